What follows belongs to an exercise in optimizing a design on an open flow for small area and a short achievable clock period; a production flow would make more cautious choices.
RTL that was checked went through simulation tests only; none was proved equivalent to the original.
The runs stand in the order in which they began. Some may have run side by side, so a run need not build on the results above it, and the first need not be the original design.
Some runs may be left out. An edit can pass the tests and still lose a function that they never use.
No functional check of the RTL was part of runs 2 to 5, 14, 15, 19, 25, 26, 28 and 29.
Power and IR drop assume default switching activity.

`flow/design.v`:
```
module adder16_7 (
    input [5:0] alufn,
    input [15:0] a,
    input [15:0] b,
    output reg [15:0] out,
    output reg z,
    output reg n,
    output reg v
  );
  reg [15:0] sum;
  reg [15:0] xb;
  always @* begin
    xb = b ^ {5'h10{alufn[0+0-:1]}};
    case (alufn[0+1-:2])
      2'h0: begin
        sum = a + b;
      end
      2'h1: begin
        sum = a - b;
      end
      2'h2: begin
        sum = a * b;
      end
      2'h3: begin
        sum = xb + 1'h1;
      end
      default: begin
        sum = a - b;
      end
    endcase
    v = (a[15+0-:1] & xb[15+0-:1] & ~sum[15+0-:1]) | (~a[15+0-:1] & ~xb[15+0-:1] & sum[15+0-:1]);
    n = sum[15+0-:1];
    z = (~|sum);
    out = sum;
  end
endmodule
module boolean16_9 (
    input [5:0] alufn,
    input [15:0] a,
    input [15:0] b,
    output reg [15:0] out
  );
  always @* begin
    case (alufn[0+3-:4])
      4'h8: begin
        out = a & b;
      end
      4'he: begin
        out = a | b;
      end
      4'h6: begin
        out = a ^ b;
      end
      4'ha: begin
        out = a;
      end
      default: begin
        out = 16'h0000;
      end
    endcase
  end
endmodule
module compare16_10 (
    input [5:0] alufn,
    input z,
    input v,
    input n,
    output reg [15:0] out
  );
  always @* begin
    case (alufn[1+1-:2])
      2'h1: begin
        out = z;
      end
      2'h2: begin
        out = n ^ v;
      end
      2'h3: begin
        out = z | (n ^ v);
      end
      default: begin
        out = 1'h0;
      end
    endcase
  end
endmodule
module shifter16_8 (
    input [15:0] a,
    input [15:0] b,
    input [5:0] alufn,
    output reg [15:0] out
  );
  always @* begin
    case (alufn[0+1-:2])
      2'h0: begin
        out = a <<< b[0+4-:5];
      end
      2'h1: begin
        out = a >>> b[0+4-:5];
      end
      2'h3: begin
        out = $signed(a) >>> b[0+4-:5];
      end
      default: begin
        out = 1'h0;
      end
    endcase
  end
endmodule
module alu_3 (
    input [5:0] alufn,
    input [15:0] a,
    input [15:0] b,
    output reg [15:0] alu_output
  );
  wire [16-1:0] M_add_out;
  wire [1-1:0] M_add_z;
  wire [1-1:0] M_add_n;
  wire [1-1:0] M_add_v;
  reg [6-1:0] M_add_alufn;
  reg [16-1:0] M_add_a;
  reg [16-1:0] M_add_b;
  adder16_7 add (
    .alufn(M_add_alufn),
    .a(M_add_a),
    .b(M_add_b),
    .out(M_add_out),
    .z(M_add_z),
    .n(M_add_n),
    .v(M_add_v)
  );
  wire [16-1:0] M_shift_out;
  reg [16-1:0] M_shift_a;
  reg [16-1:0] M_shift_b;
  reg [6-1:0] M_shift_alufn;
  shifter16_8 shift (
    .a(M_shift_a),
    .b(M_shift_b),
    .alufn(M_shift_alufn),
    .out(M_shift_out)
  );
  wire [16-1:0] M_bool_out;
  reg [6-1:0] M_bool_alufn;
  reg [16-1:0] M_bool_a;
  reg [16-1:0] M_bool_b;
  boolean16_9 bool (
    .alufn(M_bool_alufn),
    .a(M_bool_a),
    .b(M_bool_b),
    .out(M_bool_out)
  );
  wire [16-1:0] M_comp_out;
  reg [6-1:0] M_comp_alufn;
  reg [1-1:0] M_comp_z;
  reg [1-1:0] M_comp_v;
  reg [1-1:0] M_comp_n;
  compare16_10 comp (
    .alufn(M_comp_alufn),
    .z(M_comp_z),
    .v(M_comp_v),
    .n(M_comp_n),
    .out(M_comp_out)
  );
  always @* begin
    M_add_a = a;
    M_add_b = b;
    M_add_alufn = alufn;
    if (alufn[5:4] == 2'h3) begin
      M_add_alufn[1:0] = 2'h1;
    end
    M_comp_v = M_add_v;
    M_comp_n = M_add_n;
    M_comp_z = M_add_z;
    M_comp_alufn = alufn;
    M_bool_a = a;
    M_bool_b = b;
    M_bool_alufn = alufn;
    M_shift_a = a;
    M_shift_b = b;
    M_shift_alufn = alufn;
    case (alufn[4+1-:2])
      2'h0: begin
        alu_output = M_add_out;
      end
      2'h1: begin
        alu_output = M_bool_out;
      end
      2'h2: begin
        alu_output = M_shift_out;
      end
      2'h3: begin
        alu_output = M_comp_out;
      end
      default: begin
        alu_output = 16'h0000;
      end
    endcase
  end
endmodule
module alu16_top (
    input clk,
    input [5:0] alufn,
    input [15:0] a,
    input [15:0] b,
    output reg [15:0] y
  );
  reg [5:0] alufn_q;
  reg [15:0] a_q;
  reg [15:0] b_q;
  wire [15:0] alu_out;
  alu_3 alu (
    .alufn(alufn_q),
    .a(a_q),
    .b(b_q),
    .alu_output(alu_out)
  );
  always @(posedge clk) begin
    alufn_q <= alufn;
    a_q <= a;
    b_q <= b;
    y <= alu_out;
  end
endmodule
```
`flow/run.sh`:
```
#!/bin/bash
# synth_recipe.tcl (not shown) runs the flow's synth.tcl, then flattens the netlist and writes it again
# the make line also repeats each setting of config.mk as NAME=value (left out here)
make -C /OpenROAD-flow-scripts/flow DESIGN_CONFIG=/design/flow/config.mk WORK_HOME=/design/flow/orfs CLKGATE_MAP_FILE= SYNTH_SCRIPT=/design/flow/synth_recipe.tcl finish
```
`flow/config.mk`:
```
export PLATFORM = sky130hd
export DESIGN_NAME = alu16_top
export DESIGN_NICKNAME = alu16_top
export VERILOG_FILES = /design/flow/design.v
export SDC_FILE = /design/flow/constraint.sdc
export NUM_CORES = 4
export LEC_CHECK = 0
export CAP_MARGIN = 20
export CORE_MARGIN = 2
export CORE_UTILIZATION = 40
export SLEW_MARGIN = 20
```
`flow/constraint.sdc`:
```
create_clock -name core_clock -period 6.5 [get_ports {clk}]
set_input_delay 1.3000 -clock core_clock [delete_from_list [all_inputs] [get_ports {clk}]]
set_output_delay 1.3000 -clock core_clock [all_outputs]
set_load 0.01 [all_outputs]
```
==> results of run 1 <==
## state kept, by name, summed over array words and instances, names as in the netlist
signal	flops
a_q	16
b_q	16
y	16
alufn_q	6
## routing by layer
metal / share of wire / vias up / global-route usage
met1: 0.42 / 4209 / 0.409
met3: 0.10 / 102 / 0.0597
met2: 0.42 / 534 / 0.445
met4: 0.056 / 0 / 0.146
li1: - / 3972 / -
met5: 0 / - / 0
## through the flow
step           area [µm²]  hold slack [ns]  setup WS, ns   util
2_1_floorplan        9080            0.682        0.0195      -
3_3_place_gp        10100            0.736         0.420  0.452
3_5_place_dp        10100            0.779         0.348  0.452
4_1_cts             10300            0.797         0.344  0.459
5_1_grt             10300            0.879        0.0180  0.459
6_report            10300            0.796         0.219  0.459
## how the worst max path moves through the flow
| stage | start | end | depth (start not counted) |
|---|---|---|---|
| after detailed placement | b_q[5]$_DFF_P_ | y[0]$_DFF_P_ | 22 |
| after global placement | a_q[4]$_DFF_P_ | y[0]$_DFF_P_ | 22 |
| after floorplan | b_q[2]$_DFF_P_ | y[0]$_DFF_P_ | 23 |
| final | a_q[4]$_DFF_P_ | y[0]$_DFF_P_ | 20 |
| after global routing | b_q[5]$_DFF_P_ | y[0]$_DFF_P_ | 22 |
| after CTS | b_q[5]$_DFF_P_ | y[0]$_DFF_P_ | 22 |
## cell usage in the layout, fill, tap and decap left out, drive strengths merged, types with 9 or more instances in the layout
cell type / n
xor2: 16
fa: 81
o221ai: 10
o211ai: 9
o21ai: 69
buf: 57
nor3: 18
mux4: 11
nand3: 17
clkdlybuf4s50: 54
xnor2: 59
ha: 98
nor2: 121
a22oi: 12
clkinv: 11
mux2i: 13
inv: 149
dfxtp: 54
a21oi: 59
a211oi: 12
o22ai: 11
nand2: 126
nand2b: 12
## final cells by class
class	count	area [µm²]
Fill cell	2308	12100
Multi-Input combinational cell	871	7120
Sequential cell	54	1080
Timing Repair Buffer	111	993
Inverter	158	593
Tap cell	285	357
Clock buffer	5	125
Clock inverter	3	21.3
## worst min-delay path, delay by kind of cell, from the launching register on
family	cells	cell delay [ns]
AOI/OAI and AO/OA	3	0.37
DFF	1	0.40
## logic make-up after synthesis
group,after synthesis,share of synthesized area
and+or+nand+nor,326,0.158
AOI/OAI and AO/OA,261,0.190
buffers and inverters,224,0.0978
adders and majority gates,179,0.313
xor gates and xnor gates,76,0.0748
DFF,54,0.119
muxes,29,0.0478
## where the power goes
group | switching [W] | total, W | leakage, nW | internal (W)
Combinational | 0.00152 | 0.00264 | 4.10 | 0.00112
Sequential | 0.0000308 | 0.000393 | 0.453 | 0.000362
Clock | 0.000139 | 0.000282 | 0.0698 | 0.000143
==> results.toml, run 1 <==
[clock_tree]
clk_latency_ns = 0.31
postCtsSetupBuffers = 0
cts_resized = 0
hold_buffers = 0
cts_tree = "built"
clock_path_buffers = 2
numClockSinks = 54
cts_inserted_buffers = 5
root_buffer = "clkbuf_16"
clk_pin_slew_ns = 0.08
h-tree-depth = 2

[sta]
fin_skew_ns = 0.00807
final.period_utilization = 0.966
timing.setup.tns_ns = 0
setup_violations = 0
clock.fmax_mhz = 159
period_needed_ns = 6.28
rsz0062_at_grt = "false"
maxSlewViolCount = 0
tightestPinTransition_ns = 0.977
max_slew_margin = 0.348
hold_viol = 0

[routing]
wl_per_cell_um = 23.6
first_pass_iters = 6
post_drt_via_cell_ratio = 5.93
detail-route-antenna-nets = 0
drtIter0Drc = 810
wirelength_um = 35200
vias = 8817
drcViolationCount = 0

[floorplan]
dieArea_um2 = 23900
io_pins = 55
fp.dieH_um = 155
core_area_um2 = 22400
start_util = 0.405
rows = 55
die_width_um = 155

[logic_synthesis]
ys_async_sr_fraction = 0
synth-seq-area-share = 0.119
yosysWarnings = 6
synth_edf_count = 0
yosysTopAreaCell = "fa_1"
synth.distinct_cells = 75
syn_area_um2 = 9080
synthTopCellsByCount = "148 x inv_1, 126 x nand2_1, 120 x nor2_1"
ys.flop_type = "dfxtp_1"
synth_seq_cells = 54
syn-mean-instance-area_um2 = 7.91
synth_cells = 1149
synth_area_leaders = "fa_1 18%, ha_1 13%, dfxtp_1 12%, inv_1 6.1%, xnor2_1 5.7%"
synth_top_area_frac = 0.178
synthMostInstantiatedCell = "inv_1"

[setup_path]
worstSetupStartpointType = "register"
end_kind = "register"
crit_slowest_cell = "dfxtp_1"
critPathBufInv = 4
critPathMaxStageDelay_ns = 0.58
cp_top_family = "adder cells"
reg2reg_depth = 20
cp_common_cell = "fa_1"
cp_max_fo = 9
criticalPathCategory = "register to register"
r2r_slack_ns = 0.22
worstPathCellList = "inv_1 > nor2_1 > fa_1 > fa_1 > ha_1 > fa_1 > inv_1 > fa_1 > fa_1 > inv_1 > ha_1 > or3_1 > o21ai_0 > o21ai_0 > a31oi_1 > xnor2_1 > a222oi_1 > buf_4 > o22ai_1 > a41o_1"
reg2reg_to = "y[0]$_DFF_P_"
reg2reg_from = "a_q[4]$_DFF_P_"
crit_required_ns = 6.71
critPathArrivalTime_ns = 6.49

[placed_design]
hpwl_um = 27600
dpl.cell_count = 1479
port_buffers = 54
gp_congestion = 0.978

[job]
drv.max_cap_violation_count = 0

[global_route]
antenna_found_initial = 0
grt_max_degree = 44
grt_use_total = 0.297
gr-total-overflow = 0
grt_first_pass_wirelength_um = 53300
grt_pass1_vias = 8741

[power]
power_density_nw_per_um2 = 322
total_power_w = 0.00331
leakage_nw = 4.62
vdd_drop_max_uv = 224

[cells_and_area]
drive_gt1_frac = 0.0824
fin_cells = 1487
area_growth_pct = 13.3
layout.nets = 1419
diodes = 0

[run_status]
status = "complete, no violations"

[min_path]
min-delay-start = "alufn_q[2]$_DFF_P_"
hold_path_class = "register to register"
min_to = "y[0]$_DFF_P_"
holdPathStages = 3
==> inputs of run 2 (changes only) <==
==> flow/design.v (replaced) <==
module adder16_7 (
    input [15:0] x,
    input [15:0] y,
    output [15:0] sum
  );
  assign sum = x + y;
endmodule
module boolean16_9 (
    input [5:0] alufn,
    input [15:0] a,
    input [15:0] b,
    output [15:0] out
  );
  wire f_and = alufn[3:0] == 4'h8;
  wire f_or  = alufn[3:0] == 4'he;
  wire f_xor = alufn[3:0] == 4'h6;
  wire f_a   = alufn[3:0] == 4'ha;
  assign out = ({16{f_and}} & (a & b)) | ({16{f_or}} & (a | b)) |
               ({16{f_xor}} & (a ^ b)) | ({16{f_a}} & a);
endmodule
module compare16_10 (
    input eqsel,
    input ltf,
    input ltd,
    input [15:0] d,
    output out
  );
  assign out = (eqsel & ~|d) | ltf | (ltd & d[15]);
endmodule
module shifter16_8 (
    input [4:0] s,
    output [15:0] fill
  );
  genvar i;
  generate for (i = 0; i < 16; i = i + 1) begin : g_fill
    assign fill[i] = s > i;
  end endgenerate
endmodule
module alu_3 (
    input  [5:0]  alufn,
    input  [15:0] a,
    input  [15:0] b,
    output [15:0] r0,
    output [15:0] r1
  );
  wire [1:0] grp = alufn[5:4];
  wire arith = grp == 2'b00;
  wire mul   = arith & (alufn[1:0] == 2'b10);
  wire addl  = (arith & ~alufn[1]) | (grp == 2'b11);  
  wire subl  = (arith & alufn[0]) | (grp == 2'b11);  
  wire shen  = (grp == 2'b10) & ~(alufn[1] & ~alufn[0]);
  wire rsh   = (grp == 2'b10) & alufn[0];       
  wire sra   = rsh & alufn[1];
  wire cmpl  = grp == 2'b11;
  wire [15:0] arev;
  genvar gi;
  generate for (gi = 0; gi < 16; gi = gi + 1) begin : g_rev
    assign arev[gi] = a[15 - gi];
  end endgenerate
  wire [15:0] m = rsh ? arev : a;
  wire [15:0] boolr;
  boolean16_9 bu (.alufn(alufn), .a(a), .b(b), .out(boolr));
  wire [15:0] fillm;
  shifter16_8 sh (.s(b[4:0]), .fill(fillm));
  wire [15:0] yv = subl ? ~b :
                   ((arith & ~alufn[1]) ? b :
                   ((grp == 2'b01) ? boolr :
                   ((sra & a[15]) ? fillm : 16'h0000)));
  wire [16:0] bx = {b, 1'b0};
  wire [7:0] bone, btwo, bneg, one, two, neg;
  generate for (gi = 0; gi < 8; gi = gi + 1) begin : g_booth
    assign bone[gi] = bx[2*gi+1] ^ bx[2*gi];
    assign btwo[gi] = (bx[2*gi+2] & ~bx[2*gi+1] & ~bx[2*gi]) |
                      (~bx[2*gi+2] & bx[2*gi+1] & bx[2*gi]);
    assign bneg[gi] = bx[2*gi+2];
    wire hit = shen & ~b[4] & (b[3:1] == gi);
    assign one[gi] = (mul & bone[gi]) | (hit & ~b[0]) | ((gi == 0) & addl);
    assign two[gi] = (mul & btwo[gi]) | (hit & b[0]);
    assign neg[gi] = mul & bneg[gi];
  end endgenerate
  wire [16:0] mx = {m, 1'b0};
  wire [15:0] pp0;
  generate for (gi = 0; gi < 16; gi = gi + 1) begin : g_pp0
    assign pp0[gi] = ((one[0] & mx[gi + 1]) | (two[0] & mx[gi])) ^ neg[0];
  end endgenerate
  wire [13:0] pp1;
  generate for (gi = 0; gi < 14; gi = gi + 1) begin : g_pp1
    assign pp1[gi] = ((one[1] & mx[gi + 1]) | (two[1] & mx[gi]) | yv[gi + 2]) ^ neg[1];
  end endgenerate
  wire [11:0] pp2;
  generate for (gi = 0; gi < 12; gi = gi + 1) begin : g_pp2
    assign pp2[gi] = ((one[2] & mx[gi + 1]) | (two[2] & mx[gi])) ^ neg[2];
  end endgenerate
  wire [9:0] pp3;
  generate for (gi = 0; gi < 10; gi = gi + 1) begin : g_pp3
    assign pp3[gi] = ((one[3] & mx[gi + 1]) | (two[3] & mx[gi])) ^ neg[3];
  end endgenerate
  wire [7:0] pp4;
  generate for (gi = 0; gi < 8; gi = gi + 1) begin : g_pp4
    assign pp4[gi] = ((one[4] & mx[gi + 1]) | (two[4] & mx[gi])) ^ neg[4];
  end endgenerate
  wire [5:0] pp5;
  generate for (gi = 0; gi < 6; gi = gi + 1) begin : g_pp5
    assign pp5[gi] = ((one[5] & mx[gi + 1]) | (two[5] & mx[gi])) ^ neg[5];
  end endgenerate
  wire [3:0] pp6;
  generate for (gi = 0; gi < 4; gi = gi + 1) begin : g_pp6
    assign pp6[gi] = ((one[6] & mx[gi + 1]) | (two[6] & mx[gi])) ^ neg[6];
  end endgenerate
  wire [1:0] pp7;
  generate for (gi = 0; gi < 2; gi = gi + 1) begin : g_pp7
    assign pp7[gi] = ((one[7] & mx[gi + 1]) | (two[7] & mx[gi])) ^ neg[7];
  end endgenerate
  wire e0 = neg[0] | yv[0];
  wire cin = subl;
  wire fs0 = pp0[0] ^ e0 ^ cin;
  wire fc0 = (pp0[0] & e0) | (pp0[0] & cin) | (e0 & cin);
  wire hs1 = pp0[10] ^ pp1[8];
  wire hc1 = pp0[10] & pp1[8];
  wire hs2 = pp0[11] ^ pp1[9];
  wire hc2 = pp0[11] & pp1[9];
  wire fs3 = pp0[12] ^ pp1[10] ^ pp2[8];
  wire fc3 = (pp0[12] & pp1[10]) | (pp0[12] & pp2[8]) | (pp1[10] & pp2[8]);
  wire hs4 = pp3[6] ^ pp4[4];
  wire hc4 = pp3[6] & pp4[4];
  wire fs5 = pp0[13] ^ pp1[11] ^ pp2[9];
  wire fc5 = (pp0[13] & pp1[11]) | (pp0[13] & pp2[9]) | (pp1[11] & pp2[9]);
  wire hs6 = pp3[7] ^ pp4[5];
  wire hc6 = pp3[7] & pp4[5];
  wire fs7 = pp0[14] ^ pp1[12] ^ pp2[10];
  wire fc7 = (pp0[14] & pp1[12]) | (pp0[14] & pp2[10]) | (pp1[12] & pp2[10]);
  wire fs8 = pp3[8] ^ pp4[6] ^ pp5[4];
  wire fc8 = (pp3[8] & pp4[6]) | (pp3[8] & pp5[4]) | (pp4[6] & pp5[4]);
  wire hs9 = pp6[2] ^ pp7[0];
  wire hc9 = pp6[2] & pp7[0];
  wire fs10 = pp0[15] ^ pp1[13] ^ pp2[11];
  wire fs11 = pp3[9] ^ pp4[7] ^ pp5[5];
  wire hs12 = pp6[3] ^ pp7[1];
  wire hs13 = pp0[6] ^ pp1[4];
  wire hc13 = pp0[6] & pp1[4];
  wire hs14 = pp0[7] ^ pp1[5];
  wire hc14 = pp0[7] & pp1[5];
  wire fs15 = pp0[8] ^ pp1[6] ^ pp2[4];
  wire fc15 = (pp0[8] & pp1[6]) | (pp0[8] & pp2[4]) | (pp1[6] & pp2[4]);
  wire hs16 = pp3[2] ^ pp4[0];
  wire hc16 = pp3[2] & pp4[0];
  wire fs17 = pp0[9] ^ pp1[7] ^ pp2[5];
  wire fc17 = (pp0[9] & pp1[7]) | (pp0[9] & pp2[5]) | (pp1[7] & pp2[5]);
  wire hs18 = pp3[3] ^ pp4[1];
  wire hc18 = pp3[3] & pp4[1];
  wire fs19 = pp2[6] ^ pp3[4] ^ pp4[2];
  wire fc19 = (pp2[6] & pp3[4]) | (pp2[6] & pp4[2]) | (pp3[4] & pp4[2]);
  wire fs20 = pp5[0] ^ neg[5] ^ hs1;
  wire fc20 = (pp5[0] & neg[5]) | (pp5[0] & hs1) | (neg[5] & hs1);
  wire fs21 = pp2[7] ^ pp3[5] ^ pp4[3];
  wire fc21 = (pp2[7] & pp3[5]) | (pp2[7] & pp4[3]) | (pp3[5] & pp4[3]);
  wire fs22 = pp5[1] ^ hc1 ^ hs2;
  wire fc22 = (pp5[1] & hc1) | (pp5[1] & hs2) | (hc1 & hs2);
  wire fs23 = pp5[2] ^ pp6[0] ^ neg[6];
  wire fc23 = (pp5[2] & pp6[0]) | (pp5[2] & neg[6]) | (pp6[0] & neg[6]);
  wire fs24 = hc2 ^ fs3 ^ hs4;
  wire fc24 = (hc2 & fs3) | (hc2 & hs4) | (fs3 & hs4);
  wire fs25 = pp5[3] ^ pp6[1] ^ fc3;
  wire fc25 = (pp5[3] & pp6[1]) | (pp5[3] & fc3) | (pp6[1] & fc3);
  wire fs26 = hc4 ^ fs5 ^ hs6;
  wire fc26 = (hc4 & fs5) | (hc4 & hs6) | (fs5 & hs6);
  wire fs27 = neg[7] ^ fc5 ^ hc6;
  wire fc27 = (neg[7] & fc5) | (neg[7] & hc6) | (fc5 & hc6);
  wire fs28 = fs7 ^ fs8 ^ hs9;
  wire fc28 = (fs7 & fs8) | (fs7 & hs9) | (fs8 & hs9);
  wire fs29 = fc7 ^ fc8 ^ hc9;
  wire fs30 = fs10 ^ fs11 ^ hs12;
  wire hs31 = pp0[4] ^ pp1[2];
  wire hc31 = pp0[4] & pp1[2];
  wire hs32 = pp0[5] ^ pp1[3];
  wire hc32 = pp0[5] & pp1[3];
  wire fs33 = pp2[2] ^ pp3[0] ^ neg[3];
  wire fc33 = (pp2[2] & pp3[0]) | (pp2[2] & neg[3]) | (pp3[0] & neg[3]);
  wire fs34 = pp2[3] ^ pp3[1] ^ hc13;
  wire fc34 = (pp2[3] & pp3[1]) | (pp2[3] & hc13) | (pp3[1] & hc13);
  wire fs35 = neg[4] ^ hc14 ^ fs15;
  wire fc35 = (neg[4] & hc14) | (neg[4] & fs15) | (hc14 & fs15);
  wire fs36 = fc15 ^ hc16 ^ fs17;
  wire fc36 = (fc15 & hc16) | (fc15 & fs17) | (hc16 & fs17);
  wire fs37 = fc17 ^ hc18 ^ fs19;
  wire fc37 = (fc17 & hc18) | (fc17 & fs19) | (hc18 & fs19);
  wire fs38 = fc19 ^ fc20 ^ fs21;
  wire fc38 = (fc19 & fc20) | (fc19 & fs21) | (fc20 & fs21);
  wire fs39 = fc21 ^ fc22 ^ fs23;
  wire fc39 = (fc21 & fc22) | (fc21 & fs23) | (fc22 & fs23);
  wire fs40 = fc23 ^ fc24 ^ fs25;
  wire fc40 = (fc23 & fc24) | (fc23 & fs25) | (fc24 & fs25);
  wire fs41 = fc25 ^ fc26 ^ fs27;
  wire fc41 = (fc25 & fc26) | (fc25 & fs27) | (fc26 & fs27);
  wire fs42 = fc27 ^ fc28 ^ fs29;
  wire hs43 = pp0[1] ^ yv[1];
  wire hc43 = pp0[1] & yv[1];
  wire fs44 = pp0[2] ^ pp1[0] ^ neg[1];
  wire fc44 = (pp0[2] & pp1[0]) | (pp0[2] & neg[1]) | (pp1[0] & neg[1]);
  wire hs45 = pp0[3] ^ pp1[1];
  wire hc45 = pp0[3] & pp1[1];
  wire fs46 = pp2[0] ^ neg[2] ^ hs31;
  wire fc46 = (pp2[0] & neg[2]) | (pp2[0] & hs31) | (neg[2] & hs31);
  wire fs47 = pp2[1] ^ hc31 ^ hs32;
  wire fc47 = (pp2[1] & hc31) | (pp2[1] & hs32) | (hc31 & hs32);
  wire fs48 = hs13 ^ hc32 ^ fs33;
  wire fc48 = (hs13 & hc32) | (hs13 & fs33) | (hc32 & fs33);
  wire fs49 = hs14 ^ fc33 ^ fs34;
  wire fc49 = (hs14 & fc33) | (hs14 & fs34) | (fc33 & fs34);
  wire fs50 = hs16 ^ fc34 ^ fs35;
  wire fc50 = (hs16 & fc34) | (hs16 & fs35) | (fc34 & fs35);
  wire fs51 = hs18 ^ fc35 ^ fs36;
  wire fc51 = (hs18 & fc35) | (hs18 & fs36) | (fc35 & fs36);
  wire fs52 = fs20 ^ fc36 ^ fs37;
  wire fc52 = (fs20 & fc36) | (fs20 & fs37) | (fc36 & fs37);
  wire fs53 = fs22 ^ fc37 ^ fs38;
  wire fc53 = (fs22 & fc37) | (fs22 & fs38) | (fc37 & fs38);
  wire fs54 = fs24 ^ fc38 ^ fs39;
  wire fc54 = (fs24 & fc38) | (fs24 & fs39) | (fc38 & fs39);
  wire fs55 = fs26 ^ fc39 ^ fs40;
  wire fc55 = (fs26 & fc39) | (fs26 & fs40) | (fc39 & fs40);
  wire fs56 = fs28 ^ fc40 ^ fs41;
  wire fc56 = (fs28 & fc40) | (fs28 & fs41) | (fc40 & fs41);
  wire fs57 = fs30 ^ fc41 ^ fs42;
  assign r0 = {fc56, fc55, fc54, fc53, fc52, fc51, fc50, fc49, fc48, fc47, fc46, hc45, fc44, hc43, fc0, fs0};
  assign r1 = {fs57, fs56, fs55, fs54, fs53, fs52, fs51, fs50, fs49, fs48, fs47, fs46, hs45, fs44, hs43, 1'b0};
endmodule
module alu16_top (
    input clk,
    input [5:0] alufn,
    input [15:0] a,
    input [15:0] b,
    output reg [15:0] y
  );
  wire [15:0] r0, r1;
  alu_3 alu (.alufn(alufn), .a(a), .b(b), .r0(r0), .r1(r1));
  wire [1:0] grp = alufn[5:4];
  reg [15:0] r0_q;
  reg [15:1] r1_q;   
  reg sel_sum_q, sel_rev_q, eqsel_q, ltf_q, ltd_q;
  always @(posedge clk) begin
    r0_q <= r0;
    r1_q <= r1[15:1];
    sel_sum_q <= ~grp[1] | (~grp[0] & ~alufn[0]);
    sel_rev_q <= (grp == 2'b10) & alufn[0];
    eqsel_q <= (grp == 2'b11) & alufn[1];
    ltf_q <= (grp == 2'b11) & alufn[2] & a[15] & ~b[15];
    ltd_q <= (grp == 2'b11) & alufn[2] & ~(a[15] ^ b[15]);
  end
  wire [15:0] sum;
  adder16_7 add (.x(r0_q), .y({r1_q, 1'b0}), .sum(sum));
  wire cmp;
  compare16_10 comp (.eqsel(eqsel_q), .ltf(ltf_q), .ltd(ltd_q), .d(sum), .out(cmp));
  wire [15:0] rv = r0_q | {r1_q, 1'b0};
  wire [15:0] rrev;
  genvar i;
  generate for (i = 0; i < 16; i = i + 1) begin : g_rev
    assign rrev[i] = rv[15 - i];
  end endgenerate
  wire [15:0] res = ({16{sel_sum_q}} & sum) | ({16{sel_rev_q}} & rrev) |
                    {15'd0, cmp};
  always @(posedge clk) begin
    y <= res;
  end
endmodule
--- a/flow/config.mk
+++ b/flow/config.mk
@@ -5,7 +5,8 @@
 export SDC_FILE = /design/flow/constraint.sdc
 export NUM_CORES = 4
 export LEC_CHECK = 0
+export ABC_CLOCK_PERIOD_IN_PS = 3500
 export CAP_MARGIN = 20
 export CORE_MARGIN = 2
-export CORE_UTILIZATION = 40
+export CORE_UTILIZATION = 70
 export SLEW_MARGIN = 20
==> run 2 against run 1 <==
Still clean. Sequential share of layout area up 2.8 points. Final cell count down 30%. Hold slack worse by 0.31 ns. Die area shrank 55%. Routed wire length down 36%. Sequential power up 17%. Clock-buffer cell count stayed put. Area after synthesis is 24% lower. Clock power shrank 35%. Critical path depth stayed put. Core utilization is 35 points higher. Critical path type is now input pin to register. Largest cell class unchanged. Largest power group unchanged. Highest routed layer unchanged.
==> results.toml, run 2 <==
[run_status]
status = "complete, no violations"

[power]
power_density_nw_per_um2 = 191
leakage_nw = 3.34
vdd_drop_max_uv = 165

[sta]
hold_viol = 0
setup_violations = 0
clock.fmax_mhz = 159
tightestPinTransition_ns = 0.898
max_slew_margin = 0.395
final.period_utilization = 0.968
maxSlewViolCount = 0
rsz0062_at_grt = "false"
timing.setup.tns_ns = 0
period_needed_ns = 6.29
fin_skew_ns = 0.00828

[routing]
drtIter0Drc = 1022
vias = 7051
post_drt_via_cell_ratio = 6.75
wirelength_um = 22300
drcViolationCount = 0
first_pass_iters = 9
detail-route-antenna-nets = 0
wl_per_cell_um = 21.4

[placed_design]
dpl-instance-area_um2 = 7750
port_buffers = 54
gp_congestion = 1.01
hpwl_um = 17500

[logic_synthesis]
synth_seq_cells = 52
synth_cells = 863
syn-mean-instance-area_um2 = 8.05
synth-seq-area-share = 0.150
synthTopCellsByCount = "104 x inv_1, 82 x ha_1, 63 x xnor2_1"
yosysWarnings = 1
synth_top_area_frac = 0.150
synthMostInstantiatedCell = "inv_1"
ys.flop_type = "dfxtp_1"
synth_edf_count = 0
syn_area_um2 = 6940
yosysTopAreaCell = "dfxtp_1"
synth_area_leaders = "dfxtp_1 15%, ha_1 15%, fa_1 9.8%, xnor2_1 7.9%, a22oi_1 5.9%"
synth.distinct_cells = 69
ys_async_sr_fraction = 0

[cells_and_area]
area_growth_pct = 12.8
final_area_um2 = 7840
drive_gt1_frac = 0.0735
nFillCells = 619
mostFrequentLayoutCells = "104 x inv_1, 82 x ha_1, 63 x xnor2_1"
final_common_cell = "inv_1"
layout.nets = 1066
diodes = 0
top_regs = "r0_q (16), y (16), r1_q (15)"

[clock_tree]
cts_tree = "built"
hold_buffers = 0
clk_latency_ns = 0.31
postCtsSetupBuffers = 0
h-tree-depth = 2
cts_resized = 0
numClockSinks = 52
clk_pin_slew_ns = 0.10
root_buffer = "clkbuf_8"
clock_path_buffers = 2
cts_inserted_buffers = 5

[global_route]
gr-total-overflow = 0
grt_pass1_vias = 6788
antenna_found_initial = 0
grt_use_total = 0.413
grt_first_pass_wirelength_um = 35700
grt_max_degree = 23

[min_path]
min-delay-start = "sel_rev_q$_DFF_P_"
min_to = "y[15]$_DFF_P_"
hold_path_class = "register to register"
holdPathStages = 1

[floorplan]
io_pins = 55
dieArea_um2 = 10700
core_area_um2 = 9680
die_width_um = 104
start_util = 0.717
fp.dieH_um = 104
rows = 36

[setup_path]
worstSetupStartpointType = "input pin"
criticalPathCategory = "input pin to register"
end_kind = "register"
critPathArrivalTime_ns = 6.49
reg2reg_to = "y[0]$_DFF_P_"
crit_required_ns = 6.70
r2r_slack_ns = 3.49
reg2reg_depth = 10
cp_max_fo = 13
reg2reg_from = "r1_q[1]$_DFF_P_"

[job]
drv.max_cap_violation_count = 0
==> run 2: cell count changes after synthesis, sizes merged, moves of 15 or more <==
cell and change:
a22oi +43, xor2 +19, o21ai -17, inv -44, ha -16, nand2 -63
nor2 -85, buf -15, fa -47
==> run 2: critical path: stages <==
cell	delay (ns)
clkdlybuf4s50_1	0.64
nor4bb_2	0.53
buf_4	0.31
a22oi_1	0.11
o21ai_0	0.09
a21oi_1	0.07
o211ai_1	0.20
o21ai_0	0.18
o221ai_1	0.14
xor2_1	0.27
fa_1	0.50
fa_1	0.49
xnor2_1	0.29
xnor2_1	0.20
xnor2_1	0.18
xnor2_1	0.16
xnor2_1	0.16
xnor3_1	0.37
xnor2_1	0.15
xnor2_1	0.13
==> run 2: final cells by class <==
type                       instances  area (µm²)  share of cell area
timing repair buffer              94         841               0.107
clock inverter                     3        18.8             0.00240
tap                              133         166              0.0212
clock buffer                       5        68.8             0.00878
sequential                        52        1040               0.133
multi-input combinational        652        5300               0.677
inverter                         106         398              0.0508
==> run 2: how the worst max path moves through the flow <==
stage | end | depth (start not counted) | start | slack [ns]
after detailed placement | r1_q[15]$_DFF_P_ | 20 | alufn[0] | 0.26
after global placement | r1_q[15]$_DFF_P_ | 20 | alufn[1] | 0.35
after floorplan | r1_q[15]$_DFF_P_ | 18 | b[1] | 0.86
after global routing | r1_q[15]$_DFF_P_ | 20 | alufn[0] | 0.03
final | r1_q[15]$_DFF_P_ | 20 | alufn[0] | 0.21
after CTS | r1_q[15]$_DFF_P_ | 20 | alufn[0] | 0.36
==> run 2: logic make-up after synthesis <==
family | Yosys count | share of synthesized area
AO/OA/AOI/OAI | 270 | 0.263
flip-flops | 52 | 0.150
adder cells (fa/ha/maj) | 116 | 0.246
XOR/XNOR | 99 | 0.127
multiplexers | 5 | 0.00739
AND/OR/NAND/NOR | 162 | 0.118
buffers and inverters | 159 | 0.0892
==> run 2: power breakdown <==
part | switching (W) | internal [W] | total, W
clock | 0.000107 | 0.0000752 | 0.000182
sequential | 0.0000487 | 0.000412 | 0.000461
combinational | 0.000485 | 0.000368 | 0.000852
total | 0.000640 | 0.000855 | 0.00149
==> run 2: stage by stage <==
| step | hold slack, ns | std cells | utilization | total power [W] | worst slack, ns |
|---|---|---|---|---|---|
| floorplan | 0.413 | 863 | - | 0.000967 | 0.856 |
| global placement | 0.440 | 1037 | 0.800 | 0.00122 | 0.347 |
| detailed placement | 0.445 | 1037 | 0.800 | 0.00128 | 0.258 |
| CTS | 0.478 | 1045 | 0.809 | 0.00146 | 0.359 |
| global route | 0.498 | 1045 | 0.809 | 0.00157 | 0.0322 |
| finish | 0.485 | 1045 | 0.809 | 0.00149 | 0.210 |
==> run 2: routing by layer <==
layer | track usage | wire length (µm)
met2 | 0.659 | 9880
met1 | 0.555 | 8620
met3 | 0.0894 | 2780
met5 | 0 | 0
met4 | 0.153 | 1050
==> inputs of run 3 (changes only) <==
--- a/flow/config.mk
+++ b/flow/config.mk
@@ -5,8 +5,7 @@
 export SDC_FILE = /design/flow/constraint.sdc
 export NUM_CORES = 4
 export LEC_CHECK = 0
-export ABC_CLOCK_PERIOD_IN_PS = 3500
 export CAP_MARGIN = 20
 export CORE_MARGIN = 2
-export CORE_UTILIZATION = 70
+export CORE_UTILIZATION = 40
 export SLEW_MARGIN = 20
==> run 3 against run 2 <==
Combinational power decreased by 5.5%. Hold slack got worse by 0.031 ns. Sequential share of layout area decreased by 0.40 points. Cell area increased by 3.1%. Setup slack improved by 0.31 ns. Via count decreased by 8.3%. Non-clock buffer count increased by 8. Critical endpoint unchanged. Highest routed layer unchanged.
==> results.toml, run 3 <==
[routing]
drtIter0Drc = 569
first_pass_iters = 5
detail-route-antenna-nets = 0
wl_per_cell_um = 18.1
post_drt_via_cell_ratio = 5.65
drcViolationCount = 0
wirelength_um = 20700
vias = 6469

[cells_and_area]
diodes = 0
final_common_cell = "inv_1"
mostFrequentLayoutCells = "104 x inv_1, 82 x ha_1, 63 x xnor2_1"
top_regs = "r0_q (16), y (16), r1_q (15)"
nFillCells = 1730
layout.nets = 1074
area_growth_pct = 16.3
postLayoutCoreUtil = 0.472
drive_gt1_frac = 0.0815
fin_cells = 1145

[sta]
period_needed_ns = 5.98
clock.fmax_mhz = 167
final.period_utilization = 0.920
max_slew_margin = 0.302
fin_skew_ns = 0.00649
tightestPinTransition_ns = 1.04
hold_viol = 0
maxSlewViolCount = 0
rsz0062_at_grt = "false"
timing.setup.tns_ns = 0
setup_violations = 0

[global_route]
gr-total-overflow = 0
grt_pass1_vias = 6274
grt_use_total = 0.231
antenna_found_initial = 0
grt_max_degree = 27
grt_first_pass_wirelength_um = 33300

[setup_path]
critPathArrivalTime_ns = 6.15
criticalPathCategory = "input pin to register"
end_kind = "register"
worstSetupStartpointType = "input pin"
crit_required_ns = 6.68
cp_max_fo = 16

[logic_synthesis]
synthMostInstantiatedCell = "inv_1"
synth_seq_cells = 52
yosysTopAreaCell = "dfxtp_1"
syn_area_um2 = 6940
syn-mean-instance-area_um2 = 8.05
synth.distinct_cells = 69
ys.flop_type = "dfxtp_1"
synth_edf_count = 0
synthTopCellsByCount = "104 x inv_1, 82 x ha_1, 63 x xnor2_1"
synth_area_leaders = "dfxtp_1 15%, ha_1 15%, fa_1 9.8%, xnor2_1 7.9%, a22oi_1 5.9%"
synth-seq-area-share = 0.150
synth_cells = 863
yosysWarnings = 1
ys_async_sr_fraction = 0
synth_top_area_frac = 0.150

[clock_tree]
hold_buffers = 0
numClockSinks = 52
clk_pin_slew_ns = 0.07
h-tree-depth = 2
postCtsSetupBuffers = 0
cts_tree = "built"
clock_path_buffers = 2
clk_latency_ns = 0.29
cts_inserted_buffers = 5
root_buffer = "clkbuf_16"
cts_resized = 0

[floorplan]
dieArea_um2 = 18400
rows = 48
start_util = 0.406
die_width_um = 136
core_area_um2 = 17100
io_pins = 55
fp.dieH_um = 136

[job]
drv.max_cap_violation_count = 0

[power]
power_density_nw_per_um2 = 188
vdd_drop_max_uv = 216
leakage_nw = 3.40

[min_path]
hold_path_class = "register to register"

[placed_design]
hpwl_um = 17100
gp_congestion = 0.938
dpl.cell_count = 1137
port_buffers = 54

[run_status]
status = "complete, no violations"
-- run 3: worst max-delay path, stage by stage --
cell,delay [ns]
clkdlybuf4s50_1,0.68
nor2b_2,0.35
nor3b_2,0.11
a221oi_4,0.68
o22ai_1,0.19
xnor2_1,0.20
fa_1,0.43
inv_1,0.09
fa_1,0.43
fa_1,0.39
xnor2_1,0.19
xnor2_1,0.15
xnor2_1,0.15
xnor2_1,0.17
xnor3_1,0.36
xnor2_1,0.15
xnor2_1,0.12
-- run 3: power by group --
part	switching, W	internal (W)
logic	0.000443	0.000362
registers	0.0000370	0.000412
clock network	0.000118	0.000146
-- run 3: per-layer routing --
metal | share of wire | GRT usage | wire length [µm] | vias up
met5 | 0 | 0 | 0 | -
met1 | 0.44 | 0.313 | 9160 | 3038
li1 | - | - | - | 3115
met3 | 0.060 | 0.0172 | 1250 | 60
met2 | 0.45 | 0.374 | 9410 | 256
met4 | 0.043 | 0.105 | 884 | 0
-- run 3: path summary, 6_finish.rpt --
kind	start	end	slack [ns]	cells past startpoint
worst min-delay path	ltd_q$_DFF_P_	y[0]$_DFF_P_	0.45	2
worst max register to register	r1_q[1]$_DFF_P_	y[0]$_DFF_P_	3.44	10
worst min register to register	ltd_q$_DFF_P_	y[0]$_DFF_P_	0.45	2
worst max-delay path	alufn[1]	r1_q[15]$_DFF_P_	0.52	17
-- run 3: layout make-up --
class	count	area (µm²)	area share
sequential	52	1040	0.129
inverter	106	398	0.0493
tap	225	282	0.0349
clock buffer	5	125	0.0155
multi-input combinational	652	5300	0.656
clock inverter	3	27.5	0.00341
timing repair buffer	102	901	0.112
-- run 3: stage by stage --
stage               worst slack, ns  hold slack [ns]  instance area (µm²)  power, W
global route                  0.233            0.474                 8080   0.00164
global placement              0.354            0.447                 7920   0.00125
detailed placement            0.249            0.438                 7920   0.00126
finish                        0.523            0.454                 8080   0.00152
CTS                           0.543            0.459                 8080   0.00153
floorplan                     0.856            0.413                 6940  0.000967
-- run 3: kinds of logic (layout without fill, tap and decap cells) --
logic type,Yosys count,after routing,share of synthesized area
AO/OA/AOI/OAI,270,270,0.263
XOR/XNOR,99,99,0.127
adder cells (fa/ha/maj),116,116,0.246
buffers and inverters,159,216,0.0892
flip-flops,52,52,0.150
multiplexers,5,5,0.00739
AND/OR/NAND/NOR,162,162,0.118
==> inputs of run 4 (changes only) <==
==> flow/design.v (replaced) <==
module fa1 (input a, input b, input ci, output s, output co);
  assign s = a ^ b ^ ci;
  assign co = (a & b) | (a & ci) | (b & ci);
endmodule
module ha1 (input a, input b, output s, output co);
  assign s = a ^ b;
  assign co = a & b;
endmodule
module adder16_7 (
    input [15:0] x,
    input [15:0] y,
    output [15:0] sum
  );
  wire [15:0] p = x ^ y;
  wire [15:0] g[0:4];
  wire [15:0] q[0:4];
  assign g[0] = x & y;
  assign q[0] = p;
  genvar l, i;
  generate for (l = 0; l < 4; l = l + 1) begin : g_lvl
    for (i = 0; i < 16; i = i + 1) begin : g_bit
      if ((i >> l) & 1) begin : g_op
        localparam integer J = ((i >> l) << l) - 1;
        assign g[l + 1][i] = g[l][i] | (q[l][i] & g[l][J]);
        assign q[l + 1][i] = q[l][i] & q[l][J];
      end else begin : g_pass
        assign g[l + 1][i] = g[l][i];
        assign q[l + 1][i] = q[l][i];
      end
    end
  end endgenerate
  assign sum = p ^ {g[4][14:0], 1'b0};
endmodule
module boolean16_9 (
    input [5:0] alufn,
    input [15:0] a,
    input [15:0] b,
    output [15:0] out
  );
  wire f_and = alufn[3:0] == 4'h8;
  wire f_or  = alufn[3:0] == 4'he;
  wire f_xor = alufn[3:0] == 4'h6;
  wire f_a   = alufn[3:0] == 4'ha;
  assign out = ({16{f_and}} & (a & b)) | ({16{f_or}} & (a | b)) |
               ({16{f_xor}} & (a ^ b)) | ({16{f_a}} & a);
endmodule
module compare16_10 (
    input eqsel,
    input ltf,
    input ltd,
    input [15:0] d,
    output out
  );
  assign out = (eqsel & ~|d) | ltf | (ltd & d[15]);
endmodule
module shifter16_8 (
    input [4:0] s,
    output [15:0] fill
  );
  assign fill = s[4] ? 16'hffff : ~(16'hffff << s[3:0]);
endmodule
module bpp (input one, input two, input neg, input m1, input m0, output p);
  assign p = ((one & m1) | (two & m0)) ^ neg;
endmodule
module bppi (input one, input two, input neg, input m1, input m0, input inj, output p);
  assign p = ((one & m1) | (two & m0) | inj) ^ neg;
endmodule
module benc (input b2, input b1, input b0, input mul, input f1, input f2,
             output one, output two, output neg);
  assign one = (mul & (b1 ^ b0)) | f1;
  assign two = (mul & ((b2 & ~b1 & ~b0) | (~b2 & b1 & b0))) | f2;
  assign neg = mul & b2;
endmodule
module alu_3 (
    input  [5:0]  alufn,
    input  [15:0] a,
    input  [15:0] b,
    output [30:0] cs
  );
  wire [1:0] grp = alufn[5:4];
  wire arith = grp == 2'b00;
  wire mul   = arith & (alufn[1:0] == 2'b10);
  wire addl  = (arith & ~alufn[1]) | (grp == 2'b11);  
  wire subl  = (arith & alufn[0]) | (grp == 2'b11);   
  wire shen  = (grp == 2'b10) & ~(alufn[1] & ~alufn[0]);
  wire rsh   = (grp == 2'b10) & alufn[0];             
  wire sra   = rsh & alufn[1];
  wire [15:0] m;
  genvar gi;
  generate for (gi = 0; gi < 16; gi = gi + 1) begin : g_m
    assign m[gi] = rsh ? a[15 - gi] : a[gi];
  end endgenerate
  wire [15:0] boolr;
  boolean16_9 bu (.alufn(alufn), .a(a), .b(b), .out(boolr));
  wire [15:0] fillm;
  shifter16_8 sh (.s(b[4:0]), .fill(fillm));
  wire [15:0] yv = subl ? ~b :
                   ((arith & ~alufn[1]) ? b :
                   ((grp == 2'b01) ? boolr :
                   ((sra & a[15]) ? fillm : 16'h0000)));
  wire [16:0] bx = {b, 1'b0};
  wire [7:0] one, two, neg;
  generate for (gi = 0; gi < 8; gi = gi + 1) begin : g_booth
    wire hit = shen & ~b[4] & (b[3:1] == gi);
    benc u_enc (.b2(bx[2*gi+2]), .b1(bx[2*gi+1]), .b0(bx[2*gi]), .mul(mul),
                .f1((hit & ~b[0]) | ((gi == 0) & addl)), .f2(hit & b[0]),
                .one(one[gi]), .two(two[gi]), .neg(neg[gi]));
  end endgenerate
  wire [16:0] mx = {m, 1'b0};
  wire [15:0] pp0;
  generate for (gi = 0; gi < 16; gi = gi + 1) begin : g_pp0
    bpp u_pp (.one(one[0]), .two(two[0]), .neg(neg[0]), .m1(mx[gi + 1]), .m0(mx[gi]), .p(pp0[gi]));
  end endgenerate
  wire [13:0] pp1;
  generate for (gi = 0; gi < 14; gi = gi + 1) begin : g_pp1
    bppi u_pp (.one(one[1]), .two(two[1]), .neg(neg[1]), .m1(mx[gi + 1]), .m0(mx[gi]), .inj(yv[gi + 2]), .p(pp1[gi]));
  end endgenerate
  wire [11:0] pp2;
  generate for (gi = 0; gi < 12; gi = gi + 1) begin : g_pp2
    bpp u_pp (.one(one[2]), .two(two[2]), .neg(neg[2]), .m1(mx[gi + 1]), .m0(mx[gi]), .p(pp2[gi]));
  end endgenerate
  wire [9:0] pp3;
  generate for (gi = 0; gi < 10; gi = gi + 1) begin : g_pp3
    bpp u_pp (.one(one[3]), .two(two[3]), .neg(neg[3]), .m1(mx[gi + 1]), .m0(mx[gi]), .p(pp3[gi]));
  end endgenerate
  wire [7:0] pp4;
  generate for (gi = 0; gi < 8; gi = gi + 1) begin : g_pp4
    bpp u_pp (.one(one[4]), .two(two[4]), .neg(neg[4]), .m1(mx[gi + 1]), .m0(mx[gi]), .p(pp4[gi]));
  end endgenerate
  wire [5:0] pp5;
  generate for (gi = 0; gi < 6; gi = gi + 1) begin : g_pp5
    bpp u_pp (.one(one[5]), .two(two[5]), .neg(neg[5]), .m1(mx[gi + 1]), .m0(mx[gi]), .p(pp5[gi]));
  end endgenerate
  wire [3:0] pp6;
  generate for (gi = 0; gi < 4; gi = gi + 1) begin : g_pp6
    bpp u_pp (.one(one[6]), .two(two[6]), .neg(neg[6]), .m1(mx[gi + 1]), .m0(mx[gi]), .p(pp6[gi]));
  end endgenerate
  wire [1:0] pp7;
  generate for (gi = 0; gi < 2; gi = gi + 1) begin : g_pp7
    bpp u_pp (.one(one[7]), .two(two[7]), .neg(neg[7]), .m1(mx[gi + 1]), .m0(mx[gi]), .p(pp7[gi]));
  end endgenerate
  wire e0 = neg[0] | yv[0];
  wire cin = subl;
  wire s1, c2;
  fa1 u_s1 (.a(pp0[0]), .b(e0), .ci(cin), .s(s1), .co(c2));
  wire s3, c4;
  ha1 u_s3 (.a(pp0[10]), .b(pp1[8]), .s(s3), .co(c4));
  wire s5, c6;
  ha1 u_s5 (.a(pp0[11]), .b(pp1[9]), .s(s5), .co(c6));
  wire s7, c8;
  fa1 u_s7 (.a(pp0[12]), .b(pp1[10]), .ci(pp2[8]), .s(s7), .co(c8));
  wire s9, c10;
  ha1 u_s9 (.a(pp3[6]), .b(pp4[4]), .s(s9), .co(c10));
  wire s11, c12;
  fa1 u_s11 (.a(pp0[13]), .b(pp1[11]), .ci(pp2[9]), .s(s11), .co(c12));
  wire s13, c14;
  ha1 u_s13 (.a(pp3[7]), .b(pp4[5]), .s(s13), .co(c14));
  wire s15, c16;
  fa1 u_s15 (.a(pp0[14]), .b(pp1[12]), .ci(pp2[10]), .s(s15), .co(c16));
  wire s17, c18;
  fa1 u_s17 (.a(pp3[8]), .b(pp4[6]), .ci(pp5[4]), .s(s17), .co(c18));
  wire s19, c20;
  ha1 u_s19 (.a(pp6[2]), .b(pp7[0]), .s(s19), .co(c20));
  wire s21;
  fa1 u_s21 (.a(pp0[15]), .b(pp1[13]), .ci(pp2[11]), .s(s21), .co());
  wire s22;
  fa1 u_s22 (.a(pp3[9]), .b(pp4[7]), .ci(pp5[5]), .s(s22), .co());
  wire s23 = pp6[3] ^ pp7[1];
  wire s24, c25;
  ha1 u_s24 (.a(pp0[6]), .b(pp1[4]), .s(s24), .co(c25));
  wire s26, c27;
  ha1 u_s26 (.a(pp0[7]), .b(pp1[5]), .s(s26), .co(c27));
  wire s28, c29;
  fa1 u_s28 (.a(pp0[8]), .b(pp1[6]), .ci(pp2[4]), .s(s28), .co(c29));
  wire s30, c31;
  ha1 u_s30 (.a(pp3[2]), .b(pp4[0]), .s(s30), .co(c31));
  wire s32, c33;
  fa1 u_s32 (.a(pp0[9]), .b(pp1[7]), .ci(pp2[5]), .s(s32), .co(c33));
  wire s34, c35;
  ha1 u_s34 (.a(pp3[3]), .b(pp4[1]), .s(s34), .co(c35));
  wire s36, c37;
  fa1 u_s36 (.a(pp2[6]), .b(pp3[4]), .ci(pp4[2]), .s(s36), .co(c37));
  wire s38, c39;
  fa1 u_s38 (.a(pp5[0]), .b(neg[5]), .ci(s3), .s(s38), .co(c39));
  wire s40, c41;
  fa1 u_s40 (.a(pp2[7]), .b(pp3[5]), .ci(pp4[3]), .s(s40), .co(c41));
  wire s42, c43;
  fa1 u_s42 (.a(pp5[1]), .b(c4), .ci(s5), .s(s42), .co(c43));
  wire s44, c45;
  fa1 u_s44 (.a(pp5[2]), .b(pp6[0]), .ci(neg[6]), .s(s44), .co(c45));
  wire s46, c47;
  fa1 u_s46 (.a(c6), .b(s7), .ci(s9), .s(s46), .co(c47));
  wire s48, c49;
  fa1 u_s48 (.a(pp5[3]), .b(pp6[1]), .ci(c8), .s(s48), .co(c49));
  wire s50, c51;
  fa1 u_s50 (.a(c10), .b(s11), .ci(s13), .s(s50), .co(c51));
  wire s52, c53;
  fa1 u_s52 (.a(neg[7]), .b(c12), .ci(c14), .s(s52), .co(c53));
  wire s54, c55;
  fa1 u_s54 (.a(s15), .b(s17), .ci(s19), .s(s54), .co(c55));
  wire s56;
  fa1 u_s56 (.a(c16), .b(c18), .ci(c20), .s(s56), .co());
  wire s57;
  fa1 u_s57 (.a(s21), .b(s22), .ci(s23), .s(s57), .co());
  wire s58, c59;
  ha1 u_s58 (.a(pp0[4]), .b(pp1[2]), .s(s58), .co(c59));
  wire s60, c61;
  ha1 u_s60 (.a(pp0[5]), .b(pp1[3]), .s(s60), .co(c61));
  wire s62, c63;
  fa1 u_s62 (.a(pp2[2]), .b(pp3[0]), .ci(neg[3]), .s(s62), .co(c63));
  wire s64, c65;
  fa1 u_s64 (.a(pp2[3]), .b(pp3[1]), .ci(c25), .s(s64), .co(c65));
  wire s66, c67;
  fa1 u_s66 (.a(neg[4]), .b(c27), .ci(s28), .s(s66), .co(c67));
  wire s68, c69;
  fa1 u_s68 (.a(c29), .b(c31), .ci(s32), .s(s68), .co(c69));
  wire s70, c71;
  fa1 u_s70 (.a(c33), .b(c35), .ci(s36), .s(s70), .co(c71));
  wire s72, c73;
  fa1 u_s72 (.a(c37), .b(c39), .ci(s40), .s(s72), .co(c73));
  wire s74, c75;
  fa1 u_s74 (.a(c41), .b(c43), .ci(s44), .s(s74), .co(c75));
  wire s76, c77;
  fa1 u_s76 (.a(c45), .b(c47), .ci(s48), .s(s76), .co(c77));
  wire s78, c79;
  fa1 u_s78 (.a(c49), .b(c51), .ci(s52), .s(s78), .co(c79));
  wire s80;
  fa1 u_s80 (.a(c53), .b(c55), .ci(s56), .s(s80), .co());
  wire s81, c82;
  ha1 u_s81 (.a(pp0[1]), .b(yv[1]), .s(s81), .co(c82));
  wire s83, c84;
  fa1 u_s83 (.a(pp0[2]), .b(pp1[0]), .ci(neg[1]), .s(s83), .co(c84));
  wire s85, c86;
  ha1 u_s85 (.a(pp0[3]), .b(pp1[1]), .s(s85), .co(c86));
  wire s87, c88;
  fa1 u_s87 (.a(pp2[0]), .b(neg[2]), .ci(s58), .s(s87), .co(c88));
  wire s89, c90;
  fa1 u_s89 (.a(pp2[1]), .b(c59), .ci(s60), .s(s89), .co(c90));
  wire s91, c92;
  fa1 u_s91 (.a(s24), .b(c61), .ci(s62), .s(s91), .co(c92));
  wire s93, c94;
  fa1 u_s93 (.a(s26), .b(c63), .ci(s64), .s(s93), .co(c94));
  wire s95, c96;
  fa1 u_s95 (.a(s30), .b(c65), .ci(s66), .s(s95), .co(c96));
  wire s97, c98;
  fa1 u_s97 (.a(s34), .b(c67), .ci(s68), .s(s97), .co(c98));
  wire s99, c100;
  fa1 u_s99 (.a(s38), .b(c69), .ci(s70), .s(s99), .co(c100));
  wire s101, c102;
  fa1 u_s101 (.a(s42), .b(c71), .ci(s72), .s(s101), .co(c102));
  wire s103, c104;
  fa1 u_s103 (.a(s46), .b(c73), .ci(s74), .s(s103), .co(c104));
  wire s105, c106;
  fa1 u_s105 (.a(s50), .b(c75), .ci(s76), .s(s105), .co(c106));
  wire s107, c108;
  fa1 u_s107 (.a(s54), .b(c77), .ci(s78), .s(s107), .co(c108));
  wire s109;
  fa1 u_s109 (.a(s57), .b(c79), .ci(s80), .s(s109), .co());
  assign cs = {s109, c108, s107, c106, s105, c104, s103, c102, s101, c100, s99, c98, s97, c96, s95, c94, s93, c92, s91, c90, s89, c88, s87, c86, s85, c84, s83, c82, s81, c2, s1};
endmodule
module alu16_top (
    input clk,
    input [5:0] alufn,
    input [15:0] a,
    input [15:0] b,
    output reg [15:0] y
  );
  wire [30:0] cs;
  alu_3 alu (.alufn(alufn), .a(a), .b(b), .cs(cs));
  wire [1:0] grp = alufn[5:4];
  reg [30:0] cs_q;
  reg sel_sum_q, sel_rev_q, eqsel_q, ltf_q, ltd_q;
  always @(posedge clk) begin
    cs_q <= cs;
    sel_sum_q <= ~grp[1] | (~grp[0] & ~alufn[0]);    
    sel_rev_q <= (grp == 2'b10) & alufn[0];           
    eqsel_q <= (grp == 2'b11) & alufn[1];
    ltf_q <= (grp == 2'b11) & alufn[2] & a[15] & ~b[15];
    ltd_q <= (grp == 2'b11) & alufn[2] & ~(a[15] ^ b[15]);
  end
  wire [15:0] sx = {cs_q[29], cs_q[27], cs_q[25], cs_q[23], cs_q[21], cs_q[19], cs_q[17], cs_q[15], cs_q[13], cs_q[11], cs_q[9], cs_q[7], cs_q[5], cs_q[3], cs_q[1], cs_q[0]};
  wire [15:0] sy = {cs_q[30], cs_q[28], cs_q[26], cs_q[24], cs_q[22], cs_q[20], cs_q[18], cs_q[16], cs_q[14], cs_q[12], cs_q[10], cs_q[8], cs_q[6], cs_q[4], cs_q[2], 1'b0};
  wire [15:0] sum;
  adder16_7 add (.x(sx), .y(sy), .sum(sum));
  wire cmp;
  compare16_10 comp (.eqsel(eqsel_q), .ltf(ltf_q), .ltd(ltd_q), .d(sum), .out(cmp));
  wire [15:0] rv;
  assign rv[15] = cs_q[0];
  assign rv[14] = cs_q[1] | cs_q[2];
  assign rv[13] = cs_q[3] | cs_q[4];
  assign rv[12] = cs_q[5] | cs_q[6];
  assign rv[11] = cs_q[7] | cs_q[8];
  assign rv[10] = cs_q[9] | cs_q[10];
  assign rv[9] = cs_q[11] | cs_q[12];
  assign rv[8] = cs_q[13] | cs_q[14];
  assign rv[7] = cs_q[15] | cs_q[16];
  assign rv[6] = cs_q[17] | cs_q[18];
  assign rv[5] = cs_q[19] | cs_q[20];
  assign rv[4] = cs_q[21] | cs_q[22];
  assign rv[3] = cs_q[23] | cs_q[24];
  assign rv[2] = cs_q[25] | cs_q[26];
  assign rv[1] = cs_q[27] | cs_q[28];
  assign rv[0] = cs_q[29] | cs_q[30];
  wire [15:0] res = ({16{sel_sum_q}} & sum) | ({16{sel_rev_q}} & rv) |
                    {15'd0, cmp};
  always @(posedge clk) begin
    y <= res;
  end
endmodule
--- a/flow/config.mk
+++ b/flow/config.mk
@@ -7,5 +7,6 @@
 export LEC_CHECK = 0
 export CAP_MARGIN = 20
 export CORE_MARGIN = 2
-export CORE_UTILIZATION = 40
+export CORE_UTILIZATION = 55
+export SETUP_SLACK_MARGIN = 3.2
 export SLEW_MARGIN = 20
==> run 4 against run 3 <==
Setup slack gained 1.1 ns. Largest cell class unchanged. Power increased by 6.3%. Area after synthesis fell by 6.2%. Cell area increased by 9.6%. Critical path depth fell by 1. Still clean. Synthesized cell count shrank 7.8%. First-iteration DRC count is 68% higher. Clock power increased by 3%. Critical path type unchanged. Global-route usage up 12 points. Sequential power rose by 3%.
==> results.toml, run 4 <==
[run_status]
status = "complete, no violations"

[logic_synthesis]
synthTopCellsByCount = "98 x inv_1, 79 x ha_1, 67 x o22ai_1"
ys.flop_type = "dfxtp_1"
syn_area_um2 = 6510
yosysTopAreaCell = "dfxtp_1"
synth_cells = 796
synth_edf_count = 0
synthMostInstantiatedCell = "inv_1"
synth.distinct_cells = 60
synth_top_area_frac = 0.160
synth_area_leaders = "dfxtp_1 16%, ha_1 15%, fa_1 11%, xnor2_1 8.1%, o22ai_1 6.4%"
synth_seq_cells = 52
ys_async_sr_fraction = 0
yosysWarnings = 2
syn-mean-instance-area_um2 = 8.18
synth-seq-area-share = 0.160

[cells_and_area]
regMostFlops = "cs_q"
nFillCells = 820
mostFrequentLayoutCells = "86 x inv_1, 72 x buf_4, 71 x ha_1"
layout.nets = 1064
largest_reg_flops = 31
final-seq-area_um2 = 1050
multiInputGateArea_um2 = 5610
final_common_cell = "inv_1"
drive_gt1_frac = 0.278
diodes = 0
fin_cells = 1054
top_regs = "cs_q (31), y (16)"
area_growth_pct = 35.8

[sta]
clock.fmax_mhz = 204
fin_skew_ns = 0.00738
setup_violations = 0
final.period_utilization = 0.754
maxSlewViolCount = 0
fin_hold_ws_ns = 0.507
max_slew_margin = 0.393
hold_viol = 0
timing.setup.tns_ns = 0
tightestPinTransition_ns = 0.904
rsz0062_at_grt = "true"
period_needed_ns = 4.90

[global_route]
grt_first_pass_wirelength_um = 34900
grt_use_total = 0.347
gr-total-overflow = 0
grt_max_degree = 35
antenna_found_initial = 0
grt_pass1_vias = 6440

[routing]
post_drt_via_cell_ratio = 6.34
drtIter0Drc = 957
first_pass_iters = 9
wirelength_um = 22800
detail-route-antenna-nets = 0
drcViolationCount = 0
wl_met3_um = 2400
wl_met1_um = 9250
wl_per_cell_um = 21.6
wl_met2_um = 10300
vias = 6681
top_layer = "met4"

[setup_path]
crit_slowest_cell = "nor3_1"
reg2reg_to = "y[0]$_DFF_P_"
crit_required_ns = 6.68
worstSetupStartpointType = "input pin"
reg2reg_from = "cs_q[8]$_DFF_P_"
worstPathCellList = "buf_12 > nor3_1 > a221o_1 > o21ai_2 > o221ai_2 > xnor2_2 > fa_2 > inv_2 > fa_2 > fa_2 > xnor2_2 > xnor2_2 > xnor2_1 > xnor2_1 > xnor2_1 > xnor3_1"
critPathMaxStageDelay_ns = 0.74
reg2reg_depth = 15
r2r_slack_ns = 3.05
end_kind = "register"
cp_max_fo = 5
cp_top_family = "adder cells"
criticalPathCategory = "input pin to register"
critPathBufInv = 2
critPathArrivalTime_ns = 5.08

[clock_tree]
cts_tree = "built"
root_buffer = "clkbuf_16"
hold_buffers = 0
clk_latency_ns = 0.29
h-tree-depth = 2
clock_path_buffers = 2
clk_pin_slew_ns = 0.07
numClockSinks = 52
cts_inserted_buffers = 5

[floorplan]
start_util = 0.568
io_pins = 55
die_width_um = 113
core_area_um2 = 11500
dieArea_um2 = 12700
fp.dieH_um = 113
rows = 39

[power]
swShare = 0.404
switchingPower_w = 0.000651
p_int_w = 0.000963
leakage_nw = 3.81
seq_power_share = 0.288
power_frac_clock = 0.168
power_density_nw_per_um2 = 182
vdd_drop_max_uv = 222
combPwrFrac = 0.544
total_power_w = 0.00161

[placed_design]
hpwl_um = 16200
port_buffers = 54
gp_congestion = 0.982
dpl.cell_count = 984

[min_path]
min-delay-start = "cs_q[0]$_DFF_P_"
min_to = "y[15]$_DFF_P_"
hold_path_class = "register to register"
holdPathStages = 2

[job]
drv.max_cap_violation_count = 0
[run 4: timing repair]
item | in CTS | in global routing
gates resized for setup | 198 | 59
setup endpoints to repair | 32 | 32
gates cloned | 2 | 1
pin swaps | 69 | 42
buffers inserted | 45 | 14
hold endpoints to repair | 0 | 0
[run 4: kinds of logic after synthesis]
kind of cell / synth area share
AOI/OAI and AO/OA: 0.233
and+or+nand+nor: 0.119
buffers and inverters: 0.0843
adders and majority gates: 0.262
xor gates and xnor gates: 0.134
DFF: 0.160
muxes: 0.00768
[run 4: power by group through the flow]
stage | sequential [W] | combinational, W | clock (W)
finish | 0.000464 | 0.000878 | 0.000272
global placement | 0.000466 | 0.000737 | 0
detailed placement | 0.000469 | 0.000756 | 0
global route | 0.000472 | 0.000954 | 0.000285
floorplan | 0.000473 | 0.000465 | 0
CTS | 0.000462 | 0.000817 | 0.000274
[run 4: worst min-delay path, delay by kind of cell (launching register included)]
family / cells / cell delay, ns
DFF: 1 / 0.33
AOI/OAI and AO/OA: 1 / 0.06
and+or+nand+nor: 1 / 0.07
[run 4: cell type report]
type                            instances  area share
Tap cell                              143      0.0202
Timing Repair Buffer                  154       0.168
Multi-Input combinational cell        599       0.634
Clock buffer                            5      0.0141
Sequential cell                        52       0.118
Clock inverter                          3     0.00311
Inverter                               98      0.0419
[run 4: stage by stage]
| stage | instance area (µm²) | utilization | setup slack (ns) |
|---|---|---|---|
| 6_report | 8850 | 0.772 | 1.60 |
| 5_1_grt | 8850 | 0.772 | 1.47 |
| 4_1_cts | 8450 | 0.737 | 1.61 |
| 3_5_place_dp | 7510 | 0.655 | 0.394 |
| 3_3_place_gp | 7510 | 0.655 | 0.602 |
| 2_1_floorplan | 6800 | - | 1.49 |
[run 4: worst max path at each step]
stage	startpoint	to	slack (ns)	cells after the start
floorplan	alufn[0]	cs_q[30]$_DFF_P_	1.49	18
global placement	alufn[5]	cs_q[30]$_DFF_P_	0.60	17
detailed placement	alufn[5]	cs_q[30]$_DFF_P_	0.39	17
CTS	a[13]	cs_q[30]$_DFF_P_	1.61	19
global route	a[13]	cs_q[30]$_DFF_P_	1.47	19
finish	alufn[1]	cs_q[30]$_DFF_P_	1.60	16
[run 4: metal layers]
metal,track usage,vias to the layer above
met3,0.0884,75
met5,0,-
met2,0.547,380
li1,-,3024
met1,0.472,3202
met4,0.104,0
==> inputs of run 5 (changes only) <==
--- a/flow/config.mk
+++ b/flow/config.mk
@@ -8,5 +8,5 @@
 export CAP_MARGIN = 20
 export CORE_MARGIN = 2
 export CORE_UTILIZATION = 55
-export SETUP_SLACK_MARGIN = 3.2
+export SETUP_SLACK_MARGIN = 2.5
 export SLEW_MARGIN = 20
==> run 5 against run 4 <==
Fmax rose by 1.6%. Critical endpoint unchanged. Still clean on timing, DRC and antenna. Die area did not move. Largest power group unchanged. Setup slack improved by 0.076 ns.
==> results.toml, run 5 <==
[run_status]
status = "complete, no violations"

[logic_synthesis]
synthMostInstantiatedCell = "inv_1"
synthTopCellsByCount = "98 x inv_1, 79 x ha_1, 67 x o22ai_1"
synth_edf_count = 0
synth_area_leaders = "dfxtp_1 16%, ha_1 15%, fa_1 11%, xnor2_1 8.1%, o22ai_1 6.4%"
synth_seq_cells = 52
ys_async_sr_fraction = 0
syn_area_um2 = 6510
synth_cells = 796
ys.flop_type = "dfxtp_1"
yosysTopAreaCell = "dfxtp_1"
syn-mean-instance-area_um2 = 8.18
synth-seq-area-share = 0.160
yosysWarnings = 2
synth_top_area_frac = 0.160
synth.distinct_cells = 60

[clock_tree]
clk_latency_ns = 0.30
root_buffer = "clkbuf_16"
clk_pin_slew_ns = 0.07
cts_inserted_buffers = 5
cts_tree = "built"
numClockSinks = 52
hold_buffers = 0
h-tree-depth = 2
clock_path_buffers = 2

[sta]
setup_violations = 0
worst_slack_ns = 1.67
tightestPinTransition_ns = 0.575
max_slew_margin = 0.615
period_needed_ns = 4.83
hold_viol = 0
rsz0062_at_grt = "true"
maxSlewViolCount = 0
clock.fmax_mhz = 207
final.period_utilization = 0.743
timing.setup.tns_ns = 0
fin_hold_ws_ns = 0.485
fin_skew_ns = 0.00470

[placed_design]
hpwl_um = 16600
pre_cts_ws_ns = 0.317
gp_congestion = 0.966
port_buffers = 54

[setup_path]
reg2reg_depth = 15
reg2reg_to = "y[0]$_DFF_P_"
cp_max_fo = 9
crit_start = "b[5]"
crit_required_ns = 6.68
reg2reg_from = "cs_q[8]$_DFF_P_"
criticalPathCategory = "input pin to register"
worstSetupStartpointType = "input pin"
r2r_slack_ns = 2.73
critPathArrivalTime_ns = 5.00
end_kind = "register"
setup.worst_path.end = "cs_q[30]$_DFF_P_"

[routing]
drcViolationCount = 0
wirelength_um = 21900
first_pass_iters = 8
drtIter0Drc = 846
post_drt_via_cell_ratio = 6.23
detail-route-antenna-nets = 0
vias = 6490
wl_per_cell_um = 21.0

[floorplan]
core_area_um2 = 11500
fp.dieH_um = 113
io_pins = 55
dieArea_um2 = 12700
start_util = 0.568
rows = 39
die_width_um = 113

[cells_and_area]
mostFrequentLayoutCells = "85 x inv_1, 74 x ha_1, 73 x buf_4"
area_growth_pct = 32.2
regMostFlops = "cs_q"
drive_gt1_frac = 0.253
top_regs = "cs_q (31), y (16)"
layout.nets = 1052
diodes = 0
largest_reg_flops = 31
final_common_cell = "inv_1"

[power]
vdd_drop_max_uv = 227
power_density_nw_per_um2 = 183
leakage_nw = 3.68

[global_route]
grt_pass1_vias = 6397
grt_max_degree = 35
grt_use_total = 0.343
gr-total-overflow = 0
antenna_found_initial = 0
grt_first_pass_wirelength_um = 34300

[min_path]
hold_path_class = "register to register"

[job]
drv.max_cap_violation_count = 0
[run 5: cell count changes in the layout (fill, tap and decap cells not counted), sizes merged]
cell	change
buf	-15
bufbuf	+1
clkbuf	-1
clkdlybuf4s15	+5
clkdlybuf4s50	+1
clkinv	-1
dlygate4sd2	-2
dlymetal6s2s	-1
inv	+1
[run 5: cells by family after synthesis]
group,share of synthesized area
compound gates,0.233
xor+xnor,0.134
fa+ha+maj,0.262
buf+inv,0.0843
flops,0.160
mux,0.00768
simple gates,0.119
[run 5: final cells by class]
class                           count  area (µm²)
Timing Repair Buffer              142        1350
Sequential cell                    52        1040
Clock buffer                        5         125
Tap cell                          143         179
Fill cell                         866        2860
Multi-Input combinational cell    599        5530
Clock inverter                      3        25.0
Inverter                           98         370
[run 5: worst min-delay path by stage]
stage	startpoint	end	slack [ns]	cells past startpoint
floorplan	sel_rev_q$_DFF_P_	y[15]$_DFF_P_	0.44	2
CTS	cs_q[0]$_DFF_P_	y[15]$_DFF_P_	0.49	2
detailed placement	cs_q[0]$_DFF_P_	y[15]$_DFF_P_	0.47	2
global placement	cs_q[0]$_DFF_P_	y[15]$_DFF_P_	0.47	2
global route	cs_q[0]$_DFF_P_	y[15]$_DFF_P_	0.52	2
finish	cs_q[0]$_DFF_P_	y[15]$_DFF_P_	0.48	2
[run 5: where the power goes]
group	internal, W	total [W]	switching (W)	leakage (nW)
Combinational	0.000385	0.000839	0.000454	3.17
Clock	0.000146	0.000274	0.000129	0.0708
Sequential	0.000411	0.000462	0.0000509	0.433
Total	0.000942	0.00158	0.000634	3.68
[run 5: worst max-delay path, stage by stage]
cell and delay [ns]:
dlygate4sd2_1 0.36, buf_4 0.24, nand2b_1 0.13, o21ai_0 0.13, a32oi_1 0.26, buf_4 0.23
o22ai_1 0.11, xnor2_1 0.16, ha_1 0.22, inv_1 0.07, fa_1 0.44, fa_2 0.37
xnor2_2 0.14, xnor2_1 0.16, xnor2_1 0.15, xnor2_1 0.15, xnor2_1 0.14, xnor3_1 0.22
[run 5: routing by layer]
| layer | track usage | share of wire | vias to the layer above |
|---|---|---|---|
| met2 | 0.543 | 0.45 | 316 |
| li1 | - | - | 2998 |
| met5 | 0 | 0 | - |
| met1 | 0.476 | 0.42 | 3107 |
| met3 | 0.0648 | 0.093 | 69 |
| met4 | 0.109 | 0.033 | 0 |
[run 5: per-stage QoR]
step | cells | utilization | power [W] | cell area, µm²
global route | 1042 | 0.751 | 0.00167 | 8610
global placement | 988 | 0.658 | 0.00120 | 7540
finish | 1042 | 0.751 | 0.00158 | 8610
detailed placement | 988 | 0.658 | 0.00123 | 7540
CTS | 1035 | 0.735 | 0.00155 | 8430
floorplan | 796 | - | 0.000937 | 6800
[run 5: what timing repair did]
item	CTS	global route
endpoints found under the setup margin	26	18
setup buffers	37	7
cloned	2	0
pin swaps	52	14
gates resized for setup	194	31
==> inputs of run 6 (changes only) <==
==> flow/design.v (replaced) <==
module fa1 (input a, input b, input ci, output s, output co);
  assign s = a ^ b ^ ci;
  assign co = (a & b) | (a & ci) | (b & ci);
endmodule
module ha1 (input a, input b, output s, output co);
  assign s = a ^ b;
  assign co = a & b;
endmodule
module adder16_7 (
    input [15:0] x,
    input [15:0] y,
    output [15:0] sum
  );
  wire [15:0] p = x ^ y;
  wire [15:0] g[0:4];
  wire [15:0] q[0:4];
  assign g[0] = x & y;
  assign q[0] = p;
  genvar l, i;
  generate for (l = 0; l < 4; l = l + 1) begin : g_lvl
    for (i = 0; i < 16; i = i + 1) begin : g_bit
      if ((i >> l) & 1) begin : g_op
        localparam integer J = ((i >> l) << l) - 1;
        assign g[l + 1][i] = g[l][i] | (q[l][i] & g[l][J]);
        assign q[l + 1][i] = q[l][i] & q[l][J];
      end else begin : g_pass
        assign g[l + 1][i] = g[l][i];
        assign q[l + 1][i] = q[l][i];
      end
    end
  end endgenerate
  assign sum = p ^ {g[4][14:0], 1'b0};
endmodule
module boolean16_9 (
    input [5:0] alufn,
    input [15:0] a,
    input [15:0] b,
    output [15:0] out
  );
  wire f_and = alufn[3:0] == 4'h8;
  wire f_or  = alufn[3:0] == 4'he;
  wire f_xor = alufn[3:0] == 4'h6;
  wire f_a   = alufn[3:0] == 4'ha;
  assign out = ({16{f_and}} & (a & b)) | ({16{f_or}} & (a | b)) |
               ({16{f_xor}} & (a ^ b)) | ({16{f_a}} & a);
endmodule
module compare16_10 (
    input eq,
    input ltf,
    input ltd,
    input d15,
    output out
  );
  assign out = eq | ltf | (ltd & d15);
endmodule
module shifter16_8 (
    input [4:0] s,
    output [15:0] fill
  );
  assign fill = s[4] ? 16'hffff : ~(16'hffff << s[3:0]);
endmodule
module bpp (input one, input two, input neg, input m1, input m0, output p);
  assign p = ((one & m1) | (two & m0)) ^ neg;
endmodule
module bppi (input one, input two, input neg, input m1, input m0, input inj, output p);
  assign p = ((one & m1) | (two & m0) | inj) ^ neg;
endmodule
module benc (input b2, input b1, input b0, input mul, input f1, input f2,
             output one, output two, output neg);
  assign one = (mul & (b1 ^ b0)) | f1;
  assign two = (mul & ((b2 & ~b1 & ~b0) | (~b2 & b1 & b0))) | f2;
  assign neg = mul & b2;
endmodule
module alu_3 (
    input  [5:0]  alufn,
    input  [15:0] a,
    input  [15:0] b,
    output [57:0] cs
  );
  wire [1:0] grp = alufn[5:4];
  wire arith = grp == 2'b00;
  wire mul   = arith & (alufn[1:0] == 2'b10);
  wire addl  = (arith & ~alufn[1]) | (grp == 2'b11);  
  wire subl  = (arith & alufn[0]) | (grp == 2'b11);   
  wire shen  = (grp == 2'b10) & ~(alufn[1] & ~alufn[0]);
  wire rsh   = (grp == 2'b10) & alufn[0];             
  wire sra   = rsh & alufn[1];
  wire [15:0] m;
  genvar gi;
  generate for (gi = 0; gi < 16; gi = gi + 1) begin : g_m
    assign m[gi] = rsh ? a[15 - gi] : a[gi];
  end endgenerate
  wire [15:0] boolr;
  boolean16_9 bu (.alufn(alufn), .a(a), .b(b), .out(boolr));
  wire [15:0] fillm;
  shifter16_8 sh (.s(b[4:0]), .fill(fillm));
  wire [15:0] yv = subl ? ~b :
                   ((arith & ~alufn[1]) ? b :
                   ((grp == 2'b01) ? boolr :
                   ((sra & a[15]) ? fillm : 16'h0000)));
  wire [16:0] bx = {b, 1'b0};
  wire [7:0] one, two, neg;
  generate for (gi = 0; gi < 8; gi = gi + 1) begin : g_booth
    wire hit = shen & ~b[4] & (b[3:1] == gi);
    benc u_enc (.b2(bx[2*gi+2]), .b1(bx[2*gi+1]), .b0(bx[2*gi]), .mul(mul),
                .f1((hit & ~b[0]) | ((gi == 0) & addl)), .f2(hit & b[0]),
                .one(one[gi]), .two(two[gi]), .neg(neg[gi]));
  end endgenerate
  wire [16:0] mx = {m, 1'b0};
  wire [15:0] pp0;
  generate for (gi = 0; gi < 16; gi = gi + 1) begin : g_pp0
    bpp u_pp (.one(one[0]), .two(two[0]), .neg(neg[0]), .m1(mx[gi + 1]), .m0(mx[gi]), .p(pp0[gi]));
  end endgenerate
  wire [13:0] pp1;
  generate for (gi = 0; gi < 14; gi = gi + 1) begin : g_pp1
    bppi u_pp (.one(one[1]), .two(two[1]), .neg(neg[1]), .m1(mx[gi + 1]), .m0(mx[gi]), .inj(yv[gi + 2]), .p(pp1[gi]));
  end endgenerate
  wire [11:0] pp2;
  generate for (gi = 0; gi < 12; gi = gi + 1) begin : g_pp2
    bpp u_pp (.one(one[2]), .two(two[2]), .neg(neg[2]), .m1(mx[gi + 1]), .m0(mx[gi]), .p(pp2[gi]));
  end endgenerate
  wire [9:0] pp3;
  generate for (gi = 0; gi < 10; gi = gi + 1) begin : g_pp3
    bpp u_pp (.one(one[3]), .two(two[3]), .neg(neg[3]), .m1(mx[gi + 1]), .m0(mx[gi]), .p(pp3[gi]));
  end endgenerate
  wire [7:0] pp4;
  generate for (gi = 0; gi < 8; gi = gi + 1) begin : g_pp4
    bpp u_pp (.one(one[4]), .two(two[4]), .neg(neg[4]), .m1(mx[gi + 1]), .m0(mx[gi]), .p(pp4[gi]));
  end endgenerate
  wire [5:0] pp5;
  generate for (gi = 0; gi < 6; gi = gi + 1) begin : g_pp5
    bpp u_pp (.one(one[5]), .two(two[5]), .neg(neg[5]), .m1(mx[gi + 1]), .m0(mx[gi]), .p(pp5[gi]));
  end endgenerate
  wire [3:0] pp6;
  generate for (gi = 0; gi < 4; gi = gi + 1) begin : g_pp6
    bpp u_pp (.one(one[6]), .two(two[6]), .neg(neg[6]), .m1(mx[gi + 1]), .m0(mx[gi]), .p(pp6[gi]));
  end endgenerate
  wire [1:0] pp7;
  generate for (gi = 0; gi < 2; gi = gi + 1) begin : g_pp7
    bpp u_pp (.one(one[7]), .two(two[7]), .neg(neg[7]), .m1(mx[gi + 1]), .m0(mx[gi]), .p(pp7[gi]));
  end endgenerate
  wire e0 = neg[0] | yv[0];
  wire cin = subl;
  wire s1, c2;
  fa1 u_s1 (.a(e0), .b(cin), .ci(pp0[0]), .s(s1), .co(c2));
  wire s3, c4;
  fa1 u_s3 (.a(neg[1]), .b(pp0[2]), .ci(pp1[0]), .s(s3), .co(c4));
  wire s5, c6;
  fa1 u_s5 (.a(neg[2]), .b(pp0[4]), .ci(pp1[2]), .s(s5), .co(c6));
  wire s7, c8;
  fa1 u_s7 (.a(pp0[5]), .b(pp1[3]), .ci(pp2[1]), .s(s7), .co(c8));
  wire s9, c10;
  fa1 u_s9 (.a(neg[3]), .b(pp0[6]), .ci(pp1[4]), .s(s9), .co(c10));
  wire s11, c12;
  fa1 u_s11 (.a(pp0[7]), .b(pp1[5]), .ci(pp2[3]), .s(s11), .co(c12));
  wire s13, c14;
  fa1 u_s13 (.a(neg[4]), .b(pp0[8]), .ci(pp1[6]), .s(s13), .co(c14));
  wire s15, c16;
  fa1 u_s15 (.a(pp2[4]), .b(pp3[2]), .ci(pp4[0]), .s(s15), .co(c16));
  wire s17, c18;
  fa1 u_s17 (.a(pp0[9]), .b(pp1[7]), .ci(pp2[5]), .s(s17), .co(c18));
  wire s19, c20;
  fa1 u_s19 (.a(neg[5]), .b(pp0[10]), .ci(pp1[8]), .s(s19), .co(c20));
  wire s21, c22;
  fa1 u_s21 (.a(pp2[6]), .b(pp3[4]), .ci(pp4[2]), .s(s21), .co(c22));
  wire s23, c24;
  fa1 u_s23 (.a(pp0[11]), .b(pp1[9]), .ci(pp2[7]), .s(s23), .co(c24));
  wire s25, c26;
  fa1 u_s25 (.a(pp3[5]), .b(pp4[3]), .ci(pp5[1]), .s(s25), .co(c26));
  wire s27, c28;
  fa1 u_s27 (.a(neg[6]), .b(pp0[12]), .ci(pp1[10]), .s(s27), .co(c28));
  wire s29, c30;
  fa1 u_s29 (.a(pp2[8]), .b(pp3[6]), .ci(pp4[4]), .s(s29), .co(c30));
  wire s31, c32;
  fa1 u_s31 (.a(pp0[13]), .b(pp1[11]), .ci(pp2[9]), .s(s31), .co(c32));
  wire s33, c34;
  fa1 u_s33 (.a(pp3[7]), .b(pp4[5]), .ci(pp5[3]), .s(s33), .co(c34));
  wire s35, c36;
  fa1 u_s35 (.a(neg[7]), .b(pp0[14]), .ci(pp1[12]), .s(s35), .co(c36));
  wire s37, c38;
  fa1 u_s37 (.a(pp2[10]), .b(pp3[8]), .ci(pp4[6]), .s(s37), .co(c38));
  wire s39, c40;
  fa1 u_s39 (.a(pp5[4]), .b(pp6[2]), .ci(pp7[0]), .s(s39), .co(c40));
  wire s41;
  fa1 u_s41 (.a(pp0[15]), .b(pp1[13]), .ci(pp2[11]), .s(s41), .co());
  wire s42;
  fa1 u_s42 (.a(pp3[9]), .b(pp4[7]), .ci(pp5[5]), .s(s42), .co());
  assign cs = {pp7[1], pp6[3], s42, s41, c40, c38, c36, s39, s37, s35, c34, c32, pp6[1], s33, s31, c30, c28, pp6[0], pp5[2], s29, s27, c26, c24, s25, s23, c22, c20, pp5[0], s21, s19, c18, pp4[1], pp3[3], s17, c16, c14, s15, s13, c12, pp3[1], s11, c10, pp3[0], pp2[2], s9, c8, s7, c6, pp2[0], s5, pp1[1], pp0[3], c4, s3, pp0[1], yv[1], c2, s1};
endmodule
module alu16_top (
    input clk,
    input [5:0] alufn,
    input [15:0] a,
    input [15:0] b,
    output reg [15:0] y
  );
  wire [57:0] cs;
  alu_3 alu (.alufn(alufn), .a(a), .b(b), .cs(cs));
  wire [1:0] grp = alufn[5:4];
  reg [57:0] cs_q;
  reg sel_sum_q, sel_rev_q, eqsel_q, ltf_q, ltd_q;
  always @(posedge clk) begin
    cs_q <= cs;
    sel_sum_q <= ~grp[1] | (~grp[0] & ~alufn[0]);    
    sel_rev_q <= (grp == 2'b10) & alufn[0];           
    eqsel_q <= (grp == 2'b11) & alufn[1] & (a == b);
    ltf_q <= (grp == 2'b11) & alufn[2] & a[15] & ~b[15];
    ltd_q <= (grp == 2'b11) & alufn[2] & ~(a[15] ^ b[15]);
  end
  wire s43 = cs_q[51] ^ cs_q[52];
  wire s44, c45;
  ha1 u_s44 (.a(cs_q[22]), .b(cs_q[23]), .s(s44), .co(c45));
  wire s46, c47;
  ha1 u_s46 (.a(cs_q[27]), .b(cs_q[28]), .s(s46), .co(c47));
  wire s48, c49;
  ha1 u_s48 (.a(cs_q[31]), .b(cs_q[32]), .s(s48), .co(c49));
  wire s50, c51;
  fa1 u_s50 (.a(cs_q[35]), .b(cs_q[36]), .ci(cs_q[37]), .s(s50), .co(c51));
  wire s52, c53;
  ha1 u_s52 (.a(cs_q[38]), .b(cs_q[39]), .s(s52), .co(c53));
  wire s54, c55;
  fa1 u_s54 (.a(cs_q[41]), .b(cs_q[42]), .ci(cs_q[43]), .s(s54), .co(c55));
  wire s56, c57;
  ha1 u_s56 (.a(cs_q[44]), .b(cs_q[45]), .s(s56), .co(c57));
  wire s58, c59;
  fa1 u_s58 (.a(cs_q[46]), .b(cs_q[47]), .ci(cs_q[48]), .s(s58), .co(c59));
  wire s60, c61;
  ha1 u_s60 (.a(cs_q[49]), .b(cs_q[50]), .s(s60), .co(c61));
  wire s62;
  fa1 u_s62 (.a(cs_q[53]), .b(cs_q[54]), .ci(cs_q[55]), .s(s62), .co());
  wire s63;
  fa1 u_s63 (.a(cs_q[56]), .b(cs_q[57]), .ci(s43), .s(s63), .co());
  wire s64, c65;
  ha1 u_s64 (.a(cs_q[12]), .b(cs_q[13]), .s(s64), .co(c65));
  wire s66, c67;
  ha1 u_s66 (.a(cs_q[16]), .b(cs_q[17]), .s(s66), .co(c67));
  wire s68, c69;
  ha1 u_s68 (.a(cs_q[19]), .b(cs_q[20]), .s(s68), .co(c69));
  wire s70, c71;
  fa1 u_s70 (.a(cs_q[24]), .b(cs_q[25]), .ci(cs_q[26]), .s(s70), .co(c71));
  wire s72, c73;
  fa1 u_s72 (.a(cs_q[29]), .b(cs_q[30]), .ci(c45), .s(s72), .co(c73));
  wire s74, c75;
  fa1 u_s74 (.a(cs_q[33]), .b(cs_q[34]), .ci(c47), .s(s74), .co(c75));
  wire s76, c77;
  fa1 u_s76 (.a(cs_q[40]), .b(c49), .ci(s52), .s(s76), .co(c77));
  wire s78, c79;
  fa1 u_s78 (.a(c53), .b(s56), .ci(c51), .s(s78), .co(c79));
  wire s80, c81;
  fa1 u_s80 (.a(c57), .b(s60), .ci(c55), .s(s80), .co(c81));
  wire s82;
  fa1 u_s82 (.a(c61), .b(c59), .ci(s62), .s(s82), .co());
  wire s83, c84;
  ha1 u_s83 (.a(cs_q[1]), .b(cs_q[2]), .s(s83), .co(c84));
  wire s85, c86;
  ha1 u_s85 (.a(cs_q[5]), .b(cs_q[6]), .s(s85), .co(c86));
  wire s87, c88;
  ha1 u_s87 (.a(cs_q[8]), .b(cs_q[9]), .s(s87), .co(c88));
  wire s89, c90;
  ha1 u_s89 (.a(cs_q[10]), .b(cs_q[11]), .s(s89), .co(c90));
  wire s91, c92;
  fa1 u_s91 (.a(cs_q[14]), .b(cs_q[15]), .ci(s64), .s(s91), .co(c92));
  wire s93, c94;
  fa1 u_s93 (.a(cs_q[18]), .b(c65), .ci(s66), .s(s93), .co(c94));
  wire s95, c96;
  fa1 u_s95 (.a(cs_q[21]), .b(c67), .ci(s68), .s(s95), .co(c96));
  wire s97, c98;
  fa1 u_s97 (.a(s44), .b(c69), .ci(s70), .s(s97), .co(c98));
  wire s99, c100;
  fa1 u_s99 (.a(s46), .b(c71), .ci(s72), .s(s99), .co(c100));
  wire s101, c102;
  fa1 u_s101 (.a(s48), .b(c73), .ci(s74), .s(s101), .co(c102));
  wire s103, c104;
  fa1 u_s103 (.a(s50), .b(c75), .ci(s76), .s(s103), .co(c104));
  wire s105, c106;
  fa1 u_s105 (.a(s54), .b(c77), .ci(s78), .s(s105), .co(c106));
  wire s107, c108;
  fa1 u_s107 (.a(s58), .b(c79), .ci(s80), .s(s107), .co(c108));
  wire s109;
  fa1 u_s109 (.a(s63), .b(c81), .ci(s82), .s(s109), .co());
  wire [15:0] sx = {c108, c106, c104, c102, c100, c98, c96, c94, c92, c90, c88, c86, cs_q[7], cs_q[4], cs_q[3], cs_q[0]};
  wire [15:0] sy = {s109, s107, s105, s103, s101, s99, s97, s95, s93, s91, s89, s87, s85, c84, s83, 1'b0};
  wire [15:0] sum;
  adder16_7 add (.x(sx), .y(sy), .sum(sum));
  wire cmp;
  compare16_10 comp (.eq(eqsel_q), .ltf(ltf_q), .ltd(ltd_q), .d15(sum[15]), .out(cmp));
  wire [15:0] rv;
  assign rv[15] = cs_q[0];
  assign rv[14] = cs_q[1] | cs_q[2] | cs_q[3];
  assign rv[13] = cs_q[4];
  assign rv[12] = cs_q[5] | cs_q[6] | cs_q[7];
  assign rv[11] = cs_q[8] | cs_q[9];
  assign rv[10] = cs_q[10] | cs_q[11];
  assign rv[9] = cs_q[12] | cs_q[13] | cs_q[14] | cs_q[15];
  assign rv[8] = cs_q[16] | cs_q[17] | cs_q[18];
  assign rv[7] = cs_q[19] | cs_q[20] | cs_q[21];
  assign rv[6] = cs_q[22] | cs_q[23] | cs_q[24] | cs_q[25] | cs_q[26];
  assign rv[5] = cs_q[27] | cs_q[28] | cs_q[29] | cs_q[30];
  assign rv[4] = cs_q[31] | cs_q[32] | cs_q[33] | cs_q[34];
  assign rv[3] = cs_q[35] | cs_q[36] | cs_q[37] | cs_q[38] | cs_q[39] | cs_q[40];
  assign rv[2] = cs_q[41] | cs_q[42] | cs_q[43] | cs_q[44] | cs_q[45];
  assign rv[1] = cs_q[46] | cs_q[47] | cs_q[48] | cs_q[49] | cs_q[50];
  assign rv[0] = cs_q[51] | cs_q[52] | cs_q[53] | cs_q[54] | cs_q[55] | cs_q[56] | cs_q[57];
  wire [15:0] res = ({16{sel_sum_q}} & sum) | ({16{sel_rev_q}} & rv) |
                    {15'd0, cmp};
  always @(posedge clk) begin
    y <= res;
  end
endmodule
--- a/flow/config.mk
+++ b/flow/config.mk
@@ -8,5 +8,5 @@
 export CAP_MARGIN = 20
 export CORE_MARGIN = 2
 export CORE_UTILIZATION = 55
-export SETUP_SLACK_MARGIN = 2.5
+export SETUP_SLACK_MARGIN = 3.0
 export SLEW_MARGIN = 20
==> run 6 against run 5 <==
Synthesized cell count rose by 7.0%. Largest power group unchanged. Sequential share of layout area up 5.4 points. Still clean on timing, DRC and antenna. First-iteration DRC count is 22% lower.
==> results.toml, run 6 <==
[placed_design]
port_buffers = 54
dpl-instance-area_um2 = 8150
hpwl_um = 18600
gp_congestion = 1.03

[global_route]
groute.layer.met3.usage = 0.0484
grt_use_total = 0.340
gr-total-overflow = 0
antenna_found_initial = 0
grt_first_pass_wirelength_um = 38200
grt.met1_usage = 0.410
grt_max_degree = 25
use_met2 = 0.583
grt_busiest_layer = "met2"
grt_pass1_vias = 6925

[cells_and_area]
diodes = 0
final-seq-area_um2 = 1590
top_regs = "cs_q (58), y (16)"
final_common_cell = "inv_1"
mostFrequentLayoutCells = "106 x inv_1, 75 x dfxtp_1, 74 x xnor2_1, 74 x ha_1, 57 x nand2_1"
drive_gt1_frac = 0.184
final_area_um2 = 9070
layout.nets = 1069
largest_reg_flops = 58
regMostFlops = "cs_q"
nFillCells = 1080
multiInputGateArea_um2 = 5670
area_growth_pct = 19.8

[sta]
timing.setup.tns_ns = 0
maxSlewViolCount = 0
max_slew_margin = 0.375
setup_violations = 0
hold_viol = 0
fin_skew_ns = 0.0104
period_needed_ns = 3.52
fin_hold_ws_ns = 0.482
final.period_utilization = 0.542
clock.fmax_mhz = 284
rsz0062_at_grt = "true"
tightestPinTransition_ns = 0.928

[routing]
post_drt_via_cell_ratio = 6.31
first_pass_iters = 5
drcViolationCount = 0
wl_per_cell_um = 22.8
wirelength_um = 24800
drtIter0Drc = 656
vias = 6883
detail-route-antenna-nets = 0

[logic_synthesis]
synth-seq-area-share = 0.209
synth_top_area_frac = 0.209
yosysTopAreaCell = "dfxtp_1"
synth_edf_count = 0
yosysWarnings = 2
synth.distinct_cells = 81
synth_seq_cells = 79
syn-mean-instance-area_um2 = 8.89
ys.flop_type = "dfxtp_1"
synthTopCellsByCount = "111 x inv_1, 79 x dfxtp_1, 79 x ha_1, 79 x xnor2_1, 59 x nand2_1"
synth_cells = 852
synth_area_leaders = "dfxtp_1 21%, ha_1 13%, fa_1 11%, xnor2_1 9.1%, inv_1 5.5%"
ys_async_sr_fraction = 0
syn_area_um2 = 7570
synthMostInstantiatedCell = "inv_1"

[power]
vdd_drop_max_uv = 130
p_int_w = 0.00134
leakage_nw = 3.86
swShare = 0.337
seq_power_share = 0.299
power_density_nw_per_um2 = 223
combPwrFrac = 0.414
total_power_w = 0.00202
switchingPower_w = 0.000681
power_frac_clock = 0.287

[setup_path]
reg2reg_depth = 12
worstPathCellList = "clkbuf_4 > nor4b_4 > buf_4 > and2_1 > buf_4 > a31oi_1 > o32ai_4 > buf_4 > a22oi_1 > xnor2_1 > fa_1"
crit_required_ns = 6.71
worstSetupStartpointType = "input pin"
critPathMaxStageDelay_ns = 0.43
cp_max_fo = 15
critPathArrivalTime_ns = 3.73
criticalPathCategory = "input pin to register"
cp_common_cell = "buf_4"
crit_slowest_cell = "fa_1"
end_kind = "register"

[clock_tree]
clock_path_buffers = 2
numClockSinks = 79
cts_tree = "built"
hold_buffers = 0
cts_inserted_buffers = 9
root_buffer = "clkbuf_16"
clk_latency_ns = 0.33
h-tree-depth = 3
clk_pin_slew_ns = 0.06

[min_path]
hold_path_class = "register to register"
holdPathStages = 1

[floorplan]
die_width_um = 121
rows = 42
start_util = 0.567
core_area_um2 = 13300
io_pins = 55
dieArea_um2 = 14700
fp.dieH_um = 121

[run_status]
status = "complete, no violations"

[job]
drv.max_cap_violation_count = 0
[run 6: metal layers]
metal | part of all wire | wire length, µm | vias to the layer above
met4 | 0.059 | 1460 | 0
li1 | - | - | 3103
met2 | 0.48 | 12000 | 396
met3 | 0.065 | 1610 | 93
met5 | 0 | 0 | -
met1 | 0.39 | 9790 | 3291
[run 6: worst paths after layout]
| check | to | startpoint | slack, ns |
|---|---|---|---|
| setup / recovery | cs_q[43]$_DFF_P_ | alufn[1] | 2.98 |
| hold / removal | y[0]$_DFF_P_ | ltd_q$_DFF_P_ | 0.48 |
| setup reg to reg | y[0]$_DFF_P_ | cs_q[28]$_DFF_P_ | 3.12 |
| hold reg to reg | y[0]$_DFF_P_ | ltd_q$_DFF_P_ | 0.48 |
[run 6: cell families (layout without fill, tap and decap cells)]
kind of cell / Yosys count / after routing / synth area share
muxes: 5 / 5 / 0.00694
adders and majority gates: 119 / 119 / 0.236
and+or+nand+nor: 152 / 152 / 0.109
DFF: 79 / 79 / 0.209
xor gates and xnor gates: 100 / 100 / 0.116
AOI/OAI and AO/OA: 236 / 238 / 0.235
buffers and inverters: 161 / 222 / 0.0884
[run 6: final cells by class]
class | instances | area share
Clock inverter | 3 | 0.00993
Sequential cell | 79 | 0.175
Inverter | 114 | 0.0490
Clock buffer | 12 | 0.0283
Multi-Input combinational cell | 614 | 0.625
Timing Repair Buffer | 93 | 0.0892
Tap cell | 176 | 0.0243
[run 6: worst max-delay path: cells and delay by family]
family          cells  cell delay (ns)
xor+xnor            1             0.16
simple gates        2             0.31
buf+inv             4             0.76
compound gates      3             0.76
fa+ha+maj           1             0.43
[run 6: per-stage QoR]
step,util,instances,setup WS (ns)
2_1_floorplan,-,852,3.04
3_3_place_gp,0.610,1042,1.45
3_5_place_dp,0.610,1042,1.38
4_1_cts,0.671,1086,2.90
5_1_grt,0.680,1091,2.93
6_report,0.680,1091,2.98
[run 6: timing repair]
item | 4_1_cts | 5_1_grt
setup endpoints to repair | 61 | 35
gates cloned | 1 | 1
resized for setup | 128 | 54
pin swaps | 12 | 18
setup buffers | 28 | 4
[run 6: power by group through the flow]
stage | combinational, W | sequential (W) | clock, W
global placement | 0.000701 | 0.000614 | 0
floorplan | 0.000455 | 0.000625 | 0
finish | 0.000837 | 0.000606 | 0.000581
CTS | 0.000772 | 0.000606 | 0.000585
detailed placement | 0.000723 | 0.000616 | 0
global route | 0.000911 | 0.000613 | 0.000607
==> inputs of run 7 (changes only) <==
==> flow/flow/run.sh (new file) <==
#!/bin/bash
# Standard layout with half-adder cells kept out of synthesis (abc maps
# half adders to plain gates); every tool's output goes to a log here.
set -e
cat >> "$FLOW_CONFIG" <<'EOC'
export DONT_USE_CELLS += sky130_fd_sc_hd__ha_1 sky130_fd_sc_hd__ha_2 sky130_fd_sc_hd__ha_4
EOC
bash standard.sh > standard.log 2>&1
==> flow/standard.sh (new file) <==
#!/bin/bash
# synth_recipe.tcl (not shown) runs the flow's synth.tcl, then flattens the netlist and writes it again
# the make line also repeats each setting of config.mk as NAME=value (left out here)
make -C /OpenROAD-flow-scripts/flow DESIGN_CONFIG=/design/flow/config.mk WORK_HOME=/design/flow/orfs CLKGATE_MAP_FILE= SYNTH_SCRIPT=/design/flow/synth_recipe.tcl "${@:-finish}"
--- a/flow/config.mk
+++ b/flow/config.mk
@@ -10,3 +10,4 @@
 export CORE_UTILIZATION = 55
 export SETUP_SLACK_MARGIN = 3.0
 export SLEW_MARGIN = 20
+export DONT_USE_CELLS += sky130_fd_sc_hd__ha_1 sky130_fd_sc_hd__ha_2 sky130_fd_sc_hd__ha_4
removed: flow/run.sh
==> run 7 against run 6 <==
Synthesized cell count is 5.9% lower. Die area is 12% lower. Hold slack better by 0.014 ns. Critical path type unchanged.
==> results.toml, run 7 <==
[run_status]
status = "complete, no violations"

[logic_synthesis]
ys_async_sr_fraction = 0
synth_area_leaders = "dfxtp_1 24%, xnor2_1 13%, fa_1 12%, o22ai_1 5.9%, xor2_1 5.4%"
syn-mean-instance-area_um2 = 8.27
synth.distinct_cells = 64
yosysWarnings = 2
synth_cells = 802
synthMostInstantiatedCell = "xnor2_1"
synth-seq-area-share = 0.238
yosysTopAreaCell = "dfxtp_1"
synth_top_area_frac = 0.238
syn_area_um2 = 6640
ys.flop_type = "dfxtp_1"
synth_edf_count = 0
synthTopCellsByCount = "95 x xnor2_1, 79 x dfxtp_1, 71 x nand2_1"
synth_seq_cells = 79

[global_route]
grt_first_pass_wirelength_um = 31800
gr-total-overflow = 0
grt_max_degree = 27
grt_pass1_vias = 6101
antenna_found_initial = 0
grt_use_total = 0.314

[setup_path]
crit_start = "alufn[5]"
r2r_slack_ns = 3.22
worstPathCellList = "clkdlybuf4s15_2 > and2_4 > a21oi_2 > buf_6 > inv_4 > a2111oi_2 > a21oi_1 > nor2_1 > xor2_1 > fa_1"
cp_num_cells = 10
end_kind = "register"
worstSetupStartpointType = "input pin"
crit_required_ns = 6.71
cp_max_fo = 26
reg2reg_depth = 10
critPathMaxStageDelay_ns = 0.45
cp_top_family = "compound AO/OA/AOI/OAI gates"
reg2reg_from = "cs_q[24]$_DFF_P_"
setup.worst_path.end = "cs_q[11]$_DFF_P_"
criticalPathCategory = "input pin to register"
critPathBufInv = 3
reg2reg_to = "y[15]$_DFF_P_"
crit_slowest_cell = "fa_1"
critPathArrivalTime_ns = 3.64

[cells_and_area]
top_regs = "cs_q (58), y (16)"
largest_reg_flops = 58
mostFrequentLayoutCells = "95 x xnor2_1, 79 x dfxtp_1, 67 x nand2_1"
fin_cells = 1007
area_growth_pct = 23.3
final_common_cell = "xnor2_1"
regMostFlops = "cs_q"
final_area_um2 = 8180
drive_gt1_frac = 0.140
nFillCells = 988
layout.nets = 934
diodes = 0

[sta]
clock.fmax_mhz = 292
timing.setup.tns_ns = 0
fin_skew_ns = 0.00608
max_slew_margin = 0.510
rsz0062_at_grt = "false"
tightestPinTransition_ns = 0.733
maxSlewViolCount = 0
period_needed_ns = 3.43
final.period_utilization = 0.528
setup_violations = 0
hold_viol = 0

[routing]
wl_per_cell_um = 20.1
vias = 6267
drcViolationCount = 0
drtIter0Drc = 521
first_pass_iters = 5
detail-route-antenna-nets = 0
post_drt_via_cell_ratio = 6.22
wirelength_um = 20200

[floorplan]
rows = 40
die_width_um = 114
start_util = 0.557
fp.dieH_um = 114
io_pins = 55
dieArea_um2 = 13000
core_area_um2 = 11900

[clock_tree]
clk_pin_slew_ns = 0.06
cts_tree = "built"
root_buffer = "clkbuf_16"
h-tree-depth = 3
cts_inserted_buffers = 9
clock_path_buffers = 2
numClockSinks = 79
hold_buffers = 0
clk_latency_ns = 0.34

[power]
switchingPower_w = 0.000615
vdd_drop_max_uv = 176
swShare = 0.324
power_frac_clock = 0.304
power_density_nw_per_um2 = 232
combPwrFrac = 0.370
seq_power_share = 0.327
total_power_w = 0.00190
p_int_w = 0.00128
leakage_nw = 3.19

[placed_design]
dpl.cell_count = 960
dpl-instance-area_um2 = 7260
gp_congestion = 0.902
port_buffers = 54
hpwl_um = 14500

[job]
drv.max_cap_violation_count = 0

[min_path]
holdPathStages = 2
hold_path_class = "register to register"
run 7: cell types whose count changed in the layout (fill, tap and decap cells not counted), sizes merged, moves of 13 or more:
cell           previous run  this run
ha                       79         0
inv                     109        55
a22oi                    41         7
o21ai                    30        61
xor2                     21        42
xnor2                    79        95
mux2i                     3        18
a32oi                     1        14
clkdlybuf4s50            21        34
run 7: cell type report:
cell class,count,area [µm²],share of cell area
multi-input cells,615,4960,0.606
flip-flops and latches,79,1580,0.193
repair buffers,96,896,0.110
clock buffers,11,243,0.0297
inverters,54,210,0.0257
well taps,147,184,0.0225
clock inverters,5,104,0.0127
run 7: metal layers:
metal	vias up	wire, µm	track usage
li1	2923	-	-
met1	2973	8190	0.386
met2	300	9760	0.546
met3	71	1340	0.0399
met4	0	948	0.150
met5	-	0	0
run 7: worst register-to-register path: cells and delay by family, from the launching register on:
kind | cells | cell delay (ns)
flip-flops | 1 | 0.37
adder cells (fa/ha/maj) | 2 | 1.01
AO/OA/AOI/OAI | 7 | 1.75
AND/OR/NAND/NOR | 1 | 0.06
run 7: how the worst min path moves through the flow:
stage                startpoint            to  slack, ns
2_1_floorplan     ltf_q$_DFF_P_  y[0]$_DFF_P_       0.43
3_3_place_gp   cs_q[34]$_DFF_P_  y[4]$_DFF_P_       0.48
3_5_place_dp   cs_q[34]$_DFF_P_  y[4]$_DFF_P_       0.47
4_1_cts        cs_q[34]$_DFF_P_  y[4]$_DFF_P_       0.49
5_1_grt           ltf_q$_DFF_P_  y[0]$_DFF_P_       0.52
6_report       cs_q[21]$_DFF_P_  y[7]$_DFF_P_       0.50
run 7: power groups by stage:
stage                     clock (W)  combinational, W  sequential (W)
final                      0.000576          0.000702        0.000620
after global routing       0.000605          0.000777        0.000629
after CTS                  0.000584          0.000691        0.000620
after detailed placement          0          0.000666        0.000631
after global placement            0          0.000646        0.000628
after floorplan                   0          0.000437        0.000638
run 7: stage by stage:
stage	hold WS [ns]	utilization	worst slack (ns)
floorplan	0.427	-	3.01
global placement	0.477	0.609	1.71
detailed placement	0.475	0.609	1.64
CTS	0.490	0.673	3.01
global route	0.522	0.687	2.96
finish	0.496	0.687	3.07
run 7: what timing repair did:
action	in CTS	in global routing
setup endpoints to repair	57	34
buffers inserted	16	12
resized for setup	91	42
cloned	2	1
pin swaps	7	20
run 7: cells by family after synthesis:
group / synth area share
adder cells (fa/ha/maj): 0.124
AO/OA/AOI/OAI: 0.236
XOR/XNOR: 0.182
flip-flops: 0.238
AND/OR/NAND/NOR: 0.129
buffers and inverters: 0.0635
multiplexers: 0.0272
==> inputs of run 8 (changes only) <==
==> flow/flow/run.sh (replaced) <==
#!/bin/bash
# Standard layout (standard.sh) with two changes to its settings:
# half-adder cells are kept out of synthesis (abc maps half adders to plain
# gates), and the port buffers are the smallest buffer cell.  The tools'
# output goes to standard.log here.
set -e
cat >> "$FLOW_CONFIG" <<'EOC'
export DONT_USE_CELLS += sky130_fd_sc_hd__ha_1 sky130_fd_sc_hd__ha_2 sky130_fd_sc_hd__ha_4
export BUFFER_PORTS_ARGS = -buffer_cell sky130_fd_sc_hd__buf_1
EOC
bash standard.sh > standard.log 2>&1
--- a/flow/config.mk
+++ b/flow/config.mk
@@ -8,6 +8,8 @@
 export CAP_MARGIN = 20
 export CORE_MARGIN = 2
 export CORE_UTILIZATION = 55
-export SETUP_SLACK_MARGIN = 3.0
+export CTS_BUF_LIST = sky130_fd_sc_hd__clkbuf_4 sky130_fd_sc_hd__clkbuf_8
+export SETUP_SLACK_MARGIN = 3.6
 export SLEW_MARGIN = 20
 export DONT_USE_CELLS += sky130_fd_sc_hd__ha_1 sky130_fd_sc_hd__ha_2 sky130_fd_sc_hd__ha_4
+export BUFFER_PORTS_ARGS = -buffer_cell sky130_fd_sc_hd__buf_1
==> run 8 against run 7 <==
Via count grew 14%. Area after synthesis is the same. Largest cell class unchanged. Clock-buffer cell count shrank 2.
==> results.toml, run 8 <==
[floorplan]
dieArea_um2 = 13000
die_width_um = 114
start_util = 0.557
rows = 40
core_area_um2 = 11900
fp.dieH_um = 114
io_pins = 55

[logic_synthesis]
syn-mean-instance-area_um2 = 8.27
synth_cells = 802
synthTopCellsByCount = "95 x xnor2_1, 79 x dfxtp_1, 71 x nand2_1"
synth_seq_cells = 79
ys_async_sr_fraction = 0
synth-seq-area-share = 0.238
yosysWarnings = 2
synthMostInstantiatedCell = "xnor2_1"
synth_area_leaders = "dfxtp_1 24%, xnor2_1 13%, fa_1 12%, o22ai_1 5.9%, xor2_1 5.4%"
yosysTopAreaCell = "dfxtp_1"
syn_area_um2 = 6640
ys.flop_type = "dfxtp_1"
synth_edf_count = 0
synth_top_area_frac = 0.238
synth.distinct_cells = 64

[setup_path]
worstPathCellList = "buf_8 > buf_12 > nand2b_4 > nand3b_1 > buf_6 > nor3_4 > buf_6 > buf_4 > a31oi_4 > o22ai_1 > xnor2_1 > fa_2"
end_kind = "register"
critPathBufInv = 5
critPathArrivalTime_ns = 3.59
criticalPathCategory = "input pin to register"
crit_slowest_cell = "a31oi_4"
worstSetupStartpointType = "input pin"
cp_common_cell = "buf_6"
cp_top_family = "compound AO/OA/AOI/OAI gates"
crit_required_ns = 6.75
critPathMaxStageDelay_ns = 0.49
cp_max_fo = 7

[sta]
rsz0062_at_grt = "true"
final.period_utilization = 0.514
max_slew_margin = 0.485
clock.fmax_mhz = 299
tightestPinTransition_ns = 0.753
setup_violations = 0
maxSlewViolCount = 0
timing.setup.tns_ns = 0
hold_viol = 0
fin_skew_ns = 0.0130
worst_slack_ns = 3.16
period_needed_ns = 3.34

[global_route]
antenna_found_initial = 0
grt_pass1_vias = 6644
gr-total-overflow = 0
grt_use_total = 0.362
grt_first_pass_wirelength_um = 36100
grt_max_degree = 25

[job]
drv.max_cap_violation_count = 0

[cells_and_area]
area_growth_pct = 43.9
fin_cells = 1087
mostFrequentLayoutCells = "83 x buf_4, 75 x dfxtp_1, 71 x xnor2_1"
largest_reg_flops = 58
layout.nets = 1014
top_regs = "cs_q (58), y (16)"
drive_gt1_frac = 0.352
diodes = 0
regMostFlops = "cs_q"
final_common_cell = "buf_4"

[power]
vdd_drop_max_uv = 89.6
total_power_w = 0.00177
power_density_nw_per_um2 = 186
leakage_nw = 3.70

[clock_tree]
cts_tree = "built"
root_buffer = "clkbuf_8"
clk_pin_slew_ns = 0.09
clk_latency_ns = 0.37
cts_inserted_buffers = 9
clock_path_buffers = 2
numClockSinks = 79
h-tree-depth = 3

[min_path]
hold_path_class = "register to register"

[routing]
drtIter0Drc = 725
top_layer = "met4"
detail-route-antenna-nets = 0
first_pass_iters = 5
post_drt_via_cell_ratio = 6.60
wl_met1_um = 9080
vias = 7175
wl_met3_um = 2220
drcViolationCount = 0
wl_met2_um = 12300
wl_per_cell_um = 23.9
wirelength_um = 26000

[run_status]
status = "complete, no violations"

[placed_design]
hpwl_um = 14900
dpl.cell_count = 955
port_buffers = 54
pre_cts_ws_ns = 1.73
gp_congestion = 0.927
[run 8: cell counts after synthesis]
Identical to the previous run, type by type.
[run 8: cell type report]
type,count,area (µm²)
inverter,54,223
fill,732,2370
tap,147,184
clock buffer,9,124
sequential,79,1590
multi-input combinational,616,5870
timing repair buffer,175,1500
clock inverter,7,57.6
[run 8: worst register-to-register path, stage by stage, from the launching register on]
cell and delay (ns):
dfxtp_2 0.33, fa_1 0.49, fa_2 0.59, nor2_2 0.05
o21ai_2 0.19, a31oi_2 0.06, a311o_1 0.36, a311oi_2 0.26
buf_4 0.17, o31ai_4 0.07, a2111o_1 0.37, o211ai_1 0.09
[run 8: repair_timing]
| item | 4_1_cts | 5_1_grt |
|---|---|---|
| endpoints found under the setup margin | 62 | 48 |
| setup buffers | 65 | 42 |
| cloned | 6 | 3 |
| pin swaps | 80 | 76 |
| hold buffers | 0 | 0 |
| gates resized for setup | 183 | 97 |
[run 8: layer usage]
metal	vias to the layer above	track usage
li1	3083	-
met1	3374	0.421
met2	528	0.625
met3	190	0.0537
met4	0	0.233
met5	-	0
[run 8: through the flow]
| stage | cell area [µm²] | util | hold WS (ns) |
|---|---|---|---|
| after global placement | 7020 | 0.589 | 0.467 |
| final | 9550 | 0.801 | 0.490 |
| after CTS | 8730 | 0.733 | 0.491 |
| after detailed placement | 7030 | 0.590 | 0.479 |
| after floorplan | 6880 | - | 0.427 |
| after global routing | 9550 | 0.801 | 0.519 |
[run 8: final timing paths]
path | start | end | slack [ns] | cells after the start
setup / recovery | alufn[1] | cs_q[11]$_DFF_P_ | 3.16 | 12
hold / removal | ltd_q$_DFF_P_ | y[0]$_DFF_P_ | 0.49 | 2
setup reg to reg | cs_q[26]$_DFF_P_ | y[15]$_DFF_P_ | 3.40 | 11
hold reg to reg | ltd_q$_DFF_P_ | y[0]$_DFF_P_ | 0.49 | 2
[run 8: power breakdown]
group          switching, W  leakage, nW  internal (W)
sequential        0.0000510        0.655      0.000569
clock              0.000202       0.0877      0.000143
combinational      0.000456         2.95      0.000352
total              0.000709         3.70       0.00106
[run 8: cells by family after synthesis]
logic type / Yosys count / synth area share
flip-flops: 79 / 0.238
adder cells (fa/ha/maj): 42 / 0.124
AO/OA/AOI/OAI: 237 / 0.236
AND/OR/NAND/NOR: 179 / 0.129
XOR/XNOR: 137 / 0.182
multiplexers: 18 / 0.0272
buffers and inverters: 110 / 0.0635
==> inputs of run 9 (changes only) <==
--- a/flow/flow/run.sh
+++ b/flow/flow/run.sh
@@ -6,6 +6,5 @@
 set -e
 cat >> "$FLOW_CONFIG" <<'EOC'
 export DONT_USE_CELLS += sky130_fd_sc_hd__ha_1 sky130_fd_sc_hd__ha_2 sky130_fd_sc_hd__ha_4
-export BUFFER_PORTS_ARGS = -buffer_cell sky130_fd_sc_hd__buf_1
 EOC
 bash standard.sh > standard.log 2>&1
--- a/flow/config.mk
+++ b/flow/config.mk
@@ -9,7 +9,6 @@
 export CORE_MARGIN = 2
 export CORE_UTILIZATION = 55
 export CTS_BUF_LIST = sky130_fd_sc_hd__clkbuf_4 sky130_fd_sc_hd__clkbuf_8
-export SETUP_SLACK_MARGIN = 3.6
+export SETUP_SLACK_MARGIN = 3.0
 export SLEW_MARGIN = 20
 export DONT_USE_CELLS += sky130_fd_sc_hd__ha_1 sky130_fd_sc_hd__ha_2 sky130_fd_sc_hd__ha_4
-export BUFFER_PORTS_ARGS = -buffer_cell sky130_fd_sc_hd__buf_1
==> run 9 against run 8 <==
Still clean. Sequential power about the same. Via count down 12%. Critical path depth down 3. Area after synthesis unchanged. Global-route usage down 5.2 points. Synthesized cell count unchanged. First-iteration DRC count down 32%. Critical endpoint is now cs_q[28]$_DFF_P_. Largest power group unchanged. Highest routed layer unchanged.
==> results.toml, run 9 <==
[logic_synthesis]
synth.distinct_cells = 64
ys_async_sr_fraction = 0
syn-mean-instance-area_um2 = 8.27
syn_area_um2 = 6640
synthTopCellsByCount = "95 x xnor2_1, 79 x dfxtp_1, 71 x nand2_1"
synth_cells = 802
synth_top_area_frac = 0.238
yosysTopAreaCell = "dfxtp_1"
synthMostInstantiatedCell = "xnor2_1"
synth_seq_cells = 79
yosysWarnings = 2
synth_edf_count = 0
ys.flop_type = "dfxtp_1"
synth_area_leaders = "dfxtp_1 24%, xnor2_1 13%, fa_1 12%, o22ai_1 5.9%, xor2_1 5.4%"
synth-seq-area-share = 0.238

[sta]
fin_hold_ws_ns = 0.496
hold_viol = 0
max_slew_margin = 0.470
period_needed_ns = 3.42
timing.setup.tns_ns = 0
setup_violations = 0
maxSlewViolCount = 0
rsz0062_at_grt = "true"
fin_skew_ns = 0.00771
worst_slack_ns = 3.08
tightestPinTransition_ns = 0.773
clock.fmax_mhz = 293
final.period_utilization = 0.526

[setup_path]
crit_required_ns = 6.74
critPathArrivalTime_ns = 3.65
worstSetupStartpointType = "input pin"
end_kind = "register"
criticalPathCategory = "input pin to register"
cp_max_fo = 6

[placed_design]
port_buffers = 54
pre_cts_ws_ns = 1.64
dpl.cell_count = 960
hpwl_um = 14500
gp_congestion = 0.902

[routing]
wirelength_um = 20100
drcViolationCount = 0
wl_per_cell_um = 20.0
drtIter0Drc = 496
vias = 6311
detail-route-antenna-nets = 0
first_pass_iters = 5
post_drt_via_cell_ratio = 6.27

[power]
leakage_nw = 3.14
power_density_nw_per_um2 = 219
vdd_drop_max_uv = 103

[floorplan]
io_pins = 55
die_width_um = 114
start_util = 0.557
dieArea_um2 = 13000
rows = 40
fp.dieH_um = 114
core_area_um2 = 11900

[clock_tree]
clk_pin_slew_ns = 0.08
clk_latency_ns = 0.35
clock_path_buffers = 2
cts_inserted_buffers = 9
cts_tree = "built"
h-tree-depth = 3
numClockSinks = 79
root_buffer = "clkbuf_8"
hold_buffers = 0

[run_status]
status = "complete, no violations"

[cells_and_area]
drive_gt1_frac = 0.140
final-seq-area_um2 = 1580
regMostFlops = "cs_q"
mostFrequentLayoutCells = "95 x xnor2_1, 79 x dfxtp_1, 68 x nand2_1"
nFillCells = 1014
final_common_cell = "xnor2_1"
layout.nets = 934
multiInputGateArea_um2 = 4960
fin_cells = 1007
top_regs = "cs_q (58), y (16)"
largest_reg_flops = 58
diodes = 0
area_growth_pct = 21.6

[global_route]
grt_first_pass_wirelength_um = 31500
grt_pass1_vias = 6038
antenna_found_initial = 0
grt_max_degree = 27
gr-total-overflow = 0
grt_use_total = 0.310

[min_path]
hold_path_class = "register to register"

[job]
drv.max_cap_violation_count = 0
-- run 9: changes by cell type in the layout (fill, tap and decap cells not counted), sizes merged, moves of 2 or more --
| cell | before | now |
|---|---|---|
| bufinv | 0 | 3 |
| clkinv | 3 | 1 |
| clkdlybuf4s50 | 0 | 34 |
| buf | 169 | 47 |
| dlygate4sd2 | 0 | 2 |
| clkdlybuf4s15 | 0 | 3 |
| dlymetal6s2s | 0 | 6 |
| clkinvlp | 2 | 0 |
-- run 9: layout make-up --
class / count / share of cell area
Tap cell: 147 / 0.0228
Timing Repair Buffer: 96 / 0.109
Multi-Input combinational cell: 615 / 0.615
Clock inverter: 5 / 0.0129
Clock buffer: 11 / 0.0180
Inverter: 54 / 0.0264
Sequential cell: 79 / 0.196
-- run 9: per-stage QoR --
stage,instance area [µm²],power [W],util
after CTS,7870,0.00176,0.660
after floorplan,6660,0.00107,-
final,8070,0.00177,0.678
after detailed placement,7260,0.00130,0.609
after global routing,8070,0.00188,0.678
after global placement,7250,0.00127,0.609
-- run 9: worst max-delay path: stages --
cell and delay (ns):
clkdlybuf4s50_1 0.63, inv_1 0.11, a21o_1 0.17, a32oi_1 0.21, o221ai_1 0.12, o21ai_0 0.25
o221ai_1 0.19, xnor2_1 0.24, fa_1 0.43
-- run 9: repair_timing --
item,CTS,global route
setup endpoints to repair,57,33
setup buffers,12,15
gates cloned,2,2
pin swaps,4,20
resized for setup,87,46
-- run 9: worst paths after layout --
kind	startpoint	to	slack [ns]	cells past startpoint
max	b[10]	cs_q[28]$_DFF_P_	3.08	9
min	cs_q[30]$_DFF_P_	y[5]$_DFF_P_	0.50	2
max reg2reg	cs_q[24]$_DFF_P_	y[15]$_DFF_P_	3.22	10
min reg2reg	cs_q[30]$_DFF_P_	y[5]$_DFF_P_	0.50	2
-- run 9: kinds of logic after synthesis --
group,after synthesis,share of synthesized area
xor gates and xnor gates,137,0.182
AOI/OAI and AO/OA,237,0.236
DFF,79,0.238
and+or+nand+nor,179,0.129
adders and majority gates,42,0.124
buffers and inverters,110,0.0635
muxes,18,0.0272
-- run 9: routing by layer --
layer | part of all wire | global-route usage | up-vias
met5 | 0 | 0 | -
met4 | 0.044 | 0.146 | 0
met3 | 0.066 | 0.0313 | 73
met2 | 0.48 | 0.535 | 344
met1 | 0.41 | 0.392 | 2966
li1 | - | - | 2928
-- run 9: power breakdown --
group          leakage (nW)  internal (W)  switching (W)
registers             0.653      0.000568      0.0000503
clock network         0.127      0.000271       0.000175
logic                  2.36      0.000328       0.000375
==> inputs of run 10 (changes only) <==
--- a/flow/flow/run.sh
+++ b/flow/flow/run.sh
@@ -6,5 +6,6 @@
 set -e
 cat >> "$FLOW_CONFIG" <<'EOC'
 export DONT_USE_CELLS += sky130_fd_sc_hd__ha_1 sky130_fd_sc_hd__ha_2 sky130_fd_sc_hd__ha_4
+export BUFFER_PORTS_ARGS = -buffer_cell sky130_fd_sc_hd__buf_1
 EOC
 bash standard.sh > standard.log 2>&1
--- a/flow/config.mk
+++ b/flow/config.mk
@@ -12,3 +12,4 @@
 export SETUP_SLACK_MARGIN = 3.0
 export SLEW_MARGIN = 20
 export DONT_USE_CELLS += sky130_fd_sc_hd__ha_1 sky130_fd_sc_hd__ha_2 sky130_fd_sc_hd__ha_4
+export BUFFER_PORTS_ARGS = -buffer_cell sky130_fd_sc_hd__buf_1
==> run 10 against run 9 <==
Final cell count fell by 0.70%. Cell area fell by 6.0%. Power fell by 7.1%. Register-to-register slack improved by 0.07 ns. Die area did not move. Largest power group unchanged. Synthesized cell count did not move. First-iteration DRC count rose by 17%. Largest cell class unchanged. Highest routed layer unchanged. Core utilization fell by 4.0 points.
==> results.toml, run 10 <==
[run_status]
status = "complete, no violations"

[power]
seq_power_share = 0.375
switchingPower_w = 0.000600
vdd_drop_max_uv = 108
p_int_w = 0.00104
combPwrFrac = 0.390
power_density_nw_per_um2 = 216
swShare = 0.365
power_frac_clock = 0.234
leakage_nw = 2.88
total_power_w = 0.00164

[cells_and_area]
fin_cells = 1000
diodes = 0
area_growth_pct = 14.4
regMostFlops = "cs_q"
layout.nets = 927
final_area_um2 = 7590
drive_gt1_frac = 0.121
mostFrequentLayoutCells = "95 x xnor2_1, 79 x dfxtp_1, 68 x nand2_1"
nFillCells = 1080
final_common_cell = "xnor2_1"
largest_reg_flops = 58
top_regs = "cs_q (58), y (16)"

[logic_synthesis]
synthTopCellsByCount = "95 x xnor2_1, 79 x dfxtp_1, 71 x nand2_1"
ys.flop_type = "dfxtp_1"
synth-seq-area-share = 0.238
yosysTopAreaCell = "dfxtp_1"
synth_cells = 802
syn_area_um2 = 6640
synth_edf_count = 0
synthMostInstantiatedCell = "xnor2_1"
synth_seq_cells = 79
ys_async_sr_fraction = 0
yosysWarnings = 2
syn-mean-instance-area_um2 = 8.27
synth.distinct_cells = 64
synth_area_leaders = "dfxtp_1 24%, xnor2_1 13%, fa_1 12%, o22ai_1 5.9%, xor2_1 5.4%"
synth_top_area_frac = 0.238

[placed_design]
pre_cts_ws_ns = 1.73
port_buffers = 54
gp_congestion = 0.914
dpl-instance-area_um2 = 6910
hpwl_um = 14800
dpl.cell_count = 958

[routing]
wirelength_um = 20500
drcViolationCount = 0
post_drt_via_cell_ratio = 6.27
wl_per_cell_um = 20.5
detail-route-antenna-nets = 0
vias = 6269
first_pass_iters = 6
drtIter0Drc = 579

[clock_tree]
hold_buffers = 0
clk_pin_slew_ns = 0.08
h-tree-depth = 3
numClockSinks = 79
clk_latency_ns = 0.34
root_buffer = "clkbuf_8"
clock_path_buffers = 2
cts_inserted_buffers = 9
cts_tree = "built"

[sta]
final.period_utilization = 0.536
setup_violations = 0
timing.setup.tns_ns = 0
tightestPinTransition_ns = 0.795
maxSlewViolCount = 0
worst_slack_ns = 3.02
hold_viol = 0
max_slew_margin = 0.456
fin_skew_ns = 0.00591
clock.fmax_mhz = 287
period_needed_ns = 3.48
rsz0062_at_grt = "false"

[setup_path]
end_kind = "register"
crit_slowest_cell = "nor2b_1"
worstSetupStartpointType = "input pin"
crit_required_ns = 6.72
cp_top_family = "simple AND/OR/NAND/NOR gates"
critPathArrivalTime_ns = 3.70
cp_max_fo = 18
critPathBufInv = 1
worstPathCellList = "buf_2 > nor2b_1 > a22oi_2 > o22ai_1 > xnor2_1 > fa_1"
critPathMaxStageDelay_ns = 0.73
criticalPathCategory = "input pin to register"

[min_path]
hold_path_class = "register to register"

[global_route]
grt_busiest_layer = "met2"
grt_max_degree = 24
grt_first_pass_wirelength_um = 31800
grt_pass1_vias = 5924
grt_use_total = 0.315
gr-total-overflow = 0
antenna_found_initial = 0
grt.met1_usage = 0.402
use_met2 = 0.540
groute.layer.met3.usage = 0.0319

[floorplan]
start_util = 0.557
io_pins = 55
die_width_um = 114
fp.dieH_um = 114
core_area_um2 = 11900
rows = 40
dieArea_um2 = 13000

[job]
drv.max_cap_violation_count = 0
==> run 10: cell counts after synthesis <==
Identical to the previous run, type by type.
==> run 10: routing by layer <==
layer / vias up / wire [µm]
li1: 2903 / -
met1: 2952 / 8270
met2: 343 / 9850
met3: 71 / 1320
met4: 0 / 1090
met5: - / 0
==> run 10: logic make-up (layout without fill, tap and decap cells) <==
| group | after synthesis | in the layout | share of synthesized area |
|---|---|---|---|
| AOI/OAI and AO/OA | 237 | 238 | 0.236 |
| buffers and inverters | 110 | 160 | 0.0635 |
| xor gates and xnor gates | 137 | 137 | 0.182 |
| DFF | 79 | 79 | 0.238 |
| muxes | 18 | 18 | 0.0272 |
| and+or+nand+nor | 179 | 179 | 0.129 |
| adders and majority gates | 42 | 42 | 0.124 |
==> run 10: what timing repair did <==
item,in CTS,in global routing
endpoints found under the setup margin,46,38
resized for setup,40,26
pin swaps,2,5
setup buffers,8,14
cloned,2,2
==> run 10: worst paths after layout <==
check	start	endpoint	slack, ns	cells past startpoint
worst min register to register	cs_q[21]$_DFF_P_	y[7]$_DFF_P_	0.51	2
worst min-delay path	cs_q[21]$_DFF_P_	y[7]$_DFF_P_	0.51	2
worst max-delay path	b[2]	cs_q[17]$_DFF_P_	3.02	6
worst max register to register	cs_q[26]$_DFF_P_	y[0]$_DFF_P_	3.29	10
==> run 10: cell type report <==
type	count	area, µm²	area share
repair buffers	90	510	0.0672
flip-flops and latches	79	1580	0.208
multi-input cells	614	4890	0.644
well taps	147	184	0.0242
clock buffers	12	165	0.0218
clock inverters	4	51.3	0.00676
inverters	54	206	0.0272
==> run 10: power by group through the flow <==
stage | logic (W) | registers (W) | clock network, W
after floorplan | 0.000437 | 0.000638 | 0
after CTS | 0.000626 | 0.000617 | 0.000395
after detailed placement | 0.000606 | 0.000628 | 0
after global placement | 0.000588 | 0.000626 | 0
after global routing | 0.000713 | 0.000626 | 0.000412
final | 0.000642 | 0.000617 | 0.000385
==> run 10: per-stage QoR <==
step / utilization / hold WS [ns]
floorplan: - / 0.427
global placement: 0.579 / 0.476
detailed placement: 0.580 / 0.485
CTS: 0.621 / 0.508
global route: 0.637 / 0.530
finish: 0.637 / 0.511
==> run 10: worst reg2reg max path: stages (launching register included) <==
cell      delay (ns)
dfxtp_1         0.33
fa_1            0.49
fa_1            0.57
nor2_1          0.07
o21ai_1         0.21
inv_1           0.06
a311o_1         0.42
a311oi_2        0.35
o31ai_2         0.16
a2111o_1        0.38
o211ai_1        0.09
==> inputs of run 11 (changes only) <==
--- a/flow/config.mk
+++ b/flow/config.mk
@@ -9,7 +9,7 @@
 export CORE_MARGIN = 2
 export CORE_UTILIZATION = 55
 export CTS_BUF_LIST = sky130_fd_sc_hd__clkbuf_4 sky130_fd_sc_hd__clkbuf_8
-export SETUP_SLACK_MARGIN = 3.0
+export SETUP_SLACK_MARGIN = 3.3
 export SLEW_MARGIN = 20
 export DONT_USE_CELLS += sky130_fd_sc_hd__ha_1 sky130_fd_sc_hd__ha_2 sky130_fd_sc_hd__ha_4
 export BUFFER_PORTS_ARGS = -buffer_cell sky130_fd_sc_hd__buf_1
==> run 11 against run 10 <==
Still clean on timing, DRC and antenna. Sequential share of layout area shrank 2.2 points. Setup slack gained 0.23 ns. Final cell count rose by 4.1%. Register-to-register slack improved by 0.03 ns. Critical path type unchanged. Critical endpoint is now cs_q[49]$_DFF_P_.
==> results.toml, run 11 <==
[routing]
wl_per_cell_um = 21.2
post_drt_via_cell_ratio = 6.37
detail-route-antenna-nets = 0
vias = 6629
wirelength_um = 22000
drtIter0Drc = 511
drcViolationCount = 0
first_pass_iters = 5

[floorplan]
core_area_um2 = 11900
io_pins = 55
die_width_um = 114
rows = 40
dieArea_um2 = 13000
start_util = 0.557
fp.dieH_um = 114

[global_route]
grt_use_total = 0.328
grt_pass1_vias = 6105
grt_first_pass_wirelength_um = 32700
gr-total-overflow = 0
grt_max_degree = 21
antenna_found_initial = 0

[sta]
timing.setup.tns_ns = 0
final.period_utilization = 0.500
fin_skew_ns = 0.00815
setup_violations = 0
clock.fmax_mhz = 307
rsz0062_at_grt = "true"
max_slew_margin = 0.500
period_needed_ns = 3.25
worst_slack_ns = 3.25
tightestPinTransition_ns = 0.749
maxSlewViolCount = 0
hold_viol = 0

[cells_and_area]
diodes = 0
area_growth_pct = 28.3
nFillCells = 953
final_common_cell = "xnor2_1"
regMostFlops = "cs_q"
mostFrequentLayoutCells = "92 x xnor2_1, 78 x dfxtp_1, 66 x nand2_1"
drive_gt1_frac = 0.221
layout.nets = 968
top_regs = "cs_q (58), y (16)"
largest_reg_flops = 58

[logic_synthesis]
synth_cells = 802
synth_area_leaders = "dfxtp_1 24%, xnor2_1 13%, fa_1 12%, o22ai_1 5.9%, xor2_1 5.4%"
syn_area_um2 = 6640
synth_seq_cells = 79
ys.flop_type = "dfxtp_1"
ys_async_sr_fraction = 0
yosysWarnings = 2
synth_top_area_frac = 0.238
synthMostInstantiatedCell = "xnor2_1"
synth_edf_count = 0
yosysTopAreaCell = "dfxtp_1"
synth-seq-area-share = 0.238
syn-mean-instance-area_um2 = 8.27
synth.distinct_cells = 64
synthTopCellsByCount = "95 x xnor2_1, 79 x dfxtp_1, 71 x nand2_1"

[setup_path]
critPathArrivalTime_ns = 3.49
reg2reg_depth = 10
end_kind = "register"
crit_required_ns = 6.73
cp_max_fo = 18
criticalPathCategory = "input pin to register"
worstSetupStartpointType = "input pin"

[clock_tree]
cts_inserted_buffers = 9
clk_pin_slew_ns = 0.09
numClockSinks = 79
cts_tree = "built"
clk_latency_ns = 0.36
hold_buffers = 0
root_buffer = "clkbuf_8"
h-tree-depth = 3
clock_path_buffers = 2

[min_path]
holdPathStages = 2
hold_path_class = "register to register"

[power]
vdd_drop_max_uv = 100
leakage_nw = 3.22
power_density_nw_per_um2 = 203

[placed_design]
hpwl_um = 14800
port_buffers = 54
gp_congestion = 0.958
pre_cts_ws_ns = 1.81

[run_status]
status = "complete, no violations"

[job]
drv.max_cap_violation_count = 0
-- run 11: cell counts after synthesis --
No cell type changed its count.
-- run 11: power breakdown --
group,switching (W),internal (W),total (W)
registers,0.0000488,0.000568,0.000617
clock network,0.000196,0.000181,0.000378
logic,0.000416,0.000319,0.000735
total,0.000661,0.00107,0.00173
-- run 11: metrics by stage --
stage               instances   util  hold slack, ns  cell area, µm²  total power, W
floorplan                 802      -           0.427            6840         0.00109
global placement          956  0.587           0.465            6990         0.00122
detailed placement        956  0.588           0.478            7000         0.00124
global route             1041  0.715           0.514            8510         0.00183
finish                   1041  0.715           0.487            8510         0.00173
CTS                      1008  0.669           0.497            7970         0.00167
-- run 11: cell families after synthesis --
logic type               share of synthesized area
AO/OA/AOI/OAI                                0.236
AND/OR/NAND/NOR                              0.129
XOR/XNOR                                     0.182
buffers and inverters                       0.0635
flip-flops                                   0.238
adder cells (fa/ha/maj)                      0.124
multiplexers                                0.0272
-- run 11: layout make-up --
type | count | area [µm²] | area share
Clock buffer | 9 | 124 | 0.0146
Clock inverter | 7 | 80.1 | 0.00941
Inverter | 54 | 220 | 0.0259
Multi-Input combinational cell | 615 | 5290 | 0.622
Sequential cell | 79 | 1580 | 0.186
Tap cell | 147 | 184 | 0.0216
Timing Repair Buffer | 130 | 1030 | 0.121
-- run 11: worst paths after layout --
check | start | to | slack [ns]
max | b[2] | cs_q[49]$_DFF_P_ | 3.25
min | ltd_q$_DFF_P_ | y[0]$_DFF_P_ | 0.49
max reg2reg | cs_q[25]$_DFF_P_ | y[15]$_DFF_P_ | 3.32
min reg2reg | ltd_q$_DFF_P_ | y[0]$_DFF_P_ | 0.49
-- run 11: worst max-delay path, cell delays in order --
cell and delay, ns:
buf_1 0.07, buf_4 0.21, nor2_2 0.23, inv_1 0.10, nor2_2 0.32, a22o_1 0.23, inv_1 0.15, o22ai_2 0.21
xnor2_1 0.17, fa_1 0.49
-- run 11: timing repair --
action                                  CTS  global route
resized for setup                        94            62
buffers inserted                         32            30
endpoints found under the setup margin   60            40
pin swaps                                22            39
gates cloned                              4             3
-- run 11: layer usage --
metal	vias up	GRT usage	part of all wire
met2	403	0.545	0.47
met5	-	0	0
met4	0	0.199	0.070
li1	3005	-	-
met3	111	0.0361	0.064
met1	3110	0.411	0.39
==> inputs of run 12 (changes only) <==
--- a/flow/config.mk
+++ b/flow/config.mk
@@ -9,7 +9,7 @@
 export CORE_MARGIN = 2
 export CORE_UTILIZATION = 55
 export CTS_BUF_LIST = sky130_fd_sc_hd__clkbuf_4 sky130_fd_sc_hd__clkbuf_8
-export SETUP_SLACK_MARGIN = 3.3
+export SETUP_SLACK_MARGIN = 2.7
 export SLEW_MARGIN = 20
 export DONT_USE_CELLS += sky130_fd_sc_hd__ha_1 sky130_fd_sc_hd__ha_2 sky130_fd_sc_hd__ha_4
 export BUFFER_PORTS_ARGS = -buffer_cell sky130_fd_sc_hd__buf_1
==> run 12 against run 11 <==
Critical path depth down 1. Final cell count down 6.2%. Cell area down 15%. Sequential power about the same. Critical endpoint is now cs_q[8]$_DFF_P_. Clock skew about the same. Global-route usage down 1.9 points. Routed wire length down 12%. Register-to-register slack worse by 0.08 ns. Via count down 8.8%.
==> results.toml, run 12 <==
[run_status]
status = "complete, no violations"

[routing]
wirelength_um = 19500
first_pass_iters = 5
wl_per_cell_um = 20.0
post_drt_via_cell_ratio = 6.19
drtIter0Drc = 423
vias = 6043
detail-route-antenna-nets = 0
drcViolationCount = 0

[logic_synthesis]
yosysTopAreaCell = "dfxtp_1"
synth_cells = 802
synth.distinct_cells = 64
syn-mean-instance-area_um2 = 8.27
synth_edf_count = 0
synthTopCellsByCount = "95 x xnor2_1, 79 x dfxtp_1, 71 x nand2_1"
synth_area_leaders = "dfxtp_1 24%, xnor2_1 13%, fa_1 12%, o22ai_1 5.9%, xor2_1 5.4%"
ys_async_sr_fraction = 0
synth_top_area_frac = 0.238
syn_area_um2 = 6640
synth_seq_cells = 79
ys.flop_type = "dfxtp_1"
synth-seq-area-share = 0.238
synthMostInstantiatedCell = "xnor2_1"
yosysWarnings = 2

[floorplan]
die_width_um = 114
rows = 40
dieArea_um2 = 13000
fp.dieH_um = 114
start_util = 0.557
io_pins = 55
core_area_um2 = 11900

[global_route]
grt_max_degree = 27
grt_use_total = 0.309
grt_first_pass_wirelength_um = 31400
antenna_found_initial = 0
grt_pass1_vias = 5984
gr-total-overflow = 0

[cells_and_area]
multiInputGateArea_um2 = 4730
largest_reg_flops = 58
drive_gt1_frac = 0.0748
layout.nets = 903
top_regs = "cs_q (58), y (16)"
final_common_cell = "xnor2_1"
final-seq-area_um2 = 1580
mostFrequentLayoutCells = "95 x xnor2_1, 79 x dfxtp_1, 69 x nand2_1"
nFillCells = 1117
area_growth_pct = 8.56
regMostFlops = "cs_q"
diodes = 0

[setup_path]
crit_slowest_cell = "buf_1"
reg2reg_from = "cs_q[26]$_DFF_P_"
cp_common_cell = "nor2_1"
crit_start = "b[2]"
cp_max_fo = 18
critPathBufInv = 3
critPathMaxStageDelay_ns = 0.69
criticalPathCategory = "input pin to register"
worstPathCellList = "buf_1 > nor2_1 > inv_1 > nor2_1 > a221oi_1 > buf_4 > o22ai_1 > xnor2_1 > fa_1"
cp_top_family = "buffers and inverters"
end_kind = "register"
crit_required_ns = 6.73
worstSetupStartpointType = "input pin"
critPathArrivalTime_ns = 3.97

[sta]
max_slew_margin = 0.370
period_needed_ns = 3.73
clock.fmax_mhz = 268
maxSlewViolCount = 0
final.period_utilization = 0.575
rsz0062_at_grt = "true"
setup_violations = 0
fin_skew_ns = 0.00823
hold_viol = 0
timing.setup.tns_ns = 0
tightestPinTransition_ns = 0.919

[power]
power_density_nw_per_um2 = 221
leakage_nw = 2.72
total_power_w = 0.00160
vdd_drop_max_uv = 103

[clock_tree]
root_buffer = "clkbuf_8"
numClockSinks = 79
clk_latency_ns = 0.36
clk_pin_slew_ns = 0.08
clock_path_buffers = 2
h-tree-depth = 3
cts_tree = "built"
hold_buffers = 0
cts_inserted_buffers = 9

[placed_design]
port_buffers = 54
hpwl_um = 14800
gp_congestion = 0.927

[min_path]
min-delay-start = "cs_q[30]$_DFF_P_"
hold_path_class = "register to register"

[job]
drv.max_cap_violation_count = 0
-- run 12: worst paths after layout --
kind              cells past startpoint  slack [ns]              end
hold reg to reg                       2        0.49     y[5]$_DFF_P_
setup / recovery                      9        2.77  cs_q[8]$_DFF_P_
hold / removal                        2        0.49     y[5]$_DFF_P_
setup reg to reg                     10        3.24    y[15]$_DFF_P_
-- run 12: worst register-to-register path: stages (launching register included) --
cell and delay, ns:
dfxtp_1 0.33, fa_1 0.49, fa_1 0.57, nor2_1 0.06
o21ai_0 0.28, inv_1 0.08, a311o_1 0.42, a311oi_2 0.33
o31ai_2 0.15, a2111o_1 0.38, o211ai_1 0.09
-- run 12: report_power, final --
group | switching, W | leakage, nW | internal (W)
Combinational | 0.000362 | 1.97 | 0.000252
Clock | 0.000184 | 0.0956 | 0.000178
Sequential | 0.0000512 | 0.653 | 0.000568
Total | 0.000597 | 2.72 | 0.000998
-- run 12: area by class of cell --
cell class | instances | area share
multi-input combinational | 613 | 0.656
tap | 147 | 0.0255
sequential | 79 | 0.220
clock inverter | 7 | 0.0101
timing repair buffer | 67 | 0.0429
clock buffer | 9 | 0.0172
inverter | 54 | 0.0287
-- run 12: routing by layer --
metal	global-route usage	vias to the layer above	part of all wire
li1	-	2839	-
met1	0.386	2901	0.42
met2	0.535	245	0.49
met3	0.0308	58	0.047
met4	0.150	0	0.040
met5	0	-	0
-- run 12: timing repair --
| action | CTS | global route |
|---|---|---|
| endpoints found under the setup margin | 41 | 33 |
| pin swaps | 1 | 0 |
| setup buffers | 1 | 0 |
| resized for setup | 13 | 18 |
-- run 12: logic make-up after synthesis --
kind of cell / synth area share
adders and majority gates: 0.124
and+or+nand+nor: 0.129
buffers and inverters: 0.0635
xor gates and xnor gates: 0.182
muxes: 0.0272
DFF: 0.238
AOI/OAI and AO/OA: 0.236
-- run 12: through the flow --
| stage | hold WS, ns | std cells | setup slack [ns] | utilization | area (µm²) |
|---|---|---|---|---|---|
| floorplan | 0.427 | 802 | 2.88 | - | 6640 |
| global placement | 0.477 | 959 | 1.83 | 0.579 | 6890 |
| CTS | 0.495 | 976 | 2.65 | 0.601 | 7160 |
| global route | 0.537 | 976 | 2.68 | 0.605 | 7200 |
| finish | 0.490 | 976 | 2.77 | 0.605 | 7200 |
| detailed placement | 0.476 | 959 | 1.80 | 0.579 | 6900 |
==> inputs of run 13 (changes only) <==
--- a/flow/config.mk
+++ b/flow/config.mk
@@ -7,9 +7,9 @@
 export LEC_CHECK = 0
 export CAP_MARGIN = 20
 export CORE_MARGIN = 2
-export CORE_UTILIZATION = 55
+export CORE_UTILIZATION = 68
 export CTS_BUF_LIST = sky130_fd_sc_hd__clkbuf_4 sky130_fd_sc_hd__clkbuf_8
-export SETUP_SLACK_MARGIN = 2.7
+export SETUP_SLACK_MARGIN = 3.0
 export SLEW_MARGIN = 20
 export DONT_USE_CELLS += sky130_fd_sc_hd__ha_1 sky130_fd_sc_hd__ha_2 sky130_fd_sc_hd__ha_4
 export BUFFER_PORTS_ARGS = -buffer_cell sky130_fd_sc_hd__buf_1
==> run 13 against run 12 <==
Largest power group is now combinational cells. Synthesized cell count did not move. Highest routed layer unchanged. Global-route usage increased by 7.4 points. Sequential cell count is the same. Hold slack better by 0.012 ns. Combinational power increased by 4.6%. Fmax up 6.8%. Core utilization rose by 17 points. Clock skew shrank 0.0018 ns.
==> results.toml, run 13 <==
[sta]
fin_hold_ws_ns = 0.502
timing.setup.tns_ns = 0
setup_violations = 0
max_slew_margin = 0.472
maxSlewViolCount = 0
clock.fmax_mhz = 286
hold_viol = 0
final.period_utilization = 0.538
rsz0062_at_grt = "true"
fin_skew_ns = 0.00647
period_needed_ns = 3.50
tightestPinTransition_ns = 0.772
worst_slack_ns = 3.00

[logic_synthesis]
ys.flop_type = "dfxtp_1"
synth_edf_count = 0
synth_top_area_frac = 0.238
yosysWarnings = 2
yosysTopAreaCell = "dfxtp_1"
synth.distinct_cells = 64
ys_async_sr_fraction = 0
syn-mean-instance-area_um2 = 8.27
synth_cells = 802
synthMostInstantiatedCell = "xnor2_1"
synth_seq_cells = 79
syn_area_um2 = 6640
synthTopCellsByCount = "95 x xnor2_1, 79 x dfxtp_1, 71 x nand2_1"
synth_area_leaders = "dfxtp_1 24%, xnor2_1 13%, fa_1 12%, o22ai_1 5.9%, xor2_1 5.4%"
synth-seq-area-share = 0.238

[power]
power_frac_clock = 0.248
total_power_w = 0.00168
switchingPower_w = 0.000615
vdd_drop_max_uv = 123
swShare = 0.367
leakage_nw = 2.85
combPwrFrac = 0.383
seq_power_share = 0.369
p_int_w = 0.00106
power_density_nw_per_um2 = 223

[cells_and_area]
regMostFlops = "cs_q"
final_common_cell = "xnor2_1"
mostFrequentLayoutCells = "95 x xnor2_1, 79 x dfxtp_1, 68 x nand2_1"
multiInputGateArea_um2 = 4860
postLayoutCoreUtil = 0.779
area_growth_pct = 13.2
diodes = 0
final-seq-area_um2 = 1580
drive_gt1_frac = 0.114
largest_reg_flops = 58
layout.nets = 922
nFillCells = 686
top_regs = "cs_q (58), y (16)"

[clock_tree]
clock_path_buffers = 2
clk_pin_slew_ns = 0.08
clk_latency_ns = 0.36
hold_buffers = 0
root_buffer = "clkbuf_8"
cts_inserted_buffers = 9
cts_tree = "built"
numClockSinks = 79
h-tree-depth = 3

[setup_path]
reg2reg_to = "y[15]$_DFF_P_"
reg2reg_from = "cs_q[24]$_DFF_P_"
criticalPathCategory = "input pin to register"
crit_required_ns = 6.75
worstSetupStartpointType = "input pin"
r2r_slack_ns = 3.21
critPathMaxStageDelay_ns = 0.44
crit_slowest_cell = "fa_1"
reg2reg_depth = 10
end_kind = "register"
worstPathCellList = "buf_1 > buf_6 > nand2b_4 > nand3b_1 > nor4_2 > o21a_1 > a21oi_4 > o22ai_1 > nor2_1 > xor2_1 > fa_1"
cp_max_fo = 12
crit_start = "alufn[1]"
setup.worst_path.end = "cs_q[37]$_DFF_P_"
critPathArrivalTime_ns = 3.75

[routing]
vias = 6369
wl_per_cell_um = 20.3
drcViolationCount = 0
detail-route-antenna-nets = 0
post_drt_via_cell_ratio = 6.49
wirelength_um = 19900
drtIter0Drc = 681
first_pass_iters = 8

[global_route]
grt_use_total = 0.383
antenna_found_initial = 0
grt_first_pass_wirelength_um = 31000
gr-total-overflow = 0
grt_pass1_vias = 6194
grt_max_degree = 27

[placed_design]
pre_cts_ws_ns = 1.87
hpwl_um = 14300
gp_congestion = 0.990
port_buffers = 54

[floorplan]
start_util = 0.688
dieArea_um2 = 10600
fp.dieH_um = 103
io_pins = 55
core_area_um2 = 9640
rows = 36
die_width_um = 103

[min_path]
hold_path_class = "register to register"

[job]
drv.max_cap_violation_count = 0

[run_status]
status = "complete, no violations"
[run 13: cell counts after synthesis]
No cell type changed its count.
[run 13: routing by layer]
layer / vias to the layer above / routed length, µm / track usage / share of wire
li1: 2892 / - / - / -
met1: 2957 / 7470 / 0.461 / 0.38
met2: 423 / 9740 / 0.663 / 0.49
met3: 97 / 1660 / 0.0651 / 0.083
met4: 0 / 1010 / 0.192 / 0.051
met5: - / 0 / 0 / 0
[run 13: worst max-delay path: cells and delay by family]
kind,cells,cell delay (ns)
compound gates,3,0.71
simple gates,4,0.64
fa+ha+maj,1,0.44
buf+inv,2,0.36
xor+xnor,1,0.29
[run 13: final cells by class]
type | count | share of cell area
clock buffer | 11 | 0.0193
clock inverter | 5 | 0.0108
inverter | 54 | 0.0278
multi-input combinational | 613 | 0.647
sequential | 79 | 0.210
tap | 133 | 0.0221
timing repair buffer | 86 | 0.0624
[run 13: power by group through the flow]
stage | clock, W | sequential, W | combinational [W]
after CTS | 0.000414 | 0.000618 | 0.000621
after floorplan | 0 | 0.000638 | 0.000437
after global routing | 0.000439 | 0.000632 | 0.000713
final | 0.000415 | 0.000619 | 0.000642
after detailed placement | 0 | 0.000629 | 0.000606
after global placement | 0 | 0.000625 | 0.000578
[run 13: worst min-delay path by stage]
| stage | cells after the start | to | slack, ns | start |
|---|---|---|---|---|
| after floorplan | 2 | y[0]$_DFF_P_ | 0.43 | ltf_q$_DFF_P_ |
| after global placement | 2 | y[4]$_DFF_P_ | 0.47 | cs_q[34]$_DFF_P_ |
| after detailed placement | 2 | y[5]$_DFF_P_ | 0.48 | cs_q[30]$_DFF_P_ |
| after CTS | 2 | y[8]$_DFF_P_ | 0.50 | cs_q[18]$_DFF_P_ |
| after global routing | 2 | y[0]$_DFF_P_ | 0.53 | ltd_q$_DFF_P_ |
| final | 2 | y[7]$_DFF_P_ | 0.50 | cs_q[21]$_DFF_P_ |
[run 13: cell families (layout without fill, tap and decap cells)]
kind of cell | Yosys count | after routing | synth area share
adder cells (fa/ha/maj) | 42 | 42 | 0.124
XOR/XNOR | 137 | 137 | 0.182
AO/OA/AOI/OAI | 237 | 237 | 0.236
multiplexers | 18 | 18 | 0.0272
buffers and inverters | 110 | 156 | 0.0635
AND/OR/NAND/NOR | 179 | 179 | 0.129
flip-flops | 79 | 79 | 0.238
[run 13: stage by stage]
step	area, µm²	instances
global route	7510	981
floorplan	6660	802
CTS	7320	968
detailed placement	6920	948
finish	7510	981
global placement	6910	947
[run 13: what timing repair did]
item | in CTS | in global routing
setup buffers | 3 | 11
cloned | 1 | 2
pin swaps | 1 | 7
endpoints found under the setup margin | 46 | 38
gates resized for setup | 30 | 26
==> inputs of run 14 (changes only) <==
--- a/flow/design.v
+++ b/flow/design.v
@@ -207,79 +207,80 @@
     ltf_q <= (grp == 2'b11) & alufn[2] & a[15] & ~b[15];
     ltd_q <= (grp == 2'b11) & alufn[2] & ~(a[15] ^ b[15]);
   end
-  wire s43 = cs_q[51] ^ cs_q[52];
-  wire s44, c45;
-  ha1 u_s44 (.a(cs_q[22]), .b(cs_q[23]), .s(s44), .co(c45));
-  wire s46, c47;
-  ha1 u_s46 (.a(cs_q[27]), .b(cs_q[28]), .s(s46), .co(c47));
-  wire s48, c49;
-  ha1 u_s48 (.a(cs_q[31]), .b(cs_q[32]), .s(s48), .co(c49));
-  wire s50, c51;
-  fa1 u_s50 (.a(cs_q[35]), .b(cs_q[36]), .ci(cs_q[37]), .s(s50), .co(c51));
-  wire s52, c53;
-  ha1 u_s52 (.a(cs_q[38]), .b(cs_q[39]), .s(s52), .co(c53));
-  wire s54, c55;
-  fa1 u_s54 (.a(cs_q[41]), .b(cs_q[42]), .ci(cs_q[43]), .s(s54), .co(c55));
-  wire s56, c57;
-  ha1 u_s56 (.a(cs_q[44]), .b(cs_q[45]), .s(s56), .co(c57));
-  wire s58, c59;
-  fa1 u_s58 (.a(cs_q[46]), .b(cs_q[47]), .ci(cs_q[48]), .s(s58), .co(c59));
-  wire s60, c61;
-  ha1 u_s60 (.a(cs_q[49]), .b(cs_q[50]), .s(s60), .co(c61));
-  wire s62;
-  fa1 u_s62 (.a(cs_q[53]), .b(cs_q[54]), .ci(cs_q[55]), .s(s62), .co());
-  wire s63;
-  fa1 u_s63 (.a(cs_q[56]), .b(cs_q[57]), .ci(s43), .s(s63), .co());
-  wire s64, c65;
-  ha1 u_s64 (.a(cs_q[12]), .b(cs_q[13]), .s(s64), .co(c65));
-  wire s66, c67;
-  ha1 u_s66 (.a(cs_q[16]), .b(cs_q[17]), .s(s66), .co(c67));
-  wire s68, c69;
-  ha1 u_s68 (.a(cs_q[19]), .b(cs_q[20]), .s(s68), .co(c69));
-  wire s70, c71;
-  fa1 u_s70 (.a(cs_q[24]), .b(cs_q[25]), .ci(cs_q[26]), .s(s70), .co(c71));
-  wire s72, c73;
-  fa1 u_s72 (.a(cs_q[29]), .b(cs_q[30]), .ci(c45), .s(s72), .co(c73));
-  wire s74, c75;
-  fa1 u_s74 (.a(cs_q[33]), .b(cs_q[34]), .ci(c47), .s(s74), .co(c75));
-  wire s76, c77;
-  fa1 u_s76 (.a(cs_q[40]), .b(c49), .ci(s52), .s(s76), .co(c77));
-  wire s78, c79;
-  fa1 u_s78 (.a(c53), .b(s56), .ci(c51), .s(s78), .co(c79));
-  wire s80, c81;
-  fa1 u_s80 (.a(c57), .b(s60), .ci(c55), .s(s80), .co(c81));
-  wire s82;
-  fa1 u_s82 (.a(c61), .b(c59), .ci(s62), .s(s82), .co());
+  wire s43, c44;
+  ha1 u_s43 (.a(cs_q[22]), .b(cs_q[23]), .s(s43), .co(c44));
+  wire s45, c46;
+  ha1 u_s45 (.a(cs_q[27]), .b(cs_q[28]), .s(s45), .co(c46));
+  wire s47, c48;
+  ha1 u_s47 (.a(cs_q[31]), .b(cs_q[32]), .s(s47), .co(c48));
+  wire s49, c50;
+  fa1 u_s49 (.a(cs_q[35]), .b(cs_q[36]), .ci(cs_q[37]), .s(s49), .co(c50));
+  wire s51, c52;
+  ha1 u_s51 (.a(cs_q[38]), .b(cs_q[39]), .s(s51), .co(c52));
+  wire s53, c54;
+  fa1 u_s53 (.a(cs_q[41]), .b(cs_q[42]), .ci(cs_q[43]), .s(s53), .co(c54));
+  wire s55, c56;
+  ha1 u_s55 (.a(cs_q[44]), .b(cs_q[45]), .s(s55), .co(c56));
+  wire s57, c58;
+  fa1 u_s57 (.a(cs_q[46]), .b(cs_q[47]), .ci(cs_q[48]), .s(s57), .co(c58));
+  wire s59, c60;
+  ha1 u_s59 (.a(cs_q[49]), .b(cs_q[50]), .s(s59), .co(c60));
+  wire s61, c62;
+  ha1 u_s61 (.a(cs_q[12]), .b(cs_q[13]), .s(s61), .co(c62));
+  wire s63, c64;
+  ha1 u_s63 (.a(cs_q[16]), .b(cs_q[17]), .s(s63), .co(c64));
+  wire s65, c66;
+  ha1 u_s65 (.a(cs_q[19]), .b(cs_q[20]), .s(s65), .co(c66));
+  wire s67, c68;
+  fa1 u_s67 (.a(cs_q[24]), .b(cs_q[25]), .ci(cs_q[26]), .s(s67), .co(c68));
+  wire s69, c70;
+  fa1 u_s69 (.a(cs_q[29]), .b(cs_q[30]), .ci(c44), .s(s69), .co(c70));
+  wire s71, c72;
+  fa1 u_s71 (.a(cs_q[33]), .b(cs_q[34]), .ci(c46), .s(s71), .co(c72));
+  wire s73, c74;
+  fa1 u_s73 (.a(cs_q[40]), .b(c48), .ci(s51), .s(s73), .co(c74));
+  wire s75, c76;
+  fa1 u_s75 (.a(c52), .b(s55), .ci(c50), .s(s75), .co(c76));
+  wire s77, c78;
+  fa1 u_s77 (.a(c56), .b(s59), .ci(c54), .s(s77), .co(c78));
+  wire s79, c80;
+  ha1 u_s79 (.a(cs_q[1]), .b(cs_q[2]), .s(s79), .co(c80));
+  wire s81, c82;
+  ha1 u_s81 (.a(cs_q[5]), .b(cs_q[6]), .s(s81), .co(c82));
   wire s83, c84;
-  ha1 u_s83 (.a(cs_q[1]), .b(cs_q[2]), .s(s83), .co(c84));
+  ha1 u_s83 (.a(cs_q[8]), .b(cs_q[9]), .s(s83), .co(c84));
   wire s85, c86;
-  ha1 u_s85 (.a(cs_q[5]), .b(cs_q[6]), .s(s85), .co(c86));
+  ha1 u_s85 (.a(cs_q[10]), .b(cs_q[11]), .s(s85), .co(c86));
   wire s87, c88;
-  ha1 u_s87 (.a(cs_q[8]), .b(cs_q[9]), .s(s87), .co(c88));
+  fa1 u_s87 (.a(cs_q[14]), .b(cs_q[15]), .ci(s61), .s(s87), .co(c88));
   wire s89, c90;
-  ha1 u_s89 (.a(cs_q[10]), .b(cs_q[11]), .s(s89), .co(c90));
+  fa1 u_s89 (.a(cs_q[18]), .b(c62), .ci(s63), .s(s89), .co(c90));
   wire s91, c92;
-  fa1 u_s91 (.a(cs_q[14]), .b(cs_q[15]), .ci(s64), .s(s91), .co(c92));
+  fa1 u_s91 (.a(cs_q[21]), .b(c64), .ci(s65), .s(s91), .co(c92));
   wire s93, c94;
-  fa1 u_s93 (.a(cs_q[18]), .b(c65), .ci(s66), .s(s93), .co(c94));
+  fa1 u_s93 (.a(s43), .b(c66), .ci(s67), .s(s93), .co(c94));
   wire s95, c96;
-  fa1 u_s95 (.a(cs_q[21]), .b(c67), .ci(s68), .s(s95), .co(c96));
+  fa1 u_s95 (.a(s45), .b(c68), .ci(s69), .s(s95), .co(c96));
   wire s97, c98;
-  fa1 u_s97 (.a(s44), .b(c69), .ci(s70), .s(s97), .co(c98));
+  fa1 u_s97 (.a(s47), .b(c70), .ci(s71), .s(s97), .co(c98));
   wire s99, c100;
-  fa1 u_s99 (.a(s46), .b(c71), .ci(s72), .s(s99), .co(c100));
+  fa1 u_s99 (.a(s49), .b(c72), .ci(s73), .s(s99), .co(c100));
   wire s101, c102;
-  fa1 u_s101 (.a(s48), .b(c73), .ci(s74), .s(s101), .co(c102));
+  fa1 u_s101 (.a(s53), .b(c74), .ci(s75), .s(s101), .co(c102));
   wire s103, c104;
-  fa1 u_s103 (.a(s50), .b(c75), .ci(s76), .s(s103), .co(c104));
-  wire s105, c106;
-  fa1 u_s105 (.a(s54), .b(c77), .ci(s78), .s(s105), .co(c106));
-  wire s107, c108;
-  fa1 u_s107 (.a(s58), .b(c79), .ci(s80), .s(s107), .co(c108));
-  wire s109;
-  fa1 u_s109 (.a(s63), .b(c81), .ci(s82), .s(s109), .co());
-  wire [15:0] sx = {c108, c106, c104, c102, c100, c98, c96, c94, c92, c90, c88, c86, cs_q[7], cs_q[4], cs_q[3], cs_q[0]};
-  wire [15:0] sy = {s109, s107, s105, s103, s101, s99, s97, s95, s93, s91, s89, s87, s85, c84, s83, 1'b0};
+  fa1 u_s103 (.a(s57), .b(c76), .ci(s77), .s(s103), .co(c104));
+  wire p105 = cs_q[51] ^ cs_q[52];
+  wire p106 = cs_q[53] ^ cs_q[54];
+  wire p107 = cs_q[55] ^ cs_q[56];
+  wire p108 = cs_q[57] ^ p105;
+  wire p109 = p106 ^ p107;
+  wire p110 = c60 ^ p108;
+  wire p111 = p109 ^ c58;
+  wire p112 = p110 ^ p111;
+  wire p113 = p112 ^ c78;
+  wire p114 = p113 ^ c104;
+  wire [15:0] sx = {p114, c102, c100, c98, c96, c94, c92, c90, c88, c86, c84, c82, cs_q[7], cs_q[4], cs_q[3], cs_q[0]};
+  wire [15:0] sy = {1'b0, s103, s101, s99, s97, s95, s93, s91, s89, s87, s85, s83, s81, c80, s79, 1'b0};
   wire [15:0] sum;
   adder16_7 add (.x(sx), .y(sy), .sum(sum));
   wire cmp;
--- a/flow/config.mk
+++ b/flow/config.mk
@@ -7,7 +7,7 @@
 export LEC_CHECK = 0
 export CAP_MARGIN = 20
 export CORE_MARGIN = 2
-export CORE_UTILIZATION = 68
+export CORE_UTILIZATION = 55
 export CTS_BUF_LIST = sky130_fd_sc_hd__clkbuf_4 sky130_fd_sc_hd__clkbuf_8
 export SETUP_SLACK_MARGIN = 3.0
 export SLEW_MARGIN = 20
==> run 14 against run 13 <==
Sequential share of layout area shrank 0.49 points. Setup slack gained 0.045 ns. Highest routed layer unchanged. Non-clock buffer count shrank 10. Largest power group unchanged. Still clean on timing, DRC and antenna. Critical path type unchanged. Largest cell class unchanged. Sequential power grew 1%. Hold slack lost 0.019 ns.
==> results.toml, run 14 <==
[setup_path]
criticalPathCategory = "input pin to register"
cp_top_family = "multiplexers"
r2r_slack_ns = 3.34
worstPathCellList = "buf_2 > and3b_4 > buf_4 > mux2i_1 > o221ai_1 > xnor2_1 > fa_1"
end_kind = "register"
cp_max_fo = 12
critPathMaxStageDelay_ns = 0.57
reg2reg_depth = 10
reg2reg_to = "y[13]$_DFF_P_"
critPathBufInv = 2
critPathArrivalTime_ns = 3.68
crit_slowest_cell = "mux2i_1"
reg2reg_from = "cs_q[28]$_DFF_P_"
worstSetupStartpointType = "input pin"
crit_required_ns = 6.73

[power]
vdd_drop_max_uv = 108
leakage_nw = 2.85
total_power_w = 0.00185
power_density_nw_per_um2 = 240

[sta]
maxSlewViolCount = 0
max_slew_margin = 0.404
tightestPinTransition_ns = 0.872
fin_skew_ns = 0.0138
period_needed_ns = 3.45
hold_viol = 0
rsz0062_at_grt = "false"
clock.fmax_mhz = 290
setup_violations = 0
final.period_utilization = 0.531
timing.setup.tns_ns = 0

[cells_and_area]
final_common_cell = "xnor2_1"
area_growth_pct = 12.2
drive_gt1_frac = 0.114
layout.nets = 916
mostFrequentLayoutCells = "100 x xnor2_1, 79 x dfxtp_1, 60 x o22ai_1"
largest_reg_flops = 58
diodes = 0
regMostFlops = "cs_q"
top_regs = "cs_q (58), y (16)"

[logic_synthesis]
synthMostInstantiatedCell = "xnor2_1"
synth_area_leaders = "dfxtp_1 23%, xnor2_1 13%, fa_1 12%, o22ai_1 5.6%, xor2_1 5.0%"
synth_cells = 809
synth-seq-area-share = 0.231
synth_seq_cells = 79
synth.distinct_cells = 65
synthTopCellsByCount = "100 x xnor2_1, 79 x dfxtp_1, 61 x o22ai_1"
syn_area_um2 = 6850
ys.flop_type = "dfxtp_1"
yosysTopAreaCell = "dfxtp_1"
yosysWarnings = 2
syn-mean-instance-area_um2 = 8.47
synth_edf_count = 0
ys_async_sr_fraction = 0
synth_top_area_frac = 0.231

[clock_tree]
cts_inserted_buffers = 9
clk_pin_slew_ns = 0.07
clk_latency_ns = 0.35
numClockSinks = 79
root_buffer = "clkbuf_8"
cts_tree = "built"
clock_path_buffers = 2
h-tree-depth = 3

[min_path]
holdPathStages = 2
min-delay-start = "cs_q[34]$_DFF_P_"
hold_path_class = "register to register"
min_to = "y[4]$_DFF_P_"

[routing]
vias = 6295
detail-route-antenna-nets = 0
first_pass_iters = 5
drtIter0Drc = 529
post_drt_via_cell_ratio = 6.24
wl_per_cell_um = 20.9
wirelength_um = 21100
drcViolationCount = 0

[global_route]
grt_first_pass_wirelength_um = 32900
grt_max_degree = 28
grt_pass1_vias = 6117
antenna_found_initial = 0
grt_use_total = 0.322
gr-total-overflow = 0

[placed_design]
gp_congestion = 0.975
port_buffers = 54
hpwl_um = 15500

[floorplan]
core_area_um2 = 12100
dieArea_um2 = 13400
rows = 40
die_width_um = 116
fp.dieH_um = 116
io_pins = 55
start_util = 0.566

[run_status]
status = "complete, no violations"

[job]
drv.max_cap_violation_count = 0
==> run 14: changes by cell type in the layout (fill, tap and decap cells not counted), moves of 7 or more <==
cell	previous run	this run
a21oi_1	19	26
mux2i_1	11	24
o211ai_1	16	8
nor2b_1	11	3
buf_4	26	16
o21ai_0	56	46
nand2_1	68	56
==> run 14: how the worst max path moves through the flow <==
stage                     depth (start not counted)                to  slack [ns]      from
after detailed placement                          6  cs_q[17]$_DFF_P_        1.62  alufn[5]
after CTS                                        10  cs_q[13]$_DFF_P_        2.97  alufn[1]
final                                             7  cs_q[33]$_DFF_P_        3.05  alufn[4]
after global routing                              9  cs_q[17]$_DFF_P_        3.01      b[7]
after global placement                            6  cs_q[17]$_DFF_P_        1.76  alufn[5]
after floorplan                                   9  cs_q[13]$_DFF_P_        3.06  alufn[0]
==> run 14: final cells by class <==
| type | count | area (µm²) |
|---|---|---|
| multi-input cells | 618 | 5050 |
| clock buffers | 12 | 146 |
| flip-flops and latches | 79 | 1580 |
| well taps | 168 | 210 |
| inverters | 53 | 204 |
| clock inverters | 3 | 68.8 |
| repair buffers | 76 | 432 |
| fillers | 1121 | 4420 |
==> run 14: worst register-to-register path, cell delays in order, from the launching register on <==
cell and delay, ns:
dfxtp_1 0.41, nand2_1 0.10, fa_1 0.55, inv_1 0.05, fa_1 0.57, xor2_1 0.28, nor3b_1 0.39, o21ai_0 0.16
o221a_2 0.28, xnor2_1 0.16, o21ai_0 0.09
==> run 14: routing by layer <==
metal  wire length (µm)  global-route usage  vias up
li1                   -                   -     2933
met1               8660               0.409     2965
met2              10000               0.539      322
met3               1370              0.0397       75
met4               1030               0.166        0
met5                  0                   0        -
==> run 14: timing repair <==
action	CTS	global route
endpoints found under the setup margin	49	37
pin swaps	4	2
gates resized for setup	40	30
hold buffers	0	0
gates cloned	1	1
buffers inserted	9	1
==> run 14: per-stage QoR <==
stage | hold slack [ns] | setup slack, ns | area (µm²) | util | cells
final | 0.483 | 3.05 | 7690 | 0.635 | 1009
after global routing | 0.514 | 3.01 | 7690 | 0.635 | 1009
after CTS | 0.490 | 2.97 | 7550 | 0.623 | 1007
after detailed placement | 0.470 | 1.62 | 7090 | 0.585 | 982
after global placement | 0.463 | 1.76 | 7090 | 0.585 | 982
after floorplan | 0.410 | 3.06 | 6850 | - | 809
==> run 14: cells by family (layout without fill, tap and decap cells) <==
kind of cell / count (synthesis) / after routing / share of synthesized area
muxes: 34 / 34 / 0.0500
xor gates and xnor gates: 139 / 139 / 0.178
and+or+nand+nor: 163 / 163 / 0.119
AOI/OAI and AO/OA: 239 / 240 / 0.236
adders and majority gates: 42 / 42 / 0.120
buffers and inverters: 113 / 144 / 0.0670
DFF: 79 / 79 / 0.231
==> run 14: report_power, final <==
part / internal, W / leakage [nW] / total, W / switching, W
clock network: 0.000228 / 0.111 / 0.000399 / 0.000170
registers: 0.000575 / 0.654 / 0.000627 / 0.0000522
logic: 0.000348 / 2.08 / 0.000821 / 0.000473
total: 0.00115 / 2.85 / 0.00185 / 0.000695
==> inputs of run 15 (changes only) <==
--- a/flow/design.v
+++ b/flow/design.v
@@ -45,13 +45,12 @@
                ({16{f_xor}} & (a ^ b)) | ({16{f_a}} & a);
 endmodule
 module compare16_10 (
-    input eq,
-    input ltf,
+    input force1,
     input ltd,
     input d15,
     output out
   );
-  assign out = eq | ltf | (ltd & d15);
+  assign out = force1 | (ltd & d15);
 endmodule
 module shifter16_8 (
     input [4:0] s,
@@ -75,7 +74,7 @@
     input  [5:0]  alufn,
     input  [15:0] a,
     input  [15:0] b,
-    output [57:0] cs
+    output [55:0] cs
   );
   wire [1:0] grp = alufn[5:4];
   wire arith = grp == 2'b00;
@@ -181,11 +180,13 @@
   fa1 u_s37 (.a(pp2[10]), .b(pp3[8]), .ci(pp4[6]), .s(s37), .co(c38));
   wire s39, c40;
   fa1 u_s39 (.a(pp5[4]), .b(pp6[2]), .ci(pp7[0]), .s(s39), .co(c40));
-  wire s41;
-  fa1 u_s41 (.a(pp0[15]), .b(pp1[13]), .ci(pp2[11]), .s(s41), .co());
-  wire s42;
-  fa1 u_s42 (.a(pp3[9]), .b(pp4[7]), .ci(pp5[5]), .s(s42), .co());
-  assign cs = {pp7[1], pp6[3], s42, s41, c40, c38, c36, s39, s37, s35, c34, c32, pp6[1], s33, s31, c30, c28, pp6[0], pp5[2], s29, s27, c26, c24, s25, s23, c22, c20, pp5[0], s21, s19, c18, pp4[1], pp3[3], s17, c16, c14, s15, s13, c12, pp3[1], s11, c10, pp3[0], pp2[2], s9, c8, s7, c6, pp2[0], s5, pp1[1], pp0[3], c4, s3, pp0[1], yv[1], c2, s1};
+  wire p41 = pp0[15] ^ pp1[13];
+  wire p42 = pp2[11] ^ pp3[9];
+  wire p43 = pp4[7] ^ pp5[5];
+  wire p44 = pp6[3] ^ pp7[1];
+  wire p45 = p41 ^ p42;
+  wire p46 = p43 ^ p44;
+  assign cs = {p46, p45, c40, c38, c36, s39, s37, s35, c34, c32, pp6[1], s33, s31, c30, c28, pp6[0], pp5[2], s29, s27, c26, c24, s25, s23, c22, c20, pp5[0], s21, s19, c18, pp4[1], pp3[3], s17, c16, c14, s15, s13, c12, pp3[1], s11, c10, pp3[0], pp2[2], s9, c8, s7, c6, pp2[0], s5, pp1[1], pp0[3], c4, s3, pp0[1], yv[1], c2, s1};
 endmodule
 module alu16_top (
     input clk,
@@ -194,97 +195,94 @@
     input [15:0] b,
     output reg [15:0] y
   );
-  wire [57:0] cs;
+  wire [55:0] cs;
   alu_3 alu (.alufn(alufn), .a(a), .b(b), .cs(cs));
   wire [1:0] grp = alufn[5:4];
-  reg [57:0] cs_q;
-  reg sel_sum_q, sel_rev_q, eqsel_q, ltf_q, ltd_q;
+  reg [55:0] cs_q;
+  reg sel_sum_q, sel_rev_q, force_q, ltd_q;
   always @(posedge clk) begin
     cs_q <= cs;
     sel_sum_q <= ~grp[1] | (~grp[0] & ~alufn[0]);    
     sel_rev_q <= (grp == 2'b10) & alufn[0];           
-    eqsel_q <= (grp == 2'b11) & alufn[1] & (a == b);
-    ltf_q <= (grp == 2'b11) & alufn[2] & a[15] & ~b[15];
+    force_q <= (grp == 2'b11) & ((alufn[1] & (a == b)) | (alufn[2] & a[15] & ~b[15]));
     ltd_q <= (grp == 2'b11) & alufn[2] & ~(a[15] ^ b[15]);
   end
-  wire s43, c44;
-  ha1 u_s43 (.a(cs_q[22]), .b(cs_q[23]), .s(s43), .co(c44));
-  wire s45, c46;
-  ha1 u_s45 (.a(cs_q[27]), .b(cs_q[28]), .s(s45), .co(c46));
   wire s47, c48;
-  ha1 u_s47 (.a(cs_q[31]), .b(cs_q[32]), .s(s47), .co(c48));
+  ha1 u_s47 (.a(cs_q[22]), .b(cs_q[23]), .s(s47), .co(c48));
   wire s49, c50;
-  fa1 u_s49 (.a(cs_q[35]), .b(cs_q[36]), .ci(cs_q[37]), .s(s49), .co(c50));
+  ha1 u_s49 (.a(cs_q[27]), .b(cs_q[28]), .s(s49), .co(c50));
   wire s51, c52;
-  ha1 u_s51 (.a(cs_q[38]), .b(cs_q[39]), .s(s51), .co(c52));
+  ha1 u_s51 (.a(cs_q[31]), .b(cs_q[32]), .s(s51), .co(c52));
   wire s53, c54;
-  fa1 u_s53 (.a(cs_q[41]), .b(cs_q[42]), .ci(cs_q[43]), .s(s53), .co(c54));
+  fa1 u_s53 (.a(cs_q[35]), .b(cs_q[36]), .ci(cs_q[37]), .s(s53), .co(c54));
   wire s55, c56;
-  ha1 u_s55 (.a(cs_q[44]), .b(cs_q[45]), .s(s55), .co(c56));
+  ha1 u_s55 (.a(cs_q[38]), .b(cs_q[39]), .s(s55), .co(c56));
   wire s57, c58;
-  fa1 u_s57 (.a(cs_q[46]), .b(cs_q[47]), .ci(cs_q[48]), .s(s57), .co(c58));
+  fa1 u_s57 (.a(cs_q[41]), .b(cs_q[42]), .ci(cs_q[43]), .s(s57), .co(c58));
   wire s59, c60;
-  ha1 u_s59 (.a(cs_q[49]), .b(cs_q[50]), .s(s59), .co(c60));
+  ha1 u_s59 (.a(cs_q[44]), .b(cs_q[45]), .s(s59), .co(c60));
   wire s61, c62;
-  ha1 u_s61 (.a(cs_q[12]), .b(cs_q[13]), .s(s61), .co(c62));
+  fa1 u_s61 (.a(cs_q[46]), .b(cs_q[47]), .ci(cs_q[48]), .s(s61), .co(c62));
   wire s63, c64;
-  ha1 u_s63 (.a(cs_q[16]), .b(cs_q[17]), .s(s63), .co(c64));
+  ha1 u_s63 (.a(cs_q[49]), .b(cs_q[50]), .s(s63), .co(c64));
   wire s65, c66;
-  ha1 u_s65 (.a(cs_q[19]), .b(cs_q[20]), .s(s65), .co(c66));
+  ha1 u_s65 (.a(cs_q[12]), .b(cs_q[13]), .s(s65), .co(c66));
   wire s67, c68;
-  fa1 u_s67 (.a(cs_q[24]), .b(cs_q[25]), .ci(cs_q[26]), .s(s67), .co(c68));
+  ha1 u_s67 (.a(cs_q[16]), .b(cs_q[17]), .s(s67), .co(c68));
   wire s69, c70;
-  fa1 u_s69 (.a(cs_q[29]), .b(cs_q[30]), .ci(c44), .s(s69), .co(c70));
+  ha1 u_s69 (.a(cs_q[19]), .b(cs_q[20]), .s(s69), .co(c70));
   wire s71, c72;
-  fa1 u_s71 (.a(cs_q[33]), .b(cs_q[34]), .ci(c46), .s(s71), .co(c72));
+  fa1 u_s71 (.a(cs_q[24]), .b(cs_q[25]), .ci(cs_q[26]), .s(s71), .co(c72));
   wire s73, c74;
-  fa1 u_s73 (.a(cs_q[40]), .b(c48), .ci(s51), .s(s73), .co(c74));
+  fa1 u_s73 (.a(cs_q[29]), .b(cs_q[30]), .ci(c48), .s(s73), .co(c74));
   wire s75, c76;
-  fa1 u_s75 (.a(c52), .b(s55), .ci(c50), .s(s75), .co(c76));
+  fa1 u_s75 (.a(cs_q[33]), .b(cs_q[34]), .ci(c50), .s(s75), .co(c76));
   wire s77, c78;
-  fa1 u_s77 (.a(c56), .b(s59), .ci(c54), .s(s77), .co(c78));
+  fa1 u_s77 (.a(cs_q[40]), .b(c52), .ci(s55), .s(s77), .co(c78));
   wire s79, c80;
-  ha1 u_s79 (.a(cs_q[1]), .b(cs_q[2]), .s(s79), .co(c80));
+  fa1 u_s79 (.a(c56), .b(s59), .ci(c54), .s(s79), .co(c80));
   wire s81, c82;
-  ha1 u_s81 (.a(cs_q[5]), .b(cs_q[6]), .s(s81), .co(c82));
+  fa1 u_s81 (.a(c60), .b(s63), .ci(c58), .s(s81), .co(c82));
   wire s83, c84;
-  ha1 u_s83 (.a(cs_q[8]), .b(cs_q[9]), .s(s83), .co(c84));
+  ha1 u_s83 (.a(cs_q[1]), .b(cs_q[2]), .s(s83), .co(c84));
   wire s85, c86;
-  ha1 u_s85 (.a(cs_q[10]), .b(cs_q[11]), .s(s85), .co(c86));
+  ha1 u_s85 (.a(cs_q[5]), .b(cs_q[6]), .s(s85), .co(c86));
   wire s87, c88;
-  fa1 u_s87 (.a(cs_q[14]), .b(cs_q[15]), .ci(s61), .s(s87), .co(c88));
+  ha1 u_s87 (.a(cs_q[8]), .b(cs_q[9]), .s(s87), .co(c88));
   wire s89, c90;
-  fa1 u_s89 (.a(cs_q[18]), .b(c62), .ci(s63), .s(s89), .co(c90));
+  ha1 u_s89 (.a(cs_q[10]), .b(cs_q[11]), .s(s89), .co(c90));
   wire s91, c92;
-  fa1 u_s91 (.a(cs_q[21]), .b(c64), .ci(s65), .s(s91), .co(c92));
+  fa1 u_s91 (.a(cs_q[14]), .b(cs_q[15]), .ci(s65), .s(s91), .co(c92));
   wire s93, c94;
-  fa1 u_s93 (.a(s43), .b(c66), .ci(s67), .s(s93), .co(c94));
+  fa1 u_s93 (.a(cs_q[18]), .b(c66), .ci(s67), .s(s93), .co(c94));
   wire s95, c96;
-  fa1 u_s95 (.a(s45), .b(c68), .ci(s69), .s(s95), .co(c96));
+  fa1 u_s95 (.a(cs_q[21]), .b(c68), .ci(s69), .s(s95), .co(c96));
   wire s97, c98;
   fa1 u_s97 (.a(s47), .b(c70), .ci(s71), .s(s97), .co(c98));
   wire s99, c100;
   fa1 u_s99 (.a(s49), .b(c72), .ci(s73), .s(s99), .co(c100));
   wire s101, c102;
-  fa1 u_s101 (.a(s53), .b(c74), .ci(s75), .s(s101), .co(c102));
+  fa1 u_s101 (.a(s51), .b(c74), .ci(s75), .s(s101), .co(c102));
   wire s103, c104;
-  fa1 u_s103 (.a(s57), .b(c76), .ci(s77), .s(s103), .co(c104));
-  wire p105 = cs_q[51] ^ cs_q[52];
-  wire p106 = cs_q[53] ^ cs_q[54];
-  wire p107 = cs_q[55] ^ cs_q[56];
-  wire p108 = cs_q[57] ^ p105;
-  wire p109 = p106 ^ p107;
-  wire p110 = c60 ^ p108;
-  wire p111 = p109 ^ c58;
-  wire p112 = p110 ^ p111;
-  wire p113 = p112 ^ c78;
-  wire p114 = p113 ^ c104;
-  wire [15:0] sx = {p114, c102, c100, c98, c96, c94, c92, c90, c88, c86, c84, c82, cs_q[7], cs_q[4], cs_q[3], cs_q[0]};
-  wire [15:0] sy = {1'b0, s103, s101, s99, s97, s95, s93, s91, s89, s87, s85, s83, s81, c80, s79, 1'b0};
+  fa1 u_s103 (.a(s53), .b(c76), .ci(s77), .s(s103), .co(c104));
+  wire s105, c106;
+  fa1 u_s105 (.a(s57), .b(c78), .ci(s79), .s(s105), .co(c106));
+  wire s107, c108;
+  fa1 u_s107 (.a(s61), .b(c80), .ci(s81), .s(s107), .co(c108));
+  wire p109 = cs_q[51] ^ cs_q[52];
+  wire p110 = cs_q[53] ^ cs_q[54];
+  wire p111 = cs_q[55] ^ p109;
+  wire p112 = p110 ^ c64;
+  wire p113 = p111 ^ c62;
+  wire p114 = p112 ^ p113;
+  wire p115 = p114 ^ c82;
+  wire p116 = p115 ^ c108;
+  wire [15:0] sx = {p116, c106, c104, c102, c100, c98, c96, c94, c92, c90, c88, c86, cs_q[7], cs_q[4], cs_q[3], cs_q[0]};
+  wire [15:0] sy = {1'b0, s107, s105, s103, s101, s99, s97, s95, s93, s91, s89, s87, s85, c84, s83, 1'b0};
   wire [15:0] sum;
   adder16_7 add (.x(sx), .y(sy), .sum(sum));
   wire cmp;
-  compare16_10 comp (.eq(eqsel_q), .ltf(ltf_q), .ltd(ltd_q), .d15(sum[15]), .out(cmp));
+  compare16_10 comp (.force1(force_q), .ltd(ltd_q), .d15(sum[15]), .out(cmp));
   wire [15:0] rv;
   assign rv[15] = cs_q[0];
   assign rv[14] = cs_q[1] | cs_q[2] | cs_q[3];
@@ -301,7 +299,7 @@
   assign rv[3] = cs_q[35] | cs_q[36] | cs_q[37] | cs_q[38] | cs_q[39] | cs_q[40];
   assign rv[2] = cs_q[41] | cs_q[42] | cs_q[43] | cs_q[44] | cs_q[45];
   assign rv[1] = cs_q[46] | cs_q[47] | cs_q[48] | cs_q[49] | cs_q[50];
-  assign rv[0] = cs_q[51] | cs_q[52] | cs_q[53] | cs_q[54] | cs_q[55] | cs_q[56] | cs_q[57];
+  assign rv[0] = cs_q[51] | cs_q[52] | cs_q[53] | cs_q[54] | cs_q[55];
   wire [15:0] res = ({16{sel_sum_q}} & sum) | ({16{sel_rev_q}} & rv) |
                     {15'd0, cmp};
   always @(posedge clk) begin
--- a/flow/config.mk
+++ b/flow/config.mk
@@ -5,11 +5,11 @@
 export SDC_FILE = /design/flow/constraint.sdc
 export NUM_CORES = 4
 export LEC_CHECK = 0
-export CAP_MARGIN = 20
+export CAP_MARGIN = 0
 export CORE_MARGIN = 2
 export CORE_UTILIZATION = 55
 export CTS_BUF_LIST = sky130_fd_sc_hd__clkbuf_4 sky130_fd_sc_hd__clkbuf_8
 export SETUP_SLACK_MARGIN = 3.0
-export SLEW_MARGIN = 20
+export SLEW_MARGIN = 0
 export DONT_USE_CELLS += sky130_fd_sc_hd__ha_1 sky130_fd_sc_hd__ha_2 sky130_fd_sc_hd__ha_4
 export BUFFER_PORTS_ARGS = -buffer_cell sky130_fd_sc_hd__buf_1
==> run 15 against run 14 <==
Still clean on timing, DRC and antenna. Register-to-register slack worse by 0.04 ns. Area after synthesis up 3.0%. Sequential share of layout area decreased by 0.98 points. Sequential power shrank 3%. Critical endpoint is now cs_q[11]$_DFF_P_.
==> results.toml, run 15 <==
[logic_synthesis]
ys_async_sr_fraction = 0
synth_simple_gate_area_frac = 0.123
synth_top_family_by_area = "compound AO/OA/AOI/OAI gates"
ys.flop_type = "dfxtp_1"
synth_top_area_frac = 0.216
synth_fa_ha_area_frac = 0.122
synth_cells = 824
synth-seq-area-share = 0.216
synth_seq_cells = 76
synth_xor_area_frac = 0.172
synthMostInstantiatedCell = "xnor2_1"
synthTopCellsByCount = "116 x xnor2_1, 76 x dfxtp_1, 57 x nand2_1"
yosysWarnings = 2
synth.distinct_cells = 78
synth-compound-area-share = 0.239
syn-mean-instance-area_um2 = 8.57
synth_edf_count = 0
syn_area_um2 = 7060
yosysTopAreaCell = "dfxtp_1"
synth_area_leaders = "dfxtp_1 22%, xnor2_1 14%, fa_1 11%, mux2i_1 4.5%, a22oi_1 3.5%"
muxShareOfSynthArea = 0.0613

[floorplan]
core_area_um2 = 12600
fp.dieH_um = 117
start_util = 0.562
dieArea_um2 = 13800
rows = 41
io_pins = 55
die_width_um = 117

[sta]
clock.fmax_mhz = 292
setup_violations = 0
final.period_utilization = 0.528
rsz0062_at_grt = "false"
fin_hold_ws_ns = 0.465
tightestPinTransition_ns = 0.834
worst_slack_ns = 3.07
maxSlewViolCount = 0
hold_viol = 0
max_slew_margin = 0.443
fin_skew_ns = 0.00729
period_needed_ns = 3.43
timing.setup.tns_ns = 0

[placed_design]
pre_cts_ws_ns = 2.00
dpl-instance-area_um2 = 7280
gp_congestion = 0.980
port_buffers = 54
hpwl_um = 16800

[setup_path]
reg2reg_depth = 8
end_kind = "register"
crit_required_ns = 6.73
critPathArrivalTime_ns = 3.66
cp_max_fo = 27
worstSetupStartpointType = "input pin"
criticalPathCategory = "input pin to register"

[global_route]
grt_first_pass_wirelength_um = 34500
antenna_found_initial = 1
grt_use_total = 0.331
gr-total-overflow = 0
grt_max_degree = 30
grt_pass1_vias = 6372

[cells_and_area]
area_growth_pct = 10.1
final_common_cell = "xnor2_1"
final-seq-area_um2 = 1520
diodes = 0
drive_gt1_frac = 0.124
nFillCells = 1139
largest_reg_flops = 56
top_regs = "cs_q (56), y (16)"
final_area_um2 = 7770
layout.nets = 923
regMostFlops = "cs_q"
mostFrequentLayoutCells = "115 x xnor2_1, 76 x dfxtp_1, 56 x nand2_1"
multiInputGateArea_um2 = 5210

[power]
power_density_nw_per_um2 = 226
leakage_nw = 2.87
vdd_drop_max_uv = 102

[clock_tree]
cts_inserted_buffers = 9
clk_latency_ns = 0.35
cts_tree = "built"
numClockSinks = 76
clock_path_buffers = 2
clk_pin_slew_ns = 0.08
hold_buffers = 0
h-tree-depth = 3
root_buffer = "clkbuf_8"

[run_status]
status = "complete, no violations"

[min_path]
hold_path_class = "register to register"
holdPathStages = 2

[routing]
vias = 6560
wl_per_cell_um = 21.8
post_drt_via_cell_ratio = 6.43
drtIter0Drc = 604
detail-route-antenna-nets = 0
drcViolationCount = 0
first_pass_iters = 5
wirelength_um = 22200

[job]
drv.max_cap_violation_count = 0
run 15: changes by cell type after synthesis, moves of 8 or more:
cell,delta
a22oi_1,+28
inv_1,-8
o21ai_0,-12
mux2_2,+8
xnor2_1,+16
xor2_1,-19
o22ai_1,-24
o221ai_1,-8
run 15: where the power goes:
part	switching [W]	internal (W)	leakage [nW]
registers	0.0000561	0.000553	0.629
logic	0.000446	0.000319	2.13
clock network	0.000173	0.000211	0.109
run 15: layer usage:
metal / up-vias / GRT usage / share of wire
met5: - / 0 / 0
met4: 0 / 0.175 / 0.049
met3: 83 / 0.0391 / 0.059
met2: 351 / 0.564 / 0.48
met1: 3148 / 0.409 / 0.41
li1: 2978 / - / -
run 15: final timing paths:
kind,from,to,slack (ns)
worst max-delay path,alufn[1],cs_q[11]$_DFF_P_,3.07
worst min-delay path,force_q$_DFF_P_,y[0]$_DFF_P_,0.46
worst max register to register,cs_q[26]$_DFF_P_,y[13]$_DFF_P_,3.30
worst min register to register,force_q$_DFF_P_,y[0]$_DFF_P_,0.46
run 15: area by class of cell:
cell class	instances	area share
multi-input cells	633	0.671
well taps	172	0.0277
flip-flops and latches	76	0.196
repair buffers	75	0.0548
clock buffers	9	0.0159
repair inverters	1	0.000966
clock inverters	6	0.0103
inverters	48	0.0237
run 15: repair_timing:
action / in CTS / in global routing
endpoints found under the setup margin: 39 / 34
gates cloned: 1 / 0
gates resized for setup: 18 / 32
pin swaps: 0 / 1
buffers inserted: 0 / 11
run 15: cell families (layout without fill, tap and decap cells):
group | after synthesis | count (layout)
AOI/OAI and AO/OA | 234 | 234
xor gates and xnor gates | 137 | 137
adders and majority gates | 46 | 46
buffers and inverters | 115 | 139
DFF | 76 | 76
muxes | 42 | 42
and+or+nand+nor | 174 | 174
run 15: metrics by stage:
step | total power [W] | instances | utilization
after CTS | 0.00174 | 1009 | 0.601
after global placement | 0.00133 | 993 | 0.579
after floorplan | 0.00117 | 824 | -
final | 0.00176 | 1020 | 0.618
after global routing | 0.00187 | 1020 | 0.618
after detailed placement | 0.00136 | 993 | 0.579
run 15: critical path, stage by stage:
cell     delay [ns]
buf_1          0.09
buf_6          0.25
nor4b_2        0.24
buf_4          0.24
nand2_2        0.15
o21ai_1        0.21
nand2_1        0.14
o21ai_4        0.16
a22oi_1        0.16
xnor2_1        0.26
fa_1           0.46
==> inputs of run 16 (changes only) <==
==> flow/design.v: back to that of run 6 <==
==> run 16 against run 15 <==
Fmax decreased by 0.36%. Register-to-register slack got worse by 0.08 ns. Combinational power decreased by 16%. Clock-buffer cell count increased by 3. Synthesized cell count decreased by 2.7%. Setup slack got worse by 0.012 ns. Non-clock buffer count increased by 15. Critical endpoint is now cs_q[8]$_DFF_P_. Highest routed layer unchanged.
==> results.toml, run 16 <==
[global_route]
grt_pass1_vias = 5889
grt_max_degree = 24
antenna_found_initial = 0
grt_first_pass_wirelength_um = 31800
grt_use_total = 0.318
gr-total-overflow = 0

[clock_tree]
hold_buffers = 0
clock_path_buffers = 2
h-tree-depth = 3
clk_latency_ns = 0.35
root_buffer = "clkbuf_8"
clk_pin_slew_ns = 0.07
cts_inserted_buffers = 9
numClockSinks = 79
cts_tree = "built"

[power]
vdd_drop_max_uv = 94.7
seq_power_share = 0.389
leakage_nw = 2.86
combPwrFrac = 0.405
power_density_nw_per_um2 = 210
total_power_w = 0.00159
swShare = 0.376
switchingPower_w = 0.000596
p_int_w = 0.000990
power_frac_clock = 0.207

[setup_path]
crit_required_ns = 6.73
critPathArrivalTime_ns = 3.67
critPathMaxStageDelay_ns = 0.50
cp_max_fo = 19
critPathBufInv = 1
worstSetupStartpointType = "input pin"
criticalPathCategory = "input pin to register"
cp_top_family = "compound AO/OA/AOI/OAI gates"
crit_slowest_cell = "clkdlybuf4s18_2"
end_kind = "register"
worstPathCellList = "clkdlybuf4s18_2 > nor2b_1 > o211ai_1 > a21oi_1 > o31a_1 > o221ai_1 > o21ai_0 > nor2_1 > xor2_1 > fa_1"

[sta]
final.period_utilization = 0.529
maxSlewViolCount = 0
tightestPinTransition_ns = 0.796
clock.fmax_mhz = 291
setup_violations = 0
worst_slack_ns = 3.06
rsz0062_at_grt = "false"
timing.setup.tns_ns = 0
hold_viol = 0
period_needed_ns = 3.44
fin_hold_ws_ns = 0.503
fin_skew_ns = 0.00838
max_slew_margin = 0.455

[cells_and_area]
diodes = 0
largest_reg_flops = 58
layout.nets = 928
top_regs = "cs_q (58), y (16)"
regMostFlops = "cs_q"
area_growth_pct = 13.7
mostFrequentLayoutCells = "95 x xnor2_1, 79 x dfxtp_1, 68 x nand2_1"
final_common_cell = "xnor2_1"
nFillCells = 1055
drive_gt1_frac = 0.125

[logic_synthesis]
syn-mean-instance-area_um2 = 8.27
yosysTopAreaCell = "dfxtp_1"
ys.flop_type = "dfxtp_1"
syn_area_um2 = 6640
synthTopCellsByCount = "95 x xnor2_1, 79 x dfxtp_1, 71 x nand2_1"
synthMostInstantiatedCell = "xnor2_1"
synth_edf_count = 0
synth_seq_cells = 79
synth.distinct_cells = 64
yosysWarnings = 2
ys_async_sr_fraction = 0
synth_area_leaders = "dfxtp_1 24%, xnor2_1 13%, fa_1 12%, o22ai_1 5.9%, xor2_1 5.4%"
synth_cells = 802
synth-seq-area-share = 0.238
synth_top_area_frac = 0.238

[floorplan]
fp.dieH_um = 114
dieArea_um2 = 13000
core_area_um2 = 11900
die_width_um = 114
rows = 40
start_util = 0.557
io_pins = 55

[routing]
wirelength_um = 20700
detail-route-antenna-nets = 0
drtIter0Drc = 614
first_pass_iters = 5
drcViolationCount = 0
wl_per_cell_um = 20.7
vias = 6295
post_drt_via_cell_ratio = 6.30

[min_path]
hold_path_class = "register to register"

[run_status]
status = "complete, no violations"

[placed_design]
pre_cts_ws_ns = 1.78
port_buffers = 54
gp_congestion = 0.914
hpwl_um = 14700

[job]
drv.max_cap_violation_count = 0
## run 16: area by class of cell
cell class	count	area [µm²]	share of cell area
multi-input combinational	615	4890	0.649
sequential	79	1580	0.210
timing repair buffer	90	503	0.0667
inverter	54	209	0.0277
tap	147	184	0.0244
clock buffer	12	153	0.0202
clock inverter	3	20.0	0.00265
## run 16: tightest hold or removal path, cell delays in order (launching register included)
cell and delay, ns:
dfxtp_1 0.33, o31ai_1 0.08, o21ai_0 0.06
## run 16: path summary, 6_finish.rpt
check                    from  cells after the start              end  slack (ns)
min          cs_q[21]$_DFF_P_                      2     y[7]$_DFF_P_        0.50
max reg2reg  cs_q[26]$_DFF_P_                     10     y[0]$_DFF_P_        3.22
max                      b[4]                     10  cs_q[8]$_DFF_P_        3.06
min reg2reg  cs_q[21]$_DFF_P_                      2     y[7]$_DFF_P_        0.50
## run 16: power groups by stage
stage                     combinational (W)  sequential [W]  clock [W]
final                              0.000642        0.000617   0.000328
after detailed placement           0.000605        0.000628          0
after global routing               0.000715        0.000626   0.000355
after global placement             0.000588        0.000626          0
after CTS                          0.000624        0.000616   0.000333
after floorplan                    0.000437        0.000638          0
## run 16: cells by family after synthesis
family	count (synthesis)	share of synthesized area
buf+inv	110	0.0635
flops	79	0.238
mux	18	0.0272
simple gates	179	0.129
compound gates	237	0.236
xor+xnor	137	0.182
fa+ha+maj	42	0.124
## run 16: repair_timing
item	CTS	global route
gates resized for setup	45	26
endpoints found under the setup margin	47	32
pin swaps	2	2
setup buffers	4	19
cloned	2	3
## run 16: metrics by stage
step | cells | util | cell area, µm²
3_3_place_gp | 957 | 0.579 | 6900
5_1_grt | 1000 | 0.633 | 7540
6_report | 1000 | 0.633 | 7540
3_5_place_dp | 957 | 0.579 | 6900
4_1_cts | 978 | 0.616 | 7330
2_1_floorplan | 802 | - | 6660
## run 16: layer usage
| metal | wire [µm] | vias to the layer above | global-route usage |
|---|---|---|---|
| met4 | 957 | 0 | 0.156 |
| li1 | - | 2904 | - |
| met1 | 8290 | 2943 | 0.409 |
| met2 | 10000 | 371 | 0.538 |
| met5 | 0 | - | 0 |
| met3 | 1380 | 77 | 0.0298 |
==> inputs of run 17 (changes only) <==
--- a/flow/config.mk
+++ b/flow/config.mk
@@ -5,6 +5,7 @@
 export SDC_FILE = /design/flow/constraint.sdc
 export NUM_CORES = 4
 export LEC_CHECK = 0
+export ABC_AREA = 1
 export CAP_MARGIN = 0
 export CORE_MARGIN = 2
 export CORE_UTILIZATION = 55
==> run 17 against run 16 <==
Combinational power rose by 2%. Global-route usage rose by 0.25 points. Routed wire length rose by 6.5%. Largest cell class unchanged. Die area rose by 9.6%. Non-clock buffer count fell by 32. Highest routed layer unchanged. First-iteration DRC count fell by 13%. Clock-buffer cell count fell by 1. Sequential share of layout area fell by 0.81 points. Cell area rose by 4.0%. Fmax rose by 1.9%. Register-to-register slack improved by 0.27 ns.
==> results.toml, run 17 <==
[power]
leakage_nw = 4.13
power_density_nw_per_um2 = 210
vdd_drop_max_uv = 91.6

[sta]
setup_violations = 0
timing.setup.tns_ns = 0
max_slew_margin = 0.330
period_needed_ns = 3.38
maxSlewViolCount = 0
tightestPinTransition_ns = 1.00
clock.fmax_mhz = 296
hold_viol = 0
rsz0062_at_grt = "false"
fin_hold_ws_ns = 0.449
worst_slack_ns = 3.12
fin_skew_ns = 0.0113
final.period_utilization = 0.520

[global_route]
grt_use_total = 0.320
gr-total-overflow = 0
antenna_found_initial = 0
grt_first_pass_wirelength_um = 35700
grt_pass1_vias = 6838
grt_max_degree = 27

[min_path]
hold_path_class = "register to register"
min-delay-start = "eqsel_q$_DFF_P_"

[logic_synthesis]
syn_area_um2 = 7300
ys.flop_type = "dfxtp_1"
ys_async_sr_fraction = 0
synth_cells = 1149
syn-mean-instance-area_um2 = 6.35
yosysWarnings = 2
synth.distinct_cells = 40
yosysTopAreaCell = "dfxtp_1"
synth_edf_count = 0
synth-seq-area-share = 0.217
synth_area_leaders = "dfxtp_1 22%, nand2_1 19%, fa_1 11%, xor2_1 7.4%, inv_1 7.4%"
synth_seq_cells = 79
synth_top_area_frac = 0.217
synthMostInstantiatedCell = "nand2_1"
synthTopCellsByCount = "370 x nand2_1, 144 x inv_1, 80 x nor2_1"

[routing]
first_pass_iters = 5
post_drt_via_cell_ratio = 5.35
wirelength_um = 22000
drtIter0Drc = 536
wl_per_cell_um = 16.1
detail-route-antenna-nets = 0
vias = 7309
drcViolationCount = 0

[setup_path]
crit_slowest_cell = "o21ai_1"
cp_max_fo = 26
critPathArrivalTime_ns = 3.61
end_kind = "register"
r2r_slack_ns = 3.49
worstSetupStartpointType = "input pin"
crit_start = "alufn[5]"
worstPathCellList = "buf_1 > inv_2 > nor2_2 > nand2_4 > o21ai_1 > inv_1 > o22ai_1 > xor2_1 > fa_1"
reg2reg_from = "cs_q[22]$_DFF_P_"
criticalPathCategory = "input pin to register"
critPathMaxStageDelay_ns = 0.58
crit_required_ns = 6.73

[cells_and_area]
largest_reg_flops = 58
top_regs = "cs_q (58), y (16)"
regMostFlops = "cs_q"
area_growth_pct = 7.51
layout.nets = 1263
postLayoutCoreUtil = 0.599
final_area_um2 = 7840
mostFrequentLayoutCells = "367 x nand2_1, 143 x inv_1, 79 x nand3_1, 79 x dfxtp_1, 78 x nor2_1"
diodes = 0
final_common_cell = "nand2_1"
drive_gt1_frac = 0.0690

[floorplan]
core_area_um2 = 13100
die_width_um = 119
rows = 42
fp.dieH_um = 119
start_util = 0.558
io_pins = 55
dieArea_um2 = 14200

[clock_tree]
numClockSinks = 79
clk_pin_slew_ns = 0.08
root_buffer = "clkbuf_8"
cts_inserted_buffers = 9
cts_tree = "built"
clk_latency_ns = 0.36
hold_buffers = 0
h-tree-depth = 3
clock_path_buffers = 2

[placed_design]
port_buffers = 54
dpl-instance-area_um2 = 7580
hpwl_um = 17700
gp_congestion = 1.01
pre_cts_ws_ns = 2.01

[run_status]
status = "complete, no violations"

[job]
drv.max_cap_violation_count = 0
-- run 17: cell count changes after synthesis, moves of 17 or more --
cell	change
xnor2_1	-88
inv_1	+92
nor2_1	+42
o22ai_1	-30
o21ai_1	+28
nand3_1	+71
mux2i_1	-18
nand2_1	+299
inv_2	+17
xor2_1	+21
clkbuf_1	-31
-- run 17: metal layers --
layer | part of all wire | track usage | vias to the layer above
li1 | - | - | 3735
met1 | 0.43 | 0.411 | 3302
met2 | 0.50 | 0.569 | 234
met3 | 0.053 | 0.0369 | 38
met4 | 0.019 | 0.0863 | 0
met5 | 0 | 0 | -
-- run 17: cell type report --
type	count	area, µm²
clock buffer	11	145
clock inverter	5	56.3
fill	1360	5240
tap	176	220
inverter	163	612
multi-input combinational	873	4990
timing repair buffer	58	241
sequential	79	1580
-- run 17: where the power goes --
group	internal, W	switching, W	leakage, nW
sequential	0.000566	0.0000433	0.653
clock	0.000192	0.000187	0.103
combinational	0.000224	0.000433	3.38
-- run 17: path summary, 6_finish.rpt --
path	cells after the start	to
hold / removal	2	y[0]$_DFF_P_
hold reg to reg	2	y[0]$_DFF_P_
setup / recovery	9	cs_q[49]$_DFF_P_
setup reg to reg	15	y[0]$_DFF_P_
-- run 17: kinds of logic after synthesis --
logic type | after synthesis | share of synthesized area
flops | 79 | 0.217
compound gates | 187 | 0.155
fa+ha+maj | 40 | 0.110
xor+xnor | 69 | 0.0828
simple gates | 577 | 0.329
buf+inv | 197 | 0.106
-- run 17: metrics by stage --
step           total power (W)  std cells
2_1_floorplan          0.00109       1149
3_5_place_dp           0.00127       1348
3_3_place_gp           0.00126       1348
6_report               0.00165       1365
5_1_grt                0.00177       1365
4_1_cts                0.00165       1365
-- run 17: worst max-delay path, delay by kind of cell --
kind / cells / cell delay [ns]
AO/OA/AOI/OAI: 2 / 0.84
buffers and inverters: 3 / 0.41
AND/OR/NAND/NOR: 2 / 0.37
adder cells (fa/ha/maj): 1 / 0.43
XOR/XNOR: 1 / 0.24
-- run 17: repair_timing --
action | 4_1_cts | 5_1_grt
gates resized for setup | 11 | 13
pin swaps | 1 | 1
cloned | 0 | 0
setup buffers | 1 | 0
endpoints found under the setup margin | 44 | 34
==> inputs of run 18 (changes only) <==
--- a/flow/design.v
+++ b/flow/design.v
@@ -37,21 +37,30 @@
     input [15:0] b,
     output [15:0] out
   );
-  wire f_and = alufn[3:0] == 4'h8;
-  wire f_or  = alufn[3:0] == 4'he;
-  wire f_xor = alufn[3:0] == 4'h6;
-  wire f_a   = alufn[3:0] == 4'ha;
-  assign out = ({16{f_and}} & (a & b)) | ({16{f_or}} & (a | b)) |
-               ({16{f_xor}} & (a ^ b)) | ({16{f_a}} & a);
+  wire arith = alufn[5:4] == 2'b00;
+  wire add   = arith & (alufn[1:0] == 2'b00);
+  wire sub   = (arith & alufn[0]) | (alufn[5:4] == 2'b11);
+  wire bl    = alufn[5:4] == 2'b01;
+  wire f_and = bl & (alufn[3:0] == 4'h8);
+  wire f_or  = bl & (alufn[3:0] == 4'he);
+  wire f_xor = bl & (alufn[3:0] == 4'h6);
+  wire f_a   = bl & (alufn[3:0] == 4'ha);
+  wire t11 = add | f_and | f_or | f_a;
+  wire t01 = add | f_or | f_xor;
+  wire t10 = sub | f_or | f_xor | f_a;
+  wire t00 = sub;
+  genvar i;
+  generate for (i = 0; i < 16; i = i + 1) begin : g_bit
+    assign out[i] = a[i] ? (b[i] ? t11 : t10) : (b[i] ? t01 : t00);
+  end endgenerate
 endmodule
 module compare16_10 (
-    input eq,
-    input ltf,
+    input force1,
     input ltd,
     input d15,
     output out
   );
-  assign out = eq | ltf | (ltd & d15);
+  assign out = force1 | (ltd & d15);
 endmodule
 module shifter16_8 (
     input [4:0] s,
@@ -75,7 +84,7 @@
     input  [5:0]  alufn,
     input  [15:0] a,
     input  [15:0] b,
-    output [57:0] cs
+    output [55:0] cs
   );
   wire [1:0] grp = alufn[5:4];
   wire arith = grp == 2'b00;
@@ -90,14 +99,11 @@
   generate for (gi = 0; gi < 16; gi = gi + 1) begin : g_m
     assign m[gi] = rsh ? a[15 - gi] : a[gi];
   end endgenerate
-  wire [15:0] boolr;
-  boolean16_9 bu (.alufn(alufn), .a(a), .b(b), .out(boolr));
+  wire [15:0] opnd;
+  boolean16_9 bu (.alufn(alufn), .a(a), .b(b), .out(opnd));
   wire [15:0] fillm;
   shifter16_8 sh (.s(b[4:0]), .fill(fillm));
-  wire [15:0] yv = subl ? ~b :
-                   ((arith & ~alufn[1]) ? b :
-                   ((grp == 2'b01) ? boolr :
-                   ((sra & a[15]) ? fillm : 16'h0000)));
+  wire [15:0] yv = opnd | ({16{sra & a[15]}} & fillm);
   wire [16:0] bx = {b, 1'b0};
   wire [7:0] one, two, neg;
   generate for (gi = 0; gi < 8; gi = gi + 1) begin : g_booth
@@ -181,11 +187,13 @@
   fa1 u_s37 (.a(pp2[10]), .b(pp3[8]), .ci(pp4[6]), .s(s37), .co(c38));
   wire s39, c40;
   fa1 u_s39 (.a(pp5[4]), .b(pp6[2]), .ci(pp7[0]), .s(s39), .co(c40));
-  wire s41;
-  fa1 u_s41 (.a(pp0[15]), .b(pp1[13]), .ci(pp2[11]), .s(s41), .co());
-  wire s42;
-  fa1 u_s42 (.a(pp3[9]), .b(pp4[7]), .ci(pp5[5]), .s(s42), .co());
-  assign cs = {pp7[1], pp6[3], s42, s41, c40, c38, c36, s39, s37, s35, c34, c32, pp6[1], s33, s31, c30, c28, pp6[0], pp5[2], s29, s27, c26, c24, s25, s23, c22, c20, pp5[0], s21, s19, c18, pp4[1], pp3[3], s17, c16, c14, s15, s13, c12, pp3[1], s11, c10, pp3[0], pp2[2], s9, c8, s7, c6, pp2[0], s5, pp1[1], pp0[3], c4, s3, pp0[1], yv[1], c2, s1};
+  wire p41 = pp0[15] ^ pp1[13];
+  wire p42 = pp2[11] ^ pp3[9];
+  wire p43 = pp4[7] ^ pp5[5];
+  wire p44 = pp6[3] ^ pp7[1];
+  wire p45 = p41 ^ p42;
+  wire p46 = p43 ^ p44;
+  assign cs = {p46, p45, c40, c38, c36, s39, s37, s35, c34, c32, pp6[1], s33, s31, c30, c28, pp6[0], pp5[2], s29, s27, c26, c24, s25, s23, c22, c20, pp5[0], s21, s19, c18, pp4[1], pp3[3], s17, c16, c14, s15, s13, c12, pp3[1], s11, c10, pp3[0], pp2[2], s9, c8, s7, c6, pp2[0], s5, pp1[1], pp0[3], c4, s3, pp0[1], yv[1], c2, s1};
 endmodule
 module alu16_top (
     input clk,
@@ -194,62 +202,54 @@
     input [15:0] b,
     output reg [15:0] y
   );
-  wire [57:0] cs;
+  wire [55:0] cs;
   alu_3 alu (.alufn(alufn), .a(a), .b(b), .cs(cs));
   wire [1:0] grp = alufn[5:4];
-  reg [57:0] cs_q;
-  reg sel_sum_q, sel_rev_q, eqsel_q, ltf_q, ltd_q;
+  reg [55:0] cs_q;
+  reg sel_sum_q, sel_rev_q, force_q, ltd_q;
   always @(posedge clk) begin
     cs_q <= cs;
     sel_sum_q <= ~grp[1] | (~grp[0] & ~alufn[0]);    
     sel_rev_q <= (grp == 2'b10) & alufn[0];           
-    eqsel_q <= (grp == 2'b11) & alufn[1] & (a == b);
-    ltf_q <= (grp == 2'b11) & alufn[2] & a[15] & ~b[15];
+    force_q <= (grp == 2'b11) & ((alufn[1] & (a == b)) | (alufn[2] & a[15] & ~b[15]));
     ltd_q <= (grp == 2'b11) & alufn[2] & ~(a[15] ^ b[15]);
   end
-  wire s43 = cs_q[51] ^ cs_q[52];
-  wire s44, c45;
-  ha1 u_s44 (.a(cs_q[22]), .b(cs_q[23]), .s(s44), .co(c45));
-  wire s46, c47;
-  ha1 u_s46 (.a(cs_q[27]), .b(cs_q[28]), .s(s46), .co(c47));
-  wire s48, c49;
-  ha1 u_s48 (.a(cs_q[31]), .b(cs_q[32]), .s(s48), .co(c49));
-  wire s50, c51;
-  fa1 u_s50 (.a(cs_q[35]), .b(cs_q[36]), .ci(cs_q[37]), .s(s50), .co(c51));
-  wire s52, c53;
-  ha1 u_s52 (.a(cs_q[38]), .b(cs_q[39]), .s(s52), .co(c53));
-  wire s54, c55;
-  fa1 u_s54 (.a(cs_q[41]), .b(cs_q[42]), .ci(cs_q[43]), .s(s54), .co(c55));
-  wire s56, c57;
-  ha1 u_s56 (.a(cs_q[44]), .b(cs_q[45]), .s(s56), .co(c57));
-  wire s58, c59;
-  fa1 u_s58 (.a(cs_q[46]), .b(cs_q[47]), .ci(cs_q[48]), .s(s58), .co(c59));
-  wire s60, c61;
-  ha1 u_s60 (.a(cs_q[49]), .b(cs_q[50]), .s(s60), .co(c61));
-  wire s62;
-  fa1 u_s62 (.a(cs_q[53]), .b(cs_q[54]), .ci(cs_q[55]), .s(s62), .co());
-  wire s63;
-  fa1 u_s63 (.a(cs_q[56]), .b(cs_q[57]), .ci(s43), .s(s63), .co());
-  wire s64, c65;
-  ha1 u_s64 (.a(cs_q[12]), .b(cs_q[13]), .s(s64), .co(c65));
-  wire s66, c67;
-  ha1 u_s66 (.a(cs_q[16]), .b(cs_q[17]), .s(s66), .co(c67));
-  wire s68, c69;
-  ha1 u_s68 (.a(cs_q[19]), .b(cs_q[20]), .s(s68), .co(c69));
-  wire s70, c71;
-  fa1 u_s70 (.a(cs_q[24]), .b(cs_q[25]), .ci(cs_q[26]), .s(s70), .co(c71));
-  wire s72, c73;
-  fa1 u_s72 (.a(cs_q[29]), .b(cs_q[30]), .ci(c45), .s(s72), .co(c73));
-  wire s74, c75;
-  fa1 u_s74 (.a(cs_q[33]), .b(cs_q[34]), .ci(c47), .s(s74), .co(c75));
-  wire s76, c77;
-  fa1 u_s76 (.a(cs_q[40]), .b(c49), .ci(s52), .s(s76), .co(c77));
-  wire s78, c79;
-  fa1 u_s78 (.a(c53), .b(s56), .ci(c51), .s(s78), .co(c79));
-  wire s80, c81;
-  fa1 u_s80 (.a(c57), .b(s60), .ci(c55), .s(s80), .co(c81));
-  wire s82;
-  fa1 u_s82 (.a(c61), .b(c59), .ci(s62), .s(s82), .co());
+  wire s47, c48;
+  ha1 u_s47 (.a(cs_q[22]), .b(cs_q[23]), .s(s47), .co(c48));
+  wire s49, c50;
+  ha1 u_s49 (.a(cs_q[27]), .b(cs_q[28]), .s(s49), .co(c50));
+  wire s51, c52;
+  ha1 u_s51 (.a(cs_q[31]), .b(cs_q[32]), .s(s51), .co(c52));
+  wire s53, c54;
+  fa1 u_s53 (.a(cs_q[35]), .b(cs_q[36]), .ci(cs_q[37]), .s(s53), .co(c54));
+  wire s55, c56;
+  ha1 u_s55 (.a(cs_q[38]), .b(cs_q[39]), .s(s55), .co(c56));
+  wire s57, c58;
+  fa1 u_s57 (.a(cs_q[41]), .b(cs_q[42]), .ci(cs_q[43]), .s(s57), .co(c58));
+  wire s59, c60;
+  ha1 u_s59 (.a(cs_q[44]), .b(cs_q[45]), .s(s59), .co(c60));
+  wire s61, c62;
+  fa1 u_s61 (.a(cs_q[46]), .b(cs_q[47]), .ci(cs_q[48]), .s(s61), .co(c62));
+  wire s63, c64;
+  ha1 u_s63 (.a(cs_q[49]), .b(cs_q[50]), .s(s63), .co(c64));
+  wire s65, c66;
+  ha1 u_s65 (.a(cs_q[12]), .b(cs_q[13]), .s(s65), .co(c66));
+  wire s67, c68;
+  ha1 u_s67 (.a(cs_q[16]), .b(cs_q[17]), .s(s67), .co(c68));
+  wire s69, c70;
+  ha1 u_s69 (.a(cs_q[19]), .b(cs_q[20]), .s(s69), .co(c70));
+  wire s71, c72;
+  fa1 u_s71 (.a(cs_q[24]), .b(cs_q[25]), .ci(cs_q[26]), .s(s71), .co(c72));
+  wire s73, c74;
+  fa1 u_s73 (.a(cs_q[29]), .b(cs_q[30]), .ci(c48), .s(s73), .co(c74));
+  wire s75, c76;
+  fa1 u_s75 (.a(cs_q[33]), .b(cs_q[34]), .ci(c50), .s(s75), .co(c76));
+  wire s77, c78;
+  fa1 u_s77 (.a(cs_q[40]), .b(c52), .ci(s55), .s(s77), .co(c78));
+  wire s79, c80;
+  fa1 u_s79 (.a(c56), .b(s59), .ci(c54), .s(s79), .co(c80));
+  wire s81, c82;
+  fa1 u_s81 (.a(c60), .b(s63), .ci(c58), .s(s81), .co(c82));
   wire s83, c84;
   ha1 u_s83 (.a(cs_q[1]), .b(cs_q[2]), .s(s83), .co(c84));
   wire s85, c86;
@@ -259,31 +259,37 @@
   wire s89, c90;
   ha1 u_s89 (.a(cs_q[10]), .b(cs_q[11]), .s(s89), .co(c90));
   wire s91, c92;
-  fa1 u_s91 (.a(cs_q[14]), .b(cs_q[15]), .ci(s64), .s(s91), .co(c92));
+  fa1 u_s91 (.a(cs_q[14]), .b(cs_q[15]), .ci(s65), .s(s91), .co(c92));
   wire s93, c94;
-  fa1 u_s93 (.a(cs_q[18]), .b(c65), .ci(s66), .s(s93), .co(c94));
+  fa1 u_s93 (.a(cs_q[18]), .b(c66), .ci(s67), .s(s93), .co(c94));
   wire s95, c96;
-  fa1 u_s95 (.a(cs_q[21]), .b(c67), .ci(s68), .s(s95), .co(c96));
+  fa1 u_s95 (.a(cs_q[21]), .b(c68), .ci(s69), .s(s95), .co(c96));
   wire s97, c98;
-  fa1 u_s97 (.a(s44), .b(c69), .ci(s70), .s(s97), .co(c98));
+  fa1 u_s97 (.a(s47), .b(c70), .ci(s71), .s(s97), .co(c98));
   wire s99, c100;
-  fa1 u_s99 (.a(s46), .b(c71), .ci(s72), .s(s99), .co(c100));
+  fa1 u_s99 (.a(s49), .b(c72), .ci(s73), .s(s99), .co(c100));
   wire s101, c102;
-  fa1 u_s101 (.a(s48), .b(c73), .ci(s74), .s(s101), .co(c102));
+  fa1 u_s101 (.a(s51), .b(c74), .ci(s75), .s(s101), .co(c102));
   wire s103, c104;
-  fa1 u_s103 (.a(s50), .b(c75), .ci(s76), .s(s103), .co(c104));
+  fa1 u_s103 (.a(s53), .b(c76), .ci(s77), .s(s103), .co(c104));
   wire s105, c106;
-  fa1 u_s105 (.a(s54), .b(c77), .ci(s78), .s(s105), .co(c106));
+  fa1 u_s105 (.a(s57), .b(c78), .ci(s79), .s(s105), .co(c106));
   wire s107, c108;
-  fa1 u_s107 (.a(s58), .b(c79), .ci(s80), .s(s107), .co(c108));
-  wire s109;
-  fa1 u_s109 (.a(s63), .b(c81), .ci(s82), .s(s109), .co());
-  wire [15:0] sx = {c108, c106, c104, c102, c100, c98, c96, c94, c92, c90, c88, c86, cs_q[7], cs_q[4], cs_q[3], cs_q[0]};
-  wire [15:0] sy = {s109, s107, s105, s103, s101, s99, s97, s95, s93, s91, s89, s87, s85, c84, s83, 1'b0};
+  fa1 u_s107 (.a(s61), .b(c80), .ci(s81), .s(s107), .co(c108));
+  wire p109 = cs_q[51] ^ cs_q[52];
+  wire p110 = cs_q[53] ^ cs_q[54];
+  wire p111 = cs_q[55] ^ p109;
+  wire p112 = p110 ^ c64;
+  wire p113 = p111 ^ c62;
+  wire p114 = p112 ^ p113;
+  wire p115 = p114 ^ c82;
+  wire p116 = p115 ^ c108;
+  wire [15:0] sx = {p116, c106, c104, c102, c100, c98, c96, c94, c92, c90, c88, c86, cs_q[7], cs_q[4], cs_q[3], cs_q[0]};
+  wire [15:0] sy = {1'b0, s107, s105, s103, s101, s99, s97, s95, s93, s91, s89, s87, s85, c84, s83, 1'b0};
   wire [15:0] sum;
   adder16_7 add (.x(sx), .y(sy), .sum(sum));
   wire cmp;
-  compare16_10 comp (.eq(eqsel_q), .ltf(ltf_q), .ltd(ltd_q), .d15(sum[15]), .out(cmp));
+  compare16_10 comp (.force1(force_q), .ltd(ltd_q), .d15(sum[15]), .out(cmp));
   wire [15:0] rv;
   assign rv[15] = cs_q[0];
   assign rv[14] = cs_q[1] | cs_q[2] | cs_q[3];
@@ -300,7 +306,7 @@
   assign rv[3] = cs_q[35] | cs_q[36] | cs_q[37] | cs_q[38] | cs_q[39] | cs_q[40];
   assign rv[2] = cs_q[41] | cs_q[42] | cs_q[43] | cs_q[44] | cs_q[45];
   assign rv[1] = cs_q[46] | cs_q[47] | cs_q[48] | cs_q[49] | cs_q[50];
-  assign rv[0] = cs_q[51] | cs_q[52] | cs_q[53] | cs_q[54] | cs_q[55] | cs_q[56] | cs_q[57];
+  assign rv[0] = cs_q[51] | cs_q[52] | cs_q[53] | cs_q[54] | cs_q[55];
   wire [15:0] res = ({16{sel_sum_q}} & sum) | ({16{sel_rev_q}} & rv) |
                     {15'd0, cmp};
   always @(posedge clk) begin
--- a/flow/config.mk
+++ b/flow/config.mk
@@ -5,7 +5,6 @@
 export SDC_FILE = /design/flow/constraint.sdc
 export NUM_CORES = 4
 export LEC_CHECK = 0
-export ABC_AREA = 1
 export CAP_MARGIN = 0
 export CORE_MARGIN = 2
 export CORE_UTILIZATION = 55
==> run 18 against run 17 <==
Critical path depth grew 3. Setup slack lost 0.080 ns. Non-clock buffer count grew 28. Via count shrank 19%. Sequential cell count shrank 3. First-iteration DRC count grew 5.0%. Critical path type unchanged. Largest power group unchanged.
==> results.toml, run 18 <==
[run_status]
status = "complete, no violations"

[logic_synthesis]
synth_top_family_by_area = "compound AO/OA/AOI/OAI gates"
synth-seq-area-share = 0.237
synth-compound-area-share = 0.230
muxShareOfSynthArea = 0.0281
synth_xor_area_frac = 0.189
yosysWarnings = 2
ys.flop_type = "dfxtp_1"
synth_edf_count = 0
synthTopCellsByCount = "97 x xnor2_1, 76 x dfxtp_1, 62 x o22ai_1"
ys_async_sr_fraction = 0
synth_seq_cells = 76
synthMostInstantiatedCell = "xnor2_1"
synth_fa_ha_area_frac = 0.132
synth_cells = 754
synth_simple_gate_area_frac = 0.126
synth_area_leaders = "dfxtp_1 24%, xnor2_1 13%, fa_1 12%, o22ai_1 6.0%, xor2_1 5.2%"
synth_top_area_frac = 0.237
synth.distinct_cells = 68
syn_area_um2 = 6420
syn-mean-instance-area_um2 = 8.51
yosysTopAreaCell = "dfxtp_1"

[floorplan]
start_util = 0.562
fp.dieH_um = 112
dieArea_um2 = 12500
core_area_um2 = 11400
rows = 39
die_width_um = 112
io_pins = 55

[power]
seq_power_share = 0.362
power_frac_clock = 0.225
total_power_w = 0.00165
swShare = 0.373
p_int_w = 0.00104
combPwrFrac = 0.414
leakage_nw = 2.78
switchingPower_w = 0.000616
vdd_drop_max_uv = 219
power_density_nw_per_um2 = 224

[setup_path]
criticalPathCategory = "input pin to register"
cp_top_family = "compound AO/OA/AOI/OAI gates"
end_kind = "register"
crit_slowest_cell = "fa_1"
worstPathCellList = "clkbuf_4 > and2b_2 > o21ai_4 > nor3_2 > o21a_1 > a21oi_1 > buf_6 > nor2_1 > a211oi_2 > o21ai_1 > xnor2_1 > fa_1"
crit_required_ns = 6.74
reg2reg_to = "y[15]$_DFF_P_"
critPathMaxStageDelay_ns = 0.46
cp_max_fo = 14
reg2reg_from = "cs_q[28]$_DFF_P_"
critPathArrivalTime_ns = 3.70
worstSetupStartpointType = "input pin"
r2r_slack_ns = 3.17
cp_num_cells = 12
crit_start = "alufn[4]"
setup.worst_path.end = "cs_q[37]$_DFF_P_"
critPathBufInv = 2
reg2reg_depth = 11

[placed_design]
gp_congestion = 0.935
dpl.cell_count = 903
port_buffers = 54
pre_cts_ws_ns = 1.70
hpwl_um = 13800

[cells_and_area]
final_common_cell = "xnor2_1"
area_growth_pct = 14.9
largest_reg_flops = 56
multiInputGateArea_um2 = 4740
nFillCells = 1028
diodes = 0
regMostFlops = "cs_q"
top_regs = "cs_q (56), y (16)"
layout.nets = 876
mostFrequentLayoutCells = "96 x xnor2_1, 75 x dfxtp_1, 62 x o22ai_1"
drive_gt1_frac = 0.138
fin_cells = 945
final-seq-area_um2 = 1520

[routing]
drtIter0Drc = 563
wirelength_um = 19100
drcViolationCount = 0
post_drt_via_cell_ratio = 6.23
vias = 5887
wl_per_cell_um = 20.3
detail-route-antenna-nets = 0
first_pass_iters = 5

[clock_tree]
cts_inserted_buffers = 9
clk_pin_slew_ns = 0.08
clk_latency_ns = 0.36
numClockSinks = 76
clock_path_buffers = 2
h-tree-depth = 3
cts_tree = "built"
hold_buffers = 0
root_buffer = "clkbuf_8"

[sta]
final.period_utilization = 0.532
setup_violations = 0
clock.fmax_mhz = 289
maxSlewViolCount = 0
hold_viol = 0
tightestPinTransition_ns = 0.761
timing.setup.tns_ns = 0
fin_hold_ws_ns = 0.497
max_slew_margin = 0.478
rsz0062_at_grt = "true"
period_needed_ns = 3.46
worst_slack_ns = 3.04
fin_skew_ns = 0.0128

[min_path]
hold_path_class = "register to register"

[global_route]
gr-total-overflow = 0
grt_pass1_vias = 5657
grt_use_total = 0.303
grt_max_degree = 23
antenna_found_initial = 0
grt_first_pass_wirelength_um = 29900

[job]
drv.max_cap_violation_count = 0
-- run 18: kinds of logic (layout without fill, tap and decap cells) --
logic type / after synthesis / count (layout)
AOI/OAI and AO/OA: 224 / 225
and+or+nand+nor: 161 / 161
xor gates and xnor gates: 137 / 137
buffers and inverters: 94 / 141
DFF: 76 / 76
adders and majority gates: 44 / 44
muxes: 18 / 18
-- run 18: how the worst min path moves through the flow --
stage / from / to / slack, ns / cells past startpoint
final: cs_q[34]$_DFF_P_ / y[4]$_DFF_P_ / 0.50 / 2
after global routing: cs_q[34]$_DFF_P_ / y[4]$_DFF_P_ / 0.52 / 2
after CTS: cs_q[34]$_DFF_P_ / y[4]$_DFF_P_ / 0.50 / 2
after detailed placement: cs_q[30]$_DFF_P_ / y[5]$_DFF_P_ / 0.48 / 2
after global placement: cs_q[34]$_DFF_P_ / y[4]$_DFF_P_ / 0.47 / 2
after floorplan: cs_q[34]$_DFF_P_ / y[4]$_DFF_P_ / 0.44 / 2
-- run 18: area by class of cell --
cell class | count | share of cell area
multi-input combinational | 585 | 0.643
sequential | 76 | 0.207
timing repair buffer | 86 | 0.0781
tap | 143 | 0.0243
inverter | 39 | 0.0204
clock buffer | 11 | 0.0197
clock inverter | 5 | 0.00832
-- run 18: worst min-delay path, stage by stage (launching register included) --
cell	delay [ns]
dfxtp_1	0.33
o41ai_1	0.08
o21ai_0	0.07
-- run 18: what timing repair did --
item	4_1_cts	5_1_grt
cloned	0	1
setup endpoints to repair	48	36
buffers inserted	23	2
endpoints found under the hold margin	0	0
pin swaps	2	4
resized for setup	36	18
-- run 18: layer usage --
| metal | vias to the layer above | track usage | wire [µm] |
|---|---|---|---|
| met4 | 0 | 0.152 | 806 |
| li1 | 2733 | - | - |
| met2 | 306 | 0.507 | 9110 |
| met1 | 2783 | 0.386 | 7770 |
| met3 | 65 | 0.0427 | 1450 |
| met5 | - | 0 | 0 |
-- run 18: power by group through the flow --
stage                     clock network [W]  registers, W  logic, W
after floorplan                           0      0.000615  0.000473
after global placement                    0      0.000606  0.000622
after detailed placement                  0      0.000607  0.000640
after CTS                          0.000375      0.000596  0.000668
after global routing               0.000391      0.000605  0.000754
final                              0.000372      0.000597  0.000683
-- run 18: through the flow --
| step | cell area [µm²] | util |
|---|---|---|
| 6_report | 7370 | 0.646 |
| 5_1_grt | 7370 | 0.646 |
| 4_1_cts | 7280 | 0.638 |
| 3_5_place_dp | 6660 | 0.584 |
| 3_3_place_gp | 6660 | 0.584 |
| 2_1_floorplan | 6460 | - |
==> inputs of run 19 (changes only) <==
--- a/flow/design.v
+++ b/flow/design.v
@@ -291,22 +291,10 @@
   wire cmp;
   compare16_10 comp (.force1(force_q), .ltd(ltd_q), .d15(sum[15]), .out(cmp));
   wire [15:0] rv;
-  assign rv[15] = cs_q[0];
-  assign rv[14] = cs_q[1] | cs_q[2] | cs_q[3];
-  assign rv[13] = cs_q[4];
-  assign rv[12] = cs_q[5] | cs_q[6] | cs_q[7];
-  assign rv[11] = cs_q[8] | cs_q[9];
-  assign rv[10] = cs_q[10] | cs_q[11];
-  assign rv[9] = cs_q[12] | cs_q[13] | cs_q[14] | cs_q[15];
-  assign rv[8] = cs_q[16] | cs_q[17] | cs_q[18];
-  assign rv[7] = cs_q[19] | cs_q[20] | cs_q[21];
-  assign rv[6] = cs_q[22] | cs_q[23] | cs_q[24] | cs_q[25] | cs_q[26];
-  assign rv[5] = cs_q[27] | cs_q[28] | cs_q[29] | cs_q[30];
-  assign rv[4] = cs_q[31] | cs_q[32] | cs_q[33] | cs_q[34];
-  assign rv[3] = cs_q[35] | cs_q[36] | cs_q[37] | cs_q[38] | cs_q[39] | cs_q[40];
-  assign rv[2] = cs_q[41] | cs_q[42] | cs_q[43] | cs_q[44] | cs_q[45];
-  assign rv[1] = cs_q[46] | cs_q[47] | cs_q[48] | cs_q[49] | cs_q[50];
-  assign rv[0] = cs_q[51] | cs_q[52] | cs_q[53] | cs_q[54] | cs_q[55];
+  genvar ri;
+  generate for (ri = 0; ri < 16; ri = ri + 1) begin : g_rev
+    assign rv[ri] = sum[15 - ri];
+  end endgenerate
   wire [15:0] res = ({16{sel_sum_q}} & sum) | ({16{sel_rev_q}} & rv) |
                     {15'd0, cmp};
   always @(posedge clk) begin
==> run 19 against run 18 <==
Cell area is 2.1% higher. Via count is 2.3% higher. Register-to-register slack hardly changed. Largest power group unchanged. Still clean. Largest cell class unchanged. Critical path depth is 3 lower. Highest routed layer unchanged. Area after synthesis is 2.0% higher.
==> results.toml, run 19 <==
[power]
vdd_drop_max_uv = 127
leakage_nw = 2.82
total_power_w = 0.00171
power_density_nw_per_um2 = 228

[min_path]
holdPathStages = 1
hold_path_class = "register to register"
min-delay-start = "force_q$_DFF_P_"
min_to = "y[0]$_DFF_P_"

[cells_and_area]
diodes = 0
final_common_cell = "xnor2_1"
nFillCells = 1011
drive_gt1_frac = 0.160
regMostFlops = "cs_q"
top_regs = "cs_q (56), y (16)"
mostFrequentLayoutCells = "111 x xnor2_1, 76 x dfxtp_1, 60 x nand2_1"
largest_reg_flops = 56
final-seq-area_um2 = 1520
area_growth_pct = 14.9
final_area_um2 = 7520
multiInputGateArea_um2 = 5000
layout.nets = 879

[floorplan]
io_pins = 55
fp.dieH_um = 113
core_area_um2 = 11500
dieArea_um2 = 12800
die_width_um = 113
rows = 39
start_util = 0.568

[setup_path]
critPathArrivalTime_ns = 3.73
crit_start = "alufn[4]"
critPathMaxStageDelay_ns = 0.54
worstSetupStartpointType = "input pin"
crit_required_ns = 6.74
criticalPathCategory = "input pin to register"
reg2reg_from = "cs_q[37]$_DFF_P_"
critPathBufInv = 1
reg2reg_to = "y[0]$_DFF_P_"
cp_top_family = "simple AND/OR/NAND/NOR gates"
cp_max_fo = 14
reg2reg_depth = 12
r2r_slack_ns = 3.16
worstPathCellList = "clkbuf_4 > nand2b_4 > or4_4 > o21ai_4 > a31oi_2 > o22ai_1 > nor2_1 > xor2_1 > fa_1"
crit_slowest_cell = "or4_4"
end_kind = "register"

[logic_synthesis]
synth_area_leaders = "dfxtp_1 23%, xnor2_1 15%, fa_1 12%, o22ai_1 4.7%, xor2_1 3.9%"
synth.distinct_cells = 73
synthTopCellsByCount = "112 x xnor2_1, 76 x dfxtp_1, 63 x nand2_1"
synth_top_area_frac = 0.232
syn_area_um2 = 6550
synth-seq-area-share = 0.232
syn-mean-instance-area_um2 = 8.68
synth_seq_cells = 76
synth_edf_count = 0
synth_cells = 754
ys.flop_type = "dfxtp_1"
yosysWarnings = 2
synthMostInstantiatedCell = "xnor2_1"
yosysTopAreaCell = "dfxtp_1"
ys_async_sr_fraction = 0

[routing]
wl_per_cell_um = 21.6
drtIter0Drc = 705
detail-route-antenna-nets = 0
first_pass_iters = 18
drcViolationCount = 0
wirelength_um = 20500
vias = 6024
post_drt_via_cell_ratio = 6.35

[clock_tree]
clk_pin_slew_ns = 0.08
clk_latency_ns = 0.36
cts_inserted_buffers = 9
clock_path_buffers = 2
root_buffer = "clkbuf_8"
cts_tree = "built"
h-tree-depth = 3
numClockSinks = 76

[sta]
clock.fmax_mhz = 287
worst_slack_ns = 3.01
tightestPinTransition_ns = 0.719
timing.setup.tns_ns = 0
period_needed_ns = 3.49
max_slew_margin = 0.520
maxSlewViolCount = 0
final.period_utilization = 0.537
rsz0062_at_grt = "true"
hold_viol = 0
fin_skew_ns = 0.0133
setup_violations = 0

[placed_design]
hpwl_um = 14900
gp_congestion = 1.04
pre_cts_ws_ns = 1.50
dpl-instance-area_um2 = 6830
port_buffers = 54

[global_route]
grt_max_degree = 22
grt_use_total = 0.324
antenna_found_initial = 0
grt_first_pass_wirelength_um = 31900
grt_pass1_vias = 5719
gr-total-overflow = 0

[job]
drv.max_cap_violation_count = 0

[run_status]
status = "complete, no violations"
## run 19: cell type report
type,count,area share
tap,143,0.0238
clock buffer,12,0.0211
clock inverter,4,0.00732
inverter,44,0.0234
multi-input combinational,588,0.665
timing repair buffer,81,0.0569
sequential,76,0.202
## run 19: worst max-delay path by stage
stage	cells past startpoint	slack, ns	to
floorplan	9	2.95	cs_q[33]$_DFF_P_
global placement	10	1.68	cs_q[20]$_DFF_P_
detailed placement	10	1.50	cs_q[20]$_DFF_P_
CTS	9	2.97	cs_q[20]$_DFF_P_
global route	10	2.97	cs_q[13]$_DFF_P_
finish	9	3.01	cs_q[43]$_DFF_P_
## run 19: cell families (layout without fill, tap and decap cells)
group	count (synthesis)	in the layout	synth area share
compound gates	200	202	0.214
simple gates	176	176	0.134
xor+xnor	141	141	0.189
buf+inv	92	141	0.0543
flops	76	76	0.232
fa+ha+maj	44	44	0.128
mux	25	25	0.0480
## run 19: where the power goes
part           switching (W)  total (W)  internal (W)
registers          0.0000387   0.000588      0.000549
logic               0.000433   0.000741      0.000308
clock network       0.000178   0.000384      0.000205
## run 19: stage by stage
step / cells / util / hold slack [ns]
after floorplan: 754 / - / 0.400
after global placement: 910 / 0.593 / 0.410
after detailed placement: 910 / 0.593 / 0.422
after CTS: 935 / 0.635 / 0.441
after global routing: 948 / 0.653 / 0.455
final: 948 / 0.653 / 0.438
## run 19: layer usage
layer | global-route usage | up-vias | part of all wire
li1 | - | 2742 | -
met5 | 0 | - | 0
met4 | 0.125 | 0 | 0.037
met3 | 0.0595 | 55 | 0.086
met2 | 0.535 | 332 | 0.47
met1 | 0.424 | 2895 | 0.40
## run 19: timing repair
item / 4_1_cts / 5_1_grt
gates resized for setup: 43 / 27
setup endpoints to repair: 54 / 23
buffers inserted: 8 / 12
hold endpoints to repair: 0 / 0
gates cloned: 1 / 1
hold buffers: 0 / 0
pin swaps: 7 / 11
==> inputs of run 20 (changes only) <==
--- a/flow/design.v
+++ b/flow/design.v
@@ -291,10 +291,22 @@
   wire cmp;
   compare16_10 comp (.force1(force_q), .ltd(ltd_q), .d15(sum[15]), .out(cmp));
   wire [15:0] rv;
-  genvar ri;
-  generate for (ri = 0; ri < 16; ri = ri + 1) begin : g_rev
-    assign rv[ri] = sum[15 - ri];
-  end endgenerate
+  assign rv[15] = cs_q[0];
+  assign rv[14] = cs_q[1] | cs_q[2] | cs_q[3];
+  assign rv[13] = cs_q[4];
+  assign rv[12] = cs_q[5] | cs_q[6] | cs_q[7];
+  assign rv[11] = cs_q[8] | cs_q[9];
+  assign rv[10] = cs_q[10] | cs_q[11];
+  assign rv[9] = cs_q[12] | cs_q[13] | cs_q[14] | cs_q[15];
+  assign rv[8] = cs_q[16] | cs_q[17] | cs_q[18];
+  assign rv[7] = cs_q[19] | cs_q[20] | cs_q[21];
+  assign rv[6] = cs_q[22] | cs_q[23] | cs_q[24] | cs_q[25] | cs_q[26];
+  assign rv[5] = cs_q[27] | cs_q[28] | cs_q[29] | cs_q[30];
+  assign rv[4] = cs_q[31] | cs_q[32] | cs_q[33] | cs_q[34];
+  assign rv[3] = cs_q[35] | cs_q[36] | cs_q[37] | cs_q[38] | cs_q[39] | cs_q[40];
+  assign rv[2] = cs_q[41] | cs_q[42] | cs_q[43] | cs_q[44] | cs_q[45];
+  assign rv[1] = cs_q[46] | cs_q[47] | cs_q[48] | cs_q[49] | cs_q[50];
+  assign rv[0] = cs_q[51] | cs_q[52] | cs_q[53] | cs_q[54] | cs_q[55];
   wire [15:0] res = ({16{sel_sum_q}} & sum) | ({16{sel_rev_q}} & rv) |
                     {15'd0, cmp};
   always @(posedge clk) begin
--- a/flow/config.mk
+++ b/flow/config.mk
@@ -9,7 +9,7 @@
 export CORE_MARGIN = 2
 export CORE_UTILIZATION = 55
 export CTS_BUF_LIST = sky130_fd_sc_hd__clkbuf_4 sky130_fd_sc_hd__clkbuf_8
-export SETUP_SLACK_MARGIN = 3.0
+export SETUP_SLACK_MARGIN = 3.15
 export SLEW_MARGIN = 0
 export DONT_USE_CELLS += sky130_fd_sc_hd__ha_1 sky130_fd_sc_hd__ha_2 sky130_fd_sc_hd__ha_4
 export BUFFER_PORTS_ARGS = -buffer_cell sky130_fd_sc_hd__buf_1
==> run 20 against run 19 <==
Still clean on timing, DRC and antenna. Hold slack gained 0.055 ns. Area after synthesis shrank 2.0%. Sequential cell count is the same. Sequential share of layout area shrank 0.55 points. Clock-buffer cell count shrank 3. Global-route usage shrank 1.9 points. Routed wire length shrank 5.1%. Core utilization grew 2.6 points. Cell area grew 3.1%. Non-clock buffer count grew 16. Clock power grew 5%. Setup slack gained 0.17 ns. Critical endpoint is now cs_q[8]$_DFF_P_. Largest cell class unchanged.
==> results.toml, run 20 <==
[min_path]
holdPathStages = 2
hold_path_class = "register to register"

[cells_and_area]
top_regs = "cs_q (56), y (16)"
diodes = 0
mostFrequentLayoutCells = "92 x xnor2_1, 72 x dfxtp_1, 58 x o22ai_1"
final_area_um2 = 7760
nFillCells = 938
postLayoutCoreUtil = 0.680
final_common_cell = "xnor2_1"
drive_gt1_frac = 0.196
layout.nets = 887
largest_reg_flops = 56
regMostFlops = "cs_q"
area_growth_pct = 20.9

[logic_synthesis]
yosysWarnings = 2
yosysTopAreaCell = "dfxtp_1"
syn-mean-instance-area_um2 = 8.51
synthMostInstantiatedCell = "xnor2_1"
ys.flop_type = "dfxtp_1"
synth_top_area_frac = 0.237
synth_cells = 754
synth_edf_count = 0
synth.distinct_cells = 68
ys_async_sr_fraction = 0
synth_area_leaders = "dfxtp_1 24%, xnor2_1 13%, fa_1 12%, o22ai_1 6.0%, xor2_1 5.2%"
synthTopCellsByCount = "97 x xnor2_1, 76 x dfxtp_1, 62 x o22ai_1"
syn_area_um2 = 6420
synth_seq_cells = 76
synth-seq-area-share = 0.237

[routing]
wl_per_cell_um = 20.3
detail-route-antenna-nets = 0
first_pass_iters = 5
drtIter0Drc = 477
post_drt_via_cell_ratio = 6.23
vias = 5957
drcViolationCount = 0
wirelength_um = 19400

[global_route]
antenna_found_initial = 0
grt_first_pass_wirelength_um = 30300
grt_max_degree = 23
gr-total-overflow = 0
grt_use_total = 0.305
grt_pass1_vias = 5785

[clock_tree]
clk_latency_ns = 0.35
cts_tree = "built"
numClockSinks = 76
clock_path_buffers = 2
h-tree-depth = 3
hold_buffers = 0
clk_pin_slew_ns = 0.09
cts_inserted_buffers = 9
root_buffer = "clkbuf_8"

[power]
leakage_nw = 2.89
power_density_nw_per_um2 = 224
vdd_drop_max_uv = 204
total_power_w = 0.00174

[setup_path]
critPathMaxStageDelay_ns = 0.44
cp_max_fo = 8
critPathArrivalTime_ns = 3.55
criticalPathCategory = "input pin to register"
reg2reg_depth = 11
end_kind = "register"
cp_common_cell = "buf_12"
crit_slowest_cell = "fa_1"
r2r_slack_ns = 3.25
worstPathCellList = "buf_4 > inv_4 > nor4_4 > buf_12 > buf_6 > a221o_1 > a31oi_4 > buf_12 > o22ai_1 > xnor2_1 > fa_1"
worstSetupStartpointType = "input pin"
crit_required_ns = 6.73

[placed_design]
port_buffers = 54
dpl-instance-area_um2 = 6760
pre_cts_ws_ns = 1.91
hpwl_um = 13600
gp_congestion = 0.976

[floorplan]
rows = 39
io_pins = 55
core_area_um2 = 11400
fp.dieH_um = 112
die_width_um = 112
dieArea_um2 = 12500
start_util = 0.562

[job]
drv.max_cap_violation_count = 0

[sta]
fin_skew_ns = 0.00957
period_needed_ns = 3.32
worst_slack_ns = 3.18
rsz0062_at_grt = "true"
max_slew_margin = 0.464
maxSlewViolCount = 0
final.period_utilization = 0.511
timing.setup.tns_ns = 0
hold_viol = 0
tightestPinTransition_ns = 0.803
clock.fmax_mhz = 301
setup_violations = 0

[run_status]
status = "complete, no violations"
## run 20: layer usage
layer	vias up	global-route usage	routed length [µm]
li1	2774	-	-
met1	2810	0.383	7800
met2	289	0.524	9480
met3	84	0.0378	1160
met4	0	0.148	954
met5	-	0	0
## run 20: final cells by class
type | count | area [µm²] | area share
Timing Repair Buffer | 97 | 684 | 0.0882
Clock inverter | 7 | 98.8 | 0.0127
Clock buffer | 9 | 124 | 0.0160
Sequential cell | 76 | 1530 | 0.197
Tap cell | 143 | 179 | 0.0231
Multi-Input combinational cell | 585 | 4990 | 0.643
Inverter | 39 | 160 | 0.0206
## run 20: cell families after synthesis
kind of cell	after synthesis	synth area share
xor+xnor	137	0.189
buf+inv	94	0.0575
compound gates	224	0.230
flops	76	0.237
mux	18	0.0281
simple gates	161	0.126
fa+ha+maj	44	0.132
## run 20: final timing paths
kind / start / endpoint
setup / recovery: alufn[1] / cs_q[8]$_DFF_P_
hold / removal: cs_q[34]$_DFF_P_ / y[4]$_DFF_P_
setup reg to reg: cs_q[27]$_DFF_P_ / y[15]$_DFF_P_
hold reg to reg: cs_q[34]$_DFF_P_ / y[4]$_DFF_P_
## run 20: through the flow
stage	hold WS, ns	std cells
after floorplan	0.438	754
after global placement	0.470	900
after detailed placement	0.479	900
after CTS	0.497	941
after global routing	0.536	956
final	0.494	956
## run 20: what timing repair did
action | 4_1_cts | 5_1_grt
cloned | 2 | 0
pin swaps | 4 | 24
resized for setup | 47 | 52
endpoints found under the setup margin | 51 | 38
buffers inserted | 23 | 15
## run 20: power by group
group | switching, W | internal, W | leakage (nW)
clock | 0.000184 | 0.000218 | 0.110
sequential | 0.0000484 | 0.000547 | 0.630
combinational | 0.000412 | 0.000326 | 2.15
## run 20: critical path, delay by kind of cell
kind                       cells  cell delay [ns]
xor gates and xnor gates       1             0.17
buffers and inverters          5             0.73
and+or+nand+nor                1             0.37
adders and majority gates      1             0.44
AOI/OAI and AO/OA              3             0.55
==> inputs of run 21 (changes only) <==
--- a/flow/config.mk
+++ b/flow/config.mk
@@ -9,7 +9,8 @@
 export CORE_MARGIN = 2
 export CORE_UTILIZATION = 55
 export CTS_BUF_LIST = sky130_fd_sc_hd__clkbuf_4 sky130_fd_sc_hd__clkbuf_8
-export SETUP_SLACK_MARGIN = 3.15
+export PLACE_DENSITY = 0.75
+export SETUP_SLACK_MARGIN = 3.0
 export SLEW_MARGIN = 0
 export DONT_USE_CELLS += sky130_fd_sc_hd__ha_1 sky130_fd_sc_hd__ha_2 sky130_fd_sc_hd__ha_4
 export BUFFER_PORTS_ARGS = -buffer_cell sky130_fd_sc_hd__buf_1
==> run 21 against run 20 <==
Register-to-register slack worse by 0.13 ns. Sequential power hardly changed. Die area stayed put. Sequential cell count stayed put. Non-clock buffer count is 2 higher. Cell area is 3.5% lower. Critical path depth is 3 lower. Global-route usage is 0.97 points lower. Highest routed layer unchanged.
==> results.toml, run 21 <==
[cells_and_area]
final_common_cell = "xnor2_1"
drive_gt1_frac = 0.157
nFillCells = 951
mostFrequentLayoutCells = "96 x xnor2_1, 73 x dfxtp_1, 62 x o22ai_1"
diodes = 0
fin_cells = 957
final-seq-area_um2 = 1530
regMostFlops = "cs_q"
multiInputGateArea_um2 = 4790
largest_reg_flops = 56
top_regs = "cs_q (56), y (16)"
layout.nets = 888
area_growth_pct = 16.8
postLayoutCoreUtil = 0.656

[setup_path]
end_kind = "register"
cp_top_family = "XOR/XNOR gates"
critPathArrivalTime_ns = 3.68
r2r_slack_ns = 3.12
crit_required_ns = 6.78
crit_slowest_cell = "nor2b_2"
reg2reg_depth = 10
cp_max_fo = 22
setup.worst_path.end = "cs_q[54]$_DFF_P_"
worstSetupStartpointType = "input pin"
critPathMaxStageDelay_ns = 0.56
reg2reg_to = "y[15]$_DFF_P_"
reg2reg_from = "cs_q[26]$_DFF_P_"
cp_common_cell = "xnor2_1"
critPathBufInv = 1
crit_start = "b[2]"
criticalPathCategory = "input pin to register"
worstPathCellList = "clkdlybuf4s15_2 > nor2b_2 > a22oi_2 > o22ai_1 > xor2_1 > xnor2_1 > xnor2_1 > xnor2_1"
cp_num_cells = 8

[logic_synthesis]
yosysWarnings = 2
synth_fa_ha_area_frac = 0.132
synth_xor_area_frac = 0.189
syn-mean-instance-area_um2 = 8.51
synth.distinct_cells = 68
syn_area_um2 = 6420
synth_cells = 754
synth_top_family_by_area = "compound AO/OA/AOI/OAI gates"
synthTopCellsByCount = "97 x xnor2_1, 76 x dfxtp_1, 62 x o22ai_1"
synth_simple_gate_area_frac = 0.126
synthMostInstantiatedCell = "xnor2_1"
synth_seq_cells = 76
synth_area_leaders = "dfxtp_1 24%, xnor2_1 13%, fa_1 12%, o22ai_1 6.0%, xor2_1 5.2%"
yosysTopAreaCell = "dfxtp_1"
synth-seq-area-share = 0.237
synth_edf_count = 0
ys.flop_type = "dfxtp_1"
synth_top_area_frac = 0.237
muxShareOfSynthArea = 0.0281
ys_async_sr_fraction = 0
synth-compound-area-share = 0.230

[floorplan]
rows = 39
dieArea_um2 = 12500
fp.dieH_um = 112
die_width_um = 112
core_area_um2 = 11400
io_pins = 55
start_util = 0.562

[global_route]
grt_first_pass_wirelength_um = 29500
gr-total-overflow = 0
grt_use_total = 0.296
antenna_found_initial = 0
grt_pass1_vias = 5613
grt_max_degree = 23

[clock_tree]
h-tree-depth = 3
cts_inserted_buffers = 9
clk_pin_slew_ns = 0.09
hold_buffers = 0
root_buffer = "clkbuf_8"
clock_path_buffers = 2
cts_tree = "built"
numClockSinks = 76
clk_latency_ns = 0.37

[job]
drv.max_cap_violation_count = 0

[run_status]
status = "complete, no violations"

[routing]
drtIter0Drc = 600
wirelength_um = 18800
drcViolationCount = 0
wl_per_cell_um = 19.6
vias = 5987
first_pass_iters = 7
detail-route-antenna-nets = 0
post_drt_via_cell_ratio = 6.26

[sta]
worst_slack_ns = 3.09
fin_skew_ns = 0.00925
tightestPinTransition_ns = 0.764
hold_viol = 0
timing.setup.tns_ns = 0
max_slew_margin = 0.476
period_needed_ns = 3.41
maxSlewViolCount = 0
fin_hold_ws_ns = 0.485
rsz0062_at_grt = "false"
final.period_utilization = 0.524
setup_violations = 0
clock.fmax_mhz = 293

[placed_design]
dpl.cell_count = 902
gp_congestion = 0.959
port_buffers = 54
pre_cts_ws_ns = 1.66
hpwl_um = 13600

[min_path]
hold_path_class = "register to register"
holdPathStages = 2

[power]
power_density_nw_per_um2 = 217
leakage_nw = 2.82
vdd_drop_max_uv = 175
-- run 21: cell counts after synthesis --
Identical to the previous run, type by type.
-- run 21: kinds of logic (layout without fill, tap and decap cells) --
| family | Yosys count | in the layout |
|---|---|---|
| AOI/OAI and AO/OA | 224 | 224 |
| muxes | 18 | 18 |
| xor gates and xnor gates | 137 | 137 |
| and+or+nand+nor | 161 | 161 |
| adders and majority gates | 44 | 44 |
| DFF | 76 | 76 |
| buffers and inverters | 94 | 154 |
-- run 21: through the flow --
stage	area [µm²]	power, W
after floorplan	6460	0.00109
after global placement	6660	0.00122
after detailed placement	6660	0.00124
after CTS	7270	0.00160
after global routing	7490	0.00173
final	7490	0.00162
-- run 21: worst reg2reg max path: stages (launching register included) --
cell and delay (ns):
dfxtp_1 0.33, fa_1 0.55, fa_1 0.51, maj3_2 0.35, maj3_2 0.31, maj3_2 0.34
o21a_4 0.15, a21oi_2 0.18, nor4bb_1 0.07, a211oi_1 0.29, a41oi_1 0.16
-- run 21: cell type report --
cell class / count / area share
well taps: 143 / 0.0239
repair buffers: 99 / 0.0890
clock inverters: 7 / 0.00685
clock buffers: 9 / 0.0165
flip-flops and latches: 76 / 0.204
multi-input cells: 584 / 0.640
inverters: 39 / 0.0200
-- run 21: where the power goes --
| group | total, W | internal [W] | switching (W) | leakage, nW |
|---|---|---|---|---|
| Clock | 0.000329 | 0.000140 | 0.000189 | 0.0856 |
| Sequential | 0.000595 | 0.000547 | 0.0000483 | 0.629 |
| Combinational | 0.000699 | 0.000304 | 0.000395 | 2.11 |
-- run 21: routing by layer --
layer	vias up	wire, µm	GRT usage
li1	2765	-	-
met1	2830	7780	0.389
met2	331	8740	0.483
met3	61	1420	0.0540
met4	0	842	0.122
met5	-	0	0
-- run 21: how the worst min path moves through the flow --
stage                           startpoint           end  slack [ns]
after floorplan           cs_q[34]$_DFF_P_  y[4]$_DFF_P_        0.44
after global placement    cs_q[21]$_DFF_P_  y[7]$_DFF_P_        0.47
after detailed placement  cs_q[21]$_DFF_P_  y[7]$_DFF_P_        0.47
after CTS                 cs_q[21]$_DFF_P_  y[7]$_DFF_P_        0.49
after global routing      cs_q[34]$_DFF_P_  y[4]$_DFF_P_        0.52
final                     cs_q[21]$_DFF_P_  y[7]$_DFF_P_        0.49
-- run 21: timing repair --
action,CTS,global route
gates cloned,0,1
pin swaps,2,7
setup endpoints to repair,47,33
resized for setup,37,26
buffers inserted,24,14
==> inputs of run 22 (changes only) <==
--- a/flow/config.mk
+++ b/flow/config.mk
@@ -9,8 +9,8 @@
 export CORE_MARGIN = 2
 export CORE_UTILIZATION = 55
 export CTS_BUF_LIST = sky130_fd_sc_hd__clkbuf_4 sky130_fd_sc_hd__clkbuf_8
-export PLACE_DENSITY = 0.75
 export SETUP_SLACK_MARGIN = 3.0
 export SLEW_MARGIN = 0
+export SYNTH_HIERARCHICAL = 1
 export DONT_USE_CELLS += sky130_fd_sc_hd__ha_1 sky130_fd_sc_hd__ha_2 sky130_fd_sc_hd__ha_4
 export BUFFER_PORTS_ARGS = -buffer_cell sky130_fd_sc_hd__buf_1
==> run 22 against run 21 <==
Final cell count increased by 2.2%. Sequential power grew 2%. Register-to-register slack gained 0.15 ns. Global-route usage is 0.76 points lower. Non-clock buffer count shrank 24. Critical endpoint is now cs_q[43]$_DFF_P_.
==> results.toml, run 22 <==
[sta]
timing.setup.tns_ns = 0
maxSlewViolCount = 0
setup_violations = 0
fin_skew_ns = 0.0155
hold_viol = 0
clock.fmax_mhz = 288
period_needed_ns = 3.47
max_slew_margin = 0.530
tightestPinTransition_ns = 0.706
rsz0062_at_grt = "true"
final.period_utilization = 0.534

[global_route]
gr-total-overflow = 0
antenna_found_initial = 0
grt_first_pass_wirelength_um = 32400
grt_pass1_vias = 5758
grt_use_total = 0.288
grt_max_degree = 36

[placed_design]
hpwl_um = 15500
dpl.cell_count = 940
dpl-instance-area_um2 = 7580
port_buffers = 54
gp_congestion = 0.906

[floorplan]
core_area_um2 = 13300
rows = 42
start_util = 0.570
die_width_um = 122
io_pins = 55
dieArea_um2 = 14800
fp.dieH_um = 122

[setup_path]
critPathArrivalTime_ns = 3.69
cp_max_fo = 17
worstSetupStartpointType = "input pin"
criticalPathCategory = "input pin to register"
crit_required_ns = 6.72
end_kind = "register"

[logic_synthesis]
syn-mean-instance-area_um2 = 9.78
ys_async_sr_fraction = 0
synth_seq_cells = 76
yosysTopAreaCell = "dfxtp_1"
synth_top_area_frac = 0.200
yosysWarnings = 8
synthTopCellsByCount = "102 x xnor2_1, 76 x dfxtp_1, 61 x buf_4"
ys.flop_type = "dfxtp_1"
synth_area_leaders = "dfxtp_1 20%, xnor2_1 12%, fa_1 11%, a22oi_2 9.5%, buf_4 6.0%"
synth_edf_count = 0
synth-seq-area-share = 0.200
synth_cells = 778
synthMostInstantiatedCell = "xnor2_1"
synth.distinct_cells = 62
syn_area_um2 = 7610

[cells_and_area]
top_regs = "cs_q (56), y (16)"
layout.nets = 878
area_growth_pct = 6.60
multiInputGateArea_um2 = 5700
nFillCells = 1182
final_common_cell = "xnor2_1"
final_area_um2 = 8110
diodes = 0
final-seq-area_um2 = 1520
mostFrequentLayoutCells = "99 x xnor2_1, 76 x dfxtp_1, 58 x a22oi_2"
postLayoutCoreUtil = 0.607
largest_reg_flops = 56
drive_gt1_frac = 0.261
regMostFlops = "cs_q"
fin_cells = 978

[clock_tree]
hold_buffers = 0
root_buffer = "clkbuf_8"
cts_tree = "built"
clk_pin_slew_ns = 0.08
cts_inserted_buffers = 9
clock_path_buffers = 2
clk_latency_ns = 0.36
numClockSinks = 76
h-tree-depth = 3

[power]
power_frac_clock = 0.242
combPwrFrac = 0.426
power_density_nw_per_um2 = 224
swShare = 0.370
seq_power_share = 0.332
vdd_drop_max_uv = 124
p_int_w = 0.00114
switchingPower_w = 0.000673
leakage_nw = 3.16

[routing]
wirelength_um = 20900
first_pass_iters = 5
drtIter0Drc = 357
drcViolationCount = 0
wl_per_cell_um = 21.3
vias = 6018
post_drt_via_cell_ratio = 6.15
detail-route-antenna-nets = 0

[run_status]
status = "complete, no violations"

[job]
drv.max_cap_violation_count = 0

[min_path]
hold_path_class = "register to register"
==> run 22: worst paths after layout <==
check                        start                to  slack (ns)  depth (start not counted)
setup / recovery          alufn[5]  cs_q[43]$_DFF_P_        3.03                          8
hold / removal    cs_q[34]$_DFF_P_      y[4]$_DFF_P_        0.50                          2
setup reg to reg  cs_q[23]$_DFF_P_      y[0]$_DFF_P_        3.27                         11
hold reg to reg   cs_q[34]$_DFF_P_      y[4]$_DFF_P_        0.50                          2
==> run 22: power groups by stage <==
stage	combinational, W	clock (W)	sequential, W
after CTS	0.000763	0.000453	0.000604
after detailed placement	0.000757	0	0.000615
after floorplan	0.000618	0	0.000624
after global placement	0.000738	0	0.000614
final	0.000773	0.000440	0.000604
after global routing	0.000853	0.000476	0.000614
==> run 22: layer usage <==
metal,up-vias,track usage,share of wire
met3,32,0.0379,0.043
met1,2962,0.399,0.46
met4,0,0.0898,0.023
li1,2823,-,-
met5,-,0,0
met2,201,0.470,0.48
==> run 22: area by class of cell <==
| type | instances | area share |
|---|---|---|
| repair buffers | 75 | 0.0474 |
| clock inverters | 7 | 0.0153 |
| flip-flops and latches | 76 | 0.188 |
| well taps | 176 | 0.0272 |
| multi-input cells | 627 | 0.704 |
| inverters | 8 | 0.00370 |
| clock buffers | 9 | 0.0153 |
==> run 22: what timing repair did <==
action                                  CTS  global route
gates resized for setup                  12            21
endpoints found under the setup margin   42            33
pin swaps                                 3             3
setup buffers                             4            14
gates cloned                              2             2
==> run 22: logic make-up (layout without fill, tap and decap cells) <==
group           Yosys count  in the layout  synth area share
flops                    76             76             0.200
simple gates            188            190             0.141
compound gates          196            198             0.245
other cells               2             14          0.000987
buf+inv                  91             99            0.0798
fa+ha+maj                45             45             0.115
xor+xnor                148            148             0.170
mux                      32             32            0.0474
==> run 22: metrics by stage <==
stage / power (W) / hold WS [ns] / setup slack (ns)
floorplan: 0.00124 / 0.462 / 2.95
global placement: 0.00135 / 0.481 / 2.35
detailed placement: 0.00137 / 0.487 / 2.23
CTS: 0.00182 / 0.506 / 3.01
global route: 0.00194 / 0.543 / 2.93
finish: 0.00182 / 0.496 / 3.03
==> run 22: worst max-delay path, stage by stage <==
cell and delay (ns):
buf_2 0.39, nand2b_4 0.08, or4_4 0.55, nor3_1 0.29, a211o_4 0.28, a22oi_2 0.09, xnor2_1 0.27, fa_1 0.44
==> run 22: per-module statistics from Yosys, one instance, submodules excluded <==
module,cells inside,copies in the design,flip-flops and latches,area (µm²)
ha1,2,13,0,16.3
bpp,2,58,0,21.3
compare16_10,1,1,0,7.51
benc,6,8,0,45.0
alu16_top,167,1,76,2080
bppi,2,14,0,23.8
fa1,1,38,0,20.0
shifter16_8,26,1,0,134
boolean16_9,105,1,0,787
alu_3,139,1,0,1050
adder16_7,84,1,0,648
==> inputs of run 23 (changes only) <==
--- a/flow/config.mk
+++ b/flow/config.mk
@@ -9,8 +9,7 @@
 export CORE_MARGIN = 2
 export CORE_UTILIZATION = 55
 export CTS_BUF_LIST = sky130_fd_sc_hd__clkbuf_4 sky130_fd_sc_hd__clkbuf_8
-export SETUP_SLACK_MARGIN = 3.0
+export SETUP_SLACK_MARGIN = 2.7
 export SLEW_MARGIN = 0
-export SYNTH_HIERARCHICAL = 1
 export DONT_USE_CELLS += sky130_fd_sc_hd__ha_1 sky130_fd_sc_hd__ha_2 sky130_fd_sc_hd__ha_4
 export BUFFER_PORTS_ARGS = -buffer_cell sky130_fd_sc_hd__buf_1
==> run 23 against run 22 <==
Still clean on timing, DRC and antenna. Clock power down 14%. Power fell by 10%. Global-route usage increased by 1.8 points. Area after synthesis shrank 16%. Sequential cell count stayed put. Critical path type unchanged. Critical endpoint is now cs_q[13]$_DFF_P_.
==> results.toml, run 23 <==
[sta]
max_slew_margin = 0.422
period_needed_ns = 3.71
setup_violations = 0
final.period_utilization = 0.571
clock.fmax_mhz = 269
hold_viol = 0
fin_skew_ns = 0.0148
rsz0062_at_grt = "true"
maxSlewViolCount = 0
tightestPinTransition_ns = 0.843
timing.setup.tns_ns = 0
worst_slack_ns = 2.79

[logic_synthesis]
synth_top_area_frac = 0.237
synth_area_leaders = "dfxtp_1 24%, xnor2_1 13%, fa_1 12%, o22ai_1 6.0%, xor2_1 5.2%"
syn-mean-instance-area_um2 = 8.51
synthMostInstantiatedCell = "xnor2_1"
synth-seq-area-share = 0.237
yosysWarnings = 2
synth_cells = 754
syn_area_um2 = 6420
ys_async_sr_fraction = 0
ys.flop_type = "dfxtp_1"
synth_edf_count = 0
yosysTopAreaCell = "dfxtp_1"
synth.distinct_cells = 68
synthTopCellsByCount = "97 x xnor2_1, 76 x dfxtp_1, 62 x o22ai_1"
synth_seq_cells = 76

[floorplan]
fp.dieH_um = 112
core_area_um2 = 11400
rows = 39
dieArea_um2 = 12500
start_util = 0.562
io_pins = 55
die_width_um = 112

[min_path]
hold_path_class = "register to register"
holdPathStages = 2

[power]
total_power_w = 0.00163
seq_power_share = 0.365
swShare = 0.383
power_frac_clock = 0.231
power_density_nw_per_um2 = 229
leakage_nw = 2.67
p_int_w = 0.00101
vdd_drop_max_uv = 240
combPwrFrac = 0.404
switchingPower_w = 0.000625

[setup_path]
crit_required_ns = 6.75
setup.worst_path.end = "cs_q[13]$_DFF_P_"
r2r_slack_ns = 3.05
worstSetupStartpointType = "input pin"
reg2reg_depth = 10
cp_max_fo = 12
critPathArrivalTime_ns = 3.96
criticalPathCategory = "input pin to register"
end_kind = "register"
reg2reg_to = "y[15]$_DFF_P_"
crit_start = "alufn[5]"
reg2reg_from = "cs_q[26]$_DFF_P_"

[clock_tree]
clk_latency_ns = 0.37
cts_tree = "built"
hold_buffers = 0
root_buffer = "clkbuf_8"
clock_path_buffers = 2
cts_inserted_buffers = 9
clk_pin_slew_ns = 0.08
numClockSinks = 76
h-tree-depth = 3

[cells_and_area]
drive_gt1_frac = 0.105
diodes = 0
top_regs = "cs_q (56), y (16)"
area_growth_pct = 11.4
largest_reg_flops = 56
regMostFlops = "cs_q"
final_common_cell = "xnor2_1"
layout.nets = 862
fin_cells = 931
mostFrequentLayoutCells = "97 x xnor2_1, 76 x dfxtp_1, 62 x o22ai_1"

[global_route]
grt_pass1_vias = 5741
antenna_found_initial = 0
grt_max_degree = 23
use_met2 = 0.496
grt.met1_usage = 0.394
gr-total-overflow = 0
groute.layer.met3.usage = 0.0335
grt_first_pass_wirelength_um = 30000
grt_use_total = 0.306
grt_busiest_layer = "met2"

[job]
drv.max_cap_violation_count = 0

[routing]
first_pass_iters = 5
drtIter0Drc = 459
wirelength_um = 18900
detail-route-antenna-nets = 0
post_drt_via_cell_ratio = 6.17
wl_per_cell_um = 20.3
drcViolationCount = 0
vias = 5745

[placed_design]
port_buffers = 54
gp_congestion = 0.951
pre_cts_ws_ns = 1.64
dpl.cell_count = 904
hpwl_um = 14000

[run_status]
status = "complete, no violations"
-- run 23: cell count changes in the layout (fill, tap and decap cells not counted), moves of 20 or more --
cell	change
a21o_1	-20
a21oi_1	+25
mux2_2	-31
o21ai_0	+31
a22oi_2	-54
nor3_1	-21
o22ai_1	+58
inv_1	+28
-- run 23: per-stage QoR --
| step | instance area, µm² | utilization | hold WS (ns) |
|---|---|---|---|
| global placement | 6640 | 0.581 | 0.470 |
| global route | 7150 | 0.626 | 0.527 |
| finish | 7150 | 0.626 | 0.481 |
| floorplan | 6420 | - | 0.438 |
| CTS | 7010 | 0.614 | 0.493 |
| detailed placement | 6640 | 0.581 | 0.470 |
-- run 23: per-layer routing --
layer | share of wire | up-vias
met5 | 0 | -
met4 | 0.056 | 0
met3 | 0.050 | 66
met2 | 0.46 | 219
met1 | 0.43 | 2744
li1 | - | 2716
-- run 23: repair_timing --
| action | in CTS | in global routing |
|---|---|---|
| gates cloned | 0 | 1 |
| buffers inserted | 6 | 4 |
| resized for setup | 19 | 19 |
| setup endpoints to repair | 46 | 38 |
| pin swaps | 1 | 2 |
-- run 23: power by group through the flow --
stage	clock network [W]	registers, W	logic (W)
6_report	0.000378	0.000596	0.000660
5_1_grt	0.000401	0.000604	0.000738
4_1_cts	0.000384	0.000595	0.000648
3_5_place_dp	0	0.000606	0.000636
3_3_place_gp	0	0.000606	0.000618
2_1_floorplan	0	0.000615	0.000470
-- run 23: logic make-up after synthesis --
group / after synthesis / synth area share
compound gates: 224 / 0.230
xor+xnor: 137 / 0.189
fa+ha+maj: 44 / 0.132
buf+inv: 94 / 0.0575
flops: 76 / 0.237
mux: 18 / 0.0281
simple gates: 161 / 0.126
-- run 23: worst min path at each step --
stage / from / end
4_1_cts: cs_q[21]$_DFF_P_ / y[7]$_DFF_P_
5_1_grt: cs_q[34]$_DFF_P_ / y[4]$_DFF_P_
6_report: cs_q[21]$_DFF_P_ / y[7]$_DFF_P_
2_1_floorplan: cs_q[34]$_DFF_P_ / y[4]$_DFF_P_
3_5_place_dp: cs_q[21]$_DFF_P_ / y[7]$_DFF_P_
3_3_place_gp: cs_q[30]$_DFF_P_ / y[5]$_DFF_P_
-- run 23: layout make-up --
cell class                      instances  area [µm²]
Clock inverter                          7        80.1
Tap cell                              143         179
Inverter                               39         150
Multi-Input combinational cell        585        4700
Timing Repair Buffer                   72         394
Clock buffer                            9         124
Sequential cell                        76        1520
Fill cell                            1018        4270
-- run 23: critical path, cell delays in order --
cell,delay [ns]
buf_1,0.36
and2b_1,0.26
nand2_4,0.14
clkinvlp_4,0.17
buf_12,0.16
mux2i_4,0.52
o221ai_1,0.19
nor2_1,0.14
xor2_1,0.24
fa_1,0.46
==> inputs of run 24 (changes only) <==
--- a/flow/config.mk
+++ b/flow/config.mk
@@ -9,7 +9,7 @@
 export CORE_MARGIN = 2
 export CORE_UTILIZATION = 55
 export CTS_BUF_LIST = sky130_fd_sc_hd__clkbuf_4 sky130_fd_sc_hd__clkbuf_8
-export SETUP_SLACK_MARGIN = 2.7
+export SETUP_SLACK_MARGIN = 2.5
 export SLEW_MARGIN = 0
 export DONT_USE_CELLS += sky130_fd_sc_hd__ha_1 sky130_fd_sc_hd__ha_2 sky130_fd_sc_hd__ha_4
 export BUFFER_PORTS_ARGS = -buffer_cell sky130_fd_sc_hd__buf_1
==> run 24 against run 23 <==
Still clean on timing, DRC and antenna. Power is 0.51% lower. Via count hardly changed. Register-to-register slack hardly changed. Setup slack worse by 0.16 ns. Routed wire length is 0.99% lower. Sequential power hardly changed. Core utilization is 1.0 points lower. Highest routed layer unchanged.
==> results.toml, run 24 <==
[logic_synthesis]
synth_cells = 754
synth_top_area_frac = 0.237
syn_area_um2 = 6420
synth_seq_cells = 76
yosysWarnings = 2
synth_area_leaders = "dfxtp_1 24%, xnor2_1 13%, fa_1 12%, o22ai_1 6.0%, xor2_1 5.2%"
yosysTopAreaCell = "dfxtp_1"
synth_edf_count = 0
synthTopCellsByCount = "97 x xnor2_1, 76 x dfxtp_1, 62 x o22ai_1"
syn-mean-instance-area_um2 = 8.51
ys.flop_type = "dfxtp_1"
synth.distinct_cells = 68
synthMostInstantiatedCell = "xnor2_1"
ys_async_sr_fraction = 0
synth-seq-area-share = 0.237

[clock_tree]
cts_inserted_buffers = 9
h-tree-depth = 3
clk_latency_ns = 0.37
hold_buffers = 0
cts_tree = "built"
root_buffer = "clkbuf_8"
clock_path_buffers = 2
clk_pin_slew_ns = 0.09
numClockSinks = 76

[cells_and_area]
fin_cells = 926
regMostFlops = "cs_q"
top_regs = "cs_q (56), y (16)"
diodes = 0
final_common_cell = "xnor2_1"
area_growth_pct = 9.52
layout.nets = 857
largest_reg_flops = 56
final_area_um2 = 7030
drive_gt1_frac = 0.0907
mostFrequentLayoutCells = "97 x xnor2_1, 76 x dfxtp_1, 62 x o22ai_1"

[routing]
drcViolationCount = 0
first_pass_iters = 6
wirelength_um = 18700
wl_per_cell_um = 20.2
drtIter0Drc = 411
vias = 5743
detail-route-antenna-nets = 0
post_drt_via_cell_ratio = 6.20

[sta]
worst_slack_ns = 2.62
maxSlewViolCount = 0
fin_skew_ns = 0.0149
final.period_utilization = 0.596
period_needed_ns = 3.88
timing.setup.tns_ns = 0
tightestPinTransition_ns = 1.03
hold_viol = 0
clock.fmax_mhz = 258
fin_hold_ws_ns = 0.484
setup_violations = 0
rsz0062_at_grt = "false"
max_slew_margin = 0.316

[floorplan]
start_util = 0.562
fp.dieH_um = 112
die_width_um = 112
dieArea_um2 = 12500
core_area_um2 = 11400
io_pins = 55
rows = 39

[setup_path]
end_kind = "register"
critPathArrivalTime_ns = 4.12
cp_max_fo = 18
criticalPathCategory = "input pin to register"
crit_required_ns = 6.75
worstSetupStartpointType = "input pin"

[placed_design]
dpl-instance-area_um2 = 6640
gp_congestion = 0.951
dpl.cell_count = 904
pre_cts_ws_ns = 1.64
port_buffers = 54
hpwl_um = 14000

[min_path]
hold_path_class = "register to register"

[global_route]
grt_pass1_vias = 5737
gr-total-overflow = 0
grt_use_total = 0.306
grt_first_pass_wirelength_um = 30100
antenna_found_initial = 0
grt_max_degree = 23

[power]
vdd_drop_max_uv = 240
power_density_nw_per_um2 = 231
leakage_nw = 2.62

[run_status]
status = "complete, no violations"

[job]
drv.max_cap_violation_count = 0
run 24: cell counts after synthesis:
No cell type changed its count.
run 24: where the power goes:
group          internal [W]  switching (W)  leakage [nW]
clock              0.000183       0.000195         0.103
sequential         0.000547      0.0000490         0.628
combinational      0.000273       0.000378          1.89
run 24: cells by family (layout without fill, tap and decap cells):
kind of cell    Yosys count  after routing  synth area share
compound gates          224            224             0.230
simple gates            161            161             0.126
buf+inv                  94            123            0.0575
xor+xnor                137            137             0.189
fa+ha+maj                44             44             0.132
flops                    76             76             0.237
mux                      18             18            0.0281
run 24: per-stage QoR:
step	total power [W]	util
after floorplan	0.00108	-
after global placement	0.00122	0.581
after detailed placement	0.00124	0.581
after CTS	0.00163	0.612
after global routing	0.00173	0.615
final	0.00163	0.615
run 24: worst max-delay path, cell delays in order:
cell             delay [ns]
clkdlybuf4s15_1        0.58
and3_1                 0.47
a22oi_1                0.83
o22ai_1                0.24
xnor2_1                0.23
fa_1                   0.45
run 24: final timing paths:
path	from	end	slack (ns)	cells past startpoint
setup / recovery	b[1]	cs_q[38]$_DFF_P_	2.62	6
hold / removal	cs_q[21]$_DFF_P_	y[7]$_DFF_P_	0.48	2
setup reg to reg	cs_q[26]$_DFF_P_	y[15]$_DFF_P_	3.05	10
hold reg to reg	cs_q[21]$_DFF_P_	y[7]$_DFF_P_	0.48	2
run 24: final cells by class:
cell class	instances	area, µm²
clock buffers	9	124
multi-input cells	584	4640
repair buffers	68	329
well taps	143	179
fillers	1037	4390
inverters	39	150
clock inverters	7	80.1
flip-flops and latches	76	1520
run 24: timing repair:
| action | CTS | global route |
|---|---|---|
| resized for setup | 16 | 8 |
| setup endpoints to repair | 41 | 35 |
| buffers inserted | 6 | 0 |
run 24: metal layers:
layer | up-vias | global-route usage | share of wire
met2 | 247 | 0.496 | 0.46
li1 | 2694 | - | -
met1 | 2745 | 0.394 | 0.43
met5 | - | 0 | 0
met4 | 0 | 0.186 | 0.050
met3 | 57 | 0.0335 | 0.057
==> inputs of run 25 (changes only) <==
--- a/flow/design.v
+++ b/flow/design.v
@@ -72,7 +72,7 @@
   assign p = ((one & m1) | (two & m0)) ^ neg;
 endmodule
 module bppi (input one, input two, input neg, input m1, input m0, input inj, output p);
-  assign p = ((one & m1) | (two & m0) | inj) ^ neg;
+  assign p = (((one & m1) | (two & m0)) ^ neg) | inj;
 endmodule
 module benc (input b2, input b1, input b0, input mul, input f1, input f2,
              output one, output two, output neg);
--- a/flow/config.mk
+++ b/flow/config.mk
@@ -9,7 +9,7 @@
 export CORE_MARGIN = 2
 export CORE_UTILIZATION = 55
 export CTS_BUF_LIST = sky130_fd_sc_hd__clkbuf_4 sky130_fd_sc_hd__clkbuf_8
-export SETUP_SLACK_MARGIN = 2.5
+export SETUP_SLACK_MARGIN = 3.0
 export SLEW_MARGIN = 0
 export DONT_USE_CELLS += sky130_fd_sc_hd__ha_1 sky130_fd_sc_hd__ha_2 sky130_fd_sc_hd__ha_4
 export BUFFER_PORTS_ARGS = -buffer_cell sky130_fd_sc_hd__buf_1
==> run 25 against run 24 <==
Largest power group unchanged. Global-route usage up 0.47 points. Critical endpoint is now cs_q[17]$_DFF_P_. Via count is 0.49% lower. Hold slack lost 0.015 ns. Critical path depth rose by 2. Non-clock buffer count increased by 6. Synthesized cell count decreased by 4.2%.
==> results.toml, run 25 <==
[run_status]
status = "complete, no violations"

[clock_tree]
cts_tree = "built"
root_buffer = "clkbuf_8"
cts_inserted_buffers = 9
numClockSinks = 76
clk_pin_slew_ns = 0.08
h-tree-depth = 3
clock_path_buffers = 2
clk_latency_ns = 0.35

[floorplan]
rows = 39
start_util = 0.569
io_pins = 55
fp.dieH_um = 113
die_width_um = 113
core_area_um2 = 11500
dieArea_um2 = 12800

[logic_synthesis]
yosysTopAreaCell = "dfxtp_1"
synth_fa_ha_area_frac = 0.137
syn-mean-instance-area_um2 = 9.08
muxShareOfSynthArea = 0.0859
synth_xor_area_frac = 0.182
synth_simple_gate_area_frac = 0.125
synth_edf_count = 0
synthMostInstantiatedCell = "xnor2_1"
syn_area_um2 = 6560
synth_seq_cells = 76
yosysWarnings = 2
synth_cells = 722
synthTopCellsByCount = "100 x xnor2_1, 76 x dfxtp_1, 66 x o22ai_1"
synth-seq-area-share = 0.232
synth-compound-area-share = 0.184
synth_top_family_by_area = "compound AO/OA/AOI/OAI gates"
ys.flop_type = "dfxtp_1"
synth_top_area_frac = 0.232
synth_area_leaders = "dfxtp_1 23%, xnor2_1 13%, fa_1 13%, o22ai_1 6.3%, mux4_2 5.2%"
synth.distinct_cells = 72
ys_async_sr_fraction = 0

[sta]
rsz0062_at_grt = "true"
tightestPinTransition_ns = 0.737
maxSlewViolCount = 0
timing.setup.tns_ns = 0
hold_viol = 0
clock.fmax_mhz = 291
final.period_utilization = 0.529
period_needed_ns = 3.44
setup_violations = 0
max_slew_margin = 0.508
fin_skew_ns = 0.0102

[setup_path]
criticalPathCategory = "input pin to register"
end_kind = "register"
crit_required_ns = 6.72
cp_max_fo = 18
worstSetupStartpointType = "input pin"
critPathArrivalTime_ns = 3.66

[routing]
drtIter0Drc = 524
drcViolationCount = 0
wirelength_um = 18900
detail-route-antenna-nets = 0
first_pass_iters = 16
wl_per_cell_um = 20.7
vias = 5715
post_drt_via_cell_ratio = 6.28

[placed_design]
hpwl_um = 14300
port_buffers = 54
gp_congestion = 0.947

[cells_and_area]
regMostFlops = "cs_q"
top_regs = "cs_q (56), y (16)"
area_growth_pct = 12.2
final_common_cell = "xnor2_1"
layout.nets = 842
drive_gt1_frac = 0.154
mostFrequentLayoutCells = "100 x xnor2_1, 75 x dfxtp_1, 63 x o22ai_1"
largest_reg_flops = 56
diodes = 0

[global_route]
grt_pass1_vias = 5737
grt_use_total = 0.310
use_met2 = 0.522
antenna_found_initial = 0
grt_busiest_layer = "met2"
grt.met1_usage = 0.394
gr-total-overflow = 0
groute.layer.met3.usage = 0.0482
grt_first_pass_wirelength_um = 30800
grt_max_degree = 23

[power]
vdd_drop_max_uv = 101
combPwrFrac = 0.428
switchingPower_w = 0.000663
swShare = 0.371
power_frac_clock = 0.231
power_density_nw_per_um2 = 243
p_int_w = 0.00113
leakage_nw = 2.73
seq_power_share = 0.341
total_power_w = 0.00179

[job]
drv.max_cap_violation_count = 0

[min_path]
hold_path_class = "register to register"
==> run 25: cell types whose count changed in the layout (fill, tap and decap cells not counted), sizes merged, moves of 6 or more <==
| cell | before | now |
|---|---|---|
| o211ai | 3 | 15 |
| clkbuf | 11 | 18 |
| mux4 | 0 | 15 |
| a21oi | 37 | 21 |
| nand2 | 59 | 43 |
| o21ai | 51 | 31 |
| nand4 | 1 | 7 |
| a31oi | 9 | 2 |
| o221ai | 10 | 0 |
==> run 25: path summary, 6_finish.rpt <==
check,startpoint,endpoint,slack (ns),cells after the start
worst max register to register,cs_q[37]$_DFF_P_,y[15]$_DFF_P_,3.12,11
worst min register to register,ltd_q$_DFF_P_,y[0]$_DFF_P_,0.47,1
worst max-delay path,alufn[4],cs_q[17]$_DFF_P_,3.06,8
worst min-delay path,ltd_q$_DFF_P_,y[0]$_DFF_P_,0.47,1
==> run 25: worst max-delay path, cell delays in order <==
cell	delay, ns
clkbuf_2	0.22
nand3b_1	0.14
buf_4	0.41
mux2i_4	0.54
o22ai_1	0.20
xnor2_1	0.19
nand3_1	0.14
fa_1	0.49
==> run 25: timing repair <==
action / CTS / global route
setup endpoints to repair: 46 / 42
gates resized for setup: 32 / 24
pin swaps: 0 / 1
buffers inserted: 11 / 1
hold buffers: 0 / 0
==> run 25: per-layer routing <==
| layer | up-vias | share of wire |
|---|---|---|
| met3 | 48 | 0.077 |
| met1 | 2719 | 0.40 |
| li1 | 2644 | - |
| met4 | 0 | 0.039 |
| met2 | 304 | 0.49 |
| met5 | - | 0 |
==> run 25: final cells by class <==
| type | instances | area, µm² |
|---|---|---|
| clock buffer | 12 | 165 |
| clock inverter | 4 | 70.1 |
| fill | 1007 | 4160 |
| inverter | 43 | 165 |
| multi-input combinational | 558 | 4880 |
| sequential | 76 | 1520 |
| tap | 143 | 179 |
| timing repair buffer | 74 | 375 |
==> run 25: logic make-up (layout without fill, tap and decap cells) <==
kind of cell	after synthesis	count (layout)
compound gates	181	181
flops	76	76
xor+xnor	136	136
fa+ha+maj	48	48
simple gates	156	156
mux	37	37
buf+inv	88	133
==> run 25: power by group through the flow <==
| stage | sequential (W) | clock [W] | combinational [W] |
|---|---|---|---|
| final | 0.000609 | 0.000414 | 0.000765 |
| after global routing | 0.000618 | 0.000441 | 0.000851 |
| after CTS | 0.000608 | 0.000424 | 0.000738 |
| after detailed placement | 0.000619 | 0 | 0.000717 |
| after global placement | 0.000618 | 0 | 0.000690 |
| after floorplan | 0.000624 | 0 | 0.000522 |
==> run 25: stage by stage <==
step	hold slack [ns]	cell area, µm²	utilization	worst slack (ns)	instances
after floorplan	0.437	6580	-	2.99	722
after global placement	0.447	6820	0.592	1.99	882
after detailed placement	0.455	6820	0.592	1.90	882
after CTS	0.468	7300	0.634	2.97	909
after global routing	0.482	7360	0.639	2.95	910
final	0.469	7360	0.639	3.06	910
==> inputs of run 26 (changes only) <==
--- a/flow/config.mk
+++ b/flow/config.mk
@@ -9,7 +9,7 @@
 export CORE_MARGIN = 2
 export CORE_UTILIZATION = 55
 export CTS_BUF_LIST = sky130_fd_sc_hd__clkbuf_4 sky130_fd_sc_hd__clkbuf_8
-export SETUP_SLACK_MARGIN = 3.0
+export SETUP_SLACK_MARGIN = 2.85
 export SLEW_MARGIN = 0
 export DONT_USE_CELLS += sky130_fd_sc_hd__ha_1 sky130_fd_sc_hd__ha_2 sky130_fd_sc_hd__ha_4
 export BUFFER_PORTS_ARGS = -buffer_cell sky130_fd_sc_hd__buf_1
==> run 26 against run 25 <==
Power decreased by 2.0%. Combinational power decreased by 1%. Die area unchanged. Sequential share of layout area increased by 0.21 points. Fmax decreased by 4.0%. Sequential cell count unchanged. Final cell count decreased by 0.22%. Clock skew decreased by 0.0038 ns. Critical path depth decreased by 1. Critical endpoint is now cs_q[43]$_DFF_P_. Largest cell class unchanged. Largest power group unchanged.
==> results.toml, run 26 <==
[routing]
post_drt_via_cell_ratio = 6.31
vias = 5730
drcViolationCount = 0
first_pass_iters = 16
wirelength_um = 18500
wl_per_cell_um = 20.3
detail-route-antenna-nets = 0
drtIter0Drc = 556

[setup_path]
crit_required_ns = 6.73
worstPathCellList = "buf_1 > or2_4 > nor3_2 > a32oi_2 > o22ai_1 > xnor2_1 > fa_1"
crit_slowest_cell = "a32oi_2"
critPathArrivalTime_ns = 3.81
cp_max_fo = 11
cp_top_family = "compound AO/OA/AOI/OAI gates"
critPathBufInv = 1
worstSetupStartpointType = "input pin"
end_kind = "register"
critPathMaxStageDelay_ns = 0.63
criticalPathCategory = "input pin to register"

[sta]
period_needed_ns = 3.58
fin_hold_ws_ns = 0.478
timing.setup.tns_ns = 0
rsz0062_at_grt = "true"
fin_skew_ns = 0.00633
hold_viol = 0
max_slew_margin = 0.478
tightestPinTransition_ns = 0.784
setup_violations = 0
final.period_utilization = 0.551
clock.fmax_mhz = 279
maxSlewViolCount = 0

[logic_synthesis]
synth-seq-area-share = 0.232
synth_cells = 722
synth_seq_cells = 76
ys_async_sr_fraction = 0
synth.distinct_cells = 72
yosysWarnings = 2
yosysTopAreaCell = "dfxtp_1"
ys.flop_type = "dfxtp_1"
synth_top_area_frac = 0.232
syn_area_um2 = 6560
synthMostInstantiatedCell = "xnor2_1"
synth_edf_count = 0
syn-mean-instance-area_um2 = 9.08
synthTopCellsByCount = "100 x xnor2_1, 76 x dfxtp_1, 66 x o22ai_1"
synth_area_leaders = "dfxtp_1 23%, xnor2_1 13%, fa_1 13%, o22ai_1 6.3%, mux4_2 5.2%"

[cells_and_area]
top_regs = "cs_q (56), y (16)"
largest_reg_flops = 56
final_common_cell = "xnor2_1"
regMostFlops = "cs_q"
layout.nets = 840
fin_cells = 908
diodes = 0
drive_gt1_frac = 0.131
postLayoutCoreUtil = 0.632
mostFrequentLayoutCells = "100 x xnor2_1, 76 x dfxtp_1, 66 x o22ai_1"
area_growth_pct = 11.0

[power]
leakage_nw = 2.69
vdd_drop_max_uv = 118
power_density_nw_per_um2 = 241

[global_route]
antenna_found_initial = 0
gr-total-overflow = 0
grt_use_total = 0.297
grt_max_degree = 23
grt_first_pass_wirelength_um = 29600
grt_pass1_vias = 5581

[run_status]
status = "complete, no violations"

[clock_tree]
h-tree-depth = 3
cts_inserted_buffers = 9
clk_latency_ns = 0.35
cts_tree = "built"
clock_path_buffers = 2
clk_pin_slew_ns = 0.08
root_buffer = "clkbuf_8"
numClockSinks = 76

[placed_design]
port_buffers = 54
hpwl_um = 14000
gp_congestion = 0.927
dpl.cell_count = 883

[floorplan]
dieArea_um2 = 12800
fp.dieH_um = 113
rows = 39
die_width_um = 113
io_pins = 55
start_util = 0.569
core_area_um2 = 11500

[min_path]
hold_path_class = "register to register"

[job]
drv.max_cap_violation_count = 0
run 26: cell counts after synthesis:
No cell type changed its count.
run 26: cell type report:
type                            count  area [µm²]
Fill cell                         983        4240
Inverter                           43         161
Clock buffer                       10         131
Timing Repair Buffer               72         375
Multi-Input combinational cell    558        4820
Tap cell                          143         179
Clock inverter                      6        88.8
Sequential cell                    76        1520
run 26: layer usage:
metal | up-vias | part of all wire | wire, µm | GRT usage
met5 | - | 0 | 0 | 0
met4 | 0 | 0.041 | 752 | 0.157
met3 | 50 | 0.063 | 1170 | 0.0354
met2 | 299 | 0.49 | 8960 | 0.492
met1 | 2747 | 0.41 | 7570 | 0.382
li1 | 2634 | - | - | -
run 26: per-stage QoR:
stage               area [µm²]  worst slack, ns  total power, W
finish                    7280             2.92         0.00175
global route              7280             2.85         0.00188
floorplan                 6560             2.95         0.00115
CTS                       7140             2.83         0.00173
detailed placement        6810             2.00         0.00133
global placement          6810             2.07         0.00131
run 26: cells by family (layout without fill, tap and decap cells):
logic type / count (synthesis) / after routing / synth area share
buffers and inverters: 88 / 131 / 0.0548
xor gates and xnor gates: 136 / 136 / 0.182
muxes: 37 / 37 / 0.0859
adders and majority gates: 48 / 48 / 0.137
AOI/OAI and AO/OA: 181 / 181 / 0.184
DFF: 76 / 76 / 0.232
and+or+nand+nor: 156 / 156 / 0.125
run 26: what timing repair did:
item,CTS,global route
setup endpoints to repair,44,39
resized for setup,17,21
pin swaps,0,3
setup buffers,2,7
hold buffers,0,0
gates cloned,0,0
hold endpoints to repair,0,0
run 26: power by group:
group | leakage, nW | internal (W) | switching [W] | total [W]
clock network | 0.106 | 0.000220 | 0.000171 | 0.000391
logic | 1.96 | 0.000322 | 0.000432 | 0.000754
registers | 0.629 | 0.000553 | 0.0000540 | 0.000607
run 26: final timing paths:
| kind | slack [ns] | cells past startpoint | start | to |
|---|---|---|---|---|
| worst min-delay path | 0.48 | 1 | ltd_q$_DFF_P_ | y[0]$_DFF_P_ |
| worst max register to register | 3.02 | 11 | cs_q[37]$_DFF_P_ | y[15]$_DFF_P_ |
| worst max-delay path | 2.92 | 7 | b[3] | cs_q[43]$_DFF_P_ |
| worst min register to register | 0.48 | 1 | ltd_q$_DFF_P_ | y[0]$_DFF_P_ |
run 26: worst register-to-register path: cells and delay by family (launching register included):
kind,cells,cell delay [ns]
AO/OA/AOI/OAI,3,0.59
flip-flops,1,0.36
buffers and inverters,2,0.12
AND/OR/NAND/NOR,2,0.51
adder cells (fa/ha/maj),4,1.79
==> inputs of run 27 (changes only) <==
--- a/flow/design.v
+++ b/flow/design.v
@@ -72,7 +72,7 @@
   assign p = ((one & m1) | (two & m0)) ^ neg;
 endmodule
 module bppi (input one, input two, input neg, input m1, input m0, input inj, output p);
-  assign p = (((one & m1) | (two & m0)) ^ neg) | inj;
+  assign p = ((one & m1) | (two & m0) | inj) ^ neg;
 endmodule
 module benc (input b2, input b1, input b0, input mul, input f1, input f2,
              output one, output two, output neg);
==> run 27 against run 26 <==
Largest power group unchanged. Clock power grew 3%. Critical endpoint is now cs_q[24]$_DFF_P_. Clock-buffer cell count down 1. Die area shrank 2.1%. Sequential power fell by 2%. Register-to-register slack improved by 0.02 ns.
==> results.toml, run 27 <==
[logic_synthesis]
synth_top_area_frac = 0.237
syn-mean-instance-area_um2 = 8.51
synthMostInstantiatedCell = "xnor2_1"
syn_area_um2 = 6420
synthTopCellsByCount = "97 x xnor2_1, 76 x dfxtp_1, 62 x o22ai_1"
ys.flop_type = "dfxtp_1"
yosysWarnings = 2
synth_cells = 754
ys_async_sr_fraction = 0
synth_edf_count = 0
yosysTopAreaCell = "dfxtp_1"
synth-seq-area-share = 0.237
synth.distinct_cells = 68
synth_area_leaders = "dfxtp_1 24%, xnor2_1 13%, fa_1 12%, o22ai_1 6.0%, xor2_1 5.2%"
synth_seq_cells = 76

[placed_design]
pre_cts_ws_ns = 1.70
gp_congestion = 0.976
port_buffers = 54
hpwl_um = 13800

[power]
leakage_nw = 2.69
vdd_drop_max_uv = 185
power_density_nw_per_um2 = 232

[clock_tree]
clk_latency_ns = 0.36
numClockSinks = 76
cts_inserted_buffers = 9
h-tree-depth = 3
clk_pin_slew_ns = 0.08
clock_path_buffers = 2
root_buffer = "clkbuf_8"
cts_tree = "built"

[global_route]
gr-total-overflow = 0
grt_max_degree = 23
antenna_found_initial = 1
grt_pass1_vias = 5730
grt_first_pass_wirelength_um = 29900
grt_use_total = 0.303

[sta]
fin_skew_ns = 0.0104
maxSlewViolCount = 0
hold_viol = 0
final.period_utilization = 0.542
period_needed_ns = 3.52
rsz0062_at_grt = "false"
max_slew_margin = 0.415
setup_violations = 0
worst_slack_ns = 2.98
clock.fmax_mhz = 284
fin_hold_ws_ns = 0.491
tightestPinTransition_ns = 0.853
timing.setup.tns_ns = 0

[floorplan]
io_pins = 55
core_area_um2 = 11400
die_width_um = 112
rows = 39
fp.dieH_um = 112
start_util = 0.562
dieArea_um2 = 12500

[routing]
vias = 5712
drtIter0Drc = 339
wirelength_um = 18300
post_drt_via_cell_ratio = 6.12
drcViolationCount = 0
first_pass_iters = 5
wl_per_cell_um = 19.6
detail-route-antenna-nets = 0

[cells_and_area]
final_common_cell = "xnor2_1"
nFillCells = 1042
postLayoutCoreUtil = 0.625
multiInputGateArea_um2 = 4670
drive_gt1_frac = 0.113
regMostFlops = "cs_q"
final-seq-area_um2 = 1520
top_regs = "cs_q (56), y (16)"
largest_reg_flops = 56
layout.nets = 864
diodes = 0
area_growth_pct = 11.3
mostFrequentLayoutCells = "97 x xnor2_1, 76 x dfxtp_1, 62 x o22ai_1"

[min_path]
hold_path_class = "register to register"

[job]
drv.max_cap_violation_count = 0

[run_status]
status = "complete, no violations"

[setup_path]
critPathMaxStageDelay_ns = 0.50
critPathArrivalTime_ns = 3.76
worstSetupStartpointType = "input pin"
end_kind = "register"
crit_required_ns = 6.74
worstPathCellList = "buf_2 > and2b_1 > nand2_4 > clkinvlp_4 > buf_12 > mux2i_2 > o221ai_1 > xnor2_1 > fa_1"
crit_slowest_cell = "mux2i_2"
criticalPathCategory = "input pin to register"
cp_max_fo = 13
[run 27: cell types whose count changed after synthesis, moves of 5 or more]
cell	previous run	this run
o211ai_1	15	2
clkbuf_1	27	44
o21ai_0	30	46
nand4_1	7	1
a32oi_1	2	7
buf_2	14	7
o221ai_1	0	9
a31oi_1	2	9
mux4_2	15	0
nand2_1	42	57
a21oi_1	21	37
inv_1	42	37
[run 27: power breakdown]
| group | internal (W) | switching [W] | total (W) |
|---|---|---|---|
| clock | 0.000218 | 0.000183 | 0.000401 |
| sequential | 0.000547 | 0.0000488 | 0.000595 |
| combinational | 0.000277 | 0.000380 | 0.000657 |
| total | 0.00104 | 0.000611 | 0.00165 |
[run 27: metal layers]
| metal | vias up | global-route usage | part of all wire |
|---|---|---|---|
| met3 | 37 | 0.0416 | 0.055 |
| met4 | 0 | 0.124 | 0.034 |
| li1 | 2714 | - | - |
| met5 | - | 0 | 0 |
| met1 | 2744 | 0.384 | 0.43 |
| met2 | 217 | 0.524 | 0.48 |
[run 27: cell type report]
| type | count | share of cell area |
|---|---|---|
| clock buffers | 9 | 0.0174 |
| clock inverters | 7 | 0.0138 |
| inverters | 39 | 0.0210 |
| multi-input cells | 584 | 0.654 |
| flip-flops and latches | 76 | 0.213 |
| well taps | 143 | 0.0251 |
| repair buffers | 75 | 0.0557 |
[run 27: cells by family (layout without fill, tap and decap cells)]
| family | after synthesis | after routing | share of synthesized area |
|---|---|---|---|
| AOI/OAI and AO/OA | 224 | 224 | 0.230 |
| and+or+nand+nor | 161 | 161 | 0.126 |
| xor gates and xnor gates | 137 | 137 | 0.189 |
| buffers and inverters | 94 | 130 | 0.0575 |
| DFF | 76 | 76 | 0.237 |
| adders and majority gates | 44 | 44 | 0.132 |
| muxes | 18 | 18 | 0.0281 |
[run 27: final timing paths]
kind / from / end / slack [ns] / depth (start not counted)
worst max-delay path: alufn[4] / cs_q[24]$_DFF_P_ / 2.98 / 9
worst min register to register: cs_q[34]$_DFF_P_ / y[4]$_DFF_P_ / 0.49 / 2
worst max register to register: cs_q[26]$_DFF_P_ / y[15]$_DFF_P_ / 3.04 / 10
worst min-delay path: cs_q[34]$_DFF_P_ / y[4]$_DFF_P_ / 0.49 / 2
[run 27: timing repair]
| item | in CTS | in global routing |
|---|---|---|
| gates cloned | 0 | 0 |
| setup endpoints to repair | 45 | 37 |
| resized for setup | 23 | 16 |
| pin swaps | 2 | 0 |
| hold buffers | 0 | 0 |
| buffers inserted | 9 | 5 |
[run 27: metrics by stage]
| step | std cells | area, µm² | total power (W) |
|---|---|---|---|
| floorplan | 754 | 6420 | 0.00108 |
| global placement | 903 | 6640 | 0.00122 |
| detailed placement | 903 | 6640 | 0.00124 |
| CTS | 928 | 7060 | 0.00165 |
| global route | 933 | 7140 | 0.00176 |
| finish | 933 | 7140 | 0.00165 |
[run 27: worst max-delay path, delay by kind of cell]
family	cells	cell delay (ns)
AO/OA/AOI/OAI	1	0.28
XOR/XNOR	1	0.24
buffers and inverters	3	0.56
adder cells (fa/ha/maj)	1	0.44
AND/OR/NAND/NOR	2	0.44
multiplexers	1	0.50
==> inputs of run 28 (changes only) <==
--- a/flow/design.v
+++ b/flow/design.v
@@ -200,7 +200,7 @@
     input [5:0] alufn,
     input [15:0] a,
     input [15:0] b,
-    output reg [15:0] y
+    output [15:0] y
   );
   wire [55:0] cs;
   alu_3 alu (.alufn(alufn), .a(a), .b(b), .cs(cs));
@@ -289,27 +289,21 @@
   wire [15:0] sum;
   adder16_7 add (.x(sx), .y(sy), .sum(sum));
   wire cmp;
-  compare16_10 comp (.force1(force_q), .ltd(ltd_q), .d15(sum[15]), .out(cmp));
-  wire [15:0] rv;
-  assign rv[15] = cs_q[0];
-  assign rv[14] = cs_q[1] | cs_q[2] | cs_q[3];
-  assign rv[13] = cs_q[4];
-  assign rv[12] = cs_q[5] | cs_q[6] | cs_q[7];
-  assign rv[11] = cs_q[8] | cs_q[9];
-  assign rv[10] = cs_q[10] | cs_q[11];
-  assign rv[9] = cs_q[12] | cs_q[13] | cs_q[14] | cs_q[15];
-  assign rv[8] = cs_q[16] | cs_q[17] | cs_q[18];
-  assign rv[7] = cs_q[19] | cs_q[20] | cs_q[21];
-  assign rv[6] = cs_q[22] | cs_q[23] | cs_q[24] | cs_q[25] | cs_q[26];
-  assign rv[5] = cs_q[27] | cs_q[28] | cs_q[29] | cs_q[30];
-  assign rv[4] = cs_q[31] | cs_q[32] | cs_q[33] | cs_q[34];
-  assign rv[3] = cs_q[35] | cs_q[36] | cs_q[37] | cs_q[38] | cs_q[39] | cs_q[40];
-  assign rv[2] = cs_q[41] | cs_q[42] | cs_q[43] | cs_q[44] | cs_q[45];
-  assign rv[1] = cs_q[46] | cs_q[47] | cs_q[48] | cs_q[49] | cs_q[50];
-  assign rv[0] = cs_q[51] | cs_q[52] | cs_q[53] | cs_q[54] | cs_q[55];
-  wire [15:0] res = ({16{sel_sum_q}} & sum) | ({16{sel_rev_q}} & rv) |
-                    {15'd0, cmp};
+  reg [15:0] sum_q;
+  reg sel_sum_qq, sel_rev_qq, force_qq, ltd_qq;
   always @(posedge clk) begin
-    y <= res;
+    sum_q <= sum;
+    sel_sum_qq <= sel_sum_q;
+    sel_rev_qq <= sel_rev_q;
+    force_qq <= force_q;
+    ltd_qq <= ltd_q;
   end
+  compare16_10 comp (.force1(force_qq), .ltd(ltd_qq), .d15(sum_q[15]), .out(cmp));
+  wire [15:0] rv;
+  genvar ri;
+  generate for (ri = 0; ri < 16; ri = ri + 1) begin : g_rev
+    assign rv[ri] = sum_q[15 - ri];
+  end endgenerate
+  assign y = ({16{sel_sum_qq}} & sum_q) | ({16{sel_rev_qq}} & rv) |
+             {15'd0, cmp};
 endmodule
==> run 28 against run 27 <==
Setup slack got worse by 0.11 ns. Critical path depth stayed put. Sequential power increased by 5.7%. Largest power group unchanged. First-iteration DRC count grew 55%. Area after synthesis up 3.0%. Cell area increased by 1.4%. Sequential cell count increased by 4. Clock power decreased by 7.2%. Clock-buffer cell count up 2. Fmax shrank 3.0%. Final cell count is 0.75% lower. Still clean on timing, DRC and antenna.
==> results.toml, run 28 <==
[setup_path]
cp_top_family = "compound AO/OA/AOI/OAI gates"
reg2reg_to = "sum_q[15]$_DFF_P_"
critPathMaxStageDelay_ns = 0.73
cp_max_fo = 14
worstSetupStartpointType = "input pin"
critPathArrivalTime_ns = 3.88
reg2reg_from = "cs_q[37]$_DFF_P_"
reg2reg_depth = 12
critPathBufInv = 2
crit_slowest_cell = "o21ai_0"
worstPathCellList = "buf_2 > nor2b_2 > nand2_4 > clkinv_8 > o21ai_0 > nand2_1 > xor2_1 > o22ai_1 > fa_1"
end_kind = "register"
criticalPathCategory = "input pin to register"
crit_required_ns = 6.75
r2r_slack_ns = 3.05

[routing]
vias = 5682
wirelength_um = 19400
wl_per_cell_um = 20.9
drcViolationCount = 0
drtIter0Drc = 527
first_pass_iters = 5
post_drt_via_cell_ratio = 6.14
detail-route-antenna-nets = 0

[global_route]
gr-total-overflow = 0
antenna_found_initial = 0
grt_max_degree = 28
grt_pass1_vias = 5460
grt_first_pass_wirelength_um = 30000
grt_use_total = 0.304

[placed_design]
dpl.cell_count = 907
gp_congestion = 1.00
port_buffers = 54
dpl-instance-area_um2 = 6810
hpwl_um = 14800

[cells_and_area]
layout.nets = 853
mostFrequentLayoutCells = "95 x xnor2_1, 80 x dfxtp_1, 59 x nand2_1"
drive_gt1_frac = 0.112
area_growth_pct = 9.58
final_common_cell = "xnor2_1"
final_area_um2 = 7240
largest_reg_flops = 56
diodes = 0
regMostFlops = "cs_q"
fin_cells = 926
nFillCells = 1079
top_regs = "cs_q (56), sum_q (16)"

[floorplan]
die_width_um = 114
dieArea_um2 = 12900
rows = 40
io_pins = 55
start_util = 0.557
fp.dieH_um = 114
core_area_um2 = 11900

[logic_synthesis]
yosysWarnings = 2
yosysTopAreaCell = "dfxtp_1"
synth_cells = 749
synth-seq-area-share = 0.242
synth_edf_count = 0
ys_async_sr_fraction = 0
syn-mean-instance-area_um2 = 8.82
synth_area_leaders = "dfxtp_1 24%, xnor2_1 13%, fa_1 12%, xor2_1 5.7%, o22ai_1 4.9%"
ys.flop_type = "dfxtp_1"
syn_area_um2 = 6610
synth.distinct_cells = 75
synthTopCellsByCount = "95 x xnor2_1, 80 x dfxtp_1, 61 x nand2_1"
synth_top_area_frac = 0.242
synth_seq_cells = 80
synthMostInstantiatedCell = "xnor2_1"

[clock_tree]
cts_inserted_buffers = 9
numClockSinks = 80
clk_latency_ns = 0.36
root_buffer = "clkbuf_8"
h-tree-depth = 3
cts_tree = "built"
clock_path_buffers = 2
clk_pin_slew_ns = 0.08

[power]
leakage_nw = 2.69
vdd_drop_max_uv = 99.7
power_density_nw_per_um2 = 232

[min_path]
hold_path_class = "register to register"
min-delay-start = "cs_q[0]$_DFF_P_"
min_to = "sum_q[0]$_DFF_P_"
holdPathStages = 0

[sta]
period_needed_ns = 3.63
timing.setup.tns_ns = 0
maxSlewViolCount = 0
max_slew_margin = 0.410
rsz0062_at_grt = "false"
clock.fmax_mhz = 275
final.period_utilization = 0.559
tightestPinTransition_ns = 0.876
fin_skew_ns = 0.0101
hold_viol = 0
setup_violations = 0

[job]
drv.max_cap_violation_count = 0

[run_status]
status = "complete, no violations"
## run 28: cell count changes after synthesis, sizes merged, moves of 6 or more
cell    before  now
o21ai       51   25
a22o         0   15
clkbuf      44   30
nand2b       4   14
o22ai       62   53
inv         39   46
buf         11   17
## run 28: timing repair
action | in CTS | in global routing
hold buffers | 0 | 0
pin swaps | 0 | 1
resized for setup | 25 | 18
endpoints found under the setup margin | 47 | 30
cloned | 0 | 1
buffers inserted | 0 | 2
## run 28: metal layers
| layer | GRT usage | up-vias | part of all wire |
|---|---|---|---|
| met5 | 0 | - | 0 |
| met4 | 0.112 | 0 | 0.029 |
| met3 | 0.0457 | 42 | 0.068 |
| met2 | 0.505 | 272 | 0.48 |
| met1 | 0.405 | 2707 | 0.42 |
| li1 | - | 2661 | - |
## run 28: worst max-delay path by stage
stage | startpoint | end | slack [ns] | cells after the start
after floorplan | alufn[0] | cs_q[17]$_DFF_P_ | 2.98 | 10
after global placement | alufn[5] | cs_q[11]$_DFF_P_ | 1.89 | 9
after detailed placement | alufn[5] | cs_q[11]$_DFF_P_ | 1.74 | 9
after CTS | alufn[1] | cs_q[37]$_DFF_P_ | 2.85 | 9
after global routing | alufn[5] | cs_q[50]$_DFF_P_ | 2.86 | 9
final | alufn[5] | cs_q[50]$_DFF_P_ | 2.87 | 9
## run 28: kinds of logic after synthesis
logic type,count (synthesis),synth area share
simple gates,171,0.131
xor+xnor,139,0.186
flops,80,0.242
fa+ha+maj,45,0.129
mux,28,0.0528
buf+inv,93,0.0589
compound gates,193,0.199
## run 28: layout make-up
class	instances	area, µm²	area share
Clock buffer	11	145	0.0200
Clock inverter	5	56.3	0.00777
Inverter	46	185	0.0256
Multi-Input combinational cell	576	4800	0.663
Sequential cell	80	1600	0.221
Tap cell	147	184	0.0254
Timing Repair Buffer	60	256	0.0354
Timing Repair inverter	1	8.76	0.00121
## run 28: per-stage QoR
stage,setup slack (ns),hold WS (ns),util,power (W)
floorplan,2.98,0.310,-,0.00112
global placement,1.89,0.313,0.574,0.00128
detailed placement,1.74,0.312,0.574,0.00130
CTS,2.85,0.330,0.602,0.00168
global route,2.86,0.337,0.611,0.00178
finish,2.87,0.329,0.611,0.00168
## run 28: power by group
group,switching [W],internal [W],total (W)
clock,0.000181,0.000192,0.000372
sequential,0.0000500,0.000579,0.000629
combinational,0.000400,0.000282,0.000682
total,0.000631,0.00105,0.00168
==> inputs of run 29 (changes only) <==
--- a/flow/config.mk
+++ b/flow/config.mk
@@ -9,7 +9,7 @@
 export CORE_MARGIN = 2
 export CORE_UTILIZATION = 55
 export CTS_BUF_LIST = sky130_fd_sc_hd__clkbuf_4 sky130_fd_sc_hd__clkbuf_8
-export SETUP_SLACK_MARGIN = 2.85
+export SETUP_SLACK_MARGIN = 3.1
 export SLEW_MARGIN = 0
 export DONT_USE_CELLS += sky130_fd_sc_hd__ha_1 sky130_fd_sc_hd__ha_2 sky130_fd_sc_hd__ha_4
 export BUFFER_PORTS_ARGS = -buffer_cell sky130_fd_sc_hd__buf_1
==> run 29 against run 28 <==
Hold slack better by 0.0030 ns. Die area unchanged. First-iteration DRC count increased by 5.9%. Register-to-register slack improved by 0.22 ns. Sequential share of layout area shrank 0.76 points. Clock-buffer cell count fell by 1. Power increased by 3.5%. Via count up 0.63%. Area after synthesis unchanged. Cell area rose by 3.7%. Routed wire length up 0.29%. Sequential cell count is the same. Critical endpoint is now cs_q[33]$_DFF_P_.
==> results.toml, run 29 <==
[floorplan]
fp.dieH_um = 114
die_width_um = 114
io_pins = 55
start_util = 0.557
rows = 40
core_area_um2 = 11900
dieArea_um2 = 12900

[global_route]
grt_use_total = 0.309
antenna_found_initial = 0
gr-total-overflow = 0
grt_max_degree = 28
grt_pass1_vias = 5429
grt_first_pass_wirelength_um = 30200

[routing]
wirelength_um = 19500
vias = 5718
drcViolationCount = 0
detail-route-antenna-nets = 0
drtIter0Drc = 558
wl_met3_um = 1290
wl_per_cell_um = 20.6
wl_met1_um = 8230
first_pass_iters = 5
post_drt_via_cell_ratio = 6.06
wl_met2_um = 9060
top_layer = "met4"

[job]
drv.max_cap_violation_count = 0

[power]
power_frac_clock = 0.222
vdd_drop_max_uv = 106
seq_power_share = 0.360
swShare = 0.380
leakage_nw = 2.80
combPwrFrac = 0.418
switchingPower_w = 0.000662
p_int_w = 0.00108
power_density_nw_per_um2 = 232

[sta]
rsz0062_at_grt = "true"
clock.fmax_mhz = 295
fin_skew_ns = 0.00901
setup_violations = 0
maxSlewViolCount = 0
period_needed_ns = 3.39
hold_viol = 0
max_slew_margin = 0.529
final.period_utilization = 0.521
timing.setup.tns_ns = 0
worst_slack_ns = 3.11
tightestPinTransition_ns = 0.706

[logic_synthesis]
synth_top_area_frac = 0.242
ys_async_sr_fraction = 0
syn-mean-instance-area_um2 = 8.82
synth_seq_cells = 80
yosysTopAreaCell = "dfxtp_1"
synth_cells = 749
synthTopCellsByCount = "95 x xnor2_1, 80 x dfxtp_1, 61 x nand2_1"
synthMostInstantiatedCell = "xnor2_1"
synth-seq-area-share = 0.242
synth.distinct_cells = 75
syn_area_um2 = 6610
synth_edf_count = 0
yosysWarnings = 2
synth_area_leaders = "dfxtp_1 24%, xnor2_1 13%, fa_1 12%, xor2_1 5.7%, o22ai_1 4.9%"
ys.flop_type = "dfxtp_1"

[clock_tree]
numClockSinks = 80
root_buffer = "clkbuf_8"
clk_latency_ns = 0.36
h-tree-depth = 3
clk_pin_slew_ns = 0.08
clock_path_buffers = 2
cts_tree = "built"
cts_inserted_buffers = 9

[setup_path]
cp_max_fo = 27
r2r_slack_ns = 3.27
reg2reg_from = "cs_q[23]$_DFF_P_"
cp_top_family = "simple AND/OR/NAND/NOR gates"
reg2reg_depth = 11
critPathArrivalTime_ns = 3.62
end_kind = "register"
crit_slowest_cell = "fa_1"
critPathBufInv = 2
worstSetupStartpointType = "input pin"
criticalPathCategory = "input pin to register"
worstPathCellList = "clkbuf_4 > nor2b_4 > nand2_4 > inv_16 > and3_1 > nand2_2 > o22ai_1 > a21oi_1 > o221ai_1 > xnor2_1 > fa_1"
critPathMaxStageDelay_ns = 0.45
crit_required_ns = 6.74
reg2reg_to = "sum_q[15]$_DFF_P_"

[cells_and_area]
layout.nets = 870
diodes = 0
mostFrequentLayoutCells = "94 x xnor2_1, 78 x dfxtp_1, 59 x nand2_1"
postLayoutCoreUtil = 0.633
top_regs = "cs_q (56), sum_q (16)"
drive_gt1_frac = 0.149
largest_reg_flops = 56
nFillCells = 1031
area_growth_pct = 13.7
final_common_cell = "xnor2_1"
regMostFlops = "cs_q"

[placed_design]
pre_cts_ws_ns = 1.82
hpwl_um = 14800
port_buffers = 54
gp_congestion = 1.00

[min_path]
min_to = "ltd_qq$_DFF_P_"
min-delay-start = "ltd_q$_DFF_P_"
holdPathStages = 0
hold_path_class = "register to register"

[run_status]
status = "complete, no violations"
[run 29: cell types whose count changed in the layout (fill, tap and decap cells not counted), sizes merged]
cell,previous run,this run
inv,46,47
buf,57,73
a2bb2oi,1,2
clkinv,4,2
clkinvlp,1,2
[run 29: how the worst max path moves through the flow]
| stage | endpoint | slack (ns) | depth (start not counted) | startpoint |
|---|---|---|---|---|
| 6_report | cs_q[33]$_DFF_P_ | 3.11 | 11 | alufn[5] |
| 3_3_place_gp | cs_q[11]$_DFF_P_ | 1.92 | 9 | alufn[5] |
| 3_5_place_dp | cs_q[8]$_DFF_P_ | 1.82 | 8 | alufn[5] |
| 2_1_floorplan | cs_q[17]$_DFF_P_ | 3.08 | 10 | alufn[0] |
| 4_1_cts | sum_q[15]$_DFF_P_ | 3.11 | 11 | cs_q[28]$_DFF_P_ |
| 5_1_grt | cs_q[13]$_DFF_P_ | 3.08 | 8 | alufn[4] |
[run 29: power groups by stage]
stage                     Sequential (W)  Clock [W]  Combinational (W)
after global placement          0.000634          0           0.000654
final                           0.000628   0.000387           0.000728
after global routing            0.000638   0.000420           0.000798
after detailed placement        0.000638          0           0.000671
after CTS                       0.000627   0.000397           0.000702
after floorplan                 0.000624          0           0.000497
[run 29: cell families (layout without fill, tap and decap cells)]
group / after synthesis / in the layout / synth area share
AO/OA/AOI/OAI: 193 / 194 / 0.199
XOR/XNOR: 139 / 139 / 0.186
adder cells (fa/ha/maj): 45 / 45 / 0.129
buffers and inverters: 93 / 139 / 0.0589
flip-flops: 80 / 80 / 0.242
multiplexers: 28 / 28 / 0.0528
AND/OR/NAND/NOR: 171 / 171 / 0.131
[run 29: stage by stage]
stage | cell area, µm² | hold WS, ns | total power, W | instances
3_3_place_gp | 6820 | 0.314 | 0.00129 | 906
5_1_grt | 7510 | 0.342 | 0.00186 | 943
2_1_floorplan | 6640 | 0.310 | 0.00112 | 749
3_5_place_dp | 6820 | 0.313 | 0.00131 | 906
6_report | 7510 | 0.332 | 0.00174 | 943
4_1_cts | 7290 | 0.333 | 0.00173 | 929
[run 29: layer usage]
metal / track usage / vias to the layer above
met1: 0.403 / 2707
met3: 0.0579 / 54
met4: 0.147 / 0
met2: 0.498 / 262
met5: 0 / -
li1: - / 2695
[run 29: timing repair]
action	4_1_cts	5_1_grt
pin swaps	2	8
hold buffers	0	0
gates cloned	0	1
endpoints found under the setup margin	49	25
gates resized for setup	45	26
setup buffers	7	13
[run 29: worst register-to-register path: stages (launching register included)]
cell	delay [ns]
dfxtp_1	0.34
nand2_1	0.09
fa_1	0.55
inv_1	0.06
fa_2	0.57
o31a_1	0.15
a21oi_1	0.07
maj3_1	0.38
a221o_1	0.38
a21oi_2	0.17
a221oi_2	0.11
xnor2_2	0.27
[run 29: cell type report]
class	count	area, µm²	share of cell area
Clock inverter	6	75.1	0.00999
Inverter	46	193	0.0256
Timing Repair Buffer	77	413	0.0550
Tap cell	147	184	0.0245
Clock buffer	10	138	0.0183
Sequential cell	80	1600	0.214
Multi-Input combinational cell	577	4910	0.653
==> inputs of run 30 (changes only) <==
--- a/flow/design.v
+++ b/flow/design.v
@@ -200,7 +200,7 @@
     input [5:0] alufn,
     input [15:0] a,
     input [15:0] b,
-    output [15:0] y
+    output reg [15:0] y
   );
   wire [55:0] cs;
   alu_3 alu (.alufn(alufn), .a(a), .b(b), .cs(cs));
@@ -289,21 +289,27 @@
   wire [15:0] sum;
   adder16_7 add (.x(sx), .y(sy), .sum(sum));
   wire cmp;
-  reg [15:0] sum_q;
-  reg sel_sum_qq, sel_rev_qq, force_qq, ltd_qq;
+  compare16_10 comp (.force1(force_q), .ltd(ltd_q), .d15(sum[15]), .out(cmp));
+  wire [15:0] rv;
+  assign rv[15] = cs_q[0];
+  assign rv[14] = cs_q[1] | cs_q[2] | cs_q[3];
+  assign rv[13] = cs_q[4];
+  assign rv[12] = cs_q[5] | cs_q[6] | cs_q[7];
+  assign rv[11] = cs_q[8] | cs_q[9];
+  assign rv[10] = cs_q[10] | cs_q[11];
+  assign rv[9] = cs_q[12] | cs_q[13] | cs_q[14] | cs_q[15];
+  assign rv[8] = cs_q[16] | cs_q[17] | cs_q[18];
+  assign rv[7] = cs_q[19] | cs_q[20] | cs_q[21];
+  assign rv[6] = cs_q[22] | cs_q[23] | cs_q[24] | cs_q[25] | cs_q[26];
+  assign rv[5] = cs_q[27] | cs_q[28] | cs_q[29] | cs_q[30];
+  assign rv[4] = cs_q[31] | cs_q[32] | cs_q[33] | cs_q[34];
+  assign rv[3] = cs_q[35] | cs_q[36] | cs_q[37] | cs_q[38] | cs_q[39] | cs_q[40];
+  assign rv[2] = cs_q[41] | cs_q[42] | cs_q[43] | cs_q[44] | cs_q[45];
+  assign rv[1] = cs_q[46] | cs_q[47] | cs_q[48] | cs_q[49] | cs_q[50];
+  assign rv[0] = cs_q[51] | cs_q[52] | cs_q[53] | cs_q[54] | cs_q[55];
+  wire [15:0] res = ({16{sel_sum_q}} & sum) | ({16{sel_rev_q}} & rv) |
+                    {15'd0, cmp};
   always @(posedge clk) begin
-    sum_q <= sum;
-    sel_sum_qq <= sel_sum_q;
-    sel_rev_qq <= sel_rev_q;
-    force_qq <= force_q;
-    ltd_qq <= ltd_q;
+    y <= res;
   end
-  compare16_10 comp (.force1(force_qq), .ltd(ltd_qq), .d15(sum_q[15]), .out(cmp));
-  wire [15:0] rv;
-  genvar ri;
-  generate for (ri = 0; ri < 16; ri = ri + 1) begin : g_rev
-    assign rv[ri] = sum_q[15 - ri];
-  end endgenerate
-  assign y = ({16{sel_sum_qq}} & sum_q) | ({16{sel_rev_qq}} & rv) |
-             {15'd0, cmp};
 endmodule
--- a/flow/config.mk
+++ b/flow/config.mk
@@ -7,9 +7,9 @@
 export LEC_CHECK = 0
 export CAP_MARGIN = 0
 export CORE_MARGIN = 2
-export CORE_UTILIZATION = 55
+export CORE_UTILIZATION = 45
 export CTS_BUF_LIST = sky130_fd_sc_hd__clkbuf_4 sky130_fd_sc_hd__clkbuf_8
-export SETUP_SLACK_MARGIN = 3.1
+export SETUP_SLACK_MARGIN = 2.9
 export SLEW_MARGIN = 0
 export DONT_USE_CELLS += sky130_fd_sc_hd__ha_1 sky130_fd_sc_hd__ha_2 sky130_fd_sc_hd__ha_4
 export BUFFER_PORTS_ARGS = -buffer_cell sky130_fd_sc_hd__buf_1
==> run 30 against run 29 <==
Still clean. Register-to-register slack worse by 0.14 ns. Hold slack improved by 0.16 ns. Critical path depth is 1 higher. Cell area down 3.1%. Setup slack worse by 0.15 ns. Clock skew grew 0.0033 ns. Synthesized cell count increased by 0.67%. Routed wire length decreased by 1.0%. Core utilization is 11 points lower. Sequential power shrank 5.3%. Critical path type unchanged. Critical endpoint is now cs_q[37]$_DFF_P_. Highest routed layer unchanged.
==> results.toml, run 30 <==
[cells_and_area]
top_regs = "cs_q (56), y (16)"
regMostFlops = "cs_q"
layout.nets = 875
largest_reg_flops = 56
drive_gt1_frac = 0.130
nFillCells = 1322
area_growth_pct = 13.5
diodes = 0
final_common_cell = "xnor2_1"
postLayoutCoreUtil = 0.525
mostFrequentLayoutCells = "97 x xnor2_1, 76 x dfxtp_1, 62 x o22ai_1"

[global_route]
grt_max_degree = 23
grt_pass1_vias = 5532
grt_first_pass_wirelength_um = 29800
gr-total-overflow = 0
antenna_found_initial = 0
grt_use_total = 0.257

[sta]
fin_skew_ns = 0.0123
final.period_utilization = 0.544
max_slew_margin = 0.476
setup_violations = 0
rsz0062_at_grt = "false"
timing.setup.tns_ns = 0
maxSlewViolCount = 0
tightestPinTransition_ns = 0.764
period_needed_ns = 3.54
clock.fmax_mhz = 283
worst_slack_ns = 2.96
hold_viol = 0

[logic_synthesis]
syn_area_um2 = 6420
syn-mean-instance-area_um2 = 8.51
synthMostInstantiatedCell = "xnor2_1"
synth_top_area_frac = 0.237
yosysWarnings = 2
synth_area_leaders = "dfxtp_1 24%, xnor2_1 13%, fa_1 12%, o22ai_1 6.0%, xor2_1 5.2%"
synth_cells = 754
yosysTopAreaCell = "dfxtp_1"
synth.distinct_cells = 68
synth_edf_count = 0
ys_async_sr_fraction = 0
ys.flop_type = "dfxtp_1"
synth_seq_cells = 76
synth-seq-area-share = 0.237
synthTopCellsByCount = "97 x xnor2_1, 76 x dfxtp_1, 62 x o22ai_1"

[placed_design]
gp_congestion = 0.980
hpwl_um = 14100
port_buffers = 54
pre_cts_ws_ns = 1.65

[setup_path]
crit_required_ns = 6.74
crit_slowest_cell = "fa_1"
critPathMaxStageDelay_ns = 0.47
reg2reg_depth = 10
worstPathCellList = "clkbuf_2 > inv_2 > nor4_4 > buf_4 > buf_4 > o21a_1 > a21oi_4 > nor2_1 > a211oi_1 > o21ai_0 > xnor2_1 > fa_1"
end_kind = "register"
criticalPathCategory = "input pin to register"
reg2reg_to = "y[15]$_DFF_P_"
cp_max_fo = 8
r2r_slack_ns = 3.13
reg2reg_from = "cs_q[26]$_DFF_P_"
cp_common_cell = "buf_4"
critPathArrivalTime_ns = 3.78
worstSetupStartpointType = "input pin"

[power]
seq_power_share = 0.362
vdd_drop_max_uv = 148
p_int_w = 0.00101
combPwrFrac = 0.407
power_frac_clock = 0.231
swShare = 0.385
leakage_nw = 2.72
switchingPower_w = 0.000632
power_density_nw_per_um2 = 226
total_power_w = 0.00164

[routing]
first_pass_iters = 8
drtIter0Drc = 502
wirelength_um = 19300
wl_per_cell_um = 19.6
detail-route-antenna-nets = 0
drcViolationCount = 0
post_drt_via_cell_ratio = 5.96
vias = 5842

[min_path]
holdPathStages = 2
hold_path_class = "register to register"
min_to = "y[7]$_DFF_P_"
min-delay-start = "cs_q[21]$_DFF_P_"

[floorplan]
die_width_um = 123
rows = 43
io_pins = 55
dieArea_um2 = 15200
core_area_um2 = 13900
fp.dieH_um = 123
start_util = 0.462

[clock_tree]
hold_buffers = 0
cts_tree = "built"
clk_pin_slew_ns = 0.09
clock_path_buffers = 2
h-tree-depth = 3
clk_latency_ns = 0.37
numClockSinks = 76
root_buffer = "clkbuf_8"
cts_inserted_buffers = 9

[run_status]
status = "complete, no violations"

[job]
drv.max_cap_violation_count = 0
## run 30: changes by cell type after synthesis, sizes merged, moves of 5 or more
cell / before / now
o31ai: 1 / 6
inv: 46 / 39
o22ai: 53 / 62
o21ai: 25 / 51
clkbuf: 30 / 44
or4: 0 / 5
buf: 17 / 11
mux4: 5 / 0
nand2b: 14 / 4
a22o: 15 / 0
## run 30: power groups by stage
stage	registers [W]	logic [W]	clock network, W
2_1_floorplan	0.000615	0.000471	0
3_3_place_gp	0.000605	0.000627	0
3_5_place_dp	0.000606	0.000641	0
4_1_cts	0.000595	0.000659	0.000385
5_1_grt	0.000606	0.000738	0.000408
6_report	0.000595	0.000669	0.000380
## run 30: area by class of cell
| type | instances | area, µm² | area share |
|---|---|---|---|
| sequential | 76 | 1520 | 0.209 |
| clock inverter | 7 | 81.3 | 0.0112 |
| timing repair buffer | 85 | 474 | 0.0651 |
| tap | 180 | 225 | 0.0309 |
| multi-input combinational | 585 | 4710 | 0.646 |
| inverter | 39 | 150 | 0.0206 |
| clock buffer | 9 | 124 | 0.0170 |
## run 30: how the worst max path moves through the flow
stage,start,to,slack [ns],cells past startpoint
after detailed placement,alufn[5],cs_q[13]$_DFF_P_,1.65,9
after floorplan,alufn[5],cs_q[21]$_DFF_P_,2.87,10
after CTS,alufn[1],cs_q[44]$_DFF_P_,2.83,9
final,alufn[1],cs_q[37]$_DFF_P_,2.96,12
after global routing,alufn[1],cs_q[37]$_DFF_P_,2.85,11
after global placement,alufn[5],cs_q[13]$_DFF_P_,1.77,9
## run 30: cells by family after synthesis
logic type      Yosys count  share of synthesized area
compound gates          224                      0.230
simple gates            161                      0.126
xor+xnor                137                      0.189
buf+inv                  94                     0.0575
flops                    76                      0.237
fa+ha+maj                44                      0.132
mux                      18                     0.0281
## run 30: worst max-delay path, delay by kind of cell
kind / cells / cell delay, ns
compound gates: 4 / 0.95
xor+xnor: 1 / 0.25
fa+ha+maj: 1 / 0.47
buf+inv: 4 / 0.67
simple gates: 2 / 0.13
## run 30: metal layers
metal | share of wire | global-route usage | up-vias
met1 | 0.43 | 0.348 | 2763
met2 | 0.47 | 0.422 | 293
met4 | 0.034 | 0.102 | 0
met5 | 0 | 0 | -
met3 | 0.064 | 0.0231 | 48
li1 | - | - | 2738
## run 30: timing repair
| item | in CTS | in global routing |
|---|---|---|
| setup buffers | 12 | 11 |
| setup endpoints to repair | 47 | 37 |
| gates cloned | 0 | 1 |
| pin swaps | 1 | 3 |
| resized for setup | 27 | 13 |
## run 30: stage by stage
stage | std cells | cell area [µm²] | hold WS, ns
2_1_floorplan | 754 | 6430 | 0.438
3_3_place_gp | 941 | 6690 | 0.470
3_5_place_dp | 941 | 6690 | 0.477
4_1_cts | 969 | 7150 | 0.499
5_1_grt | 981 | 7280 | 0.524
6_report | 981 | 7280 | 0.488
==> inputs of run 31 (changes only) <==
--- a/flow/config.mk
+++ b/flow/config.mk
@@ -7,7 +7,7 @@
 export LEC_CHECK = 0
 export CAP_MARGIN = 0
 export CORE_MARGIN = 2
-export CORE_UTILIZATION = 45
+export CORE_UTILIZATION = 62
 export CTS_BUF_LIST = sky130_fd_sc_hd__clkbuf_4 sky130_fd_sc_hd__clkbuf_8
 export SETUP_SLACK_MARGIN = 2.9
 export SLEW_MARGIN = 0
==> run 31 against run 30 <==
Still clean. Final cell count shrank 5.2%. Clock skew shrank 0.0076 ns. Sequential share of layout area grew 0.21 points. Critical path depth shrank 1. Combinational power grew 0.7%. Power shrank 1.2%. Setup slack gained 0.024 ns. Critical path type unchanged.
==> results.toml, run 31 <==
[logic_synthesis]
yosysWarnings = 2
synth_seq_cells = 76
synth_cells = 754
syn_area_um2 = 6420
synth_area_leaders = "dfxtp_1 24%, xnor2_1 13%, fa_1 12%, o22ai_1 6.0%, xor2_1 5.2%"
synthMostInstantiatedCell = "xnor2_1"
ys.flop_type = "dfxtp_1"
ys_async_sr_fraction = 0
syn-mean-instance-area_um2 = 8.51
synth_edf_count = 0
synth.distinct_cells = 68
synth-seq-area-share = 0.237
yosysTopAreaCell = "dfxtp_1"
synthTopCellsByCount = "97 x xnor2_1, 76 x dfxtp_1, 62 x o22ai_1"
synth_top_area_frac = 0.237

[placed_design]
port_buffers = 54
gp_congestion = 0.942
dpl-instance-area_um2 = 6630
hpwl_um = 13700

[routing]
vias = 5864
detail-route-antenna-nets = 0
drtIter0Drc = 619
drcViolationCount = 0
wirelength_um = 18600
post_drt_via_cell_ratio = 6.31
first_pass_iters = 7
wl_per_cell_um = 20.0

[power]
power_frac_clock = 0.218
combPwrFrac = 0.415
vdd_drop_max_uv = 154
leakage_nw = 2.72
p_int_w = 0.00101
swShare = 0.380
total_power_w = 0.00162
switchingPower_w = 0.000617
power_density_nw_per_um2 = 225
seq_power_share = 0.367

[clock_tree]
numClockSinks = 76
root_buffer = "clkbuf_8"
cts_inserted_buffers = 9
clock_path_buffers = 2
cts_tree = "built"
clk_pin_slew_ns = 0.08
clk_latency_ns = 0.35
h-tree-depth = 3

[global_route]
gr-total-overflow = 0
grt_use_total = 0.339
grt_first_pass_wirelength_um = 29500
grt_max_degree = 23
grt_pass1_vias = 5604
antenna_found_initial = 0

[setup_path]
end_kind = "register"
crit_required_ns = 6.73
cp_max_fo = 14
crit_start = "alufn[4]"
criticalPathCategory = "input pin to register"
reg2reg_from = "cs_q[26]$_DFF_P_"
worstSetupStartpointType = "input pin"
critPathArrivalTime_ns = 3.74

[sta]
period_needed_ns = 3.51
max_slew_margin = 0.439
maxSlewViolCount = 0
fin_hold_ws_ns = 0.495
final.period_utilization = 0.540
tightestPinTransition_ns = 0.818
rsz0062_at_grt = "true"
setup_violations = 0
fin_skew_ns = 0.00463
hold_viol = 0
clock.fmax_mhz = 285
timing.setup.tns_ns = 0

[floorplan]
dieArea_um2 = 11200
io_pins = 55
start_util = 0.630
die_width_um = 106
rows = 37
core_area_um2 = 10200
fp.dieH_um = 106

[cells_and_area]
diodes = 0
area_growth_pct = 12.5
nFillCells = 825
top_regs = "cs_q (56), y (16)"
mostFrequentLayoutCells = "97 x xnor2_1, 75 x dfxtp_1, 62 x o22ai_1"
regMostFlops = "cs_q"
final-seq-area_um2 = 1520
final_area_um2 = 7220
largest_reg_flops = 56
drive_gt1_frac = 0.125
multiInputGateArea_um2 = 4720
final_common_cell = "xnor2_1"
layout.nets = 868

[job]
drv.max_cap_violation_count = 0

[min_path]
hold_path_class = "register to register"
min-delay-start = "cs_q[21]$_DFF_P_"

[run_status]
status = "complete, no violations"
-- run 31: cell counts after synthesis --
Identical to the previous run, type by type.
-- run 31: critical path, stage by stage --
cell        delay [ns]
buf_2             0.21
and2b_1           0.26
nand2_4           0.19
clkinvlp_4        0.17
buf_4             0.17
nand3_4           0.18
o22ai_1           0.13
a211oi_2          0.22
o221ai_1          0.19
xnor2_1           0.25
fa_1              0.47
-- run 31: per-layer routing --
layer  share of wire  GRT usage  vias up
met3           0.064     0.0291       50
met4           0.038      0.149        0
li1                -          -     2719
met2            0.49      0.582      303
met1            0.41      0.436     2792
met5               0          0        -
-- run 31: final cells by class --
type                            count  share of cell area
Tap cell                          136              0.0236
Multi-Input combinational cell    584               0.654
Clock inverter                      7             0.00919
Timing Repair Buffer               79              0.0647
Sequential cell                    76               0.211
Clock buffer                        9              0.0172
Inverter                           39              0.0208
-- run 31: power by group through the flow --
stage | logic [W] | registers [W] | clock network [W]
floorplan | 0.000471 | 0.000615 | 0
global placement | 0.000614 | 0.000604 | 0
detailed placement | 0.000640 | 0.000606 | 0
CTS | 0.000659 | 0.000595 | 0.000361
global route | 0.000741 | 0.000605 | 0.000376
finish | 0.000674 | 0.000596 | 0.000353
-- run 31: through the flow --
| step | utilization | instances | setup slack (ns) |
|---|---|---|---|
| floorplan | - | 754 | 2.87 |
| detailed placement | 0.651 | 896 | 1.69 |
| global placement | 0.651 | 896 | 1.83 |
| global route | 0.708 | 930 | 2.81 |
| CTS | 0.698 | 924 | 2.91 |
| finish | 0.708 | 930 | 2.99 |
-- run 31: path summary, 6_finish.rpt --
path | cells after the start | slack (ns) | end
max | 11 | 2.99 | cs_q[8]$_DFF_P_
min reg2reg | 2 | 0.50 | y[7]$_DFF_P_
min | 2 | 0.50 | y[7]$_DFF_P_
max reg2reg | 10 | 3.08 | y[15]$_DFF_P_
-- run 31: logic make-up after synthesis --
| logic type | count (synthesis) | synth area share |
|---|---|---|
| XOR/XNOR | 137 | 0.189 |
| buffers and inverters | 94 | 0.0575 |
| flip-flops | 76 | 0.237 |
| AND/OR/NAND/NOR | 161 | 0.126 |
| adder cells (fa/ha/maj) | 44 | 0.132 |
| AO/OA/AOI/OAI | 224 | 0.230 |
| multiplexers | 18 | 0.0281 |
-- run 31: what timing repair did --
action | 4_1_cts | 5_1_grt
buffers inserted | 12 | 6
setup endpoints to repair | 46 | 41
pin swaps | 2 | 0
gates cloned | 0 | 0
hold buffers | 0 | 0
gates resized for setup | 36 | 12

-- static timing again, ports no longer ideal --
In the flow no input, the clock included, has a driving cell. The finished layouts below were timed again as built, in two steps.
Step 1: set_driving_cell puts a clkbuf_16 on clk and a buf_2 on each other input, an assumption about the parent block.
Step 2 times the ports against the registers' clock, not the clock port: input delays grow and output delays shrink by t, the midpoint of the rising clock arrivals with the driver on.
Slacks: no drivers / after step 1 / after step 2; pairs: no drivers / after step 1.
run | shift t [ns] | setup WS [ns] | worst setup path after step 2 | pins driven straight from the clock port
run 1 | 0.353 | 0.219 / 0.219 / 0.219 | register to register | 1
run 2 | 0.333 | 0.210 / 0.211 / -0.122 | input to register | 1
run 3 | 0.321 | 0.523 / 0.531 / 0.211 | input to register | 1
run 4 | 0.324 | 1.596 / 1.537 / 1.213 | input to register | 1
run 5 | 0.326 | 1.672 / 1.682 / 1.357 | input to register | 1
run 6 | 0.368 | 2.977 / 2.996 / 2.628 | input to register | 1
run 7 | 0.368 | 3.070 / 3.083 / 2.715 | input to register | 1
run 8 | 0.394 | 3.156 / 3.139 / 2.746 | input to register | 1
run 9 | 0.381 | 3.083 / 3.089 / 2.708 | input to register | 1
run 10 | 0.369 | 3.016 / 3.028 / 2.659 | input to register | 1
run 11 | 0.389 | 3.247 / 3.259 / 2.871 | input to register | 1
run 12 | 0.382 | 2.765 / 2.765 / 2.383 | input to register | 1
run 13 | 0.393 | 3.001 / 3.008 / 2.616 | input to register | 1
run 14 | 0.379 | 3.046 / 3.065 / 2.686 | input to register | 1
run 15 | 0.383 | 3.071 / 3.080 / 2.697 | input to register | 1
run 16 | 0.383 | 3.059 / 3.066 / 2.683 | input to register | 1
run 17 | 0.388 | 3.122 / 3.134 / 2.746 | input to register | 1
run 18 | 0.384 | 3.043 / 3.052 / 2.669 | input to register | 1
run 19 | 0.393 | 3.011 / 3.019 / 2.627 | input to register | 1
run 20 | 0.387 | 3.181 / 3.194 / 2.807 | input to register | 1
run 21 | 0.390 | 3.091 / 3.101 / 2.711 | input to register | 1
run 22 | 0.384 | 3.032 / 3.041 / 2.658 | input to register | 1
run 23 | 0.391 | 2.788 / 2.796 / 2.405 | input to register | 1
run 24 | 0.388 | 2.624 / 2.629 / 2.241 | input to register | 1
run 25 | 0.376 | 3.061 / 3.070 / 2.694 | input to register | 1
run 26 | 0.380 | 2.919 / 2.931 / 2.552 | input to register | 1
run 27 | 0.387 | 2.979 / 2.992 / 2.606 | input to register | 1
run 28 | 0.393 | 2.869 / 2.888 / 2.495 | input to register | 1
run 29 | 0.402 | 3.114 / 3.133 / 2.731 | input to register | 1
run 30 | 0.393 | 2.965 / 2.976 / 2.583 | input to register | 1
run 31 | 0.374 | 2.988 / 2.998 / 2.624 | input to register | 1
Met with ideal ports but missed after step 2: setup timing in run 2. The setup slack of run 8, which loses most, moves by -0.017 ns with the drivers and by -0.410 ns with both steps.
